This is an optimization exercise on Yosys and OpenROAD, whose aim is small area, a short achievable clock period and few clock cycles per item, not a production implementation. RTL that was checked went through simulation tests only; none was proved equivalent to the original. Order is by start time. A run may have started before the one above it ended, and the first run may already hold edits. The series may have gaps, and a smaller design here may also do less where the tests do not look. Function not checked in runs 2, 3, 7 to 11, 17, 20, 24, 28, 29, 36, 39, 46 and 47: the RTL went through the layout flow alone.

### flow/design.v
`timescale 1ns / 1ps
module fp_carpma(
    input clk_i,rst_i,en_i,
    input [31:0] x1_i,x2_i,
    output [31:0] sonuc_o,
    output done_o
    );
    reg [31:0] say_x1,say_x2;
    reg sign_1, sign_2;
    reg sign;
    reg [7:0] exp_1,exp_2;
    reg [7:0] exp;
    reg [23:0] man_1,man_2;
    reg [22:0] man;
    reg [47:0] man_ara;
    reg [3:0] durum;
    integer sayac, say_ic;
    reg [31:0] snc;
    reg done;
    assign sonuc_o = snc;
    assign done_o = done;
    always @(posedge clk_i) begin
        if (rst_i) begin
            sign=0;
            man=0;
            exp=0;
            durum=0;
            say_ic=24;
            sayac=0;
            man_ara=0;
            done=0;
        end
        else begin 
            if(en_i==1)begin
                sayac=sayac+1;
                case (durum)
                    0:begin
                        if(sayac <=3)begin
                            if(x1_i == 0 || x2_i == 0)begin
                                durum = 5;
                            end else begin 
                                say_x1=x1_i;
                                say_x2=x2_i;
                                sign_1=say_x1[31];
                                sign_2=say_x2[31];
                                exp_1=say_x1[30:23];
                                exp_2=say_x2[30:23];
                                man_1[22:0]=say_x1[22:0];
                                man_2[22:0]=say_x2[22:0];
                                sign = sign_1  ^  sign_2;
                                exp = exp_1 + exp_2  - 8'b0111_1111;
                                man_1[23]={1'b1};
                                man_2[23]={1'b1};
                            end
                        end else begin
                            durum=1;
                        end
                    end
                    1:begin              
                        man_ara=man_ara << 1;
                        say_ic = say_ic - 1;
                        durum=2;
                    end
                    2:begin
                        if (man_2[say_ic]==1) begin
                            man_ara = man_ara +  man_1;
                            durum=3;
                        end
                        else begin
                            durum=3; 
                        end     
                    end 
                    3:begin
                        if (say_ic != 0) begin
                            durum=1;
                        end
                        else begin
                            durum=4; 
                        end
                    end  
                    4:begin
                        if(man_ara[47] == 0)begin
                            man_ara = man_ara << 2 ;
                            man = man_ara[47:25]; 
                            durum = 5;
                        end
                        else begin
                            man_ara = man_ara << 1 ;
                            man = man_ara[47:25];
                            exp = exp + 1'b1;
                            durum = 5;
                        end  
                    end
                    5:begin
                        if(x1_i == 0 || x2_i == 0)begin 
                            snc = 0;
                            durum = 6;
                        end else begin
                            snc = {sign,exp,man};
                            durum = 6;
                        end
                        done = 1;
                    end
                    6:begin
                        sign_1 = 0;
                        sign_2 = 0;
                        sign = 0 ;
                        say_x1 = 0;
                        say_x2 = 0;
                        man_1 = 0;
                        man_2 = 0;
                        man = 0;
                        man_ara = 0;
                        exp_1 = 0;
                        exp_2 = 0;
                        exp = 0;
                        say_ic=24;
                        sayac = 0;
                        durum = 0;
                    end
                endcase    
            end else begin
                sign_1 = 0;
                sign_2 = 0;
                sign = 0 ;
                say_x1 = 0;
                say_x2 = 0;
                man_1 = 0;
                man_2 = 0;
                man = 0;
                man_ara = 0;
                exp_1 = 0;
                exp_2 = 0;
                exp = 0;
                say_ic=24;
                sayac = 0;
                durum = 0;
                done = 0;
            end
        end     
    end
endmodule
### flow/run.sh
#!/bin/bash
# synth_recipe.tcl (not shown) runs the flow's synth.tcl, then flattens the netlist and writes it again
# the make line also repeats each setting of config.mk as NAME=value (left out here)
make -C /OpenROAD-flow-scripts/flow DESIGN_CONFIG=/design/flow/config.mk WORK_HOME=/design/flow/orfs CLKGATE_MAP_FILE= SYNTH_SCRIPT=/design/flow/synth_recipe.tcl finish
### flow/config.mk
export PLATFORM = sky130hd
export DESIGN_NAME = fp_carpma
export DESIGN_NICKNAME = fp_carpma
export VERILOG_FILES = /design/flow/design.v
export SDC_FILE = /design/flow/constraint.sdc
export NUM_CORES = 4
export LEC_CHECK = 0
export CAP_MARGIN = 20
export CORE_MARGIN = 2
export CORE_UTILIZATION = 40
export SLEW_MARGIN = 20
### flow/constraint.sdc
create_clock -name core_clock -period 10.0 [get_ports {clk_i}]
set_input_delay 2.0000 -clock core_clock [delete_from_list [all_inputs] [get_ports {clk_i}]]
set_output_delay 2.0000 -clock core_clock [all_outputs]
set_load 0.01 [all_outputs]
==> impl_metrics.py, run 1 <==
metrics = {
    "timing": {
        "finalMaxSlewViolations": 0,
        "skew_ns": 0.02453,
        "setup_violations": 0,
        "tightest_slew_ns": 0.9876,
        "fmax_mhz": 198.5,
        "fin_tns_setup_ns": 0,
        "hold_viol_final": 0,
        "timing.slew.headroom": 0.3400,
        "rsz0062_at_grt": "no",
        "min_period_ns": 5.038,
        "fin_crit_sh": 0.5038,
    },
    "synth": {
        "netlist.area_leader.share": 0.2292,
        "synth_fp_nets": 1567,
        "synth_ff_type": "dfxtp_1",
        "synth_warnings": 1,
        "synth_seq_area_share": 0.4127,
        "synth.avg_cell_area_um2": 8.873,
        "synth_cell_types": 75,
        "synth_seq_cells": 227,
        "syn_area_um2": 12930,
        "synth_edf_count": 79,
        "synth_area_leaders": "dfxtp_1 (23%), edfxtp_1 (18%), a21oi_1 (4.2%), nor2_1 (4.1%), ha_1 (4.0%)",
        "yosysMostFrequentCell": "dfxtp_1",
        "synthArstFlopShare": 0,
        "synthCells": 1457,
        "synth_area_leader_cell": "dfxtp_1",
        "ys_top_cells_by_count": "dfxtp_1 (148), nor2_1 (141), a21oi_1 (109), nand2_1 (101), clkbuf_1 (96)",
    },
    "clock_network": {
        "clk_pin_slew_ns": 0.06,
        "cts_max_path_buffers": 3,
        "postCtsSetupRepairBufs": 0,
        "worstSkewPairLatency_ns": 0.55,
        "cts_tree": "done",
        "h-tree-depth": 1,
        "cts-resized-gates": 0,
        "clockRootBuffer": "clkbuf_16",
        "cts_num_sinks": 227,
        "hold_buffers": 0,
        "cts_made_buffers": 27,
    },
    "critical_path": {
        "cp.required_ns": 10.47,
        "worst-r2r-setup-slack_ns": 5.58,
        "cp_num_buf_inv": 1,
        "worst_ep_arrival_time_ns": 5.51,
        "crit_end": "exp[0]$_SDFFE_PP0P_",
        "critPathTopFamily": "simple AND/OR/NAND/NOR gates",
        "rr_startpoint": "sayac[2]$_SDFF_PP0_",
        "cpMaxStageDelayCell": "o22a_1",
        "cp-start-kind": "input port",
        "cp_max_fo": 34,
        "startpoint": "x1_i[30]",
        "critical_path.endpoint_type": "flop",
        "cp_cell_sequence": "clkdlybuf4s50_1 > nor4_1 > nand4_1 > o22a_1 > and2_1 > o21ai_0 > nor4_2 > nor3_1 > or3_1 > mux2i_1",
        "cpPeakStageDelay_ns": 0.60,
        "path_class": "input port to flop",
        "critical_path_depth": 10,
        "timing.rr.end": "man_1[12]$_SDFFCE_PP0P_",
        "r2r_cells": 10,
    },
    "route": {
        "finalWirelength_mm": 34.81,
        "firstDrtPassIters": 6,
        "met3_length_mm": 2.410,
        "wl_met2_mm": 15.47,
        "initialDrtViolationCount": 1060,
        "ant_nets": 0,
        "dr.max_layer_used": "met5",
        "wl_per_cell_um": 18.21,
        "wl_met1_mm": 16.18,
        "vias": 11370,
        "via_per_inst": 5.948,
        "drcViolationCount": 0,
    },
    "die": {
        "fp.dieH_um": 183.8,
        "rows": 65,
        "initial_utilization": 0.4076,
        "coreArea_um2": 31720,
        "num_io_pins": 100,
        "die_area_um2": 33770,
        "die_x_um": 183.8,
    },
    "cells_and_area": {
        "syn_to_final_growth_pct": 16.48,
        "drive_above_1_share": 0.06623,
        "nFillCells": 2982,
        "final_cell_area_um2": 15060,
        "final_nets": 1599,
        "num_antenna_cells": 0,
    },
    "run": {
        "cap_violations": 0,
    },
    "global_routing": {
        "grt_usage": 0.2015,
        "grt_pass1_vias": 10540,
        "grt_pass1_wl_mm": 55.60,
        "antenna_found_initial": 1,
        "overflow": 0,
        "grt_max_degree": 80,
    },
    "placement": {
        "place_congestion": 0.8230,
        "hpwl_mm": 23.55,
        "post_dp_cell_area_um2": 14160,
        "port_buffers": 99,
    },
    "outcome": {
        "status": "timing/DRC/antenna clean",
    },
    "min_path": {
        "hold_start": "man[0]$_SDFFE_PP0N_",
        "hold_path_class": "flop to flop",
    },
}
-- layout by cell type (no fill, tap or decap), types with 15 or more instances in the layout --
cell type	Yosys	final
nand4_1	32	32
or4_1	21	21
xor2_1	22	22
xnor2_1	35	35
nand3_1	42	42
o21ai_0	63	62
a211oi_1	18	17
ha_1	41	41
nor4_1	29	29
a31oi_1	17	17
dfxtp_1	148	148
clkbuf_16	0	28
a21oi_1	109	108
inv_1	26	26
a21o_1	17	17
buf_4	1	15
nor3_1	37	36
clkdlybuf4s50_1	0	99
edfxtp_1	79	79
and3_1	65	65
nand2_1	101	100
mux2i_1	25	25
o311ai_0	15	15
a222oi_1	17	17
nor2_1	141	139
and2_1	43	43
-- final cells by class --
| class | count | area, um^2 | share of cell area |
|---|---|---|---|
| Multi-Input combinational cell | 1093 | 7122 | 0.4730 |
| Timing Repair Buffer | 114 | 1104 | 0.07329 |
| Clock buffer | 38 | 758.2 | 0.05035 |
| Inverter | 26 | 97.59 | 0.006481 |
| Tap cell | 402 | 503.0 | 0.03340 |
| Clock inverter | 12 | 138.9 | 0.009223 |
| Sequential cell | 227 | 5335 | 0.3543 |
-- through the flow --
stage	cells	util	setup slack (ns)	hold WS, ns
after CTS	1912	0.4747	4.985	0.4491
after detailed placement	1862	0.4464	4.449	0.4414
after global routing	1912	0.4748	4.661	0.4609
after floorplan	1457	-	4.265	0.4273
final	1912	0.4748	4.962	0.4451
after global placement	1862	0.4464	4.446	0.4390
-- registers in the layout, summed over array words and instances, names as in the netlist --
signal	flops
sign	1
say_ic	32
sayac	32
man_2	24
man_1	23
done	1
durum	3
exp	8
man	23
snc	32
man_ara	48
-- worst reg2reg max path, delay by kind of cell (launching register included) --
kind	cells	cell delay (ns)
AOI/OAI and AO/OA	2	0.56
buffers and inverters	1	0.52
DFF	1	0.46
and+or+nand+nor	7	2.47
-- worst min path at each step --
stage	to	cells after the start	slack [ns]
finish	man[0]$_SDFFE_PP0N_	2	0.45
global route	man[1]$_SDFFE_PP0N_	2	0.46
CTS	man[0]$_SDFFE_PP0N_	2	0.45
detailed placement	man[5]$_SDFFE_PP0N_	2	0.44
global placement	man[0]$_SDFFE_PP0N_	2	0.44
floorplan	man[5]$_SDFFE_PP0N_	2	0.43
-- logic make-up after synthesis --
kind of cell,Yosys count,share of synthesized area
AOI/OAI and AO/OA,380,0.1966
and+or+nand+nor,568,0.2263
xor gates and xnor gates,57,0.03862
adders and majority gates,43,0.04278
DFF,227,0.4127
muxes,45,0.04201
buffers and inverters,137,0.04104
-- layer usage --
layer / track usage / vias to the layer above
met4: 0.05632 / 2
met5: 0 / -
met1: 0.2846 / 5362
li1: - / 5544
met3: 0.02833 / 55
met2: 0.3220 / 409
Testbench counts, summed over its fixed seeds: cycles 179,484, items 2,400.
Power of run 1 is not shown: the default activity estimate is doubtful for this run.
==> run 2: too many edits to list; what changed since run 1 <==
flow/design.v: 142 -> 440 lines; modules unchanged: 0
  fp_carpma: edited, 141 -> 440 lines, not shown
  code outside the modules changed too, not shown
==> impl_metrics.py, run 2 <==
metrics = {
    "outcome": {
        "status": "timing/DRC/antenna clean",
    },
    "clock_network": {
        "hold_buffers": 0,
        "worstSkewPairLatency_ns": 0.35,
        "h-tree-depth": 3,
        "cts_made_buffers": 9,
        "clk_pin_slew_ns": 0.06,
        "clockRootBuffer": "clkbuf_16",
        "cts-resized-gates": 0,
        "cts_num_sinks": 62,
        "cts_tree": "done",
        "cts_max_path_buffers": 2,
        "postCtsSetupRepairBufs": 0,
    },
    "die": {
        "die_x_um": 161.5,
        "die_area_um2": 26080,
        "coreArea_um2": 24320,
        "initial_utilization": 0.4080,
        "fp.dieH_um": 161.5,
        "num_io_pins": 100,
        "rows": 57,
    },
    "timing": {
        "fin_crit_sh": 0.6694,
        "setup_violations": 0,
        "rsz0062_at_grt": "no",
        "fin_tns_setup_ns": 0,
        "setup_slack_ns": 3.306,
        "fmax_mhz": 149.4,
        "tightest_slew_ns": 0.9986,
        "timing.slew.headroom": 0.3336,
        "min_period_ns": 6.694,
        "finalMaxSlewViolations": 0,
        "hold_viol_final": 0,
        "skew_ns": 0.006309,
    },
    "global_routing": {
        "grt_max_degree": 53,
        "overflow": 0,
        "grt_pass1_vias": 8099,
        "grt_pass1_wl_mm": 43.80,
        "grt_usage": 0.2177,
        "antenna_found_initial": 1,
    },
    "synth": {
        "synth_area_leader_cell": "fa_1",
        "synth-compound-area-share": 0.1021,
        "synth_area_leaders": "fa_1 (37%), dfxtp_1 (13%), ha_1 (7.7%), inv_1 (7.6%), and2_1 (5.9%)",
        "synth_seq_cells": 62,
        "ys_top_cells_by_count": "inv_1 (202), fa_1 (181), nand2_1 (148), and2_1 (93), dfxtp_1 (62)",
        "synth_cell_types": 61,
        "syn_area_um2": 9923,
        "synthArstFlopShare": 0,
        "synthSimpleGateAreaFrac": 0.1724,
        "yosys-mux-area-fraction": 0.03013,
        "synth_warnings": 1,
        "netlist.area_leader.share": 0.3651,
        "synthAdderAreaFrac": 0.4421,
        "synth.avg_cell_area_um2": 8.924,
        "synth_edf_count": 0,
        "synth_top_family_by_area": "adder cells",
        "synth-xor-area-share": 0.02824,
        "synth_seq_area_share": 0.1251,
        "synth_fp_nets": 1421,
        "synthCells": 1112,
        "synth_ff_type": "dfxtp_1",
        "yosysMostFrequentCell": "inv_1",
    },
    "critical_path": {
        "timing.rr.end": "c_q[14]$_DFF_P_",
        "cp.required_ns": 8.00,
        "cp_cell_sequence": "inv_1 > fa_1 > inv_1 > fa_1 > a211oi_1 > o2111ai_2 > nand4_2 > a2111oi_4 > nor3_2 > nor2_4 > buf_4 > ha_1 > and3_1 > nand3_1 > or2_2 > xnor2_1 > clkdlybuf4s50_1",
        "cp-start-kind": "flop",
        "worst_ep_arrival_time_ns": 4.69,
        "cpPeakStageDelay_ns": 0.55,
        "r2r_cells": 13,
        "worst-r2r-setup-slack_ns": 5.47,
        "cpMaxStageDelayCell": "clkdlybuf4s50_1",
        "critical_path.endpoint_type": "primary output",
        "cp_max_fo": 23,
        "rr_startpoint": "cnt_q[0]$_SDFFE_PN0N_",
        "path_class": "flop to primary output",
    },
    "min_path": {
        "hold_depth": 2,
        "hold_path_class": "flop to flop",
        "hold_start": "c_q[5]$_DFF_P_",
        "hold_end": "c_q[5]$_DFF_P_",
    },
    "route": {
        "vias": 7653,
        "firstDrtPassIters": 6,
        "finalWirelength_mm": 26.63,
        "initialDrtViolationCount": 477,
        "drcViolationCount": 0,
        "wl_per_cell_um": 17.71,
        "ant_nets": 0,
        "via_per_inst": 5.088,
    },
    "cells_and_area": {
        "reg_top3": "c_q (25), s_q (25), e_q (8)",
        "final_cell_mix": "inv_1 (202), fa_1 (181), nand2_1 (148), clkdlybuf4s50_1 (99), and2_1 (93)",
        "num_antenna_cells": 0,
        "finish.utilization": 0.4747,
        "final_nets": 1484,
        "syn_to_final_growth_pct": 16.33,
        "final_cell_area_um2": 11540,
        "final_common_cell": "inv_1",
        "drive_above_1_share": 0.05339,
        "nFillCells": 2386,
    },
    "placement": {
        "pre_cts_ws_ns": 3.319,
        "post_dp_cell_area_um2": 11170,
        "port_buffers": 99,
        "place_congestion": 0.9012,
        "hpwl_mm": 22.46,
    },
    "run": {
        "cap_violations": 0,
    },
}
run 2: metrics by stage:
step	hold WS, ns	std cells
4_1_cts	0.4594	1504
5_1_grt	0.4744	1504
6_report	0.4525	1504
2_1_floorplan	0.4291	1112
3_3_place_gp	0.4424	1488
3_5_place_dp	0.4471	1488
run 2: kinds of logic (layout without fill, tap and decap cells):
family / Yosys count / after routing
flops: 62 / 62
mux: 21 / 21
xor+xnor: 32 / 32
buf+inv: 259 / 327
simple gates: 346 / 346
fa+ha+maj: 242 / 242
compound gates: 150 / 150
run 2: layout make-up:
cell class                      count  area, um^2  share of cell area
Multi-Input combinational cell    791        7702              0.6672
Clock inverter                      7       145.1             0.01257
Timing Repair Buffer              109        1066             0.09235
Tap cell                          324       405.4             0.03512
Sequential cell                    62        1241              0.1075
Clock buffer                        9       225.2             0.01951
Inverter                          202       758.2             0.06568
run 2: worst max path at each step:
stage / cells after the start / slack (ns) / startpoint / to
global route: 17 / 3.02 / s_q[0]$_DFF_P_ / sonuc_o[30]
floorplan: 12 / 4.31 / x1_i[16] / c_q[17]$_DFF_P_
CTS: 17 / 3.28 / s_q[0]$_DFF_P_ / sonuc_o[30]
global placement: 12 / 3.32 / x1_i[6] / c_q[17]$_DFF_P_
finish: 17 / 3.31 / s_q[0]$_DFF_P_ / sonuc_o[30]
detailed placement: 12 / 3.32 / x1_i[6] / c_q[17]$_DFF_P_
run 2: worst max-delay path, delay by kind of cell, from the launching register on:
family / cells / cell delay (ns)
buffers and inverters: 4 / 1.08
xor gates and xnor gates: 1 / 0.13
DFF: 1 / 0.37
and+or+nand+nor: 6 / 1.06
adders and majority gates: 3 / 0.93
AOI/OAI and AO/OA: 3 / 0.79
run 2: per-layer routing:
metal	vias to the layer above	GRT usage	wire length, um
met5	-	0	11
met4	2	0.05519	495
met3	28	0.03364	1286
met2	171	0.3642	12830
met1	3836	0.2965	12010
li1	3616	-	-
Power of run 2 is not shown: the default activity estimate is doubtful for this run.
==> run 3, diff against run 2 <==
==> flow/design.v (replaced) <==
module fp_carpma(
    input clk_i, rst_i, en_i,
    input [31:0] x1_i, x2_i,
    output [31:0] sonuc_o,
    output done_o
    );
  wire nz1 = |x1_i;
  wire nz2 = |x2_i;
  wire [23:0] ma = {nz1, x1_i[22:0]};
  wire [23:0] mb = {nz2, x2_i[22:0]};
  reg [2:0] cnt_q;
  reg [24:0] s_q, c_q;
  reg cy_q;
  reg [7:0] e_q;
  reg sg_q;
  wire run = en_i & ~rst_i;
  wire hold = (cnt_q == 3'd4);
  wire sh = run & ~hold;
  wire hd = run & hold;
  reg [5:0] dig;
  always @(*) begin
    case (cnt_q)
      3'd0: dig = mb[5:0];
      3'd1: dig = mb[11:6];
      3'd2: dig = mb[17:12];
      3'd3: dig = mb[23:18];
      default: dig = 6'b0;
    endcase
  end
  wire [23:0] pp0 = ma & {24{dig[0]}};
  wire [23:0] pp1 = ma & {24{dig[1]}};
  wire [23:0] pp2 = ma & {24{dig[2]}};
  wire [23:0] pp3 = ma & {24{dig[3]}};
  wire [23:0] pp4 = ma & {24{dig[4]}};
  wire [23:0] pp5 = ma & {24{dig[5]}};
  wire hs0 = c_q[5] ^ s_q[5];
  wire hc0 = c_q[5] & s_q[5];
  wire fs0 = c_q[6] ^ s_q[6] ^ pp0[5];
  wire fc0 = (c_q[6] & s_q[6]) | (c_q[6] & pp0[5]) | (s_q[6] & pp0[5]);
  wire hs1 = pp1[4] ^ pp2[3];
  wire hc1 = pp1[4] & pp2[3];
  wire fs1 = c_q[7] ^ s_q[7] ^ pp0[6];
  wire fc1 = (c_q[7] & s_q[7]) | (c_q[7] & pp0[6]) | (s_q[7] & pp0[6]);
  wire fs2 = pp1[5] ^ pp2[4] ^ pp3[3];
  wire fc2 = (pp1[5] & pp2[4]) | (pp1[5] & pp3[3]) | (pp2[4] & pp3[3]);
  wire fs3 = c_q[8] ^ s_q[8] ^ pp0[7];
  wire fc3 = (c_q[8] & s_q[8]) | (c_q[8] & pp0[7]) | (s_q[8] & pp0[7]);
  wire fs4 = pp1[6] ^ pp2[5] ^ pp3[4];
  wire fc4 = (pp1[6] & pp2[5]) | (pp1[6] & pp3[4]) | (pp2[5] & pp3[4]);
  wire fs5 = c_q[9] ^ s_q[9] ^ pp0[8];
  wire fc5 = (c_q[9] & s_q[9]) | (c_q[9] & pp0[8]) | (s_q[9] & pp0[8]);
  wire fs6 = pp1[7] ^ pp2[6] ^ pp3[5];
  wire fc6 = (pp1[7] & pp2[6]) | (pp1[7] & pp3[5]) | (pp2[6] & pp3[5]);
  wire fs7 = c_q[10] ^ s_q[10] ^ pp0[9];
  wire fc7 = (c_q[10] & s_q[10]) | (c_q[10] & pp0[9]) | (s_q[10] & pp0[9]);
  wire fs8 = pp1[8] ^ pp2[7] ^ pp3[6];
  wire fc8 = (pp1[8] & pp2[7]) | (pp1[8] & pp3[6]) | (pp2[7] & pp3[6]);
  wire fs9 = c_q[11] ^ s_q[11] ^ pp0[10];
  wire fc9 = (c_q[11] & s_q[11]) | (c_q[11] & pp0[10]) | (s_q[11] & pp0[10]);
  wire fs10 = pp1[9] ^ pp2[8] ^ pp3[7];
  wire fc10 = (pp1[9] & pp2[8]) | (pp1[9] & pp3[7]) | (pp2[8] & pp3[7]);
  wire fs11 = c_q[12] ^ s_q[12] ^ pp0[11];
  wire fc11 = (c_q[12] & s_q[12]) | (c_q[12] & pp0[11]) | (s_q[12] & pp0[11]);
  wire fs12 = pp1[10] ^ pp2[9] ^ pp3[8];
  wire fc12 = (pp1[10] & pp2[9]) | (pp1[10] & pp3[8]) | (pp2[9] & pp3[8]);
  wire fs13 = c_q[13] ^ s_q[13] ^ pp0[12];
  wire fc13 = (c_q[13] & s_q[13]) | (c_q[13] & pp0[12]) | (s_q[13] & pp0[12]);
  wire fs14 = pp1[11] ^ pp2[10] ^ pp3[9];
  wire fc14 = (pp1[11] & pp2[10]) | (pp1[11] & pp3[9]) | (pp2[10] & pp3[9]);
  wire fs15 = c_q[14] ^ s_q[14] ^ pp0[13];
  wire fc15 = (c_q[14] & s_q[14]) | (c_q[14] & pp0[13]) | (s_q[14] & pp0[13]);
  wire fs16 = pp1[12] ^ pp2[11] ^ pp3[10];
  wire fc16 = (pp1[12] & pp2[11]) | (pp1[12] & pp3[10]) | (pp2[11] & pp3[10]);
  wire fs17 = c_q[15] ^ s_q[15] ^ pp0[14];
  wire fc17 = (c_q[15] & s_q[15]) | (c_q[15] & pp0[14]) | (s_q[15] & pp0[14]);
  wire fs18 = pp1[13] ^ pp2[12] ^ pp3[11];
  wire fc18 = (pp1[13] & pp2[12]) | (pp1[13] & pp3[11]) | (pp2[12] & pp3[11]);
  wire fs19 = c_q[16] ^ s_q[16] ^ pp0[15];
  wire fc19 = (c_q[16] & s_q[16]) | (c_q[16] & pp0[15]) | (s_q[16] & pp0[15]);
  wire fs20 = pp1[14] ^ pp2[13] ^ pp3[12];
  wire fc20 = (pp1[14] & pp2[13]) | (pp1[14] & pp3[12]) | (pp2[13] & pp3[12]);
  wire fs21 = c_q[17] ^ s_q[17] ^ pp0[16];
  wire fc21 = (c_q[17] & s_q[17]) | (c_q[17] & pp0[16]) | (s_q[17] & pp0[16]);
  wire fs22 = pp1[15] ^ pp2[14] ^ pp3[13];
  wire fc22 = (pp1[15] & pp2[14]) | (pp1[15] & pp3[13]) | (pp2[14] & pp3[13]);
  wire fs23 = c_q[18] ^ s_q[18] ^ pp0[17];
  wire fc23 = (c_q[18] & s_q[18]) | (c_q[18] & pp0[17]) | (s_q[18] & pp0[17]);
  wire fs24 = pp1[16] ^ pp2[15] ^ pp3[14];
  wire fc24 = (pp1[16] & pp2[15]) | (pp1[16] & pp3[14]) | (pp2[15] & pp3[14]);
  wire fs25 = c_q[19] ^ s_q[19] ^ pp0[18];
  wire fc25 = (c_q[19] & s_q[19]) | (c_q[19] & pp0[18]) | (s_q[19] & pp0[18]);
  wire fs26 = pp1[17] ^ pp2[16] ^ pp3[15];
  wire fc26 = (pp1[17] & pp2[16]) | (pp1[17] & pp3[15]) | (pp2[16] & pp3[15]);
  wire fs27 = c_q[20] ^ s_q[20] ^ pp0[19];
  wire fc27 = (c_q[20] & s_q[20]) | (c_q[20] & pp0[19]) | (s_q[20] & pp0[19]);
  wire fs28 = pp1[18] ^ pp2[17] ^ pp3[16];
  wire fc28 = (pp1[18] & pp2[17]) | (pp1[18] & pp3[16]) | (pp2[17] & pp3[16]);
  wire fs29 = c_q[21] ^ s_q[21] ^ pp0[20];
  wire fc29 = (c_q[21] & s_q[21]) | (c_q[21] & pp0[20]) | (s_q[21] & pp0[20]);
  wire fs30 = pp1[19] ^ pp2[18] ^ pp3[17];
  wire fc30 = (pp1[19] & pp2[18]) | (pp1[19] & pp3[17]) | (pp2[18] & pp3[17]);
  wire fs31 = c_q[22] ^ s_q[22] ^ pp0[21];
  wire fc31 = (c_q[22] & s_q[22]) | (c_q[22] & pp0[21]) | (s_q[22] & pp0[21]);
  wire fs32 = pp1[20] ^ pp2[19] ^ pp3[18];
  wire fc32 = (pp1[20] & pp2[19]) | (pp1[20] & pp3[18]) | (pp2[19] & pp3[18]);
  wire fs33 = c_q[23] ^ s_q[23] ^ pp0[22];
  wire fc33 = (c_q[23] & s_q[23]) | (c_q[23] & pp0[22]) | (s_q[23] & pp0[22]);
  wire fs34 = pp1[21] ^ pp2[20] ^ pp3[19];
  wire fc34 = (pp1[21] & pp2[20]) | (pp1[21] & pp3[19]) | (pp2[20] & pp3[19]);
  wire fs35 = c_q[24] ^ s_q[24] ^ pp0[23];
  wire fc35 = (c_q[24] & s_q[24]) | (c_q[24] & pp0[23]) | (s_q[24] & pp0[23]);
  wire fs36 = pp1[22] ^ pp2[21] ^ pp3[20];
  wire fc36 = (pp1[22] & pp2[21]) | (pp1[22] & pp3[20]) | (pp2[21] & pp3[20]);
  wire hs2 = pp1[23] ^ pp2[22];
  wire hc2 = pp1[23] & pp2[22];
  wire hs3 = c_q[3] ^ s_q[3];
  wire hc3 = c_q[3] & s_q[3];
  wire fs37 = c_q[4] ^ s_q[4] ^ pp0[3];
  wire fc37 = (c_q[4] & s_q[4]) | (c_q[4] & pp0[3]) | (s_q[4] & pp0[3]);
  wire hs4 = pp1[2] ^ pp2[1];
  wire hc4 = pp1[2] & pp2[1];
  wire fs38 = hs0 ^ pp0[4] ^ pp1[3];
  wire fc38 = (hs0 & pp0[4]) | (hs0 & pp1[3]) | (pp0[4] & pp1[3]);
  wire fs39 = pp2[2] ^ pp3[1] ^ pp4[0];
  wire fc39 = (pp2[2] & pp3[1]) | (pp2[2] & pp4[0]) | (pp3[1] & pp4[0]);
  wire fs40 = hc0 ^ pp3[2] ^ pp4[1];
  wire fc40 = (hc0 & pp3[2]) | (hc0 & pp4[1]) | (pp3[2] & pp4[1]);
  wire fs41 = pp5[0] ^ hs1 ^ fs0;
  wire fc41 = (pp5[0] & hs1) | (pp5[0] & fs0) | (hs1 & fs0);
  wire fs42 = pp4[2] ^ pp5[1] ^ hc1;
  wire fc42 = (pp4[2] & pp5[1]) | (pp4[2] & hc1) | (pp5[1] & hc1);
  wire fs43 = fc0 ^ fs1 ^ fs2;
  wire fc43 = (fc0 & fs1) | (fc0 & fs2) | (fs1 & fs2);
  wire fs44 = pp4[3] ^ pp5[2] ^ fc1;
  wire fc44 = (pp4[3] & pp5[2]) | (pp4[3] & fc1) | (pp5[2] & fc1);
  wire fs45 = fc2 ^ fs3 ^ fs4;
  wire fc45 = (fc2 & fs3) | (fc2 & fs4) | (fs3 & fs4);
  wire fs46 = pp4[4] ^ pp5[3] ^ fc3;
  wire fc46 = (pp4[4] & pp5[3]) | (pp4[4] & fc3) | (pp5[3] & fc3);
  wire fs47 = fc4 ^ fs5 ^ fs6;
  wire fc47 = (fc4 & fs5) | (fc4 & fs6) | (fs5 & fs6);
  wire fs48 = pp4[5] ^ pp5[4] ^ fc5;
  wire fc48 = (pp4[5] & pp5[4]) | (pp4[5] & fc5) | (pp5[4] & fc5);
  wire fs49 = fc6 ^ fs7 ^ fs8;
  wire fc49 = (fc6 & fs7) | (fc6 & fs8) | (fs7 & fs8);
  wire fs50 = pp4[6] ^ pp5[5] ^ fc7;
  wire fc50 = (pp4[6] & pp5[5]) | (pp4[6] & fc7) | (pp5[5] & fc7);
  wire fs51 = fc8 ^ fs10 ^ fs9;
  wire fc51 = (fc8 & fs10) | (fc8 & fs9) | (fs10 & fs9);
  wire fs52 = pp4[7] ^ pp5[6] ^ fc10;
  wire fc52 = (pp4[7] & pp5[6]) | (pp4[7] & fc10) | (pp5[6] & fc10);
  wire fs53 = fc9 ^ fs11 ^ fs12;
  wire fc53 = (fc9 & fs11) | (fc9 & fs12) | (fs11 & fs12);
  wire fs54 = pp4[8] ^ pp5[7] ^ fc11;
  wire fc54 = (pp4[8] & pp5[7]) | (pp4[8] & fc11) | (pp5[7] & fc11);
  wire fs55 = fc12 ^ fs13 ^ fs14;
  wire fc55 = (fc12 & fs13) | (fc12 & fs14) | (fs13 & fs14);
  wire fs56 = pp4[9] ^ pp5[8] ^ fc13;
  wire fc56 = (pp4[9] & pp5[8]) | (pp4[9] & fc13) | (pp5[8] & fc13);
  wire fs57 = fc14 ^ fs15 ^ fs16;
  wire fc57 = (fc14 & fs15) | (fc14 & fs16) | (fs15 & fs16);
  wire fs58 = pp4[10] ^ pp5[9] ^ fc15;
  wire fc58 = (pp4[10] & pp5[9]) | (pp4[10] & fc15) | (pp5[9] & fc15);
  wire fs59 = fc16 ^ fs17 ^ fs18;
  wire fc59 = (fc16 & fs17) | (fc16 & fs18) | (fs17 & fs18);
  wire fs60 = pp4[11] ^ pp5[10] ^ fc17;
  wire fc60 = (pp4[11] & pp5[10]) | (pp4[11] & fc17) | (pp5[10] & fc17);
  wire fs61 = fc18 ^ fs19 ^ fs20;
  wire fc61 = (fc18 & fs19) | (fc18 & fs20) | (fs19 & fs20);
  wire fs62 = pp4[12] ^ pp5[11] ^ fc19;
  wire fc62 = (pp4[12] & pp5[11]) | (pp4[12] & fc19) | (pp5[11] & fc19);
  wire fs63 = fc20 ^ fs21 ^ fs22;
  wire fc63 = (fc20 & fs21) | (fc20 & fs22) | (fs21 & fs22);
  wire fs64 = pp4[13] ^ pp5[12] ^ fc21;
  wire fc64 = (pp4[13] & pp5[12]) | (pp4[13] & fc21) | (pp5[12] & fc21);
  wire fs65 = fc22 ^ fs23 ^ fs24;
  wire fc65 = (fc22 & fs23) | (fc22 & fs24) | (fs23 & fs24);
  wire fs66 = pp4[14] ^ pp5[13] ^ fc23;
  wire fc66 = (pp4[14] & pp5[13]) | (pp4[14] & fc23) | (pp5[13] & fc23);
  wire fs67 = fc24 ^ fs25 ^ fs26;
  wire fc67 = (fc24 & fs25) | (fc24 & fs26) | (fs25 & fs26);
  wire fs68 = pp4[15] ^ pp5[14] ^ fc25;
  wire fc68 = (pp4[15] & pp5[14]) | (pp4[15] & fc25) | (pp5[14] & fc25);
  wire fs69 = fc26 ^ fs27 ^ fs28;
  wire fc69 = (fc26 & fs27) | (fc26 & fs28) | (fs27 & fs28);
  wire fs70 = pp4[16] ^ pp5[15] ^ fc27;
  wire fc70 = (pp4[16] & pp5[15]) | (pp4[16] & fc27) | (pp5[15] & fc27);
  wire fs71 = fc28 ^ fs29 ^ fs30;
  wire fc71 = (fc28 & fs29) | (fc28 & fs30) | (fs29 & fs30);
  wire fs72 = pp4[17] ^ pp5[16] ^ fc29;
  wire fc72 = (pp4[17] & pp5[16]) | (pp4[17] & fc29) | (pp5[16] & fc29);
  wire fs73 = fc30 ^ fs31 ^ fs32;
  wire fc73 = (fc30 & fs31) | (fc30 & fs32) | (fs31 & fs32);
  wire fs74 = pp4[18] ^ pp5[17] ^ fc31;
  wire fc74 = (pp4[18] & pp5[17]) | (pp4[18] & fc31) | (pp5[17] & fc31);
  wire fs75 = fc32 ^ fs33 ^ fs34;
  wire fc75 = (fc32 & fs33) | (fc32 & fs34) | (fs33 & fs34);
  wire fs76 = pp4[19] ^ pp5[18] ^ fc33;
  wire fc76 = (pp4[19] & pp5[18]) | (pp4[19] & fc33) | (pp5[18] & fc33);
  wire fs77 = fc34 ^ fs35 ^ fs36;
  wire fc77 = (fc34 & fs35) | (fc34 & fs36) | (fs35 & fs36);
  wire fs78 = pp3[21] ^ pp4[20] ^ pp5[19];
  wire fc78 = (pp3[21] & pp4[20]) | (pp3[21] & pp5[19]) | (pp4[20] & pp5[19]);
  wire fs79 = hs2 ^ fc35 ^ fc36;
  wire fc79 = (hs2 & fc35) | (hs2 & fc36) | (fc35 & fc36);
  wire fs80 = pp2[23] ^ pp3[22] ^ pp4[21];
  wire fc80 = (pp2[23] & pp3[22]) | (pp2[23] & pp4[21]) | (pp3[22] & pp4[21]);
  wire hs5 = pp5[20] ^ hc2;
  wire hc5 = pp5[20] & hc2;
  wire hs6 = pp3[23] ^ pp4[22];
  wire hc6 = pp3[23] & pp4[22];
  wire hs7 = c_q[2] ^ s_q[2];
  wire hc7 = c_q[2] & s_q[2];
  wire fs81 = hs3 ^ pp0[2] ^ pp1[1];
  wire fc81 = (hs3 & pp0[2]) | (hs3 & pp1[1]) | (pp0[2] & pp1[1]);
  wire fs82 = hc3 ^ pp3[0] ^ hs4;
  wire fc82 = (hc3 & pp3[0]) | (hc3 & hs4) | (pp3[0] & hs4);
  wire fs83 = hc4 ^ fc37 ^ fs38;
  wire fc83 = (hc4 & fc37) | (hc4 & fs38) | (fc37 & fs38);
  wire fs84 = fc38 ^ fc39 ^ fs40;
  wire fc84 = (fc38 & fc39) | (fc38 & fs40) | (fc39 & fs40);
  wire fs85 = fc40 ^ fs42 ^ fc41;
  wire fc85 = (fc40 & fs42) | (fc40 & fc41) | (fs42 & fc41);
  wire fs86 = fc42 ^ fc43 ^ fs44;
  wire fc86 = (fc42 & fc43) | (fc42 & fs44) | (fc43 & fs44);
  wire fs87 = fc44 ^ fc45 ^ fs46;
  wire fc87 = (fc44 & fc45) | (fc44 & fs46) | (fc45 & fs46);
  wire fs88 = fc46 ^ fc47 ^ fs48;
  wire fc88 = (fc46 & fc47) | (fc46 & fs48) | (fc47 & fs48);
  wire fs89 = fc48 ^ fc49 ^ fs50;
  wire fc89 = (fc48 & fc49) | (fc48 & fs50) | (fc49 & fs50);
  wire fs90 = fc50 ^ fc51 ^ fs52;
  wire fc90 = (fc50 & fc51) | (fc50 & fs52) | (fc51 & fs52);
  wire fs91 = fc52 ^ fc53 ^ fs54;
  wire fc91 = (fc52 & fc53) | (fc52 & fs54) | (fc53 & fs54);
  wire fs92 = fc54 ^ fc55 ^ fs56;
  wire fc92 = (fc54 & fc55) | (fc54 & fs56) | (fc55 & fs56);
  wire fs93 = fc56 ^ fc57 ^ fs58;
  wire fc93 = (fc56 & fc57) | (fc56 & fs58) | (fc57 & fs58);
  wire fs94 = fc58 ^ fc59 ^ fs60;
  wire fc94 = (fc58 & fc59) | (fc58 & fs60) | (fc59 & fs60);
  wire fs95 = fc60 ^ fc61 ^ fs62;
  wire fc95 = (fc60 & fc61) | (fc60 & fs62) | (fc61 & fs62);
  wire fs96 = fc62 ^ fc63 ^ fs64;
  wire fc96 = (fc62 & fc63) | (fc62 & fs64) | (fc63 & fs64);
  wire fs97 = fc64 ^ fc65 ^ fs66;
  wire fc97 = (fc64 & fc65) | (fc64 & fs66) | (fc65 & fs66);
  wire fs98 = fc66 ^ fc67 ^ fs68;
  wire fc98 = (fc66 & fc67) | (fc66 & fs68) | (fc67 & fs68);
  wire fs99 = fc68 ^ fc69 ^ fs70;
  wire fc99 = (fc68 & fc69) | (fc68 & fs70) | (fc69 & fs70);
  wire fs100 = fc70 ^ fc71 ^ fs72;
  wire fc100 = (fc70 & fc71) | (fc70 & fs72) | (fc71 & fs72);
  wire fs101 = fc72 ^ fc73 ^ fs74;
  wire fc101 = (fc72 & fc73) | (fc72 & fs74) | (fc73 & fs74);
  wire fs102 = fc74 ^ fc75 ^ fs76;
  wire fc102 = (fc74 & fc75) | (fc74 & fs76) | (fc75 & fs76);
  wire fs103 = fs78 ^ fc76 ^ fc77;
  wire fc103 = (fs78 & fc76) | (fs78 & fc77) | (fc76 & fc77);
  wire fs104 = fc78 ^ fs80 ^ hs5;
  wire fc104 = (fc78 & fs80) | (fc78 & hs5) | (fs80 & hs5);
  wire fs105 = pp5[21] ^ hs6 ^ fc80;
  wire fc105 = (pp5[21] & hs6) | (pp5[21] & fc80) | (hs6 & fc80);
  wire hs8 = pp4[23] ^ pp5[22];
  wire hc8 = pp4[23] & pp5[22];
  wire hs9 = c_q[0] ^ cy_q;
  wire hc9 = c_q[0] & cy_q;
  wire fs106 = c_q[1] ^ s_q[1] ^ pp0[0];
  wire fc106 = (c_q[1] & s_q[1]) | (c_q[1] & pp0[0]) | (s_q[1] & pp0[0]);
  wire fs107 = hs7 ^ pp0[1] ^ pp1[0];
  wire fc107 = (hs7 & pp0[1]) | (hs7 & pp1[0]) | (pp0[1] & pp1[0]);
  wire fs108 = hc7 ^ pp2[0] ^ fs81;
  wire fc108 = (hc7 & pp2[0]) | (hc7 & fs81) | (pp2[0] & fs81);
  wire fs109 = fc81 ^ fs37 ^ fs82;
  wire fc109 = (fc81 & fs37) | (fc81 & fs82) | (fs37 & fs82);
  wire fs110 = fs39 ^ fc82 ^ fs83;
  wire fc110 = (fs39 & fc82) | (fs39 & fs83) | (fc82 & fs83);
  wire fs111 = fc83 ^ fs41 ^ fs84;
  wire fc111 = (fc83 & fs41) | (fc83 & fs84) | (fs41 & fs84);
  wire fs112 = fc84 ^ fs43 ^ fs85;
  wire fc112 = (fc84 & fs43) | (fc84 & fs85) | (fs43 & fs85);
  wire fs113 = fs45 ^ fc85 ^ fs86;
  wire fc113 = (fs45 & fc85) | (fs45 & fs86) | (fc85 & fs86);
  wire fs114 = fs47 ^ fc86 ^ fs87;
  wire fc114 = (fs47 & fc86) | (fs47 & fs87) | (fc86 & fs87);
  wire fs115 = fs49 ^ fc87 ^ fs88;
  wire fc115 = (fs49 & fc87) | (fs49 & fs88) | (fc87 & fs88);
  wire fs116 = fs51 ^ fc88 ^ fs89;
  wire fc116 = (fs51 & fc88) | (fs51 & fs89) | (fc88 & fs89);
  wire fs117 = fs53 ^ fc89 ^ fs90;
  wire fc117 = (fs53 & fc89) | (fs53 & fs90) | (fc89 & fs90);
  wire fs118 = fs55 ^ fc90 ^ fs91;
  wire fc118 = (fs55 & fc90) | (fs55 & fs91) | (fc90 & fs91);
  wire fs119 = fs57 ^ fc91 ^ fs92;
  wire fc119 = (fs57 & fc91) | (fs57 & fs92) | (fc91 & fs92);
  wire fs120 = fs59 ^ fc92 ^ fs93;
  wire fc120 = (fs59 & fc92) | (fs59 & fs93) | (fc92 & fs93);
  wire fs121 = fs61 ^ fc93 ^ fs94;
  wire fc121 = (fs61 & fc93) | (fs61 & fs94) | (fc93 & fs94);
  wire fs122 = fs63 ^ fc94 ^ fs95;
  wire fc122 = (fs63 & fc94) | (fs63 & fs95) | (fc94 & fs95);
  wire fs123 = fs65 ^ fc95 ^ fs96;
  wire fc123 = (fs65 & fc95) | (fs65 & fs96) | (fc95 & fs96);
  wire fs124 = fs67 ^ fc96 ^ fs97;
  wire fc124 = (fs67 & fc96) | (fs67 & fs97) | (fc96 & fs97);
  wire fs125 = fs69 ^ fc97 ^ fs98;
  wire fc125 = (fs69 & fc97) | (fs69 & fs98) | (fc97 & fs98);
  wire fs126 = fs71 ^ fc98 ^ fs99;
  wire fc126 = (fs71 & fc98) | (fs71 & fs99) | (fc98 & fs99);
  wire fs127 = fs73 ^ fc99 ^ fs100;
  wire fc127 = (fs73 & fc99) | (fs73 & fs100) | (fc99 & fs100);
  wire fs128 = fs75 ^ fc100 ^ fs101;
  wire fc128 = (fs75 & fc100) | (fs75 & fs101) | (fc100 & fs101);
  wire fs129 = fs77 ^ fc101 ^ fs102;
  wire fc129 = (fs77 & fc101) | (fs77 & fs102) | (fc101 & fs102);
  wire fs130 = fs79 ^ fc102 ^ fs103;
  wire fc130 = (fs79 & fc102) | (fs79 & fs103) | (fc102 & fs103);
  wire fs131 = fc79 ^ fs104 ^ fc103;
  wire fc131 = (fc79 & fs104) | (fc79 & fc103) | (fs104 & fc103);
  wire fs132 = hc5 ^ fs105 ^ fc104;
  wire fc132 = (hc5 & fs105) | (hc5 & fc104) | (fs105 & fc104);
  wire fs133 = hc6 ^ hs8 ^ fc105;
  wire fc133 = (hc6 & hs8) | (hc6 & fc105) | (hs8 & fc105);
  wire hs10 = pp5[23] ^ hc8;
  wire hc10 = pp5[23] & hc8;
  wire [30:0] ts = {hc10, hs10, fs133, fs132, fc130, fc129, fc128, fc127, fc126, fc125, fc124, fc123, fc122, fc121, fc120, fc119, fc118, fc117, fc116, fc115, fc114, fc113, fc112, fc111, fc110, fc109, fc108, fc107, fc106, hc9, s_q[0]};
  wire [30:0] tc = {1'b0, fc133, fc132, fc131, fs131, fs130, fs129, fs128, fs127, fs126, fs125, fs124, fs123, fs122, fs121, fs120, fs119, fs118, fs117, fs116, fs115, fs114, fs113, fs112, fs111, fs110, fs109, fs108, fs107, fs106, hs9};
  wire [6:0] lo_sum = {1'b0, ts[5:0]} + {1'b0, tc[5:0]};
  wire cy_d = lo_sum[6];
  always @(posedge clk_i) begin
    cnt_q <= run ? (hold ? cnt_q : cnt_q + 3'd1) : 3'd0;
    s_q <= (ts[30:6] & {25{sh}}) | (s_q & {25{hd}});
    c_q <= (tc[30:6] & {25{sh}}) | (c_q & {25{hd}});
    cy_q <= (cy_d & sh) | (cy_q & hd);
    e_q <= (nz1 & nz2) ? (x1_i[30:23] + x2_i[30:23] + 8'd129) : 8'd0;
    sg_q <= nz1 & nz2 & (x1_i[31] ^ x2_i[31]);
  end
  wire [24:0] r = s_q + c_q + {24'd0, cy_q};
  wire [22:0] man = r[24] ? r[23:1] : r[22:0];
  wire [7:0] e = e_q + {7'd0, r[24]};
  assign sonuc_o = {sg_q, e, man};
  assign done_o = hold;
endmodule
==> impl_metrics.py, run 3 <==
metrics = {
    "outcome": {
        "status": "timing/DRC/antenna clean",
    },
    "clock_network": {
        "clk_pin_slew_ns": 0.05,
        "postCtsSetupRepairBufs": 0,
        "cts_num_sinks": 63,
        "hold_buffers": 0,
        "h-tree-depth": 3,
        "cts-resized-gates": 0,
        "cts_tree": "done",
        "cts_max_path_buffers": 2,
        "clockRootBuffer": "clkbuf_16",
        "cts_made_buffers": 9,
        "worstSkewPairLatency_ns": 0.35,
    },
    "synth": {
        "synth_fp_nets": 1181,
        "synth_area_leaders": "fa_1 (32%), dfxtp_1 (15%), ha_1 (8.4%), and2_1 (6.1%), inv_1 (5.3%)",
        "synthArstFlopShare": 0,
        "syn_area_um2": 8481,
        "netlist.area_leader.share": 0.3234,
        "synth_edf_count": 0,
        "ys_top_cells_by_count": "fa_1 (137), inv_1 (120), nand2_1 (110), and2_1 (83), dfxtp_1 (63)",
        "synth.avg_cell_area_um2": 9.218,
        "synth_area_leader_cell": "fa_1",
        "synth_ff_type": "dfxtp_1",
        "synth_warnings": 1,
        "yosysMostFrequentCell": "fa_1",
        "synthCells": 920,
        "synth_seq_cells": 63,
        "synth_seq_area_share": 0.1487,
        "synth_cell_types": 61,
    },
    "global_routing": {
        "antenna_found_initial": 0,
        "grt_usage": 0.2138,
        "grt_max_degree": 90,
        "grt_pass1_wl_mm": 36.75,
        "grt_pass1_vias": 6893,
        "overflow": 0,
    },
    "critical_path": {
        "cp-start-kind": "flop",
        "cp.required_ns": 8.00,
        "worst_ep_arrival_time_ns": 4.61,
        "rr_startpoint": "cnt_q[0]$_SDFFE_PN0N_",
        "worst-r2r-setup-slack_ns": 5.59,
        "path_class": "flop to primary output",
        "r2r_cells": 12,
        "cp_max_fo": 24,
        "cp_common_cell": "inv_1",
        "timing.rr.end": "c_q[19]$_DFF_P_",
        "crit_end": "sonuc_o[27]",
        "critical_path.endpoint_type": "primary output",
        "startpoint": "s_q[0]$_DFF_P_",
        "cpMaxStageDelayCell": "clkdlybuf4s50_1",
        "cpPeakStageDelay_ns": 0.56,
        "cp_cell_sequence": "inv_1 > fa_1 > inv_1 > fa_1 > a21oi_1 > o21a_2 > o221ai_4 > a31oi_4 > o31a_4 > mux2i_2 > and2_4 > inv_1 > ha_1 > ha_1 > nand3_1 > xnor2_1 > clkdlybuf4s50_1",
    },
    "route": {
        "initialDrtViolationCount": 359,
        "ant_nets": 0,
        "drcViolationCount": 0,
        "vias": 6707,
        "firstDrtPassIters": 5,
        "via_per_inst": 5.236,
        "finalWirelength_mm": 22.34,
        "wl_per_cell_um": 17.44,
    },
    "timing": {
        "hold_viol_final": 0,
        "fmax_mhz": 151.2,
        "fin_crit_sh": 0.6614,
        "rsz0062_at_grt": "no",
        "tightest_slew_ns": 0.8986,
        "min_period_ns": 6.614,
        "finalMaxSlewViolations": 0,
        "timing.slew.headroom": 0.3969,
        "setup_violations": 0,
        "fin_tns_setup_ns": 0,
        "skew_ns": 0.01130,
    },
    "die": {
        "fp.dieH_um": 149.6,
        "die_x_um": 149.6,
        "initial_utilization": 0.4060,
        "coreArea_um2": 20890,
        "rows": 53,
        "num_io_pins": 100,
        "die_area_um2": 22380,
    },
    "cells_and_area": {
        "final_nets": 1264,
        "drive_above_1_share": 0.05467,
        "syn_to_final_growth_pct": 18.15,
        "final_common_cell": "fa_1",
        "reg_top3": "c_q (25), s_q (25), e_q (8)",
        "num_antenna_cells": 0,
        "final_cell_mix": "fa_1 (137), inv_1 (120), nand2_1 (109), clkdlybuf4s50_1 (99), and2_1 (83)",
    },
    "run": {
        "cap_violations": 0,
    },
    "min_path": {
        "hold_path_class": "flop to flop",
        "hold_depth": 2,
    },
    "placement": {
        "place_congestion": 0.8678,
        "port_buffers": 99,
        "hpwl_mm": 17.74,
    },
}
==> run 3: cell count changes after synthesis, moves of 23 or more <==
cell      before  now
fa_1         181  137
o21ai_0       55   18
inv_1        202  120
nand2_1      148  110
a211oi_1       4   41
nor2_1        36   59
==> run 3: worst min path at each step <==
stage / startpoint / end
3_5_place_dp: s_q[2]$_DFF_P_ / s_q[2]$_DFF_P_
5_1_grt: s_q[24]$_DFF_P_ / s_q[24]$_DFF_P_
2_1_floorplan: s_q[2]$_DFF_P_ / s_q[2]$_DFF_P_
3_3_place_gp: s_q[2]$_DFF_P_ / s_q[2]$_DFF_P_
6_report: c_q[0]$_DFF_P_ / c_q[0]$_DFF_P_
4_1_cts: c_q[0]$_DFF_P_ / c_q[0]$_DFF_P_
==> run 3: worst max-delay path: cells and delay by family (launching register included) <==
kind,cells,cell delay (ns)
compound gates,5,1.02
xor+xnor,1,0.12
fa+ha+maj,4,1.10
buf+inv,4,0.80
flops,1,0.35
mux,1,0.28
simple gates,2,0.59
==> run 3: routing by layer <==
metal,part of all wire,track usage,up-vias
met5,0,0,-
met4,0.022,0.06095,0
met3,0.040,0.02957,29
met2,0.49,0.3624,160
met1,0.45,0.2857,3335
li1,-,-,3183
==> run 3: final cells by class <==
cell class	instances	area [um^2]
clock buffer	11	252.7
fill	2034	10870
clock inverter	3	67.56
sequential	63	1261
tap	275	344.1
inverter	121	454.2
timing repair buffer	107	1051
multi-input combinational	701	6589
==> run 3: cells by family after synthesis <==
| group | synth area share |
|---|---|
| adders and majority gates | 0.4075 |
| xor gates and xnor gates | 0.03615 |
| muxes | 0.03231 |
| AOI/OAI and AO/OA | 0.1236 |
| and+or+nand+nor | 0.1754 |
| DFF | 0.1487 |
| buffers and inverters | 0.07627 |
==> run 3: through the flow <==
stage / hold slack [ns] / cells / cell area [um^2] / utilization / setup slack, ns
final: 0.4760 / 1281 / 10020 / 0.4797 / 3.386
after detailed placement: 0.4540 / 1267 / 9699 / 0.4643 / 3.737
after global placement: 0.4468 / 1267 / 9699 / 0.4643 / 3.863
after floorplan: 0.4362 / 920 / 8481 / - / 4.677
after CTS: 0.4760 / 1281 / 10020 / 0.4797 / 3.349
after global routing: 0.4927 / 1281 / 10020 / 0.4797 / 3.090
Power of run 3 is not shown: the default activity estimate is doubtful for this run.
==> run 4, diff against run 3 <==
--- a/flow/design.v
+++ b/flow/design.v
@@ -325,7 +325,7 @@
   wire hc10 = pp5[23] & hc8;
   wire [30:0] ts = {hc10, hs10, fs133, fs132, fc130, fc129, fc128, fc127, fc126, fc125, fc124, fc123, fc122, fc121, fc120, fc119, fc118, fc117, fc116, fc115, fc114, fc113, fc112, fc111, fc110, fc109, fc108, fc107, fc106, hc9, s_q[0]};
   wire [30:0] tc = {1'b0, fc133, fc132, fc131, fs131, fs130, fs129, fs128, fs127, fs126, fs125, fs124, fs123, fs122, fs121, fs120, fs119, fs118, fs117, fs116, fs115, fs114, fs113, fs112, fs111, fs110, fs109, fs108, fs107, fs106, hs9};
-  wire [6:0] lo_sum = {1'b0, ts[5:0]} + {1'b0, tc[5:0]};
+  wire [6:0] lo_sum = ts[5:0] + tc[5:0];
   wire cy_d = lo_sum[6];
   always @(posedge clk_i) begin
     cnt_q <= run ? (hold ? cnt_q : cnt_q + 3'd1) : 3'd0;
@@ -335,9 +335,11 @@
     e_q <= (nz1 & nz2) ? (x1_i[30:23] + x2_i[30:23] + 8'd129) : 8'd0;
     sg_q <= nz1 & nz2 & (x1_i[31] ^ x2_i[31]);
   end
-  wire [24:0] r = s_q + c_q + {24'd0, cy_q};
+  wire [25:0] r1 = {s_q, cy_q} + {c_q, cy_q};
+  wire [24:0] r = r1[25:1];
   wire [22:0] man = r[24] ? r[23:1] : r[22:0];
-  wire [7:0] e = e_q + {7'd0, r[24]};
+  wire [7:0] e_inc = e_q + 8'd1;
+  wire [7:0] e = r[24] ? e_inc : e_q;
   assign sonuc_o = {sg_q, e, man};
   assign done_o = hold;
 endmodule
--- a/flow/config.mk
+++ b/flow/config.mk
@@ -5,7 +5,9 @@
 export SDC_FILE = /design/flow/constraint.sdc
 export NUM_CORES = 4
 export LEC_CHECK = 0
+export ABC_CLOCK_PERIOD_IN_PS = 4000
 export CAP_MARGIN = 20
 export CORE_MARGIN = 2
 export CORE_UTILIZATION = 40
+export SETUP_SLACK_MARGIN = 5
 export SLEW_MARGIN = 20
==> impl_metrics.py, run 4 <==
metrics = {
    "outcome": {
        "status": "timing/DRC/antenna clean",
    },
    "cells_and_area": {
        "final_nets": 1358,
        "final_cell_mix": "fa_1 (111), nand2_1 (108), inv_1 (105), and2_1 (65), nor2_1 (58)",
        "drive_above_1_share": 0.2983,
        "syn_to_final_growth_pct": 33.94,
        "reg_top3": "c_q (25), s_q (25), e_q (8)",
        "final_common_cell": "fa_1",
        "num_antenna_cells": 0,
        "final_cell_area_um2": 11500,
    },
    "clock_network": {
        "clk_pin_slew_ns": 0.06,
        "cts_tree": "done",
        "cts_num_sinks": 63,
        "h-tree-depth": 3,
        "cts_made_buffers": 9,
        "clockRootBuffer": "clkbuf_16",
        "cts_max_path_buffers": 2,
        "worstSkewPairLatency_ns": 0.35,
        "hold_buffers": 0,
    },
    "critical_path": {
        "path_class": "flop to primary output",
        "rr_startpoint": "cnt_q[2]$_SDFFE_PN0N_",
        "cp_common_cell": "buf_6",
        "cp_cell_sequence": "ha_4 > a21o_1 > nand3_4 > a2111oi_4 > buf_4 > o21ai_4 > a21oi_2 > nand4b_4 > buf_6 > buf_6 > buf_6 > buf_16 > mux2_4 > buf_6",
        "cp-start-kind": "flop",
        "worst_ep_arrival_time_ns": 3.20,
        "critical_path.endpoint_type": "primary output",
        "startpoint": "c_q[0]$_DFF_P_",
        "cp_num_buf_inv": 6,
        "r2r_cells": 16,
        "cpMaxStageDelayCell": "a2111oi_4",
        "cpPeakStageDelay_ns": 0.48,
        "worst-r2r-setup-slack_ns": 5.79,
        "cp_max_fo": 4,
        "critPathTopFamily": "compound AO/OA/AOI/OAI gates",
        "timing.rr.end": "cy_q$_DFF_P_",
        "cp.required_ns": 8.00,
    },
    "timing": {
        "skew_ns": 0.008765,
        "worst_hold_slack_ns": 0.4805,
        "timing.slew.headroom": 0.3345,
        "hold_viol_final": 0,
        "setup_violations": 0,
        "rsz0062_at_grt": "yes",
        "fin_crit_sh": 0.5196,
        "fmax_mhz": 192.5,
        "tightest_slew_ns": 0.9983,
        "finalMaxSlewViolations": 0,
        "min_period_ns": 5.196,
        "fin_tns_setup_ns": 0,
    },
    "global_routing": {
        "antenna_found_initial": 0,
        "grt_pass1_vias": 7443,
        "grt_max_degree": 90,
        "overflow": 0,
        "grt_pass1_wl_mm": 41.34,
        "grt_usage": 0.2421,
    },
    "route": {
        "ant_nets": 0,
        "initialDrtViolationCount": 484,
        "wl_per_cell_um": 19.42,
        "firstDrtPassIters": 5,
        "via_per_inst": 5.327,
        "drcViolationCount": 0,
        "finalWirelength_mm": 26.76,
        "vias": 7340,
    },
    "die": {
        "initial_utilization": 0.4084,
        "die_x_um": 150.5,
        "rows": 53,
        "num_io_pins": 100,
        "die_area_um2": 22650,
        "coreArea_um2": 21020,
        "fp.dieH_um": 150.5,
    },
    "min_path": {
        "hold_end": "c_q[0]$_DFF_P_",
        "hold_depth": 2,
        "hold_path_class": "flop to flop",
        "hold_start": "c_q[0]$_DFF_P_",
    },
    "placement": {
        "port_buffers": 99,
        "place_congestion": 0.8473,
        "post_dp_cell_area_um2": 9814,
        "hpwl_mm": 17.94,
    },
    "synth": {
        "synth_area_leader_cell": "fa_1",
        "synth_seq_cells": 63,
        "synthCells": 944,
        "synth_warnings": 1,
        "synth_seq_area_share": 0.1469,
        "synth_edf_count": 0,
        "synth.avg_cell_area_um2": 9.095,
        "ys_top_cells_by_count": "fa_1 (136), inv_1 (116), nand2_1 (112), and2_1 (83), dfxtp_1 (63)",
        "yosysMostFrequentCell": "fa_1",
        "netlist.area_leader.share": 0.3171,
        "synth_cell_types": 56,
        "synth_area_leaders": "fa_1 (32%), dfxtp_1 (15%), ha_1 (8.3%), and2_1 (6.0%), inv_1 (5.1%)",
        "synth_ff_type": "dfxtp_1",
        "synthArstFlopShare": 0,
        "synthAdderAreaFrac": 0.4002,
        "synthSimpleGateAreaFrac": 0.1858,
        "syn_area_um2": 8586,
        "synth-compound-area-share": 0.1170,
        "synth_fp_nets": 1204,
        "yosys-mux-area-fraction": 0.03760,
        "synth_top_family_by_area": "adder cells",
        "synth-xor-area-share": 0.03978,
    },
    "run": {
        "cap_violations": 0,
    },
}
-- run 4: cell count changes after synthesis, moves of 6 or more --
cell / before / now
nand4_1: 7 / 13
mux2_4: 11 / 18
xnor2_1: 23 / 31
a21oi_1: 36 / 49
-- run 4: logic make-up after synthesis --
family / Yosys count
simple gates: 318
fa+ha+maj: 193
buf+inv: 157
compound gates: 151
flops: 63
xor+xnor: 39
mux: 23
-- run 4: worst max-delay path by stage --
| stage | end | cells after the start | slack, ns |
|---|---|---|---|
| global placement | c_q[19]$_DFF_P_ | 11 | 4.03 |
| global route | sonuc_o[29] | 14 | 4.74 |
| CTS | sonuc_o[19] | 12 | 4.77 |
| detailed placement | cy_q$_DFF_P_ | 12 | 4.22 |
| floorplan | cy_q$_DFF_P_ | 12 | 5.01 |
| finish | sonuc_o[7] | 14 | 4.80 |
-- run 4: repair_timing --
item	in CTS	in global routing
cloned	13	1
setup endpoints to repair	76	72
endpoints found under the hold margin	0	0
resized for setup	259	175
pin swaps	46	83
setup buffers	38	25
-- run 4: layout make-up --
cell class / count / area (um^2)
multi-input combinational: 728 / 7491
fill: 1899 / 9522
tap: 275 / 344.1
sequential: 63 / 1281
inverter: 117 / 439.2
timing repair buffer: 179 / 1659
clock buffer: 10 / 239.0
clock inverter: 6 / 46.29
-- run 4: metrics by stage --
step,setup WS (ns),instances,util
final,4.804,1378,0.5471
after global routing,4.737,1378,0.5471
after CTS,4.773,1352,0.5237
after detailed placement,4.215,1285,0.4669
after global placement,4.030,1285,0.4665
after floorplan,5.011,944,-
-- run 4: worst min-delay path, stage by stage, from the launching register on --
cell and delay [ns]:
dfxtp_2 0.34, nand2_1 0.06, a21oi_1 0.05
-- run 4: metal layers --
| layer | vias to the layer above | track usage | part of all wire |
|---|---|---|---|
| met5 | - | 0 | 0 |
| met4 | 0 | 0.05991 | 0.026 |
| met3 | 38 | 0.03788 | 0.058 |
| met2 | 240 | 0.4114 | 0.49 |
| met1 | 3644 | 0.3236 | 0.43 |
| li1 | 3418 | - | - |
Testbench counts for the RTL of run 4, summed over its fixed seeds: cycles 11,992, items 2,400.
Power of run 4 is not shown: the default activity estimate is doubtful for this run.
==> run 5, diff against run 4 <==
--- a/flow/config.mk
+++ b/flow/config.mk
@@ -5,7 +5,6 @@
 export SDC_FILE = /design/flow/constraint.sdc
 export NUM_CORES = 4
 export LEC_CHECK = 0
-export ABC_CLOCK_PERIOD_IN_PS = 4000
 export CAP_MARGIN = 20
 export CORE_MARGIN = 2
 export CORE_UTILIZATION = 40
==> impl_metrics.py, run 5 <==
metrics = {
    "outcome": {
        "status": "timing/DRC/antenna clean",
    },
    "critical_path": {
        "timing.rr.end": "cy_q$_DFF_P_",
        "crit_end": "sonuc_o[7]",
        "rr_startpoint": "cnt_q[2]$_SDFFE_PN0N_",
        "cpMaxStageDelayCell": "a2111oi_4",
        "cp.required_ns": 8.00,
        "r2r_cells": 16,
        "cpPeakStageDelay_ns": 0.48,
        "startpoint": "c_q[0]$_DFF_P_",
        "path_class": "flop to primary output",
        "worst-r2r-setup-slack_ns": 5.79,
        "cp-start-kind": "flop",
        "cp_max_fo": 4,
        "worst_ep_arrival_time_ns": 3.20,
        "critical_path.endpoint_type": "primary output",
        "cp_common_cell": "buf_6",
        "cp_cell_sequence": "ha_4 > a21o_1 > nand3_4 > a2111oi_4 > buf_4 > o21ai_4 > a21oi_2 > nand4b_4 > buf_6 > buf_6 > buf_6 > buf_16 > mux2_4 > buf_6",
    },
    "synth": {
        "synthArstFlopShare": 0,
        "synth_top_family_by_area": "adder cells",
        "synth.avg_cell_area_um2": 9.095,
        "synthAdderAreaFrac": 0.4002,
        "ys_top_cells_by_count": "fa_1 (136), inv_1 (116), nand2_1 (112), and2_1 (83), dfxtp_1 (63)",
        "synthCells": 944,
        "yosys-mux-area-fraction": 0.03760,
        "yosysMostFrequentCell": "fa_1",
        "synth_cell_types": 56,
        "synth_area_leader_cell": "fa_1",
        "synth_warnings": 1,
        "synth_ff_type": "dfxtp_1",
        "netlist.area_leader.share": 0.3171,
        "syn_area_um2": 8586,
        "synth-compound-area-share": 0.1170,
        "synth_edf_count": 0,
        "synth_seq_cells": 63,
        "synthSimpleGateAreaFrac": 0.1858,
        "synth_fp_nets": 1204,
        "synth-xor-area-share": 0.03978,
        "synth_seq_area_share": 0.1469,
        "synth_area_leaders": "fa_1 (32%), dfxtp_1 (15%), ha_1 (8.3%), and2_1 (6.0%), inv_1 (5.1%)",
    },
    "route": {
        "via_per_inst": 5.327,
        "vias": 7340,
        "finalWirelength_mm": 26.76,
        "wl_per_cell_um": 19.42,
        "initialDrtViolationCount": 484,
        "drcViolationCount": 0,
        "firstDrtPassIters": 5,
        "ant_nets": 0,
    },
    "timing": {
        "tightest_slew_ns": 0.9983,
        "rsz0062_at_grt": "yes",
        "min_period_ns": 5.196,
        "fin_crit_sh": 0.5196,
        "fin_tns_setup_ns": 0,
        "finalMaxSlewViolations": 0,
        "timing.slew.headroom": 0.3345,
        "hold_viol_final": 0,
        "setup_violations": 0,
        "fmax_mhz": 192.5,
        "skew_ns": 0.008765,
    },
    "global_routing": {
        "grt_pass1_wl_mm": 41.34,
        "overflow": 0,
        "grt_max_degree": 90,
        "antenna_found_initial": 0,
        "grt_pass1_vias": 7443,
        "grt_usage": 0.2421,
    },
    "cells_and_area": {
        "syn_to_final_growth_pct": 33.94,
        "final_nets": 1358,
        "reg_top3": "c_q (25), s_q (25), e_q (8)",
        "final_common_cell": "fa_1",
        "num_antenna_cells": 0,
        "final_cell_mix": "fa_1 (111), nand2_1 (108), inv_1 (105), and2_1 (65), nor2_1 (58)",
        "drive_above_1_share": 0.2983,
    },
    "run": {
        "cap_violations": 0,
    },
    "clock_network": {
        "cts_num_sinks": 63,
        "cts_max_path_buffers": 2,
        "clockRootBuffer": "clkbuf_16",
        "clk_pin_slew_ns": 0.06,
        "cts_made_buffers": 9,
        "h-tree-depth": 3,
        "worstSkewPairLatency_ns": 0.35,
        "cts_tree": "done",
        "hold_buffers": 0,
    },
    "die": {
        "die_area_um2": 22650,
        "fp.dieH_um": 150.5,
        "die_x_um": 150.5,
        "num_io_pins": 100,
        "rows": 53,
        "coreArea_um2": 21020,
        "initial_utilization": 0.4084,
    },
    "placement": {
        "hpwl_mm": 17.94,
        "port_buffers": 99,
        "place_congestion": 0.8473,
    },
    "min_path": {
        "hold_path_class": "flop to flop",
    },
}
-- run 5: what timing repair did --
| action | 4_1_cts | 5_1_grt |
|---|---|---|
| buffers inserted | 38 | 25 |
| resized for setup | 259 | 175 |
| pin swaps | 46 | 83 |
| cloned | 13 | 1 |
| endpoints found under the setup margin | 76 | 72 |
-- run 5: worst min path at each step --
stage / slack, ns / cells after the start / start / end
after floorplan: 0.44 / 2 / s_q[2]$_DFF_P_ / s_q[2]$_DFF_P_
after global placement: 0.45 / 2 / s_q[2]$_DFF_P_ / s_q[2]$_DFF_P_
after detailed placement: 0.47 / 2 / s_q[2]$_DFF_P_ / s_q[2]$_DFF_P_
after CTS: 0.48 / 2 / c_q[0]$_DFF_P_ / c_q[0]$_DFF_P_
after global routing: 0.50 / 2 / c_q[0]$_DFF_P_ / c_q[0]$_DFF_P_
final: 0.48 / 2 / c_q[0]$_DFF_P_ / c_q[0]$_DFF_P_
-- run 5: cell families after synthesis --
family                   count (synthesis)
XOR/XNOR                                39
multiplexers                            23
buffers and inverters                  157
adder cells (fa/ha/maj)                193
AO/OA/AOI/OAI                          151
AND/OR/NAND/NOR                        318
flip-flops                              63
-- run 5: through the flow --
| stage | instance area (um^2) | util | hold WS (ns) | cells | setup slack [ns] |
|---|---|---|---|---|---|
| floorplan | 8589 | - | 0.4362 | 944 | 5.011 |
| detailed placement | 9814 | 0.4669 | 0.4668 | 1285 | 4.215 |
| global placement | 9807 | 0.4665 | 0.4514 | 1285 | 4.030 |
| finish | 11500 | 0.5471 | 0.4805 | 1378 | 4.804 |
| CTS | 11010 | 0.5237 | 0.4797 | 1352 | 4.773 |
| global route | 11500 | 0.5471 | 0.5039 | 1378 | 4.737 |
-- run 5: layout make-up --
type | count | area, um^2
tap | 275 | 344.1
multi-input combinational | 728 | 7491
fill | 1899 | 9522
sequential | 63 | 1281
inverter | 117 | 439.2
clock inverter | 6 | 46.29
timing repair buffer | 179 | 1659
clock buffer | 10 | 239.0
-- run 5: layer usage --
metal | GRT usage | wire length [um]
met1 | 0.3236 | 11450
met2 | 0.4114 | 13040
met3 | 0.03788 | 1558
met4 | 0.05991 | 708
met5 | 0 | 0
-- run 5: critical path: cells and delay by family, from the launching register on --
kind | cells | cell delay (ns)
AO/OA/AOI/OAI | 4 | 0.93
buffers and inverters | 6 | 0.74
flip-flops | 1 | 0.34
multiplexers | 1 | 0.30
AND/OR/NAND/NOR | 2 | 0.28
adder cells (fa/ha/maj) | 1 | 0.26
Power of run 5 is not shown: the default activity estimate is doubtful for this run.
==> run 6, diff against run 5 <==
--- a/flow/config.mk
+++ b/flow/config.mk
@@ -8,5 +8,4 @@
 export CAP_MARGIN = 20
 export CORE_MARGIN = 2
 export CORE_UTILIZATION = 40
-export SETUP_SLACK_MARGIN = 5
 export SLEW_MARGIN = 20
==> impl_metrics.py, run 6 <==
metrics = {
    "synth": {
        "ys_top_cells_by_count": "fa_1 (136), inv_1 (116), nand2_1 (112), and2_1 (83), dfxtp_1 (63)",
        "syn_area_um2": 8586,
        "synth_ff_type": "dfxtp_1",
        "synth_edf_count": 0,
        "synth.avg_cell_area_um2": 9.095,
        "synthCells": 944,
        "yosysMostFrequentCell": "fa_1",
        "synth_area_leader_cell": "fa_1",
        "synthArstFlopShare": 0,
        "synth_cell_types": 56,
        "netlist.area_leader.share": 0.3171,
        "synth_seq_cells": 63,
        "synth_area_leaders": "fa_1 (32%), dfxtp_1 (15%), ha_1 (8.3%), and2_1 (6.0%), inv_1 (5.1%)",
        "synth_warnings": 1,
        "synth_seq_area_share": 0.1469,
        "synth_fp_nets": 1204,
    },
    "timing": {
        "setup_violations": 0,
        "finalMaxSlewViolations": 0,
        "fin_crit_sh": 0.6000,
        "min_period_ns": 6.000,
        "fin_tns_setup_ns": 0,
        "fmax_mhz": 166.7,
        "tightest_slew_ns": 0.9078,
        "skew_ns": 0.007905,
        "hold_viol_final": 0,
        "timing.slew.headroom": 0.3948,
        "rsz0062_at_grt": "no",
    },
    "route": {
        "finalWirelength_mm": 22.41,
        "firstDrtPassIters": 5,
        "vias": 6808,
        "drcViolationCount": 0,
        "via_per_inst": 5.237,
        "ant_nets": 0,
        "initialDrtViolationCount": 347,
        "wl_per_cell_um": 17.24,
    },
    "die": {
        "initial_utilization": 0.4084,
        "fp.dieH_um": 150.5,
        "num_io_pins": 100,
        "die_x_um": 150.5,
        "coreArea_um2": 21020,
        "die_area_um2": 22650,
        "rows": 53,
    },
    "clock_network": {
        "h-tree-depth": 3,
        "cts_tree": "done",
        "worstSkewPairLatency_ns": 0.34,
        "clk_pin_slew_ns": 0.05,
        "cts_num_sinks": 63,
        "clockRootBuffer": "clkbuf_16",
        "cts_made_buffers": 9,
        "hold_buffers": 0,
        "cts_max_path_buffers": 2,
        "cts-resized-gates": 0,
        "postCtsSetupRepairBufs": 0,
    },
    "global_routing": {
        "overflow": 0,
        "grt_max_degree": 90,
        "grt_pass1_wl_mm": 37.37,
        "antenna_found_initial": 0,
        "grt_pass1_vias": 7140,
        "grt_usage": 0.2124,
    },
    "run": {
        "cap_violations": 0,
    },
    "cells_and_area": {
        "final_cell_mix": "fa_1 (136), inv_1 (116), nand2_1 (111), clkdlybuf4s50_1 (99), and2_1 (83)",
        "final_common_cell": "fa_1",
        "drive_above_1_share": 0.05756,
        "nFillCells": 2028,
        "final_nets": 1281,
        "fin_cells": 1300,
        "reg_top3": "c_q (25), s_q (25), e_q (8)",
        "syn_to_final_growth_pct": 17.92,
        "num_antenna_cells": 0,
    },
    "outcome": {
        "status": "timing/DRC/antenna clean",
    },
    "critical_path": {
        "path_class": "flop to primary output",
        "cp_max_fo": 32,
        "critical_path.endpoint_type": "primary output",
        "cp-start-kind": "flop",
        "cp_cell_sequence": "ha_1 > and2_4 > nand3_2 > a2111oi_2 > o21ai_0 > nand3_2 > nand4b_4 > nand4_1 > xnor2_1 > clkdlybuf4s50_1",
        "cpMaxStageDelayCell": "nand4b_4",
        "worst_ep_arrival_time_ns": 4.00,
        "cpPeakStageDelay_ns": 0.60,
        "cp_common_cell": "nand3_2",
        "cp.required_ns": 8.00,
    },
    "placement": {
        "hpwl_mm": 17.74,
        "port_buffers": 99,
        "placed_cells": 1285,
        "place_congestion": 0.8614,
    },
    "min_path": {
        "hold_path_class": "flop to flop",
    },
}
run 6: cell counts after synthesis:
No cell type changed its count.
run 6: critical path, delay by kind of cell (launching register included):
family / cells / cell delay (ns)
and+or+nand+nor: 5 / 1.39
xor gates and xnor gates: 1 / 0.15
AOI/OAI and AO/OA: 2 / 0.85
buffers and inverters: 1 / 0.56
DFF: 1 / 0.31
adders and majority gates: 1 / 0.40
run 6: kinds of logic after synthesis:
kind of cell / Yosys count / synth area share
AO/OA/AOI/OAI: 151 / 0.1170
XOR/XNOR: 39 / 0.03978
adder cells (fa/ha/maj): 193 / 0.4002
buffers and inverters: 157 / 0.07272
flip-flops: 63 / 0.1469
multiplexers: 23 / 0.03760
AND/OR/NAND/NOR: 318 / 0.1858
run 6: path summary, 6_finish.rpt:
kind / end / slack (ns) / start / cells past startpoint
max: sonuc_o[28] / 4.00 / s_q[3]$_DFF_P_ / 10
min: s_q[2]$_DFF_P_ / 0.47 / s_q[2]$_DFF_P_ / 2
max reg2reg: cy_q$_DFF_P_ / 5.98 / cnt_q[0]$_SDFFE_PN0N_ / 14
min reg2reg: s_q[2]$_DFF_P_ / 0.47 / s_q[2]$_DFF_P_ / 2
run 6: cell type report:
type | count | area, um^2 | share of cell area
inverter | 117 | 439.2 | 0.04338
tap | 275 | 344.1 | 0.03398
multi-input combinational | 724 | 6724 | 0.6641
timing repair buffer | 106 | 1044 | 0.1031
sequential | 63 | 1261 | 0.1246
clock buffer | 11 | 242.7 | 0.02397
clock inverter | 4 | 70.07 | 0.006920
run 6: stage by stage:
step	worst slack [ns]	instance area, um^2	hold WS [ns]	utilization
6_report	4.000	10120	0.4724	0.4816
5_1_grt	3.701	10120	0.5005	0.4816
3_5_place_dp	4.180	9804	0.4604	0.4664
4_1_cts	3.908	10120	0.4712	0.4813
2_1_floorplan	4.930	8586	0.4362	-
3_3_place_gp	4.237	9804	0.4588	0.4664
run 6: metal layers:
metal / up-vias / global-route usage / wire [um]
li1: 3246 / - / -
met1: 3373 / 0.2847 / 10230
met2: 158 / 0.3552 / 10770
met3: 31 / 0.02848 / 807
met5: - / 0 / 0
met4: 0 / 0.06981 / 603
Power of run 6 is not shown: the default activity estimate is doubtful for this run.
==> run 7: too many edits to list; what changed since run 6 <==
flow/design.v: 345 -> 650 lines; modules unchanged: 0
  fp_carpma: edited, 345 -> 650 lines, not shown
--- a/flow/config.mk
+++ b/flow/config.mk
@@ -5,7 +5,9 @@
 export SDC_FILE = /design/flow/constraint.sdc
 export NUM_CORES = 4
 export LEC_CHECK = 0
+export ABC_AREA = 1
 export CAP_MARGIN = 20
 export CORE_MARGIN = 2
 export CORE_UTILIZATION = 40
+export SETUP_SLACK_MARGIN = 5
 export SLEW_MARGIN = 20
==> impl_metrics.py, run 7 <==
metrics = {
    "synth": {
        "synth_ff_type": "dfxtp_1",
        "synth_area_leader_cell": "fa_1",
        "synth_area_leaders": "fa_1 (31%), xor2_1 (14%), inv_1 (9.4%), o22ai_1 (9.0%), nand2_1 (7.5%)",
        "synthArstFlopShare": 0,
        "synth_seq_area_share": 0.07279,
        "synthCells": 2158,
        "synth_cell_types": 37,
        "synth_warnings": 1,
        "syn_area_um2": 16780,
        "synth.avg_cell_area_um2": 7.774,
        "synth_edf_count": 0,
        "yosysMostFrequentCell": "inv_1",
        "synth_seq_cells": 61,
        "netlist.area_leader.share": 0.3079,
        "synth_fp_nets": 2576,
        "ys_top_cells_by_count": "inv_1 (422), nand2_1 (333), xor2_1 (274), fa_1 (258), o22ai_1 (241)",
    },
    "critical_path": {
        "cpPeakStageDelay_ns": 0.63,
        "cp_max_fo": 23,
        "cp-start-kind": "input port",
        "critical_path.endpoint_type": "flop",
        "cp_common_cell": "fa_1",
        "cp_cell_sequence": "clkdlybuf4s15_2 > inv_1 > buf_6 > o22ai_2 > xor2_1 > fa_1 > fa_1 > fa_2 > fa_1 > inv_2 > fa_2 > ha_4 > nand2_4 > nor2_4 > nand4_1 > inv_1 > nand3_1 > nand3_1",
        "worst_ep_arrival_time_ns": 6.36,
        "cp.required_ns": 10.29,
        "path_class": "input port to flop",
        "cpMaxStageDelayCell": "fa_1",
    },
    "timing": {
        "timing.slew.headroom": 0.3896,
        "rsz0062_at_grt": "yes",
        "setup_violations": 0,
        "fin_crit_sh": 0.6067,
        "tightest_slew_ns": 0.9106,
        "fin_tns_setup_ns": 0,
        "finalMaxSlewViolations": 0,
        "setup_slack_ns": 3.933,
        "fmax_mhz": 164.8,
        "hold_viol_final": 0,
        "min_period_ns": 6.067,
    },
    "clock_network": {
        "cts_made_buffers": 9,
        "clk_pin_slew_ns": 0.07,
        "h-tree-depth": 3,
        "clockRootBuffer": "clkbuf_16",
        "cts_max_path_buffers": 2,
        "cts_tree": "done",
        "cts_num_sinks": 61,
    },
    "die": {
        "coreArea_um2": 41670,
        "die_x_um": 208.8,
        "num_io_pins": 100,
        "initial_utilization": 0.4027,
        "fp.dieH_um": 208.8,
        "rows": 75,
        "die_area_um2": 43600,
    },
    "cells_and_area": {
        "drive_above_1_share": 0.2941,
        "final_common_cell": "inv_1",
        "final_cell_mix": "inv_1 (328), nand2_1 (312), xor2_1 (268), o22ai_1 (203), fa_1 (174)",
        "nFillCells": 3766,
        "reg_top3": "c_q (25), s_q (25), e_q (8)",
        "syn_to_final_growth_pct": 32.93,
        "final_nets": 2786,
    },
    "route": {
        "wl_per_cell_um": 23.87,
        "met3_length_mm": 9.812,
        "wl_met2_mm": 28.32,
        "ant_nets": 0,
        "vias": 17090,
        "initialDrtViolationCount": 2234,
        "wl_met1_mm": 25.67,
        "firstDrtPassIters": 10,
        "drcViolationCount": 0,
        "finalWirelength_mm": 69.52,
        "via_per_inst": 5.866,
        "dr.max_layer_used": "met5",
    },
    "global_routing": {
        "antenna_found_initial": 2,
        "grt_usage": 0.3098,
        "grt_pass1_vias": 17610,
        "grt_pass1_wl_mm": 102.3,
        "grt_max_degree": 32,
        "overflow": 0,
    },
    "placement": {
        "place_congestion": 0.9643,
        "port_buffers": 99,
        "hpwl_mm": 43.30,
        "pre_cts_ws_ns": 1.994,
    },
    "run": {
        "cap_violations": 0,
    },
    "outcome": {
        "status": "timing/DRC/antenna clean",
    },
    "min_path": {
        "hold_path_class": "input port to flop",
    },
}
[run 7: cell types whose count changed in the layout (fill, tap and decap cells not counted), sizes merged, moves of 21 or more]
cell / delta
buf: +228
clkdlybuf4s50: -55
ha: +36
nand3: +40
o22ai: +240
nand2: +237
o221ai: +23
and2: -82
a211oi: -41
xor2: +266
xnor2: -21
fa: +122
inv: +319
nor2: +46
[run 7: worst max-delay path: cells and delay by family]
| family | cells | cell delay, ns |
|---|---|---|
| adder cells (fa/ha/maj) | 6 | 2.73 |
| buffers and inverters | 5 | 0.85 |
| AND/OR/NAND/NOR | 5 | 0.45 |
| XOR/XNOR | 1 | 0.17 |
| AO/OA/AOI/OAI | 1 | 0.14 |
[run 7: final cells by class]
| cell class | count | area (um^2) | area share |
|---|---|---|---|
| Multi-Input combinational cell | 1522 | 14860 | 0.6661 |
| Clock inverter | 7 | 98.84 | 0.004432 |
| Inverter | 443 | 1842 | 0.08258 |
| Timing Repair Buffer | 311 | 3271 | 0.1466 |
| Sequential cell | 61 | 1221 | 0.05475 |
| Tap cell | 539 | 674.4 | 0.03024 |
| Clock buffer | 9 | 225.2 | 0.01010 |
| Timing Repair inverter | 20 | 112.6 | 0.005049 |
| Antenna cell | 1 | 2.502 | 0.0001122 |
[run 7: kinds of logic after synthesis]
group                    share of synthesized area
AO/OA/AOI/OAI                               0.1266
XOR/XNOR                                    0.1483
buffers and inverters                       0.1407
AND/OR/NAND/NOR                             0.1345
adder cells (fa/ha/maj)                     0.3772
flip-flops                                 0.07279
[run 7: layer usage]
layer / vias to the layer above / GRT usage
met5: - / 0
met4: 6 / 0.1938
met3: 450 / 0.1078
met2: 1378 / 0.4577
met1: 8045 / 0.3871
li1: 7209 / -
[run 7: path summary, 6_finish.rpt]
check | endpoint | startpoint | depth (start not counted)
min | sg_q$_DFF_P_ | x1_i[31] | 3
max | cy_q$_DFF_P_ | x1_i[1] | 18
[run 7: repair_timing]
item / CTS / global route
pin swaps: 129 / 92
hold buffers: 0 / 0
endpoints found under the setup margin: 57 / 78
setup buffers: 145 / 21
gates resized for setup: 540 / 132
cloned: 30 / 5
[run 7: per-stage QoR]
stage               area [um^2]    util  cells  hold slack (ns)
global route              22300  0.5352   2912            2.011
floorplan                 17520       -   2158            2.071
CTS                       21630  0.5191   2886            1.970
finish                    22300  0.5353   2913            1.985
detailed placement        18530  0.4447   2695            2.523
global placement          18520  0.4446   2695            2.528
Power of run 7 is not shown: the default activity estimate is doubtful for this run.
==> run 8: too many edits to list; what changed since run 7 <==
flow/design.v: 650 -> 652 lines; modules unchanged: 0
  fp_carpma: edited, 650 -> 652 lines, not shown
==> impl_metrics.py, run 8 <==
metrics = {
    "global_routing": {
        "antenna_found_initial": 5,
        "grt_max_degree": 26,
        "grt_pass1_vias": 17610,
        "grt_usage": 0.3288,
        "overflow": 0,
        "grt_pass1_wl_mm": 110.0,
    },
    "die": {
        "die_x_um": 213.5,
        "rows": 76,
        "coreArea_um2": 43170,
        "num_io_pins": 100,
        "fp.dieH_um": 213.5,
        "initial_utilization": 0.4066,
        "die_area_um2": 45570,
    },
    "timing": {
        "min_period_ns": 5.787,
        "setup_violations": 0,
        "fmax_mhz": 172.8,
        "hold_viol_final": 0,
        "finalMaxSlewViolations": 0,
        "timing.slew.headroom": 0.3577,
        "rsz0062_at_grt": "yes",
        "tightest_slew_ns": 0.9566,
        "fin_tns_setup_ns": 0,
        "fin_crit_sh": 0.5787,
    },
    "cells_and_area": {
        "nFillCells": 3897,
        "final_cell_mix": "nand2_1 (373), inv_1 (348), xor2_1 (253), o22ai_1 (190), fa_1 (164)",
        "reg_top3": "c_q (36), s_q (36), e_q (8)",
        "fin_cells": 3144,
        "finish.utilization": 0.5608,
        "drive_above_1_share": 0.3088,
        "final_nets": 2965,
        "syn_to_final_growth_pct": 37.94,
        "final_common_cell": "nand2_1",
    },
    "placement": {
        "placed_cells": 2889,
        "hpwl_mm": 47.94,
        "port_buffers": 99,
        "place_congestion": 0.9176,
    },
    "route": {
        "wl_per_cell_um": 24.42,
        "vias": 18070,
        "via_per_inst": 5.748,
        "initialDrtViolationCount": 2148,
        "drcViolationCount": 0,
        "firstDrtPassIters": 6,
        "ant_nets": 0,
        "finalWirelength_mm": 76.77,
    },
    "clock_network": {
        "clk_pin_slew_ns": 0.08,
        "cts_made_buffers": 9,
        "h-tree-depth": 3,
        "cts_num_sinks": 83,
        "cts_tree": "done",
        "cts_max_path_buffers": 2,
        "clockRootBuffer": "clkbuf_16",
    },
    "synth": {
        "synthArstFlopShare": 0,
        "synth_seq_cells": 83,
        "synth_warnings": 1,
        "netlist.area_leader.share": 0.2977,
        "syn_area_um2": 17550,
        "synthCells": 2309,
        "ys_top_cells_by_count": "inv_1 (442), nand2_1 (419), xor2_1 (268), fa_1 (261), o22ai_1 (241)",
        "synth_cell_types": 40,
        "synth_area_leaders": "fa_1 (30%), xor2_1 (13%), dfxtp_1 (9.5%), inv_1 (9.5%), nand2_1 (9.0%)",
        "yosysMostFrequentCell": "inv_1",
        "synth_seq_area_share": 0.09467,
        "synth_ff_type": "dfxtp_1",
        "synth_area_leader_cell": "fa_1",
        "synth_fp_nets": 2721,
        "synth.avg_cell_area_um2": 7.601,
        "synth_edf_count": 0,
    },
    "critical_path": {
        "cp_max_fo": 6,
        "cpMaxStageDelayCell": "fa_2",
        "worst_ep_arrival_time_ns": 6.04,
        "cpPeakStageDelay_ns": 0.58,
        "cp.required_ns": 10.25,
        "critical_path.endpoint_type": "flop",
        "path_class": "input port to flop",
        "cp_cell_sequence": "buf_4 > nor4_4 > nand4_1 > nor2_4 > buf_12 > buf_8 > o21ai_2 > nand2_1 > nand2_2 > fa_2 > inv_2 > fa_1 > fa_2 > inv_2 > fa_1 > inv_2 > fa_2",
        "cp-start-kind": "input port",
    },
    "outcome": {
        "status": "timing/DRC/antenna clean",
    },
    "run": {
        "cap_violations": 0,
    },
    "min_path": {
        "hold_path_class": "input port to flop",
    },
}
## run 8: final timing paths
path	slack [ns]	start	cells after the start	to
worst max-delay path	4.21	x1_i[6]	17	c_q[16]$_DFF_P_
worst min-delay path	1.95	x1_i[22]	2	s_q[35]$_DFF_P_
## run 8: critical path: cells and delay by family
kind            cells  cell delay, ns
compound gates      1            0.05
fa+ha+maj           5            2.25
buf+inv             6            0.58
simple gates        5            1.17
## run 8: cell families (layout without fill, tap and decap cells)
| kind of cell | Yosys count | after routing | synth area share |
|---|---|---|---|
| compound gates | 350 | 354 | 0.1249 |
| xor+xnor | 274 | 274 | 0.1367 |
| fa+ha+maj | 345 | 345 | 0.3576 |
| buf+inv | 603 | 840 | 0.1341 |
| flops | 83 | 83 | 0.09467 |
| other cells | 0 | 1 | 0 |
| simple gates | 654 | 662 | 0.1521 |
## run 8: per-stage QoR
stage	area (um^2)	hold WS, ns	worst slack (ns)
5_1_grt	24210	1.947	4.171
2_1_floorplan	18190	2.071	4.294
3_5_place_dp	19340	2.543	2.068
3_3_place_gp	19340	2.530	2.314
4_1_cts	22700	1.929	4.325
6_report	24210	1.951	4.213
## run 8: per-layer routing
metal  wire length (um)  track usage  vias up
met3               9249      0.08114      406
met2              32540       0.4962     1358
met1              28910       0.4276     8576
met5                  0            0        -
li1                   -            -     7733
met4               6070       0.1952        0
## run 8: what timing repair did
item	in CTS	in global routing
hold buffers	0	0
resized for setup	622	233
gates cloned	34	6
pin swaps	171	141
setup endpoints to repair	113	95
setup buffers	128	70
## run 8: area by class of cell
type                    count  area (um^2)  area share
clock buffers               9        225.2    0.009302
repair inverters           13        122.6    0.005065
flip-flops and latches     83         1663     0.06868
clock inverters             7        102.6    0.004238
diodes                      1        2.502   0.0001034
inverters                 461         1929     0.07969
multi-input cells        1635        15640      0.6459
repair buffers            350         3795      0.1567
well taps                 585        732.0     0.03023
Power of run 8 is not shown: the default activity estimate is doubtful for this run.
==> run 9, diff against run 8 <==
--- a/flow/config.mk
+++ b/flow/config.mk
@@ -9,5 +9,5 @@
 export CAP_MARGIN = 20
 export CORE_MARGIN = 2
 export CORE_UTILIZATION = 40
-export SETUP_SLACK_MARGIN = 5
+export SETUP_SLACK_MARGIN = 0
 export SLEW_MARGIN = 20
==> impl_metrics.py, run 9 <==
metrics = {
    "synth": {
        "synth_seq_area_share": 0.09467,
        "yosysMostFrequentCell": "inv_1",
        "synth.avg_cell_area_um2": 7.601,
        "synth_cell_types": 40,
        "synth_edf_count": 0,
        "netlist.area_leader.share": 0.2977,
        "synth_area_leaders": "fa_1 (30%), xor2_1 (13%), dfxtp_1 (9.5%), inv_1 (9.5%), nand2_1 (9.0%)",
        "synth_warnings": 1,
        "syn_area_um2": 17550,
        "synth_fp_nets": 2721,
        "synth_area_leader_cell": "fa_1",
        "synthArstFlopShare": 0,
        "synth_seq_cells": 83,
        "ys_top_cells_by_count": "inv_1 (442), nand2_1 (419), xor2_1 (268), fa_1 (261), o22ai_1 (241)",
        "synthCells": 2309,
        "synth_ff_type": "dfxtp_1",
    },
    "route": {
        "via_per_inst": 5.496,
        "initialDrtViolationCount": 1649,
        "drcViolationCount": 0,
        "finalWirelength_mm": 61.68,
        "vias": 16000,
        "wl_per_cell_um": 21.19,
        "firstDrtPassIters": 6,
        "ant_nets": 0,
    },
    "clock_network": {
        "cts_made_buffers": 9,
        "postCtsSetupRepairBufs": 0,
        "clockRootBuffer": "clkbuf_16",
        "cts_num_sinks": 83,
        "cts_tree": "done",
        "cts_max_path_buffers": 2,
        "h-tree-depth": 3,
        "hold_buffers": 0,
        "cts-resized-gates": 0,
        "clk_pin_slew_ns": 0.07,
    },
    "global_routing": {
        "antenna_found_initial": 2,
        "grt_pass1_wl_mm": 95.12,
        "grt_pass1_vias": 16050,
        "overflow": 0,
        "grt_max_degree": 35,
        "grt_usage": 0.2770,
    },
    "timing": {
        "setup_violations": 0,
        "tightest_slew_ns": 1.196,
        "fin_tns_setup_ns": 0,
        "timing.slew.headroom": 0.2018,
        "rsz0062_at_grt": "no",
        "finalMaxSlewViolations": 0,
        "min_period_ns": 7.850,
        "fin_crit_sh": 0.7850,
        "hold_viol_final": 0,
        "fmax_mhz": 127.4,
    },
    "critical_path": {
        "critPathTopFamily": "adder cells",
        "worst_ep_arrival_time_ns": 8.08,
        "cp_cell_sequence": "clkdlybuf4s50_1 > inv_1 > nand2_1 > nor4_1 > nand2_1 > nor2_4 > inv_2 > o221ai_1 > fa_1 > fa_1 > fa_1 > fa_1 > inv_1 > fa_1",
        "path_class": "input port to flop",
        "cpMaxStageDelayCell": "inv_1",
        "cp_max_fo": 34,
        "cp_num_buf_inv": 4,
        "cp.required_ns": 10.23,
        "cpPeakStageDelay_ns": 0.90,
        "critical_path.endpoint_type": "flop",
        "cp_common_cell": "fa_1",
        "cp-start-kind": "input port",
    },
    "run": {
        "cap_violations": 0,
    },
    "die": {
        "num_io_pins": 100,
        "coreArea_um2": 43170,
        "die_area_um2": 45570,
        "initial_utilization": 0.4066,
        "die_x_um": 213.5,
        "rows": 76,
        "fp.dieH_um": 213.5,
    },
    "min_path": {
        "hold_end": "done_q$_DFF_P_",
        "hold_start": "en_i",
        "hold_depth": 3,
        "hold_path_class": "input port to flop",
    },
    "placement": {
        "port_buffers": 99,
        "hpwl_mm": 46.85,
        "place_congestion": 0.9322,
    },
    "cells_and_area": {
        "ff_latch_area_um2": 1662,
        "final_common_cell": "inv_1",
        "drive_above_1_share": 0.04086,
        "multi_input_area_um2": 13540,
        "final_cell_mix": "inv_1 (442), nand2_1 (419), xor2_1 (268), fa_1 (261), o22ai_1 (241)",
        "reg_top3": "c_q (36), s_q (36), e_q (8)",
        "syn_to_final_growth_pct": 9.795,
        "nFillCells": 4432,
        "final_nets": 2732,
    },
    "outcome": {
        "status": "timing/DRC/antenna clean",
    },
}
[run 9: cell counts after synthesis]
Identical to the previous run, type by type.
[run 9: cell families (layout without fill, tap and decap cells)]
group                    count (synthesis)  after routing  share of synthesized area
AO/OA/AOI/OAI                          350            350                     0.1249
XOR/XNOR                               274            274                     0.1367
adder cells (fa/ha/maj)                345            345                     0.3576
buffers and inverters                  603            619                     0.1341
flip-flops                              83             83                    0.09467
other                                    0              1                          0
AND/OR/NAND/NOR                        654            654                     0.1521
[run 9: layout make-up]
class,instances,area share
sequential,83,0.08622
timing repair buffer,142,0.06817
inverter,461,0.08979
clock buffer,9,0.01169
multi-input combinational,1623,0.7024
tap,585,0.03798
clock inverter,7,0.003571
antenna,1,0.0001299
[run 9: worst max path at each step]
stage                      end  cells past startpoint    start  slack [ns]
2_1_floorplan  c_q[19]$_DFF_P_                     16  x2_i[7]        4.06
3_3_place_gp   c_q[20]$_DFF_P_                     14  x2_i[5]        2.10
3_5_place_dp   c_q[20]$_DFF_P_                     14  x2_i[5]        1.86
4_1_cts        c_q[20]$_DFF_P_                     14  x2_i[5]        2.24
5_1_grt        c_q[20]$_DFF_P_                     14  x2_i[5]        1.95
6_report       c_q[20]$_DFF_P_                     14  x2_i[5]        2.15
[run 9: metrics by stage]
stage | instances | utilization | setup slack [ns] | hold slack (ns) | area [um^2]
after CTS | 2910 | 0.4463 | 2.244 | 2.156 | 19270
after floorplan | 2309 | - | 4.062 | 2.071 | 17550
after global routing | 2910 | 0.4463 | 1.951 | 2.205 | 19270
final | 2911 | 0.4464 | 2.150 | 2.163 | 19270
after global placement | 2894 | 0.4395 | 2.104 | 2.530 | 18970
after detailed placement | 2894 | 0.4395 | 1.863 | 2.525 | 18970
[run 9: routing by layer]
metal	vias to the layer above	global-route usage	wire, um
li1	7244	-	-
met1	7716	0.3803	25620
met2	897	0.4320	27120
met3	141	0.05697	6550
met4	2	0.1015	2371
met5	-	0	13
Power of run 9 is not shown: the default activity estimate is doubtful for this run.
==> run 10, diff against run 9 <==
--- a/flow/config.mk
+++ b/flow/config.mk
@@ -9,5 +9,5 @@
 export CAP_MARGIN = 20
 export CORE_MARGIN = 2
 export CORE_UTILIZATION = 40
-export SETUP_SLACK_MARGIN = 0
+export SETUP_SLACK_MARGIN = 3.5
 export SLEW_MARGIN = 20
==> impl_metrics.py, run 10 <==
metrics = {
    "die": {
        "coreArea_um2": 43170,
        "rows": 76,
        "die_area_um2": 45570,
        "fp.dieH_um": 213.5,
        "num_io_pins": 100,
        "initial_utilization": 0.4066,
        "die_x_um": 213.5,
    },
    "global_routing": {
        "grt_pass1_vias": 16300,
        "overflow": 0,
        "grt_max_degree": 35,
        "antenna_found_initial": 3,
        "grt_pass1_wl_mm": 96.87,
        "grt_usage": 0.2830,
    },
    "synth": {
        "yosysMostFrequentCell": "inv_1",
        "synth_fp_nets": 2721,
        "synth_edf_count": 0,
        "synthArstFlopShare": 0,
        "synth.avg_cell_area_um2": 7.601,
        "synth_area_leaders": "fa_1 (30%), xor2_1 (13%), dfxtp_1 (9.5%), inv_1 (9.5%), nand2_1 (9.0%)",
        "ys_top_cells_by_count": "inv_1 (442), nand2_1 (419), xor2_1 (268), fa_1 (261), o22ai_1 (241)",
        "syn_area_um2": 17550,
        "netlist.area_leader.share": 0.2977,
        "synth_seq_cells": 83,
        "synth_cell_types": 40,
        "synth_ff_type": "dfxtp_1",
        "synth_warnings": 1,
        "synth_seq_area_share": 0.09467,
        "synthCells": 2309,
        "synth_area_leader_cell": "fa_1",
    },
    "route": {
        "vias": 16340,
        "wl_per_cell_um": 21.49,
        "via_per_inst": 5.512,
        "finalWirelength_mm": 63.70,
        "ant_nets": 0,
        "firstDrtPassIters": 6,
        "initialDrtViolationCount": 1726,
        "drcViolationCount": 0,
    },
    "cells_and_area": {
        "final_common_cell": "inv_1",
        "reg_top3": "c_q (36), s_q (36), e_q (8)",
        "syn_to_final_growth_pct": 13.51,
        "nFillCells": 4389,
        "drive_above_1_share": 0.07482,
        "num_antenna_cells": 0,
        "final_cell_mix": "inv_1 (433), nand2_1 (417), xor2_1 (268), fa_1 (260), o22ai_1 (241)",
        "final_nets": 2786,
    },
    "critical_path": {
        "crit_end": "c_q[12]$_DFF_P_",
        "path_class": "input port to flop",
        "startpoint": "x1_i[14]",
        "cp_max_fo": 18,
        "cp.required_ns": 10.23,
        "cp-start-kind": "input port",
        "worst_ep_arrival_time_ns": 6.62,
        "critical_path.endpoint_type": "flop",
    },
    "placement": {
        "hpwl_mm": 46.85,
        "place_congestion": 0.9322,
        "port_buffers": 99,
    },
    "timing": {
        "timing.slew.headroom": 0.2323,
        "finalMaxSlewViolations": 0,
        "fin_crit_sh": 0.6390,
        "hold_viol_final": 0,
        "fmax_mhz": 156.5,
        "fin_tns_setup_ns": 0,
        "tightest_slew_ns": 1.150,
        "setup_violations": 0,
        "min_period_ns": 6.390,
        "rsz0062_at_grt": "yes",
    },
    "clock_network": {
        "cts_num_sinks": 83,
        "cts_max_path_buffers": 2,
        "clockRootBuffer": "clkbuf_16",
        "hold_buffers": 0,
        "cts_made_buffers": 9,
        "h-tree-depth": 3,
        "clk_pin_slew_ns": 0.06,
        "cts_tree": "done",
    },
    "outcome": {
        "status": "timing/DRC/antenna clean",
    },
    "min_path": {
        "hold_path_class": "input port to flop",
    },
    "run": {
        "cap_violations": 0,
    },
}
==> run 10: critical path: stages <==
cell and delay [ns]:
clkdlybuf4s50_1 0.58, nor4_4 0.39, nand4_1 0.25, nor2_4 0.22
inv_2 0.22, nand2_1 0.15, nand2_1 0.06, o21ai_0 0.20
fa_1 0.53, fa_1 0.42, fa_1 0.52, fa_1 0.54
inv_1 0.05, fa_1 0.46
==> run 10: timing repair <==
action	in CTS	in global routing
pin swaps	2	7
endpoints found under the setup margin	65	32
setup buffers	18	27
resized for setup	47	30
cloned	7	2
==> run 10: per-layer routing <==
metal | GRT usage | part of all wire | up-vias
li1 | - | - | 7345
met1 | 0.3879 | 0.41 | 7855
met2 | 0.4418 | 0.44 | 943
met3 | 0.05492 | 0.11 | 192
met4 | 0.1097 | 0.046 | 2
met5 | 0 | 0.00020 | -
==> run 10: cell families after synthesis <==
kind of cell,after synthesis,share of synthesized area
XOR/XNOR,274,0.1367
AND/OR/NAND/NOR,654,0.1521
adder cells (fa/ha/maj),345,0.3576
AO/OA/AOI/OAI,350,0.1249
buffers and inverters,603,0.1341
flip-flops,83,0.09467
==> run 10: cell type report <==
class,count,area [um^2],area share
Multi-Input combinational cell,1623,13680,0.6864
Inverter,461,1787,0.08968
Timing Repair Buffer,187,1710,0.08585
Sequential cell,83,1662,0.08340
Tap cell,585,732.0,0.03674
Clock buffer,9,225.2,0.01130
Clock inverter,7,68.82,0.003454
Timing Repair inverter,9,62.56,0.003140
==> run 10: worst min path at each step <==
stage          startpoint              to  slack (ns)  depth (start not counted)
2_1_floorplan       rst_i  done_q$_DFF_P_        2.07                          1
3_3_place_gp         en_i  done_q$_DFF_P_        2.53                          3
3_5_place_dp         en_i  done_q$_DFF_P_        2.53                          3
4_1_cts              en_i  done_q$_DFF_P_        2.16                          3
5_1_grt             rst_i  done_q$_DFF_P_        2.21                          2
6_report             en_i  done_q$_DFF_P_        2.16                          3
==> run 10: stage by stage <==
step	std cells	util	hold WS, ns	instance area (um^2)	worst slack (ns)
final	2964	0.4615	2.163	19920	3.610
after floorplan	2309	-	2.071	17550	4.062
after detailed placement	2894	0.4395	2.525	18970	1.863
after global routing	2964	0.4615	2.205	19920	3.474
after CTS	2935	0.4540	2.156	19600	3.509
after global placement	2894	0.4395	2.530	18970	2.104
Power of run 10 is not shown: the default activity estimate is doubtful for this run.
## Run 11: large edit since run 10, in outline
flow/design.v: 652 -> 379 lines; modules unchanged: 0
  fp_carpma: edited, 652 -> 379 lines, not shown
==> impl_metrics.py, run 11 <==
metrics = {
    "critical_path": {
        "startpoint": "x1_i[2]",
        "cpPeakStageDelay_ns": 0.56,
        "rr_startpoint": "cnt_q[0]$_SDFFE_PN0N_",
        "crit_end": "s_q[16]$_DFF_P_",
        "critical_path.endpoint_type": "flop",
        "cp_cell_sequence": "clkdlybuf4s50_1 > inv_1 > nand3_1 > nor3_1 > nand4_1 > inv_1 > o22ai_1 > xor2_1 > fa_1 > fa_1 > fa_1 > inv_1 > fa_1 > o21ai_0",
        "cp.required_ns": 10.26,
        "cpMaxStageDelayCell": "clkdlybuf4s50_1",
        "cp_common_cell": "fa_1",
        "worst_ep_arrival_time_ns": 6.67,
        "timing.rr.end": "cy_q$_DFF_P_",
        "cp_max_fo": 11,
        "path_class": "input port to flop",
        "worst-r2r-setup-slack_ns": 4.67,
        "r2r_cells": 20,
        "cp-start-kind": "input port",
    },
    "clock_network": {
        "clockRootBuffer": "clkbuf_16",
        "cts_max_path_buffers": 2,
        "cts_num_sinks": 62,
        "h-tree-depth": 3,
        "cts_tree": "done",
        "clk_pin_slew_ns": 0.06,
        "cts_made_buffers": 9,
        "worstSkewPairLatency_ns": 0.33,
    },
    "timing": {
        "tightest_slew_ns": 0.8663,
        "timing.slew.headroom": 0.4217,
        "skew_ns": 0.01264,
        "fmax_mhz": 155.8,
        "finalMaxSlewViolations": 0,
        "setup_violations": 0,
        "fin_crit_sh": 0.6417,
        "min_period_ns": 6.417,
        "rsz0062_at_grt": "yes",
        "hold_viol_final": 0,
        "fin_tns_setup_ns": 0,
    },
    "placement": {
        "post_dp_cell_area_um2": 12690,
        "hpwl_mm": 29.30,
        "port_buffers": 99,
        "place_congestion": 0.9154,
    },
    "global_routing": {
        "antenna_found_initial": 0,
        "met1_usage": 0.3596,
        "grt_pass1_vias": 10350,
        "grt_max_degree": 51,
        "grt_util_met2": 0.3742,
        "gr-max-usage-layer": "met2",
        "overflow": 0,
        "groute.layer.met3.usage": 0.02997,
        "grt_pass1_wl_mm": 57.99,
        "grt_usage": 0.2428,
    },
    "cells_and_area": {
        "syn_to_final_growth_pct": 14.89,
        "final_cell_mix": "nand2_1 (344), inv_1 (275), xor2_1 (143), fa_1 (140), clkdlybuf4s50_1 (99)",
        "final_cell_area_um2": 13320,
        "final_nets": 1918,
        "drive_above_1_share": 0.06216,
        "final_common_cell": "nand2_1",
        "num_antenna_cells": 0,
        "reg_top3": "c_q (25), s_q (25), e_q (8)",
    },
    "route": {
        "firstDrtPassIters": 6,
        "wl_per_cell_um": 18.23,
        "ant_nets": 0,
        "vias": 10670,
        "drcViolationCount": 0,
        "finalWirelength_mm": 37.20,
        "via_per_inst": 5.225,
        "initialDrtViolationCount": 900,
    },
    "min_path": {
        "hold_depth": 2,
        "hold_path_class": "flop to flop",
    },
    "outcome": {
        "status": "timing/DRC/antenna clean",
    },
    "synth": {
        "yosysMostFrequentCell": "nand2_1",
        "synth_seq_cells": 62,
        "synth.avg_cell_area_um2": 7.245,
        "synthArstFlopShare": 0,
        "synth_cell_types": 44,
        "synth_area_leader_cell": "fa_1",
        "netlist.area_leader.share": 0.2418,
        "synthCells": 1600,
        "synth_area_leaders": "fa_1 (24%), nand2_1 (11%), xor2_1 (11%), dfxtp_1 (11%), inv_1 (9.0%)",
        "ys_top_cells_by_count": "nand2_1 (352), inv_1 (277), xor2_1 (143), fa_1 (140), o22ai_1 (94)",
        "synth_warnings": 1,
        "synth_edf_count": 0,
        "synth_fp_nets": 1866,
        "synth_ff_type": "dfxtp_1",
        "syn_area_um2": 11590,
        "synth_seq_area_share": 0.1071,
    },
    "die": {
        "rows": 62,
        "initial_utilization": 0.4050,
        "coreArea_um2": 28630,
        "fp.dieH_um": 174.2,
        "num_io_pins": 100,
        "die_area_um2": 30360,
        "die_x_um": 174.2,
    },
    "run": {
        "cap_violations": 0,
    },
}
==> run 11: cell count changes after synthesis, moves of 20 or more <==
| cell | before | now |
|---|---|---|
| buf_1 | 27 | 1 |
| clkbuf_1 | 74 | 38 |
| dfxtp_1 | 83 | 62 |
| fa_1 | 261 | 140 |
| ha_1 | 84 | 59 |
| inv_1 | 442 | 277 |
| nand2_1 | 419 | 352 |
| nor2_1 | 123 | 72 |
| o21ai_0 | 29 | 81 |
| o22ai_1 | 241 | 94 |
| o22ai_2 | 0 | 20 |
| xor2_1 | 268 | 143 |
==> run 11: worst min-delay path by stage <==
stage | slack, ns | start | end
6_report | 0.46 | c_q[6]$_DFF_P_ | c_q[6]$_DFF_P_
3_3_place_gp | 0.44 | s_q[9]$_DFF_P_ | s_q[9]$_DFF_P_
5_1_grt | 0.48 | s_q[15]$_DFF_P_ | s_q[15]$_DFF_P_
2_1_floorplan | 0.43 | c_q[10]$_DFF_P_ | c_q[10]$_DFF_P_
3_5_place_dp | 0.45 | s_q[8]$_DFF_P_ | s_q[8]$_DFF_P_
4_1_cts | 0.47 | c_q[6]$_DFF_P_ | c_q[6]$_DFF_P_
==> run 11: layout make-up <==
type / instances / area [um^2]
fillers: 2859 / 15310
multi-input cells: 1169 / 8984
flip-flops and latches: 62 / 1241
repair buffers: 121 / 1197
inverters: 287 / 1105
well taps: 384 / 480.5
clock buffers: 9 / 225.2
clock inverters: 7 / 72.57
repair inverters: 2 / 13.76
==> run 11: critical path: cells and delay by family <==
kind	cells	cell delay, ns
xor+xnor	1	0.31
fa+ha+maj	4	2.04
simple gates	3	0.53
buf+inv	4	1.41
compound gates	2	0.37
==> run 11: layer usage <==
metal | vias to the layer above | routed length, um
li1 | 5165 | -
met2 | 415 | 16150
met4 | 0 | 879
met3 | 54 | 2598
met1 | 5031 | 17570
met5 | - | 0
==> run 11: timing repair <==
item                       in CTS  in global routing
pin swaps                       0                  4
hold buffers                    0                  0
resized for setup              11                 31
setup endpoints to repair      31                 39
buffers inserted                0                 15
cloned                          0                  4
==> run 11: stage by stage <==
step / setup WS (ns) / hold WS, ns / util / std cells
6_report: 3.583 / 0.4589 / 0.4653 / 2041
5_1_grt: 3.458 / 0.4809 / 0.4653 / 2041
4_1_cts: 3.394 / 0.4659 / 0.4550 / 2021
3_5_place_dp: 2.708 / 0.4516 / 0.4432 / 2005
3_3_place_gp: 2.772 / 0.4446 / 0.4432 / 2005
2_1_floorplan: 4.090 / 0.4322 / - / 1600
==> run 11: cell families after synthesis <==
family                     after synthesis  synth area share
adders and majority gates              199            0.3055
DFF                                     62            0.1071
and+or+nand+nor                        551            0.1976
xor gates and xnor gates               151            0.1141
muxes                                    2          0.001727
buffers and inverters                  371            0.1309
AOI/OAI and AO/OA                      264            0.1431
Power of run 11 is not shown: the default activity estimate is doubtful for this run.
## Run 12: large edit since run 11, in outline
flow/design.v: 379 -> 382 lines; modules unchanged: 0
  fp_carpma: edited, 379 -> 382 lines, not shown
--- a/flow/config.mk
+++ b/flow/config.mk
@@ -9,5 +9,5 @@
 export CAP_MARGIN = 20
 export CORE_MARGIN = 2
 export CORE_UTILIZATION = 40
-export SETUP_SLACK_MARGIN = 3.5
+export SETUP_SLACK_MARGIN = 4
 export SLEW_MARGIN = 20
==> impl_metrics.py, run 12 <==
metrics = {
    "outcome": {
        "status": "timing/DRC/antenna clean",
    },
    "min_path": {
        "hold_start": "cy_q$_DFF_P_",
        "hold_path_class": "flop to flop",
        "hold_depth": 2,
        "hold_end": "cy_q$_DFF_P_",
    },
    "critical_path": {
        "r2r_cells": 16,
        "timing.rr.end": "c_q[6]$_DFF_P_",
        "cp.required_ns": 10.19,
        "critical_path.endpoint_type": "flop",
        "rr_startpoint": "cnt_q[0]$_SDFFE_PN0N_",
        "cp-start-kind": "input port",
        "cp_max_fo": 12,
        "path_class": "input port to flop",
        "worst_ep_arrival_time_ns": 6.06,
        "worst-r2r-setup-slack_ns": 4.93,
    },
    "timing": {
        "finalMaxSlewViolations": 0,
        "fin_tns_setup_ns": 0,
        "min_period_ns": 5.864,
        "worst_hold_slack_ns": 0.4613,
        "setup_violations": 0,
        "hold_viol_final": 0,
        "fmax_mhz": 170.5,
        "fin_crit_sh": 0.5864,
        "setup_slack_ns": 4.136,
        "rsz0062_at_grt": "yes",
        "skew_ns": 0.01621,
        "timing.slew.headroom": 0.3511,
        "tightest_slew_ns": 0.9644,
    },
    "route": {
        "wl_per_cell_um": 20.20,
        "finalWirelength_mm": 41.59,
        "vias": 11140,
        "drcViolationCount": 0,
        "via_per_inst": 5.410,
        "ant_nets": 0,
        "firstDrtPassIters": 6,
        "initialDrtViolationCount": 923,
    },
    "synth": {
        "synthCells": 1612,
        "synth_seq_cells": 71,
        "ys_top_cells_by_count": "inv_1 (277), nand2_1 (265), xor2_1 (158), fa_1 (137), nor2_1 (119)",
        "synth_area_leader_cell": "fa_1",
        "synth_ff_type": "dfxtp_1",
        "synth_fp_nets": 1876,
        "synth_cell_types": 43,
        "netlist.area_leader.share": 0.2228,
        "yosysMostFrequentCell": "inv_1",
        "synthArstFlopShare": 0,
        "synth_edf_count": 0,
        "syn_area_um2": 12310,
        "synth.avg_cell_area_um2": 7.637,
        "synth_area_leaders": "fa_1 (22%), dfxtp_1 (12%), xor2_1 (11%), inv_1 (8.4%), nand2_1 (8.1%)",
        "synth_warnings": 1,
        "synth_seq_area_share": 0.1155,
    },
    "global_routing": {
        "grt_usage": 0.2541,
        "grt_pass1_vias": 11090,
        "overflow": 0,
        "grt_max_degree": 61,
        "grt_pass1_wl_mm": 63.81,
        "antenna_found_initial": 0,
    },
    "die": {
        "die_x_um": 179.4,
        "initial_utilization": 0.4046,
        "num_io_pins": 100,
        "rows": 64,
        "coreArea_um2": 30430,
        "fp.dieH_um": 179.4,
        "die_area_um2": 32200,
    },
    "placement": {
        "place_congestion": 0.8967,
        "pre_cts_ws_ns": 3.231,
        "port_buffers": 99,
        "hpwl_mm": 31.95,
    },
    "run": {
        "cap_violations": 0,
    },
    "clock_network": {
        "cts_tree": "done",
        "clk_pin_slew_ns": 0.06,
        "cts_max_path_buffers": 2,
        "clockRootBuffer": "clkbuf_16",
        "worstSkewPairLatency_ns": 0.35,
        "cts_num_sinks": 71,
        "cts_made_buffers": 9,
        "h-tree-depth": 3,
        "hold_buffers": 0,
    },
    "cells_and_area": {
        "finish.utilization": 0.4608,
        "num_antenna_cells": 0,
        "final_cell_mix": "inv_1 (276), nand2_1 (259), xor2_1 (158), fa_1 (137), nor2_1 (117)",
        "syn_to_final_growth_pct": 13.89,
        "final_nets": 1922,
        "final_common_cell": "inv_1",
        "drive_above_1_share": 0.09381,
        "reg_top3": "c_q (29), s_q (29), e_q (8)",
    },
}
## run 12: worst max path at each step
| stage | startpoint | endpoint | slack [ns] | cells past startpoint |
|---|---|---|---|---|
| finish | x2_i[19] | c_q[6]$_DFF_P_ | 4.14 | 16 |
| detailed placement | x2_i[15] | c_q[5]$_DFF_P_ | 3.23 | 16 |
| global placement | x2_i[15] | c_q[5]$_DFF_P_ | 3.29 | 16 |
| CTS | x2_i[15] | c_q[5]$_DFF_P_ | 4.00 | 15 |
| global route | x2_i[13] | c_q[5]$_DFF_P_ | 3.98 | 15 |
| floorplan | x2_i[17] | c_q[17]$_DFF_P_ | 4.59 | 15 |
## run 12: final cells by class
cell class | count | area [um^2]
Tap cell | 396 | 495.5
Timing Repair Buffer | 120 | 1241
Multi-Input combinational cell | 1171 | 9482
Inverter | 285 | 1075
Sequential cell | 71 | 1421
Clock buffer | 10 | 239.0
Fill cell | 3107 | 16410
Clock inverter | 6 | 67.56
## run 12: critical path, cell delays in order
cell and delay, ns:
clkdlybuf4s50_1 0.47, or2_1 0.11, o21ai_2 0.12, buf_12 0.20, buf_4 0.13, o21ai_2 0.32, nand2_8 0.16, o22ai_2 0.13
xor2_1 0.11, fa_1 0.59, inv_1 0.07, fa_1 0.45, fa_1 0.51, inv_1 0.06, fa_1 0.53, o21ai_0 0.07
## run 12: what timing repair did
| action | CTS | global route |
|---|---|---|
| gates resized for setup | 20 | 24 |
| hold endpoints to repair | 0 | 0 |
| pin swaps | 1 | 3 |
| cloned | 0 | 4 |
| buffers inserted | 1 | 8 |
| setup endpoints to repair | 46 | 39 |
## run 12: routing by layer
layer,vias up,wire (um),GRT usage,share of wire
met3,78,3410,0.04558,0.082
met1,5383,18450,0.3540,0.44
met5,-,0,0,0
met4,0,1529,0.09366,0.037
met2,458,18200,0.3937,0.44
li1,5220,-,-,-
## run 12: kinds of logic after synthesis
group | after synthesis | synth area share
AND/OR/NAND/NOR | 501 | 0.1747
buffers and inverters | 372 | 0.1289
AO/OA/AOI/OAI | 300 | 0.1753
adder cells (fa/ha/maj) | 197 | 0.2838
XOR/XNOR | 169 | 0.1202
flip-flops | 71 | 0.1155
multiplexers | 2 | 0.001626
## run 12: through the flow
| stage | cells | instance area, um^2 |
|---|---|---|
| floorplan | 1612 | 12310 |
| global placement | 2030 | 13380 |
| detailed placement | 2030 | 13380 |
| CTS | 2047 | 13800 |
| global route | 2059 | 14020 |
| finish | 2059 | 14020 |
Testbench counts for the RTL of run 12, summed over its fixed seeds: cycles 7,192, items 2,400.
Power of run 12 is left out: the tool's default activity adds up to more than one toggle a clock period on the data nets, which glitch-free logic cannot reach.
==> run 13, diff against run 12 <==
==> flow/flow/run.sh (new file) <==
#!/bin/bash
# The standard layout (standard.sh, unchanged synthesis and steps), except
# that the port buffers use sky130_fd_sc_hd__buf_4 instead of the cell that
# buffer_ports picks by default (a slow delay buffer).
set -uo pipefail
export BUFFER_PORTS_ARGS="-buffer_cell sky130_fd_sc_hd__buf_4"
bash standard.sh > flow.log 2>&1
==> flow/standard.sh (new file) <==
#!/bin/bash
# synth_recipe.tcl (not shown) runs the flow's synth.tcl, then flattens the netlist and writes it again
# the make line also repeats each setting of config.mk as NAME=value (left out here)
make -C /OpenROAD-flow-scripts/flow DESIGN_CONFIG=/design/flow/config.mk WORK_HOME=/design/flow/orfs CLKGATE_MAP_FILE= SYNTH_SCRIPT=/design/flow/synth_recipe.tcl "${@:-finish}"
removed: flow/run.sh
==> impl_metrics.py, run 13 <==
metrics = {
    "synth": {
        "synth_seq_cells": 71,
        "synth_fp_nets": 1876,
        "synth_area_leaders": "fa_1 (22%), dfxtp_1 (12%), xor2_1 (11%), inv_1 (8.4%), nand2_1 (8.1%)",
        "synth_warnings": 1,
        "syn_area_um2": 12310,
        "synth_area_leader_cell": "fa_1",
        "synth_seq_area_share": 0.1155,
        "netlist.area_leader.share": 0.2228,
        "synth.avg_cell_area_um2": 7.637,
        "yosysMostFrequentCell": "inv_1",
        "synth_edf_count": 0,
        "synth_cell_types": 43,
        "ys_top_cells_by_count": "inv_1 (277), nand2_1 (265), xor2_1 (158), fa_1 (137), nor2_1 (119)",
        "synthArstFlopShare": 0,
        "synthCells": 1612,
        "synth_ff_type": "dfxtp_1",
    },
    "route": {
        "drcViolationCount": 0,
        "via_per_inst": 5.381,
        "vias": 11010,
        "initialDrtViolationCount": 891,
        "firstDrtPassIters": 5,
        "finalWirelength_mm": 39.15,
        "wl_per_cell_um": 19.12,
        "ant_nets": 0,
    },
    "die": {
        "die_x_um": 179.4,
        "coreArea_um2": 30430,
        "die_area_um2": 32200,
        "num_io_pins": 100,
        "initial_utilization": 0.4046,
        "rows": 64,
        "fp.dieH_um": 179.4,
    },
    "timing": {
        "rsz0062_at_grt": "yes",
        "finalMaxSlewViolations": 0,
        "setup_violations": 0,
        "fin_crit_sh": 0.5892,
        "fmax_mhz": 169.7,
        "min_period_ns": 5.892,
        "skew_ns": 0.01307,
        "fin_tns_setup_ns": 0,
        "hold_viol_final": 0,
        "tightest_slew_ns": 0.8971,
        "timing.slew.headroom": 0.3964,
    },
    "clock_network": {
        "worstSkewPairLatency_ns": 0.34,
        "cts_tree": "done",
        "clockRootBuffer": "clkbuf_16",
        "cts_made_buffers": 9,
        "h-tree-depth": 3,
        "cts_num_sinks": 71,
        "cts_max_path_buffers": 2,
        "postCtsSetupRepairBufs": 0,
        "clk_pin_slew_ns": 0.07,
        "hold_buffers": 0,
    },
    "critical_path": {
        "cp-start-kind": "input port",
        "worst_ep_arrival_time_ns": 6.10,
        "critical_path.endpoint_type": "flop",
        "cp_cell_sequence": "buf_4 > or2_1 > o21ai_4 > buf_6 > or2_1 > nand2_1 > nand2_4 > o21ai_0 > xor2_1 > fa_1 > fa_1 > fa_1 > inv_1 > fa_1 > o21ai_0",
        "cpMaxStageDelayCell": "fa_1",
        "cpPeakStageDelay_ns": 0.57,
        "path_class": "input port to flop",
        "cp_common_cell": "fa_1",
        "worst-r2r-setup-slack_ns": 4.64,
        "cp.required_ns": 10.21,
        "cp_max_fo": 28,
    },
    "global_routing": {
        "grt_usage": 0.2421,
        "grt_max_degree": 61,
        "antenna_found_initial": 0,
        "overflow": 0,
        "grt_pass1_wl_mm": 61.78,
        "grt_pass1_vias": 11130,
    },
    "placement": {
        "port_buffers": 99,
        "place_congestion": 0.9021,
        "hpwl_mm": 30.64,
    },
    "outcome": {
        "status": "timing/DRC/antenna clean",
    },
    "cells_and_area": {
        "final_cell_mix": "inv_1 (276), nand2_1 (263), xor2_1 (158), fa_1 (137), nor2_1 (117)",
        "syn_to_final_growth_pct": 9.310,
        "drive_above_1_share": 0.1418,
        "final_nets": 1909,
        "reg_top3": "c_q (29), s_q (29), e_q (8)",
        "final_common_cell": "inv_1",
    },
    "run": {
        "cap_violations": 0,
    },
    "min_path": {
        "hold_path_class": "flop to flop",
    },
}
run 13: final timing paths:
path | cells after the start | startpoint | end
worst max-delay path | 15 | x2_i[15] | c_q[21]$_DFF_P_
worst min-delay path | 2 | cy_q$_DFF_P_ | cy_q$_DFF_P_
worst max register to register | 15 | cnt_q[0]$_SDFFE_PN0N_ | c_q[21]$_DFF_P_
worst min register to register | 2 | cy_q$_DFF_P_ | cy_q$_DFF_P_
run 13: repair_timing:
action / CTS / global route
pin swaps: 0 / 0
gates cloned: 0 / 0
endpoints found under the setup margin: 33 / 33
resized for setup: 7 / 4
run 13: final cells by class:
type | count | area (um^2)
clock inverters | 5 | 32.53
well taps | 396 | 495.5
multi-input cells | 1169 | 9360
inverters | 285 | 1072
diodes | 1 | 2.502
repair buffers | 109 | 829.5
clock buffers | 11 | 242.7
fillers | 3160 | 16970
flip-flops and latches | 71 | 1421
run 13: routing by layer:
| layer | up-vias | track usage | part of all wire |
|---|---|---|---|
| met3 | 67 | 0.04660 | 0.078 |
| met2 | 429 | 0.3773 | 0.44 |
| li1 | 5192 | - | - |
| met1 | 5326 | 0.3389 | 0.45 |
| met5 | - | 0 | 0 |
| met4 | 0 | 0.07512 | 0.029 |
run 13: cell families (layout without fill, tap and decap cells):
group                    Yosys count  count (layout)  share of synthesized area
AO/OA/AOI/OAI                    300             300                     0.1753
flip-flops                        71              71                     0.1155
adder cells (fa/ha/maj)          197             197                     0.2838
XOR/XNOR                         169             169                     0.1202
other                              0               1                          0
buffers and inverters            372             410                     0.1289
multiplexers                       2               2                   0.001626
AND/OR/NAND/NOR                  501             501                     0.1747
run 13: stage by stage:
step / utilization / instances / area (um^2) / setup WS, ns / hold WS, ns
after floorplan: - / 1612 / 12310 / 4.587 / 0.4257
after global placement: 0.4316 / 2030 / 13130 / 3.511 / 0.4450
after detailed placement: 0.4316 / 2030 / 13130 / 3.458 / 0.4515
after CTS: 0.4416 / 2046 / 13440 / 4.016 / 0.4627
after global routing: 0.4421 / 2046 / 13450 / 3.940 / 0.4910
final: 0.4422 / 2047 / 13460 / 4.108 / 0.4593
run 13: critical path, delay by kind of cell:
kind / cells / cell delay (ns)
fa+ha+maj: 4 / 2.11
simple gates: 4 / 0.94
buf+inv: 3 / 0.49
compound gates: 3 / 0.34
xor+xnor: 1 / 0.19
Power of run 13 is left out for the same reason.
==> run 14, diff against run 13 <==
--- a/flow/config.mk
+++ b/flow/config.mk
@@ -9,5 +9,5 @@
 export CAP_MARGIN = 20
 export CORE_MARGIN = 2
 export CORE_UTILIZATION = 40
-export SETUP_SLACK_MARGIN = 4
+export SETUP_SLACK_MARGIN = 5
 export SLEW_MARGIN = 20
==> impl_metrics.py, run 14 <==
metrics = {
    "synth": {
        "synthCells": 1612,
        "synth_area_leaders": "fa_1 (22%), dfxtp_1 (12%), xor2_1 (11%), inv_1 (8.4%), nand2_1 (8.1%)",
        "synth_edf_count": 0,
        "synth.avg_cell_area_um2": 7.637,
        "synth_ff_type": "dfxtp_1",
        "synthArstFlopShare": 0,
        "netlist.area_leader.share": 0.2228,
        "synth_warnings": 1,
        "synth_fp_nets": 1876,
        "synth_area_leader_cell": "fa_1",
        "synth_cell_types": 43,
        "synth_seq_area_share": 0.1155,
        "syn_area_um2": 12310,
        "synth_seq_cells": 71,
        "ys_top_cells_by_count": "inv_1 (277), nand2_1 (265), xor2_1 (158), fa_1 (137), nor2_1 (119)",
        "yosysMostFrequentCell": "inv_1",
    },
    "timing": {
        "timing.slew.headroom": 0.2804,
        "fin_tns_setup_ns": 0,
        "rsz0062_at_grt": "yes",
        "hold_viol_final": 0,
        "finalMaxSlewViolations": 0,
        "skew_ns": 0.01309,
        "setup_violations": 0,
        "fin_crit_sh": 0.5221,
        "fmax_mhz": 191.5,
        "min_period_ns": 5.221,
        "tightest_slew_ns": 1.069,
    },
    "global_routing": {
        "overflow": 0,
        "grt_usage": 0.2698,
        "grt_util_met2": 0.4244,
        "groute.layer.met3.usage": 0.03890,
        "grt_pass1_wl_mm": 68.21,
        "grt_max_degree": 61,
        "grt_pass1_vias": 11790,
        "met1_usage": 0.3741,
        "gr-max-usage-layer": "met2",
        "antenna_found_initial": 0,
    },
    "cells_and_area": {
        "drive_above_1_share": 0.2371,
        "final_common_cell": "inv_1",
        "syn_to_final_growth_pct": 25.13,
        "nFillCells": 2867,
        "final_nets": 1984,
        "reg_top3": "c_q (29), s_q (29), e_q (8)",
        "final_cell_mix": "inv_1 (267), nand2_1 (250), xor2_1 (141), buf_4 (135), nor2_1 (114)",
        "num_antenna_cells": 0,
        "fin_cells": 2121,
    },
    "critical_path": {
        "cp.required_ns": 10.30,
        "crit_end": "cy_q$_DFF_P_",
        "timing.rr.end": "cy_q$_DFF_P_",
        "cp-start-kind": "input port",
        "r2r_cells": 21,
        "worst_ep_arrival_time_ns": 5.52,
        "rr_startpoint": "cnt_q[0]$_SDFFE_PN0N_",
        "startpoint": "x2_i[15]",
        "path_class": "input port to flop",
        "critical_path.endpoint_type": "flop",
        "cp_max_fo": 6,
        "worst-r2r-setup-slack_ns": 5.11,
    },
    "placement": {
        "placed_cells": 2031,
        "place_congestion": 0.9363,
        "port_buffers": 99,
        "hpwl_mm": 31.27,
    },
    "die": {
        "rows": 64,
        "fp.dieH_um": 179.4,
        "initial_utilization": 0.4046,
        "die_x_um": 179.4,
        "num_io_pins": 100,
        "die_area_um2": 32200,
        "coreArea_um2": 30430,
    },
    "route": {
        "drcViolationCount": 0,
        "ant_nets": 0,
        "firstDrtPassIters": 7,
        "vias": 11970,
        "finalWirelength_mm": 46.38,
        "via_per_inst": 5.644,
        "wl_per_cell_um": 21.87,
        "initialDrtViolationCount": 1308,
    },
    "outcome": {
        "status": "timing/DRC/antenna clean",
    },
    "clock_network": {
        "clockRootBuffer": "clkbuf_16",
        "h-tree-depth": 3,
        "cts_tree": "done",
        "worstSkewPairLatency_ns": 0.35,
        "cts_made_buffers": 9,
        "cts_num_sinks": 71,
        "clk_pin_slew_ns": 0.06,
        "hold_buffers": 0,
        "cts_max_path_buffers": 2,
    },
    "min_path": {
        "hold_path_class": "flop to flop",
    },
    "run": {
        "cap_violations": 0,
    },
}
==> run 14: cell counts after synthesis <==
Identical to the previous run, type by type.
==> run 14: kinds of logic (layout without fill, tap and decap cells) <==
| family | Yosys count | count (layout) | share of synthesized area |
|---|---|---|---|
| and+or+nand+nor | 501 | 516 | 0.1747 |
| buffers and inverters | 372 | 470 | 0.1289 |
| AOI/OAI and AO/OA | 300 | 300 | 0.1753 |
| adders and majority gates | 197 | 197 | 0.2838 |
| xor gates and xnor gates | 169 | 169 | 0.1202 |
| DFF | 71 | 71 | 0.1155 |
| muxes | 2 | 2 | 0.001626 |
==> run 14: per-layer routing <==
| layer | up-vias | share of wire |
|---|---|---|
| met5 | - | 0 |
| met4 | 0 | 0.054 |
| met3 | 159 | 0.093 |
| met2 | 692 | 0.45 |
| met1 | 5746 | 0.40 |
| li1 | 5374 | - |
==> run 14: final cells by class <==
type | count | area [um^2] | share of cell area
Clock buffer | 10 | 239.0 | 0.01551
Tap cell | 396 | 495.5 | 0.03216
Multi-Input combinational cell | 1184 | 10390 | 0.6743
Sequential cell | 71 | 1421 | 0.09227
Clock inverter | 6 | 90.09 | 0.005848
Timing Repair Buffer | 169 | 1662 | 0.1079
Inverter | 285 | 1110 | 0.07204
==> run 14: worst min-delay path by stage <==
stage | startpoint | to | slack, ns | cells past startpoint
5_1_grt | c_q[5]$_DFF_P_ | c_q[5]$_DFF_P_ | 0.48 | 2
2_1_floorplan | cy_q$_DFF_P_ | cy_q$_DFF_P_ | 0.43 | 2
6_report | cy_q$_DFF_P_ | cy_q$_DFF_P_ | 0.46 | 2
3_3_place_gp | cy_q$_DFF_P_ | cy_q$_DFF_P_ | 0.45 | 2
3_5_place_dp | c_q[25]$_DFF_P_ | c_q[25]$_DFF_P_ | 0.45 | 2
4_1_cts | c_q[5]$_DFF_P_ | c_q[5]$_DFF_P_ | 0.46 | 2
==> run 14: through the flow <==
step	hold WS [ns]	worst slack [ns]	utilization	instance area, um^2
after global placement	0.4459	3.738	0.4337	13200
after CTS	0.4638	4.870	0.4774	14530
final	0.4608	4.779	0.5063	15400
after detailed placement	0.4531	3.720	0.4337	13200
after floorplan	0.4257	4.867	-	12400
after global routing	0.4836	4.695	0.5063	15400
==> run 14: worst max-delay path, stage by stage <==
cell,delay (ns)
buf_6,0.09
or2_4,0.23
o21ai_4,0.07
buf_12,0.16
buf_6,0.11
o21ai_4,0.06
buf_12,0.15
nand2_8,0.11
o22ai_4,0.08
xor2_2,0.18
fa_1,0.59
inv_1,0.07
fa_2,0.54
ha_1,0.24
ha_1,0.29
nand3_1,0.12
a21oi_2,0.13
nand2_1,0.07
nand2_2,0.09
nand2_1,0.06
nand2_1,0.06
==> run 14: what timing repair did <==
item,in CTS,in global routing
endpoints found under the hold margin,0,0
resized for setup,104,100
buffers inserted,24,27
cloned,15,8
pin swaps,26,36
setup endpoints to repair,81,75
Power of run 14 is left out for the same reason.
==> run 15, diff against run 14 <==
--- a/flow/config.mk
+++ b/flow/config.mk
@@ -9,5 +9,5 @@
 export CAP_MARGIN = 20
 export CORE_MARGIN = 2
 export CORE_UTILIZATION = 40
-export SETUP_SLACK_MARGIN = 5
+export SETUP_SLACK_MARGIN = 4.5
 export SLEW_MARGIN = 20
==> impl_metrics.py, run 15 <==
metrics = {
    "timing": {
        "min_period_ns": 5.440,
        "fmax_mhz": 183.8,
        "setup_violations": 0,
        "rsz0062_at_grt": "yes",
        "hold_viol_final": 0,
        "skew_ns": 0.01323,
        "fin_crit_sh": 0.5440,
        "fin_tns_setup_ns": 0,
        "timing.slew.headroom": 0.3841,
        "tightest_slew_ns": 0.9227,
        "finalMaxSlewViolations": 0,
    },
    "global_routing": {
        "overflow": 0,
        "grt_max_degree": 61,
        "antenna_found_initial": 0,
        "grt_usage": 0.2483,
        "grt_pass1_vias": 11300,
        "grt_pass1_wl_mm": 63.35,
    },
    "cells_and_area": {
        "syn_to_final_growth_pct": 15.21,
        "drive_above_1_share": 0.1748,
        "multi_input_area_um2": 9741,
        "reg_top3": "c_q (29), s_q (29), e_q (8)",
        "nFillCells": 3064,
        "final_common_cell": "inv_1",
        "ff_latch_area_um2": 1421,
        "final_nets": 1941,
        "final_cell_mix": "inv_1 (276), nand2_1 (255), xor2_1 (154), fa_1 (124), buf_4 (120)",
    },
    "critical_path": {
        "worst_ep_arrival_time_ns": 5.66,
        "critical_path.endpoint_type": "flop",
        "cp_common_cell": "fa_1",
        "critPathTopFamily": "adder cells",
        "cp_cell_sequence": "buf_4 > or2_1 > o21ai_4 > buf_12 > inv_2 > o21ai_4 > buf_4 > nand2_4 > o22ai_2 > xor2_1 > fa_1 > inv_1 > fa_2 > fa_1 > inv_1 > fa_1 > o21ai_0",
        "cpMaxStageDelayCell": "fa_1",
        "crit_end": "c_q[10]$_DFF_P_",
        "cp.required_ns": 10.22,
        "path_class": "input port to flop",
        "worst-r2r-setup-slack_ns": 5.00,
        "cpPeakStageDelay_ns": 0.54,
        "timing.rr.end": "c_q[10]$_DFF_P_",
        "rr_startpoint": "cnt_q[0]$_SDFFE_PN0N_",
        "r2r_cells": 17,
        "cp_num_buf_inv": 6,
        "cp_max_fo": 11,
        "cp-start-kind": "input port",
        "critical_path_depth": 17,
        "startpoint": "x2_i[15]",
    },
    "clock_network": {
        "clockRootBuffer": "clkbuf_16",
        "h-tree-depth": 3,
        "cts_max_path_buffers": 2,
        "clk_pin_slew_ns": 0.07,
        "worstSkewPairLatency_ns": 0.35,
        "cts_num_sinks": 71,
        "cts_made_buffers": 9,
        "cts_tree": "done",
    },
    "synth": {
        "ys_top_cells_by_count": "inv_1 (277), nand2_1 (265), xor2_1 (158), fa_1 (137), nor2_1 (119)",
        "synthAdderAreaFrac": 0.2838,
        "syn_area_um2": 12310,
        "synthCells": 1612,
        "synthSimpleGateAreaFrac": 0.1747,
        "synth_seq_area_share": 0.1155,
        "synth_ff_type": "dfxtp_1",
        "synth_seq_cells": 71,
        "synth.avg_cell_area_um2": 7.637,
        "synth-xor-area-share": 0.1202,
        "synth_fp_nets": 1876,
        "synth_edf_count": 0,
        "synth_area_leaders": "fa_1 (22%), dfxtp_1 (12%), xor2_1 (11%), inv_1 (8.4%), nand2_1 (8.1%)",
        "synth_area_leader_cell": "fa_1",
        "synth_top_family_by_area": "adder cells",
        "synthArstFlopShare": 0,
        "yosysMostFrequentCell": "inv_1",
        "synth_cell_types": 43,
        "synth-compound-area-share": 0.1753,
        "synth_warnings": 1,
        "netlist.area_leader.share": 0.2228,
        "yosys-mux-area-fraction": 0.001626,
    },
    "route": {
        "wl_met2_mm": 18.32,
        "ant_nets": 0,
        "finalWirelength_mm": 41.66,
        "wl_per_cell_um": 20.04,
        "met3_length_mm": 3.598,
        "firstDrtPassIters": 5,
        "wl_met1_mm": 18.04,
        "dr.max_layer_used": "met4",
        "initialDrtViolationCount": 1098,
        "drcViolationCount": 0,
        "vias": 11410,
        "via_per_inst": 5.489,
    },
    "die": {
        "die_x_um": 179.4,
        "initial_utilization": 0.4046,
        "num_io_pins": 100,
        "fp.dieH_um": 179.4,
        "rows": 64,
        "die_area_um2": 32200,
        "coreArea_um2": 30430,
    },
    "min_path": {
        "hold_start": "cy_q$_DFF_P_",
        "hold_path_class": "flop to flop",
    },
    "run": {
        "cap_violations": 0,
    },
    "placement": {
        "hpwl_mm": 30.64,
        "place_congestion": 0.9021,
        "port_buffers": 99,
    },
    "outcome": {
        "status": "timing/DRC/antenna clean",
    },
}
run 15: cell counts after synthesis:
Identical to the previous run, type by type.
run 15: how the worst min path moves through the flow:
stage | end | slack [ns] | depth (start not counted)
final | cy_q$_DFF_P_ | 0.46 | 2
after global routing | c_q[0]$_DFF_P_ | 0.49 | 2
after CTS | cy_q$_DFF_P_ | 0.46 | 2
after detailed placement | c_q[6]$_DFF_P_ | 0.45 | 2
after global placement | c_q[23]$_DFF_P_ | 0.45 | 2
after floorplan | cy_q$_DFF_P_ | 0.43 | 2
run 15: layout make-up:
type | count | share of cell area
well taps | 396 | 0.03493
diodes | 1 | 0.0001764
flip-flops and latches | 71 | 0.1002
multi-input cells | 1177 | 0.6868
clock inverters | 5 | 0.002294
repair buffers | 133 | 0.08239
inverters | 285 | 0.07613
clock buffers | 11 | 0.01711
run 15: what timing repair did:
item,4_1_cts,5_1_grt
buffers inserted,5,16
cloned,6,5
gates resized for setup,37,49
pin swaps,5,10
endpoints found under the setup margin,49,41
hold buffers,0,0
run 15: tightest hold or removal path, stage by stage (launching register included):
cell and delay [ns]:
dfxtp_1 0.31, nand2_1 0.06, nand2_1 0.05
run 15: logic make-up (layout without fill, tap and decap cells):
kind of cell / count (synthesis) / after routing
buffers and inverters: 372 / 434
xor gates and xnor gates: 169 / 169
DFF: 71 / 71
and+or+nand+nor: 501 / 509
muxes: 2 / 2
adders and majority gates: 197 / 197
AOI/OAI and AO/OA: 300 / 300
other: 0 / 1
run 15: metal layers:
| layer | up-vias | global-route usage |
|---|---|---|
| li1 | 5271 | - |
| met1 | 5497 | 0.3457 |
| met2 | 535 | 0.3968 |
| met3 | 108 | 0.03930 |
| met4 | 0 | 0.07480 |
| met5 | - | 0 |
run 15: through the flow:
stage / setup slack (ns) / instance area (um^2) / hold slack, ns / std cells / utilization
floorplan: 4.587 / 12310 / 0.4257 / 1612 / -
global placement: 3.511 / 13130 / 0.4450 / 2030 / 0.4316
detailed placement: 3.458 / 13130 / 0.4515 / 2030 / 0.4316
CTS: 4.477 / 13740 / 0.4627 / 2057 / 0.4516
global route: 4.419 / 14180 / 0.4910 / 2078 / 0.4660
finish: 4.560 / 14180 / 0.4607 / 2079 / 0.4661
Power of run 15 is left out for the same reason.
==> run 16, diff against run 15 <==
==> flow/flow/run.sh (replaced) <==
#!/bin/bash
# The standard layout (standard.sh, unchanged synthesis and steps), except
# that the port buffers use sky130_fd_sc_hd__buf_4 instead of the cell that
# buffer_ports picks by default (a slow delay buffer), and Yosys maps the
# logic without its early ABC pass (SYNTH_ARGS=-noabc), so that the full adders
# are found in the equations as written.
set -uo pipefail
export BUFFER_PORTS_ARGS="-buffer_cell sky130_fd_sc_hd__buf_4"
export SYNTH_ARGS="-noabc"
bash standard.sh > flow.log 2>&1
==> impl_metrics.py, run 16 <==
metrics = {
    "timing": {
        "tightest_slew_ns": 0.9169,
        "fin_crit_sh": 0.5414,
        "finalMaxSlewViolations": 0,
        "fmax_mhz": 184.7,
        "hold_viol_final": 0,
        "min_period_ns": 5.414,
        "timing.slew.headroom": 0.3879,
        "fin_tns_setup_ns": 0,
        "rsz0062_at_grt": "no",
        "setup_violations": 0,
        "skew_ns": 0.01653,
    },
    "clock_network": {
        "cts_made_buffers": 9,
        "worstSkewPairLatency_ns": 0.36,
        "clockRootBuffer": "clkbuf_16",
        "hold_buffers": 0,
        "h-tree-depth": 3,
        "cts_num_sinks": 71,
        "cts_max_path_buffers": 2,
        "clk_pin_slew_ns": 0.05,
        "cts_tree": "done",
    },
    "cells_and_area": {
        "final_nets": 1681,
        "ff_latch_area_um2": 1421,
        "multi_input_area_um2": 9125,
        "num_antenna_cells": 0,
        "drive_above_1_share": 0.1551,
        "reg_top3": "c_q (29), s_q (29), e_q (8)",
        "final_cell_mix": "nand2_1 (193), xor2_1 (159), fa_1 (137), inv_1 (116), buf_4 (112)",
        "final_common_cell": "nand2_1",
        "syn_to_final_growth_pct": 13.39,
        "nFillCells": 2726,
    },
    "critical_path": {
        "cp_common_cell": "fa_1",
        "cp_max_fo": 24,
        "r2r_cells": 14,
        "timing.rr.end": "c_q[13]$_DFF_P_",
        "worst-r2r-setup-slack_ns": 5.14,
        "critical_path.endpoint_type": "flop",
        "cp-start-kind": "input port",
        "cpMaxStageDelayCell": "fa_1",
        "rr_startpoint": "cnt_q[0]$_SDFFE_PN0N_",
        "cpPeakStageDelay_ns": 0.54,
        "worst_ep_arrival_time_ns": 5.65,
        "path_class": "input port to flop",
        "cp.required_ns": 10.24,
        "cp_cell_sequence": "buf_4 > or2_1 > o21ai_4 > bufinv_16 > nor3_2 > nor2_2 > buf_6 > o22ai_2 > xor2_1 > fa_1 > fa_1 > fa_1 > fa_1 > a22o_1",
    },
    "global_routing": {
        "gr-max-usage-layer": "met2",
        "overflow": 0,
        "met1_usage": 0.3618,
        "grt_pass1_vias": 10110,
        "grt_util_met2": 0.3906,
        "grt_max_degree": 61,
        "grt_pass1_wl_mm": 58.53,
        "antenna_found_initial": 0,
        "groute.layer.met3.usage": 0.06546,
        "grt_usage": 0.2595,
    },
    "synth": {
        "netlist.area_leader.share": 0.2471,
        "synth_area_leader_cell": "fa_1",
        "yosysMostFrequentCell": "nand2_1",
        "synth_edf_count": 0,
        "synth.avg_cell_area_um2": 8.291,
        "synth_seq_area_share": 0.1253,
        "synth_seq_cells": 71,
        "synth_ff_type": "dfxtp_1",
        "syn_area_um2": 11340,
        "synth_area_leaders": "fa_1 (25%), dfxtp_1 (13%), xor2_1 (12%), ha_1 (6.7%), nand2_1 (6.6%)",
        "synth_cell_types": 43,
        "synthCells": 1368,
        "synthArstFlopShare": 0,
        "synth_warnings": 1,
        "synth_fp_nets": 1636,
        "ys_top_cells_by_count": "nand2_1 (198), xor2_1 (161), fa_1 (140), inv_1 (117), nor2_1 (103)",
    },
    "die": {
        "fp.dieH_um": 172.4,
        "rows": 61,
        "num_io_pins": 100,
        "initial_utilization": 0.4071,
        "die_x_um": 172.4,
        "die_area_um2": 29720,
        "coreArea_um2": 27860,
    },
    "route": {
        "initialDrtViolationCount": 815,
        "drcViolationCount": 0,
        "firstDrtPassIters": 7,
        "wl_per_cell_um": 21.13,
        "finalWirelength_mm": 37.95,
        "vias": 10200,
        "via_per_inst": 5.678,
        "ant_nets": 0,
    },
    "placement": {
        "place_congestion": 0.9046,
        "port_buffers": 99,
        "hpwl_mm": 28.53,
    },
    "min_path": {
        "hold_path_class": "flop to flop",
        "hold_end": "c_q[12]$_DFF_P_",
        "hold_start": "c_q[12]$_DFF_P_",
        "hold_depth": 1,
    },
    "run": {
        "cap_violations": 0,
    },
    "outcome": {
        "status": "timing/DRC/antenna clean",
    },
}
-- run 16: through the flow --
step                      utilization  cells  setup slack, ns  area, um^2  hold slack [ns]
final                          0.4617   1796            4.586       12860           0.4793
after floorplan                     -   1368            4.682       11340           0.4347
after detailed placement       0.4373   1764            3.502       12180           0.4663
after CTS                      0.4522   1782            4.503       12600           0.4800
after global routing           0.4617   1796            4.491       12860           0.4835
after global placement         0.4373   1764            3.568       12180           0.4611
-- run 16: how the worst max path moves through the flow --
stage	start	to	slack, ns	cells after the start
after global placement	x2_i[12]	c_q[16]$_DFF_P_	3.57	12
after floorplan	x2_i[15]	c_q[13]$_DFF_P_	4.68	15
after CTS	x2_i[21]	c_q[6]$_DFF_P_	4.50	13
after global routing	x2_i[17]	c_q[19]$_DFF_P_	4.49	14
after detailed placement	x2_i[12]	c_q[15]$_DFF_P_	3.50	12
final	x2_i[17]	c_q[13]$_DFF_P_	4.59	14
-- run 16: routing by layer --
metal | share of wire | vias up
met2 | 0.44 | 472
li1 | - | 4705
met4 | 0.032 | 0
met5 | 0 | -
met1 | 0.44 | 4951
met3 | 0.094 | 69
-- run 16: cells by family (layout without fill, tap and decap cells) --
family,after synthesis,count (layout),share of synthesized area
DFF,71,71,0.1253
adders and majority gates,201,201,0.3144
AOI/OAI and AO/OA,311,312,0.1950
and+or+nand+nor,393,393,0.1483
buffers and inverters,218,267,0.08263
xor gates and xnor gates,174,174,0.1344
-- run 16: critical path: cells and delay by family --
kind                       cells  cell delay, ns
and+or+nand+nor                3            0.49
AOI/OAI and AO/OA              3            0.48
xor gates and xnor gates       1            0.26
adders and majority gates      4            1.86
buffers and inverters          3            0.56
-- run 16: layout make-up --
cell class | instances | share of cell area
timing repair inverter | 5 | 0.003113
clock buffer | 11 | 0.01965
multi-input combinational | 1080 | 0.7095
tap | 378 | 0.03677
clock inverter | 5 | 0.004378
inverter | 130 | 0.04582
timing repair buffer | 116 | 0.07024
sequential | 71 | 0.1105
-- run 16: timing repair --
item	CTS	global route
endpoints found under the setup margin	45	47
setup buffers	1	9
gates resized for setup	19	37
cloned	1	5
pin swaps	0	14
Power of run 16 is not shown: the default activity estimate is doubtful for this run.
==> run 17: too many edits to list; what changed since run 16 <==
flow/design.v: 382 -> 653 lines; modules unchanged: 0
  fp_carpma: edited, 382 -> 653 lines, not shown
==> impl_metrics.py, run 17 <==
metrics = {
    "synth": {
        "yosysMostFrequentCell": "nand2_1",
        "synth_seq_area_share": 0.1011,
        "synth_ff_type": "dfxtp_1",
        "synth_warnings": 1,
        "synthArstFlopShare": 0,
        "ys_top_cells_by_count": "nand2_1 (331), xor2_1 (270), o22ai_1 (264), fa_1 (262), inv_1 (223)",
        "syn_area_um2": 16630,
        "netlist.area_leader.share": 0.3154,
        "synth.avg_cell_area_um2": 8.215,
        "synthCells": 2024,
        "synth_area_leader_cell": "fa_1",
        "synth_seq_cells": 84,
        "synth_cell_types": 43,
        "synth_area_leaders": "fa_1 (32%), xor2_1 (14%), dfxtp_1 (10%), o22ai_1 (9.9%), nand2_1 (7.5%)",
        "synth_fp_nets": 2443,
        "synth_edf_count": 0,
    },
    "clock_network": {
        "h-tree-depth": 3,
        "cts_max_path_buffers": 2,
        "cts_made_buffers": 9,
        "hold_buffers": 0,
        "cts_num_sinks": 84,
        "cts_tree": "done",
        "clockRootBuffer": "clkbuf_16",
        "clk_pin_slew_ns": 0.07,
    },
    "timing": {
        "tightest_slew_ns": 0.8759,
        "fin_crit_sh": 0.5443,
        "timing.slew.headroom": 0.4125,
        "worst_hold_slack_ns": 1.778,
        "setup_violations": 0,
        "finalMaxSlewViolations": 0,
        "hold_viol_final": 0,
        "min_period_ns": 5.443,
        "fmax_mhz": 183.7,
        "rsz0062_at_grt": "yes",
        "fin_tns_setup_ns": 0,
    },
    "critical_path": {
        "cp_num_buf_inv": 2,
        "worst_ep_arrival_time_ns": 5.69,
        "cpPeakStageDelay_ns": 0.64,
        "critPathTopFamily": "adder cells",
        "path_class": "input port to flop",
        "cp.required_ns": 10.24,
        "cp_max_fo": 26,
        "critical_path_depth": 12,
        "cp_cell_sequence": "buf_8 > or2_4 > nand2_1 > o21ai_4 > buf_4 > o22ai_1 > xor2_1 > fa_1 > fa_2 > fa_2 > fa_1 > fa_1",
        "cpMaxStageDelayCell": "fa_1",
        "critical_path.endpoint_type": "flop",
        "cp_common_cell": "fa_1",
        "cp-start-kind": "input port",
    },
    "route": {
        "firstDrtPassIters": 6,
        "vias": 14950,
        "via_per_inst": 5.769,
        "ant_nets": 0,
        "wl_per_cell_um": 22.88,
        "finalWirelength_mm": 59.29,
        "drcViolationCount": 0,
        "initialDrtViolationCount": 1653,
    },
    "global_routing": {
        "grt_usage": 0.2662,
        "overflow": 0,
        "antenna_found_initial": 0,
        "grt_pass1_vias": 14980,
        "grt_max_degree": 33,
        "grt_pass1_wl_mm": 88.30,
    },
    "cells_and_area": {
        "nFillCells": 4001,
        "num_antenna_cells": 0,
        "drive_above_1_share": 0.1365,
        "reg_top3": "c_q (36), s_q (36), e_q (8)",
        "syn_to_final_growth_pct": 12.55,
        "final_cell_mix": "nand2_1 (321), xor2_1 (270), o22ai_1 (257), fa_1 (252), inv_1 (208)",
        "final_nets": 2473,
        "final_common_cell": "nand2_1",
    },
    "placement": {
        "port_buffers": 99,
        "place_congestion": 0.9425,
        "hpwl_mm": 40.84,
    },
    "die": {
        "initial_utilization": 0.4063,
        "die_x_um": 207.9,
        "rows": 74,
        "die_area_um2": 43210,
        "coreArea_um2": 40920,
        "num_io_pins": 100,
        "fp.dieH_um": 207.9,
    },
    "min_path": {
        "hold_path_class": "input port to flop",
        "hold_depth": 2,
    },
    "run": {
        "cap_violations": 0,
    },
    "outcome": {
        "status": "timing/DRC/antenna clean",
    },
}
[run 17: repair_timing]
item                                    CTS  global route
gates resized for setup                  61            58
gates cloned                              8             6
endpoints found under the setup margin   53            34
pin swaps                                 2            16
setup buffers                            12            16
[run 17: layer usage]
metal  vias to the layer above  track usage  wire length (um)
li1                       6615            -                 -
met1                      7260       0.3594             24460
met2                       898       0.4139             26050
met3                       175      0.05688              6319
met4                         0       0.1110              2461
met5                         -            0                 0
[run 17: area by class of cell]
| type | count | area (um^2) | share of cell area |
|---|---|---|---|
| clock buffers | 9 | 225.2 | 0.01203 |
| clock inverters | 7 | 76.32 | 0.004078 |
| inverters | 249 | 988.4 | 0.05282 |
| multi-input cells | 1559 | 13750 | 0.7345 |
| flip-flops and latches | 84 | 1682 | 0.08986 |
| well taps | 532 | 665.6 | 0.03557 |
| repair buffers | 143 | 1284 | 0.06860 |
| repair inverters | 8 | 47.55 | 0.002541 |
[run 17: metrics by stage]
| step | setup slack (ns) | cells | cell area [um^2] | util |
|---|---|---|---|---|
| finish | 4.557 | 2591 | 18710 | 0.4573 |
| global route | 4.476 | 2591 | 18710 | 0.4573 |
| CTS | 4.494 | 2569 | 18300 | 0.4472 |
| detailed placement | 3.378 | 2533 | 17610 | 0.4304 |
| global placement | 3.461 | 2533 | 17610 | 0.4302 |
| floorplan | 4.505 | 2024 | 16760 | - |
[run 17: logic make-up after synthesis]
kind of cell,count (synthesis),share of synthesized area
DFF,84,0.1011
and+or+nand+nor,570,0.1455
AOI/OAI and AO/OA,351,0.1301
adders and majority gates,352,0.3832
xor gates and xnor gates,284,0.1496
buffers and inverters,383,0.09045
[run 17: path summary, 6_finish.rpt]
check                          to  slack [ns]  startpoint
setup / recovery  c_q[14]$_DFF_P_        4.56    x2_i[19]
hold / removal     done_q$_DFF_P_        1.78       rst_i
Power of run 17 is not shown: the default activity estimate is doubtful for this run.
==> run 18, diff against run 17 <==
==> flow/design.v: back to that of run 12 <==
==> flow/flow/run.sh (replaced) <==
#!/bin/bash
set -uo pipefail
export BUFFER_PORTS_ARGS="-buffer_cell sky130_fd_sc_hd__buf_4"
export SYNTH_ARGS="-noabc"
bash standard.sh > flow.log 2>&1
==> impl_metrics.py, run 18 <==
metrics = {
    "cells_and_area": {
        "drive_above_1_share": 0.1551,
        "final_nets": 1681,
        "reg_top3": "c_q (29), s_q (29), e_q (8)",
        "nFillCells": 2726,
        "final_cell_mix": "nand2_1 (193), xor2_1 (159), fa_1 (137), inv_1 (116), buf_4 (112)",
        "num_antenna_cells": 0,
        "ff_latch_area_um2": 1421,
        "final_common_cell": "nand2_1",
        "syn_to_final_growth_pct": 13.39,
        "multi_input_area_um2": 9125,
    },
    "synth": {
        "netlist.area_leader.share": 0.2471,
        "synth_ff_type": "dfxtp_1",
        "yosysMostFrequentCell": "nand2_1",
        "ys_top_cells_by_count": "nand2_1 (198), xor2_1 (161), fa_1 (140), inv_1 (117), nor2_1 (103)",
        "synthCells": 1368,
        "syn_area_um2": 11340,
        "synth_area_leaders": "fa_1 (25%), dfxtp_1 (13%), xor2_1 (12%), ha_1 (6.7%), nand2_1 (6.6%)",
        "synth_seq_area_share": 0.1253,
        "synth.avg_cell_area_um2": 8.291,
        "synthArstFlopShare": 0,
        "synth_seq_cells": 71,
        "synth_warnings": 1,
        "synth_cell_types": 43,
        "synth_area_leader_cell": "fa_1",
        "synth_fp_nets": 1636,
        "synth_edf_count": 0,
    },
    "clock_network": {
        "clk_pin_slew_ns": 0.05,
        "clockRootBuffer": "clkbuf_16",
        "cts_made_buffers": 9,
        "cts_num_sinks": 71,
        "cts_tree": "done",
        "cts_max_path_buffers": 2,
        "h-tree-depth": 3,
        "worstSkewPairLatency_ns": 0.36,
    },
    "die": {
        "rows": 61,
        "coreArea_um2": 27860,
        "fp.dieH_um": 172.4,
        "initial_utilization": 0.4071,
        "die_x_um": 172.4,
        "die_area_um2": 29720,
        "num_io_pins": 100,
    },
    "timing": {
        "min_period_ns": 5.414,
        "rsz0062_at_grt": "no",
        "hold_viol_final": 0,
        "tightest_slew_ns": 0.9169,
        "fin_tns_setup_ns": 0,
        "timing.slew.headroom": 0.3879,
        "finalMaxSlewViolations": 0,
        "skew_ns": 0.01653,
        "fin_crit_sh": 0.5414,
        "setup_violations": 0,
        "fmax_mhz": 184.7,
    },
    "min_path": {
        "hold_path_class": "flop to flop",
    },
    "route": {
        "vias": 10200,
        "finalWirelength_mm": 37.95,
        "via_per_inst": 5.678,
        "initialDrtViolationCount": 815,
        "drcViolationCount": 0,
        "wl_per_cell_um": 21.13,
        "ant_nets": 0,
        "firstDrtPassIters": 7,
    },
    "critical_path": {
        "cpMaxStageDelayCell": "fa_1",
        "cp_common_cell": "fa_1",
        "critPathTopFamily": "adder cells",
        "cp-start-kind": "input port",
        "cp.required_ns": 10.24,
        "cp_max_fo": 24,
        "path_class": "input port to flop",
        "worst_ep_arrival_time_ns": 5.65,
        "cpPeakStageDelay_ns": 0.54,
        "cp_cell_sequence": "buf_4 > or2_1 > o21ai_4 > bufinv_16 > nor3_2 > nor2_2 > buf_6 > o22ai_2 > xor2_1 > fa_1 > fa_1 > fa_1 > fa_1 > a22o_1",
        "critical_path.endpoint_type": "flop",
        "cp_num_buf_inv": 3,
    },
    "placement": {
        "place_congestion": 0.9046,
        "hpwl_mm": 28.53,
        "port_buffers": 99,
    },
    "outcome": {
        "status": "timing/DRC/antenna clean",
    },
    "global_routing": {
        "overflow": 0,
        "grt_max_degree": 61,
        "grt_pass1_vias": 10110,
        "grt_pass1_wl_mm": 58.53,
        "grt_usage": 0.2595,
        "antenna_found_initial": 0,
    },
    "run": {
        "cap_violations": 0,
    },
}
run 18: what timing repair did:
| item | 4_1_cts | 5_1_grt |
|---|---|---|
| hold buffers | 0 | 0 |
| cloned | 1 | 5 |
| endpoints found under the setup margin | 45 | 47 |
| gates resized for setup | 19 | 37 |
| setup buffers | 1 | 9 |
| pin swaps | 0 | 14 |
run 18: area by class of cell:
| type | count | share of cell area |
|---|---|---|
| clock buffer | 11 | 0.01965 |
| clock inverter | 5 | 0.004378 |
| inverter | 130 | 0.04582 |
| multi-input combinational | 1080 | 0.7095 |
| sequential | 71 | 0.1105 |
| tap | 378 | 0.03677 |
| timing repair buffer | 116 | 0.07024 |
| timing repair inverter | 5 | 0.003113 |
run 18: worst reg2reg max path, cell delays in order (launching register included):
cell and delay [ns]:
dfxtp_1 0.92, inv_4 0.22, or2_1 0.32, o21ai_4 0.12, bufinv_16 0.25, nor3_2 0.18, nor2_2 0.05, buf_6 0.20
o22ai_2 0.14, xor2_1 0.26, fa_1 0.50, fa_1 0.41, fa_1 0.54, fa_1 0.41, a22o_1 0.23
run 18: cells by family (layout without fill, tap and decap cells):
kind of cell,Yosys count,after routing,synth area share
AOI/OAI and AO/OA,311,312,0.1950
and+or+nand+nor,393,393,0.1483
DFF,71,71,0.1253
xor gates and xnor gates,174,174,0.1344
buffers and inverters,218,267,0.08263
adders and majority gates,201,201,0.3144
run 18: metal layers:
layer,track usage,vias up,wire (um)
li1,-,4705,-
met1,0.3618,4951,16640
met2,0.3906,472,16510
met3,0.06546,69,3578
met4,0.08842,0,1220
met5,0,-,0
run 18: worst paths after layout:
path / cells past startpoint / start / end / slack, ns
worst max-delay path: 14 / x2_i[17] / c_q[13]$_DFF_P_ / 4.59
worst min-delay path: 1 / c_q[12]$_DFF_P_ / c_q[12]$_DFF_P_ / 0.48
worst max register to register: 14 / cnt_q[0]$_SDFFE_PN0N_ / c_q[13]$_DFF_P_ / 5.14
worst min register to register: 1 / c_q[12]$_DFF_P_ / c_q[12]$_DFF_P_ / 0.48
run 18: per-stage QoR:
step	utilization	hold WS (ns)	worst slack, ns	instances	area (um^2)
floorplan	-	0.4347	4.682	1368	11340
global placement	0.4373	0.4611	3.568	1764	12180
detailed placement	0.4373	0.4663	3.502	1764	12180
CTS	0.4522	0.4800	4.503	1782	12600
global route	0.4617	0.4835	4.491	1796	12860
finish	0.4617	0.4793	4.586	1796	12860
Testbench counts for the RTL of run 18, summed over its fixed seeds: cycles 7,192, items 2,400.
Power of run 18 is not shown: the default activity estimate is doubtful for this run.
==> run 19, diff against run 18 <==
==> flow/flow/run.sh (replaced) <==
#!/bin/bash
set -uo pipefail
export BUFFER_PORTS_ARGS="-buffer_cell sky130_fd_sc_hd__buf_2"
export SYNTH_ARGS="-noabc"
bash standard.sh > flow.log 2>&1
==> impl_metrics.py, run 19 <==
metrics = {
    "outcome": {
        "status": "timing/DRC/antenna clean",
    },
    "timing": {
        "tightest_slew_ns": 0.9339,
        "setup_violations": 0,
        "timing.slew.headroom": 0.3766,
        "fin_crit_sh": 0.5397,
        "skew_ns": 0.02207,
        "rsz0062_at_grt": "no",
        "setup_slack_ns": 4.603,
        "finalMaxSlewViolations": 0,
        "fmax_mhz": 185.3,
        "hold_viol_final": 0,
        "min_period_ns": 5.397,
        "fin_tns_setup_ns": 0,
    },
    "synth": {
        "synth_seq_area_share": 0.1253,
        "synth_edf_count": 0,
        "synth_fp_nets": 1636,
        "synthAdderAreaFrac": 0.3144,
        "synth-compound-area-share": 0.1950,
        "synth_cell_types": 43,
        "netlist.area_leader.share": 0.2471,
        "yosys-mux-area-fraction": 0,
        "ys_top_cells_by_count": "nand2_1 (198), xor2_1 (161), fa_1 (140), inv_1 (117), nor2_1 (103)",
        "synth.avg_cell_area_um2": 8.291,
        "synth_warnings": 1,
        "synthArstFlopShare": 0,
        "synth_area_leader_cell": "fa_1",
        "synth_top_family_by_area": "adder cells",
        "synth-xor-area-share": 0.1344,
        "synthSimpleGateAreaFrac": 0.1483,
        "synth_ff_type": "dfxtp_1",
        "syn_area_um2": 11340,
        "yosysMostFrequentCell": "nand2_1",
        "synthCells": 1368,
        "synth_seq_cells": 71,
        "synth_area_leaders": "fa_1 (25%), dfxtp_1 (13%), xor2_1 (12%), ha_1 (6.7%), nand2_1 (6.6%)",
    },
    "critical_path": {
        "cp.required_ns": 10.24,
        "critical_path.endpoint_type": "flop",
        "worst_ep_arrival_time_ns": 5.63,
        "cp-start-kind": "input port",
        "path_class": "input port to flop",
        "cp_max_fo": 15,
    },
    "cells_and_area": {
        "final_cell_area_um2": 12550,
        "final_nets": 1683,
        "fin_cells": 1798,
        "final_cell_mix": "nand2_1 (193), xor2_1 (159), fa_1 (140), inv_1 (116), nor2_1 (101)",
        "reg_top3": "c_q (29), s_q (29), e_q (8)",
        "syn_to_final_growth_pct": 10.69,
        "nFillCells": 2740,
        "num_antenna_cells": 0,
        "final_common_cell": "nand2_1",
        "drive_above_1_share": 0.1521,
    },
    "die": {
        "coreArea_um2": 27860,
        "initial_utilization": 0.4071,
        "rows": 61,
        "die_area_um2": 29720,
        "fp.dieH_um": 172.4,
        "die_x_um": 172.4,
        "num_io_pins": 100,
    },
    "global_routing": {
        "grt_util_met2": 0.3998,
        "gr-max-usage-layer": "met2",
        "overflow": 0,
        "grt_max_degree": 61,
        "antenna_found_initial": 0,
        "met1_usage": 0.3561,
        "grt_usage": 0.2525,
        "groute.layer.met3.usage": 0.04715,
        "grt_pass1_vias": 9825,
        "grt_pass1_wl_mm": 57.39,
    },
    "placement": {
        "port_buffers": 99,
        "hpwl_mm": 28.20,
        "placed_cells": 1764,
        "post_dp_cell_area_um2": 11930,
        "place_congestion": 0.8901,
        "pre_cts_ws_ns": 3.547,
    },
    "clock_network": {
        "h-tree-depth": 3,
        "cts_max_path_buffers": 2,
        "clockRootBuffer": "clkbuf_16",
        "hold_buffers": 0,
        "cts_num_sinks": 71,
        "cts_made_buffers": 9,
        "worstSkewPairLatency_ns": 0.36,
        "clk_pin_slew_ns": 0.06,
        "cts_tree": "done",
    },
    "route": {
        "initialDrtViolationCount": 867,
        "ant_nets": 0,
        "firstDrtPassIters": 5,
        "vias": 10240,
        "via_per_inst": 5.693,
        "drcViolationCount": 0,
        "wl_per_cell_um": 20.84,
        "finalWirelength_mm": 37.47,
    },
    "run": {
        "cap_violations": 0,
    },
    "min_path": {
        "hold_path_class": "flop to flop",
    },
}
[run 19: cell families after synthesis]
| family | Yosys count |
|---|---|
| simple gates | 393 |
| compound gates | 311 |
| buf+inv | 218 |
| fa+ha+maj | 201 |
| xor+xnor | 174 |
| flops | 71 |
[run 19: what timing repair did]
item	CTS	global route
setup buffers	1	11
resized for setup	20	25
setup endpoints to repair	45	38
cloned	1	5
pin swaps	0	17
[run 19: through the flow]
step	util	hold WS, ns
2_1_floorplan	-	0.4347
3_3_place_gp	0.4284	0.4609
3_5_place_dp	0.4284	0.4664
4_1_cts	0.4422	0.4808
5_1_grt	0.4507	0.4879
6_report	0.4507	0.4772
[run 19: final timing paths]
path	from	cells past startpoint	end	slack [ns]
worst max-delay path	x2_i[15]	14	c_q[15]$_DFF_P_	4.60
worst min-delay path	s_q[15]$_DFF_P_	1	s_q[15]$_DFF_P_	0.48
worst max register to register	cnt_q[0]$_SDFFE_PN0N_	14	c_q[15]$_DFF_P_	5.16
worst min register to register	s_q[15]$_DFF_P_	1	s_q[15]$_DFF_P_	0.48
[run 19: metal layers]
layer  wire length (um)  share of wire  vias to the layer above
met2              16760           0.45                      482
li1                   -              -                     4695
met5                  0              0                        -
met4                846          0.023                        0
met1              16500           0.44                     4997
met3               3365          0.090                       62
[run 19: area by class of cell]
cell class / count / area [um^2] / area share
Timing Repair Buffer: 118 / 665.6 / 0.05302
Clock inverter: 5 / 33.78 / 0.002691
Tap cell: 378 / 473.0 / 0.03767
Sequential cell: 71 / 1421 / 0.1132
Multi-Input combinational cell: 1080 / 9099 / 0.7247
Inverter: 130 / 580.6 / 0.04624
Timing Repair inverter: 5 / 38.79 / 0.003090
Clock buffer: 11 / 242.7 / 0.01933
[run 19: worst max-delay path: stages]
cell and delay [ns]:
buf_2 0.08, or2_1 0.14, o21ai_4 0.09, bufinv_16 0.29
nand3_1 0.12, nand2_2 0.18, clkinv_2 0.25, o22ai_1 0.21
xor2_1 0.21, fa_1 0.46, fa_1 0.42, fa_1 0.54
fa_1 0.41, a22o_1 0.23
Power of run 19 is not shown: the default activity estimate is doubtful for this run.
==> run 20, diff against run 19 <==
==> flow/design.v: back to that of run 17 <==
==> flow/flow/run.sh (replaced) <==
#!/bin/bash
set -uo pipefail
export BUFFER_PORTS_ARGS="-buffer_cell sky130_fd_sc_hd__buf_4"
export SYNTH_ARGS="-noabc"
bash standard.sh > flow.log 2>&1
--- a/flow/config.mk
+++ b/flow/config.mk
@@ -9,5 +9,5 @@
 export CAP_MARGIN = 20
 export CORE_MARGIN = 2
 export CORE_UTILIZATION = 40
-export SETUP_SLACK_MARGIN = 4.5
+export SETUP_SLACK_MARGIN = 4.75
 export SLEW_MARGIN = 20
==> impl_metrics.py, run 20 <==
metrics = {
    "clock_network": {
        "clockRootBuffer": "clkbuf_16",
        "cts_tree": "done",
        "cts_made_buffers": 9,
        "clk_pin_slew_ns": 0.08,
        "hold_buffers": 0,
        "h-tree-depth": 3,
        "cts_max_path_buffers": 2,
        "cts_num_sinks": 84,
    },
    "critical_path": {
        "path_class": "input port to flop",
        "cp_max_fo": 7,
        "cp-start-kind": "input port",
        "worst_ep_arrival_time_ns": 5.61,
        "cpMaxStageDelayCell": "fa_1",
        "critPathTopFamily": "adder cells",
        "cp.required_ns": 10.26,
        "cp_num_buf_inv": 5,
        "critical_path.endpoint_type": "flop",
        "cp_cell_sequence": "buf_16 > nand2_4 > inv_4 > nor2_4 > clkinvlp_4 > buf_8 > buf_4 > o22ai_1 > xor2_1 > fa_1 > fa_2 > fa_1 > ha_1 > ha_1 > a21oi_1 > nor2_1 > a211oi_2 > o21a_1 > o41ai_2",
        "cpPeakStageDelay_ns": 0.45,
    },
    "die": {
        "die_x_um": 207.9,
        "initial_utilization": 0.4063,
        "fp.dieH_um": 207.9,
        "coreArea_um2": 40920,
        "num_io_pins": 100,
        "die_area_um2": 43210,
        "rows": 74,
    },
    "min_path": {
        "hold_end": "done_q$_DFF_P_",
        "hold_path_class": "input port to flop",
        "hold_depth": 2,
        "hold_start": "rst_i",
    },
    "cells_and_area": {
        "final_cell_mix": "nand2_1 (312), xor2_1 (262), o22ai_1 (223), fa_1 (218), inv_1 (202)",
        "fin_cells": 2619,
        "drive_above_1_share": 0.1969,
        "nFillCells": 3838,
        "reg_top3": "c_q (36), s_q (36), e_q (8)",
        "final_common_cell": "nand2_1",
        "final_nets": 2501,
        "syn_to_final_growth_pct": 20.42,
        "num_antenna_cells": 0,
    },
    "route": {
        "ant_nets": 0,
        "vias": 15170,
        "wl_per_cell_um": 23.76,
        "finalWirelength_mm": 62.24,
        "via_per_inst": 5.793,
        "initialDrtViolationCount": 1722,
        "drcViolationCount": 0,
        "firstDrtPassIters": 6,
    },
    "timing": {
        "hold_viol_final": 0,
        "fin_tns_setup_ns": 0,
        "min_period_ns": 5.357,
        "rsz0062_at_grt": "yes",
        "setup_violations": 0,
        "timing.slew.headroom": 0.4075,
        "fmax_mhz": 186.7,
        "fin_crit_sh": 0.5357,
        "tightest_slew_ns": 0.8806,
        "finalMaxSlewViolations": 0,
    },
    "synth": {
        "synth_seq_cells": 84,
        "synth_cell_types": 43,
        "synth_edf_count": 0,
        "synth_fp_nets": 2443,
        "netlist.area_leader.share": 0.3154,
        "synthArstFlopShare": 0,
        "synth_ff_type": "dfxtp_1",
        "synth.avg_cell_area_um2": 8.215,
        "synth_seq_area_share": 0.1011,
        "ys_top_cells_by_count": "nand2_1 (331), xor2_1 (270), o22ai_1 (264), fa_1 (262), inv_1 (223)",
        "synthCells": 2024,
        "yosysMostFrequentCell": "nand2_1",
        "synth_area_leaders": "fa_1 (32%), xor2_1 (14%), dfxtp_1 (10%), o22ai_1 (9.9%), nand2_1 (7.5%)",
        "syn_area_um2": 16630,
        "synth_warnings": 1,
        "synth_area_leader_cell": "fa_1",
    },
    "placement": {
        "port_buffers": 99,
        "placed_cells": 2530,
        "place_congestion": 0.9083,
        "hpwl_mm": 40.97,
    },
    "global_routing": {
        "grt_usage": 0.2686,
        "antenna_found_initial": 0,
        "overflow": 0,
        "grt_pass1_vias": 14910,
        "grt_max_degree": 32,
        "grt_pass1_wl_mm": 89.35,
    },
    "run": {
        "cap_violations": 0,
    },
    "outcome": {
        "status": "timing/DRC/antenna clean",
    },
}
-- run 20: cell types whose count changed after synthesis, sizes merged, moves of 62 or more --
cell and delta:
inv +115, nand2 +135, clkbuf +62, o22ai +132, xor2 +109, fa +122
-- run 20: timing repair --
action,4_1_cts,5_1_grt
cloned,15,12
pin swaps,19,44
setup buffers,32,14
gates resized for setup,120,97
endpoints found under the setup margin,63,38
-- run 20: layer usage --
layer | part of all wire | track usage | wire (um)
met5 | 0 | 0 | 0
met4 | 0.054 | 0.1267 | 3344
met3 | 0.11 | 0.05446 | 6733
met2 | 0.45 | 0.4243 | 28060
met1 | 0.39 | 0.3533 | 24090
-- run 20: cell families (layout without fill, tap and decap cells) --
kind of cell | Yosys count | in the layout | share of synthesized area
AND/OR/NAND/NOR | 570 | 573 | 0.1455
buffers and inverters | 383 | 439 | 0.09045
adder cells (fa/ha/maj) | 352 | 352 | 0.3832
AO/OA/AOI/OAI | 351 | 355 | 0.1301
XOR/XNOR | 284 | 284 | 0.1496
flip-flops | 84 | 84 | 0.1011
-- run 20: layout make-up --
cell class	instances	area, um^2	area share
multi-input cells	1564	14430	0.7205
clock inverters	7	95.09	0.004749
repair inverters	8	51.30	0.002562
clock buffers	9	225.2	0.01125
inverters	249	1041	0.05199
well taps	532	665.6	0.03325
flip-flops and latches	84	1682	0.08399
repair buffers	166	1836	0.09168
-- run 20: how the worst max path moves through the flow --
stage | start | to | slack, ns | depth (start not counted)
2_1_floorplan | x2_i[3] | cy_q$_DFF_P_ | 4.61 | 17
3_3_place_gp | x2_i[3] | cy_q$_DFF_P_ | 3.72 | 16
3_5_place_dp | x2_i[0] | cy_q$_DFF_P_ | 3.51 | 13
4_1_cts | x1_i[9] | cy_q$_DFF_P_ | 4.70 | 14
5_1_grt | x2_i[1] | cy_q$_DFF_P_ | 4.59 | 15
6_report | x2_i[1] | cy_q$_DFF_P_ | 4.64 | 19
-- run 20: metrics by stage --
stage / hold WS [ns] / setup slack (ns) / util / cell area [um^2]
4_1_cts: 1.780 / 4.704 / 0.4693 / 19210
2_1_floorplan: 2.071 / 4.610 / - / 17310
6_report: 1.797 / 4.643 / 0.4892 / 20020
3_5_place_dp: 2.164 / 3.505 / 0.4380 / 17920
3_3_place_gp: 2.159 / 3.724 / 0.4380 / 17920
5_1_grt: 1.794 / 4.594 / 0.4892 / 20020
Power of run 20 is not shown: the default activity estimate is doubtful for this run.
==> run 21, diff against run 20 <==
==> flow/design.v: back to that of run 12 <==
==> flow/flow/run.sh (replaced) <==
#!/bin/bash
set -uo pipefail
export BUFFER_PORTS_ARGS="-buffer_cell sky130_fd_sc_hd__buf_1"
export SYNTH_ARGS="-noabc"
bash standard.sh > flow.log 2>&1
==> impl_metrics.py, run 21 <==
metrics = {
    "placement": {
        "port_buffers": 99,
        "pre_cts_ws_ns": 3.605,
        "place_congestion": 0.8994,
        "hpwl_mm": 28.23,
    },
    "critical_path": {
        "cp_num_buf_inv": 3,
        "rr_startpoint": "cnt_q[0]$_SDFFE_PN0N_",
        "cp-start-kind": "input port",
        "cpMaxStageDelayCell": "fa_2",
        "cp_max_fo": 6,
        "cp.required_ns": 10.23,
        "critPathTopFamily": "adder cells",
        "path_class": "input port to flop",
        "critical_path_depth": 14,
        "worst_ep_arrival_time_ns": 5.49,
        "startpoint": "x2_i[15]",
        "cp_common_cell": "fa_2",
        "cp_cell_sequence": "buf_6 > or2_4 > o21ai_4 > bufinv_16 > nor3_4 > nor2_4 > buf_6 > o22ai_1 > xor2_1 > fa_2 > fa_2 > fa_2 > fa_1 > a22o_1",
        "cpPeakStageDelay_ns": 0.55,
        "r2r_cells": 14,
        "critical_path.endpoint_type": "flop",
    },
    "global_routing": {
        "grt_pass1_vias": 9960,
        "antenna_found_initial": 0,
        "grt_max_degree": 61,
        "overflow": 0,
        "grt_util_met2": 0.4080,
        "grt_pass1_wl_mm": 58.38,
        "met1_usage": 0.3591,
        "groute.layer.met3.usage": 0.05745,
        "grt_usage": 0.2604,
        "gr-max-usage-layer": "met2",
    },
    "synth": {
        "syn_area_um2": 11340,
        "synth_edf_count": 0,
        "synth_area_leaders": "fa_1 (25%), dfxtp_1 (13%), xor2_1 (12%), ha_1 (6.7%), nand2_1 (6.6%)",
        "synth_warnings": 1,
        "synth_seq_area_share": 0.1253,
        "ys_top_cells_by_count": "nand2_1 (198), xor2_1 (161), fa_1 (140), inv_1 (117), nor2_1 (103)",
        "synth_area_leader_cell": "fa_1",
        "synthCells": 1368,
        "synthArstFlopShare": 0,
        "synth.avg_cell_area_um2": 8.291,
        "synth_ff_type": "dfxtp_1",
        "yosysMostFrequentCell": "nand2_1",
        "synth_cell_types": 43,
        "synth_fp_nets": 1636,
        "netlist.area_leader.share": 0.2471,
        "synth_seq_cells": 71,
    },
    "route": {
        "vias": 10360,
        "ant_nets": 0,
        "wl_per_cell_um": 21.19,
        "firstDrtPassIters": 5,
        "initialDrtViolationCount": 868,
        "via_per_inst": 5.730,
        "finalWirelength_mm": 38.31,
        "drcViolationCount": 0,
    },
    "die": {
        "die_area_um2": 29720,
        "initial_utilization": 0.4071,
        "rows": 61,
        "fp.dieH_um": 172.4,
        "coreArea_um2": 27860,
        "num_io_pins": 100,
        "die_x_um": 172.4,
    },
    "timing": {
        "skew_ns": 0.01507,
        "fin_tns_setup_ns": 0,
        "min_period_ns": 5.258,
        "rsz0062_at_grt": "yes",
        "fmax_mhz": 190.2,
        "fin_crit_sh": 0.5258,
        "tightest_slew_ns": 0.9553,
        "hold_viol_final": 0,
        "timing.slew.headroom": 0.3623,
        "setup_violations": 0,
        "setup_slack_ns": 4.742,
        "finalMaxSlewViolations": 0,
    },
    "clock_network": {
        "cts_made_buffers": 9,
        "cts_max_path_buffers": 2,
        "cts_num_sinks": 71,
        "worstSkewPairLatency_ns": 0.35,
        "cts_tree": "done",
        "clk_pin_slew_ns": 0.06,
        "clockRootBuffer": "clkbuf_16",
        "h-tree-depth": 3,
    },
    "outcome": {
        "status": "timing/DRC/antenna clean",
    },
    "run": {
        "cap_violations": 0,
    },
    "cells_and_area": {
        "drive_above_1_share": 0.1273,
        "ff_latch_area_um2": 1421,
        "final_cell_mix": "nand2_1 (188), xor2_1 (151), inv_1 (116), fa_1 (110), nor2_1 (100)",
        "multi_input_area_um2": 9393,
        "reg_top3": "c_q (29), s_q (29), e_q (8)",
        "final_common_cell": "nand2_1",
        "nFillCells": 2683,
        "num_antenna_cells": 0,
        "final_nets": 1693,
        "syn_to_final_growth_pct": 14.16,
    },
    "min_path": {
        "hold_start": "s_q[19]$_DFF_P_",
        "hold_path_class": "flop to flop",
        "hold_depth": 1,
    },
}
## run 21: cell count changes after synthesis, moves of 31 or more
| cell | previous run | this run |
|---|---|---|
| fa_1 | 262 | 140 |
| xor2_1 | 270 | 161 |
| clkbuf_1 | 94 | 32 |
| nor2_1 | 137 | 103 |
| inv_1 | 223 | 117 |
| a22o_1 | 0 | 55 |
| nand2_1 | 331 | 198 |
| o22ai_1 | 264 | 101 |
| o22ai_2 | 0 | 31 |
## run 21: final cells by class
cell class	count	share of cell area
timing repair inverter	6	0.003575
clock inverter	4	0.004058
inverter	130	0.04648
multi-input combinational	1080	0.7254
tap	378	0.03653
timing repair buffer	127	0.05440
sequential	71	0.1098
clock buffer	12	0.01981
## run 21: timing repair
| action | CTS | global route |
|---|---|---|
| hold endpoints to repair | 0 | 0 |
| endpoints found under the setup margin | 79 | 74 |
| hold buffers | 0 | 0 |
| setup buffers | 8 | 10 |
| gates resized for setup | 47 | 63 |
| cloned | 8 | 2 |
| pin swaps | 12 | 32 |
## run 21: routing by layer
layer	part of all wire	wire length, um
met1	0.43	16400
met4	0.030	1167
met5	0	0
met2	0.45	17100
met3	0.095	3639
## run 21: path summary, 6_finish.rpt
check                           slack, ns         endpoint
worst max-delay path                 4.74  c_q[13]$_DFF_P_
worst min-delay path                 0.48  s_q[19]$_DFF_P_
worst max register to register       5.26  c_q[13]$_DFF_P_
worst min register to register       0.48  s_q[19]$_DFF_P_
## run 21: kinds of logic (layout without fill, tap and decap cells)
family | after synthesis | count (layout) | synth area share
compound gates | 311 | 312 | 0.1950
xor+xnor | 174 | 174 | 0.1344
fa+ha+maj | 201 | 201 | 0.3144
buf+inv | 218 | 279 | 0.08263
flops | 71 | 71 | 0.1253
simple gates | 393 | 393 | 0.1483
## run 21: stage by stage
stage | utilization | hold slack [ns] | area [um^2] | std cells
after detailed placement | 0.4266 | 0.4618 | 11880 | 1764
after global routing | 0.4648 | 0.4971 | 12950 | 1808
final | 0.4648 | 0.4751 | 12950 | 1808
after floorplan | - | 0.4347 | 11420 | 1368
after global placement | 0.4266 | 0.4591 | 11880 | 1764
after CTS | 0.4496 | 0.4793 | 12520 | 1796
## run 21: worst register-to-register path, stage by stage (launching register included)
cell and delay, ns:
dfxtp_1 0.95, inv_4 0.22, or2_4 0.31, o21ai_4 0.07, bufinv_16 0.21, nor3_4 0.16
nor2_4 0.09, buf_6 0.16, o22ai_1 0.14, xor2_1 0.24, fa_2 0.51, fa_2 0.37
fa_2 0.55, fa_1 0.41, a22o_1 0.23
Testbench counts for the RTL of run 21, summed over its fixed seeds: cycles 7,192, items 2,400.
Power of run 21 is not shown: the default activity estimate is doubtful for this run.
==> run 22, diff against run 21 <==
--- a/flow/config.mk
+++ b/flow/config.mk
@@ -9,5 +9,5 @@
 export CAP_MARGIN = 20
 export CORE_MARGIN = 2
 export CORE_UTILIZATION = 40
-export SETUP_SLACK_MARGIN = 4.75
+export SETUP_SLACK_MARGIN = 4.25
 export SLEW_MARGIN = 20
==> impl_metrics.py, run 22 <==
metrics = {
    "die": {
        "num_io_pins": 100,
        "initial_utilization": 0.4071,
        "rows": 61,
        "fp.dieH_um": 172.4,
        "die_area_um2": 29720,
        "die_x_um": 172.4,
        "coreArea_um2": 27860,
    },
    "cells_and_area": {
        "reg_top3": "c_q (29), s_q (29), e_q (8)",
        "ff_latch_area_um2": 1421,
        "final_cell_mix": "nand2_1 (194), xor2_1 (161), fa_1 (140), inv_1 (116)",
        "nFillCells": 2832,
        "final_common_cell": "nand2_1",
        "fin_cells": 1783,
        "final_nets": 1668,
        "syn_to_final_growth_pct": 7.060,
        "num_antenna_cells": 0,
        "multi_input_area_um2": 9009,
        "drive_above_1_share": 0.06619,
    },
    "critical_path": {
        "worst-r2r-setup-slack_ns": 5.05,
        "worst_ep_arrival_time_ns": 5.81,
        "cp.required_ns": 10.24,
        "cp-start-kind": "input port",
        "cp_max_fo": 28,
        "path_class": "input port to flop",
        "critical_path.endpoint_type": "flop",
    },
    "clock_network": {
        "clk_pin_slew_ns": 0.06,
        "cts_max_path_buffers": 2,
        "cts_num_sinks": 71,
        "clockRootBuffer": "clkbuf_16",
        "cts_tree": "done",
        "cts_made_buffers": 9,
        "h-tree-depth": 3,
        "worstSkewPairLatency_ns": 0.35,
    },
    "global_routing": {
        "grt_pass1_wl_mm": 56.89,
        "groute.layer.met3.usage": 0.04189,
        "grt_max_degree": 61,
        "antenna_found_initial": 0,
        "overflow": 0,
        "grt_util_met2": 0.3943,
        "grt_usage": 0.2510,
        "gr-max-usage-layer": "met2",
        "grt_pass1_vias": 9756,
        "met1_usage": 0.3602,
    },
    "synth": {
        "synth_seq_cells": 71,
        "synth_edf_count": 0,
        "yosysMostFrequentCell": "nand2_1",
        "synth_ff_type": "dfxtp_1",
        "synth_cell_types": 43,
        "synthCells": 1368,
        "synth_fp_nets": 1636,
        "synth_area_leader_cell": "fa_1",
        "synthArstFlopShare": 0,
        "ys_top_cells_by_count": "nand2_1 (198), xor2_1 (161), fa_1 (140), inv_1 (117), nor2_1 (103)",
        "synth.avg_cell_area_um2": 8.291,
        "synth_area_leaders": "fa_1 (25%), dfxtp_1 (13%), xor2_1 (12%), ha_1 (6.7%), nand2_1 (6.6%)",
        "synth_seq_area_share": 0.1253,
        "netlist.area_leader.share": 0.2471,
        "synth_warnings": 1,
        "syn_area_um2": 11340,
    },
    "timing": {
        "timing.slew.headroom": 0.3377,
        "hold_viol_final": 0,
        "fin_crit_sh": 0.5571,
        "min_period_ns": 5.571,
        "setup_violations": 0,
        "finalMaxSlewViolations": 0,
        "skew_ns": 0.01660,
        "rsz0062_at_grt": "no",
        "fin_tns_setup_ns": 0,
        "fmax_mhz": 179.5,
        "tightest_slew_ns": 0.9887,
    },
    "route": {
        "finalWirelength_mm": 36.44,
        "via_per_inst": 5.662,
        "vias": 10100,
        "firstDrtPassIters": 7,
        "ant_nets": 0,
        "wl_per_cell_um": 20.44,
        "initialDrtViolationCount": 783,
        "drcViolationCount": 0,
    },
    "outcome": {
        "status": "timing/DRC/antenna clean",
    },
    "placement": {
        "place_congestion": 0.9174,
        "placed_cells": 1765,
        "hpwl_mm": 28.10,
        "port_buffers": 99,
    },
    "min_path": {
        "hold_path_class": "flop to flop",
    },
    "run": {
        "cap_violations": 0,
    },
}
run 22: cell type report:
| class | count | share of cell area |
|---|---|---|
| sequential | 71 | 0.1171 |
| clock inverter | 6 | 0.003091 |
| inverter | 130 | 0.04286 |
| multi-input combinational | 1079 | 0.7419 |
| timing repair buffer | 108 | 0.03668 |
| timing repair inverter | 1 | 0.0006182 |
| tap | 378 | 0.03895 |
| clock buffer | 10 | 0.01886 |
run 22: what timing repair did:
item                                    4_1_cts  5_1_grt
hold buffers                                  0        0
endpoints found under the setup margin       37       34
gates cloned                                  0        1
gates resized for setup                       4       13
pin swaps                                     0        0
buffers inserted                              0        1
run 22: logic make-up after synthesis:
family / Yosys count / synth area share
AOI/OAI and AO/OA: 311 / 0.1950
xor gates and xnor gates: 174 / 0.1344
adders and majority gates: 201 / 0.3144
buffers and inverters: 218 / 0.08263
DFF: 71 / 0.1253
and+or+nand+nor: 393 / 0.1483
run 22: metrics by stage:
step                      cell area [um^2]  utilization  hold slack (ns)  setup slack [ns]
after floorplan                      11340            -           0.4347             4.682
after detailed placement             11820       0.4242           0.4640             3.624
after CTS                            12090       0.4341           0.4789             4.283
after global routing                 12140       0.4359           0.4903             4.257
after global placement               11820       0.4242           0.4593             3.644
final                                12140       0.4359           0.4736             4.429
run 22: critical path: stages:
cell and delay [ns]:
buf_1 0.09, or2_1 0.14, o21ai_4 0.12, inv_4 0.42
nor3_2 0.09, nor2_2 0.11, buf_4 0.37, o22ai_2 0.12
xor2_1 0.23, fa_1 0.51, fa_1 0.41, fa_1 0.53
fa_1 0.41, a22o_1 0.23
run 22: worst paths after layout:
| kind | startpoint | endpoint | cells after the start |
|---|---|---|---|
| max | x2_i[19] | c_q[19]$_DFF_P_ | 14 |
| min | c_q[3]$_DFF_P_ | c_q[3]$_DFF_P_ | 1 |
| max reg2reg | cnt_q[0]$_SDFFE_PN0N_ | c_q[19]$_DFF_P_ | 14 |
| min reg2reg | c_q[3]$_DFF_P_ | c_q[3]$_DFF_P_ | 1 |
run 22: routing by layer:
layer / wire, um / share of wire / vias to the layer above
met2: 16290 / 0.45 / 451
met3: 2935 / 0.081 / 47
met5: 0 / 0 / -
met1: 16570 / 0.45 / 4936
met4: 654 / 0.018 / 0
li1: - / - / 4662
Power of run 22 is not shown: the default activity estimate is doubtful for this run.
==> run 23, diff against run 22 <==
--- a/flow/config.mk
+++ b/flow/config.mk
@@ -9,5 +9,5 @@
 export CAP_MARGIN = 20
 export CORE_MARGIN = 2
 export CORE_UTILIZATION = 40
-export SETUP_SLACK_MARGIN = 4.25
+export SETUP_SLACK_MARGIN = 4.5
 export SLEW_MARGIN = 20
==> impl_metrics.py, run 23 <==
metrics = {
    "cells_and_area": {
        "num_antenna_cells": 0,
        "final_nets": 1685,
        "ff_latch_area_um2": 1421,
        "multi_input_area_um2": 9099,
        "syn_to_final_growth_pct": 10.14,
        "final_common_cell": "nand2_1",
        "nFillCells": 2795,
        "drive_above_1_share": 0.08298,
        "final_cell_mix": "nand2_1 (192), xor2_1 (160), fa_1 (140), inv_1 (116), nor2_1 (101)",
        "final_cell_area_um2": 12490,
        "reg_top3": "c_q (29), s_q (29), e_q (8)",
    },
    "clock_network": {
        "cts_made_buffers": 9,
        "cts_num_sinks": 71,
        "clockRootBuffer": "clkbuf_16",
        "cts_tree": "done",
        "h-tree-depth": 3,
        "worstSkewPairLatency_ns": 0.35,
        "cts_max_path_buffers": 2,
        "clk_pin_slew_ns": 0.06,
    },
    "critical_path": {
        "cp.required_ns": 10.24,
        "timing.rr.end": "c_q[20]$_DFF_P_",
        "cp_cell_sequence": "buf_1 > or2_1 > o21ai_4 > bufinv_16 > nand2_1 > nand2_1 > bufinv_16 > o22ai_2 > xor2_2 > fa_1 > fa_1 > fa_1 > fa_1 > a22o_1",
        "cpPeakStageDelay_ns": 0.54,
        "worst_ep_arrival_time_ns": 5.61,
        "worst-r2r-setup-slack_ns": 5.14,
        "path_class": "input port to flop",
        "cpMaxStageDelayCell": "fa_1",
        "cp_max_fo": 23,
        "critical_path.endpoint_type": "flop",
        "r2r_cells": 14,
        "cp-start-kind": "input port",
        "cp_common_cell": "fa_1",
        "rr_startpoint": "cnt_q[0]$_SDFFE_PN0N_",
    },
    "global_routing": {
        "grt_usage": 0.2522,
        "gr-max-usage-layer": "met2",
        "groute.layer.met3.usage": 0.03845,
        "grt_pass1_vias": 9782,
        "grt_pass1_wl_mm": 57.10,
        "met1_usage": 0.3631,
        "antenna_found_initial": 0,
        "grt_util_met2": 0.3960,
        "grt_max_degree": 61,
        "overflow": 0,
    },
    "synth": {
        "synthCells": 1368,
        "synthArstFlopShare": 0,
        "synth_cell_types": 43,
        "synth_seq_area_share": 0.1253,
        "synth_fp_nets": 1636,
        "synth_ff_type": "dfxtp_1",
        "ys_top_cells_by_count": "nand2_1 (198), xor2_1 (161), fa_1 (140), inv_1 (117), nor2_1 (103)",
        "synth_edf_count": 0,
        "netlist.area_leader.share": 0.2471,
        "synth_seq_cells": 71,
        "synth_warnings": 1,
        "synth.avg_cell_area_um2": 8.291,
        "synth_area_leaders": "fa_1 (25%), dfxtp_1 (13%), xor2_1 (12%), ha_1 (6.7%), nand2_1 (6.6%)",
        "syn_area_um2": 11340,
        "synth_area_leader_cell": "fa_1",
        "yosysMostFrequentCell": "nand2_1",
    },
    "route": {
        "wl_per_cell_um": 20.83,
        "ant_nets": 0,
        "via_per_inst": 5.727,
        "firstDrtPassIters": 5,
        "initialDrtViolationCount": 831,
        "vias": 10310,
        "finalWirelength_mm": 37.50,
        "drcViolationCount": 0,
    },
    "min_path": {
        "hold_depth": 1,
        "hold_start": "c_q[3]$_DFF_P_",
        "hold_end": "c_q[3]$_DFF_P_",
        "hold_path_class": "flop to flop",
    },
    "timing": {
        "setup_violations": 0,
        "skew_ns": 0.01854,
        "fmax_mhz": 185.9,
        "fin_tns_setup_ns": 0,
        "rsz0062_at_grt": "no",
        "fin_crit_sh": 0.5379,
        "tightest_slew_ns": 0.9382,
        "min_period_ns": 5.379,
        "finalMaxSlewViolations": 0,
        "worst_hold_slack_ns": 0.4734,
        "hold_viol_final": 0,
        "timing.slew.headroom": 0.3737,
    },
    "die": {
        "die_area_um2": 29720,
        "num_io_pins": 100,
        "coreArea_um2": 27860,
        "initial_utilization": 0.4071,
        "die_x_um": 172.4,
        "rows": 61,
        "fp.dieH_um": 172.4,
    },
    "placement": {
        "post_dp_cell_area_um2": 11820,
        "port_buffers": 99,
        "place_congestion": 0.9174,
        "hpwl_mm": 28.10,
    },
    "outcome": {
        "status": "timing/DRC/antenna clean",
    },
    "run": {
        "cap_violations": 0,
    },
}
run 23: cell counts after synthesis:
Identical to the previous run, type by type.
run 23: area by class of cell:
type	count	share of cell area
clock buffers	10	0.01833
clock inverters	6	0.003005
inverters	130	0.04808
multi-input cells	1080	0.7284
flip-flops and latches	71	0.1138
well taps	378	0.03786
repair buffers	120	0.04738
repair inverters	5	0.003205
run 23: kinds of logic (layout without fill, tap and decap cells):
kind of cell	after synthesis	in the layout	synth area share
and+or+nand+nor	393	393	0.1483
AOI/OAI and AO/OA	311	312	0.1950
buffers and inverters	218	271	0.08263
adders and majority gates	201	201	0.3144
xor gates and xnor gates	174	174	0.1344
DFF	71	71	0.1253
run 23: critical path, delay by kind of cell:
| family | cells | cell delay (ns) |
|---|---|---|
| xor gates and xnor gates | 1 | 0.19 |
| adders and majority gates | 4 | 1.90 |
| AOI/OAI and AO/OA | 3 | 0.46 |
| and+or+nand+nor | 3 | 0.43 |
| buffers and inverters | 3 | 0.60 |
run 23: worst max-delay path by stage:
stage / start / to / slack, ns
floorplan: x2_i[15] / c_q[13]$_DFF_P_ / 4.68
global placement: x2_i[12] / c_q[16]$_DFF_P_ / 3.64
detailed placement: x2_i[12] / c_q[15]$_DFF_P_ / 3.62
CTS: x2_i[17] / c_q[11]$_DFF_P_ / 4.51
global route: x2_i[17] / c_q[14]$_DFF_P_ / 4.50
finish: x2_i[17] / c_q[20]$_DFF_P_ / 4.62
run 23: per-layer routing:
metal | vias to the layer above | wire length, um
met2 | 489 | 16680
met1 | 5059 | 16720
met3 | 58 | 3245
li1 | 4702 | -
met5 | - | 0
met4 | 0 | 843
run 23: per-stage QoR:
stage / cells / setup WS (ns) / utilization
3_3_place_gp: 1765 / 3.644 / 0.4242
3_5_place_dp: 1765 / 3.624 / 0.4242
6_report: 1800 / 4.621 / 0.4484
4_1_cts: 1784 / 4.507 / 0.4364
2_1_floorplan: 1368 / 4.682 / -
5_1_grt: 1800 / 4.501 / 0.4484
run 23: repair_timing:
item | 4_1_cts | 5_1_grt
pin swaps | 0 | 13
cloned | 1 | 6
hold buffers | 0 | 0
setup buffers | 2 | 10
resized for setup | 14 | 38
setup endpoints to repair | 46 | 44
Power of run 23 is not shown: the default activity estimate is doubtful for this run.
==> run 24, diff against run 23 <==
==> flow/design.v: back to that of run 17 <==
==> impl_metrics.py, run 24 <==
metrics = {
    "timing": {
        "timing.slew.headroom": 0.3767,
        "setup_violations": 0,
        "hold_viol_final": 0,
        "rsz0062_at_grt": "yes",
        "finalMaxSlewViolations": 0,
        "fin_crit_sh": 0.5439,
        "min_period_ns": 5.439,
        "fmax_mhz": 183.9,
        "tightest_slew_ns": 0.9264,
        "fin_tns_setup_ns": 0,
    },
    "run": {
        "cap_violations": 0,
    },
    "critical_path": {
        "cpMaxStageDelayCell": "fa_2",
        "startpoint": "x2_i[11]",
        "critical_path_depth": 14,
        "path_class": "input port to flop",
        "cp.required_ns": 10.24,
        "cp_cell_sequence": "buf_12 > buf_12 > nor2_4 > nor2_1 > o21bai_4 > buf_6 > buf_12 > o22ai_1 > xor2_1 > fa_1 > fa_1 > fa_2 > fa_1 > fa_1",
        "crit_end": "c_q[13]$_DFF_P_",
        "cp_common_cell": "fa_1",
        "cp_num_buf_inv": 4,
        "critPathTopFamily": "adder cells",
        "cp_max_fo": 16,
        "cp-start-kind": "input port",
        "critical_path.endpoint_type": "flop",
        "cpPeakStageDelay_ns": 0.55,
        "worst_ep_arrival_time_ns": 5.68,
    },
    "die": {
        "rows": 74,
        "coreArea_um2": 40920,
        "initial_utilization": 0.4063,
        "fp.dieH_um": 207.9,
        "die_x_um": 207.9,
        "num_io_pins": 100,
        "die_area_um2": 43210,
    },
    "synth": {
        "synth_area_leader_cell": "fa_1",
        "synth_cell_types": 43,
        "synth_ff_type": "dfxtp_1",
        "synthCells": 2024,
        "yosysMostFrequentCell": "nand2_1",
        "synthArstFlopShare": 0,
        "syn_area_um2": 16630,
        "synth.avg_cell_area_um2": 8.215,
        "ys_top_cells_by_count": "nand2_1 (331), xor2_1 (270), o22ai_1 (264), fa_1 (262), inv_1 (223)",
        "netlist.area_leader.share": 0.3154,
        "synth_fp_nets": 2443,
        "synth_seq_area_share": 0.1011,
        "synth_edf_count": 0,
        "synth_warnings": 1,
        "synth_area_leaders": "fa_1 (32%), xor2_1 (14%), dfxtp_1 (10%), o22ai_1 (9.9%), nand2_1 (7.5%)",
        "synth_seq_cells": 84,
    },
    "route": {
        "met3_length_mm": 7.187,
        "wl_met2_mm": 26.47,
        "wl_per_cell_um": 23.15,
        "initialDrtViolationCount": 1561,
        "via_per_inst": 5.818,
        "drcViolationCount": 0,
        "dr.max_layer_used": "met5",
        "ant_nets": 0,
        "wl_met1_mm": 24.33,
        "firstDrtPassIters": 6,
        "vias": 15370,
        "finalWirelength_mm": 61.15,
    },
    "clock_network": {
        "cts_tree": "done",
        "hold_buffers": 0,
        "cts_made_buffers": 9,
        "clockRootBuffer": "clkbuf_16",
        "clk_pin_slew_ns": 0.07,
        "cts_num_sinks": 84,
        "cts_max_path_buffers": 2,
        "h-tree-depth": 3,
    },
    "placement": {
        "port_buffers": 99,
        "hpwl_mm": 40.99,
        "place_congestion": 0.9156,
    },
    "cells_and_area": {
        "syn_to_final_growth_pct": 15.37,
        "nFillCells": 4055,
        "final_nets": 2523,
        "final_cell_mix": "nand2_1 (317), xor2_1 (265), o22ai_1 (246), fa_1 (236), inv_1 (208)",
        "final_common_cell": "nand2_1",
        "reg_top3": "c_q (36), s_q (36), e_q (8)",
        "drive_above_1_share": 0.1370,
        "num_antenna_cells": 0,
    },
    "min_path": {
        "hold_path_class": "input port to flop",
        "hold_start": "rst_i",
    },
    "global_routing": {
        "grt_pass1_wl_mm": 90.24,
        "overflow": 0,
        "antenna_found_initial": 1,
        "grt_max_degree": 32,
        "grt_usage": 0.2723,
        "grt_pass1_vias": 15360,
    },
    "outcome": {
        "status": "timing/DRC/antenna clean",
    },
}
run 24: layout make-up:
| class | instances | area [um^2] | area share |
|---|---|---|---|
| inverter | 249 | 989.7 | 0.05159 |
| clock buffer | 9 | 225.2 | 0.01174 |
| tap | 532 | 665.6 | 0.03470 |
| multi-input combinational | 1559 | 13960 | 0.7277 |
| timing repair inverter | 9 | 56.30 | 0.002935 |
| clock inverter | 7 | 73.82 | 0.003848 |
| sequential | 84 | 1682 | 0.08767 |
| timing repair buffer | 192 | 1530 | 0.07977 |
run 24: worst min path at each step:
stage | end | slack, ns | cells past startpoint
after global placement | done_q$_DFF_P_ | 2.15 | 2
after CTS | done_q$_DFF_P_ | 1.77 | 2
final | done_q$_DFF_P_ | 1.78 | 2
after floorplan | done_q$_DFF_P_ | 2.07 | 1
after detailed placement | done_q$_DFF_P_ | 2.16 | 2
after global routing | done_q$_DFF_P_ | 1.80 | 2
run 24: repair_timing:
action                     CTS  global route
hold endpoints to repair     0             0
resized for setup           94           102
cloned                      15             8
buffers inserted            25            38
setup endpoints to repair   64            37
pin swaps                    7            41
run 24: kinds of logic after synthesis:
family | synth area share
simple gates | 0.1455
buf+inv | 0.09045
fa+ha+maj | 0.3832
compound gates | 0.1301
xor+xnor | 0.1496
flops | 0.1011
run 24: through the flow:
stage,area [um^2],std cells,worst slack (ns),hold WS (ns),utilization
floorplan,16760,2024,4.505,2.071,-
global placement,17290,2539,3.148,2.155,0.4226
detailed placement,17300,2539,3.058,2.160,0.4227
CTS,18310,2595,4.498,1.767,0.4474
global route,19180,2641,4.410,1.800,0.4687
finish,19180,2641,4.561,1.780,0.4687
run 24: routing by layer:
| layer | track usage | vias to the layer above |
|---|---|---|
| li1 | - | 6702 |
| met1 | 0.3647 | 7467 |
| met2 | 0.4219 | 997 |
| met3 | 0.06278 | 197 |
| met4 | 0.1169 | 2 |
| met5 | 0 | - |
Power of run 24 is not shown: the default activity estimate is doubtful for this run.
--- run 25: outline of the changes from run 24 ---
flow/design.v: 653 -> 405 lines; modules unchanged: 0
  fp_carpma: edited, 653 -> 405 lines, not shown
==> impl_metrics.py, run 25 <==
metrics = {
    "timing": {
        "skew_ns": 0.02132,
        "timing.slew.headroom": 0.2093,
        "fin_tns_setup_ns": 0,
        "min_period_ns": 5.388,
        "setup_violations": 0,
        "fin_crit_sh": 0.5388,
        "fmax_mhz": 185.6,
        "setup_slack_ns": 4.612,
        "finalMaxSlewViolations": 0,
        "tightest_slew_ns": 1.175,
        "hold_viol_final": 0,
        "rsz0062_at_grt": "no",
    },
    "global_routing": {
        "grt_usage": 0.2665,
        "antenna_found_initial": 0,
        "grt_pass1_vias": 10080,
        "grt_max_degree": 38,
        "grt_pass1_wl_mm": 59.05,
        "overflow": 0,
    },
    "critical_path": {
        "cpPeakStageDelay_ns": 0.55,
        "worst_ep_arrival_time_ns": 5.59,
        "critical_path.endpoint_type": "flop",
        "cp_cell_sequence": "buf_1 > inv_1 > o22ai_4 > buf_8 > inv_2 > nand3_1 > o21a_4 > o22ai_1 > xor2_1 > fa_1 > fa_1 > fa_1 > fa_1",
        "cp.required_ns": 10.20,
        "critical_path_depth": 13,
        "critPathTopFamily": "adder cells",
        "path_class": "input port to flop",
        "cpMaxStageDelayCell": "fa_1",
        "cp-start-kind": "input port",
        "cp_max_fo": 29,
        "cp_common_cell": "fa_1",
        "r2r_cells": 14,
        "cp_num_buf_inv": 4,
    },
    "clock_network": {
        "cts_tree": "done",
        "postCtsSetupRepairBufs": 0,
        "clk_pin_slew_ns": 0.07,
        "h-tree-depth": 3,
        "cts_num_sinks": 71,
        "clockRootBuffer": "clkbuf_16",
        "cts_made_buffers": 9,
        "cts_max_path_buffers": 2,
        "worstSkewPairLatency_ns": 0.36,
    },
    "min_path": {
        "hold_path_class": "flop to flop",
        "hold_depth": 2,
    },
    "placement": {
        "pre_cts_ws_ns": 3.694,
        "hpwl_mm": 29.58,
        "place_congestion": 0.9562,
        "port_buffers": 99,
        "placed_cells": 1814,
    },
    "route": {
        "drcViolationCount": 0,
        "firstDrtPassIters": 5,
        "vias": 10190,
        "via_per_inst": 5.562,
        "initialDrtViolationCount": 866,
        "finalWirelength_mm": 38.80,
        "wl_per_cell_um": 21.18,
        "ant_nets": 0,
    },
    "die": {
        "num_io_pins": 100,
        "die_x_um": 172.4,
        "initial_utilization": 0.4072,
        "die_area_um2": 29730,
        "coreArea_um2": 27860,
        "rows": 61,
        "fp.dieH_um": 172.4,
    },
    "synth": {
        "synthArstFlopShare": 0,
        "synth_warnings": 1,
        "synth.avg_cell_area_um2": 8.069,
        "synth_ff_type": "dfxtp_1",
        "ys_top_cells_by_count": "nand2_1 (268), inv_1 (163), xor2_1 (156), fa_1 (149), o22ai_1 (123)",
        "synth_seq_cells": 71,
        "syn_area_um2": 11340,
        "synth_fp_nets": 1686,
        "synth_area_leaders": "fa_1 (26%), dfxtp_1 (13%), xor2_1 (12%), nand2_1 (8.9%), ha_1 (7.1%)",
        "synth_area_leader_cell": "fa_1",
        "synth_cell_types": 48,
        "yosysMostFrequentCell": "nand2_1",
        "synth_edf_count": 0,
        "netlist.area_leader.share": 0.2629,
        "synth_seq_area_share": 0.1253,
        "synthCells": 1406,
    },
    "cells_and_area": {
        "reg_top3": "c_q (29), s_q (29), e_q (8)",
        "fin_cells": 1832,
        "final_cell_mix": "nand2_1 (266), inv_1 (162), xor2_1 (156), fa_1 (149), o22ai_1 (123)",
        "syn_to_final_growth_pct": 8.283,
        "drive_above_1_share": 0.06121,
        "nFillCells": 2834,
        "final_common_cell": "nand2_1",
        "final_nets": 1729,
        "num_antenna_cells": 0,
        "finish.utilization": 0.4410,
    },
    "outcome": {
        "status": "timing/DRC/antenna clean",
    },
    "run": {
        "cap_violations": 0,
    },
}
run 25: timing repair:
action	in CTS	in global routing
pin swaps	0	1
cloned	0	2
hold buffers	0	0
setup endpoints to repair	47	39
resized for setup	12	18
run 25: tightest hold or removal path, stage by stage, from the launching register on:
cell,delay [ns]
dfxtp_1,0.46
nand4_1,0.17
nand2_1,0.06
run 25: metal layers:
| metal | wire [um] | track usage | vias to the layer above |
|---|---|---|---|
| met1 | 16300 | 0.3574 | 4891 |
| met4 | 1785 | 0.1235 | 0 |
| met2 | 16330 | 0.3913 | 523 |
| met5 | 0 | 0 | - |
| met3 | 4386 | 0.08286 | 82 |
| li1 | - | - | 4693 |
run 25: logic make-up after synthesis:
logic type	Yosys count	share of synthesized area
AND/OR/NAND/NOR	449	0.1664
adder cells (fa/ha/maj)	213	0.3335
buffers and inverters	253	0.09496
AO/OA/AOI/OAI	254	0.1510
flip-flops	71	0.1253
XOR/XNOR	166	0.1288
run 25: final cells by class:
cell class | instances | area (um^2) | share of cell area
clock buffers | 10 | 229.0 | 0.01864
clock inverters | 6 | 70.07 | 0.005704
inverters | 174 | 671.9 | 0.05470
multi-input cells | 1084 | 8937 | 0.7275
flip-flops and latches | 71 | 1423 | 0.1158
well taps | 378 | 473.0 | 0.03850
repair buffers | 109 | 480.5 | 0.03911
run 25: path summary, 6_finish.rpt:
check | start | end | slack (ns)
worst max-delay path | x2_i[17] | c_q[18]$_DFF_P_ | 4.61
worst min-delay path | cnt_q[1]$_SDFF_PN0_ | s_q[28]$_DFF_P_ | 0.74
worst max register to register | cnt_q[1]$_SDFF_PN0_ | c_q[17]$_DFF_P_ | 4.83
worst min register to register | cnt_q[1]$_SDFF_PN0_ | s_q[28]$_DFF_P_ | 0.74
run 25: through the flow:
step | hold slack [ns] | cell area, um^2
6_report | 0.7407 | 12280
4_1_cts | 0.7265 | 12220
3_3_place_gp | 0.6840 | 11880
2_1_floorplan | 0.5732 | 11340
3_5_place_dp | 0.7078 | 11880
5_1_grt | 0.7767 | 12280
Testbench counts for the RTL of run 25, summed over its fixed seeds: cycles 7,192, items 2,400.
Power of run 25 is not shown: the default activity estimate is doubtful for this run.
==> run 26, diff against run 25 <==
--- a/flow/config.mk
+++ b/flow/config.mk
@@ -9,5 +9,5 @@
 export CAP_MARGIN = 20
 export CORE_MARGIN = 2
 export CORE_UTILIZATION = 40
-export SETUP_SLACK_MARGIN = 4.5
+export SETUP_SLACK_MARGIN = 5
 export SLEW_MARGIN = 20
==> impl_metrics.py, run 26 <==
metrics = {
    "outcome": {
        "status": "timing/DRC/antenna clean",
    },
    "synth": {
        "yosysMostFrequentCell": "nand2_1",
        "ys_top_cells_by_count": "nand2_1 (268), inv_1 (163), xor2_1 (156), fa_1 (149), o22ai_1 (123)",
        "netlist.area_leader.share": 0.2629,
        "synth_ff_type": "dfxtp_1",
        "synth_edf_count": 0,
        "syn_area_um2": 11340,
        "synth_fp_nets": 1686,
        "synth.avg_cell_area_um2": 8.069,
        "synth_cell_types": 48,
        "synth_seq_area_share": 0.1253,
        "synthCells": 1406,
        "synthArstFlopShare": 0,
        "synth_area_leaders": "fa_1 (26%), dfxtp_1 (13%), xor2_1 (12%), nand2_1 (8.9%), ha_1 (7.1%)",
        "synth_warnings": 1,
        "synth_area_leader_cell": "fa_1",
        "synth_seq_cells": 71,
    },
    "critical_path": {
        "worst_ep_arrival_time_ns": 5.20,
        "critical_path.endpoint_type": "flop",
        "cp.required_ns": 10.22,
        "startpoint": "x2_i[1]",
        "cp_max_fo": 12,
        "r2r_cells": 13,
        "path_class": "input port to flop",
        "rr_startpoint": "cnt_q[0]$_SDFFE_PN0N_",
        "cp-start-kind": "input port",
    },
    "route": {
        "firstDrtPassIters": 5,
        "drcViolationCount": 0,
        "vias": 10800,
        "via_per_inst": 5.698,
        "ant_nets": 0,
        "initialDrtViolationCount": 1222,
        "finalWirelength_mm": 42.10,
        "wl_per_cell_um": 22.22,
    },
    "clock_network": {
        "clockRootBuffer": "clkbuf_16",
        "hold_buffers": 0,
        "cts_tree": "done",
        "worstSkewPairLatency_ns": 0.36,
        "clk_pin_slew_ns": 0.06,
        "cts_num_sinks": 71,
        "cts_max_path_buffers": 2,
        "cts_made_buffers": 9,
        "h-tree-depth": 3,
    },
    "global_routing": {
        "grt_pass1_vias": 10550,
        "grt_pass1_wl_mm": 62.53,
        "grt_max_degree": 38,
        "antenna_found_initial": 1,
        "overflow": 0,
        "grt_usage": 0.2819,
    },
    "cells_and_area": {
        "final_nets": 1792,
        "reg_top3": "c_q (29), s_q (29), e_q (8)",
        "final_cell_mix": "nand2_1 (255), inv_1 (156), xor2_1 (148), fa_1 (125), o22ai_1 (113)",
        "drive_above_1_share": 0.1463,
        "num_antenna_cells": 0,
        "ff_latch_area_um2": 1423,
        "final_cell_area_um2": 13520,
        "multi_input_area_um2": 9353,
        "finish.utilization": 0.4854,
        "final_common_cell": "nand2_1",
        "syn_to_final_growth_pct": 19.19,
        "nFillCells": 2667,
    },
    "run": {
        "cap_violations": 0,
    },
    "timing": {
        "hold_viol_final": 0,
        "skew_ns": 0.01909,
        "timing.slew.headroom": 0.2490,
        "finalMaxSlewViolations": 0,
        "fin_crit_sh": 0.4976,
        "min_period_ns": 4.976,
        "fin_tns_setup_ns": 0,
        "tightest_slew_ns": 1.116,
        "setup_violations": 0,
        "fmax_mhz": 201.0,
        "rsz0062_at_grt": "yes",
    },
    "die": {
        "initial_utilization": 0.4072,
        "rows": 61,
        "die_x_um": 172.4,
        "fp.dieH_um": 172.4,
        "num_io_pins": 100,
        "die_area_um2": 29730,
        "coreArea_um2": 27860,
    },
    "placement": {
        "post_dp_cell_area_um2": 11890,
        "port_buffers": 99,
        "hpwl_mm": 29.45,
        "place_congestion": 0.8998,
    },
    "min_path": {
        "hold_depth": 2,
        "hold_path_class": "flop to flop",
        "hold_start": "cnt_q[1]$_SDFF_PN0_",
    },
}
-- run 26: cell type report --
class | count | area share
multi-input cells | 1087 | 0.6917
inverters | 174 | 0.05247
repair inverters | 6 | 0.005459
repair buffers | 163 | 0.08643
clock buffers | 10 | 0.01693
well taps | 378 | 0.03498
clock inverters | 6 | 0.006847
flip-flops and latches | 71 | 0.1052
-- run 26: path summary, 6_finish.rpt --
path                     endpoint  slack, ns
setup / recovery   c_q[8]$_DFF_P_       5.02
hold / removal    s_q[28]$_DFF_P_       0.73
setup reg to reg   c_q[9]$_DFF_P_       5.24
hold reg to reg   s_q[28]$_DFF_P_       0.73
-- run 26: routing by layer --
metal | wire length, um | up-vias | track usage
li1 | - | 4815 | -
met1 | 16980 | 5134 | 0.3797
met2 | 18020 | 697 | 0.4346
met3 | 4850 | 150 | 0.07095
met4 | 2239 | 2 | 0.1089
met5 | 13 | - | 0.001739
-- run 26: cell families after synthesis --
group | Yosys count | share of synthesized area
fa+ha+maj | 213 | 0.3335
simple gates | 449 | 0.1664
compound gates | 254 | 0.1510
xor+xnor | 166 | 0.1288
flops | 71 | 0.1253
buf+inv | 253 | 0.09496
-- run 26: critical path, stage by stage --
cell and delay [ns]:
buf_1 0.09, nand2_2 0.09, o21ai_4 0.07, buf_12 0.15, inv_1 0.16, nand2_1 0.13
nand2_4 0.14, inv_8 0.08, o22ai_1 0.19, xor2_1 0.23, fa_2 0.52, fa_2 0.39
fa_2 0.55, fa_1 0.40
-- run 26: repair_timing --
item | 4_1_cts | 5_1_grt
gates resized for setup | 62 | 91
cloned | 13 | 5
setup endpoints to repair | 54 | 54
buffers inserted | 16 | 31
pin swaps | 13 | 63
-- run 26: stage by stage --
stage | hold WS, ns | instances | setup slack [ns]
2_1_floorplan | 0.5732 | 1406 | 5.004
5_1_grt | 0.8065 | 1895 | 4.903
4_1_cts | 0.7020 | 1859 | 5.002
3_5_place_dp | 0.6806 | 1814 | 3.863
3_3_place_gp | 0.6580 | 1814 | 3.883
6_report | 0.7310 | 1895 | 5.024
Power of run 26 is not shown: the default activity estimate is doubtful for this run.
==> run 27, diff against run 26 <==
--- a/flow/config.mk
+++ b/flow/config.mk
@@ -9,5 +9,5 @@
 export CAP_MARGIN = 20
 export CORE_MARGIN = 2
 export CORE_UTILIZATION = 40
-export SETUP_SLACK_MARGIN = 5
+export SETUP_SLACK_MARGIN = 4.75
 export SLEW_MARGIN = 20
==> impl_metrics.py, run 27 <==
metrics = {
    "global_routing": {
        "antenna_found_initial": 0,
        "grt_max_degree": 38,
        "grt_usage": 0.2690,
        "grt_pass1_vias": 10120,
        "grt_pass1_wl_mm": 59.58,
        "overflow": 0,
    },
    "critical_path": {
        "critPathTopFamily": "adder cells",
        "cpPeakStageDelay_ns": 0.54,
        "cpMaxStageDelayCell": "fa_1",
        "path_class": "input port to flop",
        "cp_cell_sequence": "buf_1 > nand2_1 > o21ai_4 > buf_12 > buf_4 > o211ai_4 > o22ai_1 > xor2_1 > fa_1 > fa_1 > fa_1 > fa_1",
        "critical_path.endpoint_type": "flop",
        "cp.required_ns": 10.21,
        "cp_common_cell": "fa_1",
        "cp_num_buf_inv": 3,
        "worst_ep_arrival_time_ns": 5.37,
        "cp_max_fo": 12,
        "cp-start-kind": "input port",
    },
    "clock_network": {
        "clk_pin_slew_ns": 0.07,
        "hold_buffers": 0,
        "cts_max_path_buffers": 2,
        "cts_num_sinks": 71,
        "cts_tree": "done",
        "h-tree-depth": 3,
        "worstSkewPairLatency_ns": 0.36,
        "clockRootBuffer": "clkbuf_16",
        "cts_made_buffers": 9,
    },
    "cells_and_area": {
        "reg_top3": "c_q (29), s_q (29), e_q (8)",
        "final_nets": 1761,
        "num_antenna_cells": 0,
        "final_common_cell": "nand2_1",
        "final_cell_mix": "nand2_1 (263), inv_1 (162), xor2_1 (156), fa_1 (149), o22ai_1 (122)",
        "fin_cells": 1864,
        "drive_above_1_share": 0.08479,
        "syn_to_final_growth_pct": 12.20,
        "nFillCells": 2779,
    },
    "route": {
        "wl_per_cell_um": 21.86,
        "vias": 10530,
        "ant_nets": 0,
        "finalWirelength_mm": 40.76,
        "initialDrtViolationCount": 1044,
        "firstDrtPassIters": 8,
        "via_per_inst": 5.651,
        "drcViolationCount": 0,
    },
    "die": {
        "die_area_um2": 29730,
        "rows": 61,
        "fp.dieH_um": 172.4,
        "coreArea_um2": 27860,
        "num_io_pins": 100,
        "die_x_um": 172.4,
        "initial_utilization": 0.4072,
    },
    "placement": {
        "hpwl_mm": 29.58,
        "place_congestion": 0.9562,
        "port_buffers": 99,
        "placed_cells": 1814,
    },
    "timing": {
        "finalMaxSlewViolations": 0,
        "setup_violations": 0,
        "skew_ns": 0.02030,
        "fmax_mhz": 193.8,
        "hold_viol_final": 0,
        "tightest_slew_ns": 1.224,
        "fin_tns_setup_ns": 0,
        "fin_crit_sh": 0.5160,
        "min_period_ns": 5.160,
        "rsz0062_at_grt": "no",
        "timing.slew.headroom": 0.1762,
    },
    "synth": {
        "synth.avg_cell_area_um2": 8.069,
        "synth_fp_nets": 1686,
        "yosysMostFrequentCell": "nand2_1",
        "synth_seq_area_share": 0.1253,
        "synthCells": 1406,
        "syn_area_um2": 11340,
        "synth_area_leader_cell": "fa_1",
        "synth_edf_count": 0,
        "synth_warnings": 1,
        "synth_cell_types": 48,
        "synthArstFlopShare": 0,
        "ys_top_cells_by_count": "nand2_1 (268), inv_1 (163), xor2_1 (156), fa_1 (149), o22ai_1 (123)",
        "synth_ff_type": "dfxtp_1",
        "netlist.area_leader.share": 0.2629,
        "synth_seq_cells": 71,
        "synth_area_leaders": "fa_1 (26%), dfxtp_1 (13%), xor2_1 (12%), nand2_1 (8.9%), ha_1 (7.1%)",
    },
    "run": {
        "cap_violations": 0,
    },
    "outcome": {
        "status": "timing/DRC/antenna clean",
    },
    "min_path": {
        "hold_path_class": "flop to flop",
    },
}
## run 27: cell counts after synthesis
No cell type changed its count.
## run 27: area by class of cell
type                       count  area (um^2)  area share
clock buffer                  10        229.0     0.01799
sequential                    71         1423      0.1118
timing repair inverter         3        22.52    0.001769
timing repair buffer         137        814.5     0.06399
multi-input combinational   1085         8997      0.7069
inverter                     174        699.4     0.05495
clock inverter                 6        70.07    0.005505
tap                          378        473.0     0.03716
## run 27: what timing repair did
action                                 in CTS  in global routing
buffers inserted                            0                 23
setup endpoints to repair                  49                 43
pin swaps                                   0                  3
gates cloned                                2                  9
endpoints found under the hold margin       0                  0
resized for setup                          26                 27
## run 27: final timing paths
kind,startpoint,end,slack (ns),cells after the start
setup / recovery,x2_i[1],c_q[12]$_DFF_P_,4.84,12
hold reg to reg,cnt_q[1]$_SDFF_PN0_,s_q[28]$_DFF_P_,0.74,2
setup reg to reg,cnt_q[1]$_SDFF_PN0_,c_q[6]$_DFF_P_,4.93,15
hold / removal,cnt_q[1]$_SDFF_PN0_,s_q[28]$_DFF_P_,0.74,2
## run 27: kinds of logic (layout without fill, tap and decap cells)
logic type | after synthesis | count (layout) | synth area share
AOI/OAI and AO/OA | 254 | 257 | 0.1510
and+or+nand+nor | 449 | 449 | 0.1664
DFF | 71 | 71 | 0.1253
adders and majority gates | 213 | 213 | 0.3335
buffers and inverters | 253 | 330 | 0.09496
xor gates and xnor gates | 166 | 166 | 0.1288
## run 27: stage by stage
step	util	hold slack (ns)	setup slack, ns	area, um^2
6_report	0.4569	0.7409	4.840	12730
5_1_grt	0.4569	0.7757	4.747	12730
4_1_cts	0.4412	0.7265	4.732	12290
3_5_place_dp	0.4263	0.7078	3.694	11880
3_3_place_gp	0.4263	0.6840	3.888	11880
2_1_floorplan	-	0.5732	4.946	11340
## run 27: worst register-to-register path, delay by kind of cell (launching register included)
family	cells	cell delay [ns]
AO/OA/AOI/OAI	2	0.33
XOR/XNOR	1	0.27
flip-flops	1	0.63
buffers and inverters	5	1.16
adder cells (fa/ha/maj)	5	2.30
AND/OR/NAND/NOR	2	0.24
## run 27: routing by layer
| metal | vias up | GRT usage | share of wire |
|---|---|---|---|
| met5 | - | 0 | 0 |
| met4 | 0 | 0.1180 | 0.052 |
| li1 | 4757 | - | - |
| met2 | 636 | 0.3960 | 0.42 |
| met1 | 5011 | 0.3666 | 0.41 |
| met3 | 129 | 0.07713 | 0.12 |
Power of run 27 is not shown: the default activity estimate is doubtful for this run.
## Run 28: large edit since run 27, in outline
flow/design.v: 405 -> 404 lines; modules unchanged: 0
  fp_carpma: edited, 405 -> 404 lines, not shown
==> impl_metrics.py, run 28 <==
metrics = {
    "critical_path": {
        "cp.required_ns": 10.23,
        "cpMaxStageDelayCell": "fa_1",
        "r2r_cells": 11,
        "cp_max_fo": 11,
        "path_class": "input port to flop",
        "cpPeakStageDelay_ns": 0.55,
        "critical_path.endpoint_type": "flop",
        "rr_startpoint": "cnt_q[1]$_SDFF_PN0_",
        "cp_num_buf_inv": 3,
        "worst-r2r-setup-slack_ns": 4.96,
        "cp_common_cell": "fa_1",
        "critPathTopFamily": "adder cells",
        "cp_cell_sequence": "buf_1 > nand2_1 > o22ai_2 > clkinvlp_4 > buf_4 > o22ai_1 > xor2_1 > fa_1 > fa_1 > fa_1 > fa_1",
        "cp-start-kind": "input port",
        "timing.rr.end": "c_q[10]$_DFF_P_",
        "worst_ep_arrival_time_ns": 5.42,
    },
    "synth": {
        "synth_edf_count": 0,
        "synth_cell_types": 40,
        "synth_warnings": 1,
        "synth_fp_nets": 1731,
        "ys_top_cells_by_count": "nand2_1 (251), inv_1 (163), xor2_1 (161), fa_1 (149), o22ai_1 (143)",
        "synthCells": 1451,
        "synth.avg_cell_area_um2": 7.851,
        "synth_area_leaders": "fa_1 (26%), dfxtp_1 (13%), xor2_1 (12%), nand2_1 (8.3%), o22ai_1 (7.9%)",
        "synth_seq_area_share": 0.1318,
        "synth_area_leader_cell": "fa_1",
        "netlist.area_leader.share": 0.2618,
        "syn_area_um2": 11390,
        "synthArstFlopShare": 0,
        "synth_ff_type": "dfxtp_1",
        "synth_seq_cells": 75,
        "yosysMostFrequentCell": "nand2_1",
    },
    "clock_network": {
        "hold_buffers": 0,
        "cts_max_path_buffers": 2,
        "cts_made_buffers": 9,
        "clockRootBuffer": "clkbuf_16",
        "worstSkewPairLatency_ns": 0.35,
        "cts_tree": "done",
        "clk_pin_slew_ns": 0.07,
        "h-tree-depth": 3,
        "cts_num_sinks": 75,
    },
    "cells_and_area": {
        "reg_top3": "c_q (31), s_q (31), e_q (8)",
        "final_common_cell": "nand2_1",
        "final_cell_area_um2": 12700,
        "finish.utilization": 0.4545,
        "nFillCells": 2808,
        "final_nets": 1817,
        "final_cell_mix": "nand2_1 (244), xor2_1 (161), inv_1 (152), fa_1 (149), o22ai_1 (139)",
        "drive_above_1_share": 0.08171,
        "num_antenna_cells": 0,
        "syn_to_final_growth_pct": 11.44,
    },
    "timing": {
        "tightest_slew_ns": 0.8142,
        "finalMaxSlewViolations": 0,
        "worst_hold_slack_ns": 0.7807,
        "setup_violations": 0,
        "fin_tns_setup_ns": 0,
        "timing.slew.headroom": 0.4566,
        "min_period_ns": 5.194,
        "rsz0062_at_grt": "no",
        "fmax_mhz": 192.5,
        "fin_crit_sh": 0.5194,
        "hold_viol_final": 0,
        "skew_ns": 0.01096,
    },
    "run": {
        "cap_violations": 0,
    },
    "die": {
        "die_area_um2": 29850,
        "die_x_um": 172.8,
        "coreArea_um2": 27930,
        "initial_utilization": 0.4078,
        "num_io_pins": 100,
        "fp.dieH_um": 172.8,
        "rows": 61,
    },
    "placement": {
        "port_buffers": 99,
        "hpwl_mm": 29.00,
        "post_dp_cell_area_um2": 11970,
        "place_congestion": 0.9285,
    },
    "min_path": {
        "hold_path_class": "flop to flop",
        "hold_start": "cnt_q[0]$_SDFFE_PN0N_",
        "hold_end": "cnt_q[0]$_SDFFE_PN0N_",
        "hold_depth": 3,
    },
    "global_routing": {
        "grt_max_degree": 36,
        "grt_usage": 0.2565,
        "antenna_found_initial": 0,
        "overflow": 0,
        "grt_pass1_wl_mm": 59.50,
        "grt_pass1_vias": 10220,
    },
    "route": {
        "initialDrtViolationCount": 1088,
        "firstDrtPassIters": 7,
        "drcViolationCount": 0,
        "vias": 10750,
        "wl_per_cell_um": 20.85,
        "finalWirelength_mm": 40.04,
        "via_per_inst": 5.599,
        "ant_nets": 0,
    },
    "outcome": {
        "status": "timing/DRC/antenna clean",
    },
}
-- run 28: cell count changes after synthesis, sizes merged, moves of 4 or more --
cell    before  now
nand4       16   11
buf         49   38
xor2       156  161
clkbuf      30   40
a21oi       52   65
nor2        91  137
nand2      274  264
dfxtp       71   75
-- run 28: routing by layer --
metal / wire, um / global-route usage / vias to the layer above
met5: 0 / 0 / -
met4: 1344 / 0.07627 / 0
met3: 4166 / 0.05211 / 109
met2: 17130 / 0.3961 / 629
met1: 17400 / 0.3634 / 5107
li1: - / - / 4905
-- run 28: logic make-up (layout without fill, tap and decap cells) --
group | after synthesis | count (layout) | share of synthesized area
compound gates | 264 | 264 | 0.1398
xor+xnor | 171 | 171 | 0.1315
fa+ha+maj | 213 | 213 | 0.3321
buf+inv | 247 | 338 | 0.08841
flops | 75 | 75 | 0.1318
simple gates | 481 | 481 | 0.1764
-- run 28: per-stage QoR --
stage | setup WS, ns | cells
2_1_floorplan | 5.041 | 1451
3_3_place_gp | 4.196 | 1860
3_5_place_dp | 4.178 | 1860
4_1_cts | 4.776 | 1898
5_1_grt | 4.739 | 1920
6_report | 4.806 | 1920
-- run 28: worst max-delay path by stage --
| stage | from | to | slack, ns | cells past startpoint |
|---|---|---|---|---|
| after floorplan | x2_i[15] | c_q[21]$_DFF_P_ | 5.04 | 13 |
| after global placement | x2_i[5] | c_q[22]$_DFF_P_ | 4.20 | 13 |
| after detailed placement | x2_i[15] | c_q[22]$_DFF_P_ | 4.18 | 13 |
| after CTS | x2_i[3] | c_q[7]$_DFF_P_ | 4.78 | 12 |
| after global routing | x2_i[17] | c_q[17]$_DFF_P_ | 4.74 | 13 |
| final | x2_i[1] | c_q[10]$_DFF_P_ | 4.81 | 11 |
-- run 28: worst min-delay path, cell delays in order (launching register included) --
cell and delay (ns):
dfxtp_1 0.30, buf_4 0.22, xor2_1 0.17, nor3_1 0.05
-- run 28: timing repair --
item / CTS / global route
buffers inserted: 17 / 18
resized for setup: 17 / 17
endpoints found under the hold margin: 0 / 0
pin swaps: 0 / 4
endpoints found under the setup margin: 42 / 37
cloned: 5 / 4
-- run 28: cell type report --
type	instances	area [um^2]	share of cell area
Clock buffer	10	229.0	0.01803
Clock inverter	6	72.57	0.005716
Inverter	169	679.4	0.05351
Multi-Input combinational cell	1129	8949	0.7048
Sequential cell	75	1501	0.1183
Tap cell	378	473.0	0.03725
Timing Repair Buffer	144	724.4	0.05706
Timing Repair inverter	9	67.56	0.005322
Power of run 28 is not shown: the default activity estimate is doubtful for this run.
==> run 29: too many edits to list; what changed since run 28 <==
flow/design.v: 404 -> 404 lines; modules unchanged: 0
  fp_carpma: edited, 404 -> 404 lines, not shown
==> impl_metrics.py, run 29 <==
metrics = {
    "outcome": {
        "status": "timing/DRC/antenna clean",
    },
    "critical_path": {
        "timing.rr.end": "cy_q$_DFF_P_",
        "critical_path.endpoint_type": "flop",
        "cp_max_fo": 25,
        "r2r_cells": 16,
        "worst_ep_arrival_time_ns": 5.38,
        "worst-r2r-setup-slack_ns": 4.95,
        "cp-start-kind": "input port",
        "path_class": "input port to flop",
        "rr_startpoint": "cnt_q[1]$_SDFF_PN0_",
        "cp.required_ns": 10.24,
    },
    "die": {
        "rows": 60,
        "coreArea_um2": 27100,
        "fp.dieH_um": 170.5,
        "initial_utilization": 0.4092,
        "die_x_um": 170.5,
        "num_io_pins": 100,
        "die_area_um2": 29070,
    },
    "timing": {
        "hold_viol_final": 0,
        "fin_crit_sh": 0.5141,
        "fin_tns_setup_ns": 0,
        "rsz0062_at_grt": "yes",
        "finalMaxSlewViolations": 0,
        "skew_ns": 0.008802,
        "tightest_slew_ns": 0.8840,
        "min_period_ns": 5.141,
        "setup_violations": 0,
        "timing.slew.headroom": 0.4087,
        "fmax_mhz": 194.5,
    },
    "synth": {
        "synth_seq_cells": 67,
        "synthCells": 1405,
        "synth_warnings": 1,
        "synth_fp_nets": 1685,
        "synth_edf_count": 0,
        "ys_top_cells_by_count": "nand2_1 (235), inv_1 (165), xor2_1 (165), fa_1 (149), o22ai_1 (141)",
        "synth_area_leader_cell": "fa_1",
        "synth_seq_area_share": 0.1210,
        "synth_ff_type": "dfxtp_1",
        "synth_cell_types": 44,
        "synth_area_leaders": "fa_1 (27%), xor2_1 (13%), dfxtp_1 (12%), nand2_1 (8.0%), o22ai_1 (8.0%)",
        "netlist.area_leader.share": 0.2690,
        "yosysMostFrequentCell": "nand2_1",
        "synthArstFlopShare": 0,
        "synth.avg_cell_area_um2": 7.893,
        "syn_area_um2": 11090,
    },
    "cells_and_area": {
        "reg_top3": "c_q (27), s_q (27), e_q (8)",
        "final_common_cell": "nand2_1",
        "multi_input_area_um2": 8874,
        "final_nets": 1769,
        "nFillCells": 2724,
        "num_antenna_cells": 0,
        "drive_above_1_share": 0.09505,
        "syn_to_final_growth_pct": 12.91,
        "ff_latch_area_um2": 1341,
        "final_cell_mix": "nand2_1 (227), xor2_1 (163), inv_1 (151), fa_1 (148), o22ai_1 (135)",
    },
    "clock_network": {
        "worstSkewPairLatency_ns": 0.35,
        "h-tree-depth": 3,
        "cts_made_buffers": 9,
        "clk_pin_slew_ns": 0.06,
        "cts_max_path_buffers": 2,
        "hold_buffers": 0,
        "cts_num_sinks": 67,
        "clockRootBuffer": "clkbuf_16",
        "cts_tree": "done",
    },
    "route": {
        "drcViolationCount": 0,
        "vias": 10380,
        "via_per_inst": 5.563,
        "met3_length_mm": 3.464,
        "wl_met2_mm": 16.45,
        "ant_nets": 0,
        "initialDrtViolationCount": 1059,
        "dr.max_layer_used": "met4",
        "wl_per_cell_um": 20.90,
        "wl_met1_mm": 17.75,
        "firstDrtPassIters": 6,
        "finalWirelength_mm": 38.99,
    },
    "global_routing": {
        "grt_pass1_wl_mm": 59.26,
        "grt_pass1_vias": 9939,
        "grt_max_degree": 36,
        "antenna_found_initial": 0,
        "overflow": 0,
        "grt_usage": 0.2723,
    },
    "placement": {
        "hpwl_mm": 29.25,
        "place_congestion": 0.9248,
        "port_buffers": 99,
    },
    "min_path": {
        "hold_depth": 3,
        "hold_end": "cnt_q[0]$_SDFFE_PN0N_",
        "hold_path_class": "flop to flop",
        "hold_start": "cnt_q[0]$_SDFFE_PN0N_",
    },
    "run": {
        "cap_violations": 0,
    },
}
run 29: cell count changes after synthesis, moves of 4 or more:
cell / before / now
nand2_1: 251 / 235
clkbuf_1: 40 / 51
buf_2: 28 / 19
o21ai_1: 4 / 12
nor2_1: 134 / 107
xor2_1: 161 / 165
dfxtp_1: 75 / 67
run 29: cell families after synthesis:
group           Yosys count  share of synthesized area
xor+xnor                174                     0.1374
compound gates          265                     0.1427
fa+ha+maj               213                     0.3412
simple gates            437                     0.1672
flops                    67                     0.1210
buf+inv                 249                    0.09049
run 29: critical path, cell delays in order:
cell and delay (ns):
buf_1 0.18, inv_1 0.11, o22ai_2 0.20, buf_12 0.26, inv_1 0.16, xor2_2 0.24, fa_1 0.46, fa_1 0.39
fa_1 0.44, ha_1 0.28, ha_1 0.27, nand2_1 0.09, nor2_1 0.05, a211oi_1 0.17, nand2_1 0.07
run 29: how the worst max path moves through the flow:
stage	start	endpoint	slack, ns	depth (start not counted)
5_1_grt	x2_i[15]	cy_q$_DFF_P_	4.70	18
3_3_place_gp	x2_i[3]	cy_q$_DFF_P_	4.12	17
4_1_cts	x2_i[1]	cy_q$_DFF_P_	4.75	17
6_report	x2_i[19]	cy_q$_DFF_P_	4.86	15
2_1_floorplan	x2_i[15]	cy_q$_DFF_P_	4.77	18
3_5_place_dp	x2_i[3]	cy_q$_DFF_P_	4.05	17
run 29: timing repair:
action	CTS	global route
pin swaps	3	7
gates cloned	9	1
setup endpoints to repair	28	41
buffers inserted	15	18
gates resized for setup	31	26
run 29: cell type report:
class,instances,area share
multi-input cells,1089,0.7087
flip-flops and latches,67,0.1071
repair buffers,142,0.06026
inverters,170,0.05476
well taps,372,0.03717
clock buffers,10,0.01909
clock inverters,6,0.007095
repair inverters,10,0.005796
run 29: through the flow:
stage            util  instances  hold slack, ns  area [um^2]  setup WS, ns
2_1_floorplan       -       1405          0.5812        11090         4.769
3_3_place_gp   0.4307       1807          0.7927        11670         4.124
3_5_place_dp   0.4307       1807          0.7898        11670         4.051
4_1_cts        0.4536       1847          0.8033        12290         4.747
5_1_grt        0.4620       1866          0.8620        12520         4.698
6_report       0.4620       1866          0.8058        12520         4.859
run 29: routing by layer:
metal | global-route usage | vias up
met5 | 0 | -
met4 | 0.1007 | 0
met3 | 0.05760 | 79
met2 | 0.3973 | 530
met1 | 0.3950 | 5007
li1 | - | 4764
Power of run 29 is not shown: the default activity estimate is doubtful for this run.
## Run 30: large edit since run 29, in outline
flow/design.v: 404 -> 406 lines; modules unchanged: 0
  fp_carpma: edited, 404 -> 406 lines, not shown
==> impl_metrics.py, run 30 <==
metrics = {
    "global_routing": {
        "grt_max_degree": 36,
        "grt_usage": 0.2577,
        "overflow": 0,
        "grt_pass1_vias": 10230,
        "antenna_found_initial": 0,
        "grt_pass1_wl_mm": 57.71,
    },
    "cells_and_area": {
        "syn_to_final_growth_pct": 11.82,
        "final_cell_mix": "nand2_1 (255), inv_1 (163), xor2_1 (158), fa_1 (146), o22ai_1 (140)",
        "reg_top3": "c_q (29), s_q (29), e_q (8)",
        "drive_above_1_share": 0.07138,
        "final_nets": 1803,
        "final_common_cell": "nand2_1",
        "num_antenna_cells": 0,
    },
    "min_path": {
        "hold_depth": 3,
        "hold_end": "cnt_q[0]$_SDFFE_PN0N_",
        "hold_path_class": "flop to flop",
        "hold_start": "cnt_q[0]$_SDFFE_PN0N_",
    },
    "run": {
        "cap_violations": 0,
    },
    "synth": {
        "synth_cell_types": 41,
        "synthArstFlopShare": 0,
        "synth_warnings": 1,
        "synth_seq_area_share": 0.1263,
        "synth_edf_count": 0,
        "synth_ff_type": "dfxtp_1",
        "yosysMostFrequentCell": "nand2_1",
        "netlist.area_leader.share": 0.2652,
        "synth_area_leaders": "fa_1 (27%), dfxtp_1 (13%), xor2_1 (12%), nand2_1 (8.7%), o22ai_1 (7.9%)",
        "synth_seq_cells": 71,
        "synth_fp_nets": 1724,
        "syn_area_um2": 11250,
        "ys_top_cells_by_count": "nand2_1 (261), inv_1 (175), xor2_1 (159), fa_1 (149), o22ai_1 (142)",
        "synthCells": 1443,
        "synth.avg_cell_area_um2": 7.796,
        "synth_area_leader_cell": "fa_1",
    },
    "critical_path": {
        "cp_max_fo": 9,
        "cp_num_buf_inv": 3,
        "cpMaxStageDelayCell": "fa_1",
        "critPathTopFamily": "adder cells",
        "r2r_cells": 14,
        "cp_cell_sequence": "buf_1 > inv_1 > nor2_1 > o21ai_0 > nand2_2 > clkinvlp_4 > o22ai_1 > xor2_1 > fa_1 > fa_1 > fa_1 > fa_1",
        "timing.rr.end": "cy_q$_DFF_P_",
        "rr_startpoint": "cnt_q[0]$_SDFFE_PN0N_",
        "cp.required_ns": 10.22,
        "cpPeakStageDelay_ns": 0.54,
        "critical_path.endpoint_type": "flop",
        "worst-r2r-setup-slack_ns": 5.11,
        "cp-start-kind": "input port",
        "path_class": "input port to flop",
        "worst_ep_arrival_time_ns": 5.35,
        "cp_common_cell": "fa_1",
    },
    "clock_network": {
        "cts_made_buffers": 9,
        "cts_num_sinks": 71,
        "h-tree-depth": 3,
        "worstSkewPairLatency_ns": 0.34,
        "clk_pin_slew_ns": 0.06,
        "cts_max_path_buffers": 2,
        "hold_buffers": 0,
        "cts_tree": "done",
        "clockRootBuffer": "clkbuf_16",
    },
    "die": {
        "die_area_um2": 29480,
        "fp.dieH_um": 171.7,
        "initial_utilization": 0.4060,
        "die_x_um": 171.7,
        "num_io_pins": 100,
        "rows": 61,
        "coreArea_um2": 27710,
    },
    "timing": {
        "setup_slack_ns": 4.874,
        "finalMaxSlewViolations": 0,
        "fin_tns_setup_ns": 0,
        "fmax_mhz": 195.1,
        "fin_crit_sh": 0.5126,
        "tightest_slew_ns": 0.8402,
        "hold_viol_final": 0,
        "timing.slew.headroom": 0.4380,
        "worst_hold_slack_ns": 0.7955,
        "rsz0062_at_grt": "yes",
        "skew_ns": 0.008054,
        "setup_violations": 0,
        "min_period_ns": 5.126,
    },
    "outcome": {
        "status": "timing/DRC/antenna clean",
    },
    "route": {
        "vias": 10450,
        "via_per_inst": 5.486,
        "finalWirelength_mm": 37.84,
        "ant_nets": 0,
        "wl_per_cell_um": 19.86,
        "firstDrtPassIters": 7,
        "initialDrtViolationCount": 1000,
        "drcViolationCount": 0,
    },
    "placement": {
        "place_congestion": 0.9373,
        "port_buffers": 99,
        "hpwl_mm": 28.29,
        "pre_cts_ws_ns": 4.206,
    },
}
==> run 30: cell types whose count changed after synthesis, moves of 5 or more <==
| cell | delta |
|---|---|
| inv_1 | +10 |
| nand2_1 | +26 |
| nor2_1 | +5 |
| xnor2_1 | +5 |
| xor2_1 | -6 |
==> run 30: how the worst max path moves through the flow <==
| stage | slack, ns | start | to | cells after the start |
|---|---|---|---|---|
| floorplan | 5.04 | x2_i[5] | c_q[19]$_DFF_P_ | 13 |
| global placement | 4.28 | x2_i[12] | c_q[14]$_DFF_P_ | 10 |
| detailed placement | 4.21 | x2_i[5] | c_q[8]$_DFF_P_ | 13 |
| CTS | 4.77 | x2_i[12] | c_q[8]$_DFF_P_ | 10 |
| global route | 4.72 | x2_i[15] | c_q[10]$_DFF_P_ | 13 |
| finish | 4.87 | x2_i[15] | c_q[20]$_DFF_P_ | 12 |
==> run 30: cells by family after synthesis <==
| kind of cell | Yosys count | share of synthesized area |
|---|---|---|
| xor gates and xnor gates | 173 | 0.1347 |
| adders and majority gates | 214 | 0.3374 |
| buffers and inverters | 256 | 0.08976 |
| and+or+nand+nor | 467 | 0.1730 |
| AOI/OAI and AO/OA | 262 | 0.1388 |
| DFF | 71 | 0.1263 |
==> run 30: final cells by class <==
cell class,instances,area (um^2)
Fill cell,2741,15130
Clock buffer,9,225.2
Inverter,177,700.7
Sequential cell,71,1421
Timing Repair Buffer,139,714.4
Timing Repair inverter,8,60.06
Clock inverter,7,97.59
Tap cell,378,473.0
Multi-Input combinational cell,1116,8887
==> run 30: per-stage QoR <==
step	area, um^2	util	cells
2_1_floorplan	11250	-	1443
4_1_cts	12380	0.4467	1889
3_5_place_dp	11850	0.4276	1850
3_3_place_gp	11850	0.4276	1850
5_1_grt	12580	0.4540	1905
6_report	12580	0.4540	1905
==> run 30: worst register-to-register path, stage by stage, from the launching register on <==
cell     delay, ns
dfxtp_1       0.31
inv_2         0.51
ha_1          0.58
inv_1         0.28
o22ai_2       0.18
buf_4         0.43
inv_1         0.21
xor2_2        0.39
fa_1          0.50
fa_1          0.46
ha_1          0.29
ha_1          0.28
and3_1        0.17
nand2_1       0.06
nand2_1       0.09
==> run 30: timing repair <==
action                                  CTS  global route
resized for setup                        18            22
endpoints found under the setup margin   44            45
pin swaps                                 0             9
cloned                                    5             3
buffers inserted                         18            13
==> run 30: per-layer routing <==
metal / GRT usage / routed length (um) / up-vias
met5: 0 / 0 / -
met1: 0.3520 / 16310 / 4988
met4: 0.09912 / 1421 / 0
met3: 0.05016 / 3059 / 102
li1: - / - / 4866
met2: 0.4028 / 17040 / 494
Testbench counts for the RTL of run 30, summed over its fixed seeds: cycles 7,192, items 2,400.
Power of run 30 is not shown: the default activity estimate is doubtful for this run.
==> run 31, diff against run 30 <==
--- a/flow/config.mk
+++ b/flow/config.mk
@@ -9,5 +9,6 @@
 export CAP_MARGIN = 20
 export CORE_MARGIN = 2
 export CORE_UTILIZATION = 40
+export PLACE_DENSITY = 0.8
 export SETUP_SLACK_MARGIN = 4.75
 export SLEW_MARGIN = 20
==> impl_metrics.py, run 31 <==
metrics = {
    "route": {
        "ant_nets": 0,
        "finalWirelength_mm": 39.17,
        "firstDrtPassIters": 6,
        "initialDrtViolationCount": 1263,
        "via_per_inst": 5.846,
        "wl_per_cell_um": 20.57,
        "vias": 11130,
        "drcViolationCount": 0,
    },
    "global_routing": {
        "grt_pass1_wl_mm": 58.42,
        "grt_max_degree": 36,
        "grt_pass1_vias": 10900,
        "grt_usage": 0.2577,
        "overflow": 0,
        "antenna_found_initial": 0,
    },
    "synth": {
        "synth_warnings": 1,
        "synth_edf_count": 0,
        "synth_ff_type": "dfxtp_1",
        "synth_area_leader_cell": "fa_1",
        "syn_area_um2": 11250,
        "synth_fp_nets": 1724,
        "synth_seq_area_share": 0.1263,
        "yosysMostFrequentCell": "nand2_1",
        "synthCells": 1443,
        "netlist.area_leader.share": 0.2652,
        "synth_seq_cells": 71,
        "synth_area_leaders": "fa_1 (27%), dfxtp_1 (13%), xor2_1 (12%), nand2_1 (8.7%), o22ai_1 (7.9%)",
        "ys_top_cells_by_count": "nand2_1 (261), inv_1 (175), xor2_1 (159), fa_1 (149), o22ai_1 (142)",
        "synth_cell_types": 41,
        "synthArstFlopShare": 0,
        "synth.avg_cell_area_um2": 7.796,
    },
    "cells_and_area": {
        "reg_top3": "c_q (29), s_q (29), e_q (8)",
        "drive_above_1_share": 0.07798,
        "final_nets": 1802,
        "final_cell_mix": "nand2_1 (253), inv_1 (163), xor2_1 (158), fa_1 (146), o22ai_1 (130)",
        "final_common_cell": "nand2_1",
        "num_antenna_cells": 0,
        "finish.utilization": 0.4546,
        "syn_to_final_growth_pct": 11.97,
    },
    "timing": {
        "tightest_slew_ns": 0.8725,
        "timing.slew.headroom": 0.4176,
        "rsz0062_at_grt": "yes",
        "min_period_ns": 5.322,
        "finalMaxSlewViolations": 0,
        "setup_violations": 0,
        "skew_ns": 0.008596,
        "fin_tns_setup_ns": 0,
        "hold_viol_final": 0,
        "fmax_mhz": 187.9,
        "fin_crit_sh": 0.5322,
    },
    "die": {
        "die_area_um2": 29480,
        "initial_utilization": 0.4060,
        "coreArea_um2": 27710,
        "fp.dieH_um": 171.7,
        "rows": 61,
        "die_x_um": 171.7,
        "num_io_pins": 100,
    },
    "clock_network": {
        "cts_max_path_buffers": 2,
        "clockRootBuffer": "clkbuf_16",
        "cts_num_sinks": 71,
        "cts_tree": "done",
        "hold_buffers": 0,
        "h-tree-depth": 3,
        "clk_pin_slew_ns": 0.06,
        "cts_made_buffers": 9,
        "worstSkewPairLatency_ns": 0.34,
    },
    "critical_path": {
        "cp_max_fo": 6,
        "startpoint": "x2_i[14]",
        "r2r_cells": 14,
        "cp.required_ns": 10.21,
        "worst_ep_arrival_time_ns": 5.53,
        "critical_path.endpoint_type": "flop",
        "rr_startpoint": "cnt_q[0]$_SDFFE_PN0N_",
        "path_class": "input port to flop",
        "cp-start-kind": "input port",
    },
    "min_path": {
        "hold_start": "cnt_q[1]$_SDFF_PN0_",
        "hold_depth": 2,
        "hold_path_class": "flop to flop",
    },
    "placement": {
        "place_congestion": 1.012,
        "hpwl_mm": 27.82,
        "port_buffers": 99,
    },
    "run": {
        "cap_violations": 0,
    },
    "outcome": {
        "status": "timing/DRC/antenna clean",
    },
}
-- run 31: cell count changes in the layout (fill, tap and decap cells not counted), moves of 2 or more --
| cell | previous run | this run |
|---|---|---|
| o22ai_2 | 2 | 12 |
| nand2_1 | 255 | 253 |
| buf_12 | 3 | 1 |
| o22ai_1 | 140 | 130 |
-- run 31: area by class of cell --
class	instances	area (um^2)
Tap cell	378	473.0
Clock buffer	10	229.0
Inverter	177	701.9
Multi-Input combinational cell	1116	8960
Clock inverter	6	71.32
Sequential cell	71	1421
Timing Repair Buffer	137	671.9
Fill cell	2535	15110
Timing Repair inverter	9	67.56
-- run 31: worst paths after layout --
kind	end	slack, ns
setup / recovery	c_q[12]$_DFF_P_	4.68
hold / removal	s_q[28]$_DFF_P_	0.74
setup reg to reg	cy_q$_DFF_P_	5.01
hold reg to reg	s_q[28]$_DFF_P_	0.74
-- run 31: per-stage QoR --
stage | hold WS, ns | cells | cell area [um^2] | setup slack, ns
global placement | 0.7165 | 1849 | 11840 | 4.299
detailed placement | 0.7174 | 1849 | 11840 | 4.203
floorplan | 0.7358 | 1443 | 11250 | 5.042
CTS | 0.7465 | 1881 | 12300 | 4.725
finish | 0.7437 | 1904 | 12600 | 4.678
global route | 0.8029 | 1904 | 12600 | 4.575
-- run 31: metal layers --
metal  vias up  GRT usage  share of wire
met2       846     0.4224           0.45
li1       4877          -              -
met5         -          0              0
met3       253    0.07225           0.12
met4         0     0.1404          0.073
met1      5154     0.3056           0.35
-- run 31: cells by family (layout without fill, tap and decap cells) --
family / Yosys count / count (layout) / synth area share
compound gates: 262 / 262 / 0.1388
xor+xnor: 173 / 173 / 0.1347
fa+ha+maj: 214 / 214 / 0.3374
buf+inv: 256 / 339 / 0.08976
flops: 71 / 71 / 0.1263
simple gates: 467 / 467 / 0.1730
-- run 31: timing repair --
item / 4_1_cts / 5_1_grt
endpoints found under the setup margin: 41 / 55
pin swaps: 0 / 4
gates resized for setup: 21 / 33
cloned: 6 / 3
buffers inserted: 10 / 20
-- run 31: worst max-delay path, stage by stage --
cell	delay, ns
buf_1	0.18
inv_1	0.08
nor2_1	0.08
o21ai_0	0.09
nand2_2	0.33
clkinvlp_4	0.32
o22ai_1	0.29
xor2_1	0.30
fa_1	0.48
fa_1	0.43
fa_1	0.53
fa_1	0.40
Power of run 31 is not shown: the default activity estimate is doubtful for this run.
==> run 32, diff against run 31 <==
--- a/flow/config.mk
+++ b/flow/config.mk
@@ -5,10 +5,8 @@
 export SDC_FILE = /design/flow/constraint.sdc
 export NUM_CORES = 4
 export LEC_CHECK = 0
-export ABC_AREA = 1
 export CAP_MARGIN = 20
 export CORE_MARGIN = 2
 export CORE_UTILIZATION = 40
-export PLACE_DENSITY = 0.8
 export SETUP_SLACK_MARGIN = 4.75
 export SLEW_MARGIN = 20
==> impl_metrics.py, run 32 <==
metrics = {
    "die": {
        "fp.dieH_um": 167.7,
        "die_x_um": 167.7,
        "rows": 59,
        "die_area_um2": 28110,
        "initial_utilization": 0.4089,
        "coreArea_um2": 26210,
        "num_io_pins": 100,
    },
    "cells_and_area": {
        "final_nets": 1510,
        "final_common_cell": "xnor2_1",
        "num_antenna_cells": 0,
        "ff_latch_area_um2": 1426,
        "multi_input_area_um2": 9288,
        "nFillCells": 2494,
        "final_cell_mix": "xnor2_1 (165), fa_1 (149), a22oi_1 (134), nand2_1 (96), buf_1 (71)",
        "final_cell_area_um2": 12410,
        "syn_to_final_growth_pct": 15.86,
        "drive_above_1_share": 0.1345,
        "reg_top3": "c_q (29), s_q (29), e_q (8)",
    },
    "route": {
        "firstDrtPassIters": 5,
        "ant_nets": 0,
        "drcViolationCount": 0,
        "finalWirelength_mm": 36.13,
        "via_per_inst": 6.071,
        "wl_per_cell_um": 23.03,
        "vias": 9526,
        "initialDrtViolationCount": 891,
    },
    "critical_path": {
        "cp_max_fo": 5,
        "cp.required_ns": 8.00,
        "cp-start-kind": "flop",
        "path_class": "flop to primary output",
        "critical_path.endpoint_type": "primary output",
        "worst_ep_arrival_time_ns": 3.29,
    },
    "synth": {
        "synth_area_leader_cell": "fa_1",
        "synth_edf_count": 0,
        "synth_ff_type": "dfxtp_1",
        "synthCells": 1158,
        "synth_cell_types": 60,
        "synth.avg_cell_area_um2": 9.253,
        "netlist.area_leader.share": 0.2784,
        "yosysMostFrequentCell": "xnor2_1",
        "synth_warnings": 1,
        "synth_fp_nets": 1439,
        "synth_seq_area_share": 0.1326,
        "synthArstFlopShare": 0,
        "synth_seq_cells": 71,
        "synth_area_leaders": "fa_1 (28%), xnor2_1 (14%), dfxtp_1 (13%), a22oi_1 (9.6%), ha_1 (7.6%)",
        "ys_top_cells_by_count": "xnor2_1 (170), fa_1 (149), a22oi_1 (137), nand2_1 (97), dfxtp_1 (71)",
        "syn_area_um2": 10720,
    },
    "placement": {
        "place_congestion": 0.9266,
        "pre_cts_ws_ns": 4.130,
        "port_buffers": 99,
        "hpwl_mm": 25.11,
        "post_dp_cell_area_um2": 11300,
    },
    "timing": {
        "rsz0062_at_grt": "yes",
        "timing.slew.headroom": 0.3257,
        "finalMaxSlewViolations": 0,
        "fin_crit_sh": 0.5289,
        "skew_ns": 0.009311,
        "min_period_ns": 5.289,
        "tightest_slew_ns": 1.011,
        "fin_tns_setup_ns": 0,
        "setup_violations": 0,
        "fmax_mhz": 189.1,
        "hold_viol_final": 0,
        "setup_slack_ns": 4.711,
    },
    "min_path": {
        "hold_path_class": "flop to flop",
    },
    "clock_network": {
        "cts_max_path_buffers": 2,
        "cts_num_sinks": 71,
        "cts_made_buffers": 9,
        "clockRootBuffer": "clkbuf_16",
        "cts_tree": "done",
        "clk_pin_slew_ns": 0.06,
        "h-tree-depth": 3,
        "worstSkewPairLatency_ns": 0.35,
    },
    "global_routing": {
        "overflow": 0,
        "antenna_found_initial": 1,
        "grt_usage": 0.2520,
        "grt_pass1_vias": 9306,
        "grt_pass1_wl_mm": 54.61,
        "grt_max_degree": 49,
    },
    "outcome": {
        "status": "timing/DRC/antenna clean",
    },
    "run": {
        "cap_violations": 0,
    },
}
-- run 32: cell count changes after synthesis, sizes merged, moves of 126 or more --
cell,change
a22oi,+137
inv,-126
nand2,-168
o22ai,-141
xnor2,+156
xor2,-140
-- run 32: through the flow --
step	hold WS, ns	std cells	utilization
final	0.6820	1569	0.4737
after global routing	0.6986	1569	0.4737
after CTS	0.6818	1551	0.4560
after detailed placement	0.6741	1519	0.4310
after global placement	0.6684	1519	0.4310
after floorplan	0.7354	1158	-
-- run 32: cell families after synthesis --
logic type      after synthesis  synth area share
fa+ha+maj                   214            0.3543
simple gates                246            0.1096
compound gates              301            0.1999
buf+inv                     136           0.04811
mux                           1         0.0009342
flops                        71            0.1326
xor+xnor                    189            0.1545
-- run 32: repair_timing --
action	4_1_cts	5_1_grt
gates cloned	2	3
pin swaps	15	24
endpoints found under the setup margin	61	76
gates resized for setup	51	87
hold buffers	0	0
buffers inserted	14	15
-- run 32: critical path: stages, from the launching register on --
cell	delay, ns
dfxtp_2	0.33
ha_4	0.23
a211o_1	0.27
a2111o_1	0.39
o2111ai_4	0.27
buf_6	0.14
nand3_4	0.11
a211oi_4	0.31
buf_6	0.14
nor2_4	0.04
o211a_1	0.23
nor4_2	0.27
buf_2	0.19
-- run 32: final cells by class --
type / instances / area share
repair buffers: 141 / 0.06249
flip-flops and latches: 71 / 0.1149
inverters: 50 / 0.01592
well taps: 335 / 0.03376
multi-input cells: 956 / 0.7481
clock buffers: 9 / 0.01814
clock inverters: 7 / 0.006652
-- run 32: per-layer routing --
metal	share of wire	global-route usage	vias to the layer above	routed length, um
li1	-	-	4195	-
met1	0.44	0.3553	4735	15810
met2	0.44	0.3812	521	16070
met3	0.094	0.06334	73	3393
met4	0.023	0.07750	2	846
met5	0.00025	0	-	9
-- run 32: worst paths after layout --
path | from | slack (ns) | cells after the start | to
worst min-delay path | cnt_q[1]$_SDFF_PN0_ | 0.68 | 3 | cnt_q[1]$_SDFF_PN0_
worst max-delay path | s_q[6]$_DFF_P_ | 4.71 | 12 | sonuc_o[20]
worst min register to register | cnt_q[1]$_SDFF_PN0_ | 0.68 | 3 | cnt_q[1]$_SDFF_PN0_
worst max register to register | cnt_q[0]$_SDFFE_PN0N_ | 5.07 | 10 | c_q[17]$_DFF_P_
Power of run 32 is not shown: the default activity estimate is doubtful for this run.
==> run 33, diff against run 32 <==
--- a/flow/config.mk
+++ b/flow/config.mk
@@ -5,8 +5,9 @@
 export SDC_FILE = /design/flow/constraint.sdc
 export NUM_CORES = 4
 export LEC_CHECK = 0
+export ABC_AREA = 1
 export CAP_MARGIN = 20
 export CORE_MARGIN = 2
 export CORE_UTILIZATION = 40
-export SETUP_SLACK_MARGIN = 4.75
+export SETUP_SLACK_MARGIN = 5
 export SLEW_MARGIN = 20
==> impl_metrics.py, run 33 <==
metrics = {
    "critical_path": {
        "cpMaxStageDelayCell": "fa_2",
        "critPathTopFamily": "adder cells",
        "cp_num_buf_inv": 2,
        "cpPeakStageDelay_ns": 0.55,
        "critical_path_depth": 11,
        "cp-start-kind": "input port",
        "cp_cell_sequence": "clkbuf_2 > nor2_2 > o21ai_0 > nand2_2 > clkinvlp_4 > o22ai_2 > xor2_2 > fa_2 > fa_2 > fa_2 > fa_2",
        "critical_path.endpoint_type": "flop",
        "cp_max_fo": 6,
        "cp_common_cell": "fa_2",
        "r2r_cells": 14,
        "cp.required_ns": 10.22,
        "worst_ep_arrival_time_ns": 5.25,
        "path_class": "input port to flop",
    },
    "clock_network": {
        "cts_tree": "done",
        "worstSkewPairLatency_ns": 0.34,
        "cts_max_path_buffers": 2,
        "clockRootBuffer": "clkbuf_16",
        "cts_num_sinks": 71,
        "h-tree-depth": 3,
        "cts_made_buffers": 9,
        "clk_pin_slew_ns": 0.05,
    },
    "route": {
        "vias": 10560,
        "finalWirelength_mm": 38.54,
        "ant_nets": 0,
        "initialDrtViolationCount": 956,
        "wl_per_cell_um": 20.09,
        "drcViolationCount": 0,
        "via_per_inst": 5.507,
        "firstDrtPassIters": 6,
    },
    "global_routing": {
        "overflow": 0,
        "grt_max_degree": 36,
        "grt_pass1_vias": 10400,
        "grt_usage": 0.2631,
        "antenna_found_initial": 0,
        "grt_pass1_wl_mm": 58.77,
    },
    "timing": {
        "timing.slew.headroom": 0.4420,
        "fmax_mhz": 198.7,
        "skew_ns": 0.008015,
        "rsz0062_at_grt": "yes",
        "tightest_slew_ns": 0.8310,
        "fin_crit_sh": 0.5032,
        "finalMaxSlewViolations": 0,
        "setup_slack_ns": 4.968,
        "hold_viol_final": 0,
        "min_period_ns": 5.032,
        "setup_violations": 0,
        "fin_tns_setup_ns": 0,
    },
    "cells_and_area": {
        "finish.utilization": 0.4774,
        "final_cell_mix": "nand2_1 (252), inv_1 (157), xor2_1 (149), fa_1 (124), o22ai_1 (111)",
        "final_common_cell": "nand2_1",
        "reg_top3": "c_q (29), s_q (29), e_q (8)",
        "multi_input_area_um2": 9336,
        "ff_latch_area_um2": 1421,
        "drive_above_1_share": 0.1422,
        "num_antenna_cells": 0,
        "syn_to_final_growth_pct": 17.58,
        "final_nets": 1816,
        "nFillCells": 2670,
        "final_cell_area_um2": 13230,
    },
    "min_path": {
        "hold_path_class": "flop to flop",
        "hold_depth": 3,
    },
    "synth": {
        "ys_top_cells_by_count": "nand2_1 (261), inv_1 (175), xor2_1 (159), fa_1 (149), o22ai_1 (142)",
        "synth_fp_nets": 1724,
        "yosysMostFrequentCell": "nand2_1",
        "netlist.area_leader.share": 0.2652,
        "synth_area_leader_cell": "fa_1",
        "synthArstFlopShare": 0,
        "synth.avg_cell_area_um2": 7.796,
        "synth_cell_types": 41,
        "synth_edf_count": 0,
        "synth_ff_type": "dfxtp_1",
        "syn_area_um2": 11250,
        "synthCells": 1443,
        "synth_seq_area_share": 0.1263,
        "synth_area_leaders": "fa_1 (27%), dfxtp_1 (13%), xor2_1 (12%), nand2_1 (8.7%), o22ai_1 (7.9%)",
        "synth_warnings": 1,
        "synth_seq_cells": 71,
    },
    "die": {
        "coreArea_um2": 27710,
        "initial_utilization": 0.4060,
        "fp.dieH_um": 171.7,
        "num_io_pins": 100,
        "die_x_um": 171.7,
        "die_area_um2": 29480,
        "rows": 61,
    },
    "placement": {
        "port_buffers": 99,
        "post_dp_cell_area_um2": 11850,
        "place_congestion": 0.9373,
        "pre_cts_ws_ns": 4.206,
        "hpwl_mm": 28.29,
    },
    "outcome": {
        "status": "timing/DRC/antenna clean",
    },
    "run": {
        "cap_violations": 0,
    },
}
run 33: changes by cell type in the layout (fill, tap and decap cells not counted), sizes merged, moves of 19 or more:
cell   delta
a22o     -19
a22oi   -137
and2     -23
buf      +23
inv     +117
nand2   +165
nand3    +25
nor2     +65
o22ai   +141
xnor2   -156
xor2    +140
run 33: final cells by class:
class,instances,share of cell area
Multi-Input combinational cell,1116,0.7058
Timing Repair inverter,8,0.004540
Sequential cell,71,0.1075
Timing Repair Buffer,152,0.06810
Clock inverter,7,0.007378
Clock buffer,9,0.01703
Inverter,177,0.05392
Tap cell,378,0.03575
run 33: path summary, 6_finish.rpt:
| kind | start | endpoint | slack, ns |
|---|---|---|---|
| max reg2reg | cnt_q[0]$_SDFFE_PN0N_ | cy_q$_DFF_P_ | 5.15 |
| min reg2reg | cnt_q[0]$_SDFFE_PN0N_ | cnt_q[0]$_SDFFE_PN0N_ | 0.81 |
| max | x2_i[16] | c_q[10]$_DFF_P_ | 4.97 |
| min | cnt_q[0]$_SDFFE_PN0N_ | cnt_q[0]$_SDFFE_PN0N_ | 0.81 |
run 33: metal layers:
layer	global-route usage	up-vias	share of wire	routed length (um)
met5	0	-	0	0
met4	0.1032	0	0.035	1365
met1	0.3547	5078	0.43	16460
met3	0.05292	101	0.083	3205
met2	0.4145	494	0.45	17500
li1	-	4890	-	-
run 33: worst register-to-register path, stage by stage (launching register included):
cell and delay (ns):
dfxtp_1 0.31, inv_2 0.55, ha_1 0.62, inv_1 0.29, o22ai_2 0.21, buf_6 0.35, inv_1 0.19, xor2_2 0.38
fa_1 0.50, fa_1 0.46, ha_1 0.29, ha_1 0.28, and3_1 0.17, nand2_1 0.07, nand2_2 0.07
run 33: metrics by stage:
step / std cells / hold WS, ns
2_1_floorplan: 1443 / 0.7358
3_3_place_gp: 1850 / 0.7628
3_5_place_dp: 1850 / 0.7662
4_1_cts: 1907 / 0.7862
5_1_grt: 1918 / 0.8402
6_report: 1918 / 0.8053
run 33: timing repair:
| item | CTS | global route |
|---|---|---|
| pin swaps | 16 | 50 |
| hold buffers | 0 | 0 |
| setup buffers | 33 | 11 |
| setup endpoints to repair | 55 | 72 |
| cloned | 8 | 0 |
| resized for setup | 52 | 132 |
run 33: cell families after synthesis:
| group | share of synthesized area |
|---|---|
| compound gates | 0.1388 |
| xor+xnor | 0.1347 |
| fa+ha+maj | 0.3374 |
| buf+inv | 0.08976 |
| flops | 0.1263 |
| simple gates | 0.1730 |
Power of run 33 is not shown: the default activity estimate is doubtful for this run.
==> run 34, diff against run 33 <==
--- a/flow/config.mk
+++ b/flow/config.mk
@@ -5,7 +5,6 @@
 export SDC_FILE = /design/flow/constraint.sdc
 export NUM_CORES = 4
 export LEC_CHECK = 0
-export ABC_AREA = 1
 export CAP_MARGIN = 20
 export CORE_MARGIN = 2
 export CORE_UTILIZATION = 40
==> impl_metrics.py, run 34 <==
metrics = {
    "min_path": {
        "hold_end": "cnt_q[1]$_SDFF_PN0_",
        "hold_path_class": "flop to flop",
        "hold_start": "cnt_q[1]$_SDFF_PN0_",
        "hold_depth": 3,
    },
    "synth": {
        "netlist.area_leader.share": 0.2784,
        "synth_cell_types": 60,
        "ys_top_cells_by_count": "xnor2_1 (170), fa_1 (149), a22oi_1 (137), nand2_1 (97), dfxtp_1 (71)",
        "synth_warnings": 1,
        "synth.avg_cell_area_um2": 9.253,
        "synth_area_leaders": "fa_1 (28%), xnor2_1 (14%), dfxtp_1 (13%), a22oi_1 (9.6%), ha_1 (7.6%)",
        "syn_area_um2": 10720,
        "synth_area_leader_cell": "fa_1",
        "synth_ff_type": "dfxtp_1",
        "synthArstFlopShare": 0,
        "synthCells": 1158,
        "synth_seq_area_share": 0.1326,
        "synth_edf_count": 0,
        "yosysMostFrequentCell": "xnor2_1",
        "synth_fp_nets": 1439,
        "synth_seq_cells": 71,
    },
    "global_routing": {
        "grt_usage": 0.2597,
        "grt_pass1_vias": 9343,
        "grt_pass1_wl_mm": 55.51,
        "grt_max_degree": 49,
        "overflow": 0,
        "antenna_found_initial": 1,
    },
    "clock_network": {
        "cts_made_buffers": 9,
        "worstSkewPairLatency_ns": 0.36,
        "clockRootBuffer": "clkbuf_16",
        "h-tree-depth": 3,
        "cts_num_sinks": 71,
        "cts_max_path_buffers": 2,
        "clk_pin_slew_ns": 0.06,
        "cts_tree": "done",
        "hold_buffers": 0,
    },
    "critical_path": {
        "cp.required_ns": 8.00,
        "path_class": "flop to primary output",
        "rr_startpoint": "c_q[6]$_DFF_P_",
        "cp_common_cell": "a21o_1",
        "cp_max_fo": 8,
        "worst-r2r-setup-slack_ns": 5.07,
        "cpMaxStageDelayCell": "a221o_2",
        "cpPeakStageDelay_ns": 0.43,
        "cp-start-kind": "flop",
        "r2r_cells": 14,
        "critical_path.endpoint_type": "primary output",
        "cp_cell_sequence": "ha_4 > a21o_1 > a21o_1 > a221o_1 > a221o_2 > a211o_4 > buf_8 > nand2_8 > nand2_1 > a21oi_1 > clkbuf_2",
        "worst_ep_arrival_time_ns": 3.23,
        "timing.rr.end": "c_q[13]$_DFF_P_",
    },
    "die": {
        "fp.dieH_um": 167.7,
        "num_io_pins": 100,
        "die_x_um": 167.7,
        "rows": 59,
        "initial_utilization": 0.4089,
        "die_area_um2": 28110,
        "coreArea_um2": 26210,
    },
    "timing": {
        "fin_tns_setup_ns": 0,
        "timing.slew.headroom": 0.3433,
        "fin_crit_sh": 0.5233,
        "min_period_ns": 5.233,
        "hold_viol_final": 0,
        "setup_slack_ns": 4.767,
        "skew_ns": 0.01259,
        "rsz0062_at_grt": "yes",
        "finalMaxSlewViolations": 0,
        "fmax_mhz": 191.1,
        "tightest_slew_ns": 0.9850,
        "setup_violations": 0,
    },
    "cells_and_area": {
        "final_common_cell": "xnor2_1",
        "drive_above_1_share": 0.1776,
        "reg_top3": "c_q (29), s_q (29), e_q (8)",
        "finish.utilization": 0.4901,
        "fin_cells": 1586,
        "final_cell_mix": "xnor2_1 (162), fa_1 (137), a22oi_1 (129), nand2_1 (96), dfxtp_1 (66)",
        "syn_to_final_growth_pct": 19.87,
        "final_nets": 1526,
    },
    "route": {
        "initialDrtViolationCount": 912,
        "ant_nets": 0,
        "via_per_inst": 6.105,
        "vias": 9683,
        "drcViolationCount": 0,
        "finalWirelength_mm": 38.03,
        "wl_per_cell_um": 23.98,
        "firstDrtPassIters": 6,
    },
    "outcome": {
        "status": "timing/DRC/antenna clean",
    },
    "placement": {
        "place_congestion": 0.8724,
        "placed_cells": 1521,
        "hpwl_mm": 25.63,
        "port_buffers": 99,
        "pre_cts_ws_ns": 4.140,
    },
    "run": {
        "cap_violations": 0,
    },
}
## run 34: cell count changes after synthesis, sizes merged, moves of 23 or more
cell   delta
a22oi   +137
and2     +23
inv     -126
nand2   -168
nand3    -25
nor2     -67
o22ai   -141
xnor2   +156
xor2    -140
## run 34: kinds of logic (layout without fill, tap and decap cells)
group                    Yosys count  in the layout  synth area share
AND/OR/NAND/NOR                  246            251            0.1096
AO/OA/AOI/OAI                    301            302            0.1999
other                              0              1                 0
multiplexers                       1              1         0.0009342
XOR/XNOR                         189            189            0.1545
buffers and inverters            136            222           0.04811
flip-flops                        71             71            0.1326
adder cells (fa/ha/maj)          214            214            0.3543
## run 34: critical path, delay by kind of cell, from the launching register on
family | cells | cell delay (ns)
AO/OA/AOI/OAI | 6 | 1.74
adder cells (fa/ha/maj) | 1 | 0.26
buffers and inverters | 2 | 0.33
flip-flops | 1 | 0.36
AND/OR/NAND/NOR | 2 | 0.16
## run 34: worst max-delay path by stage
| stage | from | to | slack [ns] | cells after the start |
|---|---|---|---|---|
| 2_1_floorplan | x2_i[19] | c_q[21]$_DFF_P_ | 4.96 | 11 |
| 3_3_place_gp | x2_i[21] | c_q[21]$_DFF_P_ | 4.20 | 11 |
| 3_5_place_dp | x2_i[21] | c_q[21]$_DFF_P_ | 4.14 | 11 |
| 4_1_cts | c_q[6]$_DFF_P_ | sonuc_o[15] | 4.75 | 11 |
| 5_1_grt | c_q[6]$_DFF_P_ | sonuc_o[22] | 4.65 | 12 |
| 6_report | s_q[24]$_DFF_P_ | sonuc_o[6] | 4.77 | 11 |
## run 34: cell type report
type,count,area (um^2)
timing repair buffer,156,1097
antenna,1,2.502
fill,2475,13360
clock inverter,7,80.08
sequential,71,1430
tap,335,419.2
inverter,50,202.7
multi-input combinational,957,9388
clock buffer,9,225.2
## run 34: what timing repair did
action                     CTS  global route
gates resized for setup     95           106
buffers inserted            18            20
cloned                       3             7
pin swaps                   26            60
setup endpoints to repair   79            69
## run 34: per-layer routing
metal  share of wire  track usage
met2            0.44       0.3983
met1            0.42       0.3552
met5         0.00034            0
met3            0.10      0.06878
met4           0.034      0.09112
## run 34: metrics by stage
stage | area [um^2] | hold WS (ns)
floorplan | 10780 | 0.7354
global placement | 11320 | 0.6290
detailed placement | 11320 | 0.6572
CTS | 12160 | 0.6633
global route | 12840 | 0.6984
finish | 12840 | 0.6661
Power of run 34 is not shown: the default activity estimate is doubtful for this run.
==> run 35, diff against run 34 <==
--- a/flow/config.mk
+++ b/flow/config.mk
@@ -5,8 +5,11 @@
 export SDC_FILE = /design/flow/constraint.sdc
 export NUM_CORES = 4
 export LEC_CHECK = 0
+export ABC_AREA = 1
 export CAP_MARGIN = 20
 export CORE_MARGIN = 2
 export CORE_UTILIZATION = 40
-export SETUP_SLACK_MARGIN = 5
+export CTS_CLUSTER_DIAMETER = 80
+export CTS_CLUSTER_SIZE = 40
+export SETUP_SLACK_MARGIN = 4.75
 export SLEW_MARGIN = 20
==> impl_metrics.py, run 35 <==
metrics = {
    "clock_network": {
        "clk_pin_slew_ns": 0.06,
        "cts_made_buffers": 9,
        "worstSkewPairLatency_ns": 0.34,
        "h-tree-depth": 3,
        "cts_num_sinks": 71,
        "cts_tree": "done",
        "cts_max_path_buffers": 2,
        "clockRootBuffer": "clkbuf_16",
    },
    "die": {
        "coreArea_um2": 27710,
        "num_io_pins": 100,
        "rows": 61,
        "fp.dieH_um": 171.7,
        "initial_utilization": 0.4060,
        "die_area_um2": 29480,
        "die_x_um": 171.7,
    },
    "route": {
        "ant_nets": 0,
        "wl_per_cell_um": 19.86,
        "vias": 10450,
        "firstDrtPassIters": 7,
        "via_per_inst": 5.486,
        "drcViolationCount": 0,
        "finalWirelength_mm": 37.84,
        "initialDrtViolationCount": 1000,
    },
    "timing": {
        "hold_viol_final": 0,
        "skew_ns": 0.008054,
        "worst_hold_slack_ns": 0.7955,
        "finalMaxSlewViolations": 0,
        "rsz0062_at_grt": "yes",
        "fin_tns_setup_ns": 0,
        "setup_slack_ns": 4.874,
        "tightest_slew_ns": 0.8402,
        "fin_crit_sh": 0.5126,
        "setup_violations": 0,
        "fmax_mhz": 195.1,
        "min_period_ns": 5.126,
        "timing.slew.headroom": 0.4380,
    },
    "synth": {
        "synth_cell_types": 41,
        "synth_fp_nets": 1724,
        "synth_edf_count": 0,
        "synth_warnings": 1,
        "synth_area_leader_cell": "fa_1",
        "synthCells": 1443,
        "ys_top_cells_by_count": "nand2_1 (261), inv_1 (175), xor2_1 (159), fa_1 (149), o22ai_1 (142)",
        "netlist.area_leader.share": 0.2652,
        "yosysMostFrequentCell": "nand2_1",
        "synth_seq_cells": 71,
        "synth_seq_area_share": 0.1263,
        "synthArstFlopShare": 0,
        "syn_area_um2": 11250,
        "synth_ff_type": "dfxtp_1",
        "synth.avg_cell_area_um2": 7.796,
        "synth_area_leaders": "fa_1 (27%), dfxtp_1 (13%), xor2_1 (12%), nand2_1 (8.7%), o22ai_1 (7.9%)",
    },
    "global_routing": {
        "grt_usage": 0.2577,
        "overflow": 0,
        "grt_max_degree": 36,
        "antenna_found_initial": 0,
        "grt_pass1_vias": 10230,
        "grt_pass1_wl_mm": 57.71,
    },
    "cells_and_area": {
        "drive_above_1_share": 0.07138,
        "final_nets": 1803,
        "final_cell_mix": "nand2_1 (255), inv_1 (163), xor2_1 (158), fa_1 (146), o22ai_1 (140)",
        "final_common_cell": "nand2_1",
        "final_cell_area_um2": 12580,
        "reg_top3": "c_q (29), s_q (29), e_q (8)",
        "multi_input_area_um2": 8887,
        "ff_latch_area_um2": 1421,
        "syn_to_final_growth_pct": 11.82,
        "nFillCells": 2741,
        "num_antenna_cells": 0,
    },
    "placement": {
        "place_congestion": 0.9373,
        "pre_cts_ws_ns": 4.206,
        "hpwl_mm": 28.29,
        "port_buffers": 99,
        "post_dp_cell_area_um2": 11850,
    },
    "critical_path": {
        "cp.required_ns": 10.22,
        "cp-start-kind": "input port",
        "cp_max_fo": 9,
        "critical_path.endpoint_type": "flop",
        "worst_ep_arrival_time_ns": 5.35,
        "path_class": "input port to flop",
    },
    "run": {
        "cap_violations": 0,
    },
    "outcome": {
        "status": "timing/DRC/antenna clean",
    },
    "min_path": {
        "hold_path_class": "flop to flop",
    },
}
[run 35: cell count changes after synthesis, sizes merged, moves of 23 or more]
| cell | previous run | this run |
|---|---|---|
| inv | 50 | 176 |
| nand2 | 98 | 266 |
| nand3 | 10 | 35 |
| and2 | 26 | 3 |
| xor2 | 19 | 159 |
| o22ai | 3 | 144 |
| nor2 | 46 | 113 |
| xnor2 | 170 | 14 |
| a22oi | 138 | 1 |
[run 35: final timing paths]
path / end / depth (start not counted) / from / slack [ns]
setup reg to reg: cy_q$_DFF_P_ / 14 / cnt_q[0]$_SDFFE_PN0N_ / 5.11
hold reg to reg: cnt_q[0]$_SDFFE_PN0N_ / 3 / cnt_q[0]$_SDFFE_PN0N_ / 0.80
hold / removal: cnt_q[0]$_SDFFE_PN0N_ / 3 / cnt_q[0]$_SDFFE_PN0N_ / 0.80
setup / recovery: c_q[20]$_DFF_P_ / 12 / x2_i[15] / 4.87
[run 35: worst max-delay path, stage by stage]
cell	delay, ns
buf_1	0.16
inv_1	0.12
nor2_1	0.13
o21ai_0	0.12
nand2_2	0.20
clkinvlp_4	0.28
o22ai_1	0.25
xor2_1	0.21
fa_1	0.46
fa_1	0.47
fa_1	0.54
fa_1	0.40
[run 35: through the flow]
step           utilization  std cells
2_1_floorplan            -       1443
3_3_place_gp        0.4276       1850
3_5_place_dp        0.4276       1850
4_1_cts             0.4467       1889
5_1_grt             0.4540       1905
6_report            0.4540       1905
[run 35: layout make-up]
cell class | count | share of cell area
inverter | 177 | 0.05570
sequential | 71 | 0.1130
timing repair inverter | 8 | 0.004774
multi-input combinational | 1116 | 0.7065
clock buffer | 9 | 0.01790
timing repair buffer | 139 | 0.05679
clock inverter | 7 | 0.007758
tap | 378 | 0.03760
[run 35: per-layer routing]
metal  share of wire  GRT usage  routed length, um  up-vias
li1                -          -                  -     4866
met1            0.43     0.3520              16310     4988
met2            0.45     0.4028              17040      494
met3           0.081    0.05016               3059      102
met4           0.038    0.09912               1421        0
met5               0          0                  0        -
[run 35: what timing repair did]
item	CTS	global route
pin swaps	0	9
setup endpoints to repair	44	45
endpoints found under the hold margin	0	0
cloned	5	3
resized for setup	18	22
hold buffers	0	0
buffers inserted	18	13
[run 35: kinds of logic (layout without fill, tap and decap cells)]
| family | Yosys count | count (layout) | share of synthesized area |
|---|---|---|---|
| DFF | 71 | 71 | 0.1263 |
| buffers and inverters | 256 | 340 | 0.08976 |
| and+or+nand+nor | 467 | 467 | 0.1730 |
| xor gates and xnor gates | 173 | 173 | 0.1347 |
| adders and majority gates | 214 | 214 | 0.3374 |
| AOI/OAI and AO/OA | 262 | 262 | 0.1388 |
Power of run 35 is not shown: the default activity estimate is doubtful for this run.
==> run 36, diff against run 35 <==
==> flow/design.v: back to that of run 29 <==
--- a/flow/config.mk
+++ b/flow/config.mk
@@ -9,7 +9,5 @@
 export CAP_MARGIN = 20
 export CORE_MARGIN = 2
 export CORE_UTILIZATION = 40
-export CTS_CLUSTER_DIAMETER = 80
-export CTS_CLUSTER_SIZE = 40
-export SETUP_SLACK_MARGIN = 4.75
+export SETUP_SLACK_MARGIN = 4.6
 export SLEW_MARGIN = 20
==> impl_metrics.py, run 36 <==
metrics = {
    "synth": {
        "synth_top_family_by_area": "adder cells",
        "synth_ff_type": "dfxtp_1",
        "synthArstFlopShare": 0,
        "synth_seq_area_share": 0.1210,
        "synth_cell_types": 44,
        "synth_seq_cells": 67,
        "syn_area_um2": 11090,
        "ys_top_cells_by_count": "nand2_1 (235), inv_1 (165), xor2_1 (165), fa_1 (149), o22ai_1 (141)",
        "synth_fp_nets": 1685,
        "synth_warnings": 1,
        "synth-xor-area-share": 0.1374,
        "synth_area_leaders": "fa_1 (27%), xor2_1 (13%), dfxtp_1 (12%), nand2_1 (8.0%), o22ai_1 (8.0%)",
        "yosysMostFrequentCell": "nand2_1",
        "synthCells": 1405,
        "synthAdderAreaFrac": 0.3412,
        "yosys-mux-area-fraction": 0,
        "synth_edf_count": 0,
        "synthSimpleGateAreaFrac": 0.1672,
        "synth_area_leader_cell": "fa_1",
        "synth-compound-area-share": 0.1427,
        "synth.avg_cell_area_um2": 7.893,
        "netlist.area_leader.share": 0.2690,
    },
    "timing": {
        "tightest_slew_ns": 1.110,
        "hold_viol_final": 0,
        "fmax_mhz": 188.6,
        "setup_violations": 0,
        "skew_ns": 0.007148,
        "fin_tns_setup_ns": 0,
        "fin_crit_sh": 0.5303,
        "min_period_ns": 5.303,
        "worst_hold_slack_ns": 0.7228,
        "timing.slew.headroom": 0.2601,
        "finalMaxSlewViolations": 0,
        "rsz0062_at_grt": "yes",
    },
    "placement": {
        "post_dp_cell_area_um2": 11670,
        "place_congestion": 0.9151,
        "port_buffers": 99,
        "hpwl_mm": 29.12,
    },
    "cells_and_area": {
        "final_common_cell": "nand2_1",
        "final_cell_area_um2": 12360,
        "final_cell_mix": "nand2_1 (229), xor2_1 (164), inv_1 (152), fa_1 (149), o22ai_1 (135)",
        "finish.utilization": 0.4562,
        "reg_top3": "c_q (27), s_q (27), e_q (8)",
        "drive_above_1_share": 0.08092,
        "syn_to_final_growth_pct": 11.49,
        "final_nets": 1758,
    },
    "clock_network": {
        "hold_buffers": 0,
        "cts_tree": "done",
        "h-tree-depth": 3,
        "cts_num_sinks": 67,
        "cts_max_path_buffers": 2,
        "cts_made_buffers": 9,
        "worstSkewPairLatency_ns": 0.35,
        "clockRootBuffer": "clkbuf_16",
        "clk_pin_slew_ns": 0.06,
    },
    "critical_path": {
        "cp.required_ns": 10.24,
        "cp-start-kind": "input port",
        "critical_path.endpoint_type": "flop",
        "cp_max_fo": 25,
        "path_class": "input port to flop",
        "worst_ep_arrival_time_ns": 5.54,
    },
    "global_routing": {
        "antenna_found_initial": 1,
        "grt_usage": 0.2670,
        "grt_pass1_wl_mm": 58.14,
        "grt_max_degree": 36,
        "grt_pass1_vias": 9825,
        "overflow": 0,
    },
    "min_path": {
        "hold_path_class": "flop to flop",
    },
    "route": {
        "drcViolationCount": 0,
        "vias": 10290,
        "finalWirelength_mm": 38.62,
        "firstDrtPassIters": 6,
        "initialDrtViolationCount": 973,
        "wl_per_cell_um": 20.81,
        "ant_nets": 0,
        "via_per_inst": 5.541,
    },
    "die": {
        "fp.dieH_um": 170.5,
        "die_x_um": 170.5,
        "num_io_pins": 100,
        "coreArea_um2": 27100,
        "initial_utilization": 0.4092,
        "rows": 60,
        "die_area_um2": 29070,
    },
    "outcome": {
        "status": "timing/DRC/antenna clean",
    },
    "run": {
        "cap_violations": 0,
    },
}
## run 36: routing by layer
metal  up-vias  share of wire  track usage
met2       536           0.41       0.3802
met1      4912           0.46       0.3950
met4         0          0.035      0.09104
met3        81          0.096      0.06176
li1       4756              -            -
met5         -              0            0
## run 36: area by class of cell
type	count	area, um^2
Antenna cell	1	2.502
Clock buffer	9	225.2
Clock inverter	7	116.4
Fill cell	2751	14740
Inverter	170	674.4
Multi-Input combinational cell	1090	8851
Sequential cell	67	1343
Tap cell	372	465.4
Timing Repair Buffer	132	633.1
Timing Repair inverter	8	52.55
## run 36: worst max-delay path, cell delays in order
cell	delay, ns
buf_1	0.21
inv_1	0.10
o22ai_2	0.19
buf_12	0.24
inv_1	0.13
xor2_1	0.32
fa_1	0.51
fa_1	0.40
fa_1	0.45
ha_1	0.30
ha_1	0.27
nand2_1	0.09
nor2_1	0.05
a211oi_1	0.16
nand2_1	0.07
## run 36: final timing paths
path,start,endpoint,slack [ns],depth (start not counted)
worst min register to register,cnt_q[1]$_SDFF_PN0_,s_q[26]$_DFF_P_,0.72,2
worst max-delay path,x2_i[19],cy_q$_DFF_P_,4.70,15
worst max register to register,cnt_q[0]$_SDFFE_PN0N_,cy_q$_DFF_P_,4.79,17
worst min-delay path,cnt_q[1]$_SDFF_PN0_,s_q[26]$_DFF_P_,0.72,2
## run 36: cells by family after synthesis
| kind of cell | Yosys count |
|---|---|
| buffers and inverters | 249 |
| AND/OR/NAND/NOR | 437 |
| flip-flops | 67 |
| XOR/XNOR | 174 |
| adder cells (fa/ha/maj) | 213 |
| AO/OA/AOI/OAI | 265 |
## run 36: metrics by stage
stage / setup slack [ns] / std cells
floorplan: 4.674 / 1405
global placement: 4.091 / 1806
detailed placement: 4.057 / 1806
CTS: 4.564 / 1836
global route: 4.564 / 1855
finish: 4.697 / 1856
## run 36: timing repair
action,CTS,global route
endpoints found under the hold margin,0,0
pin swaps,1,5
buffers inserted,8,16
gates resized for setup,14,27
endpoints found under the setup margin,9,39
gates cloned,6,3
Power of run 36 is not shown: the default activity estimate is doubtful for this run.
==> run 37, diff against run 36 <==
==> flow/design.v: back to that of run 30 <==
--- a/flow/config.mk
+++ b/flow/config.mk
@@ -6,8 +6,8 @@
 export NUM_CORES = 4
 export LEC_CHECK = 0
 export ABC_AREA = 1
-export CAP_MARGIN = 20
+export CAP_MARGIN = 0
 export CORE_MARGIN = 2
 export CORE_UTILIZATION = 40
-export SETUP_SLACK_MARGIN = 4.6
-export SLEW_MARGIN = 20
+export SETUP_SLACK_MARGIN = 4.75
+export SLEW_MARGIN = 0
==> impl_metrics.py, run 37 <==
metrics = {
    "cells_and_area": {
        "final_nets": 1803,
        "final_common_cell": "nand2_1",
        "reg_top3": "c_q (29), s_q (29), e_q (8)",
        "final_cell_mix": "nand2_1 (255), inv_1 (163), xor2_1 (158), fa_1 (146), o22ai_1 (140)",
        "nFillCells": 2741,
        "syn_to_final_growth_pct": 11.82,
        "drive_above_1_share": 0.07138,
        "finish.utilization": 0.4540,
        "num_antenna_cells": 0,
    },
    "timing": {
        "min_period_ns": 5.126,
        "fmax_mhz": 195.1,
        "finalMaxSlewViolations": 0,
        "setup_slack_ns": 4.874,
        "tightest_slew_ns": 0.8402,
        "fin_crit_sh": 0.5126,
        "setup_violations": 0,
        "fin_tns_setup_ns": 0,
        "timing.slew.headroom": 0.4380,
        "skew_ns": 0.008054,
        "rsz0062_at_grt": "yes",
        "hold_viol_final": 0,
    },
    "route": {
        "finalWirelength_mm": 37.84,
        "via_per_inst": 5.486,
        "initialDrtViolationCount": 1000,
        "ant_nets": 0,
        "vias": 10450,
        "wl_per_cell_um": 19.86,
        "drcViolationCount": 0,
        "firstDrtPassIters": 7,
    },
    "run": {
        "cap_violations": 0,
    },
    "critical_path": {
        "cp-start-kind": "input port",
        "cp.required_ns": 10.22,
        "critical_path.endpoint_type": "flop",
        "cp_max_fo": 9,
        "path_class": "input port to flop",
        "worst_ep_arrival_time_ns": 5.35,
    },
    "synth": {
        "ys_top_cells_by_count": "nand2_1 (261), inv_1 (175), xor2_1 (159), fa_1 (149), o22ai_1 (142)",
        "synthArstFlopShare": 0,
        "synth_fp_nets": 1724,
        "synth_warnings": 1,
        "synth_seq_area_share": 0.1263,
        "synth_edf_count": 0,
        "synth_seq_cells": 71,
        "synth_ff_type": "dfxtp_1",
        "syn_area_um2": 11250,
        "synth_cell_types": 41,
        "synthCells": 1443,
        "netlist.area_leader.share": 0.2652,
        "synth_area_leaders": "fa_1 (27%), dfxtp_1 (13%), xor2_1 (12%), nand2_1 (8.7%), o22ai_1 (7.9%)",
        "synth_area_leader_cell": "fa_1",
        "yosysMostFrequentCell": "nand2_1",
        "synth.avg_cell_area_um2": 7.796,
    },
    "clock_network": {
        "cts_tree": "done",
        "clockRootBuffer": "clkbuf_16",
        "cts_max_path_buffers": 2,
        "h-tree-depth": 3,
        "cts_made_buffers": 9,
        "worstSkewPairLatency_ns": 0.34,
        "clk_pin_slew_ns": 0.06,
        "cts_num_sinks": 71,
    },
    "global_routing": {
        "antenna_found_initial": 0,
        "grt_pass1_vias": 10230,
        "grt_max_degree": 36,
        "grt_usage": 0.2577,
        "groute.layer.met3.usage": 0.05016,
        "overflow": 0,
        "grt_util_met2": 0.4028,
        "met1_usage": 0.3520,
        "grt_pass1_wl_mm": 57.71,
        "gr-max-usage-layer": "met2",
    },
    "die": {
        "num_io_pins": 100,
        "initial_utilization": 0.4060,
        "die_x_um": 171.7,
        "fp.dieH_um": 171.7,
        "rows": 61,
        "coreArea_um2": 27710,
        "die_area_um2": 29480,
    },
    "placement": {
        "port_buffers": 99,
        "hpwl_mm": 28.29,
        "pre_cts_ws_ns": 4.206,
        "place_congestion": 0.9373,
    },
    "outcome": {
        "status": "timing/DRC/antenna clean",
    },
    "min_path": {
        "hold_path_class": "flop to flop",
    },
}
-- run 37: critical path, cell delays in order --
cell        delay [ns]
buf_1             0.16
inv_1             0.12
nor2_1            0.13
o21ai_0           0.12
nand2_2           0.20
clkinvlp_4        0.28
o22ai_1           0.25
xor2_1            0.21
fa_1              0.46
fa_1              0.47
fa_1              0.54
fa_1              0.40
-- run 37: cells by family after synthesis --
| group | share of synthesized area |
|---|---|
| adders and majority gates | 0.3374 |
| buffers and inverters | 0.08976 |
| DFF | 0.1263 |
| xor gates and xnor gates | 0.1347 |
| AOI/OAI and AO/OA | 0.1388 |
| and+or+nand+nor | 0.1730 |
-- run 37: final timing paths --
kind	endpoint	depth (start not counted)	slack, ns	from
worst max-delay path	c_q[20]$_DFF_P_	12	4.87	x2_i[15]
worst min-delay path	cnt_q[0]$_SDFFE_PN0N_	3	0.80	cnt_q[0]$_SDFFE_PN0N_
worst max register to register	cy_q$_DFF_P_	14	5.11	cnt_q[0]$_SDFFE_PN0N_
worst min register to register	cnt_q[0]$_SDFFE_PN0N_	3	0.80	cnt_q[0]$_SDFFE_PN0N_
-- run 37: final cells by class --
cell class / instances / area, um^2 / share of cell area
Multi-Input combinational cell: 1116 / 8887 / 0.7065
Clock buffer: 9 / 225.2 / 0.01790
Tap cell: 378 / 473.0 / 0.03760
Inverter: 177 / 700.7 / 0.05570
Timing Repair inverter: 8 / 60.06 / 0.004774
Clock inverter: 7 / 97.59 / 0.007758
Timing Repair Buffer: 139 / 714.4 / 0.05679
Sequential cell: 71 / 1421 / 0.1130
-- run 37: routing by layer --
metal  vias up  wire (um)
li1       4866          -
met3       102       3059
met2       494      17040
met5         -          0
met4         0       1421
met1      4988      16310
-- run 37: what timing repair did --
item                                    in CTS  in global routing
endpoints found under the setup margin      44                 45
setup buffers                               18                 13
cloned                                       5                  3
pin swaps                                    0                  9
hold buffers                                 0                  0
resized for setup                           18                 22
-- run 37: per-stage QoR --
stage	cells	instance area (um^2)	hold WS, ns
6_report	1905	12580	0.7955
3_3_place_gp	1850	11850	0.7628
2_1_floorplan	1443	11250	0.7358
3_5_place_dp	1850	11850	0.7662
5_1_grt	1905	12580	0.8357
4_1_cts	1889	12380	0.7862
Testbench counts for the RTL of run 37, summed over its fixed seeds: cycles 7,192, items 2,400.
Power of run 37 is not shown: the default activity estimate is doubtful for this run.
==> run 38, diff against run 37 <==
--- a/flow/config.mk
+++ b/flow/config.mk
@@ -6,8 +6,8 @@
 export NUM_CORES = 4
 export LEC_CHECK = 0
 export ABC_AREA = 1
-export CAP_MARGIN = 0
+export CAP_MARGIN = 20
 export CORE_MARGIN = 2
 export CORE_UTILIZATION = 40
-export SETUP_SLACK_MARGIN = 4.75
-export SLEW_MARGIN = 0
+export SETUP_SLACK_MARGIN = 4.85
+export SLEW_MARGIN = 20
==> impl_metrics.py, run 38 <==
metrics = {
    "synth": {
        "synth.avg_cell_area_um2": 7.796,
        "synth_seq_area_share": 0.1263,
        "synthCells": 1443,
        "synth_fp_nets": 1724,
        "syn_area_um2": 11250,
        "synth_cell_types": 41,
        "ys_top_cells_by_count": "nand2_1 (261), inv_1 (175), xor2_1 (159), fa_1 (149), o22ai_1 (142)",
        "synth_area_leader_cell": "fa_1",
        "synth_area_leaders": "fa_1 (27%), dfxtp_1 (13%), xor2_1 (12%), nand2_1 (8.7%), o22ai_1 (7.9%)",
        "synth_seq_cells": 71,
        "synthArstFlopShare": 0,
        "synth_edf_count": 0,
        "synth_ff_type": "dfxtp_1",
        "yosysMostFrequentCell": "nand2_1",
        "netlist.area_leader.share": 0.2652,
        "synth_warnings": 1,
    },
    "die": {
        "fp.dieH_um": 171.7,
        "coreArea_um2": 27710,
        "initial_utilization": 0.4060,
        "rows": 61,
        "die_area_um2": 29480,
        "die_x_um": 171.7,
        "num_io_pins": 100,
    },
    "outcome": {
        "status": "timing/DRC/antenna clean",
    },
    "timing": {
        "tightest_slew_ns": 0.8269,
        "hold_viol_final": 0,
        "rsz0062_at_grt": "yes",
        "timing.slew.headroom": 0.4448,
        "skew_ns": 0.008153,
        "finalMaxSlewViolations": 0,
        "fmax_mhz": 197.0,
        "min_period_ns": 5.076,
        "setup_violations": 0,
        "fin_tns_setup_ns": 0,
        "fin_crit_sh": 0.5076,
    },
    "cells_and_area": {
        "drive_above_1_share": 0.09293,
        "syn_to_final_growth_pct": 13.20,
        "nFillCells": 2735,
        "reg_top3": "c_q (29), s_q (29), e_q (8)",
        "final_nets": 1804,
        "ff_latch_area_um2": 1421,
        "multi_input_area_um2": 8999,
        "final_cell_mix": "nand2_1 (254), inv_1 (162), xor2_1 (156), fa_1 (134), o22ai_1 (131)",
        "final_common_cell": "nand2_1",
    },
    "route": {
        "wl_per_cell_um": 19.98,
        "initialDrtViolationCount": 963,
        "finalWirelength_mm": 38.13,
        "via_per_inst": 5.512,
        "ant_nets": 0,
        "vias": 10520,
        "drcViolationCount": 0,
        "firstDrtPassIters": 5,
    },
    "run": {
        "cap_violations": 0,
    },
    "min_path": {
        "hold_path_class": "flop to flop",
    },
    "placement": {
        "place_congestion": 0.9373,
        "hpwl_mm": 28.29,
        "port_buffers": 99,
    },
    "global_routing": {
        "grt_max_degree": 36,
        "grt_usage": 0.2608,
        "overflow": 0,
        "grt_pass1_wl_mm": 58.28,
        "grt_pass1_vias": 10330,
        "antenna_found_initial": 1,
    },
    "critical_path": {
        "cp-start-kind": "input port",
        "worst_ep_arrival_time_ns": 5.29,
        "cp_max_fo": 6,
        "cp.required_ns": 10.21,
        "critical_path.endpoint_type": "flop",
        "path_class": "input port to flop",
    },
    "clock_network": {
        "cts_tree": "done",
        "cts_made_buffers": 9,
        "cts_max_path_buffers": 2,
        "cts_num_sinks": 71,
        "h-tree-depth": 3,
        "clk_pin_slew_ns": 0.06,
        "hold_buffers": 0,
        "clockRootBuffer": "clkbuf_16",
        "worstSkewPairLatency_ns": 0.34,
    },
}
-- run 38: final timing paths --
path	startpoint	endpoint	slack (ns)	cells after the start
max reg2reg	cnt_q[1]$_SDFF_PN0_	cy_q$_DFF_P_	5.02	14
min reg2reg	cnt_q[1]$_SDFF_PN0_	s_q[28]$_DFF_P_	0.80	2
min	cnt_q[1]$_SDFF_PN0_	s_q[28]$_DFF_P_	0.80	2
max	x2_i[5]	c_q[11]$_DFF_P_	4.92	14
-- run 38: kinds of logic after synthesis --
family | count (synthesis) | synth area share
XOR/XNOR | 173 | 0.1347
flip-flops | 71 | 0.1263
buffers and inverters | 256 | 0.08976
adder cells (fa/ha/maj) | 214 | 0.3374
AND/OR/NAND/NOR | 467 | 0.1730
AO/OA/AOI/OAI | 262 | 0.1388
-- run 38: final cells by class --
| type | instances | area share |
|---|---|---|
| inverters | 177 | 0.05512 |
| well taps | 378 | 0.03714 |
| diodes | 2 | 0.0003930 |
| repair inverters | 8 | 0.004716 |
| clock inverters | 7 | 0.007664 |
| clock buffers | 9 | 0.01769 |
| repair buffers | 140 | 0.05905 |
| flip-flops and latches | 71 | 0.1116 |
| multi-input cells | 1116 | 0.7066 |
-- run 38: repair_timing --
action | CTS | global route
setup buffers | 25 | 7
endpoints found under the setup margin | 46 | 63
gates resized for setup | 26 | 53
cloned | 7 | 1
pin swaps | 2 | 15
-- run 38: critical path: stages --
cell and delay, ns:
clkbuf_2 0.13, inv_1 0.15, nor2_2 0.06, nor2_1 0.08, o211ai_1 0.10, nand2_2 0.18, buf_12 0.13, clkinvlp_4 0.20
o22ai_2 0.17, xor2_1 0.21, fa_1 0.48, fa_1 0.42, fa_2 0.55, fa_1 0.41
-- run 38: metrics by stage --
stage | hold WS (ns) | utilization | area (um^2) | setup slack [ns] | instances
after floorplan | 0.7358 | - | 11250 | 5.042 | 1443
after global placement | 0.7628 | 0.4276 | 11850 | 4.278 | 1850
after detailed placement | 0.7662 | 0.4276 | 11850 | 4.206 | 1850
after CTS | 0.7862 | 0.4503 | 12470 | 4.830 | 1898
after global routing | 0.8320 | 0.4595 | 12730 | 4.814 | 1906
final | 0.7970 | 0.4596 | 12730 | 4.924 | 1908
-- run 38: layer usage --
layer  up-vias  part of all wire  GRT usage
met5         -                 0          0
met4         0             0.038     0.1054
met3       101             0.081    0.05062
met2       506              0.45     0.4091
met1      5043              0.43     0.3532
li1       4866                 -          -
Power of run 38 is not shown: the default activity estimate is doubtful for this run.
==> run 39, diff against run 38 <==
--- a/flow/design.v
+++ b/flow/design.v
@@ -17,7 +17,145 @@
   wire hold = cnt_q[1];
   wire c0 = ~cnt_q[1] & ~cnt_q[0];
   wire c1 = cnt_q[0];
-  wire [29:0] r1 = {s_q, cy_q} + {c_q, cy_q};
+  wire [29:0] pa = {s_q, cy_q};
+  wire [29:0] pb = {c_q, cy_q};
+  wire [29:0] pg = pa & pb, pp = pa ^ pb;
+  wire ag0_1 = pg[1] | (pp[1] & pg[0]);
+  wire ap0_1 = pp[1] & pp[0];
+  wire ag0_3 = pg[3] | (pp[3] & pg[2]);
+  wire ap0_3 = pp[3] & pp[2];
+  wire ag0_5 = pg[5] | (pp[5] & pg[4]);
+  wire ap0_5 = pp[5] & pp[4];
+  wire ag0_7 = pg[7] | (pp[7] & pg[6]);
+  wire ap0_7 = pp[7] & pp[6];
+  wire ag0_9 = pg[9] | (pp[9] & pg[8]);
+  wire ap0_9 = pp[9] & pp[8];
+  wire ag0_11 = pg[11] | (pp[11] & pg[10]);
+  wire ap0_11 = pp[11] & pp[10];
+  wire ag0_13 = pg[13] | (pp[13] & pg[12]);
+  wire ap0_13 = pp[13] & pp[12];
+  wire ag0_15 = pg[15] | (pp[15] & pg[14]);
+  wire ap0_15 = pp[15] & pp[14];
+  wire ag0_17 = pg[17] | (pp[17] & pg[16]);
+  wire ap0_17 = pp[17] & pp[16];
+  wire ag0_19 = pg[19] | (pp[19] & pg[18]);
+  wire ap0_19 = pp[19] & pp[18];
+  wire ag0_21 = pg[21] | (pp[21] & pg[20]);
+  wire ap0_21 = pp[21] & pp[20];
+  wire ag0_23 = pg[23] | (pp[23] & pg[22]);
+  wire ap0_23 = pp[23] & pp[22];
+  wire ag0_25 = pg[25] | (pp[25] & pg[24]);
+  wire ap0_25 = pp[25] & pp[24];
+  wire ag0_27 = pg[27] | (pp[27] & pg[26]);
+  wire ap0_27 = pp[27] & pp[26];
+  wire ag0_29 = pg[29] | (pp[29] & pg[28]);
+  wire ap0_29 = pp[29] & pp[28];
+  wire ag1_3 = ag0_3 | (ap0_3 & ag0_1);
+  wire ap1_3 = ap0_3 & ap0_1;
+  wire ag1_5 = ag0_5 | (ap0_5 & ag0_3);
+  wire ap1_5 = ap0_5 & ap0_3;
+  wire ag1_7 = ag0_7 | (ap0_7 & ag0_5);
+  wire ap1_7 = ap0_7 & ap0_5;
+  wire ag1_9 = ag0_9 | (ap0_9 & ag0_7);
+  wire ap1_9 = ap0_9 & ap0_7;
+  wire ag1_11 = ag0_11 | (ap0_11 & ag0_9);
+  wire ap1_11 = ap0_11 & ap0_9;
+  wire ag1_13 = ag0_13 | (ap0_13 & ag0_11);
+  wire ap1_13 = ap0_13 & ap0_11;
+  wire ag1_15 = ag0_15 | (ap0_15 & ag0_13);
+  wire ap1_15 = ap0_15 & ap0_13;
+  wire ag1_17 = ag0_17 | (ap0_17 & ag0_15);
+  wire ap1_17 = ap0_17 & ap0_15;
+  wire ag1_19 = ag0_19 | (ap0_19 & ag0_17);
+  wire ap1_19 = ap0_19 & ap0_17;
+  wire ag1_21 = ag0_21 | (ap0_21 & ag0_19);
+  wire ap1_21 = ap0_21 & ap0_19;
+  wire ag1_23 = ag0_23 | (ap0_23 & ag0_21);
+  wire ap1_23 = ap0_23 & ap0_21;
+  wire ag1_25 = ag0_25 | (ap0_25 & ag0_23);
+  wire ap1_25 = ap0_25 & ap0_23;
+  wire ag1_27 = ag0_27 | (ap0_27 & ag0_25);
+  wire ap1_27 = ap0_27 & ap0_25;
+  wire ag1_29 = ag0_29 | (ap0_29 & ag0_27);
+  wire ap1_29 = ap0_29 & ap0_27;
+  wire ag2_5 = ag1_5 | (ap1_5 & ag0_1);
+  wire ap2_5 = ap1_5 & ap0_1;
+  wire ag2_7 = ag1_7 | (ap1_7 & ag1_3);
+  wire ap2_7 = ap1_7 & ap1_3;
+  wire ag2_9 = ag1_9 | (ap1_9 & ag1_5);
+  wire ap2_9 = ap1_9 & ap1_5;
+  wire ag2_11 = ag1_11 | (ap1_11 & ag1_7);
+  wire ap2_11 = ap1_11 & ap1_7;
+  wire ag2_13 = ag1_13 | (ap1_13 & ag1_9);
+  wire ap2_13 = ap1_13 & ap1_9;
+  wire ag2_15 = ag1_15 | (ap1_15 & ag1_11);
+  wire ap2_15 = ap1_15 & ap1_11;
+  wire ag2_17 = ag1_17 | (ap1_17 & ag1_13);
+  wire ap2_17 = ap1_17 & ap1_13;
+  wire ag2_19 = ag1_19 | (ap1_19 & ag1_15);
+  wire ap2_19 = ap1_19 & ap1_15;
+  wire ag2_21 = ag1_21 | (ap1_21 & ag1_17);
+  wire ap2_21 = ap1_21 & ap1_17;
+  wire ag2_23 = ag1_23 | (ap1_23 & ag1_19);
+  wire ap2_23 = ap1_23 & ap1_19;
+  wire ag2_25 = ag1_25 | (ap1_25 & ag1_21);
+  wire ap2_25 = ap1_25 & ap1_21;
+  wire ag2_27 = ag1_27 | (ap1_27 & ag1_23);
+  wire ap2_27 = ap1_27 & ap1_23;
+  wire ag2_29 = ag1_29 | (ap1_29 & ag1_25);
+  wire ap2_29 = ap1_29 & ap1_25;
+  wire ag3_9 = ag2_9 | (ap2_9 & ag0_1);
+  wire ap3_9 = ap2_9 & ap0_1;
+  wire ag3_11 = ag2_11 | (ap2_11 & ag1_3);
+  wire ap3_11 = ap2_11 & ap1_3;
+  wire ag3_13 = ag2_13 | (ap2_13 & ag2_5);
+  wire ap3_13 = ap2_13 & ap2_5;
+  wire ag3_15 = ag2_15 | (ap2_15 & ag2_7);
+  wire ap3_15 = ap2_15 & ap2_7;
+  wire ag3_17 = ag2_17 | (ap2_17 & ag2_9);
+  wire ap3_17 = ap2_17 & ap2_9;
+  wire ag3_19 = ag2_19 | (ap2_19 & ag2_11);
+  wire ap3_19 = ap2_19 & ap2_11;
+  wire ag3_21 = ag2_21 | (ap2_21 & ag2_13);
+  wire ap3_21 = ap2_21 & ap2_13;
+  wire ag3_23 = ag2_23 | (ap2_23 & ag2_15);
+  wire ap3_23 = ap2_23 & ap2_15;
+  wire ag3_25 = ag2_25 | (ap2_25 & ag2_17);
+  wire ap3_25 = ap2_25 & ap2_17;
+  wire ag3_27 = ag2_27 | (ap2_27 & ag2_19);
+  wire ap3_27 = ap2_27 & ap2_19;
+  wire ag3_29 = ag2_29 | (ap2_29 & ag2_21);
+  wire ap3_29 = ap2_29 & ap2_21;
+  wire ag4_17 = ag3_17 | (ap3_17 & ag0_1);
+  wire ap4_17 = ap3_17 & ap0_1;
+  wire ag4_19 = ag3_19 | (ap3_19 & ag1_3);
+  wire ap4_19 = ap3_19 & ap1_3;
+  wire ag4_21 = ag3_21 | (ap3_21 & ag2_5);
+  wire ap4_21 = ap3_21 & ap2_5;
+  wire ag4_23 = ag3_23 | (ap3_23 & ag2_7);
+  wire ap4_23 = ap3_23 & ap2_7;
+  wire ag4_25 = ag3_25 | (ap3_25 & ag3_9);
+  wire ap4_25 = ap3_25 & ap3_9;
+  wire ag4_27 = ag3_27 | (ap3_27 & ag3_11);
+  wire ap4_27 = ap3_27 & ap3_11;
+  wire ag4_29 = ag3_29 | (ap3_29 & ag3_13);
+  wire ap4_29 = ap3_29 & ap3_13;
+  wire agf_2 = pg[2] | (pp[2] & ag0_1);
+  wire agf_4 = pg[4] | (pp[4] & ag1_3);
+  wire agf_6 = pg[6] | (pp[6] & ag2_5);
+  wire agf_8 = pg[8] | (pp[8] & ag2_7);
+  wire agf_10 = pg[10] | (pp[10] & ag3_9);
+  wire agf_12 = pg[12] | (pp[12] & ag3_11);
+  wire agf_14 = pg[14] | (pp[14] & ag3_13);
+  wire agf_16 = pg[16] | (pp[16] & ag3_15);
+  wire agf_18 = pg[18] | (pp[18] & ag4_17);
+  wire agf_20 = pg[20] | (pp[20] & ag4_19);
+  wire agf_22 = pg[22] | (pp[22] & ag4_21);
+  wire agf_24 = pg[24] | (pp[24] & ag4_23);
+  wire agf_26 = pg[26] | (pp[26] & ag4_25);
+  wire agf_28 = pg[28] | (pp[28] & ag4_27);
+  wire [29:0] sm = pp ^ {agf_28, ag4_27, agf_26, ag4_25, agf_24, ag4_23, agf_22, ag4_21, agf_20, ag4_19, agf_18, ag4_17, agf_16, ag3_15, agf_14, ag3_13, agf_12, ag3_11, agf_10, ag3_9, agf_8, ag2_7, agf_6, ag2_5, agf_4, ag1_3, agf_2, ag0_1, pg[0], 1'b0};
+  wire [29:0] r1 = sm;
   wire [24:0] ra = r1[29:5];
   wire [36:0] rin = ({12'd0, ra} & {37{c1}}) | ({ra, 12'd0} & {37{hold}});
   wire [12:0] lx = {mb[11:0], 1'b0};
--- a/flow/config.mk
+++ b/flow/config.mk
@@ -9,5 +9,5 @@
 export CAP_MARGIN = 20
 export CORE_MARGIN = 2
 export CORE_UTILIZATION = 40
-export SETUP_SLACK_MARGIN = 4.85
+export SETUP_SLACK_MARGIN = 4.75
 export SLEW_MARGIN = 20
==> impl_metrics.py, run 39 <==
metrics = {
    "synth": {
        "synth_area_leaders": "fa_1 (30%), xor2_1 (13%), dfxtp_1 (13%), ha_1 (7.3%), o22ai_1 (5.7%)",
        "synth_fp_nets": 1492,
        "synthCells": 1200,
        "synth_seq_area_share": 0.1302,
        "synth.avg_cell_area_um2": 9.100,
        "synth_area_leader_cell": "fa_1",
        "yosysMostFrequentCell": "xor2_1",
        "ys_top_cells_by_count": "xor2_1 (164), fa_1 (161), inv_1 (123), nand2_1 (122), o22ai_1 (99)",
        "synth_warnings": 1,
        "synth_seq_cells": 71,
        "netlist.area_leader.share": 0.2951,
        "synthArstFlopShare": 0,
        "syn_area_um2": 10920,
        "synth_cell_types": 40,
        "synth_ff_type": "dfxtp_1",
        "synth_edf_count": 0,
    },
    "clock_network": {
        "cts_num_sinks": 71,
        "cts_tree": "done",
        "worstSkewPairLatency_ns": 0.36,
        "clockRootBuffer": "clkbuf_16",
        "hold_buffers": 0,
        "clk_pin_slew_ns": 0.07,
        "cts_max_path_buffers": 2,
        "cts_made_buffers": 9,
        "h-tree-depth": 3,
    },
    "global_routing": {
        "grt_pass1_vias": 9738,
        "antenna_found_initial": 0,
        "grt_pass1_wl_mm": 55.22,
        "overflow": 0,
        "grt_usage": 0.2530,
        "grt_max_degree": 36,
    },
    "timing": {
        "finalMaxSlewViolations": 0,
        "fmax_mhz": 190.8,
        "timing.slew.headroom": 0.3022,
        "tightest_slew_ns": 1.047,
        "fin_crit_sh": 0.5241,
        "fin_tns_setup_ns": 0,
        "setup_violations": 0,
        "min_period_ns": 5.241,
        "rsz0062_at_grt": "yes",
        "hold_viol_final": 0,
        "skew_ns": 0.01366,
    },
    "cells_and_area": {
        "final_cell_mix": "xor2_1 (162), fa_1 (159), inv_1 (120), nand2_1 (109), o22ai_1 (99)",
        "reg_top3": "c_q (29), s_q (29), e_q (8)",
        "drive_above_1_share": 0.1815,
        "num_antenna_cells": 0,
        "final_common_cell": "xor2_1",
        "syn_to_final_growth_pct": 13.57,
        "final_nets": 1565,
    },
    "route": {
        "via_per_inst": 5.811,
        "firstDrtPassIters": 5,
        "ant_nets": 0,
        "vias": 9408,
        "drcViolationCount": 0,
        "initialDrtViolationCount": 895,
        "finalWirelength_mm": 36.65,
        "wl_per_cell_um": 22.64,
    },
    "min_path": {
        "hold_depth": 3,
        "hold_path_class": "flop to flop",
    },
    "critical_path": {
        "worst-r2r-setup-slack_ns": 5.07,
        "r2r_cells": 13,
        "critical_path.endpoint_type": "primary output",
        "path_class": "flop to primary output",
        "cp-start-kind": "flop",
        "cp.required_ns": 8.00,
        "worst_ep_arrival_time_ns": 3.24,
        "cp_max_fo": 4,
    },
    "run": {
        "cap_violations": 0,
    },
    "die": {
        "initial_utilization": 0.4063,
        "rows": 60,
        "coreArea_um2": 26880,
        "die_area_um2": 28640,
        "fp.dieH_um": 169.2,
        "die_x_um": 169.2,
        "num_io_pins": 100,
    },
    "placement": {
        "place_congestion": 0.9046,
        "hpwl_mm": 25.71,
        "port_buffers": 99,
    },
    "outcome": {
        "status": "timing/DRC/antenna clean",
    },
}
[run 39: cell types whose count changed after synthesis, moves of 17 or more]
| cell | before | now |
|---|---|---|
| o21ai_0 | 27 | 52 |
| nand3_1 | 35 | 16 |
| o22ai_2 | 2 | 40 |
| o22ai_1 | 142 | 99 |
| inv_1 | 175 | 123 |
| buf_6 | 2 | 19 |
| nor2_1 | 112 | 67 |
| nand2_1 | 261 | 122 |
| clkbuf_1 | 51 | 20 |
[run 39: path summary, 6_finish.rpt]
| check | endpoint | from |
|---|---|---|
| setup / recovery | sonuc_o[14] | s_q[4]$_DFF_P_ |
| setup reg to reg | c_q[12]$_DFF_P_ | cnt_q[0]$_SDFFE_PN0N_ |
| hold / removal | s_q[28]$_DFF_P_ | cnt_q[1]$_SDFF_PN0_ |
| hold reg to reg | s_q[28]$_DFF_P_ | cnt_q[1]$_SDFF_PN0_ |
[run 39: critical path, stage by stage, from the launching register on]
cell and delay (ns):
dfxtp_1 0.33, ha_4 0.30, nand2_2 0.10, buf_4 0.15
nor3_1 0.33, nor2_4 0.10, o21ai_4 0.25, nand2_1 0.08
nand2_1 0.12, a21o_1 0.15, fa_1 0.56, o21ai_0 0.22
a21oi_1 0.06, buf_2 0.14
[run 39: layout make-up]
| class | instances | area (um^2) |
|---|---|---|
| clock buffers | 9 | 225.2 |
| clock inverters | 7 | 62.56 |
| fillers | 2581 | 14470 |
| inverters | 135 | 519.2 |
| multi-input cells | 920 | 8960 |
| flip-flops and latches | 71 | 1443 |
| well taps | 341 | 426.7 |
| repair buffers | 136 | 765.7 |
[run 39: timing repair]
item,CTS,global route
gates cloned,3,2
pin swaps,10,34
setup buffers,9,15
resized for setup,40,116
endpoints found under the setup margin,53,66
[run 39: stage by stage]
step / cell area, um^2 / utilization / hold slack (ns) / instances / setup WS (ns)
2_1_floorplan: 10920 / - / 0.5773 / 1200 / 5.129
4_1_cts: 11880 / 0.4421 / 0.7363 / 1602 / 4.694
3_3_place_gp: 11310 / 0.4209 / 0.7268 / 1574 / 4.175
3_5_place_dp: 11310 / 0.4209 / 0.7368 / 1574 / 4.165
6_report: 12400 / 0.4615 / 0.7413 / 1619 / 4.759
5_1_grt: 12400 / 0.4615 / 0.7681 / 1619 / 4.583
[run 39: logic make-up (layout without fill, tap and decap cells)]
kind of cell / count (synthesis) / count (layout) / synth area share
AOI/OAI and AO/OA: 278 / 281 / 0.1777
xor gates and xnor gates: 170 / 170 / 0.1363
adders and majority gates: 225 / 225 / 0.3685
buffers and inverters: 212 / 287 / 0.09200
DFF: 71 / 71 / 0.1302
and+or+nand+nor: 244 / 244 / 0.09533
[run 39: metal layers]
metal | wire length [um] | track usage | share of wire | vias up
li1 | - | - | - | 4137
met1 | 14200 | 0.3094 | 0.39 | 4673
met2 | 17450 | 0.4218 | 0.48 | 486
met3 | 3035 | 0.04734 | 0.083 | 112
met4 | 1962 | 0.1401 | 0.054 | 0
met5 | 0 | 0 | 0 | -
Power of run 39 is not shown: the default activity estimate is doubtful for this run.
==> run 40, diff against run 39 <==
--- a/flow/design.v
+++ b/flow/design.v
@@ -50,111 +50,119 @@
   wire ap0_27 = pp[27] & pp[26];
   wire ag0_29 = pg[29] | (pp[29] & pg[28]);
   wire ap0_29 = pp[29] & pp[28];
+  wire ag1_2 = pg[2] | (pp[2] & ag0_1);
+  wire ap1_2 = pp[2] & ap0_1;
   wire ag1_3 = ag0_3 | (ap0_3 & ag0_1);
   wire ap1_3 = ap0_3 & ap0_1;
-  wire ag1_5 = ag0_5 | (ap0_5 & ag0_3);
-  wire ap1_5 = ap0_5 & ap0_3;
+  wire ag1_6 = pg[6] | (pp[6] & ag0_5);
+  wire ap1_6 = pp[6] & ap0_5;
   wire ag1_7 = ag0_7 | (ap0_7 & ag0_5);
   wire ap1_7 = ap0_7 & ap0_5;
-  wire ag1_9 = ag0_9 | (ap0_9 & ag0_7);
-  wire ap1_9 = ap0_9 & ap0_7;
+  wire ag1_10 = pg[10] | (pp[10] & ag0_9);
+  wire ap1_10 = pp[10] & ap0_9;
   wire ag1_11 = ag0_11 | (ap0_11 & ag0_9);
   wire ap1_11 = ap0_11 & ap0_9;
-  wire ag1_13 = ag0_13 | (ap0_13 & ag0_11);
-  wire ap1_13 = ap0_13 & ap0_11;
+  wire ag1_14 = pg[14] | (pp[14] & ag0_13);
+  wire ap1_14 = pp[14] & ap0_13;
   wire ag1_15 = ag0_15 | (ap0_15 & ag0_13);
   wire ap1_15 = ap0_15 & ap0_13;
-  wire ag1_17 = ag0_17 | (ap0_17 & ag0_15);
-  wire ap1_17 = ap0_17 & ap0_15;
+  wire ag1_18 = pg[18] | (pp[18] & ag0_17);
+  wire ap1_18 = pp[18] & ap0_17;
   wire ag1_19 = ag0_19 | (ap0_19 & ag0_17);
   wire ap1_19 = ap0_19 & ap0_17;
-  wire ag1_21 = ag0_21 | (ap0_21 & ag0_19);
-  wire ap1_21 = ap0_21 & ap0_19;
+  wire ag1_22 = pg[22] | (pp[22] & ag0_21);
+  wire ap1_22 = pp[22] & ap0_21;
   wire ag1_23 = ag0_23 | (ap0_23 & ag0_21);
   wire ap1_23 = ap0_23 & ap0_21;
-  wire ag1_25 = ag0_25 | (ap0_25 & ag0_23);
-  wire ap1_25 = ap0_25 & ap0_23;
+  wire ag1_26 = pg[26] | (pp[26] & ag0_25);
+  wire ap1_26 = pp[26] & ap0_25;
   wire ag1_27 = ag0_27 | (ap0_27 & ag0_25);
   wire ap1_27 = ap0_27 & ap0_25;
-  wire ag1_29 = ag0_29 | (ap0_29 & ag0_27);
-  wire ap1_29 = ap0_29 & ap0_27;
-  wire ag2_5 = ag1_5 | (ap1_5 & ag0_1);
-  wire ap2_5 = ap1_5 & ap0_1;
+  wire ag2_4 = pg[4] | (pp[4] & ag1_3);
+  wire ap2_4 = pp[4] & ap1_3;
+  wire ag2_5 = ag0_5 | (ap0_5 & ag1_3);
+  wire ap2_5 = ap0_5 & ap1_3;
+  wire ag2_6 = ag1_6 | (ap1_6 & ag1_3);
+  wire ap2_6 = ap1_6 & ap1_3;
   wire ag2_7 = ag1_7 | (ap1_7 & ag1_3);
   wire ap2_7 = ap1_7 & ap1_3;
-  wire ag2_9 = ag1_9 | (ap1_9 & ag1_5);
-  wire ap2_9 = ap1_9 & ap1_5;
-  wire ag2_11 = ag1_11 | (ap1_11 & ag1_7);
-  wire ap2_11 = ap1_11 & ap1_7;
-  wire ag2_13 = ag1_13 | (ap1_13 & ag1_9);
-  wire ap2_13 = ap1_13 & ap1_9;
+  wire ag2_12 = pg[12] | (pp[12] & ag1_11);
+  wire ap2_12 = pp[12] & ap1_11;
+  wire ag2_13 = ag0_13 | (ap0_13 & ag1_11);
+  wire ap2_13 = ap0_13 & ap1_11;
+  wire ag2_14 = ag1_14 | (ap1_14 & ag1_11);
+  wire ap2_14 = ap1_14 & ap1_11;
   wire ag2_15 = ag1_15 | (ap1_15 & ag1_11);
   wire ap2_15 = ap1_15 & ap1_11;
-  wire ag2_17 = ag1_17 | (ap1_17 & ag1_13);
-  wire ap2_17 = ap1_17 & ap1_13;
-  wire ag2_19 = ag1_19 | (ap1_19 & ag1_15);
-  wire ap2_19 = ap1_19 & ap1_15;
-  wire ag2_21 = ag1_21 | (ap1_21 & ag1_17);
-  wire ap2_21 = ap1_21 & ap1_17;
+  wire ag2_20 = pg[20] | (pp[20] & ag1_19);
+  wire ap2_20 = pp[20] & ap1_19;
+  wire ag2_21 = ag0_21 | (ap0_21 & ag1_19);
+  wire ap2_21 = ap0_21 & ap1_19;
+  wire ag2_22 = ag1_22 | (ap1_22 & ag1_19);
+  wire ap2_22 = ap1_22 & ap1_19;
   wire ag2_23 = ag1_23 | (ap1_23 & ag1_19);
   wire ap2_23 = ap1_23 & ap1_19;
-  wire ag2_25 = ag1_25 | (ap1_25 & ag1_21);
-  wire ap2_25 = ap1_25 & ap1_21;
-  wire ag2_27 = ag1_27 | (ap1_27 & ag1_23);
-  wire ap2_27 = ap1_27 & ap1_23;
-  wire ag2_29 = ag1_29 | (ap1_29 & ag1_25);
-  wire ap2_29 = ap1_29 & ap1_25;
-  wire ag3_9 = ag2_9 | (ap2_9 & ag0_1);
-  wire ap3_9 = ap2_9 & ap0_1;
-  wire ag3_11 = ag2_11 | (ap2_11 & ag1_3);
-  wire ap3_11 = ap2_11 & ap1_3;
-  wire ag3_13 = ag2_13 | (ap2_13 & ag2_5);
-  wire ap3_13 = ap2_13 & ap2_5;
+  wire ag2_28 = pg[28] | (pp[28] & ag1_27);
+  wire ap2_28 = pp[28] & ap1_27;
+  wire ag2_29 = ag0_29 | (ap0_29 & ag1_27);
+  wire ap2_29 = ap0_29 & ap1_27;
+  wire ag3_8 = pg[8] | (pp[8] & ag2_7);
+  wire ap3_8 = pp[8] & ap2_7;
+  wire ag3_9 = ag0_9 | (ap0_9 & ag2_7);
+  wire ap3_9 = ap0_9 & ap2_7;
+  wire ag3_10 = ag1_10 | (ap1_10 & ag2_7);
+  wire ap3_10 = ap1_10 & ap2_7;
+  wire ag3_11 = ag1_11 | (ap1_11 & ag2_7);
+  wire ap3_11 = ap1_11 & ap2_7;
+  wire ag3_12 = ag2_12 | (ap2_12 & ag2_7);
+  wire ap3_12 = ap2_12 & ap2_7;
+  wire ag3_13 = ag2_13 | (ap2_13 & ag2_7);
+  wire ap3_13 = ap2_13 & ap2_7;
+  wire ag3_14 = ag2_14 | (ap2_14 & ag2_7);
+  wire ap3_14 = ap2_14 & ap2_7;
   wire ag3_15 = ag2_15 | (ap2_15 & ag2_7);
   wire ap3_15 = ap2_15 & ap2_7;
-  wire ag3_17 = ag2_17 | (ap2_17 & ag2_9);
-  wire ap3_17 = ap2_17 & ap2_9;
-  wire ag3_19 = ag2_19 | (ap2_19 & ag2_11);
-  wire ap3_19 = ap2_19 & ap2_11;
-  wire ag3_21 = ag2_21 | (ap2_21 & ag2_13);
-  wire ap3_21 = ap2_21 & ap2_13;
-  wire ag3_23 = ag2_23 | (ap2_23 & ag2_15);
-  wire ap3_23 = ap2_23 & ap2_15;
-  wire ag3_25 = ag2_25 | (ap2_25 & ag2_17);
-  wire ap3_25 = ap2_25 & ap2_17;
-  wire ag3_27 = ag2_27 | (ap2_27 & ag2_19);
-  wire ap3_27 = ap2_27 & ap2_19;
-  wire ag3_29 = ag2_29 | (ap2_29 & ag2_21);
-  wire ap3_29 = ap2_29 & ap2_21;
-  wire ag4_17 = ag3_17 | (ap3_17 & ag0_1);
-  wire ap4_17 = ap3_17 & ap0_1;
-  wire ag4_19 = ag3_19 | (ap3_19 & ag1_3);
-  wire ap4_19 = ap3_19 & ap1_3;
-  wire ag4_21 = ag3_21 | (ap3_21 & ag2_5);
-  wire ap4_21 = ap3_21 & ap2_5;
-  wire ag4_23 = ag3_23 | (ap3_23 & ag2_7);
-  wire ap4_23 = ap3_23 & ap2_7;
-  wire ag4_25 = ag3_25 | (ap3_25 & ag3_9);
-  wire ap4_25 = ap3_25 & ap3_9;
-  wire ag4_27 = ag3_27 | (ap3_27 & ag3_11);
-  wire ap4_27 = ap3_27 & ap3_11;
-  wire ag4_29 = ag3_29 | (ap3_29 & ag3_13);
-  wire ap4_29 = ap3_29 & ap3_13;
-  wire agf_2 = pg[2] | (pp[2] & ag0_1);
-  wire agf_4 = pg[4] | (pp[4] & ag1_3);
-  wire agf_6 = pg[6] | (pp[6] & ag2_5);
-  wire agf_8 = pg[8] | (pp[8] & ag2_7);
-  wire agf_10 = pg[10] | (pp[10] & ag3_9);
-  wire agf_12 = pg[12] | (pp[12] & ag3_11);
-  wire agf_14 = pg[14] | (pp[14] & ag3_13);
-  wire agf_16 = pg[16] | (pp[16] & ag3_15);
-  wire agf_18 = pg[18] | (pp[18] & ag4_17);
-  wire agf_20 = pg[20] | (pp[20] & ag4_19);
-  wire agf_22 = pg[22] | (pp[22] & ag4_21);
-  wire agf_24 = pg[24] | (pp[24] & ag4_23);
-  wire agf_26 = pg[26] | (pp[26] & ag4_25);
-  wire agf_28 = pg[28] | (pp[28] & ag4_27);
-  wire [29:0] sm = pp ^ {agf_28, ag4_27, agf_26, ag4_25, agf_24, ag4_23, agf_22, ag4_21, agf_20, ag4_19, agf_18, ag4_17, agf_16, ag3_15, agf_14, ag3_13, agf_12, ag3_11, agf_10, ag3_9, agf_8, ag2_7, agf_6, ag2_5, agf_4, ag1_3, agf_2, ag0_1, pg[0], 1'b0};
+  wire ag3_24 = pg[24] | (pp[24] & ag2_23);
+  wire ap3_24 = pp[24] & ap2_23;
+  wire ag3_25 = ag0_25 | (ap0_25 & ag2_23);
+  wire ap3_25 = ap0_25 & ap2_23;
+  wire ag3_26 = ag1_26 | (ap1_26 & ag2_23);
+  wire ap3_26 = ap1_26 & ap2_23;
+  wire ag3_27 = ag1_27 | (ap1_27 & ag2_23);
+  wire ap3_27 = ap1_27 & ap2_23;
+  wire ag3_28 = ag2_28 | (ap2_28 & ag2_23);
+  wire ap3_28 = ap2_28 & ap2_23;
+  wire ag3_29 = ag2_29 | (ap2_29 & ag2_23);
+  wire ap3_29 = ap2_29 & ap2_23;
+  wire ag4_16 = pg[16] | (pp[16] & ag3_15);
+  wire ap4_16 = pp[16] & ap3_15;
+  wire ag4_17 = ag0_17 | (ap0_17 & ag3_15);
+  wire ap4_17 = ap0_17 & ap3_15;
+  wire ag4_18 = ag1_18 | (ap1_18 & ag3_15);
+  wire ap4_18 = ap1_18 & ap3_15;
+  wire ag4_19 = ag1_19 | (ap1_19 & ag3_15);
+  wire ap4_19 = ap1_19 & ap3_15;
+  wire ag4_20 = ag2_20 | (ap2_20 & ag3_15);
+  wire ap4_20 = ap2_20 & ap3_15;
+  wire ag4_21 = ag2_21 | (ap2_21 & ag3_15);
+  wire ap4_21 = ap2_21 & ap3_15;
+  wire ag4_22 = ag2_22 | (ap2_22 & ag3_15);
+  wire ap4_22 = ap2_22 & ap3_15;
+  wire ag4_23 = ag2_23 | (ap2_23 & ag3_15);
+  wire ap4_23 = ap2_23 & ap3_15;
+  wire ag4_24 = ag3_24 | (ap3_24 & ag3_15);
+  wire ap4_24 = ap3_24 & ap3_15;
+  wire ag4_25 = ag3_25 | (ap3_25 & ag3_15);
+  wire ap4_25 = ap3_25 & ap3_15;
+  wire ag4_26 = ag3_26 | (ap3_26 & ag3_15);
+  wire ap4_26 = ap3_26 & ap3_15;
+  wire ag4_27 = ag3_27 | (ap3_27 & ag3_15);
+  wire ap4_27 = ap3_27 & ap3_15;
+  wire ag4_28 = ag3_28 | (ap3_28 & ag3_15);
+  wire ap4_28 = ap3_28 & ap3_15;
+  wire ag4_29 = ag3_29 | (ap3_29 & ag3_15);
+  wire ap4_29 = ap3_29 & ap3_15;
+  wire [29:0] sm = pp ^ {ag4_28, ag4_27, ag4_26, ag4_25, ag4_24, ag4_23, ag4_22, ag4_21, ag4_20, ag4_19, ag4_18, ag4_17, ag4_16, ag3_15, ag3_14, ag3_13, ag3_12, ag3_11, ag3_10, ag3_9, ag3_8, ag2_7, ag2_6, ag2_5, ag2_4, ag1_3, ag1_2, ag0_1, pg[0], 1'b0};
   wire [29:0] r1 = sm;
   wire [24:0] ra = r1[29:5];
   wire [36:0] rin = ({12'd0, ra} & {37{c1}}) | ({ra, 12'd0} & {37{hold}});
--- a/flow/config.mk
+++ b/flow/config.mk
@@ -9,5 +9,5 @@
 export CAP_MARGIN = 20
 export CORE_MARGIN = 2
 export CORE_UTILIZATION = 40
-export SETUP_SLACK_MARGIN = 4.75
+export SETUP_SLACK_MARGIN = 4.5
 export SLEW_MARGIN = 20
==> impl_metrics.py, run 40 <==
metrics = {
    "synth": {
        "synth_seq_cells": 71,
        "yosysMostFrequentCell": "nand2_1",
        "synth_area_leaders": "fa_1 (28%), dfxtp_1 (13%), xor2_1 (13%), o22ai_1 (8.2%), ha_1 (7.6%)",
        "synth_fp_nets": 1580,
        "synth_warnings": 1,
        "synth_seq_area_share": 0.1325,
        "synth_ff_type": "dfxtp_1",
        "synthCells": 1297,
        "synth_area_leader_cell": "fa_1",
        "synth.avg_cell_area_um2": 8.272,
        "synth_edf_count": 0,
        "synthArstFlopShare": 0,
        "syn_area_um2": 10730,
        "ys_top_cells_by_count": "nand2_1 (193), xor2_1 (161), fa_1 (151), inv_1 (148), o22ai_1 (140)",
        "netlist.area_leader.share": 0.2817,
        "synth_cell_types": 42,
    },
    "critical_path": {
        "timing.rr.end": "c_q[18]$_DFF_P_",
        "cp_common_cell": "fa_1",
        "cp_cell_sequence": "buf_1 > inv_1 > nor3_1 > o21ai_0 > nand2_1 > clkinvlp_4 > o22ai_1 > xor2_1 > fa_1 > fa_1 > fa_1 > fa_1",
        "cp_max_fo": 11,
        "rr_startpoint": "cnt_q[1]$_SDFF_PN0_",
        "cp_num_buf_inv": 3,
        "critical_path.endpoint_type": "flop",
        "cpMaxStageDelayCell": "fa_1",
        "cpPeakStageDelay_ns": 0.54,
        "critPathTopFamily": "adder cells",
        "cp-start-kind": "input port",
        "worst_ep_arrival_time_ns": 5.63,
        "r2r_cells": 11,
        "path_class": "input port to flop",
        "cp.required_ns": 10.23,
        "worst-r2r-setup-slack_ns": 4.78,
    },
    "min_path": {
        "hold_depth": 2,
        "hold_path_class": "flop to flop",
        "hold_start": "cnt_q[0]$_SDFFE_PN0N_",
        "hold_end": "cnt_q[0]$_SDFFE_PN0N_",
    },
    "die": {
        "coreArea_um2": 26210,
        "rows": 59,
        "initial_utilization": 0.4094,
        "die_x_um": 167.8,
        "fp.dieH_um": 167.8,
        "die_area_um2": 28150,
        "num_io_pins": 100,
    },
    "outcome": {
        "status": "timing/DRC/antenna clean",
    },
    "timing": {
        "fmax_mhz": 185.2,
        "rsz0062_at_grt": "yes",
        "tightest_slew_ns": 0.9414,
        "skew_ns": 0.008156,
        "fin_tns_setup_ns": 0,
        "finalMaxSlewViolations": 0,
        "timing.slew.headroom": 0.3685,
        "setup_violations": 0,
        "hold_viol_final": 0,
        "fin_crit_sh": 0.5401,
        "min_period_ns": 5.401,
    },
    "cells_and_area": {
        "reg_top3": "c_q (29), s_q (29), e_q (8)",
        "syn_to_final_growth_pct": 8.606,
        "ff_latch_area_um2": 1423,
        "fin_cells": 1682,
        "nFillCells": 2585,
        "final_nets": 1625,
        "final_cell_mix": "nand2_1 (192), xor2_1 (161), fa_1 (151), inv_1 (145), o22ai_1 (138)",
        "multi_input_area_um2": 8422,
        "drive_above_1_share": 0.05122,
        "num_antenna_cells": 0,
        "final_cell_area_um2": 11650,
        "final_common_cell": "nand2_1",
    },
    "run": {
        "cap_violations": 0,
    },
    "route": {
        "finalWirelength_mm": 32.47,
        "vias": 9303,
        "wl_per_cell_um": 19.31,
        "ant_nets": 0,
        "firstDrtPassIters": 5,
        "initialDrtViolationCount": 822,
        "via_per_inst": 5.531,
        "drcViolationCount": 0,
    },
    "clock_network": {
        "worstSkewPairLatency_ns": 0.36,
        "clk_pin_slew_ns": 0.06,
        "h-tree-depth": 3,
        "cts_tree": "done",
        "cts_max_path_buffers": 2,
        "hold_buffers": 0,
        "cts_num_sinks": 71,
        "clockRootBuffer": "clkbuf_16",
        "cts_made_buffers": 9,
    },
    "placement": {
        "hpwl_mm": 24.70,
        "post_dp_cell_area_um2": 11280,
        "placed_cells": 1662,
        "port_buffers": 99,
        "place_congestion": 0.9309,
    },
    "global_routing": {
        "grt_pass1_vias": 9004,
        "grt_usage": 0.2300,
        "overflow": 0,
        "grt_max_degree": 37,
        "grt_pass1_wl_mm": 50.43,
        "antenna_found_initial": 0,
    },
}
## run 40: changes by cell type after synthesis, moves of 20 or more
cell,previous run,this run
a21oi_1,65,45
clkbuf_1,20,45
inv_1,123,148
nand2_1,122,193
nor2_1,67,88
o21ai_0,52,28
o22ai_1,99,140
o22ai_2,40,2
## run 40: layer usage
layer / GRT usage / wire, um / vias up
met4: 0.06163 / 753 / 0
met3: 0.04372 / 2629 / 49
met5: 0 / 0 / -
met2: 0.3573 / 14620 / 421
li1: - / - / 4333
met1: 0.3292 / 14470 / 4500
## run 40: cell families after synthesis
| kind of cell | after synthesis | share of synthesized area |
|---|---|---|
| AO/OA/AOI/OAI | 243 | 0.1367 |
| flip-flops | 71 | 0.1325 |
| AND/OR/NAND/NOR | 363 | 0.1459 |
| adder cells (fa/ha/maj) | 216 | 0.3576 |
| buffers and inverters | 232 | 0.08700 |
| XOR/XNOR | 172 | 0.1404 |
## run 40: worst max path at each step
stage                      end  depth (start not counted)  slack [ns]  startpoint
2_1_floorplan  c_q[20]$_DFF_P_                         12        5.03     x2_i[5]
3_3_place_gp    c_q[5]$_DFF_P_                         10        4.32    x2_i[13]
3_5_place_dp    c_q[6]$_DFF_P_                         10        4.22    x2_i[13]
4_1_cts         c_q[6]$_DFF_P_                         10        4.59    x2_i[13]
5_1_grt         c_q[9]$_DFF_P_                         12        4.49     x2_i[3]
6_report       c_q[14]$_DFF_P_                         12        4.60     x2_i[3]
## run 40: final cells by class
| cell class | count | share of cell area |
|---|---|---|
| clock buffers | 10 | 0.01965 |
| repair inverters | 2 | 0.001289 |
| well taps | 335 | 0.03597 |
| multi-input cells | 994 | 0.7228 |
| inverters | 155 | 0.05057 |
| repair buffers | 109 | 0.03833 |
| flip-flops and latches | 71 | 0.1221 |
| clock inverters | 6 | 0.009342 |
## run 40: what timing repair did
action / CTS / global route
resized for setup: 0 / 6
setup buffers: 0 / 2
setup endpoints to repair: 0 / 38
hold endpoints to repair: 0 / 0
## run 40: worst reg2reg max path, stage by stage (launching register included)
cell and delay (ns):
dfxtp_1 0.53, inv_1 0.69, ha_1 0.52, nand2_1 0.13, nand2_2 0.07, buf_4 0.47
inv_1 0.50, nor2_1 0.26, fa_1 0.47, fa_1 0.48, fa_1 0.55, fa_1 0.41
## run 40: stage by stage
stage                     utilization  hold slack, ns  setup WS (ns)
after floorplan                     -          0.5937          5.032
after global placement         0.4303          0.8261          4.317
after detailed placement       0.4303          0.8582          4.220
after CTS                      0.4432          0.8765          4.585
after global routing           0.4446          0.8618          4.487
final                          0.4446          0.7871          4.599
Testbench counts for the RTL of run 40, summed over its fixed seeds: cycles 7,192, items 2,400.
Power of run 40 is not shown: the default activity estimate is doubtful for this run.
==> run 41, diff against run 40 <==
--- a/flow/config.mk
+++ b/flow/config.mk
@@ -9,5 +9,5 @@
 export CAP_MARGIN = 20
 export CORE_MARGIN = 2
 export CORE_UTILIZATION = 40
-export SETUP_SLACK_MARGIN = 4.5
+export SETUP_SLACK_MARGIN = 5
 export SLEW_MARGIN = 20
==> impl_metrics.py, run 41 <==
metrics = {
    "synth": {
        "synth.avg_cell_area_um2": 8.272,
        "yosysMostFrequentCell": "nand2_1",
        "synth_area_leader_cell": "fa_1",
        "synth_area_leaders": "fa_1 (28%), dfxtp_1 (13%), xor2_1 (13%), o22ai_1 (8.2%), ha_1 (7.6%)",
        "synth_edf_count": 0,
        "syn_area_um2": 10730,
        "netlist.area_leader.share": 0.2817,
        "synth_top_family_by_area": "adder cells",
        "synthCells": 1297,
        "yosys-mux-area-fraction": 0,
        "ys_top_cells_by_count": "nand2_1 (193), xor2_1 (161), fa_1 (151), inv_1 (148), o22ai_1 (140)",
        "synthArstFlopShare": 0,
        "synth_seq_cells": 71,
        "synth-compound-area-share": 0.1367,
        "synth_cell_types": 42,
        "synthSimpleGateAreaFrac": 0.1459,
        "synth_fp_nets": 1580,
        "synth_ff_type": "dfxtp_1",
        "synth_seq_area_share": 0.1325,
        "synthAdderAreaFrac": 0.3576,
        "synth_warnings": 1,
        "synth-xor-area-share": 0.1404,
    },
    "route": {
        "finalWirelength_mm": 34.71,
        "via_per_inst": 5.601,
        "wl_per_cell_um": 20.01,
        "drcViolationCount": 0,
        "vias": 9712,
        "firstDrtPassIters": 5,
        "ant_nets": 0,
        "initialDrtViolationCount": 802,
    },
    "placement": {
        "hpwl_mm": 24.70,
        "place_congestion": 0.9309,
        "port_buffers": 99,
        "placed_cells": 1662,
    },
    "timing": {
        "fin_crit_sh": 0.4951,
        "fmax_mhz": 202.0,
        "hold_viol_final": 0,
        "setup_violations": 0,
        "tightest_slew_ns": 0.9368,
        "timing.slew.headroom": 0.3716,
        "finalMaxSlewViolations": 0,
        "fin_tns_setup_ns": 0,
        "skew_ns": 0.007619,
        "rsz0062_at_grt": "yes",
        "min_period_ns": 4.951,
    },
    "cells_and_area": {
        "reg_top3": "c_q (29), s_q (29), e_q (8)",
        "finish.utilization": 0.4849,
        "drive_above_1_share": 0.1694,
        "final_cell_mix": "nand2_1 (184), xor2_1 (153), inv_1 (132), fa_1 (128), o22ai_1 (107)",
        "final_nets": 1677,
        "final_common_cell": "nand2_1",
        "fin_cells": 1734,
        "num_antenna_cells": 0,
        "syn_to_final_growth_pct": 18.45,
    },
    "global_routing": {
        "met1_usage": 0.3390,
        "grt_usage": 0.2416,
        "grt_max_degree": 37,
        "grt_util_met2": 0.3760,
        "grt_pass1_vias": 9324,
        "groute.layer.met3.usage": 0.04725,
        "grt_pass1_wl_mm": 52.56,
        "antenna_found_initial": 0,
        "overflow": 0,
        "gr-max-usage-layer": "met2",
    },
    "clock_network": {
        "cts_tree": "done",
        "cts_made_buffers": 9,
        "clk_pin_slew_ns": 0.06,
        "worstSkewPairLatency_ns": 0.35,
        "cts_max_path_buffers": 2,
        "h-tree-depth": 3,
        "clockRootBuffer": "clkbuf_16",
        "cts_num_sinks": 71,
    },
    "critical_path": {
        "critical_path.endpoint_type": "flop",
        "cp.required_ns": 10.23,
        "worst_ep_arrival_time_ns": 5.18,
        "worst-r2r-setup-slack_ns": 5.25,
        "cp-start-kind": "input port",
        "cpPeakStageDelay_ns": 0.59,
        "cp_cell_sequence": "buf_4 > inv_2 > nor2_1 > o21ai_1 > nand2_2 > buf_12 > clkinvlp_4 > buf_6 > o22ai_4 > xor2_2 > fa_1 > fa_1 > ha_1 > ha_1 > and3_1 > nand2_1 > nand2_1",
        "cpMaxStageDelayCell": "fa_1",
        "cp_num_buf_inv": 5,
        "critPathTopFamily": "adder cells",
        "rr_startpoint": "c_q[6]$_DFF_P_",
        "startpoint": "x2_i[3]",
        "cp_max_fo": 5,
        "path_class": "input port to flop",
    },
    "run": {
        "cap_violations": 0,
    },
    "die": {
        "coreArea_um2": 26210,
        "initial_utilization": 0.4094,
        "fp.dieH_um": 167.8,
        "die_area_um2": 28150,
        "num_io_pins": 100,
        "rows": 59,
        "die_x_um": 167.8,
    },
    "outcome": {
        "status": "timing/DRC/antenna clean",
    },
    "min_path": {
        "hold_start": "cnt_q[0]$_SDFFE_PN0N_",
        "hold_path_class": "flop to flop",
    },
}
==> run 41: tightest hold or removal path, stage by stage (launching register included) <==
cell and delay, ns:
dfxtp_2 0.48, xor2_1 0.23, nor3_1 0.06
==> run 41: timing repair <==
action / CTS / global route
resized for setup: 65 / 108
pin swaps: 16 / 49
endpoints found under the setup margin: 44 / 63
cloned: 9 / 1
hold buffers: 0 / 0
buffers inserted: 27 / 19
==> run 41: cell families (layout without fill, tap and decap cells) <==
logic type      count (synthesis)  in the layout
simple gates                  363            364
compound gates                243            243
buf+inv                       232            333
fa+ha+maj                     216            216
xor+xnor                      172            172
flops                          71             71
==> run 41: final timing paths <==
kind                            cells after the start               endpoint
worst min register to register                      2  cnt_q[0]$_SDFFE_PN0N_
worst min-delay path                                2  cnt_q[0]$_SDFFE_PN0N_
worst max register to register                     15         c_q[5]$_DFF_P_
worst max-delay path                               17           cy_q$_DFF_P_
==> run 41: stage by stage <==
stage,worst slack [ns],area (um^2),hold WS (ns)
after floorplan,5.032,10730,0.5937
final,5.049,12710,0.8034
after global placement,4.317,11280,0.8261
after CTS,4.983,12110,0.9032
after detailed placement,4.220,11280,0.8582
after global routing,4.927,12710,0.8789
==> run 41: final cells by class <==
| class | count | area (um^2) |
|---|---|---|
| Sequential cell | 71 | 1423 |
| Timing Repair Buffer | 153 | 912.1 |
| Timing Repair inverter | 9 | 67.56 |
| Fill cell | 2482 | 13500 |
| Inverter | 155 | 633.1 |
| Multi-Input combinational cell | 995 | 8916 |
| Clock inverter | 6 | 108.9 |
| Tap cell | 335 | 419.2 |
| Clock buffer | 10 | 229.0 |
==> run 41: routing by layer <==
layer,part of all wire,up-vias
met5,0,-
met4,0.033,0
met3,0.093,80
met2,0.45,538
met1,0.42,4659
li1,-,4435
Power of run 41 is not shown: the default activity estimate is doubtful for this run.
==> run 42, diff against run 41 <==
--- a/flow/config.mk
+++ b/flow/config.mk
@@ -9,5 +9,5 @@
 export CAP_MARGIN = 20
 export CORE_MARGIN = 2
 export CORE_UTILIZATION = 40
-export SETUP_SLACK_MARGIN = 5
+export SETUP_SLACK_MARGIN = 4.75
 export SLEW_MARGIN = 20
==> impl_metrics.py, run 42 <==
metrics = {
    "route": {
        "firstDrtPassIters": 5,
        "via_per_inst": 5.582,
        "finalWirelength_mm": 34.06,
        "initialDrtViolationCount": 961,
        "drcViolationCount": 0,
        "vias": 9546,
        "wl_per_cell_um": 19.92,
        "ant_nets": 0,
    },
    "timing": {
        "tightest_slew_ns": 1.013,
        "finalMaxSlewViolations": 0,
        "skew_ns": 0.008691,
        "timing.slew.headroom": 0.3200,
        "fin_crit_sh": 0.5200,
        "setup_violations": 0,
        "worst_hold_slack_ns": 0.8985,
        "hold_viol_final": 0,
        "fmax_mhz": 192.3,
        "min_period_ns": 5.200,
        "rsz0062_at_grt": "no",
        "fin_tns_setup_ns": 0,
    },
    "cells_and_area": {
        "drive_above_1_share": 0.09527,
        "final_nets": 1653,
        "final_cell_mix": "nand2_1 (187), xor2_1 (159), fa_1 (147), inv_1 (135), o22ai_1 (132)",
        "final_common_cell": "nand2_1",
        "num_antenna_cells": 0,
        "syn_to_final_growth_pct": 12.01,
        "reg_top3": "c_q (29), s_q (29), e_q (8)",
    },
    "global_routing": {
        "grt_pass1_wl_mm": 50.99,
        "grt_pass1_vias": 9072,
        "grt_max_degree": 37,
        "overflow": 0,
        "antenna_found_initial": 0,
        "grt_usage": 0.2330,
    },
    "clock_network": {
        "cts_num_sinks": 71,
        "cts_tree": "done",
        "clk_pin_slew_ns": 0.06,
        "cts_max_path_buffers": 2,
        "h-tree-depth": 3,
        "hold_buffers": 0,
        "clockRootBuffer": "clkbuf_16",
        "cts_made_buffers": 9,
        "worstSkewPairLatency_ns": 0.36,
    },
    "synth": {
        "synth_edf_count": 0,
        "synth_warnings": 1,
        "synth_seq_area_share": 0.1325,
        "synth_area_leaders": "fa_1 (28%), dfxtp_1 (13%), xor2_1 (13%), o22ai_1 (8.2%), ha_1 (7.6%)",
        "syn_area_um2": 10730,
        "synth_ff_type": "dfxtp_1",
        "synth_area_leader_cell": "fa_1",
        "synth_seq_cells": 71,
        "ys_top_cells_by_count": "nand2_1 (193), xor2_1 (161), fa_1 (151), inv_1 (148), o22ai_1 (140)",
        "synth_cell_types": 42,
        "synthCells": 1297,
        "netlist.area_leader.share": 0.2817,
        "synth_fp_nets": 1580,
        "synthArstFlopShare": 0,
        "synth.avg_cell_area_um2": 8.272,
        "yosysMostFrequentCell": "nand2_1",
    },
    "critical_path": {
        "cp.required_ns": 10.24,
        "worst_ep_arrival_time_ns": 5.44,
        "cp-start-kind": "input port",
        "rr_startpoint": "cnt_q[0]$_SDFFE_PN0N_",
        "worst-r2r-setup-slack_ns": 4.99,
        "timing.rr.end": "c_q[20]$_DFF_P_",
        "r2r_cells": 12,
        "critical_path.endpoint_type": "flop",
        "path_class": "input port to flop",
        "cp_max_fo": 4,
    },
    "min_path": {
        "hold_start": "cnt_q[1]$_SDFF_PN0_",
        "hold_depth": 2,
        "hold_end": "cnt_q[0]$_SDFFE_PN0N_",
        "hold_path_class": "flop to flop",
    },
    "die": {
        "coreArea_um2": 26210,
        "die_x_um": 167.8,
        "fp.dieH_um": 167.8,
        "rows": 59,
        "initial_utilization": 0.4094,
        "num_io_pins": 100,
        "die_area_um2": 28150,
    },
    "placement": {
        "port_buffers": 99,
        "hpwl_mm": 24.70,
        "place_congestion": 0.9309,
    },
    "run": {
        "cap_violations": 0,
    },
    "outcome": {
        "status": "timing/DRC/antenna clean",
    },
}
## run 42: cell counts after synthesis
Identical to the previous run, type by type.
## run 42: worst max-delay path by stage
| stage | startpoint | end | slack, ns | cells after the start |
|---|---|---|---|---|
| 2_1_floorplan | x2_i[5] | c_q[20]$_DFF_P_ | 5.03 | 12 |
| 3_3_place_gp | x2_i[13] | c_q[5]$_DFF_P_ | 4.32 | 10 |
| 3_5_place_dp | x2_i[13] | c_q[6]$_DFF_P_ | 4.22 | 10 |
| 4_1_cts | x2_i[13] | c_q[6]$_DFF_P_ | 4.75 | 10 |
| 5_1_grt | x2_i[1] | c_q[18]$_DFF_P_ | 4.73 | 13 |
| 6_report | x2_i[5] | cy_q$_DFF_P_ | 4.80 | 16 |
## run 42: per-layer routing
layer,track usage,up-vias,share of wire
li1,-,4390,-
met1,0.3312,4581,0.43
met2,0.3617,498,0.45
met3,0.04560,77,0.089
met4,0.06730,0,0.030
met5,0,-,0
## run 42: worst max-delay path: stages
cell and delay, ns:
buf_1 0.19, inv_2 0.10, nor3_1 0.13, o21ai_0 0.13, nand2_2 0.26, clkinvlp_4 0.24, buf_4 0.18, o22ai_1 0.15
xor2_1 0.22, fa_1 0.49, fa_1 0.47, ha_1 0.29, ha_1 0.29, and3_1 0.17, nand2_1 0.06, nand2_1 0.06
## run 42: cells by family (layout without fill, tap and decap cells)
logic type / Yosys count / count (layout) / share of synthesized area
AOI/OAI and AO/OA: 243 / 243 / 0.1367
xor gates and xnor gates: 172 / 172 / 0.1404
adders and majority gates: 216 / 216 / 0.3576
buffers and inverters: 232 / 310 / 0.08700
DFF: 71 / 71 / 0.1325
and+or+nand+nor: 363 / 363 / 0.1459
## run 42: what timing repair did
| action | CTS | global route |
|---|---|---|
| endpoints found under the hold margin | 0 | 0 |
| cloned | 3 | 6 |
| resized for setup | 9 | 44 |
| setup endpoints to repair | 34 | 43 |
| buffers inserted | 3 | 20 |
| pin swaps | 0 | 9 |
## run 42: per-stage QoR
stage	worst slack (ns)	utilization	cells	instance area (um^2)
after global routing	4.727	0.4586	1710	12020
final	4.800	0.4586	1710	12020
after CTS	4.745	0.4455	1684	11670
after global placement	4.317	0.4303	1662	11280
after floorplan	5.032	-	1297	10730
after detailed placement	4.220	0.4303	1662	11280
## run 42: final cells by class
| cell class | count | area [um^2] |
|---|---|---|
| Clock buffer | 10 | 229.0 |
| Sequential cell | 71 | 1421 |
| Fill cell | 2555 | 14190 |
| Timing Repair Buffer | 130 | 634.4 |
| Tap cell | 335 | 419.2 |
| Inverter | 155 | 620.6 |
| Clock inverter | 6 | 108.9 |
| Timing Repair inverter | 9 | 67.56 |
| Multi-Input combinational cell | 994 | 8517 |
Power of run 42 is not shown: the default activity estimate is doubtful for this run.
==> run 43, diff against run 42 <==
--- a/flow/config.mk
+++ b/flow/config.mk
@@ -9,5 +9,5 @@
 export CAP_MARGIN = 20
 export CORE_MARGIN = 2
 export CORE_UTILIZATION = 40
-export SETUP_SLACK_MARGIN = 4.75
+export SETUP_SLACK_MARGIN = 4.9
 export SLEW_MARGIN = 20
==> impl_metrics.py, run 43 <==
metrics = {
    "synth": {
        "synth_area_leader_cell": "fa_1",
        "syn_area_um2": 10730,
        "ys_top_cells_by_count": "nand2_1 (193), xor2_1 (161), fa_1 (151), inv_1 (148), o22ai_1 (140)",
        "synth_area_leaders": "fa_1 (28%), dfxtp_1 (13%), xor2_1 (13%), o22ai_1 (8.2%), ha_1 (7.6%)",
        "synth_warnings": 1,
        "yosysMostFrequentCell": "nand2_1",
        "synth.avg_cell_area_um2": 8.272,
        "synth_seq_area_share": 0.1325,
        "synthArstFlopShare": 0,
        "synth_ff_type": "dfxtp_1",
        "synth_fp_nets": 1580,
        "netlist.area_leader.share": 0.2817,
        "synth_edf_count": 0,
        "synth_cell_types": 42,
        "synth_seq_cells": 71,
        "synthCells": 1297,
    },
    "clock_network": {
        "worstSkewPairLatency_ns": 0.36,
        "cts_num_sinks": 71,
        "clockRootBuffer": "clkbuf_16",
        "cts_tree": "done",
        "cts_made_buffers": 9,
        "clk_pin_slew_ns": 0.06,
        "cts_max_path_buffers": 2,
        "h-tree-depth": 3,
    },
    "timing": {
        "fin_tns_setup_ns": 0,
        "skew_ns": 0.008941,
        "min_period_ns": 5.059,
        "hold_viol_final": 0,
        "tightest_slew_ns": 0.9236,
        "rsz0062_at_grt": "yes",
        "fmax_mhz": 197.7,
        "fin_crit_sh": 0.5059,
        "setup_violations": 0,
        "finalMaxSlewViolations": 0,
        "timing.slew.headroom": 0.3804,
    },
    "route": {
        "ant_nets": 0,
        "initialDrtViolationCount": 881,
        "drcViolationCount": 0,
        "vias": 9587,
        "wl_per_cell_um": 19.89,
        "finalWirelength_mm": 34.17,
        "via_per_inst": 5.580,
        "firstDrtPassIters": 6,
    },
    "critical_path": {
        "r2r_cells": 15,
        "rr_startpoint": "c_q[6]$_DFF_P_",
        "timing.rr.end": "c_q[5]$_DFF_P_",
        "critical_path.endpoint_type": "flop",
        "cp_max_fo": 5,
        "cp-start-kind": "input port",
        "cp.required_ns": 10.23,
        "worst_ep_arrival_time_ns": 5.29,
        "worst-r2r-setup-slack_ns": 5.25,
        "path_class": "input port to flop",
    },
    "die": {
        "fp.dieH_um": 167.8,
        "num_io_pins": 100,
        "initial_utilization": 0.4094,
        "die_x_um": 167.8,
        "coreArea_um2": 26210,
        "die_area_um2": 28150,
        "rows": 59,
    },
    "cells_and_area": {
        "reg_top3": "c_q (29), s_q (29), e_q (8)",
        "final_nets": 1661,
        "num_antenna_cells": 0,
        "final_common_cell": "nand2_1",
        "final_cell_mix": "nand2_1 (185), xor2_1 (156), fa_1 (140), inv_1 (135), o22ai_1 (118)",
        "drive_above_1_share": 0.1280,
        "syn_to_final_growth_pct": 14.57,
    },
    "min_path": {
        "hold_start": "cnt_q[0]$_SDFFE_PN0N_",
        "hold_path_class": "flop to flop",
        "hold_end": "cnt_q[0]$_SDFFE_PN0N_",
        "hold_depth": 2,
    },
    "run": {
        "cap_violations": 0,
    },
    "placement": {
        "place_congestion": 0.9309,
        "port_buffers": 99,
        "hpwl_mm": 24.70,
    },
    "global_routing": {
        "antenna_found_initial": 0,
        "grt_pass1_wl_mm": 51.92,
        "overflow": 0,
        "grt_max_degree": 37,
        "grt_pass1_vias": 9309,
        "grt_usage": 0.2382,
    },
    "outcome": {
        "status": "timing/DRC/antenna clean",
    },
}
## run 43: area by class of cell
class                      count  area, um^2
timing repair buffer         137       711.9
clock inverter                 6       108.9
clock buffer                  10       229.0
multi-input combinational    994        8700
timing repair inverter        10       72.57
inverter                     155       628.1
sequential                    71        1423
fill                        2525       13910
tap                          335       419.2
## run 43: timing repair
item                                    in CTS  in global routing
hold endpoints to repair                     0                  0
buffers inserted                            21                  9
cloned                                       7                  3
pin swaps                                    4                 18
endpoints found under the setup margin      43                 51
resized for setup                           26                 77
hold buffers                                 0                  0
## run 43: worst max path at each step
stage,startpoint,endpoint,slack (ns)
after global routing,x2_i[12],c_q[6]$_DFF_P_,4.88
after global placement,x2_i[13],c_q[5]$_DFF_P_,4.32
final,x2_i[15],c_q[14]$_DFF_P_,4.94
after floorplan,x2_i[5],c_q[20]$_DFF_P_,5.03
after detailed placement,x2_i[13],c_q[6]$_DFF_P_,4.22
after CTS,x2_i[15],c_q[16]$_DFF_P_,4.87
## run 43: cell families (layout without fill, tap and decap cells)
| family | after synthesis | count (layout) | synth area share |
|---|---|---|---|
| buffers and inverters | 232 | 318 | 0.08700 |
| DFF | 71 | 71 | 0.1325 |
| and+or+nand+nor | 363 | 363 | 0.1459 |
| xor gates and xnor gates | 172 | 172 | 0.1404 |
| adders and majority gates | 216 | 216 | 0.3576 |
| AOI/OAI and AO/OA | 243 | 243 | 0.1367 |
## run 43: layer usage
layer  global-route usage  vias up  wire (um)  share of wire
met5                    0        -          0              0
met4              0.07524        0       1216          0.036
met3              0.05313       98       3126          0.091
met2               0.3685      513      15120           0.44
met1               0.3327     4576      14700           0.43
li1                     -     4400          -              -
## run 43: metrics by stage
stage | setup slack (ns) | instances | utilization | hold WS, ns | instance area [um^2]
2_1_floorplan | 5.032 | 1297 | - | 0.5937 | 10730
3_3_place_gp | 4.317 | 1662 | 0.4303 | 0.8261 | 11280
3_5_place_dp | 4.220 | 1662 | 0.4303 | 0.8582 | 11280
4_1_cts | 4.870 | 1706 | 0.4541 | 0.8766 | 11900
5_1_grt | 4.875 | 1718 | 0.4690 | 0.8684 | 12290
6_report | 4.941 | 1718 | 0.4690 | 0.8017 | 12290
## run 43: worst max-delay path: stages
cell        delay (ns)
clkbuf_2          0.11
inv_2             0.10
nor2_2            0.05
a21oi_1           0.12
o211ai_1          0.12
nand2_2           0.25
clkinvlp_4        0.28
o22ai_1           0.19
xor2_1            0.21
fa_1              0.48
fa_1              0.43
fa_1              0.54
fa_1              0.40
Power of run 43 is not shown: the default activity estimate is doubtful for this run.
==> run 44: too many edits to list; what changed since run 43 <==
flow/design.v: 552 -> 536 lines; modules unchanged: 0
  fp_carpma: edited, 552 -> 536 lines, not shown
--- a/flow/config.mk
+++ b/flow/config.mk
@@ -9,5 +9,5 @@
 export CAP_MARGIN = 20
 export CORE_MARGIN = 2
 export CORE_UTILIZATION = 40
-export SETUP_SLACK_MARGIN = 4.9
+export SETUP_SLACK_MARGIN = 4.75
 export SLEW_MARGIN = 20
==> impl_metrics.py, run 44 <==
metrics = {
    "critical_path": {
        "cp_max_fo": 11,
        "cp-start-kind": "input port",
        "worst-r2r-setup-slack_ns": 5.07,
        "timing.rr.end": "cy_q$_DFF_P_",
        "path_class": "input port to flop",
        "cp.required_ns": 10.22,
        "r2r_cells": 17,
        "critical_path.endpoint_type": "flop",
        "worst_ep_arrival_time_ns": 5.34,
        "rr_startpoint": "cnt_q[0]$_SDFFE_PN0N_",
    },
    "route": {
        "via_per_inst": 5.512,
        "vias": 9287,
        "firstDrtPassIters": 5,
        "initialDrtViolationCount": 898,
        "ant_nets": 0,
        "finalWirelength_mm": 33.52,
        "drcViolationCount": 0,
        "wl_per_cell_um": 19.89,
    },
    "global_routing": {
        "antenna_found_initial": 0,
        "grt_usage": 0.2373,
        "overflow": 0,
        "grt_pass1_wl_mm": 51.29,
        "grt_pass1_vias": 9081,
        "grt_max_degree": 36,
    },
    "run": {
        "cap_violations": 0,
    },
    "clock_network": {
        "cts_max_path_buffers": 2,
        "clk_pin_slew_ns": 0.06,
        "clockRootBuffer": "clkbuf_16",
        "worstSkewPairLatency_ns": 0.34,
        "hold_buffers": 0,
        "h-tree-depth": 3,
        "cts_made_buffers": 9,
        "cts_num_sinks": 67,
        "cts_tree": "done",
    },
    "min_path": {
        "hold_depth": 3,
        "hold_end": "s_q[26]$_DFF_P_",
        "hold_path_class": "flop to flop",
        "hold_start": "cnt_q[1]$_SDFF_PN0_",
    },
    "die": {
        "rows": 59,
        "initial_utilization": 0.4057,
        "die_x_um": 166.1,
        "num_io_pins": 100,
        "coreArea_um2": 25910,
        "die_area_um2": 27590,
        "fp.dieH_um": 166.1,
    },
    "timing": {
        "rsz0062_at_grt": "yes",
        "tightest_slew_ns": 0.7182,
        "fin_crit_sh": 0.5128,
        "setup_violations": 0,
        "timing.slew.headroom": 0.5168,
        "fmax_mhz": 195.0,
        "min_period_ns": 5.128,
        "finalMaxSlewViolations": 0,
        "skew_ns": 0.01270,
        "fin_tns_setup_ns": 0,
        "hold_viol_final": 0,
    },
    "cells_and_area": {
        "final_nets": 1628,
        "drive_above_1_share": 0.1133,
        "ff_latch_area_um2": 1341,
        "multi_input_area_um2": 8451,
        "final_common_cell": "nand2_1",
        "num_antenna_cells": 0,
        "reg_top3": "c_q (27), s_q (27), e_q (8)",
        "nFillCells": 2520,
        "final_cell_mix": "nand2_1 (163), xor2_1 (161), fa_1 (148), o22ai_1 (132), inv_1 (129)",
        "syn_to_final_growth_pct": 14.06,
    },
    "synth": {
        "synth_fp_nets": 1541,
        "synth.avg_cell_area_um2": 8.356,
        "synth_area_leaders": "fa_1 (29%), xor2_1 (13%), dfxtp_1 (13%), o22ai_1 (8.5%), ha_1 (7.6%)",
        "synth_edf_count": 0,
        "synth_area_leader_cell": "fa_1",
        "syn_area_um2": 10510,
        "synthArstFlopShare": 0,
        "synth_cell_types": 40,
        "synth_seq_area_share": 0.1276,
        "yosysMostFrequentCell": "nand2_1",
        "synth_seq_cells": 67,
        "synth_ff_type": "dfxtp_1",
        "synth_warnings": 1,
        "synthCells": 1258,
        "netlist.area_leader.share": 0.2895,
        "ys_top_cells_by_count": "nand2_1 (171), xor2_1 (162), fa_1 (152), inv_1 (144), o22ai_1 (142)",
    },
    "placement": {
        "port_buffers": 99,
        "place_congestion": 0.9007,
        "hpwl_mm": 24.75,
    },
    "outcome": {
        "status": "timing/DRC/antenna clean",
    },
}
==> run 44: cell types whose count changed in the layout (fill, tap and decap cells not counted), sizes merged, moves of 4 or more <==
cell and change:
dfxtp -4, inv -6, nand2 -27, clkinvlp +6, clkinv -6, buf +12, nor2 -9, nand3 -4
==> run 44: layout make-up <==
cell class                 count  share of cell area
inverter                     147             0.05020
tap                          335             0.03496
multi-input combinational    964              0.7049
clock buffer                  10             0.01993
sequential                    67              0.1119
timing repair inverter        10            0.006262
timing repair buffer         146             0.06596
clock inverter                 6            0.005949
==> run 44: how the worst max path moves through the flow <==
stage                     startpoint               to  slack, ns  cells past startpoint
after floorplan             x2_i[15]     cy_q$_DFF_P_       4.78                     18
after global placement      x2_i[13]     cy_q$_DFF_P_       4.18                     18
after detailed placement    x2_i[13]     cy_q$_DFF_P_       4.03                     18
after CTS                    x2_i[1]     cy_q$_DFF_P_       4.73                     15
after global routing        x2_i[16]     cy_q$_DFF_P_       4.69                     17
final                       x2_i[17]  c_q[14]$_DFF_P_       4.87                     12
==> run 44: per-stage QoR <==
step	worst slack, ns	instance area [um^2]	hold slack, ns	std cells	utilization
after floorplan	4.779	10540	0.6039	1258	-
after global placement	4.176	11070	0.6775	1622	0.4274
after detailed placement	4.030	11070	0.6852	1622	0.4274
after CTS	4.729	11620	0.7024	1662	0.4484
after global routing	4.692	11990	0.7254	1685	0.4627
final	4.872	11990	0.6990	1685	0.4627
==> run 44: routing by layer <==
| layer | up-vias | GRT usage | part of all wire |
|---|---|---|---|
| met5 | - | 0 | 0 |
| met4 | 0 | 0.06389 | 0.027 |
| met3 | 63 | 0.06244 | 0.094 |
| met2 | 438 | 0.3536 | 0.43 |
| met1 | 4475 | 0.3414 | 0.45 |
| li1 | 4311 | - | - |
==> run 44: kinds of logic (layout without fill, tap and decap cells) <==
| logic type | count (synthesis) | count (layout) | share of synthesized area |
|---|---|---|---|
| compound gates | 246 | 246 | 0.1395 |
| xor+xnor | 176 | 176 | 0.1466 |
| fa+ha+maj | 216 | 216 | 0.3657 |
| buf+inv | 227 | 319 | 0.08773 |
| flops | 67 | 67 | 0.1276 |
| simple gates | 326 | 326 | 0.1328 |
==> run 44: timing repair <==
action                                  CTS  global route
endpoints found under the hold margin     0             0
endpoints found under the setup margin   15            39
pin swaps                                 2            19
buffers inserted                         16            21
cloned                                    8             2
resized for setup                        21            54
==> run 44: critical path: stages <==
cell	delay [ns]
clkbuf_2	0.14
inv_1	0.08
nor2_1	0.11
o21ai_0	0.13
nand2_2	0.21
clkinvlp_4	0.32
o22ai_1	0.28
xor2_1	0.20
fa_1	0.49
fa_1	0.41
fa_1	0.53
fa_1	0.43
Testbench counts for the RTL of run 44, summed over its fixed seeds: cycles 7,192, items 2,400.
Power of run 44 is not shown: the default activity estimate is doubtful for this run.
==> run 45, diff against run 44 <==
--- a/flow/config.mk
+++ b/flow/config.mk
@@ -9,5 +9,5 @@
 export CAP_MARGIN = 20
 export CORE_MARGIN = 2
 export CORE_UTILIZATION = 40
-export SETUP_SLACK_MARGIN = 4.75
+export SETUP_SLACK_MARGIN = 5
 export SLEW_MARGIN = 20
==> impl_metrics.py, run 45 <==
metrics = {
    "placement": {
        "hpwl_mm": 24.35,
        "place_congestion": 0.8902,
        "port_buffers": 99,
    },
    "cells_and_area": {
        "final_common_cell": "nand2_1",
        "reg_top3": "c_q (27), s_q (27), e_q (8)",
        "final_nets": 1652,
        "syn_to_final_growth_pct": 19.16,
        "drive_above_1_share": 0.1790,
        "final_cell_mix": "nand2_1 (160), xor2_1 (155), fa_1 (132), inv_1 (120), o22ai_1 (110)",
        "num_antenna_cells": 0,
        "finish.utilization": 0.4834,
    },
    "critical_path": {
        "worst_ep_arrival_time_ns": 5.26,
        "cp-start-kind": "input port",
        "cp.required_ns": 10.25,
        "cp_max_fo": 4,
        "critical_path.endpoint_type": "flop",
        "worst-r2r-setup-slack_ns": 5.08,
        "path_class": "input port to flop",
    },
    "global_routing": {
        "antenna_found_initial": 0,
        "grt_pass1_vias": 8988,
        "grt_usage": 0.2390,
        "grt_max_degree": 36,
        "overflow": 0,
        "grt_pass1_wl_mm": 51.57,
    },
    "synth": {
        "synth_warnings": 1,
        "synth_area_leaders": "fa_1 (29%), xor2_1 (13%), dfxtp_1 (13%), o22ai_1 (8.5%), ha_1 (7.6%)",
        "synth_seq_area_share": 0.1276,
        "synth_seq_cells": 67,
        "synth_cell_types": 40,
        "ys_top_cells_by_count": "nand2_1 (171), xor2_1 (162), fa_1 (152), inv_1 (144), o22ai_1 (142)",
        "synth.avg_cell_area_um2": 8.356,
        "syn_area_um2": 10510,
        "synth_fp_nets": 1541,
        "synth_ff_type": "dfxtp_1",
        "synth_area_leader_cell": "fa_1",
        "yosysMostFrequentCell": "nand2_1",
        "synthArstFlopShare": 0,
        "synth_edf_count": 0,
        "synthCells": 1258,
        "netlist.area_leader.share": 0.2895,
    },
    "timing": {
        "rsz0062_at_grt": "yes",
        "timing.slew.headroom": 0.5117,
        "fin_crit_sh": 0.5011,
        "min_period_ns": 5.011,
        "hold_viol_final": 0,
        "fmax_mhz": 199.6,
        "fin_tns_setup_ns": 0,
        "worst_hold_slack_ns": 0.6509,
        "tightest_slew_ns": 0.7272,
        "skew_ns": 0.01064,
        "finalMaxSlewViolations": 0,
        "setup_violations": 0,
    },
    "clock_network": {
        "clockRootBuffer": "clkbuf_16",
        "h-tree-depth": 3,
        "cts_made_buffers": 9,
        "cts_num_sinks": 67,
        "clk_pin_slew_ns": 0.07,
        "worstSkewPairLatency_ns": 0.35,
        "cts_tree": "done",
        "cts_max_path_buffers": 2,
    },
    "route": {
        "finalWirelength_mm": 34.01,
        "via_per_inst": 5.503,
        "firstDrtPassIters": 6,
        "drcViolationCount": 0,
        "wl_per_cell_um": 19.90,
        "initialDrtViolationCount": 875,
        "vias": 9405,
        "ant_nets": 0,
    },
    "die": {
        "fp.dieH_um": 166.1,
        "num_io_pins": 100,
        "coreArea_um2": 25910,
        "die_area_um2": 27590,
        "rows": 59,
        "initial_utilization": 0.4057,
        "die_x_um": 166.1,
    },
    "min_path": {
        "hold_path_class": "flop to flop",
    },
    "outcome": {
        "status": "timing/DRC/antenna clean",
    },
    "run": {
        "cap_violations": 0,
    },
}
run 45: cell families after synthesis:
| family | Yosys count | synth area share |
|---|---|---|
| buf+inv | 227 | 0.08773 |
| xor+xnor | 176 | 0.1466 |
| simple gates | 326 | 0.1328 |
| flops | 67 | 0.1276 |
| fa+ha+maj | 216 | 0.3657 |
| compound gates | 246 | 0.1395 |
run 45: path summary, 6_finish.rpt:
| path | start | end | cells after the start |
|---|---|---|---|
| hold reg to reg | cnt_q[1]$_SDFF_PN0_ | s_q[26]$_DFF_P_ | 2 |
| hold / removal | cnt_q[1]$_SDFF_PN0_ | s_q[26]$_DFF_P_ | 2 |
| setup reg to reg | cnt_q[0]$_SDFFE_PN0N_ | cy_q$_DFF_P_ | 18 |
| setup / recovery | x2_i[12] | cy_q$_DFF_P_ | 16 |
run 45: area by class of cell:
cell class,instances,area [um^2]
clock buffers,9,225.2
clock inverters,7,82.58
fillers,2459,13390
inverters,147,609.3
multi-input cells,964,8747
flip-flops and latches,67,1343
well taps,335,419.2
repair buffers,168,1010
repair inverters,12,90.09
run 45: routing by layer:
metal	wire length, um	part of all wire	GRT usage	vias up
met5	0	0	0	-
met4	918	0.027	0.06503	0
met3	3329	0.098	0.06077	66
met2	14860	0.44	0.3592	475
met1	14910	0.44	0.3422	4520
li1	-	-	-	4344
run 45: timing repair:
action,in CTS,in global routing
buffers inserted,41,19
gates resized for setup,71,98
setup endpoints to repair,41,45
hold buffers,0,0
pin swaps,17,45
cloned,10,2
run 45: per-stage QoR:
step	instances	worst slack [ns]	area (um^2)
floorplan	1258	4.832	10570
global placement	1621	4.228	11070
detailed placement	1621	4.148	11070
CTS	1688	4.914	12010
global route	1709	4.895	12530
finish	1709	4.989	12530
run 45: worst max-delay path: stages:
cell and delay, ns:
buf_6 0.09, inv_4 0.04, o22ai_4 0.17, clkinvlp_4 0.22, buf_6 0.18, o22ai_4 0.16, xor2_2 0.17, fa_1 0.46
fa_2 0.38, fa_1 0.48, ha_1 0.35, ha_4 0.25, nand2_2 0.06, nor2_2 0.04, a211oi_2 0.13, nand2_1 0.07
Power of run 45 is not shown: the default activity estimate is doubtful for this run.
==> run 46: too many edits to list; what changed since run 45 <==
flow/design.v: 536 -> 522 lines; modules unchanged: 0
  fp_carpma: edited, 536 -> 522 lines, not shown
--- a/flow/config.mk
+++ b/flow/config.mk
@@ -9,5 +9,5 @@
 export CAP_MARGIN = 20
 export CORE_MARGIN = 2
 export CORE_UTILIZATION = 40
-export SETUP_SLACK_MARGIN = 5
+export SETUP_SLACK_MARGIN = 4.75
 export SLEW_MARGIN = 20
==> impl_metrics.py, run 46 <==
metrics = {
    "outcome": {
        "status": "timing/DRC/antenna clean",
    },
    "synth": {
        "synth_warnings": 1,
        "synth_fp_nets": 1535,
        "synth_cell_types": 44,
        "synthCells": 1251,
        "yosysMostFrequentCell": "nand2_1",
        "synth_area_leaders": "fa_1 (29%), xor2_1 (14%), dfxtp_1 (12%), o22ai_1 (8.4%), ha_1 (7.5%)",
        "synth_area_leader_cell": "fa_1",
        "syn_area_um2": 10460,
        "synth_seq_area_share": 0.1206,
        "netlist.area_leader.share": 0.2949,
        "synth_edf_count": 0,
        "synth_ff_type": "dfxtp_1",
        "synth.avg_cell_area_um2": 8.357,
        "synth_seq_cells": 63,
        "ys_top_cells_by_count": "nand2_1 (178), xor2_1 (162), fa_1 (154), inv_1 (148), o22ai_1 (140)",
        "synthArstFlopShare": 0,
    },
    "timing": {
        "fmax_mhz": 190.0,
        "hold_viol_final": 0,
        "timing.slew.headroom": 0.3848,
        "skew_ns": 0.007787,
        "tightest_slew_ns": 0.9162,
        "setup_violations": 0,
        "finalMaxSlewViolations": 0,
        "fin_crit_sh": 0.5262,
        "rsz0062_at_grt": "yes",
        "fin_tns_setup_ns": 0,
        "min_period_ns": 5.262,
    },
    "run": {
        "cap_violations": 0,
    },
    "global_routing": {
        "groute.layer.met3.usage": 0.07192,
        "grt_usage": 0.2421,
        "grt_pass1_vias": 9145,
        "grt_max_degree": 36,
        "met1_usage": 0.3346,
        "grt_util_met2": 0.3587,
        "overflow": 0,
        "antenna_found_initial": 0,
        "grt_pass1_wl_mm": 52.09,
        "gr-max-usage-layer": "met2",
    },
    "clock_network": {
        "h-tree-depth": 3,
        "cts_num_sinks": 63,
        "cts_tree": "done",
        "cts_max_path_buffers": 2,
        "clockRootBuffer": "clkbuf_16",
        "clk_pin_slew_ns": 0.06,
        "worstSkewPairLatency_ns": 0.34,
        "hold_buffers": 0,
        "cts_made_buffers": 9,
    },
    "route": {
        "vias": 9210,
        "ant_nets": 0,
        "via_per_inst": 5.515,
        "drcViolationCount": 0,
        "finalWirelength_mm": 33.10,
        "wl_per_cell_um": 19.82,
        "firstDrtPassIters": 5,
        "initialDrtViolationCount": 947,
    },
    "die": {
        "coreArea_um2": 25840,
        "num_io_pins": 100,
        "die_x_um": 165.7,
        "initial_utilization": 0.4046,
        "rows": 59,
        "die_area_um2": 27450,
        "fp.dieH_um": 165.7,
    },
    "cells_and_area": {
        "num_antenna_cells": 0,
        "nFillCells": 2586,
        "syn_to_final_growth_pct": 13.03,
        "fin_cells": 1670,
        "final_cell_mix": "nand2_1 (171), xor2_1 (162), fa_1 (149), o22ai_1 (132), inv_1 (131)",
        "drive_above_1_share": 0.1056,
        "reg_top3": "c_q (25), s_q (25), e_q (8)",
        "final_nets": 1614,
        "final_common_cell": "nand2_1",
    },
    "critical_path": {
        "cpMaxStageDelayCell": "fa_1",
        "timing.rr.end": "cy_q$_DFF_P_",
        "worst_ep_arrival_time_ns": 5.49,
        "cpPeakStageDelay_ns": 0.54,
        "critical_path_depth": 17,
        "r2r_cells": 15,
        "cp_cell_sequence": "buf_1 > inv_1 > nand3_1 > nand2_4 > clkinvlp_4 > buf_4 > o22ai_1 > xor2_1 > fa_1 > fa_1 > fa_1 > ha_1 > ha_1 > a21oi_1 > nor2_1 > a211oi_1 > nand2_1",
        "cp.required_ns": 10.23,
        "startpoint": "x2_i[12]",
        "cp_max_fo": 7,
        "cp-start-kind": "input port",
        "cp_num_buf_inv": 4,
        "critical_path.endpoint_type": "flop",
        "rr_startpoint": "cnt_q[1]$_SDFF_PN0_",
        "critPathTopFamily": "adder cells",
        "cp_common_cell": "fa_1",
        "worst-r2r-setup-slack_ns": 4.92,
        "path_class": "input port to flop",
    },
    "placement": {
        "hpwl_mm": 24.30,
        "placed_cells": 1617,
        "place_congestion": 0.8735,
        "port_buffers": 99,
    },
    "min_path": {
        "hold_end": "cnt_q[0]$_SDFFE_PN0N_",
        "hold_start": "cnt_q[1]$_SDFF_PN0_",
        "hold_path_class": "flop to flop",
        "hold_depth": 2,
    },
}
-- run 46: changes by cell type after synthesis, moves of 4 or more --
cell and delta:
nor2_1 -11, buf_2 +9, nand2_1 +7, o21ai_1 -7
o21ai_0 +6, nand3_1 +5, clkbuf_1 -4, dfxtp_1 -4
inv_1 +4
-- run 46: kinds of logic after synthesis --
group	synth area share
AO/OA/AOI/OAI	0.1374
buffers and inverters	0.08904
flip-flops	0.1206
XOR/XNOR	0.1473
AND/OR/NAND/NOR	0.1354
adder cells (fa/ha/maj)	0.3703
-- run 46: tightest hold or removal path: stages (launching register included) --
cell     delay [ns]
dfxtp_1        0.49
xor2_1         0.21
nor3_1         0.05
-- run 46: repair_timing --
action,4_1_cts,5_1_grt
setup endpoints to repair,2,43
gates cloned,9,0
resized for setup,48,14
pin swaps,8,7
buffers inserted,22,6
-- run 46: metal layers --
layer,routed length (um),share of wire
met3,3345,0.10
met1,14330,0.43
met4,1078,0.033
met5,0,0
met2,14340,0.43
-- run 46: area by class of cell --
cell class	instances	area, um^2	share of cell area
repair buffers	141	772.0	0.06533
inverters	148	595.6	0.05040
flip-flops and latches	63	1261	0.1067
repair inverters	7	43.79	0.003706
clock inverters	7	81.33	0.006882
well taps	335	419.2	0.03547
multi-input cells	960	8419	0.7124
clock buffers	9	225.2	0.01906
-- run 46: how the worst max path moves through the flow --
stage and to:
2_1_floorplan cy_q$_DFF_P_, 3_3_place_gp cy_q$_DFF_P_, 3_5_place_dp cy_q$_DFF_P_, 4_1_cts cy_q$_DFF_P_, 5_1_grt cy_q$_DFF_P_, 6_report cy_q$_DFF_P_
-- run 46: through the flow --
step	hold slack (ns)	utilization	cell area (um^2)	setup slack, ns
after floorplan	0.5923	-	10510	4.700
after global placement	0.7597	0.4267	11030	3.972
after detailed placement	0.7703	0.4267	11030	3.961
after CTS	0.7897	0.4536	11720	4.734
after global routing	0.8621	0.4574	11820	4.540
final	0.8002	0.4574	11820	4.738
Power of run 46 is not shown: the default activity estimate is doubtful for this run.
==> run 47: too many edits to list; what changed since run 46 <==
flow/design.v: 522 -> 528 lines; modules unchanged: 0
  fp_carpma: edited, 522 -> 528 lines, not shown
==> impl_metrics.py, run 47 <==
metrics = {
    "cells_and_area": {
        "drive_above_1_share": 0.1293,
        "final_cell_mix": "nand2_1 (161), xor2_1 (160), fa_1 (149), o22ai_1 (129), inv_1 (128)",
        "reg_top3": "c_q (26), s_q (26), e_q (8)",
        "final_common_cell": "nand2_1",
        "syn_to_final_growth_pct": 15.92,
        "num_antenna_cells": 0,
        "nFillCells": 2541,
        "final_cell_area_um2": 12150,
        "final_nets": 1640,
    },
    "critical_path": {
        "cpPeakStageDelay_ns": 0.58,
        "cp_max_fo": 6,
        "worst_ep_arrival_time_ns": 5.44,
        "cp-start-kind": "input port",
        "cp_cell_sequence": "buf_12 > nor2_2 > a21oi_1 > nand3_1 > nand2_4 > clkinvlp_4 > o22ai_4 > xor2_2 > fa_1 > fa_1 > fa_1 > ha_4 > ha_4 > nand2_4 > nor2_4 > a211oi_2 > nand2_1",
        "critical_path.endpoint_type": "flop",
        "path_class": "input port to flop",
        "cp.required_ns": 10.23,
        "rr_startpoint": "cnt_q[1]$_SDFF_PN0_",
        "r2r_cells": 15,
        "cp_num_buf_inv": 2,
        "cpMaxStageDelayCell": "fa_1",
        "startpoint": "x2_i[1]",
        "critical_path_depth": 17,
        "critPathTopFamily": "adder cells",
        "cp_common_cell": "fa_1",
        "worst-r2r-setup-slack_ns": 5.17,
    },
    "clock_network": {
        "cts_made_buffers": 9,
        "cts_max_path_buffers": 2,
        "cts_tree": "done",
        "clk_pin_slew_ns": 0.06,
        "cts_num_sinks": 65,
        "hold_buffers": 0,
        "h-tree-depth": 3,
        "clockRootBuffer": "clkbuf_16",
        "worstSkewPairLatency_ns": 0.35,
    },
    "run": {
        "cap_violations": 0,
    },
    "synth": {
        "synth.avg_cell_area_um2": 8.297,
        "synth_ff_type": "dfxtp_1",
        "syn_area_um2": 10480,
        "synth_area_leaders": "fa_1 (29%), xor2_1 (14%), dfxtp_1 (12%), o22ai_1 (8.3%), ha_1 (7.6%)",
        "netlist.area_leader.share": 0.2923,
        "synth_seq_cells": 65,
        "synth_area_leader_cell": "fa_1",
        "yosysMostFrequentCell": "nand2_1",
        "synth_edf_count": 0,
        "synthCells": 1263,
        "synth_seq_area_share": 0.1242,
        "synth_warnings": 1,
        "synth_cell_types": 40,
        "ys_top_cells_by_count": "nand2_1 (178), xor2_1 (165), fa_1 (153), inv_1 (147), o22ai_1 (139)",
        "synth_fp_nets": 1547,
        "synthArstFlopShare": 0,
    },
    "timing": {
        "setup_slack_ns": 4.795,
        "fin_crit_sh": 0.5205,
        "finalMaxSlewViolations": 0,
        "timing.slew.headroom": 0.4620,
        "fmax_mhz": 192.1,
        "rsz0062_at_grt": "yes",
        "skew_ns": 0.01102,
        "setup_violations": 0,
        "tightest_slew_ns": 0.8061,
        "fin_tns_setup_ns": 0,
        "min_period_ns": 5.205,
        "hold_viol_final": 0,
    },
    "route": {
        "vias": 9336,
        "initialDrtViolationCount": 1072,
        "wl_per_cell_um": 19.49,
        "firstDrtPassIters": 6,
        "via_per_inst": 5.505,
        "ant_nets": 0,
        "drcViolationCount": 0,
        "finalWirelength_mm": 33.06,
    },
    "die": {
        "num_io_pins": 100,
        "initial_utilization": 0.4044,
        "die_area_um2": 27510,
        "die_x_um": 165.9,
        "rows": 59,
        "fp.dieH_um": 165.9,
        "coreArea_um2": 25910,
    },
    "global_routing": {
        "grt_usage": 0.2332,
        "grt_pass1_wl_mm": 50.42,
        "grt_max_degree": 36,
        "antenna_found_initial": 0,
        "grt_pass1_vias": 8915,
        "overflow": 0,
    },
    "placement": {
        "place_congestion": 0.8902,
        "post_dp_cell_area_um2": 11080,
        "hpwl_mm": 24.53,
        "pre_cts_ws_ns": 3.925,
        "port_buffers": 99,
    },
    "min_path": {
        "hold_start": "cnt_q[1]$_SDFF_PN0_",
        "hold_path_class": "flop to flop",
        "hold_depth": 2,
    },
    "outcome": {
        "status": "timing/DRC/antenna clean",
    },
}
[run 47: per-stage QoR]
stage / util / cells / hold WS [ns]
after CTS: 0.4497 / 1672 / 0.8006
after detailed placement: 0.4276 / 1631 / 0.7813
after global placement: 0.4276 / 1631 / 0.7863
after floorplan: - / 1263 / 0.6039
after global routing: 0.4688 / 1696 / 0.7080
final: 0.4688 / 1696 / 0.6644
[run 47: repair_timing]
item                       CTS  global route
setup buffers               17            23
setup endpoints to repair    3            39
gates resized for setup     35            85
cloned                       8             1
pin swaps                    8            34
[run 47: area by class of cell]
| cell class | instances | area [um^2] | share of cell area |
|---|---|---|---|
| Clock buffer | 13 | 260.3 | 0.02143 |
| Clock inverter | 3 | 23.77 | 0.001957 |
| Inverter | 150 | 608.1 | 0.05006 |
| Multi-Input combinational cell | 969 | 8592 | 0.7074 |
| Sequential cell | 65 | 1303 | 0.1072 |
| Tap cell | 335 | 419.2 | 0.03451 |
| Timing Repair Buffer | 153 | 880.8 | 0.07252 |
| Timing Repair inverter | 8 | 60.06 | 0.004944 |
[run 47: cell families after synthesis]
kind of cell	count (synthesis)	synth area share
flip-flops	65	0.1242
AO/OA/AOI/OAI	243	0.1385
buffers and inverters	229	0.08728
XOR/XNOR	169	0.1413
adder cells (fa/ha/maj)	217	0.3687
AND/OR/NAND/NOR	340	0.1401
[run 47: worst reg2reg max path, stage by stage, from the launching register on]
cell and delay [ns]:
dfxtp_2 0.56, clkinvlp_4 0.26, ha_1 0.42, inv_1 0.40, o22ai_4 0.12, buf_4 0.31
xor2_2 0.25, fa_1 0.49, fa_1 0.51, fa_1 0.58, ha_4 0.22, ha_4 0.25
nand2_4 0.08, nor2_4 0.03, a211oi_2 0.18, nand2_1 0.06
[run 47: path summary, 6_finish.rpt]
path | to
setup / recovery | cy_q$_DFF_P_
setup reg to reg | cy_q$_DFF_P_
hold reg to reg | s_q[25]$_DFF_P_
hold / removal | s_q[25]$_DFF_P_
[run 47: routing by layer]
| layer | share of wire | vias to the layer above | global-route usage |
|---|---|---|---|
| li1 | - | 4327 | - |
| met1 | 0.45 | 4465 | 0.3417 |
| met2 | 0.44 | 481 | 0.3550 |
| met3 | 0.090 | 63 | 0.04433 |
| met4 | 0.024 | 0 | 0.05860 |
| met5 | 0 | - | 0 |
Power of run 47 is not shown: the default activity estimate is doubtful for this run.

## what the ideal ports hide
No port has a modelled driver above. Below, the same layouts with a new extraction and two added sets of constraints.
Step 1 assumes that a clkbuf_16 drives the clock port and a buf_2 every other input.
Step 2 moves the port delays by t, midway between the first and last clock arrival at a register: inputs arrive t later, outputs are due t later. That takes back most of the time a late clock gives input paths.
a / b / c = no drivers / after step 1 / after step 2; a / b = the first two.
run | t (ns) | setup WS [ns] | clock arrival spread, ns
run 1 | 0.585 | 4.962 / 4.992 / 4.407 | 0.025 / 0.024
run 2 | 0.388 | 3.306 / 3.264 / 3.336 | 0.008 / 0.008
run 3 | 0.382 | 3.386 / 3.345 / 3.727 | 0.012 / 0.012
run 4 | 0.387 | 4.804 / 4.762 / 4.601 | 0.012 / 0.012
run 5 | 0.387 | 4.804 / 4.762 / 4.601 | 0.012 / 0.012
run 6 | 0.381 | 4.000 / 3.957 / 4.166 | 0.008 / 0.009
run 7 | 0.386 | 3.933 / 3.958 / 3.573 | 0.017 / 0.017
run 8 | 0.415 | 4.213 / 4.217 / 3.802 | 0.026 / 0.026
run 9 | 0.395 | 2.150 / 2.171 / 1.776 | 0.007 / 0.008
run 10 | 0.397 | 3.610 / 3.620 / 3.223 | 0.007 / 0.008
run 11 | 0.365 | 3.583 / 3.588 / 3.223 | 0.013 / 0.012
run 12 | 0.382 | 4.136 / 4.151 / 3.769 | 0.016 / 0.016
run 13 | 0.376 | 4.108 / 4.121 / 3.746 | 0.013 / 0.013
run 14 | 0.388 | 4.779 / 4.784 / 4.396 | 0.013 / 0.013
run 15 | 0.379 | 4.560 / 4.573 / 4.194 | 0.014 / 0.014
run 16 | 0.393 | 4.586 / 4.604 / 4.211 | 0.017 / 0.016
run 17 | 0.419 | 4.557 / 4.484 / 4.065 | 0.017 / 0.018
run 18 | 0.393 | 4.586 / 4.604 / 4.211 | 0.017 / 0.016
run 19 | 0.389 | 4.603 / 4.605 / 4.216 | 0.022 / 0.022
run 20 | 0.403 | 4.643 / 4.604 / 4.201 | 0.020 / 0.020
run 21 | 0.386 | 4.742 / 4.745 / 4.359 | 0.015 / 0.015
run 22 | 0.384 | 4.429 / 4.448 / 4.064 | 0.016 / 0.016
run 23 | 0.388 | 4.621 / 4.645 / 4.257 | 0.019 / 0.018
run 24 | 0.418 | 4.561 / 4.555 / 4.137 | 0.019 / 0.019
run 25 | 0.390 | 4.612 / 4.630 / 4.240 | 0.022 / 0.021
run 26 | 0.397 | 5.024 / 5.029 / 4.654 | 0.019 / 0.019
run 27 | 0.389 | 4.840 / 4.858 / 4.469 | 0.020 / 0.020
run 28 | 0.389 | 4.806 / 4.819 / 4.430 | 0.012 / 0.011
run 29 | 0.389 | 4.859 / 4.879 / 4.490 | 0.009 / 0.008
run 30 | 0.380 | 4.874 / 4.888 / 4.508 | 0.008 / 0.008
run 31 | 0.379 | 4.678 / 4.697 / 4.318 | 0.010 / 0.010
run 32 | 0.394 | 4.711 / 4.663 / 4.557 | 0.009 / 0.010
run 33 | 0.384 | 4.968 / 4.990 / 4.606 | 0.009 / 0.008
run 34 | 0.398 | 4.767 / 4.721 / 4.692 | 0.013 / 0.013
run 35 | 0.380 | 4.874 / 4.888 / 4.508 | 0.008 / 0.008
run 36 | 0.390 | 4.697 / 4.717 / 4.327 | 0.007 / 0.007
run 37 | 0.380 | 4.874 / 4.888 / 4.508 | 0.008 / 0.008
run 38 | 0.385 | 4.924 / 4.949 / 4.564 | 0.009 / 0.008
run 39 | 0.403 | 4.759 / 4.710 / 4.507 | 0.014 / 0.014
run 40 | 0.400 | 4.599 / 4.617 / 4.217 | 0.009 / 0.008
run 41 | 0.397 | 5.049 / 5.069 / 4.673 | 0.008 / 0.009
run 42 | 0.402 | 4.800 / 4.817 / 4.416 | 0.010 / 0.009
run 43 | 0.403 | 4.941 / 4.966 / 4.562 | 0.010 / 0.009
run 44 | 0.388 | 4.872 / 4.896 / 4.508 | 0.012 / 0.013
run 45 | 0.397 | 4.989 / 4.996 / 4.600 | 0.011 / 0.011
run 46 | 0.384 | 4.738 / 4.766 / 4.383 | 0.009 / 0.009
run 47 | 0.394 | 4.795 / 4.780 / 4.387 | 0.011 / 0.011
After both steps setup and hold are still met in every run listed. For run 1, which loses most, drivers alone change the setup slack by +0.030 ns; drivers and shift together by -0.555 ns.
